What follows belongs to an exercise in optimizing a design on an open flow for small area, a short achievable clock period and few clock cycles per item; a production flow would make more cautious choices.
At most, simulation tests tie the RTL to the original design; equivalence was not proved.
Runs are listed by start time; runs that overlapped did not see each other's results, and the first one shown may already differ from the original design.
Not every run is shown, and edits may drop behaviour that the tests do not exercise.
For runs 3, 4, 14, 16, 17 and 23, only the layout was checked, not whether the RTL still works.
Power and IR drop assume default switching activity.

<file path="run.sh">
#!/bin/bash
# synth_recipe.tcl (not shown) runs the flow's synth.tcl, then flattens the netlist and writes it again
# the make line also repeats each setting of config.mk as NAME=value (left out here)
make -C /OpenROAD-flow-scripts/flow DESIGN_CONFIG=/design/flow/config.mk WORK_HOME=/design/flow/orfs CLKGATE_MAP_FILE= SYNTH_SCRIPT=/design/flow/synth_recipe.tcl finish
</file>
<file path="config.mk">
export PLATFORM = sky130hd
export DESIGN_NAME = matrix_mul
export DESIGN_NICKNAME = matrix_mul
export VERILOG_FILES = /design/flow/design.v
export SDC_FILE = /design/flow/constraint.sdc
export NUM_CORES = 4
export LEC_CHECK = 0
export CAP_MARGIN = 20
export CORE_MARGIN = 2
export CORE_UTILIZATION = 40
export SLEW_MARGIN = 20
</file>
<file path="constraint.sdc">
create_clock -name core_clock -period 8.0 [get_ports {clk}]
set_input_delay 1.6000 -clock core_clock [delete_from_list [all_inputs] [get_ports {clk}]]
set_output_delay 1.6000 -clock core_clock [all_outputs]
set_load 0.01 [all_outputs]
</file>
<file path="design.v">
`timescale 1ns / 1ps
module matrix_mul (
    input wire clk,
    input wire rst_n,
    input wire [127:0] matrix_a,
    input wire [127:0] matrix_b,
    input wire start,
    output reg done,
    output reg [255:0] result
);
    localparam IDLE = 2'b00;
    localparam COMPUTE = 2'b01;
    localparam DONE = 2'b10;
    reg [1:0] state;
    reg [3:0] i, j, k;
    reg [15:0] temp_result;
    always @(posedge clk or negedge rst_n) begin
        if (!rst_n) begin
            state <= IDLE;
            done <= 1'b0;
            i <= 4'b0;
            j <= 4'b0;
            k <= 4'b0;
            temp_result <= 16'b0;
        end else begin
            case (state)
                IDLE: begin
                    if (start) begin
                        state <= COMPUTE;
                        i <= 4'b0;
                        j <= 4'b0;
                        k <= 4'b0;
                        temp_result <= 16'b0;
                    end
                end
                COMPUTE: begin
                    if (i < 4) begin
                        if (j < 4) begin
                            if (k < 4) begin
                                temp_result <= temp_result +
                                    matrix_a[(i*4 + k)*8 +: 8] * matrix_b[(k*4 + j)*8 +: 8];
                                k <= k + 1;
                            end else begin
                                result[(i*4 + j)*16 +: 16] <= temp_result;
                                temp_result <= 16'b0;
                                k <= 4'b0;
                                j <= j + 1;
                            end
                        end else begin
                            j <= 4'b0;
                            i <= i + 1;
                        end
                    end else begin
                        state <= DONE;
                        done <= 1'b1;
                    end
                end
                DONE: begin
                    if (!start) begin
                        state <= IDLE;
                        done <= 1'b0;
                    end
                end
            endcase
        end
    end
endmodule
</file>
==> results of run 1 <==
logic make-up after synthesis:
family,Yosys count
buffers and inverters,163
and+or+nand+nor,186
AOI/OAI and AO/OA,115
DFF,287
adders and majority gates,103
muxes,328
xor gates and xnor gates,15
metal layers:
metal / wire length, um / part of all wire, % / up-vias
li1: - / - / 5506
met2: 27140 / 49 / 389
met1: 23850 / 43 / 6208
met3: 3023 / 5.5 / 60
met5: 38 / 0.069 / -
met4: 1036 / 1.9 / 6
state kept, by name, indices dropped and copies added, names as in the netlist:
name / cells
temp_result: 16
j: 4
state: 2
k: 4
i: 4
result: 256
done: 1
synth_stat cells, types with 23 or more instances:
cell,count,area share [%]
ha_1,50,3.5
dfrtp_1,31,4.4
clkbuf_1,29,0.62
inv_1,94,2.0
and2_1,31,1.1
mux2_2,195,12
o21ai_0,23,0.65
edfxtp_1,256,44
nand2_1,71,1.5
mux2_1,23,1.5
mux4_2,64,8.2
mux2_4,30,2.6
a211oi_1,30,1.3
fa_1,53,6.0
stage by stage:
step,hold WS (ns),instances,area [um^2],setup slack [ns]
after floorplan,0.5013,1197,17630,1.681
after global placement,0.5047,2250,23220,0.6190
after detailed placement,0.5148,2250,23220,0.5420
after CTS,0.5512,2311,24320,1.104
after global routing,0.5849,2312,24330,0.7016
final,0.5460,2312,24330,1.050
layout make-up:
| cell class | instances | area share [%] |
|---|---|---|
| inverters | 95 | 1.486 |
| clock buffers | 47 | 3.950 |
| multi-input cells | 747 | 34.28 |
| well taps | 585 | 3.008 |
| flip-flops and latches | 287 | 34.80 |
| clock inverters | 14 | 0.5708 |
| repair buffers | 537 | 21.91 |
critical path, cell delays in order:
cell,delay [ns]
clkdlybuf4s50_1,0.59
mux4_2,0.28
nor2b_1,0.13
a211oi_1,0.07
a211oi_1,0.84
nand2_1,0.17
fa_1,0.47
fa_1,0.52
fa_1,0.50
fa_1,0.49
inv_1,0.04
ha_1,0.33
a21o_1,0.18
a31oi_1,0.20
a22oi_1,0.15
a311oi_1,0.48
xnor2_1,0.12
a22o_1,0.21
how the worst max path moves through the flow:
stage	slack [ns]	cells past startpoint	to	from
floorplan	1.68	18	temp_result[12]	matrix_b[42]
global placement	0.62	18	temp_result[12]	matrix_b[0]
detailed placement	0.54	18	temp_result[12]	matrix_b[0]
CTS	1.10	18	temp_result[12]	matrix_b[0]
global route	0.70	18	temp_result[15]	matrix_a[13]
finish	1.05	18	temp_result[12]	matrix_a[13]
layout by cell type, fill, tap and decap left out, types with 18 or more instances in the layout:
| cell type | synthesis | layout |
|---|---|---|
| mux4_2 | 64 | 64 |
| edfxtp_1 | 256 | 256 |
| mux2_2 | 195 | 195 |
| inv_1 | 94 | 94 |
| ha_1 | 50 | 50 |
| clkbuf_16 | 0 | 35 |
| clkdlybuf4s50_1 | 0 | 515 |
| nor2_1 | 18 | 18 |
| o21ai_0 | 23 | 23 |
| a211oi_1 | 30 | 29 |
| nor2b_1 | 18 | 18 |
| mux2_4 | 30 | 30 |
| dfrtp_1 | 31 | 29 |
| fa_1 | 53 | 53 |
| nand2_1 | 71 | 71 |
| and2_1 | 31 | 31 |
| buf_4 | 5 | 20 |
| mux2_1 | 23 | 23 |
==> run_results.csv, run 1 <==
group,metric,value,unit
setup_path,worst_ep_required_time,8.42,ns
timing,worstMarginPinSlew,1.090,ns
clocking,numCtsBuffers,34,
synth,synth_edf_count,256,
timing,finalMaxSlewViolations,0,
outcome,outcome,"timing/DRC/antenna clean",
global_route,met3_usage,5.155,%
synth,synth_area_per_cell,14.73,um^2
clocking,cts_tree,"yes",
floorplan,core_area,43270,um^2
synth,yosys.area_share.xor_xnor,1.001,%
clocking,post_cts_buffers,0,
global_route,overflow,0,
final_layout,area_growth_syn_to_layout,37.99,%
synth,synth_mux_area_share,25.56,%
routing,wl,55090,um
timing,skew,0.01547,ns
synth,synth_ff_type,"edfxtp_1",
clocking,cts_sinks,287,
final_layout,fillers,3608,
synth,synth_fa_ha_area_share,9.566,%
setup_path,cp_max_fo,8,
final_layout,nNetsFinal,2064,
routing,drcViolationCount,0,
synth,synth_top_family_by_area,"multiplexers",
timing,fin_crit_sh,86.87,%
timing,grt_setup_unrepaired,"no",
clocking,cts.path.max_buffers,3,
final_layout,layout-drive-gt1-share,23.05,%
synth,syn-num-nets,1559,
clocking,clk_pin_slew,0.06,ns
setup_path,r2r_slack,1.42,ns
worst_hold_path,worstHoldEndpoint,"done",
worst_hold_path,holdCritStartpoint,"done",
timing,hold_viol,0,
clocking,ctsResizeCount,0,
synth,ys_ff_latch,287,
timing,setup_viol,0,
setup_path,rr_worst_depth,19,
routing,drt_iter0_drc,851,
placed_design,io_buffers,515,
routing,first_pass_iters,4,
setup_path,critPathKind,"input port to flip-flop",
synth,synth_compound_area_share,4.854,%
worst_hold_path,hold_class,"flip-flop to flip-flop",
floorplan,dieArea,45770,um^2
floorplan,start_util,40.75,%
timing,slew_headroom,27.32,%
routing,wl_per_cell,23.83,um
synth,yosysSeqAreaShare,48.00,%
global_route,grt_util_met1,30.84,%
job,cap_violations,0,
synth,async_flop_share,10.80,%
synth,synth_cell_types,73,
timing,finalSetupTns,0,ns
final_layout,multiInputGateArea,8341,um^2
synth,synth-simple-area-share,6.266,%
timing,timing.final.crit_period,6.950,ns
clocking,root_buffer,"clkbuf_16",
global_route,grt_pass1_wl,82150,um
floorplan,die_width,214.0,um
setup_path,endpoint_kind,"flip-flop",
setup_path,worst_setup_path_start_kind,"input port",
global_route,grt_pass1_vias,12610,
clocking,h-tree-depth,2,
final_layout,regArea,8466,um^2
final_layout,fin_util,56.23,%
final_layout,insertedDiodeCount,0,
placed_design,gp_congestion,0.8785,
global_route,grt_max_degree,170,
timing,fmax,0.1439,GHz
floorplan,rows,76,
clocking,ctsHoldBuffers,0,
setup_path,cp.arrival,7.37,ns
global_route,antenna_found_initial,3,
global_route,grt_usage,23.67,%
setup_path,reg2reg_to,"temp_result[14]",
routing,detail-route-antenna-nets,0,
global_route,grtUsageMet2,40.37,%
synth,yosys_warnings,1,
routing,num_vias,12170,
global_route,grt-busiest-layer,"met2",
synth,synthCells,1197,
setup_path,reg2reg_from,"j[2]",
floorplan,io-pin-count,516,
clocking,clkLatencyLatePin,0.53,ns
routing,avgViaCountPerCell,5.263,
floorplan,fp.dieH,214.0,um
worst_hold_path,hold_depth,2,
placed_design,hpwl,41950,um
synth,syn_area,17630,um^2
Testbench counts, summed over its fixed seeds: cycles 22,520, items 256.
Power of run 1 is not shown: the default activity estimate is doubtful for this run.
==> run 2, diff against run 1 <==
==> design.v (replaced) <==
`timescale 1ns / 1ps
module matrix_mul (
    input wire clk,
    input wire rst_n,
    input wire [127:0] matrix_a,
    input wire [127:0] matrix_b,
    input wire start,
    output reg done,
    output reg [255:0] result
);
    reg       busy;    
    reg [1:0] k;       
    reg [31:0] a_col;
    reg [31:0] b_row;
    integer r, c;
    always @(*) begin
        for (r = 0; r < 4; r = r + 1)
            a_col[r*8 +: 8] = done ? 8'd0 : matrix_a[(r*4 + k)*8 +: 8];
        for (c = 0; c < 4; c = c + 1)
            b_row[c*8 +: 8] = matrix_b[(k*4 + c)*8 +: 8];
    end
    genvar gr, gc;
    generate
        for (gr = 0; gr < 4; gr = gr + 1) begin : row
            for (gc = 0; gc < 4; gc = gc + 1) begin : col
                wire [15:0] acc = result[(gr*4 + gc)*16 +: 16] & {16{busy | done}};
                always @(posedge clk)
                    result[(gr*4 + gc)*16 +: 16] <=
                        acc + a_col[gr*8 +: 8] * b_row[gc*8 +: 8];
            end
        end
    endgenerate
    always @(posedge clk or negedge rst_n) begin
        if (!rst_n) begin
            busy <= 1'b0;
            k <= 2'd0;
            done <= 1'b0;
        end else if (done) begin
            if (!start)
                done <= 1'b0;
        end else if (busy) begin
            k <= k + 2'd1;
            if (k == 2'd3) begin
                busy <= 1'b0;
                done <= 1'b1;
            end
        end else if (start) begin
            busy <= 1'b1;
            k <= 2'd1;
        end
    end
endmodule
==> run 2 against run 1 <==
Via count rose to 3.3 times the previous value. Clock skew grew 0.0035 ns. Flip-flop and latch count fell by 27. First-iteration DRC count rose to 3.2 times the previous value. Critical path depth increased by 1. Synthesized cell count rose to 4.8 times the previous value. Still clean on timing, DRC and antenna. Maximum frequency is 0.22% higher. Register-to-register slack worse by 0.08 ns. Final area up 130%.
==> run_results.csv, run 2 <==
group,metric,value,unit
routing,drcViolationCount,0,
setup_path,worst_setup_path_start_kind,"input port",
final_layout,mostFrequentLayoutCell,"inv_1",
clocking,cts.path.max_buffers,3,
routing,drt_iter0_drc,2742,
timing,worstMarginPinSlew,1.052,ns
global_route,grt_pass1_wl,247700,um
synth,synthTopCellsByArea,"fa_1, ha_1, inv_1",
final_layout,largest_reg_flops,256,
routing,first_pass_iters,5,
global_route,antenna_found_initial,2,
setup_path,worst_ep_required_time,8.49,ns
setup_path,endpoint_kind,"flip-flop",
routing,avgViaCountPerCell,5.063,
final_layout,fin_util,47.65,%
synth,synth_cell_types,67,
setup_path,critPathTopFamily,"adder cells",
placed_design,hpwl,131500,um
clocking,numCtsBuffers,39,
timing,finalSetupTns,0,ns
final_layout,area_growth_syn_to_layout,18.73,%
placed_design,gp_congestion,0.9153,
global_route,grt_pass1_vias,41070,
final_layout,largestRegisters,"result: 256 flops, k: 2 flops",
timing,skew,0.01898,ns
setup_path,crit_top_cell,"fa_1",
synth,ys_ff_latch,260,
clocking,ctsResizeCount,0,
clocking,ctsHoldBuffers,0,
floorplan,die_width,350.2,um
floorplan,dieArea,122700,um^2
synth,synth_most_common_cell,"inv_1",
timing,setup_viol,0,
floorplan,core_area,119500,um^2
synth,synth_area_leader_cell,"fa_1",
setup_path,slowest_stage,"a211oi_1",
synth,syn-num-nets,7325,
routing,num_vias,39720,
timing,fin_crit_sh,86.68,%
timing,timing.final.ws_setup,1.065,ns
clocking,cts_sinks,260,
timing,hold_viol,0,
synth,yosys_warnings,1,
timing,grt_setup_unrepaired,"no",
synth,async_flop_share,1.538,%
routing,detail-route-antenna-nets,0,
final_layout,multiInputGateArea,36640,um^2
setup_path,cp.arrival,7.43,ns
floorplan,fp.dieH,350.2,um
routing,wl_per_cell,20.83,um
setup_path,cp_max_fo,9,
clocking,root_buffer,"clkbuf_16",
outcome,outcome,"timing/DRC/antenna clean",
setup_path,max_stage_delay,0.81,ns
synth,syn_area,47950,um^2
routing,wl,163400,um
synth,synth_area_per_cell,8.405,um^2
global_route,grt_usage,27.00,%
timing,fmax,0.1442,GHz
global_route,overflow,0,
clocking,cts_tree,"yes",
placed_design,io_buffers,515,
synth,synthCells,5705,
floorplan,rows,127,
floorplan,io-pin-count,516,
synth,synth_ff_type,"dfxtp_1",
clocking,clkLatencyLatePin,0.62,ns
setup_path,crit_chain,"clkdlybuf4s50_1 > nor2b_1 > a211oi_1 > a21oi_1 > nand2_1 > nor2_1 > fa_1 > fa_1 > fa_1 > inv_1 > fa_1 > inv_1 > ha_1 > a21o_1 > a21oi_1 > o21ai_1 > or4_1 > a31o_2 > xnor2_1",
clocking,post_cts_buffers,0,
synth,synth_commonest_cells,"inv_1, fa_1, nand2_1, nor2_1, ha_1",
placed_design,dp.cells,7775,
setup_path,critPathKind,"input port to flip-flop",
final_layout,finalNonFillerCells,7846,
placed_design,dpl_worst_slack,0.4398,ns
synth,synth_edf_count,0,
synth,yosys.area.top_type_share,33.40,%
floorplan,start_util,40.13,%
final_layout,fillers,11720,
job,cap_violations,0,
synth,yosysSeqAreaShare,10.90,%
timing,timing.final.crit_period,6.935,ns
clocking,h-tree-depth,2,
setup_path,path_buf_inv,3,
worst_hold_path,hold_class,"flip-flop to flip-flop",
final_layout,final_cell_mix,"inv_1, fa_1, nand2_1, nor2_1, ha_1",
final_layout,regArea,5236,um^2
final_layout,nNetsFinal,7824,
final_layout,layout-drive-gt1-share,5.647,%
clocking,clk_pin_slew,0.06,ns
timing,slew_headroom,27.84,%
final_layout,regMostFlops,"result",
timing,finalMaxSlewViolations,0,
global_route,grt_max_degree,55,
run 2: changes by cell type after synthesis, moves of 56 or more:
cell and delta:
xnor2_1 +136, dfxtp_1 +256, and2_1 +101, mux4_2 -56
a21oi_1 +144, buf_2 +122, o21ai_0 +73, mux2_2 -171
nand2_1 +629, fa_1 +747, nor2_1 +595, edfxtp_1 -256
inv_1 +1288, ha_1 +511
run 2: path summary, 6_finish.rpt:
kind                               from          end  slack (ns)  cells after the start
max                        matrix_a[36]  result[111]        1.07                     19
min                          result[80]   result[80]        0.57                      2
max reg2reg                        k[0]  result[126]        1.34                     19
min reg2reg                  result[80]   result[80]        0.57                      2
max in group asynchronous         rst_n         done        6.63                      1
min in group asynchronous         rst_n         k[0]        1.19                      1
run 2: cells by family (layout without fill, tap and decap cells):
logic type | Yosys count | count (layout) | synth area share (%)
other | 0 | 1 | 0
adders and majority gates | 1361 | 1361 | 48.04
DFF | 260 | 260 | 10.90
AOI/OAI and AO/OA | 573 | 573 | 7.963
and+or+nand+nor | 1610 | 1610 | 14.11
buffers and inverters | 1620 | 2148 | 13.34
muxes | 93 | 93 | 2.213
xor gates and xnor gates | 188 | 188 | 3.434
run 2: cell type report:
cell class / count / area share, %
multi-input combinational: 3825 / 64.35
timing repair buffer: 695 / 11.54
sequential: 260 / 9.197
inverter: 1383 / 9.118
tap: 1612 / 3.543
clock buffer: 54 / 1.901
clock inverter: 16 / 0.3516
antenna: 1 / 0.004395
run 2: worst register-to-register path: cells and delay by family (launching register included):
kind	cells	cell delay, ns
adders and majority gates	5	2.38
xor gates and xnor gates	1	0.14
buffers and inverters	6	1.19
AOI/OAI and AO/OA	5	1.82
DFF	1	0.84
and+or+nand+nor	2	0.19
run 2: routing by layer:
layer,wire length [um],share of wire (%),global-route usage (%),vias up
met5,0,0,0,-
met4,7176,4.4,10.08,0
met3,14580,8.9,5.816,290
met2,74220,45,43.93,1535
met1,67440,41,35.22,19740
li1,-,-,-,18160
run 2: through the flow:
stage / area (um^2) / hold slack [ns]
2_1_floorplan: 47950 / 0.5130
3_3_place_gp: 55650 / 0.5571
3_5_place_dp: 55650 / 0.5667
4_1_cts: 56930 / 0.5793
5_1_grt: 56930 / 0.5886
6_report: 56930 / 0.5748
Testbench counts for the RTL of run 2, summed over its fixed seeds: cycles 1,528, items 256.
Power of run 2 is not shown: default switching activity piles up to over one toggle a cycle in this logic, so the estimate is an artifact.
==> run 3: too many edits to list; what changed since run 2 <==
design.v: 52 -> 1915 lines; modules unchanged: 0
  matrix_mul: edited, 51 -> 1914 lines, shown in part
==> module matrix_mul, changes in run 3, first 59 of 1952 lines <==
@@ -4,48 +4,1911 @@
     input wire [127:0] matrix_a,
     input wire [127:0] matrix_b,
     input wire start,
-    output reg done,
+    output wire done,
     output reg [255:0] result
 );
-    reg       busy;    
-    reg [1:0] k;       
-    reg [31:0] a_col;
-    reg [31:0] b_row;
-    integer r, c;
-    always @(*) begin
-        for (r = 0; r < 4; r = r + 1)
-            a_col[r*8 +: 8] = done ? 8'd0 : matrix_a[(r*4 + k)*8 +: 8];
-        for (c = 0; c < 4; c = c + 1)
-            b_row[c*8 +: 8] = matrix_b[(k*4 + c)*8 +: 8];
-    end
-    genvar gr, gc;
-    generate
-        for (gr = 0; gr < 4; gr = gr + 1) begin : row
-            for (gc = 0; gc < 4; gc = gc + 1) begin : col
-                wire [15:0] acc = result[(gr*4 + gc)*16 +: 16] & {16{busy | done}};
-                always @(posedge clk)
-                    result[(gr*4 + gc)*16 +: 16] <=
-                        acc + a_col[gr*8 +: 8] * b_row[gc*8 +: 8];
-            end
-        end
-    endgenerate
+    reg [3:0] st;
+    assign done = ~|st;
     always @(posedge clk or negedge rst_n) begin
-        if (!rst_n) begin
-            busy <= 1'b0;
-            k <= 2'd0;
-            done <= 1'b0;
-        end else if (done) begin
-            if (!start)
-                done <= 1'b0;
-        end else if (busy) begin
-            k <= k + 2'd1;
-            if (k == 2'd3) begin
-                busy <= 1'b0;
-                done <= 1'b1;
-            end
-        end else if (start) begin
-            busy <= 1'b1;
-            k <= 2'd1;
-        end
+        if (!rst_n)
+            st <= 4'b0001;
+        else
+            st <= {st[2], st[1], st[0] & start, (st[0] | done) & ~start};
+    end
+    reg [31:0] ar;
+    integer k;
+    always @(*) begin
+        ar = 32'd0;
==> run 3 against run 2 <==
Final area decreased by 11%. Flip-flop and latch count unchanged. Maximum frequency decreased by 12%. Highest routed layer is now met5. Critical path depth increased by 7. Routed wire length decreased by 24%. Critical endpoint is now result[174]. Die area decreased by 21%. Utilization increased by 6.6 points. First-iteration DRC count decreased by 32%. Clock skew increased by 0.024 ns.
==> run_results.csv, run 3 <==
group,metric,value,unit
outcome,outcome,"timing/DRC/antenna clean",
setup_path,endpoint_kind,"flip-flop",
global_route,grt_pass1_wl,186400,um
synth,syn_area,37770,um^2
placed_design,gp_congestion,0.9089,
worst_hold_path,holdCritStartpoint,"st[0]",
setup_path,max_stage_delay,0.57,ns
timing,skew,0.04263,ns
routing,wl,123600,um
synth,synthTopCellsByArea,"fa_1, edfxtp_1, and2_1",
setup_path,cp_max_fo,5,
final_layout,fin_util,54.24,%
synth,synth_cell_types,41,
final_layout,fillers,8208,
job,cap_violations,0,
synth,synth_ff_type,"edfxtp_1",
clocking,cts_sinks,260,
timing,finalSetupTns,0,ns
final_layout,layout-drive-gt1-share,19.43,%
final_layout,mostFrequentLayoutCell,"inv_1",
placed_design,hpwl,105000,um
setup_path,crit_start,"matrix_a[32]",
routing,num_vias,27460,
placed_design,io_buffers,515,
global_route,grt_pass1_vias,30320,
timing,timing.final.crit_period,7.920,ns
timing,finalMaxSlewViolations,0,
global_route,overflow,0,
timing,hold_viol,0,
clocking,numCtsBuffers,27,
synth,yosys.area.top_type_share,48.56,%
timing,grt_setup_unrepaired,"yes",
global_route,grt_usage,26.02,%
timing,setup_viol,0,
final_layout,largest_reg_flops,256,
final_layout,largestRegisters,"result: 256 flops, st: 4 flops",
setup_path,worst_setup_path_start_kind,"input port",
synth,async_flop_share,1.538,%
routing,drcViolationCount,0,
synth,yosysSeqAreaShare,20.62,%
floorplan,dieArea,96890,um^2
synth,synth_most_common_cell,"fa_1",
synth,ys_ff_latch,260,
synth,syn-num-nets,4703,
clocking,clk_pin_slew,0.06,ns
setup_path,crit_top_cell,"fa_2",
clocking,cts.path.max_buffers,3,
routing,first_pass_iters,5,
timing,worstMarginPinSlew,0.6299,ns
floorplan,fp.dieH,311.3,um
timing,fin_crit_sh,99.00,%
routing,wl_per_cell,21.59,um
floorplan,die_width,311.3,um
setup_path,slowest_stage,"fa_2",
setup_path,cp.depth,26,
floorplan,rows,112,
setup_path,critPathKind,"input port to flip-flop",
synth,synth_edf_count,256,
clocking,cts_tree,"yes",
final_layout,area_growth_syn_to_layout,34.24,%
setup_path,critPathTopFamily,"adder cells",
floorplan,core_area,93470,um^2
final_layout,regMostFlops,"result",
routing,avgViaCountPerCell,4.795,
synth,synth_area_leader_cell,"fa_1",
routing,drt_iter0_drc,1867,
global_route,antenna_found_initial,17,
timing,slew_headroom,58.01,%
routing,detail-route-antenna-nets,0,
floorplan,start_util,40.40,%
synth,synthCells,3500,
clocking,root_buffer,"clkbuf_16",
synth,synth_area_per_cell,10.79,um^2
global_route,grt_max_degree,38,
synth,synth_commonest_cells,"fa_1, inv_1, and2_1, nand2_1, edfxtp_1",
setup_path,worst_ep_required_time,8.31,ns
worst_hold_path,hold_class,"flip-flop to flip-flop",
setup_path,cp.arrival,8.23,ns
clocking,h-tree-depth,1,
setup_path,path_buf_inv,7,
setup_path,reg2reg_from,"st[1]",
final_layout,final_cell_mix,"inv_1, fa_1, and2_1, clkdlybuf4s50_1, buf_4",
clocking,clkLatencyLatePin,0.60,ns
timing,fmax,0.1263,GHz
final_layout,nNetsFinal,5645,
setup_path,rr_worst_depth,27,
worst_hold_path,hold_depth,0,
synth,yosys_warnings,1,
floorplan,io-pin-count,516,
[run 3: cell count changes after synthesis, moves of 84 or more]
cell      change
a211oi_1     -84
ha_1        -533
dfxtp_1     -256
buf_2       -131
o21ai_0      -94
edfxtp_1    +256
a21oi_1     -149
nor2_1      -599
xnor2_1      -90
inv_1       -500
and2_1      +594
nand2_1     -348
fa_1        +116
[run 3: worst paths after layout]
kind,end,slack [ns]
hold reg to reg,result[15],0.81
min in group asynchronous,st[2],1.23
hold / removal,result[15],0.81
setup / recovery,result[174],0.08
setup reg to reg,result[127],0.38
max in group asynchronous,st[0],6.54
[run 3: kinds of logic (layout without fill, tap and decap cells)]
family          after synthesis  in the layout  share of synthesized area [%]
compound gates              102            102                          2.028
other cells                   0             10                              0
xor+xnor                     76             76                          1.763
simple gates               1124           1124                          16.22
fa+ha+maj                   944            944                          49.48
buf+inv                     994           1956                          9.879
flops                       260            260                          20.62
[run 3: routing by layer]
| layer | track usage, % | routed length, um | up-vias |
|---|---|---|---|
| li1 | - | - | 12000 |
| met1 | 36.30 | 51420 | 14150 |
| met2 | 40.82 | 56750 | 1105 |
| met3 | 5.045 | 10850 | 188 |
| met4 | 8.970 | 4498 | 14 |
| met5 | 0 | 84 | - |
[run 3: timing repair]
action,4_1_cts,5_1_grt
pin swaps,102,166
cloned,3,5
resized for setup,188,275
setup endpoints to repair,96,80
setup buffers,47,31
hold buffers,0,0
[run 3: area by class of cell]
cell class	instances	area (um^2)	area share, %
multi-input cells	2246	27130	53.51
repair buffers	1025	9967	19.66
flip-flops and latches	260	7804	15.39
inverters	882	3311	6.530
well taps	1254	1569	3.095
clock buffers	28	679.4	1.340
clock inverters	21	211.5	0.4171
diodes	10	25.02	0.04936
[run 3: per-stage QoR]
step           area (um^2)  std cells  setup slack (ns)  hold slack, ns
3_5_place_dp         47820       5588            -1.422          0.7937
3_3_place_gp         47820       5588            -1.270          0.7996
4_1_cts              49650       5685          0.003104          0.7835
5_1_grt              50690       5724          -0.01820          0.8075
2_1_floorplan        37850       3500           0.01786          0.8750
6_report             50700       5726           0.08026          0.8073
Power of run 3 is left out for the same reason.
## Run 4: large edit since run 3, in outline
design.v: 1915 -> 1938 lines; modules unchanged: 0
  matrix_mul: edited, 1914 -> 1937 lines, shown in part
==> module matrix_mul, changes in run 4, first 39 of 3814 lines <==
@@ -15,1900 +15,1923 @@
         else
             st <= {st[2], st[1], st[0] & start, (st[0] | done) & ~start};
     end
-    reg [31:0] ar;
-    integer k;
+    reg [7:0] av [0:3];
+    reg [7:0] bv [0:3];
+    integer r, k;
     always @(*) begin
-        ar = 32'd0;
-        for (k = 0; k < 4; k = k + 1)
-            ar = ar | (matrix_a[k*32 +: 32] & {32{st[k]}});
+        for (r = 0; r < 4; r = r + 1) begin
+            av[r] = 8'd0;
+            bv[r] = 8'd0;
+            for (k = 0; k < 4; k = k + 1) begin
+                av[r] = av[r] | (matrix_a[(r*4 + k)*8 +: 8] & {8{st[k]}});
+                bv[r] = bv[r] | (matrix_b[(k*4 + r)*8 +: 8] & {8{st[k]}});
+            end
+        end
     end
-    wire [7:0] a0_0 = ar[7:0];
-    wire [7:0] b0_0 = matrix_b[7:0];
-    wire [7:0] a0_1 = ar[15:8];
-    wire [7:0] b0_1 = matrix_b[39:32];
-    wire [7:0] a0_2 = ar[23:16];
-    wire [7:0] b0_2 = matrix_b[71:64];
-    wire [7:0] a0_3 = ar[31:24];
-    wire [7:0] b0_3 = matrix_b[103:96];
+    wire [7:0] a0 = av[0];
+    wire [7:0] b0 = bv[0];
+    wire [15:0] q0 = result[15:0] & {16{~st[0]}};
     wire [15:0] n0;
-    wire u0_s1 = (a0_0[0] & b0_0[0]) ^ (a0_1[0] & b0_1[0]) ^ (a0_2[0] & b0_2[0]);
-    wire u0_c1 = ((a0_0[0] & b0_0[0]) & (a0_1[0] & b0_1[0])) | ((a0_0[0] & b0_0[0]) & (a0_2[0] & b0_2[0])) | ((a0_1[0] & b0_1[0]) & (a0_2[0] & b0_2[0]));
-    wire u0_s2 = (a0_0[0] & b0_0[1]) ^ (a0_0[1] & b0_0[0]) ^ (a0_1[0] & b0_1[1]);
-    wire u0_c2 = ((a0_0[0] & b0_0[1]) & (a0_0[1] & b0_0[0])) | ((a0_0[0] & b0_0[1]) & (a0_1[0] & b0_1[1])) | ((a0_0[1] & b0_0[0]) & (a0_1[0] & b0_1[1]));
-    wire u0_s3 = (a0_1[1] & b0_1[0]) ^ (a0_2[0] & b0_2[1]) ^ (a0_2[1] & b0_2[0]);
==> run 4 against run 3 <==
Via count increased by 19%. Routed wire length grew 12%. Largest cell class unchanged. Maximum frequency up 10%. Hold slack got worse by 0.21 ns. Cell count grew 14%. Sequential share of layout area down 5.0 points. First-iteration DRC count rose by 6.5%. Synthesized area increased by 9.7%. Critical endpoint is now result[159].
==> run_results.csv, run 4 <==
group,metric,value,unit
synth,synth_commonest_cells,"fa_1, inv_1, nor2_1, nand2_1, dfxtp_1",
final_layout,layout-drive-gt1-share,7.037,%
clocking,clk_pin_slew,0.06,ns
final_layout,insertedDiodeCount,0,
timing,setup_viol,0,
global_route,grt_max_degree,64,
floorplan,start_util,40.20,%
synth,synth_cell_types,66,
routing,num_vias,32760,
routing,detail-route-antenna-nets,0,
timing,grt_setup_unrepaired,"no",
clocking,cts.path.max_buffers,3,
final_layout,finalNonFillerCells,6524,
global_route,grt_pass1_wl,211800,um
routing,dr_wl_met3,11850,um
synth,synthTopCellsByArea,"fa_1, dfxtp_1, inv_1",
synth,synth_ff_type,"dfxtp_1",
floorplan,rows,118,
synth,ys_ff_latch,260,
setup_path,cp.arrival,7.66,ns
final_layout,nNetsFinal,6400,
worst_hold_path,hold_class,"flip-flop to flip-flop",
clocking,h-tree-depth,2,
clocking,clkLatencyLatePin,0.59,ns
synth,synthCells,4617,
routing,wl_met1,55510,um
floorplan,dieArea,106200,um^2
synth,syn-num-nets,5900,
floorplan,core_area,103100,um^2
setup_path,cp_max_fo,18,
final_layout,area_growth_syn_to_layout,21.76,%
synth,yosys.area.top_type_share,43.30,%
timing,slew_headroom,41.28,%
pwr,power.static_leakage,23.00,nW
routing,wl_per_cell,21.22,um
pwr,peakVddDrop,210.3,uV
synth,synth_area_per_cell,8.973,um^2
floorplan,fp.dieH,325.8,um
synth,synth_edf_count,0,
final_layout,largestRegisters,"result: 256 flops, st: 4 flops",
placed_design,io_buffers,515,
setup_path,reg2reg_from,"st[2]",
timing,skew,0.01260,ns
global_route,grt_pass1_vias,35300,
setup_path,rr_worst_depth,21,
final_layout,multiInputGateArea,31990,um^2
routing,wl,138400,um
pwr,power_density,443.6,nW/um^2
synth,async_flop_share,1.538,%
final_layout,fillers,10010,
placed_design,dp.cells,6456,
global_route,grt_usage,26.49,%
final_layout,regArea,5241,um^2
synth,yosysSeqAreaShare,12.61,%
setup_path,worst_ep_required_time,8.45,ns
routing,first_pass_iters,5,
floorplan,io-pin-count,516,
outcome,outcome,"timing/DRC/antenna clean",
routing,drt_iter0_drc,1988,
timing,timing.final.crit_period,7.203,ns
synth,synth_most_common_cell,"fa_1",
clocking,ctsHoldBuffers,0,
setup_path,reg2reg_to,"result[124]",
job,cap_violations,0,
setup_path,crit_start,"matrix_b[40]",
setup_path,critPathKind,"input port to flip-flop",
clocking,cts_tree,"yes",
setup_path,endpoint_kind,"flip-flop",
clocking,root_buffer,"clkbuf_16",
final_layout,regMostFlops,"result",
routing,met2RoutedLength,66880,um
global_route,antenna_found_initial,4,
final_layout,largest_reg_flops,256,
clocking,post_cts_buffers,0,
synth,synth_area_leader_cell,"fa_1",
timing,fin_crit_sh,90.04,%
timing,finalMaxSlewViolations,0,
timing,hold_viol,0,
final_layout,final_cell_mix,"fa_1, inv_1, nor2_1, clkdlybuf4s50_1, nand2_1",
floorplan,die_width,325.8,um
setup_path,worst_setup_path_start_kind,"input port",
timing,fmax,0.1388,GHz
routing,drcViolationCount,0,
setup_path,crit_end,"result[159]",
placed_design,hpwl,114200,um
clocking,cts_sinks,260,
synth,syn_area,41430,um^2
routing,top_layer,"met4",
placed_design,gp_congestion,0.8940,
routing,avgViaCountPerCell,5.021,
timing,worstMarginPinSlew,0.8809,ns
global_route,overflow,0,
timing,finalSetupTns,0,ns
clocking,numCtsBuffers,39,
clocking,ctsResizeCount,0,
synth,yosys_warnings,3,
final_layout,mostFrequentLayoutCell,"fa_1",
setup_path,r2r_slack,1.12,ns
-- run 4: changes by cell type after synthesis, sizes merged, moves of 100 or more --
cell,previous run,this run
nor2,14,794
and2,726,52
dfxtp,0,256
edfxtp,256,0
buf,0,176
nor2b,1,158
nand2b,1,139
xnor2,53,158
ha,28,128
-- run 4: layout make-up --
type / count / share of cell area, %
timing repair buffer: 704 / 13.80
inverter: 866 / 6.444
clock inverter: 8 / 0.1463
tap: 1380 / 3.423
sequential: 260 / 10.39
clock buffer: 60 / 2.374
multi-input combinational: 3246 / 63.42
-- run 4: cell families after synthesis --
group                    Yosys count  share of synthesized area, %
buffers and inverters           1111                         10.81
adder cells (fa/ha/maj)         1024                         47.16
multiplexers                       1                       0.02416
AO/OA/AOI/OAI                    321                         5.823
AND/OR/NAND/NOR                 1670                         18.66
flip-flops                       260                         12.61
XOR/XNOR                         230                         4.899
-- run 4: metrics by stage --
stage               utilization, %  hold slack (ns)  total power [mW]  area [um^2]  setup slack (ns)
floorplan                        -           0.3753             15.24        41430             1.014
global placement             47.72           0.5816             20.36        49170            0.2410
detailed placement           47.72           0.5830             20.60        49170            0.1402
CTS                          48.95           0.6014             22.59        50440            0.7757
global route                 48.95           0.6344             24.85        50440            0.4218
finish                       48.95           0.5968             22.38        50440            0.7972
-- run 4: worst min-delay path by stage --
| stage | from | to | slack, ns | cells after the start |
|---|---|---|---|---|
| after CTS | result[80] | result[80] | 0.60 | 2 |
| after floorplan | st[2] | st[3] | 0.38 | 0 |
| final | result[192] | result[192] | 0.60 | 2 |
| after detailed placement | result[80] | result[80] | 0.58 | 2 |
| after global routing | result[128] | result[128] | 0.63 | 2 |
| after global placement | result[64] | result[64] | 0.58 | 2 |
-- run 4: report_power, final --
group | leakage, nW | internal (mW) | switching [mW] | total [mW]
clock | 0.631 | 1.06 | 0.709 | 1.77
combinational | 20.2 | 8.01 | 9.78 | 17.8
sequential | 2.20 | 2.22 | 0.602 | 2.83
total | 23.0 | 11.3 | 11.1 | 22.4
-- run 4: worst max-delay path, cell delays in order --
cell and delay (ns):
clkdlybuf4s50_1 0.40, a22oi_1 0.34, and2_1 0.42, buf_4 0.34, nor2_1 0.11, fa_1 0.54, fa_1 0.46, fa_1 0.44
fa_1 0.42, inv_1 0.09, fa_1 0.17, inv_1 0.05, fa_1 0.45, fa_1 0.42, inv_1 0.09, fa_1 0.42
nor2b_1 0.26, and3_1 0.23, a41oi_1 0.19, nor2_1 0.15, a211oi_1 0.05
-- run 4: metal layers --
| layer | up-vias | GRT usage [%] |
|---|---|---|
| li1 | 14730 | - |
| met5 | - | 0 |
| met1 | 16630 | 33.35 |
| met4 | 0 | 7.233 |
| met2 | 1208 | 45.33 |
| met3 | 184 | 6.479 |
==> run 5: too many edits to list; what changed since run 4 <==
design.v: 1938 -> 1938 lines; modules unchanged: 0
  matrix_mul: edited, 1937 -> 1937 lines, shown in part
==> module matrix_mul as of run 5, first 44 of 1937 lines <==
module matrix_mul (
    input wire clk,
    input wire rst_n,
    input wire [127:0] matrix_a,
    input wire [127:0] matrix_b,
    input wire start,
    output wire done,
    output reg [255:0] result
);
    reg [3:0] st;
    assign done = ~|st;
    always @(posedge clk or negedge rst_n) begin
        if (!rst_n)
            st <= 4'b0001;
        else
            st <= {st[2], st[1], st[0] & start, (st[0] | done) & ~start};
    end
    reg [7:0] av [0:3];
    reg [7:0] bv [0:3];
    integer r, k;
    always @(*) begin
        for (r = 0; r < 4; r = r + 1) begin
            av[r] = 8'd0;
            bv[r] = 8'd0;
            for (k = 0; k < 4; k = k + 1) begin
                av[r] = av[r] | (matrix_a[(r*4 + k)*8 +: 8] & {8{st[k]}});
                bv[r] = bv[r] | (matrix_b[(k*4 + r)*8 +: 8] & {8{st[k]}});
            end
        end
    end
    wire [7:0] a0 = av[0];
    wire [7:0] b0 = bv[0];
    wire [15:0] q0 = result[15:0] & {16{~st[0]}};
    wire [15:0] n0;
    wire e0_s1 = (a0[0] & b0[5]) ^ (a0[1] & b0[4]);
    wire e0_c1 = (a0[0] & b0[5]) & (a0[1] & b0[4]);
    wire e0_s2 = (a0[0] & b0[6]) ^ (a0[1] & b0[5]) ^ (a0[2] & b0[4]);
    wire e0_c2 = ((a0[0] & b0[6]) & (a0[1] & b0[5])) | ((a0[0] & b0[6]) & (a0[2] & b0[4])) | ((a0[1] & b0[5]) & (a0[2] & b0[4]));
    wire e0_s3 = (a0[3] & b0[3]) ^ (a0[4] & b0[2]);
    wire e0_c3 = (a0[3] & b0[3]) & (a0[4] & b0[2]);
    wire e0_s4 = (a0[0] & b0[7]) ^ (a0[1] & b0[6]) ^ (a0[2] & b0[5]);
    wire e0_c4 = ((a0[0] & b0[7]) & (a0[1] & b0[6])) | ((a0[0] & b0[7]) & (a0[2] & b0[5])) | ((a0[1] & b0[6]) & (a0[2] & b0[5]));
    wire e0_s5 = (a0[3] & b0[4]) ^ (a0[4] & b0[3]) ^ (a0[5] & b0[2]);
    wire e0_c5 = ((a0[3] & b0[4]) & (a0[4] & b0[3])) | ((a0[3] & b0[4]) & (a0[5] & b0[2])) | ((a0[4] & b0[3]) & (a0[5] & b0[2]));
==> run 5 against run 4 <==
Routed wire length rose by 4.4%. Maximum frequency grew 6.6%. Synthesized area increased by 7.1%. Utilization grew 0.32 points. Via count increased by 12%. Critical path depth is 2 lower. Critical endpoint is now result[191]. Still clean on timing, DRC and antenna. Global-route usage fell by 0.49 points. Die area increased by 7.0%.
==> run_results.csv, run 5 <==
group,metric,value,unit
global_route,overflow,0,
synth,synth_mux_area_share,0.04511,%
floorplan,fp.dieH,337.1,um
floorplan,rows,122,
outcome,outcome,"timing/DRC/antenna clean",
final_layout,nNetsFinal,7109,
setup_path,reg2reg_to,"result[191]",
clocking,cts.path.max_buffers,3,
final_layout,layout-drive-gt1-share,7.089,%
worst_hold_path,hold_class,"flip-flop to flip-flop",
timing,timing.final.crit_period,6.755,ns
global_route,grt_max_degree,97,
timing,whs,0.5963,ns
routing,wl_met1,62530,um
routing,drt_iter0_drc,2140,
setup_path,slowest_stage,"a221oi_4",
routing,detail-route-antenna-nets,0,
final_layout,final_cell_mix,"inv_1, nor2_1, fa_1, clkdlybuf4s50_1, ha_1",
synth,synth_area_leader_cell,"fa_1",
final_layout,area_growth_syn_to_layout,22.51,%
synth,synth_compound_area_share,9.881,%
final_layout,largest_reg_flops,256,
clocking,cts_sinks,260,
synth,synth_area_per_cell,8.460,um^2
clocking,ctsHoldBuffers,0,
setup_path,cp_max_fo,8,
synth,yosys.area.top_type_share,35.36,%
synth,synth_commonest_cells,"inv_1, nor2_1, fa_1, ha_1, dfxtp_1",
setup_path,r2r_slack,1.47,ns
timing,finalSetupTns,0,ns
global_route,grt_pass1_vias,38420,
synth,synth_edf_count,0,
synth,synth_cell_types,75,
clocking,h-tree-depth,2,
timing,finalMaxSlewViolations,0,
timing,fmax,0.1480,GHz
timing,skew,0.02340,ns
synth,synth_most_common_cell,"inv_1",
job,cap_violations,0,
routing,wl_per_cell,20.01,um
routing,wl,144400,um
setup_path,critPathKind,"input port to flip-flop",
timing,worstMarginPinSlew,1.192,ns
synth,yosysSeqAreaShare,11.78,%
synth,async_flop_share,1.538,%
clocking,clk_pin_slew,0.06,ns
worst_hold_path,hold_depth,2,
placed_design,gp_congestion,0.9137,
synth,synthTopCellsByArea,"fa_1, dfxtp_1, ha_1",
timing,fin_crit_sh,84.43,%
setup_path,cp.arrival,7.24,ns
floorplan,die_width,337.1,um
setup_path,max_stage_delay,0.89,ns
clocking,root_buffer,"clkbuf_16",
synth,synth_top_family_by_area,"adder cells",
global_route,grt_usage,26.00,%
setup_path,endpoint_kind,"flip-flop",
synth,synth_fa_ha_area_share,45.74,%
synth,yosys_warnings,3,
synth,yosys.area_share.xor_xnor,4.223,%
timing,grt_setup_unrepaired,"no",
clocking,clkLatencyLatePin,0.62,ns
setup_path,rr_worst_depth,19,
placed_design,io_buffers,515,
routing,first_pass_iters,6,
final_layout,mostFrequentLayoutCell,"inv_1",
worst_hold_path,holdCritStartpoint,"result[48]",
setup_path,crit_top_cell,"fa_1",
synth,ys_ff_latch,260,
routing,met2RoutedLength,68660,um
timing,setup_viol,0,
synth,syn-num-nets,6657,
final_layout,largestRegisters,"result: 256 flops, st: 4 flops",
setup_path,worst_setup_path_start_kind,"input port",
clocking,ctsResizeCount,0,
clocking,numCtsBuffers,41,
setup_path,reg2reg_from,"st[0]",
timing,hold_viol,0,
synth,synth-simple-area-share,16.81,%
global_route,antenna_found_initial,9,
routing,avgViaCountPerCell,5.079,
routing,dr_wl_met3,9406,um
worst_hold_path,worstHoldEndpoint,"result[48]",
synth,synth_ff_type,"dfxtp_1",
floorplan,start_util,40.21,%
final_layout,regMostFlops,"result",
floorplan,core_area,110400,um^2
floorplan,io-pin-count,516,
global_route,grt_pass1_wl,225600,um
routing,num_vias,36660,
synth,synthCells,5246,
setup_path,worst_ep_required_time,8.49,ns
floorplan,dieArea,113600,um^2
routing,drcViolationCount,0,
setup_path,crit_chain,"clkdlybuf4s50_1 > a22o_1 > a221oi_4 > buf_4 > nor2_1 > fa_1 > inv_1 > fa_1 > fa_1 > fa_1 > inv_1 > ha_1 > a21o_1 > a21oi_1 > o21bai_1 > a31oi_1 > a21oi_1 > nor4_1 > a311oi_1",
timing,slew_headroom,20.52,%
clocking,cts_tree,"yes",
synth,syn_area,44380,um^2
placed_design,hpwl,115300,um
routing,top_layer,"met5",
clocking,post_cts_buffers,0,
-- run 5: cell count changes after synthesis, sizes merged, moves of 112 or more --
| cell | change |
|---|---|
| buf | -120 |
| ha | +240 |
| clkbuf | +135 |
| nand2 | -220 |
| nor2 | +238 |
| fa | -112 |
| inv | +221 |
-- run 5: layer usage --
metal | up-vias | track usage (%)
met5 | - | 0
met4 | 2 | 6.782
met3 | 162 | 4.015
met2 | 1068 | 43.80
met1 | 18470 | 34.79
li1 | 16960 | -
-- run 5: logic make-up after synthesis --
logic type / Yosys count
buf+inv: 1347
compound gates: 627
mux: 2
fa+ha+maj: 1152
flops: 260
xor+xnor: 214
simple gates: 1644
-- run 5: worst max-delay path: cells and delay by family --
family,cells,cell delay [ns]
adders and majority gates,5,2.27
AOI/OAI and AO/OA,8,2.21
buffers and inverters,4,0.83
and+or+nand+nor,2,0.33
-- run 5: area by class of cell --
type                    count  area (um^2)
diodes                      3        7.507
clock buffers              58         1211
clock inverters            14        212.7
fillers                 10510        55990
inverters                1087         4080
multi-input cells        3639        35160
flip-flops and latches    260         5239
well taps                1488         1862
repair buffers            669         6599
-- run 5: per-stage QoR --
step           setup WS (ns)  area [um^2]  cells  utilization, %
5_1_grt                1.017        54370   7216           49.26
2_1_floorplan          1.602        44380   5246               -
6_report               1.245        54370   7218           49.27
4_1_cts                1.322        54370   7215           49.26
3_5_place_dp          0.6745        52940   7143           47.97
3_3_place_gp          0.7134        52940   7143           47.97
-- run 5: worst max path at each step --
stage	startpoint	endpoint	slack, ns	cells after the start
finish	matrix_b[63]	result[191]	1.25	19
global route	matrix_b[63]	result[127]	1.02	18
CTS	matrix_a[69]	result[143]	1.32	17
detailed placement	matrix_b[63]	result[127]	0.67	18
global placement	matrix_a[69]	result[141]	0.71	17
floorplan	matrix_b[58]	result[127]	1.60	18
Testbench counts for the RTL of run 5, summed over its fixed seeds: cycles 1,528, items 256.
Power of run 5 is not shown: the default activity estimate is doubtful for this run.
==> run 6, diff against run 5 <==
--- a/config.mk
+++ b/config.mk
@@ -8,4 +8,5 @@
 export CAP_MARGIN = 20
 export CORE_MARGIN = 2
 export CORE_UTILIZATION = 40
+export SETUP_SLACK_MARGIN = 1.5
 export SLEW_MARGIN = 20
==> run 6 against run 5 <==
Routed wire length rose by 2.7%. Via count rose by 1.3%. Critical endpoint is now result[46]. First-iteration DRC count up 8.3%. Maximum frequency up 5.4%. Global-route usage rose by 0.10 points. Synthesized cell count stayed put. Highest routed layer unchanged. Setup slack improved by 0.35 ns.
==> run_results.csv, run 6 <==
group,metric,value,unit
setup_path,crit_chain,"clkdlybuf4s50_1 > a22o_1 > a221oi_4 > buf_8 > nor2_1 > fa_1 > inv_1 > fa_1 > fa_1 > fa_1 > inv_1 > ha_1 > a2111oi_1 > o211ai_1 > nand3_1 > a31oi_1 > o21a_1 > nor2_1 > xnor2_1",
final_layout,multiInputGateArea,35210,um^2
timing,finalMaxSlewViolations,0,
global_route,grt_pass1_vias,38580,
synth,yosys.area.top_type_share,35.36,%
clocking,h-tree-depth,2,
routing,num_vias,37130,
floorplan,fp.dieH,337.1,um
timing,fin_crit_sh,80.10,%
timing,grt_setup_unrepaired,"yes",
final_layout,regArea,5239,um^2
global_route,overflow,0,
timing,hold_viol,0,
timing,fmax,0.1560,GHz
job,cap_violations,0,
routing,wl,148300,um
clocking,root_buffer,"clkbuf_16",
synth,syn_area,44380,um^2
final_layout,area_growth_syn_to_layout,25.60,%
global_route,grt_max_degree,97,
routing,wl_per_cell,20.29,um
floorplan,dieArea,113600,um^2
routing,drcViolationCount,0,
timing,slew_headroom,36.64,%
synth,synth_area_per_cell,8.460,um^2
routing,avgViaCountPerCell,5.078,
synth,synth_most_common_cell,"inv_1",
clocking,cts.path.max_buffers,3,
floorplan,rows,122,
routing,first_pass_iters,5,
final_layout,regMostFlops,"result",
global_route,antenna_found_initial,8,
synth,async_flop_share,1.538,%
synth,synthCells,5246,
setup_path,worst_setup_path_start_kind,"input port",
worst_hold_path,hold_class,"flip-flop to flip-flop",
synth,synthTopCellsByArea,"fa_1, dfxtp_1, ha_1",
final_layout,layout-drive-gt1-share,8.710,%
setup_path,crit_top_cell,"fa_1",
setup_path,critPathTopFamily,"adder cells",
final_layout,mostFrequentLayoutCell,"inv_1",
final_layout,final_cell_mix,"inv_1, nor2_1, fa_1, clkdlybuf4s50_1, ha_1",
placed_design,io_buffers,515,
timing,skew,0.02664,ns
routing,detail-route-antenna-nets,0,
setup_path,worst_ep_required_time,8.54,ns
timing,setup_viol,0,
synth,yosysSeqAreaShare,11.78,%
global_route,grt_pass1_wl,226400,um
placed_design,dpl_worst_slack,0.6745,ns
setup_path,cp.arrival,6.95,ns
synth,synth_area_leader_cell,"fa_1",
global_route,grt_usage,26.10,%
timing,timing.final.ws_setup,1.592,ns
timing,timing.final.crit_period,6.408,ns
floorplan,start_util,40.21,%
setup_path,cp_max_fo,32,
clocking,clkLatencyLatePin,0.62,ns
synth,synth_commonest_cells,"inv_1, nor2_1, fa_1, ha_1, dfxtp_1",
synth,synth_cell_types,75,
setup_path,max_stage_delay,0.55,ns
setup_path,critPathKind,"input port to flip-flop",
outcome,outcome,"timing/DRC/antenna clean",
setup_path,endpoint_kind,"flip-flop",
synth,ys_ff_latch,260,
floorplan,io-pin-count,516,
clocking,numCtsBuffers,41,
synth,yosys_warnings,3,
final_layout,nNetsFinal,7203,
placed_design,gp_congestion,0.9137,
final_layout,largest_reg_flops,256,
synth,synth_edf_count,0,
clocking,clk_pin_slew,0.05,ns
synth,syn-num-nets,6657,
timing,finalSetupTns,0,ns
final_layout,largestRegisters,"result: 256 flops, st: 4 flops",
timing,worstMarginPinSlew,0.9504,ns
floorplan,core_area,110400,um^2
clocking,ctsHoldBuffers,0,
setup_path,r2r_slack,1.80,ns
synth,synth_ff_type,"dfxtp_1",
setup_path,slowest_stage,"fa_1",
clocking,cts_sinks,260,
placed_design,hpwl,115300,um
floorplan,die_width,337.1,um
final_layout,fillers,10390,
clocking,cts_tree,"yes",
setup_path,path_buf_inv,4,
routing,drt_iter0_drc,2317,
[run 6: cell counts after synthesis]
Identical to the previous run, type by type.
[run 6: layout make-up]
class                           count  share of cell area [%]
Tap cell                         1488                   3.340
Inverter                         1087                   7.319
Timing Repair Buffer              762                   14.22
Clock buffer                       58                   2.173
Multi-Input combinational cell   3640                   63.15
Antenna cell                        3                 0.01347
Clock inverter                     14                  0.3816
Sequential cell                   260                   9.398
[run 6: repair_timing]
item                                    4_1_cts  5_1_grt
endpoints found under the setup margin       11       41
gates resized for setup                       2       39
buffers inserted                             20       70
pin swaps                                     0        1
gates cloned                                  0        4
[run 6: final timing paths]
check | start | endpoint | cells past startpoint
hold / removal | result[48] | result[48] | 2
max in group asynchronous | rst_n | st[0] | 1
min in group asynchronous | rst_n | st[3] | 1
setup reg to reg | st[2] | result[239] | 20
setup / recovery | matrix_b[22] | result[46] | 19
hold reg to reg | result[48] | result[48] | 2
[run 6: kinds of logic (layout without fill, tap and decap cells)]
kind of cell | count (synthesis) | after routing | share of synthesized area, %
buffers and inverters | 1347 | 1921 | 11.52
AO/OA/AOI/OAI | 627 | 628 | 9.881
XOR/XNOR | 214 | 214 | 4.223
other | 0 | 3 | 0
AND/OR/NAND/NOR | 1644 | 1644 | 16.81
adder cells (fa/ha/maj) | 1152 | 1152 | 45.74
flip-flops | 260 | 260 | 11.78
multiplexers | 2 | 2 | 0.04511
[run 6: metrics by stage]
step	std cells	hold slack (ns)	utilization (%)	area, um^2
3_3_place_gp	7143	0.5816	47.97	52940
5_1_grt	7309	0.6291	50.50	55740
6_report	7312	0.5945	50.51	55740
4_1_cts	7235	0.5975	49.52	54650
2_1_floorplan	5246	0.3704	-	44380
3_5_place_dp	7143	0.5795	47.97	52940
[run 6: worst register-to-register path: stages (launching register included)]
cell and delay [ns]:
dfrtp_4 0.97, buf_4 0.75, a22o_1 0.32, a221oi_4 0.05, buf_12 0.20, buf_12 0.16, nor2_1 0.13, ha_1 0.25
inv_1 0.08, fa_1 0.44, fa_1 0.52, fa_1 0.54, inv_1 0.04, ha_1 0.33, a21o_1 0.20, a21oi_1 0.22
nand2_1 0.08, a21oi_1 0.17, o211ai_1 0.13, a2111o_1 0.37, o211a_1 0.12
[run 6: routing by layer]
metal / routed length, um / global-route usage (%) / vias up
met4: 4193 / 6.905 / 2
li1: - / - / 17170
met2: 70190 / 43.93 / 1110
met1: 63440 / 34.93 / 18670
met3: 10510 / 4.032 / 180
met5: 13 / 0 / -
Power of run 6 is not shown: the default activity estimate is doubtful for this run.
==> run 7, diff against run 6 <==
==> flow/run.sh (new file) <==
#!/bin/bash
# The standard layout, with a 1x buffer (sky130_fd_sc_hd__buf_1) on every
# input and output port instead of the default delay buffer. make's output
# goes to standard.log; each ORFS step logs under orfs/logs/.
set -euo pipefail
export BUFFER_PORTS_ARGS="-buffer_cell sky130_fd_sc_hd__buf_1"
bash standard.sh finish > standard.log 2>&1
==> standard.sh (new file) <==
#!/bin/bash
# synth_recipe.tcl (not shown) runs the flow's synth.tcl, then flattens the netlist and writes it again
# the make line also repeats each setting of config.mk as NAME=value (left out here)
make -C /OpenROAD-flow-scripts/flow DESIGN_CONFIG=/design/flow/config.mk WORK_HOME=/design/flow/orfs CLKGATE_MAP_FILE= SYNTH_SCRIPT=/design/flow/synth_recipe.tcl "${@:-finish}"
--- a/config.mk
+++ b/config.mk
@@ -8,5 +8,4 @@
 export CAP_MARGIN = 20
 export CORE_MARGIN = 2
 export CORE_UTILIZATION = 40
-export SETUP_SLACK_MARGIN = 1.5
 export SLEW_MARGIN = 20
removed: run.sh
==> run 7 against run 6 <==
Maximum frequency rose by 0.22%. Highest routed layer is now met4. Cell count fell by 1.6%. Critical endpoint is now result[207]. First-iteration DRC count did not move. Critical path type unchanged.
==> run_results.csv, run 7 <==
group,metric,value,unit
synth,syn-num-nets,6657,
synth,async_flop_share,1.538,%
floorplan,rows,122,
synth,synth_area_per_cell,8.460,um^2
clocking,root_buffer,"clkbuf_16",
timing,fmax,0.1564,GHz
clocking,clkLatencyLatePin,0.62,ns
global_route,grtUsageMet2,41.90,%
placed_design,dp.cells,7123,
synth,yosys.area.top_type_share,35.36,%
routing,detail-route-antenna-nets,0,
clocking,post_cts_buffers,0,
final_layout,mostFrequentLayoutCell,"inv_1",
setup_path,worst_ep_required_time,8.54,ns
setup_path,rr_worst_depth,19,
setup_path,r2r_slack,1.63,ns
outcome,outcome,"timing/DRC/antenna clean",
routing,drcViolationCount,0,
final_layout,fillers,10830,
setup_path,max_stage_delay,0.73,ns
timing,skew,0.02913,ns
timing,finalMaxSlewViolations,0,
setup_path,reg2reg_from,"st[2]",
synth,synth_most_common_cell,"inv_1",
synth,ys_ff_latch,260,
setup_path,crit_end,"result[207]",
setup_path,reg2reg_to,"result[46]",
setup_path,endpoint_kind,"flip-flop",
placed_design,io_buffers,515,
job,cap_violations,0,
placed_design,dpl_worst_slack,1.059,ns
final_layout,finalNonFillerCells,7197,
placed_design,gp_congestion,0.8970,
timing,worstMarginPinSlew,0.9991,ns
clocking,clk_pin_slew,0.05,ns
setup_path,slowest_stage,"a221oi_4",
routing,wl_per_cell,19.78,um
global_route,antenna_found_initial,3,
global_route,grt-busiest-layer,"met2",
clocking,cts_tree,"yes",
floorplan,dieArea,113600,um^2
global_route,grt_pass1_wl,222000,um
global_route,overflow,0,
routing,avgViaCountPerCell,5.095,
timing,timing.final.crit_period,6.394,ns
floorplan,io-pin-count,516,
final_layout,nNetsFinal,7088,
routing,drt_iter0_drc,2317,
setup_path,worst_setup_path_start_kind,"input port",
clocking,h-tree-depth,2,
final_layout,final_cell_mix,"inv_1, nor2_1, fa_1, buf_1, ha_1",
final_layout,regMostFlops,"result",
setup_path,critPathKind,"input port to flip-flop",
clocking,cts_sinks,260,
clocking,cts.path.max_buffers,3,
setup_path,critPathTopFamily,"adder cells",
synth,yosys_warnings,3,
setup_path,crit_start,"matrix_a[106]",
synth,synthTopCellsByArea,"fa_1, dfxtp_1, ha_1",
floorplan,core_area,110400,um^2
final_layout,layout-drive-gt1-share,6.797,%
worst_hold_path,hold_class,"flip-flop to flip-flop",
synth,synth_area_leader_cell,"fa_1",
timing,finalSetupTns,0,ns
synth,synthCells,5246,
routing,first_pass_iters,7,
synth,yosysSeqAreaShare,11.78,%
setup_path,crit_chain,"buf_1 > a22o_1 > a221oi_4 > nor2_1 > fa_1 > inv_1 > fa_1 > fa_1 > fa_1 > inv_1 > ha_1 > and3_1 > and3_1 > a211o_1 > a21oi_1 > o21ai_0 > a21oi_1 > xnor2_1",
synth,syn_area,44380,um^2
final_layout,fin_util,46.24,%
final_layout,area_growth_syn_to_layout,14.97,%
clocking,ctsHoldBuffers,0,
synth,synth_ff_type,"dfxtp_1",
setup_path,cp.depth,18,
placed_design,hpwl,113800,um
global_route,grt_max_degree,78,
timing,grt_setup_unrepaired,"no",
timing,setup_viol,0,
synth,synth_commonest_cells,"inv_1, nor2_1, fa_1, ha_1, dfxtp_1",
routing,wl,142300,um
setup_path,path_buf_inv,3,
floorplan,die_width,337.1,um
global_route,grt_pass1_vias,37990,
global_route,met3_usage,4.290,%
clocking,numCtsBuffers,40,
global_route,grt_usage,25.53,%
final_layout,largest_reg_flops,256,
timing,timing.final.ws_setup,1.606,ns
final_layout,largestRegisters,"result: 256 flops, st: 4 flops",
setup_path,cp_max_fo,11,
synth,synth_cell_types,75,
global_route,grt_util_met1,34.54,%
setup_path,cp.arrival,6.94,ns
timing,slew_headroom,33.39,%
routing,num_vias,36670,
clocking,ctsResizeCount,0,
floorplan,fp.dieH,337.1,um
setup_path,crit_top_cell,"fa_1",
timing,fin_crit_sh,79.93,%
timing,hold_viol,0,
floorplan,start_util,40.21,%
synth,synth_edf_count,0,
worst_hold_path,holdCritStartpoint,"result[224]",
## run 7: cell counts after synthesis
Identical to the previous run, type by type.
## run 7: tightest hold or removal path, cell delays in order, from the launching register on
cell	delay (ns)
dfxtp_1	0.32
nor2b_1	0.13
ha_1	0.12
## run 7: layout make-up
cell class,instances,area [um^2],area share (%)
Antenna cell,1,2.502,0.004904
Clock buffer,56,1182,2.317
Clock inverter,17,271.5,0.5321
Inverter,1087,4080,7.996
Multi-Input combinational cell,3639,35160,68.91
Sequential cell,260,5239,10.27
Tap cell,1488,1862,3.649
Timing Repair Buffer,649,3227,6.324
## run 7: worst min path at each step
stage | to | cells past startpoint
2_1_floorplan | st[2] | 0
3_3_place_gp | result[224] | 2
3_5_place_dp | result[176] | 2
4_1_cts | result[224] | 2
5_1_grt | result[224] | 2
6_report | result[224] | 2
## run 7: logic make-up (layout without fill, tap and decap cells)
logic type	after synthesis	in the layout	share of synthesized area [%]
AND/OR/NAND/NOR	1644	1644	16.81
multiplexers	2	2	0.04511
adder cells (fa/ha/maj)	1152	1152	45.74
AO/OA/AOI/OAI	627	627	9.881
flip-flops	260	260	11.78
XOR/XNOR	214	214	4.223
other	0	1	0
buffers and inverters	1347	1809	11.52
## run 7: metrics by stage
step           hold WS [ns]  cell area (um^2)
2_1_floorplan        0.3704             44380
6_report             0.5957             51030
5_1_grt              0.6467             51020
3_3_place_gp         0.5720             49570
4_1_cts              0.6048             51020
3_5_place_dp         0.5913             49570
## run 7: per-layer routing
layer  part of all wire, %  wire length, um
met5                     0                0
met4                   3.1             4390
met3                   6.9             9758
met2                    46            65710
met1                    44            62480
Power of run 7 is not shown: the default activity estimate is doubtful for this run.
==> run 8, diff against run 7 <==
==> flow/run.sh (replaced) <==
#!/bin/bash
# The standard layout with two changes:
#  - every input and output port gets a 1x buffer (sky130_fd_sc_hd__buf_1)
#    instead of the default delay buffer;
#  - after synthesis, flow/fa_polarity.tcl picks the polarity of each full
#    adder so that fewer inverters sit between adders (no register changes).
# make's output goes to standard.log; each ORFS step logs under orfs/logs/.
set -euo pipefail
export BUFFER_PORTS_ARGS="-buffer_cell sky130_fd_sc_hd__buf_1"
export POST_SYNTH_TCL="$PWD/flow/fa_polarity.tcl"
bash standard.sh finish > standard.log 2>&1
==> flow/fa_polarity.tcl (new file) <==
# Remove inverters around full-adder cells.
#
# A full adder is self-dual: FA(~a, ~b, ~c) = (~sum, ~cout). Yosys's adder
# extraction picks each adder's polarity on its own, which leaves inverters
# between adders. This chooses, for every sky130_fd_sc_hd__fa_* cell, whether
# to implement it as is or with all its inputs and outputs complemented, so
# that as few inverters as possible are needed, then rebuilds the inverters.
# Only combinational cells change; registers, ports and port nets do not.

proc fp_log {msg} { puts "fa_polarity: $msg" }

set fp_block [ord::get_db_block]
set fp_inv_master [[ord::get_db] findMaster sky130_fd_sc_hd__inv_1]

proc fp_is_inv {inst} {
  return [string match "sky130_fd_sc_hd__inv_*" [[$inst getMaster] getName]]
}
proc fp_is_fa {inst} {
  return [string match "sky130_fd_sc_hd__fa_*" [[$inst getMaster] getName]]
}
proc fp_pin {inst name} {
  foreach it [$inst getITerms] {
    if {[[$it getMTerm] getName] eq $name} { return $it }
  }
  return ""
}
proc fp_driver {net} {
  foreach it [$net getITerms] {
    if {[$it isOutputSignal]} { return $it }
  }
  return ""
}

# Inverters that are free to go: input and output nets are not port nets.
set fp_invs {}
foreach inst [$fp_block getInsts] {
  if {![fp_is_inv $inst]} { continue }
  set a [[fp_pin $inst A] getNet]
  set y [[fp_pin $inst Y] getNet]
  if {$a eq "" || $y eq ""} { continue }
  if {[llength [$a getBTerms]] || [llength [$y getBTerms]]} { continue }
  set ::fp_free([$inst getId]) 1
  lappend fp_invs $inst
}

# root and polarity of each net: follow free inverters back to their source.
proc fp_root {net} {
  set pol 0
  set n $net
  for {set i 0} {$i < 64} {incr i} {
    set d [fp_driver $n]
    if {$d eq ""} { break }
    set inst [$d getInst]
    if {![info exists ::fp_free([$inst getId])]} { break }
    set n [[fp_pin $inst A] getNet]
    set pol [expr {!$pol}]
  }
  return [list $n $pol]
}

# Loads: every input pin of a cell that is not a free inverter, and every
# output port, with the root net and polarity it needs.
# roots(net) -> list of {iterm pol fa_id}; fa_id is "" for a non-adder load.
array set fp_loads {}
array set fp_rootnet {}
set fp_nloads 0
foreach inst [$fp_block getInsts] {
  if {[info exists ::fp_free([$inst getId])]} { continue }
  set fa [expr {[fp_is_fa $inst] ? [$inst getId] : ""}]
  foreach it [$inst getITerms] {
    if {![$it isInputSignal]} { continue }
    set net [$it getNet]
    if {$net eq ""} { continue }
    lassign [fp_root $net] r pol
    set rid [$r getId]
    set fp_rootnet($rid) $r
    lappend fp_loads($rid) [list $it $pol $fa]
    incr fp_nloads
  }
}

# Adders: which roots they drive and which roots they read.
array set fp_flip {}
array set fp_drives {}
array set fp_reads {}
array set fp_drvfa {}
foreach inst [$fp_block getInsts] {
  if {![fp_is_fa $inst]} { continue }
  set id [$inst getId]
  set fp_flip($id) 0
  set fp_drives($id) {}
  set fp_reads($id) {}
  foreach p {SUM COUT} {
    set it [fp_pin $inst $p]
    set net [$it getNet]
    if {$net eq ""} { continue }
    set fp_drvfa([$net getId]) $id
    set fp_rootnet([$net getId]) $net
    lappend fp_drives($id) [$net getId]
  }
  foreach p {A B CIN} {
    set net [[fp_pin $inst $p] getNet]
    if {$net eq ""} { continue }
    lappend fp_reads($id) [[lindex [fp_root $net] 0] getId]
  }
}

proc fp_cost {rid} {
  if {![info exists ::fp_loads($rid)]} { return 0 }
  set phys 0
  if {[info exists ::fp_drvfa($rid)]} { set phys $::fp_flip($::fp_drvfa($rid)) }
  foreach l $::fp_loads($rid) {
    lassign $l it pol fa
    if {$fa ne ""} { set pol [expr {$pol ^ $::fp_flip($fa)}] }
    if {$pol != $phys} { return 1 }
  }
  return 0
}
proc fp_touch {id} {
  return [lsort -unique [concat $::fp_drives($id) $::fp_reads($id)]]
}

set fp_total 0
foreach rid [array names fp_loads] { incr fp_total [fp_cost $rid] }
fp_log "free inverters [llength $fp_invs], adders [array size fp_flip], inverted roots before $fp_total"

# Local search: flip an adder while that lowers the count.
for {set pass 0} {$pass < 20} {incr pass} {
  set gain 0
  foreach id [array names fp_flip] {
    set t [fp_touch $id]
    set before 0
    foreach r $t { incr before [fp_cost $r] }
    set fp_flip($id) [expr {!$fp_flip($id)}]
    set after 0
    foreach r $t { incr after [fp_cost $r] }
    if {$after < $before} {
      incr gain [expr {$before - $after}]
    } else {
      set fp_flip($id) [expr {!$fp_flip($id)}]
    }
  }
  fp_log "pass $pass: saved $gain"
  if {$gain == 0} { break }
}
set fp_total 0
foreach rid [array names fp_loads] { incr fp_total [fp_cost $rid] }
fp_log "inverted roots after $fp_total"

# Rebuild: drop the free inverters, connect each load to its root or to one
# new inverter of that root.
foreach inst $fp_invs {
  foreach it [$inst getITerms] { $it disconnect }
  odb::dbInst_destroy $inst
}
set fp_new 0
foreach rid [array names fp_loads] {
  set r $fp_rootnet($rid)
  set phys 0
  if {[info exists fp_drvfa($rid)]} { set phys $fp_flip($fp_drvfa($rid)) }
  set inv ""
  foreach l $fp_loads($rid) {
    lassign $l it pol fa
    if {$fa ne ""} { set pol [expr {$pol ^ $fp_flip($fa)}] }
    set old [$it getNet]
    if {$pol == $phys} {
      set want $r
    } else {
      if {$inv eq ""} {
        incr fp_new
        set inv [odb::dbNet_create $fp_block "fa_pol_n$fp_new"]
        set ii [odb::dbInst_create $fp_block $fp_inv_master "fa_pol_inv$fp_new"]
        [fp_pin $ii A] connect $r
        [fp_pin $ii Y] connect $inv
      }
      set want $inv
    }
    if {$old ne $want} {
      $it disconnect
      $it connect $want
    }
  }
}
# Nets left without pins: the inverters' old outputs.
set fp_gone 0
foreach net [$fp_block getNets] {
  if {[llength [$net getITerms]] == 0 && [llength [$net getBTerms]] == 0} {
    odb::dbNet_destroy $net
    incr fp_gone
  }
}
fp_log "removed $fp_gone empty nets"
fp_log "inverters now $fp_new"
==> run 8 against run 7 <==
The run now fails in netlist read-in after synthesis (1_synth).
==> run_results.csv, run 8 <==
group,metric,value,unit
synth,yosys_warnings,3,
outcome,error_line,"Error: synth_odb.tcl, 7 can't read \"::fp_drives(3835)\": no such variable",
outcome,outcome,"did not finish",
outcome,haltStage,"netlist read-in after synthesis (1_synth)",
==> run 9, diff against run 8 <==
--- a/config.mk
+++ b/config.mk
@@ -7,5 +7,5 @@
 export LEC_CHECK = 0
 export CAP_MARGIN = 20
 export CORE_MARGIN = 2
-export CORE_UTILIZATION = 40
+export CORE_UTILIZATION = 60
 export SLEW_MARGIN = 20
==> run 9 against run 8 <==
The flow again stops in netlist read-in after synthesis (1_synth).
==> run_results.csv, run 9 <==
group,metric,value,unit
outcome,error_line,"Error: synth_odb.tcl, 7 can't read \"::fp_drives(3835)\": no such variable",
synth,yosys_warnings,3,
outcome,haltStage,"netlist read-in after synthesis (1_synth)",
outcome,outcome,"did not finish",
==> run 10, diff against run 9 <==
--- a/flow/fa_polarity.tcl
+++ b/flow/fa_polarity.tcl
@@ -6,6 +6,12 @@
 # to implement it as is or with all its inputs and outputs complemented, so
 # that as few inverters as possible are needed, then rebuilds the inverters.
 # Only combinational cells change; registers, ports and port nets do not.
+
+# ORFS sources this from inside a proc; run it at global level instead.
+if {[info level] > 0} {
+  uplevel #0 [list source [info script]]
+  return
+}
 
 proc fp_log {msg} { puts "fa_polarity: $msg" }
 
==> run 10 against run 9 <==
The run now finishes clean.
==> run_results.csv, run 10 <==
group,metric,value,unit
clocking,h-tree-depth,2,
clocking,clk_pin_slew,0.06,ns
timing,hold_viol,0,
placed_design,dpl_worst_slack,1.136,ns
setup_path,rr_worst_depth,15,
global_route,grt_max_degree,61,
final_layout,largest_reg_flops,256,
timing,timing.final.ws_setup,1.550,ns
routing,drcViolationCount,0,
setup_path,reg2reg_to,"result[127]",
timing,slew_headroom,20.82,%
setup_path,critPathTopFamily,"adder cells",
clocking,ctsResizeCount,0,
outcome,outcome,"timing/DRC/antenna clean",
floorplan,core_area,67400,um^2
final_layout,final_cell_mix,"nor2_1, fa_1, buf_1, ha_1, dfxtp_1",
clocking,root_buffer,"clkbuf_16",
clocking,post_cts_buffers,0,
global_route,grt_pass1_vias,35200,
synth,syn_area,41010,um^2
worst_hold_path,worstHoldEndpoint,"result[0]",
setup_path,endpoint_kind,"flip-flop",
placed_design,hpwl,99530,um
clocking,cts_sinks,260,
routing,num_vias,33610,
global_route,grt_pass1_wl,199300,um
clocking,ctsHoldBuffers,0,
timing,skew,0.02220,ns
setup_path,cp_max_fo,38,
final_layout,insertedDiodeCount,0,
synth,yosys_warnings,3,
synth,synth_area_per_cell,9.433,um^2
setup_path,crit_chain,"buf_4 > a221oi_4 > buf_4 > nor2_1 > fa_1 > fa_1 > fa_1 > fa_1 > ha_1 > nor2b_1 > or2_1 > a21o_1 > a2111oi_0 > o221ai_1 > xnor2_1",
routing,first_pass_iters,5,
routing,avgViaCountPerCell,5.908,
routing,wl_per_cell,21.98,um
final_layout,regMostFlops,"result",
timing,whs,0.5906,ns
timing,worstMarginPinSlew,1.188,ns
final_layout,nNetsFinal,6200,
floorplan,die_width,265.4,um
placed_design,io_buffers,515,
floorplan,io-pin-count,516,
final_layout,fillers,5526,
routing,drt_iter0_drc,2324,
final_layout,area_growth_syn_to_layout,13.63,%
setup_path,reg2reg_from,"st[3]",
global_route,antenna_found_initial,2,
clocking,clkLatencyLatePin,0.59,ns
setup_path,crit_top_cell,"fa_1",
worst_hold_path,hold_depth,2,
timing,fin_crit_sh,80.63,%
timing,finalSetupTns,0,ns
worst_hold_path,holdCritStartpoint,"result[0]",
setup_path,worst_ep_required_time,8.47,ns
timing,finalMaxSlewViolations,0,
worst_hold_path,hold_class,"flip-flop to flip-flop",
placed_design,gp_congestion,0.9080,
setup_path,worst_setup_path_start_kind,"flip-flop",
synth,synthCells,4347,
clocking,cts.path.max_buffers,3,
setup_path,slowest_stage,"dfrtp_4",
global_route,grt_usage,36.67,%
job,cap_violations,0,
final_layout,mostFrequentLayoutCell,"nor2_1",
setup_path,cp.arrival,6.92,ns
global_route,overflow,0,
clocking,numCtsBuffers,37,
setup_path,r2r_slack,1.55,ns
final_layout,largestRegisters,"result: 256 flops, st: 4 flops",
routing,detail-route-antenna-nets,0,
setup_path,critPathKind,"flip-flop to flip-flop",
routing,wl,125100,um
floorplan,start_util,60.84,%
floorplan,dieArea,70450,um^2
timing,timing.final.crit_period,6.450,ns
floorplan,rows,95,
final_layout,layout-drive-gt1-share,8.119,%
setup_path,max_stage_delay,0.81,ns
timing,grt_setup_unrepaired,"no",
timing,fmax,0.1550,GHz
floorplan,fp.dieH,265.4,um
clocking,cts_tree,"yes",
synth,syn-num-nets,5758,
setup_path,path_buf_inv,2,
timing,setup_viol,0,
run 10: metal layers:
| metal | part of all wire [%] | GRT usage (%) | up-vias |
|---|---|---|---|
| met5 | 0.010 | 0 | - |
| met1 | 42 | 50.37 | 16920 |
| met2 | 46 | 58.96 | 1317 |
| met3 | 8.1 | 6.841 | 219 |
| met4 | 3.5 | 12.12 | 2 |
| li1 | - | - | 15150 |
run 10: worst reg2reg max path: stages, from the launching register on:
cell       delay, ns
dfrtp_4         0.81
buf_4           0.54
a221oi_4        0.78
buf_4           0.32
nor2_1          0.07
fa_1            0.53
fa_1            0.47
fa_1            0.50
fa_1            0.49
ha_1            0.35
nor2b_1         0.16
or2_1           0.22
a21o_1          0.19
a2111oi_0       0.53
o221ai_1        0.23
xnor2_1         0.16
run 10: per-stage QoR:
stage	utilization, %	cells	cell area, um^2
floorplan	-	4347	41010
global placement	67.18	5621	45280
detailed placement	67.22	5623	45300
CTS	69.14	5689	46600
global route	69.14	5689	46600
finish	69.14	5689	46600
run 10: worst max path at each step:
stage                  from          end  slack (ns)  cells past startpoint
2_1_floorplan  matrix_a[33]  result[127]        1.72                     16
3_3_place_gp   matrix_b[38]  result[141]        1.14                     15
3_5_place_dp   matrix_a[35]  result[127]        1.14                     15
4_1_cts               st[3]  result[159]        1.62                     16
5_1_grt               st[3]  result[127]        1.35                     15
6_report              st[3]  result[127]        1.55                     15
run 10: layout make-up:
type / count / area, um^2 / share of cell area (%)
Clock buffer: 53 / 1067 / 2.290
Clock inverter: 13 / 227.7 / 0.4887
Inverter: 188 / 705.7 / 1.514
Multi-Input combinational cell: 3639 / 35160 / 75.46
Sequential cell: 260 / 5239 / 11.24
Tap cell: 873 / 1092 / 2.344
Timing Repair Buffer: 663 / 3102 / 6.657
Power of run 10 is not shown: the default activity estimate is doubtful for this run.
==> run 11, diff against run 10 <==
--- a/config.mk
+++ b/config.mk
@@ -7,5 +7,5 @@
 export LEC_CHECK = 0
 export CAP_MARGIN = 20
 export CORE_MARGIN = 2
-export CORE_UTILIZATION = 60
+export CORE_UTILIZATION = 40
 export SLEW_MARGIN = 20
==> run 11 against run 10 <==
Hold slack gained 0.0050 ns. Count of clock-buffer cells in the layout decreased by 4. Flip-flop and latch count did not move. Critical path depth is the same. Maximum frequency increased by 2.4%. Utilization shrank 23 points. Still clean on timing, DRC and antenna. Clock skew increased by 0.00056 ns. Via count fell by 0.83%. Final area increased by 1.8%. Synthesized area unchanged. Non-clock buffer count fell by 1.
==> run_results.csv, run 11 <==
group,metric,value,unit
placed_design,dp.cells,6116,
clocking,root_buffer,"clkbuf_16",
timing,setup_viol,0,
synth,yosys_warnings,3,
final_layout,area_growth_syn_to_layout,15.68,%
final_layout,regMostFlops,"result",
synth,synthCells,4347,
timing,finalMaxSlewViolations,0,
setup_path,worst_setup_path_start_kind,"flip-flop",
setup_path,critPathKind,"flip-flop to flip-flop",
clocking,numCtsBuffers,39,
final_layout,finalNonFillerCells,6187,
global_route,antenna_found_initial,4,
clocking,cts.path.max_buffers,3,
floorplan,die_width,324.2,um
routing,wl,134000,um
routing,drcViolationCount,0,
timing,timing.final.crit_period,6.300,ns
routing,num_vias,33330,
placed_design,dpl_cell_area,46040,um^2
final_layout,largestRegisters,"result: 256 flops, st: 4 flops",
timing,slew_headroom,26.44,%
floorplan,start_util,40.30,%
worst_hold_path,hold_class,"flip-flop to flip-flop",
floorplan,dieArea,105100,um^2
placed_design,gp_congestion,0.8943,
clocking,ctsHoldBuffers,0,
timing,skew,0.02276,ns
placed_design,hpwl,108100,um
final_layout,final_cell_mix,"nor2_1, fa_1, buf_1, ha_1, dfxtp_1",
setup_path,worst_ep_required_time,8.53,ns
job,cap_violations,0,
routing,drt_iter0_drc,2203,
routing,avgViaCountPerCell,5.387,
timing,fmax,0.1587,GHz
routing,detail-route-antenna-nets,0,
placed_design,io_buffers,515,
setup_path,r2r_slack,1.70,ns
clocking,clk_pin_slew,0.06,ns
final_layout,mostFrequentLayoutCell,"nor2_1",
final_layout,nNetsFinal,6201,
floorplan,fp.dieH,324.2,um
clocking,clkLatencyLatePin,0.60,ns
timing,grt_setup_unrepaired,"no",
global_route,grt_pass1_vias,35090,
setup_path,cp_max_fo,29,
final_layout,largest_reg_flops,256,
clocking,h-tree-depth,2,
global_route,grt_pass1_wl,208100,um
global_route,overflow,0,
final_layout,layout-drive-gt1-share,8.240,%
routing,first_pass_iters,5,
final_layout,postLayoutCellArea,47440,um^2
timing,worstMarginPinSlew,1.103,ns
clocking,cts_tree,"yes",
synth,syn_area,41010,um^2
outcome,outcome,"timing/DRC/antenna clean",
floorplan,io-pin-count,516,
timing,hold_viol,0,
setup_path,cp.arrival,6.83,ns
setup_path,endpoint_kind,"flip-flop",
global_route,grt_usage,26.07,%
clocking,post_cts_buffers,0,
floorplan,core_area,101700,um^2
timing,finalSetupTns,0,ns
timing,fin_crit_sh,78.75,%
global_route,grt_max_degree,119,
routing,wl_per_cell,21.66,um
clocking,cts_sinks,260,
clocking,ctsResizeCount,0,
synth,synth_area_per_cell,9.433,um^2
synth,syn-num-nets,5758,
floorplan,rows,117,
## run 11: cell count changes in the layout (fill, tap and decap cells not counted), moves of 3 or more
cell / change
inv_6: +3
buf_12: +11
clkinv_2: +5
bufinv_16: +3
buf_4: -12
clkbuf_1: -4
## run 11: path summary, 6_finish.rpt
path                             from           to  cells after the start
max in group asynchronous       rst_n        st[0]                      1
max reg2reg                     st[2]  result[207]                     15
min in group asynchronous       rst_n        st[2]                      1
max                             st[2]  result[207]                     15
min reg2reg                result[80]   result[80]                      2
min                        result[80]   result[80]                      2
## run 11: per-stage QoR
| step | setup WS (ns) | utilization, % | hold WS [ns] |
|---|---|---|---|
| finish | 1.700 | 46.62 | 0.5956 |
| floorplan | 1.722 | - | 0.3704 |
| global placement | 1.059 | 45.24 | 0.5731 |
| CTS | 1.625 | 46.61 | 0.6088 |
| detailed placement | 0.9984 | 45.25 | 0.5876 |
| global route | 1.311 | 46.62 | 0.6324 |
## run 11: final cells by class
| cell class | instances | area [um^2] |
|---|---|---|
| fillers | 9809 | 54300 |
| flip-flops and latches | 260 | 5239 |
| clock buffers | 49 | 1064 |
| well taps | 1368 | 1712 |
| diodes | 1 | 2.502 |
| inverters | 188 | 705.7 |
| multi-input cells | 3639 | 35160 |
| repair buffers | 662 | 3236 |
| clock inverters | 20 | 316.6 |
## run 11: worst max-delay path, stage by stage, from the launching register on
cell	delay, ns
dfrtp_4	0.73
buf_4	0.44
a221oi_4	0.96
buf_4	0.34
nor2_1	0.09
fa_1	0.52
fa_1	0.47
fa_1	0.51
fa_1	0.49
ha_1	0.37
and3_1	0.18
a211o_1	0.26
a21oi_1	0.31
o21ai_0	0.17
a21oi_1	0.19
xnor2_1	0.13
## run 11: layer usage
| metal | share of wire, % | global-route usage [%] |
|---|---|---|
| met1 | 43 | 35.14 |
| met4 | 3.4 | 8.230 |
| met5 | 0 | 0 |
| met3 | 7.8 | 5.597 |
| met2 | 46 | 41.88 |
Power of run 11 is not shown: the default activity estimate is doubtful for this run.
==> run 12, diff against run 11 <==
--- a/config.mk
+++ b/config.mk
@@ -8,4 +8,5 @@
 export CAP_MARGIN = 20
 export CORE_MARGIN = 2
 export CORE_UTILIZATION = 40
+export SETUP_SLACK_MARGIN = 1.0
 export SLEW_MARGIN = 20
==> run 12 against run 11 <==
Synthesized area is the same. Sequential share of layout area is the same. Still clean on timing, DRC and antenna. Register-to-register slack is essentially flat. Hold slack is the same. Synthesized cell count is the same. Final area is the same. Die area is the same. Maximum frequency is the same. Global-route usage is the same. Via count is the same. Clock skew is the same. Setup slack is the same.
==> run_results.csv, run 12 <==
group,metric,value,unit
synth,synth_area_per_cell,9.433,um^2
synth,syn_area,41010,um^2
setup_path,worst_ep_required_time,8.53,ns
timing,fin_crit_sh,78.75,%
global_route,grt_max_degree,119,
floorplan,fp.dieH,324.2,um
setup_path,max_stage_delay,0.96,ns
timing,grt_setup_unrepaired,"no",
clocking,post_cts_buffers,0,
timing,hold_viol,0,
timing,timing.final.crit_period,6.300,ns
outcome,outcome,"timing/DRC/antenna clean",
worst_hold_path,holdCritStartpoint,"result[80]",
routing,detail-route-antenna-nets,0,
final_layout,area_growth_syn_to_layout,15.68,%
placed_design,io_buffers,515,
synth,syn-num-nets,5758,
routing,wl,134000,um
synth,yosys_warnings,3,
setup_path,crit_start,"st[2]",
floorplan,io-pin-count,516,
clocking,ctsResizeCount,0,
floorplan,start_util,40.30,%
floorplan,core_area,101700,um^2
setup_path,cp_max_fo,29,
setup_path,cp.arrival,6.83,ns
job,cap_violations,0,
synth,synthCells,4347,
final_layout,regMostFlops,"result",
setup_path,reg2reg_from,"st[2]",
final_layout,fillers,9809,
timing,fmax,0.1587,GHz
global_route,antenna_found_initial,4,
clocking,h-tree-depth,2,
timing,skew,0.02276,ns
timing,finalSetupTns,0,ns
placed_design,hpwl,108100,um
clocking,root_buffer,"clkbuf_16",
routing,drt_iter0_drc,2203,
routing,num_vias,33330,
timing,slew_headroom,26.44,%
setup_path,critPathKind,"flip-flop to flip-flop",
clocking,cts_sinks,260,
clocking,cts_tree,"yes",
setup_path,crit_top_cell,"fa_1",
routing,avgViaCountPerCell,5.387,
worst_hold_path,hold_class,"flip-flop to flip-flop",
final_layout,mostFrequentLayoutCell,"nor2_1",
clocking,ctsHoldBuffers,0,
floorplan,dieArea,105100,um^2
timing,worstMarginPinSlew,1.103,ns
setup_path,crit_chain,"buf_4 > a221oi_4 > buf_4 > nor2_1 > fa_1 > fa_1 > fa_1 > fa_1 > ha_1 > and3_1 > a211o_1 > a21oi_1 > o21ai_0 > a21oi_1 > xnor2_1",
final_layout,largest_reg_flops,256,
global_route,grt_usage,26.07,%
global_route,grt_pass1_wl,208100,um
routing,first_pass_iters,5,
setup_path,slowest_stage,"a221oi_4",
floorplan,die_width,324.2,um
clocking,cts.path.max_buffers,3,
final_layout,layout-drive-gt1-share,8.240,%
setup_path,worst_setup_path_start_kind,"flip-flop",
global_route,grt_pass1_vias,35090,
clocking,numCtsBuffers,39,
routing,drcViolationCount,0,
final_layout,largestRegisters,"result: 256 flops, st: 4 flops",
final_layout,nNetsFinal,6201,
routing,wl_per_cell,21.66,um
floorplan,rows,117,
setup_path,endpoint_kind,"flip-flop",
clocking,clkLatencyLatePin,0.60,ns
final_layout,final_cell_mix,"nor2_1, fa_1, buf_1, ha_1, dfxtp_1",
timing,setup_viol,0,
clocking,clk_pin_slew,0.06,ns
placed_design,gp_congestion,0.8943,
global_route,overflow,0,
timing,finalMaxSlewViolations,0,
[run 12: per-layer routing]
metal  part of all wire (%)  GRT usage [%]  up-vias
met5                      0              0        -
met4                    3.4          8.230        0
met3                    7.8          5.597      171
met2                     46          41.88     1141
met1                     43          35.14    16870
li1                       -              -    15150
[run 12: area by class of cell]
| cell class | count | area (um^2) | share of cell area [%] |
|---|---|---|---|
| Multi-Input combinational cell | 3639 | 35160 | 74.13 |
| Sequential cell | 260 | 5239 | 11.04 |
| Timing Repair Buffer | 662 | 3236 | 6.821 |
| Tap cell | 1368 | 1712 | 3.608 |
| Clock buffer | 49 | 1064 | 2.242 |
| Inverter | 188 | 705.7 | 1.488 |
| Clock inverter | 20 | 316.6 | 0.6673 |
| Antenna cell | 1 | 2.502 | 0.005275 |
[run 12: worst max-delay path: cells and delay by family (launching register included)]
kind / cells / cell delay (ns)
adders and majority gates: 5 / 2.36
DFF: 1 / 0.73
buffers and inverters: 2 / 0.78
and+or+nand+nor: 2 / 0.27
xor gates and xnor gates: 1 / 0.13
AOI/OAI and AO/OA: 5 / 1.89
[run 12: per-stage QoR]
step	cell area (um^2)	utilization [%]	setup slack [ns]	cells	hold WS, ns
after floorplan	41010	-	1.722	4347	0.3704
after global placement	46030	45.24	1.059	6115	0.5731
after detailed placement	46040	45.25	0.9984	6116	0.5876
after CTS	47420	46.61	1.625	6185	0.6088
after global routing	47440	46.62	1.311	6187	0.6324
final	47440	46.62	1.700	6187	0.5956
[run 12: final timing paths]
kind                            depth (start not counted)          end  slack (ns)
worst min-delay path                                    2   result[80]        0.60
worst min register to register                          2   result[80]        0.60
min in group asynchronous                               1        st[2]        0.82
worst max register to register                         15  result[207]        1.70
max in group asynchronous                               1        st[0]        6.93
worst max-delay path                                   15  result[207]        1.70
Power of run 12 is not shown: the default activity estimate is doubtful for this run.
==> run 13, diff against run 12 <==
--- a/config.mk
+++ b/config.mk
@@ -5,8 +5,8 @@
 export SDC_FILE = /design/flow/constraint.sdc
 export NUM_CORES = 4
 export LEC_CHECK = 0
+export ABC_AREA = 1
 export CAP_MARGIN = 20
 export CORE_MARGIN = 2
 export CORE_UTILIZATION = 40
-export SETUP_SLACK_MARGIN = 1.0
 export SLEW_MARGIN = 20
==> run 13 against run 12 <==
Still clean. Global-route usage up 0.62 points. Critical path depth rose by 2. Non-clock buffer count decreased by 56. Register-to-register slack improved by 0.50 ns. Largest cell class unchanged. Highest routed layer unchanged.
==> run_results.csv, run 13 <==
group,metric,value,unit
outcome,outcome,"timing/DRC/antenna clean",
floorplan,start_util,40.20,%
synth,syn_area,45780,um^2
placed_design,dpl_worst_slack,1.645,ns
final_layout,fin_util,44.48,%
setup_path,r2r_slack,2.20,ns
worst_hold_path,hold_class,"flip-flop to flip-flop",
clocking,post_cts_buffers,0,
clocking,numCtsBuffers,41,
routing,wl_per_cell,19.31,um
final_layout,regMostFlops,"result",
global_route,grt_usage,26.69,%
timing,fin_crit_sh,72.44,%
timing,skew,0.03601,ns
floorplan,die_width,342.3,um
timing,grt_setup_unrepaired,"no",
clocking,cts_tree,"yes",
final_layout,fillers,11660,
global_route,antenna_found_initial,6,
timing,finalSetupTns,0,ns
global_route,grt_max_degree,48,
global_route,grt_pass1_vias,40690,
placed_design,dp.cells,7952,
final_layout,multiInputGateArea,35800,um^2
placed_design,gp_congestion,0.9315,
final_layout,largestRegisters,"result: 256 flops, st: 4 flops",
routing,drcViolationCount,0,
routing,wl,155100,um
final_layout,regArea,5241,um^2
timing,slew_headroom,20.16,%
routing,avgViaCountPerCell,4.998,
timing,fmax,0.1726,GHz
setup_path,endpoint_kind,"flip-flop",
setup_path,reg2reg_from,"st[2]",
clocking,h-tree-depth,2,
setup_path,cp.arrival,6.29,ns
floorplan,core_area,113900,um^2
setup_path,cp_max_fo,43,
timing,hold_viol,0,
setup_path,worst_ep_required_time,8.50,ns
final_layout,layout-drive-gt1-share,3.927,%
synth,synthCells,6083,
floorplan,io-pin-count,516,
clocking,ctsHoldBuffers,0,
clocking,root_buffer,"clkbuf_16",
timing,timing.final.crit_period,5.795,ns
routing,first_pass_iters,5,
routing,drt_iter0_drc,2794,
worst_hold_path,hold_depth,3,
synth,synth_area_per_cell,7.527,um^2
worst_hold_path,holdCritStartpoint,"result[64]",
timing,setup_viol,0,
floorplan,dieArea,117200,um^2
synth,syn-num-nets,7494,
routing,detail-route-antenna-nets,0,
final_layout,largest_reg_flops,256,
synth,yosys_warnings,3,
final_layout,final_cell_mix,"nand2_1, nor2_1, inv_1, fa_1, buf_1",
final_layout,finalNonFillerCells,8032,
global_route,grt_pass1_wl,239600,um
clocking,cts.path.max_buffers,3,
worst_hold_path,worstHoldEndpoint,"result[64]",
floorplan,fp.dieH,342.3,um
setup_path,reg2reg_to,"result[191]",
global_route,overflow,0,
setup_path,worst_setup_path_start_kind,"flip-flop",
placed_design,hpwl,122800,um
timing,finalMaxSlewViolations,0,
floorplan,rows,124,
clocking,cts_sinks,260,
timing,worstMarginPinSlew,1.198,ns
routing,num_vias,40140,
job,cap_violations,0,
setup_path,rr_worst_depth,17,
final_layout,area_growth_syn_to_layout,10.64,%
final_layout,nNetsFinal,7899,
timing,timing.final.ws_setup,2.205,ns
placed_design,io_buffers,515,
clocking,clk_pin_slew,0.05,ns
clocking,clkLatencyLatePin,0.64,ns
final_layout,mostFrequentLayoutCell,"nand2_1",
setup_path,critPathKind,"flip-flop to flip-flop",
clocking,ctsResizeCount,0,
==> run 13: area by class of cell <==
type	instances	share of cell area, %
Antenna cell	1	0.004940
Clock buffer	57	2.386
Clock inverter	17	0.4322
Inverter	947	7.022
Multi-Input combinational cell	4632	70.68
Sequential cell	260	10.35
Tap cell	1512	3.735
Timing Repair Buffer	606	5.397
==> run 13: layer usage <==
| metal | up-vias | wire length, um | part of all wire [%] | global-route usage [%] |
|---|---|---|---|---|
| met5 | - | 0 | 0 | 0 |
| met4 | 0 | 4128 | 2.7 | 6.771 |
| met3 | 177 | 12150 | 7.8 | 5.104 |
| met2 | 1384 | 70210 | 45 | 42.90 |
| met1 | 19570 | 68580 | 44 | 36.88 |
| li1 | 19010 | - | - | - |
==> run 13: critical path, stage by stage, from the launching register on <==
cell	delay, ns
dfrtp_4	0.68
buf_4	0.36
a22o_1	0.26
nor2_4	0.85
nor2_1	0.31
fa_1	0.58
fa_1	0.47
fa_1	0.52
fa_1	0.49
ha_1	0.37
nand2_1	0.13
inv_1	0.06
nand2_1	0.06
nand2_1	0.08
a21oi_1	0.19
nand2_1	0.08
nand2_1	0.06
nand2_1	0.04
==> run 13: worst max path at each step <==
stage / slack [ns] / cells after the start / startpoint / end
after floorplan: 2.73 / 17 / matrix_a[31] / result[47]
after CTS: 2.19 / 17 / st[2] / result[191]
after detailed placement: 1.64 / 17 / matrix_a[32] / result[95]
final: 2.20 / 17 / st[2] / result[191]
after global placement: 1.61 / 16 / matrix_a[32] / result[94]
after global routing: 1.93 / 17 / st[2] / result[191]
==> run 13: metrics by stage <==
stage | area [um^2] | hold slack, ns
3_5_place_dp | 49090 | 0.5773
6_report | 50660 | 0.5852
3_3_place_gp | 49090 | 0.5682
2_1_floorplan | 45780 | 0.3700
5_1_grt | 50650 | 0.6308
4_1_cts | 50510 | 0.5917
Power of run 13 is not shown: the default activity estimate is doubtful for this run.
==> run 14, diff against run 13 <==
--- a/design.v
+++ b/design.v
@@ -145,8 +145,25 @@
     wire e0_c55 = (e0_c30 & e0_s42) | (e0_c30 & e0_c41) | (e0_s42 & e0_c41);
     wire e0_s56 = (a0[7] & b0[7]) ^ q0[14] ^ e0_c42;
     wire e0_c56 = ((a0[7] & b0[7]) & q0[14]) | ((a0[7] & b0[7]) & e0_c42) | (q0[14] & e0_c42);
-    assign n0 = {e0_c56, e0_c55, e0_c54, e0_c53, e0_c52, e0_c51, e0_c50, e0_c49, e0_c48, e0_c47, e0_c46, e0_c45, e0_c44, e0_c43, e0_s43, (a0[0] & b0[0])}
-                 + {q0[15], e0_s56, e0_s55, e0_s54, e0_s53, e0_s52, e0_s51, e0_s50, e0_s49, e0_s48, e0_s47, e0_s46, e0_s45, e0_s44, q0[1], q0[0]};
+    wire e0_s57 = (a0[0] & b0[0]) ^ q0[0];
+    wire e0_c57 = (a0[0] & b0[0]) & q0[0];
+    wire e0_s58 = e0_s43 ^ q0[1] ^ e0_c57;
+    wire e0_c58 = (e0_s43 & q0[1]) | (e0_s43 & e0_c57) | (q0[1] & e0_c57);
+    wire e0_s59 = e0_c43 ^ e0_s44 ^ e0_c58;
+    wire e0_c59 = (e0_c43 & e0_s44) | (e0_c43 & e0_c58) | (e0_s44 & e0_c58);
+    wire e0_s60 = e0_c44 ^ e0_s45 ^ e0_c59;
+    wire e0_c60 = (e0_c44 & e0_s45) | (e0_c44 & e0_c59) | (e0_s45 & e0_c59);
+    wire e0_s61 = e0_c45 ^ e0_s46 ^ e0_c60;
+    wire e0_c61 = (e0_c45 & e0_s46) | (e0_c45 & e0_c60) | (e0_s46 & e0_c60);
+    wire e0_s62 = e0_c46 ^ e0_s47 ^ e0_c61;
+    wire e0_c62 = (e0_c46 & e0_s47) | (e0_c46 & e0_c61) | (e0_s47 & e0_c61);
+    wire e0_s63 = e0_c47 ^ e0_s48 ^ e0_c62;
+    wire e0_c63 = (e0_c47 & e0_s48) | (e0_c47 & e0_c62) | (e0_s48 & e0_c62);
+    wire e0_s64 = e0_c48 ^ e0_s49 ^ e0_c63;
+    wire e0_c64 = (e0_c48 & e0_s49) | (e0_c48 & e0_c63) | (e0_s49 & e0_c63);
+    assign n0[7:0] = {e0_s64, e0_s63, e0_s62, e0_s61, e0_s60, e0_s59, e0_s58, e0_s57};
+    assign n0[15:8] = {e0_c56, e0_c55, e0_c54, e0_c53, e0_c52, e0_c51, e0_c50, e0_c49}
+                 + {q0[15], e0_s56, e0_s55, e0_s54, e0_s53, e0_s52, e0_s51, e0_s50} + e0_c64;
     wire [7:0] a1 = av[0];
     wire [7:0] b1 = bv[1];
     wire [15:0] q1 = result[31:16] & {16{~st[0]}};
@@ -263,8 +280,25 @@
     wire e1_c55 = (e1_c30 & e1_s42) | (e1_c30 & e1_c41) | (e1_s42 & e1_c41);
     wire e1_s56 = (a1[7] & b1[7]) ^ q1[14] ^ e1_c42;
     wire e1_c56 = ((a1[7] & b1[7]) & q1[14]) | ((a1[7] & b1[7]) & e1_c42) | (q1[14] & e1_c42);
-    assign n1 = {e1_c56, e1_c55, e1_c54, e1_c53, e1_c52, e1_c51, e1_c50, e1_c49, e1_c48, e1_c47, e1_c46, e1_c45, e1_c44, e1_c43, e1_s43, (a1[0] & b1[0])}
-                 + {q1[15], e1_s56, e1_s55, e1_s54, e1_s53, e1_s52, e1_s51, e1_s50, e1_s49, e1_s48, e1_s47, e1_s46, e1_s45, e1_s44, q1[1], q1[0]};
+    wire e1_s57 = (a1[0] & b1[0]) ^ q1[0];
+    wire e1_c57 = (a1[0] & b1[0]) & q1[0];
+    wire e1_s58 = e1_s43 ^ q1[1] ^ e1_c57;
+    wire e1_c58 = (e1_s43 & q1[1]) | (e1_s43 & e1_c57) | (q1[1] & e1_c57);
+    wire e1_s59 = e1_c43 ^ e1_s44 ^ e1_c58;
+    wire e1_c59 = (e1_c43 & e1_s44) | (e1_c43 & e1_c58) | (e1_s44 & e1_c58);
+    wire e1_s60 = e1_c44 ^ e1_s45 ^ e1_c59;
+    wire e1_c60 = (e1_c44 & e1_s45) | (e1_c44 & e1_c59) | (e1_s45 & e1_c59);
+    wire e1_s61 = e1_c45 ^ e1_s46 ^ e1_c60;
+    wire e1_c61 = (e1_c45 & e1_s46) | (e1_c45 & e1_c60) | (e1_s46 & e1_c60);
+    wire e1_s62 = e1_c46 ^ e1_s47 ^ e1_c61;
+    wire e1_c62 = (e1_c46 & e1_s47) | (e1_c46 & e1_c61) | (e1_s47 & e1_c61);
+    wire e1_s63 = e1_c47 ^ e1_s48 ^ e1_c62;
+    wire e1_c63 = (e1_c47 & e1_s48) | (e1_c47 & e1_c62) | (e1_s48 & e1_c62);
+    wire e1_s64 = e1_c48 ^ e1_s49 ^ e1_c63;
+    wire e1_c64 = (e1_c48 & e1_s49) | (e1_c48 & e1_c63) | (e1_s49 & e1_c63);
+    assign n1[7:0] = {e1_s64, e1_s63, e1_s62, e1_s61, e1_s60, e1_s59, e1_s58, e1_s57};
+    assign n1[15:8] = {e1_c56, e1_c55, e1_c54, e1_c53, e1_c52, e1_c51, e1_c50, e1_c49}
+                 + {q1[15], e1_s56, e1_s55, e1_s54, e1_s53, e1_s52, e1_s51, e1_s50} + e1_c64;
     wire [7:0] a2 = av[0];
     wire [7:0] b2 = bv[2];
     wire [15:0] q2 = result[47:32] & {16{~st[0]}};
@@ -381,8 +415,25 @@
     wire e2_c55 = (e2_c30 & e2_s42) | (e2_c30 & e2_c41) | (e2_s42 & e2_c41);
     wire e2_s56 = (a2[7] & b2[7]) ^ q2[14] ^ e2_c42;
     wire e2_c56 = ((a2[7] & b2[7]) & q2[14]) | ((a2[7] & b2[7]) & e2_c42) | (q2[14] & e2_c42);
-    assign n2 = {e2_c56, e2_c55, e2_c54, e2_c53, e2_c52, e2_c51, e2_c50, e2_c49, e2_c48, e2_c47, e2_c46, e2_c45, e2_c44, e2_c43, e2_s43, (a2[0] & b2[0])}
-                 + {q2[15], e2_s56, e2_s55, e2_s54, e2_s53, e2_s52, e2_s51, e2_s50, e2_s49, e2_s48, e2_s47, e2_s46, e2_s45, e2_s44, q2[1], q2[0]};
+    wire e2_s57 = (a2[0] & b2[0]) ^ q2[0];
+    wire e2_c57 = (a2[0] & b2[0]) & q2[0];
+    wire e2_s58 = e2_s43 ^ q2[1] ^ e2_c57;
+    wire e2_c58 = (e2_s43 & q2[1]) | (e2_s43 & e2_c57) | (q2[1] & e2_c57);
+    wire e2_s59 = e2_c43 ^ e2_s44 ^ e2_c58;
+    wire e2_c59 = (e2_c43 & e2_s44) | (e2_c43 & e2_c58) | (e2_s44 & e2_c58);
+    wire e2_s60 = e2_c44 ^ e2_s45 ^ e2_c59;
+    wire e2_c60 = (e2_c44 & e2_s45) | (e2_c44 & e2_c59) | (e2_s45 & e2_c59);
+    wire e2_s61 = e2_c45 ^ e2_s46 ^ e2_c60;
+    wire e2_c61 = (e2_c45 & e2_s46) | (e2_c45 & e2_c60) | (e2_s46 & e2_c60);
+    wire e2_s62 = e2_c46 ^ e2_s47 ^ e2_c61;
+    wire e2_c62 = (e2_c46 & e2_s47) | (e2_c46 & e2_c61) | (e2_s47 & e2_c61);
+    wire e2_s63 = e2_c47 ^ e2_s48 ^ e2_c62;
+    wire e2_c63 = (e2_c47 & e2_s48) | (e2_c47 & e2_c62) | (e2_s48 & e2_c62);
+    wire e2_s64 = e2_c48 ^ e2_s49 ^ e2_c63;
+    wire e2_c64 = (e2_c48 & e2_s49) | (e2_c48 & e2_c63) | (e2_s49 & e2_c63);
+    assign n2[7:0] = {e2_s64, e2_s63, e2_s62, e2_s61, e2_s60, e2_s59, e2_s58, e2_s57};
+    assign n2[15:8] = {e2_c56, e2_c55, e2_c54, e2_c53, e2_c52, e2_c51, e2_c50, e2_c49}
+                 + {q2[15], e2_s56, e2_s55, e2_s54, e2_s53, e2_s52, e2_s51, e2_s50} + e2_c64;
     wire [7:0] a3 = av[0];
     wire [7:0] b3 = bv[3];
     wire [15:0] q3 = result[63:48] & {16{~st[0]}};
@@ -499,8 +550,25 @@
     wire e3_c55 = (e3_c30 & e3_s42) | (e3_c30 & e3_c41) | (e3_s42 & e3_c41);
     wire e3_s56 = (a3[7] & b3[7]) ^ q3[14] ^ e3_c42;
     wire e3_c56 = ((a3[7] & b3[7]) & q3[14]) | ((a3[7] & b3[7]) & e3_c42) | (q3[14] & e3_c42);
-    assign n3 = {e3_c56, e3_c55, e3_c54, e3_c53, e3_c52, e3_c51, e3_c50, e3_c49, e3_c48, e3_c47, e3_c46, e3_c45, e3_c44, e3_c43, e3_s43, (a3[0] & b3[0])}
-                 + {q3[15], e3_s56, e3_s55, e3_s54, e3_s53, e3_s52, e3_s51, e3_s50, e3_s49, e3_s48, e3_s47, e3_s46, e3_s45, e3_s44, q3[1], q3[0]};
+    wire e3_s57 = (a3[0] & b3[0]) ^ q3[0];
+    wire e3_c57 = (a3[0] & b3[0]) & q3[0];
+    wire e3_s58 = e3_s43 ^ q3[1] ^ e3_c57;
+    wire e3_c58 = (e3_s43 & q3[1]) | (e3_s43 & e3_c57) | (q3[1] & e3_c57);
+    wire e3_s59 = e3_c43 ^ e3_s44 ^ e3_c58;
+    wire e3_c59 = (e3_c43 & e3_s44) | (e3_c43 & e3_c58) | (e3_s44 & e3_c58);
+    wire e3_s60 = e3_c44 ^ e3_s45 ^ e3_c59;
+    wire e3_c60 = (e3_c44 & e3_s45) | (e3_c44 & e3_c59) | (e3_s45 & e3_c59);
+    wire e3_s61 = e3_c45 ^ e3_s46 ^ e3_c60;
+    wire e3_c61 = (e3_c45 & e3_s46) | (e3_c45 & e3_c60) | (e3_s46 & e3_c60);
+    wire e3_s62 = e3_c46 ^ e3_s47 ^ e3_c61;
+    wire e3_c62 = (e3_c46 & e3_s47) | (e3_c46 & e3_c61) | (e3_s47 & e3_c61);
+    wire e3_s63 = e3_c47 ^ e3_s48 ^ e3_c62;
+    wire e3_c63 = (e3_c47 & e3_s48) | (e3_c47 & e3_c62) | (e3_s48 & e3_c62);
+    wire e3_s64 = e3_c48 ^ e3_s49 ^ e3_c63;
+    wire e3_c64 = (e3_c48 & e3_s49) | (e3_c48 & e3_c63) | (e3_s49 & e3_c63);
+    assign n3[7:0] = {e3_s64, e3_s63, e3_s62, e3_s61, e3_s60, e3_s59, e3_s58, e3_s57};
+    assign n3[15:8] = {e3_c56, e3_c55, e3_c54, e3_c53, e3_c52, e3_c51, e3_c50, e3_c49}
+                 + {q3[15], e3_s56, e3_s55, e3_s54, e3_s53, e3_s52, e3_s51, e3_s50} + e3_c64;
     wire [7:0] a4 = av[1];
     wire [7:0] b4 = bv[0];
     wire [15:0] q4 = result[79:64] & {16{~st[0]}};
@@ -617,8 +685,25 @@
     wire e4_c55 = (e4_c30 & e4_s42) | (e4_c30 & e4_c41) | (e4_s42 & e4_c41);
     wire e4_s56 = (a4[7] & b4[7]) ^ q4[14] ^ e4_c42;
     wire e4_c56 = ((a4[7] & b4[7]) & q4[14]) | ((a4[7] & b4[7]) & e4_c42) | (q4[14] & e4_c42);
-    assign n4 = {e4_c56, e4_c55, e4_c54, e4_c53, e4_c52, e4_c51, e4_c50, e4_c49, e4_c48, e4_c47, e4_c46, e4_c45, e4_c44, e4_c43, e4_s43, (a4[0] & b4[0])}
-                 + {q4[15], e4_s56, e4_s55, e4_s54, e4_s53, e4_s52, e4_s51, e4_s50, e4_s49, e4_s48, e4_s47, e4_s46, e4_s45, e4_s44, q4[1], q4[0]};
+    wire e4_s57 = (a4[0] & b4[0]) ^ q4[0];
+    wire e4_c57 = (a4[0] & b4[0]) & q4[0];
+    wire e4_s58 = e4_s43 ^ q4[1] ^ e4_c57;
+    wire e4_c58 = (e4_s43 & q4[1]) | (e4_s43 & e4_c57) | (q4[1] & e4_c57);
+    wire e4_s59 = e4_c43 ^ e4_s44 ^ e4_c58;
+    wire e4_c59 = (e4_c43 & e4_s44) | (e4_c43 & e4_c58) | (e4_s44 & e4_c58);
+    wire e4_s60 = e4_c44 ^ e4_s45 ^ e4_c59;
+    wire e4_c60 = (e4_c44 & e4_s45) | (e4_c44 & e4_c59) | (e4_s45 & e4_c59);
+    wire e4_s61 = e4_c45 ^ e4_s46 ^ e4_c60;
+    wire e4_c61 = (e4_c45 & e4_s46) | (e4_c45 & e4_c60) | (e4_s46 & e4_c60);
+    wire e4_s62 = e4_c46 ^ e4_s47 ^ e4_c61;
+    wire e4_c62 = (e4_c46 & e4_s47) | (e4_c46 & e4_c61) | (e4_s47 & e4_c61);
+    wire e4_s63 = e4_c47 ^ e4_s48 ^ e4_c62;
+    wire e4_c63 = (e4_c47 & e4_s48) | (e4_c47 & e4_c62) | (e4_s48 & e4_c62);
+    wire e4_s64 = e4_c48 ^ e4_s49 ^ e4_c63;
+    wire e4_c64 = (e4_c48 & e4_s49) | (e4_c48 & e4_c63) | (e4_s49 & e4_c63);
+    assign n4[7:0] = {e4_s64, e4_s63, e4_s62, e4_s61, e4_s60, e4_s59, e4_s58, e4_s57};
+    assign n4[15:8] = {e4_c56, e4_c55, e4_c54, e4_c53, e4_c52, e4_c51, e4_c50, e4_c49}
+                 + {q4[15], e4_s56, e4_s55, e4_s54, e4_s53, e4_s52, e4_s51, e4_s50} + e4_c64;
     wire [7:0] a5 = av[1];
     wire [7:0] b5 = bv[1];
     wire [15:0] q5 = result[95:80] & {16{~st[0]}};
@@ -735,8 +820,25 @@
     wire e5_c55 = (e5_c30 & e5_s42) | (e5_c30 & e5_c41) | (e5_s42 & e5_c41);
     wire e5_s56 = (a5[7] & b5[7]) ^ q5[14] ^ e5_c42;
     wire e5_c56 = ((a5[7] & b5[7]) & q5[14]) | ((a5[7] & b5[7]) & e5_c42) | (q5[14] & e5_c42);
-    assign n5 = {e5_c56, e5_c55, e5_c54, e5_c53, e5_c52, e5_c51, e5_c50, e5_c49, e5_c48, e5_c47, e5_c46, e5_c45, e5_c44, e5_c43, e5_s43, (a5[0] & b5[0])}
-                 + {q5[15], e5_s56, e5_s55, e5_s54, e5_s53, e5_s52, e5_s51, e5_s50, e5_s49, e5_s48, e5_s47, e5_s46, e5_s45, e5_s44, q5[1], q5[0]};
+    wire e5_s57 = (a5[0] & b5[0]) ^ q5[0];
+    wire e5_c57 = (a5[0] & b5[0]) & q5[0];
+    wire e5_s58 = e5_s43 ^ q5[1] ^ e5_c57;
+    wire e5_c58 = (e5_s43 & q5[1]) | (e5_s43 & e5_c57) | (q5[1] & e5_c57);
+    wire e5_s59 = e5_c43 ^ e5_s44 ^ e5_c58;
+    wire e5_c59 = (e5_c43 & e5_s44) | (e5_c43 & e5_c58) | (e5_s44 & e5_c58);
+    wire e5_s60 = e5_c44 ^ e5_s45 ^ e5_c59;
+    wire e5_c60 = (e5_c44 & e5_s45) | (e5_c44 & e5_c59) | (e5_s45 & e5_c59);
+    wire e5_s61 = e5_c45 ^ e5_s46 ^ e5_c60;
+    wire e5_c61 = (e5_c45 & e5_s46) | (e5_c45 & e5_c60) | (e5_s46 & e5_c60);
+    wire e5_s62 = e5_c46 ^ e5_s47 ^ e5_c61;
+    wire e5_c62 = (e5_c46 & e5_s47) | (e5_c46 & e5_c61) | (e5_s47 & e5_c61);
+    wire e5_s63 = e5_c47 ^ e5_s48 ^ e5_c62;
+    wire e5_c63 = (e5_c47 & e5_s48) | (e5_c47 & e5_c62) | (e5_s48 & e5_c62);
+    wire e5_s64 = e5_c48 ^ e5_s49 ^ e5_c63;
+    wire e5_c64 = (e5_c48 & e5_s49) | (e5_c48 & e5_c63) | (e5_s49 & e5_c63);
+    assign n5[7:0] = {e5_s64, e5_s63, e5_s62, e5_s61, e5_s60, e5_s59, e5_s58, e5_s57};
+    assign n5[15:8] = {e5_c56, e5_c55, e5_c54, e5_c53, e5_c52, e5_c51, e5_c50, e5_c49}
+                 + {q5[15], e5_s56, e5_s55, e5_s54, e5_s53, e5_s52, e5_s51, e5_s50} + e5_c64;
     wire [7:0] a6 = av[1];
     wire [7:0] b6 = bv[2];
     wire [15:0] q6 = result[111:96] & {16{~st[0]}};
@@ -853,8 +955,25 @@
     wire e6_c55 = (e6_c30 & e6_s42) | (e6_c30 & e6_c41) | (e6_s42 & e6_c41);
     wire e6_s56 = (a6[7] & b6[7]) ^ q6[14] ^ e6_c42;
     wire e6_c56 = ((a6[7] & b6[7]) & q6[14]) | ((a6[7] & b6[7]) & e6_c42) | (q6[14] & e6_c42);
-    assign n6 = {e6_c56, e6_c55, e6_c54, e6_c53, e6_c52, e6_c51, e6_c50, e6_c49, e6_c48, e6_c47, e6_c46, e6_c45, e6_c44, e6_c43, e6_s43, (a6[0] & b6[0])}
-                 + {q6[15], e6_s56, e6_s55, e6_s54, e6_s53, e6_s52, e6_s51, e6_s50, e6_s49, e6_s48, e6_s47, e6_s46, e6_s45, e6_s44, q6[1], q6[0]};
+    wire e6_s57 = (a6[0] & b6[0]) ^ q6[0];
+    wire e6_c57 = (a6[0] & b6[0]) & q6[0];
+    wire e6_s58 = e6_s43 ^ q6[1] ^ e6_c57;
+    wire e6_c58 = (e6_s43 & q6[1]) | (e6_s43 & e6_c57) | (q6[1] & e6_c57);
+    wire e6_s59 = e6_c43 ^ e6_s44 ^ e6_c58;
+    wire e6_c59 = (e6_c43 & e6_s44) | (e6_c43 & e6_c58) | (e6_s44 & e6_c58);
+    wire e6_s60 = e6_c44 ^ e6_s45 ^ e6_c59;
+    wire e6_c60 = (e6_c44 & e6_s45) | (e6_c44 & e6_c59) | (e6_s45 & e6_c59);
+    wire e6_s61 = e6_c45 ^ e6_s46 ^ e6_c60;
+    wire e6_c61 = (e6_c45 & e6_s46) | (e6_c45 & e6_c60) | (e6_s46 & e6_c60);
+    wire e6_s62 = e6_c46 ^ e6_s47 ^ e6_c61;
+    wire e6_c62 = (e6_c46 & e6_s47) | (e6_c46 & e6_c61) | (e6_s47 & e6_c61);
+    wire e6_s63 = e6_c47 ^ e6_s48 ^ e6_c62;
+    wire e6_c63 = (e6_c47 & e6_s48) | (e6_c47 & e6_c62) | (e6_s48 & e6_c62);
+    wire e6_s64 = e6_c48 ^ e6_s49 ^ e6_c63;
+    wire e6_c64 = (e6_c48 & e6_s49) | (e6_c48 & e6_c63) | (e6_s49 & e6_c63);
+    assign n6[7:0] = {e6_s64, e6_s63, e6_s62, e6_s61, e6_s60, e6_s59, e6_s58, e6_s57};
+    assign n6[15:8] = {e6_c56, e6_c55, e6_c54, e6_c53, e6_c52, e6_c51, e6_c50, e6_c49}
+                 + {q6[15], e6_s56, e6_s55, e6_s54, e6_s53, e6_s52, e6_s51, e6_s50} + e6_c64;
     wire [7:0] a7 = av[1];
     wire [7:0] b7 = bv[3];
     wire [15:0] q7 = result[127:112] & {16{~st[0]}};
@@ -971,8 +1090,25 @@
     wire e7_c55 = (e7_c30 & e7_s42) | (e7_c30 & e7_c41) | (e7_s42 & e7_c41);
     wire e7_s56 = (a7[7] & b7[7]) ^ q7[14] ^ e7_c42;
     wire e7_c56 = ((a7[7] & b7[7]) & q7[14]) | ((a7[7] & b7[7]) & e7_c42) | (q7[14] & e7_c42);
-    assign n7 = {e7_c56, e7_c55, e7_c54, e7_c53, e7_c52, e7_c51, e7_c50, e7_c49, e7_c48, e7_c47, e7_c46, e7_c45, e7_c44, e7_c43, e7_s43, (a7[0] & b7[0])}
-                 + {q7[15], e7_s56, e7_s55, e7_s54, e7_s53, e7_s52, e7_s51, e7_s50, e7_s49, e7_s48, e7_s47, e7_s46, e7_s45, e7_s44, q7[1], q7[0]};
+    wire e7_s57 = (a7[0] & b7[0]) ^ q7[0];
+    wire e7_c57 = (a7[0] & b7[0]) & q7[0];
+    wire e7_s58 = e7_s43 ^ q7[1] ^ e7_c57;
+    wire e7_c58 = (e7_s43 & q7[1]) | (e7_s43 & e7_c57) | (q7[1] & e7_c57);
+    wire e7_s59 = e7_c43 ^ e7_s44 ^ e7_c58;
+    wire e7_c59 = (e7_c43 & e7_s44) | (e7_c43 & e7_c58) | (e7_s44 & e7_c58);
+    wire e7_s60 = e7_c44 ^ e7_s45 ^ e7_c59;
+    wire e7_c60 = (e7_c44 & e7_s45) | (e7_c44 & e7_c59) | (e7_s45 & e7_c59);
+    wire e7_s61 = e7_c45 ^ e7_s46 ^ e7_c60;
+    wire e7_c61 = (e7_c45 & e7_s46) | (e7_c45 & e7_c60) | (e7_s46 & e7_c60);
+    wire e7_s62 = e7_c46 ^ e7_s47 ^ e7_c61;
+    wire e7_c62 = (e7_c46 & e7_s47) | (e7_c46 & e7_c61) | (e7_s47 & e7_c61);
+    wire e7_s63 = e7_c47 ^ e7_s48 ^ e7_c62;
+    wire e7_c63 = (e7_c47 & e7_s48) | (e7_c47 & e7_c62) | (e7_s48 & e7_c62);
+    wire e7_s64 = e7_c48 ^ e7_s49 ^ e7_c63;
+    wire e7_c64 = (e7_c48 & e7_s49) | (e7_c48 & e7_c63) | (e7_s49 & e7_c63);
+    assign n7[7:0] = {e7_s64, e7_s63, e7_s62, e7_s61, e7_s60, e7_s59, e7_s58, e7_s57};
+    assign n7[15:8] = {e7_c56, e7_c55, e7_c54, e7_c53, e7_c52, e7_c51, e7_c50, e7_c49}
+                 + {q7[15], e7_s56, e7_s55, e7_s54, e7_s53, e7_s52, e7_s51, e7_s50} + e7_c64;
     wire [7:0] a8 = av[2];
     wire [7:0] b8 = bv[0];
     wire [15:0] q8 = result[143:128] & {16{~st[0]}};
@@ -1089,8 +1225,25 @@
     wire e8_c55 = (e8_c30 & e8_s42) | (e8_c30 & e8_c41) | (e8_s42 & e8_c41);
     wire e8_s56 = (a8[7] & b8[7]) ^ q8[14] ^ e8_c42;
     wire e8_c56 = ((a8[7] & b8[7]) & q8[14]) | ((a8[7] & b8[7]) & e8_c42) | (q8[14] & e8_c42);
-    assign n8 = {e8_c56, e8_c55, e8_c54, e8_c53, e8_c52, e8_c51, e8_c50, e8_c49, e8_c48, e8_c47, e8_c46, e8_c45, e8_c44, e8_c43, e8_s43, (a8[0] & b8[0])}
-                 + {q8[15], e8_s56, e8_s55, e8_s54, e8_s53, e8_s52, e8_s51, e8_s50, e8_s49, e8_s48, e8_s47, e8_s46, e8_s45, e8_s44, q8[1], q8[0]};
+    wire e8_s57 = (a8[0] & b8[0]) ^ q8[0];
+    wire e8_c57 = (a8[0] & b8[0]) & q8[0];
+    wire e8_s58 = e8_s43 ^ q8[1] ^ e8_c57;
+    wire e8_c58 = (e8_s43 & q8[1]) | (e8_s43 & e8_c57) | (q8[1] & e8_c57);
+    wire e8_s59 = e8_c43 ^ e8_s44 ^ e8_c58;
+    wire e8_c59 = (e8_c43 & e8_s44) | (e8_c43 & e8_c58) | (e8_s44 & e8_c58);
+    wire e8_s60 = e8_c44 ^ e8_s45 ^ e8_c59;
+    wire e8_c60 = (e8_c44 & e8_s45) | (e8_c44 & e8_c59) | (e8_s45 & e8_c59);
+    wire e8_s61 = e8_c45 ^ e8_s46 ^ e8_c60;
+    wire e8_c61 = (e8_c45 & e8_s46) | (e8_c45 & e8_c60) | (e8_s46 & e8_c60);
+    wire e8_s62 = e8_c46 ^ e8_s47 ^ e8_c61;
+    wire e8_c62 = (e8_c46 & e8_s47) | (e8_c46 & e8_c61) | (e8_s47 & e8_c61);
+    wire e8_s63 = e8_c47 ^ e8_s48 ^ e8_c62;
+    wire e8_c63 = (e8_c47 & e8_s48) | (e8_c47 & e8_c62) | (e8_s48 & e8_c62);
+    wire e8_s64 = e8_c48 ^ e8_s49 ^ e8_c63;
+    wire e8_c64 = (e8_c48 & e8_s49) | (e8_c48 & e8_c63) | (e8_s49 & e8_c63);
+    assign n8[7:0] = {e8_s64, e8_s63, e8_s62, e8_s61, e8_s60, e8_s59, e8_s58, e8_s57};
+    assign n8[15:8] = {e8_c56, e8_c55, e8_c54, e8_c53, e8_c52, e8_c51, e8_c50, e8_c49}
+                 + {q8[15], e8_s56, e8_s55, e8_s54, e8_s53, e8_s52, e8_s51, e8_s50} + e8_c64;
     wire [7:0] a9 = av[2];
     wire [7:0] b9 = bv[1];
     wire [15:0] q9 = result[159:144] & {16{~st[0]}};
@@ -1207,8 +1360,25 @@
     wire e9_c55 = (e9_c30 & e9_s42) | (e9_c30 & e9_c41) | (e9_s42 & e9_c41);
     wire e9_s56 = (a9[7] & b9[7]) ^ q9[14] ^ e9_c42;
     wire e9_c56 = ((a9[7] & b9[7]) & q9[14]) | ((a9[7] & b9[7]) & e9_c42) | (q9[14] & e9_c42);
-    assign n9 = {e9_c56, e9_c55, e9_c54, e9_c53, e9_c52, e9_c51, e9_c50, e9_c49, e9_c48, e9_c47, e9_c46, e9_c45, e9_c44, e9_c43, e9_s43, (a9[0] & b9[0])}
-                 + {q9[15], e9_s56, e9_s55, e9_s54, e9_s53, e9_s52, e9_s51, e9_s50, e9_s49, e9_s48, e9_s47, e9_s46, e9_s45, e9_s44, q9[1], q9[0]};
+    wire e9_s57 = (a9[0] & b9[0]) ^ q9[0];
+    wire e9_c57 = (a9[0] & b9[0]) & q9[0];
+    wire e9_s58 = e9_s43 ^ q9[1] ^ e9_c57;
+    wire e9_c58 = (e9_s43 & q9[1]) | (e9_s43 & e9_c57) | (q9[1] & e9_c57);
+    wire e9_s59 = e9_c43 ^ e9_s44 ^ e9_c58;
+    wire e9_c59 = (e9_c43 & e9_s44) | (e9_c43 & e9_c58) | (e9_s44 & e9_c58);
+    wire e9_s60 = e9_c44 ^ e9_s45 ^ e9_c59;
+    wire e9_c60 = (e9_c44 & e9_s45) | (e9_c44 & e9_c59) | (e9_s45 & e9_c59);
+    wire e9_s61 = e9_c45 ^ e9_s46 ^ e9_c60;
+    wire e9_c61 = (e9_c45 & e9_s46) | (e9_c45 & e9_c60) | (e9_s46 & e9_c60);
+    wire e9_s62 = e9_c46 ^ e9_s47 ^ e9_c61;
+    wire e9_c62 = (e9_c46 & e9_s47) | (e9_c46 & e9_c61) | (e9_s47 & e9_c61);
+    wire e9_s63 = e9_c47 ^ e9_s48 ^ e9_c62;
+    wire e9_c63 = (e9_c47 & e9_s48) | (e9_c47 & e9_c62) | (e9_s48 & e9_c62);
+    wire e9_s64 = e9_c48 ^ e9_s49 ^ e9_c63;
+    wire e9_c64 = (e9_c48 & e9_s49) | (e9_c48 & e9_c63) | (e9_s49 & e9_c63);
+    assign n9[7:0] = {e9_s64, e9_s63, e9_s62, e9_s61, e9_s60, e9_s59, e9_s58, e9_s57};
+    assign n9[15:8] = {e9_c56, e9_c55, e9_c54, e9_c53, e9_c52, e9_c51, e9_c50, e9_c49}
+                 + {q9[15], e9_s56, e9_s55, e9_s54, e9_s53, e9_s52, e9_s51, e9_s50} + e9_c64;
     wire [7:0] a10 = av[2];
     wire [7:0] b10 = bv[2];
     wire [15:0] q10 = result[175:160] & {16{~st[0]}};
@@ -1325,8 +1495,25 @@
     wire e10_c55 = (e10_c30 & e10_s42) | (e10_c30 & e10_c41) | (e10_s42 & e10_c41);
     wire e10_s56 = (a10[7] & b10[7]) ^ q10[14] ^ e10_c42;
     wire e10_c56 = ((a10[7] & b10[7]) & q10[14]) | ((a10[7] & b10[7]) & e10_c42) | (q10[14] & e10_c42);
-    assign n10 = {e10_c56, e10_c55, e10_c54, e10_c53, e10_c52, e10_c51, e10_c50, e10_c49, e10_c48, e10_c47, e10_c46, e10_c45, e10_c44, e10_c43, e10_s43, (a10[0] & b10[0])}
-                 + {q10[15], e10_s56, e10_s55, e10_s54, e10_s53, e10_s52, e10_s51, e10_s50, e10_s49, e10_s48, e10_s47, e10_s46, e10_s45, e10_s44, q10[1], q10[0]};
+    wire e10_s57 = (a10[0] & b10[0]) ^ q10[0];
+    wire e10_c57 = (a10[0] & b10[0]) & q10[0];
+    wire e10_s58 = e10_s43 ^ q10[1] ^ e10_c57;
+    wire e10_c58 = (e10_s43 & q10[1]) | (e10_s43 & e10_c57) | (q10[1] & e10_c57);
+    wire e10_s59 = e10_c43 ^ e10_s44 ^ e10_c58;
+    wire e10_c59 = (e10_c43 & e10_s44) | (e10_c43 & e10_c58) | (e10_s44 & e10_c58);
+    wire e10_s60 = e10_c44 ^ e10_s45 ^ e10_c59;
+    wire e10_c60 = (e10_c44 & e10_s45) | (e10_c44 & e10_c59) | (e10_s45 & e10_c59);
+    wire e10_s61 = e10_c45 ^ e10_s46 ^ e10_c60;
+    wire e10_c61 = (e10_c45 & e10_s46) | (e10_c45 & e10_c60) | (e10_s46 & e10_c60);
+    wire e10_s62 = e10_c46 ^ e10_s47 ^ e10_c61;
+    wire e10_c62 = (e10_c46 & e10_s47) | (e10_c46 & e10_c61) | (e10_s47 & e10_c61);
+    wire e10_s63 = e10_c47 ^ e10_s48 ^ e10_c62;
+    wire e10_c63 = (e10_c47 & e10_s48) | (e10_c47 & e10_c62) | (e10_s48 & e10_c62);
+    wire e10_s64 = e10_c48 ^ e10_s49 ^ e10_c63;
+    wire e10_c64 = (e10_c48 & e10_s49) | (e10_c48 & e10_c63) | (e10_s49 & e10_c63);
+    assign n10[7:0] = {e10_s64, e10_s63, e10_s62, e10_s61, e10_s60, e10_s59, e10_s58, e10_s57};
+    assign n10[15:8] = {e10_c56, e10_c55, e10_c54, e10_c53, e10_c52, e10_c51, e10_c50, e10_c49}
+                 + {q10[15], e10_s56, e10_s55, e10_s54, e10_s53, e10_s52, e10_s51, e10_s50} + e10_c64;
     wire [7:0] a11 = av[2];
     wire [7:0] b11 = bv[3];
     wire [15:0] q11 = result[191:176] & {16{~st[0]}};
@@ -1443,8 +1630,25 @@
     wire e11_c55 = (e11_c30 & e11_s42) | (e11_c30 & e11_c41) | (e11_s42 & e11_c41);
     wire e11_s56 = (a11[7] & b11[7]) ^ q11[14] ^ e11_c42;
     wire e11_c56 = ((a11[7] & b11[7]) & q11[14]) | ((a11[7] & b11[7]) & e11_c42) | (q11[14] & e11_c42);
-    assign n11 = {e11_c56, e11_c55, e11_c54, e11_c53, e11_c52, e11_c51, e11_c50, e11_c49, e11_c48, e11_c47, e11_c46, e11_c45, e11_c44, e11_c43, e11_s43, (a11[0] & b11[0])}
-                 + {q11[15], e11_s56, e11_s55, e11_s54, e11_s53, e11_s52, e11_s51, e11_s50, e11_s49, e11_s48, e11_s47, e11_s46, e11_s45, e11_s44, q11[1], q11[0]};
+    wire e11_s57 = (a11[0] & b11[0]) ^ q11[0];
+    wire e11_c57 = (a11[0] & b11[0]) & q11[0];
+    wire e11_s58 = e11_s43 ^ q11[1] ^ e11_c57;
+    wire e11_c58 = (e11_s43 & q11[1]) | (e11_s43 & e11_c57) | (q11[1] & e11_c57);
+    wire e11_s59 = e11_c43 ^ e11_s44 ^ e11_c58;
+    wire e11_c59 = (e11_c43 & e11_s44) | (e11_c43 & e11_c58) | (e11_s44 & e11_c58);
+    wire e11_s60 = e11_c44 ^ e11_s45 ^ e11_c59;
+    wire e11_c60 = (e11_c44 & e11_s45) | (e11_c44 & e11_c59) | (e11_s45 & e11_c59);
+    wire e11_s61 = e11_c45 ^ e11_s46 ^ e11_c60;
+    wire e11_c61 = (e11_c45 & e11_s46) | (e11_c45 & e11_c60) | (e11_s46 & e11_c60);
+    wire e11_s62 = e11_c46 ^ e11_s47 ^ e11_c61;
+    wire e11_c62 = (e11_c46 & e11_s47) | (e11_c46 & e11_c61) | (e11_s47 & e11_c61);
+    wire e11_s63 = e11_c47 ^ e11_s48 ^ e11_c62;
+    wire e11_c63 = (e11_c47 & e11_s48) | (e11_c47 & e11_c62) | (e11_s48 & e11_c62);
+    wire e11_s64 = e11_c48 ^ e11_s49 ^ e11_c63;
+    wire e11_c64 = (e11_c48 & e11_s49) | (e11_c48 & e11_c63) | (e11_s49 & e11_c63);
+    assign n11[7:0] = {e11_s64, e11_s63, e11_s62, e11_s61, e11_s60, e11_s59, e11_s58, e11_s57};
+    assign n11[15:8] = {e11_c56, e11_c55, e11_c54, e11_c53, e11_c52, e11_c51, e11_c50, e11_c49}
+                 + {q11[15], e11_s56, e11_s55, e11_s54, e11_s53, e11_s52, e11_s51, e11_s50} + e11_c64;
     wire [7:0] a12 = av[3];
     wire [7:0] b12 = bv[0];
     wire [15:0] q12 = result[207:192] & {16{~st[0]}};
@@ -1561,8 +1765,25 @@
     wire e12_c55 = (e12_c30 & e12_s42) | (e12_c30 & e12_c41) | (e12_s42 & e12_c41);
     wire e12_s56 = (a12[7] & b12[7]) ^ q12[14] ^ e12_c42;
     wire e12_c56 = ((a12[7] & b12[7]) & q12[14]) | ((a12[7] & b12[7]) & e12_c42) | (q12[14] & e12_c42);
-    assign n12 = {e12_c56, e12_c55, e12_c54, e12_c53, e12_c52, e12_c51, e12_c50, e12_c49, e12_c48, e12_c47, e12_c46, e12_c45, e12_c44, e12_c43, e12_s43, (a12[0] & b12[0])}
-                 + {q12[15], e12_s56, e12_s55, e12_s54, e12_s53, e12_s52, e12_s51, e12_s50, e12_s49, e12_s48, e12_s47, e12_s46, e12_s45, e12_s44, q12[1], q12[0]};
+    wire e12_s57 = (a12[0] & b12[0]) ^ q12[0];
+    wire e12_c57 = (a12[0] & b12[0]) & q12[0];
+    wire e12_s58 = e12_s43 ^ q12[1] ^ e12_c57;
+    wire e12_c58 = (e12_s43 & q12[1]) | (e12_s43 & e12_c57) | (q12[1] & e12_c57);
+    wire e12_s59 = e12_c43 ^ e12_s44 ^ e12_c58;
+    wire e12_c59 = (e12_c43 & e12_s44) | (e12_c43 & e12_c58) | (e12_s44 & e12_c58);
+    wire e12_s60 = e12_c44 ^ e12_s45 ^ e12_c59;
+    wire e12_c60 = (e12_c44 & e12_s45) | (e12_c44 & e12_c59) | (e12_s45 & e12_c59);
+    wire e12_s61 = e12_c45 ^ e12_s46 ^ e12_c60;
+    wire e12_c61 = (e12_c45 & e12_s46) | (e12_c45 & e12_c60) | (e12_s46 & e12_c60);
+    wire e12_s62 = e12_c46 ^ e12_s47 ^ e12_c61;
+    wire e12_c62 = (e12_c46 & e12_s47) | (e12_c46 & e12_c61) | (e12_s47 & e12_c61);
+    wire e12_s63 = e12_c47 ^ e12_s48 ^ e12_c62;
+    wire e12_c63 = (e12_c47 & e12_s48) | (e12_c47 & e12_c62) | (e12_s48 & e12_c62);
+    wire e12_s64 = e12_c48 ^ e12_s49 ^ e12_c63;
+    wire e12_c64 = (e12_c48 & e12_s49) | (e12_c48 & e12_c63) | (e12_s49 & e12_c63);
+    assign n12[7:0] = {e12_s64, e12_s63, e12_s62, e12_s61, e12_s60, e12_s59, e12_s58, e12_s57};
+    assign n12[15:8] = {e12_c56, e12_c55, e12_c54, e12_c53, e12_c52, e12_c51, e12_c50, e12_c49}
+                 + {q12[15], e12_s56, e12_s55, e12_s54, e12_s53, e12_s52, e12_s51, e12_s50} + e12_c64;
     wire [7:0] a13 = av[3];
     wire [7:0] b13 = bv[1];
     wire [15:0] q13 = result[223:208] & {16{~st[0]}};
@@ -1679,8 +1900,25 @@
     wire e13_c55 = (e13_c30 & e13_s42) | (e13_c30 & e13_c41) | (e13_s42 & e13_c41);
     wire e13_s56 = (a13[7] & b13[7]) ^ q13[14] ^ e13_c42;
     wire e13_c56 = ((a13[7] & b13[7]) & q13[14]) | ((a13[7] & b13[7]) & e13_c42) | (q13[14] & e13_c42);
-    assign n13 = {e13_c56, e13_c55, e13_c54, e13_c53, e13_c52, e13_c51, e13_c50, e13_c49, e13_c48, e13_c47, e13_c46, e13_c45, e13_c44, e13_c43, e13_s43, (a13[0] & b13[0])}
-                 + {q13[15], e13_s56, e13_s55, e13_s54, e13_s53, e13_s52, e13_s51, e13_s50, e13_s49, e13_s48, e13_s47, e13_s46, e13_s45, e13_s44, q13[1], q13[0]};
+    wire e13_s57 = (a13[0] & b13[0]) ^ q13[0];
+    wire e13_c57 = (a13[0] & b13[0]) & q13[0];
+    wire e13_s58 = e13_s43 ^ q13[1] ^ e13_c57;
+    wire e13_c58 = (e13_s43 & q13[1]) | (e13_s43 & e13_c57) | (q13[1] & e13_c57);
+    wire e13_s59 = e13_c43 ^ e13_s44 ^ e13_c58;
+    wire e13_c59 = (e13_c43 & e13_s44) | (e13_c43 & e13_c58) | (e13_s44 & e13_c58);
+    wire e13_s60 = e13_c44 ^ e13_s45 ^ e13_c59;
+    wire e13_c60 = (e13_c44 & e13_s45) | (e13_c44 & e13_c59) | (e13_s45 & e13_c59);
+    wire e13_s61 = e13_c45 ^ e13_s46 ^ e13_c60;
+    wire e13_c61 = (e13_c45 & e13_s46) | (e13_c45 & e13_c60) | (e13_s46 & e13_c60);
+    wire e13_s62 = e13_c46 ^ e13_s47 ^ e13_c61;
+    wire e13_c62 = (e13_c46 & e13_s47) | (e13_c46 & e13_c61) | (e13_s47 & e13_c61);
+    wire e13_s63 = e13_c47 ^ e13_s48 ^ e13_c62;
+    wire e13_c63 = (e13_c47 & e13_s48) | (e13_c47 & e13_c62) | (e13_s48 & e13_c62);
+    wire e13_s64 = e13_c48 ^ e13_s49 ^ e13_c63;
+    wire e13_c64 = (e13_c48 & e13_s49) | (e13_c48 & e13_c63) | (e13_s49 & e13_c63);
+    assign n13[7:0] = {e13_s64, e13_s63, e13_s62, e13_s61, e13_s60, e13_s59, e13_s58, e13_s57};
+    assign n13[15:8] = {e13_c56, e13_c55, e13_c54, e13_c53, e13_c52, e13_c51, e13_c50, e13_c49}
+                 + {q13[15], e13_s56, e13_s55, e13_s54, e13_s53, e13_s52, e13_s51, e13_s50} + e13_c64;
     wire [7:0] a14 = av[3];
     wire [7:0] b14 = bv[2];
     wire [15:0] q14 = result[239:224] & {16{~st[0]}};
@@ -1797,8 +2035,25 @@
     wire e14_c55 = (e14_c30 & e14_s42) | (e14_c30 & e14_c41) | (e14_s42 & e14_c41);
     wire e14_s56 = (a14[7] & b14[7]) ^ q14[14] ^ e14_c42;
     wire e14_c56 = ((a14[7] & b14[7]) & q14[14]) | ((a14[7] & b14[7]) & e14_c42) | (q14[14] & e14_c42);
-    assign n14 = {e14_c56, e14_c55, e14_c54, e14_c53, e14_c52, e14_c51, e14_c50, e14_c49, e14_c48, e14_c47, e14_c46, e14_c45, e14_c44, e14_c43, e14_s43, (a14[0] & b14[0])}
-                 + {q14[15], e14_s56, e14_s55, e14_s54, e14_s53, e14_s52, e14_s51, e14_s50, e14_s49, e14_s48, e14_s47, e14_s46, e14_s45, e14_s44, q14[1], q14[0]};
+    wire e14_s57 = (a14[0] & b14[0]) ^ q14[0];
+    wire e14_c57 = (a14[0] & b14[0]) & q14[0];
+    wire e14_s58 = e14_s43 ^ q14[1] ^ e14_c57;
+    wire e14_c58 = (e14_s43 & q14[1]) | (e14_s43 & e14_c57) | (q14[1] & e14_c57);
+    wire e14_s59 = e14_c43 ^ e14_s44 ^ e14_c58;
+    wire e14_c59 = (e14_c43 & e14_s44) | (e14_c43 & e14_c58) | (e14_s44 & e14_c58);
+    wire e14_s60 = e14_c44 ^ e14_s45 ^ e14_c59;
+    wire e14_c60 = (e14_c44 & e14_s45) | (e14_c44 & e14_c59) | (e14_s45 & e14_c59);
+    wire e14_s61 = e14_c45 ^ e14_s46 ^ e14_c60;
+    wire e14_c61 = (e14_c45 & e14_s46) | (e14_c45 & e14_c60) | (e14_s46 & e14_c60);
+    wire e14_s62 = e14_c46 ^ e14_s47 ^ e14_c61;
+    wire e14_c62 = (e14_c46 & e14_s47) | (e14_c46 & e14_c61) | (e14_s47 & e14_c61);
+    wire e14_s63 = e14_c47 ^ e14_s48 ^ e14_c62;
+    wire e14_c63 = (e14_c47 & e14_s48) | (e14_c47 & e14_c62) | (e14_s48 & e14_c62);
+    wire e14_s64 = e14_c48 ^ e14_s49 ^ e14_c63;
+    wire e14_c64 = (e14_c48 & e14_s49) | (e14_c48 & e14_c63) | (e14_s49 & e14_c63);
+    assign n14[7:0] = {e14_s64, e14_s63, e14_s62, e14_s61, e14_s60, e14_s59, e14_s58, e14_s57};
+    assign n14[15:8] = {e14_c56, e14_c55, e14_c54, e14_c53, e14_c52, e14_c51, e14_c50, e14_c49}
+                 + {q14[15], e14_s56, e14_s55, e14_s54, e14_s53, e14_s52, e14_s51, e14_s50} + e14_c64;
     wire [7:0] a15 = av[3];
     wire [7:0] b15 = bv[3];
     wire [15:0] q15 = result[255:240] & {16{~st[0]}};
@@ -1915,8 +2170,25 @@
     wire e15_c55 = (e15_c30 & e15_s42) | (e15_c30 & e15_c41) | (e15_s42 & e15_c41);
     wire e15_s56 = (a15[7] & b15[7]) ^ q15[14] ^ e15_c42;
     wire e15_c56 = ((a15[7] & b15[7]) & q15[14]) | ((a15[7] & b15[7]) & e15_c42) | (q15[14] & e15_c42);
-    assign n15 = {e15_c56, e15_c55, e15_c54, e15_c53, e15_c52, e15_c51, e15_c50, e15_c49, e15_c48, e15_c47, e15_c46, e15_c45, e15_c44, e15_c43, e15_s43, (a15[0] & b15[0])}
-                 + {q15[15], e15_s56, e15_s55, e15_s54, e15_s53, e15_s52, e15_s51, e15_s50, e15_s49, e15_s48, e15_s47, e15_s46, e15_s45, e15_s44, q15[1], q15[0]};
+    wire e15_s57 = (a15[0] & b15[0]) ^ q15[0];
+    wire e15_c57 = (a15[0] & b15[0]) & q15[0];
+    wire e15_s58 = e15_s43 ^ q15[1] ^ e15_c57;
+    wire e15_c58 = (e15_s43 & q15[1]) | (e15_s43 & e15_c57) | (q15[1] & e15_c57);
+    wire e15_s59 = e15_c43 ^ e15_s44 ^ e15_c58;
+    wire e15_c59 = (e15_c43 & e15_s44) | (e15_c43 & e15_c58) | (e15_s44 & e15_c58);
+    wire e15_s60 = e15_c44 ^ e15_s45 ^ e15_c59;
+    wire e15_c60 = (e15_c44 & e15_s45) | (e15_c44 & e15_c59) | (e15_s45 & e15_c59);
+    wire e15_s61 = e15_c45 ^ e15_s46 ^ e15_c60;
+    wire e15_c61 = (e15_c45 & e15_s46) | (e15_c45 & e15_c60) | (e15_s46 & e15_c60);
+    wire e15_s62 = e15_c46 ^ e15_s47 ^ e15_c61;
+    wire e15_c62 = (e15_c46 & e15_s47) | (e15_c46 & e15_c61) | (e15_s47 & e15_c61);
+    wire e15_s63 = e15_c47 ^ e15_s48 ^ e15_c62;
+    wire e15_c63 = (e15_c47 & e15_s48) | (e15_c47 & e15_c62) | (e15_s48 & e15_c62);
+    wire e15_s64 = e15_c48 ^ e15_s49 ^ e15_c63;
+    wire e15_c64 = (e15_c48 & e15_s49) | (e15_c48 & e15_c63) | (e15_s49 & e15_c63);
+    assign n15[7:0] = {e15_s64, e15_s63, e15_s62, e15_s61, e15_s60, e15_s59, e15_s58, e15_s57};
+    assign n15[15:8] = {e15_c56, e15_c55, e15_c54, e15_c53, e15_c52, e15_c51, e15_c50, e15_c49}
+                 + {q15[15], e15_s56, e15_s55, e15_s54, e15_s53, e15_s52, e15_s51, e15_s50} + e15_c64;
     always @(posedge clk) begin
         result[15:0] <= n0;
         result[31:16] <= n1;
--- a/config.mk
+++ b/config.mk
@@ -5,7 +5,6 @@
 export SDC_FILE = /design/flow/constraint.sdc
 export NUM_CORES = 4
 export LEC_CHECK = 0
-export ABC_AREA = 1
 export CAP_MARGIN = 20
 export CORE_MARGIN = 2
 export CORE_UTILIZATION = 40
==> run 14 against run 13 <==
Still clean on timing, DRC and antenna. Non-clock buffer count increased by 145. Count of clock-buffer cells in the layout increased by 4. Die area decreased by 15%. Highest routed layer unchanged.
==> run_results.csv, run 14 <==
group,metric,value,unit
timing,fmax,0.1339,GHz
floorplan,start_util,40.37,%
timing,whs,0.6060,ns
routing,avgViaCountPerCell,5.119,
setup_path,worst_setup_path_start_kind,"input port",
setup_path,crit_chain,"buf_1 > a22o_1 > a221oi_4 > buf_4 > nor2_1 > ha_1 > fa_1 > fa_1 > fa_1 > fa_1 > fa_1 > fa_1 > fa_1 > fa_1 > fa_1 > a21o_1 > a21oi_1 > o21bai_1 > a21oi_1 > xnor2_1",
setup_path,cp.arrival,7.98,ns
clocking,cts_sinks,260,
placed_design,dpl_worst_slack,-0.06058,ns
clocking,root_buffer,"clkbuf_16",
final_layout,largestRegisters,"result: 256 flops, st: 4 flops",
floorplan,io-pin-count,516,
final_layout,fin_util,46.50,%
placed_design,dp.cells,5761,
outcome,outcome,"timing/DRC/antenna clean",
final_layout,regMostFlops,"result",
pwr,power_density,408.8,nW/um^2
floorplan,core_area,96570,um^2
synth,synthCells,3977,
final_layout,mostFrequentLayoutCell,"fa_1",
setup_path,cp.depth,20,
final_layout,postLayoutCellArea,44910,um^2
timing,fin_crit_sh,93.35,%
global_route,grt_pass1_wl,204500,um
timing,hold_viol,0,
clocking,ctsResizeCount,0,
floorplan,fp.dieH,316.2,um
setup_path,critPathTopFamily,"adder cells",
routing,wl,136300,um
final_layout,multiInputGateArea,30880,um^2
routing,num_vias,29880,
synth,syn-num-nets,5388,
final_layout,nNetsFinal,5938,
final_layout,finalNonFillerCells,5837,
timing,finalMaxSlewViolations,0,
timing,setup_viol,0,
synth,synth_area_per_cell,9.801,um^2
final_layout,largest_reg_flops,256,
timing,timing.final.crit_period,7.468,ns
setup_path,crit_top_cell,"fa_1",
routing,wl_per_cell,23.35,um
setup_path,endpoint_kind,"flip-flop",
setup_path,r2r_slack,0.65,ns
final_layout,fillers,9254,
setup_path,path_buf_inv,2,
setup_path,critPathKind,"input port to flip-flop",
final_layout,area_growth_syn_to_layout,15.21,%
final_layout,layout-drive-gt1-share,7.414,%
synth,syn_area,38980,um^2
global_route,grt_pass1_vias,32630,
routing,met2RoutedLength,63560,um
setup_path,rr_worst_depth,18,
timing,skew,0.02029,ns
final_layout,final_cell_mix,"fa_1, nor2_1, buf_1, inv_1, nand2_1",
clocking,clk_pin_slew,0.06,ns
floorplan,dieArea,99960,um^2
final_layout,regArea,5241,um^2
global_route,overflow,0,
routing,dr_wl_met3,13680,um
worst_hold_path,hold_depth,2,
setup_path,worst_ep_required_time,8.51,ns
setup_path,max_stage_delay,0.48,ns
floorplan,rows,114,
pwr,peakVddDrop,190.9,uV
clocking,cts_tree,"yes",
clocking,cts.path.max_buffers,3,
global_route,antenna_found_initial,2,
clocking,h-tree-depth,2,
placed_design,hpwl,111700,um
routing,detail-route-antenna-nets,0,
placed_design,gp_congestion,0.9258,
pwr,finalPower,18.36,mW
clocking,numCtsBuffers,40,
timing,worstMarginPinSlew,1.045,ns
placed_design,io_buffers,515,
routing,drt_iter0_drc,2177,
clocking,ctsHoldBuffers,0,
timing,slew_headroom,30.36,%
routing,wl_met1,54040,um
setup_path,cp_max_fo,8,
clocking,post_cts_buffers,0,
timing,grt_setup_unrepaired,"no",
timing,timing.final.ws_setup,0.5318,ns
global_route,grt_max_degree,48,
floorplan,die_width,316.2,um
routing,drcViolationCount,0,
global_route,grt_usage,27.93,%
worst_hold_path,hold_class,"flip-flop to flip-flop",
routing,top_layer,"met4",
job,cap_violations,0,
clocking,clkLatencyLatePin,0.59,ns
pwr,power.static_leakage,22.08,nW
timing,finalSetupTns,0,ns
setup_path,slowest_stage,"fa_1",
placed_design,dpl_cell_area,43410,um^2
synth,yosys_warnings,3,
routing,first_pass_iters,6,
## run 14: cell types whose count changed in the layout (fill, tap and decap cells not counted), moves of 40 or more
cell / delta
a22o_1: -76
a22oi_1: +108
and2_1: +40
buf_4: +131
fa_1: +128
ha_1: -128
inv_1: -488
nand2_1: -1092
nand2b_1: +181
nand3_1: -149
nor2_1: -640
nor2b_1: +125
xnor2_1: +84
xor2_1: -100
## run 14: cell type report
cell class,instances,area share [%]
diodes,2,0.01114
clock buffers,61,2.744
clock inverters,13,0.5823
inverters,458,3.828
multi-input cells,3016,68.77
flip-flops and latches,260,11.67
well taps,1276,3.555
repair buffers,751,8.835
## run 14: routing by layer
metal	vias up	GRT usage [%]
met5	-	0
met4	0	9.005
met3	216	6.730
met2	1320	45.61
met1	15220	36.65
li1	13130	-
## run 14: where the power goes
group          leakage (nW)  internal (mW)  switching (mW)
logic                  19.2           5.82            7.67
clock network         0.728           1.29           0.762
registers              2.20           2.23           0.584
## run 14: final timing paths
path / end / startpoint
max in group asynchronous: st[0] / rst_n
min: result[160] / result[160]
min in group asynchronous: st[2] / rst_n
max: result[142] / matrix_a[65]
max reg2reg: result[46] / st[3]
min reg2reg: result[160] / result[160]
## run 14: worst register-to-register path, stage by stage (launching register included)
cell and delay, ns:
dfrtp_4 1.00, a22oi_1 0.29, nand2_1 0.64, nand2_1 0.19
fa_1 0.54, inv_1 0.06, fa_1 0.50, fa_1 0.43
fa_1 0.46, fa_1 0.46, fa_1 0.46, fa_1 0.47
fa_1 0.51, fa_1 0.49, a21o_1 0.18, a21oi_1 0.21
o21bai_1 0.09, a21oi_1 0.18, xnor2_1 0.15
==> run 15, diff against run 14 <==
==> design.v: back to that of run 5 <==
--- a/config.mk
+++ b/config.mk
@@ -5,6 +5,7 @@
 export SDC_FILE = /design/flow/constraint.sdc
 export NUM_CORES = 4
 export LEC_CHECK = 0
+export ABC_CLOCK_PERIOD_IN_PS = 4000
 export CAP_MARGIN = 20
 export CORE_MARGIN = 2
 export CORE_UTILIZATION = 40
==> run 15 against run 14 <==
Cell count grew 6.0%. Maximum frequency rose by 19%. Synthesized cell count grew 9.3%. Via count rose by 12%. Count of clock-buffer cells in the layout decreased by 12. Final area increased by 5.6%. Flip-flop and latch count stayed put. Global-route usage fell by 1.9 points. Critical endpoint is now result[207]. Highest routed layer unchanged.
==> run_results.csv, run 15 <==
group,metric,value,unit
worst_hold_path,holdCritStartpoint,"result[80]",
setup_path,worst_ep_required_time,8.53,ns
floorplan,die_width,324.2,um
worst_hold_path,worstHoldEndpoint,"result[80]",
final_layout,largestRegisters,"result: 256 flops, st: 4 flops",
timing,hold_viol,0,
setup_path,r2r_slack,1.70,ns
floorplan,fp.dieH,324.2,um
clocking,clkLatencyLatePin,0.60,ns
clocking,h-tree-depth,2,
floorplan,rows,117,
routing,detail-route-antenna-nets,0,
timing,finalSetupTns,0,ns
routing,first_pass_iters,5,
routing,wl,134000,um
clocking,post_cts_buffers,0,
routing,num_vias,33330,
placed_design,io_buffers,515,
clocking,cts_sinks,260,
synth,syn-num-nets,5758,
timing,worstMarginPinSlew,1.103,ns
clocking,clk_pin_slew,0.06,ns
synth,synth_area_per_cell,9.433,um^2
timing,finalMaxSlewViolations,0,
floorplan,core_area,101700,um^2
clocking,ctsHoldBuffers,0,
global_route,antenna_found_initial,4,
global_route,overflow,0,
setup_path,reg2reg_from,"st[2]",
timing,fmax,0.1587,GHz
timing,setup_viol,0,
final_layout,area_growth_syn_to_layout,15.68,%
clocking,root_buffer,"clkbuf_16",
synth,synthCells,4347,
worst_hold_path,hold_class,"flip-flop to flip-flop",
placed_design,gp_congestion,0.8943,
global_route,grt_usage,26.07,%
timing,slew_headroom,26.44,%
setup_path,rr_worst_depth,15,
floorplan,dieArea,105100,um^2
timing,fin_crit_sh,78.75,%
final_layout,layout-drive-gt1-share,8.240,%
clocking,ctsResizeCount,0,
global_route,grt_pass1_vias,35090,
final_layout,mostFrequentLayoutCell,"nor2_1",
synth,syn_area,41010,um^2
timing,skew,0.02276,ns
global_route,grt_pass1_wl,208100,um
clocking,cts.path.max_buffers,3,
floorplan,io-pin-count,516,
job,cap_violations,0,
routing,wl_per_cell,21.66,um
final_layout,regMostFlops,"result",
setup_path,reg2reg_to,"result[207]",
clocking,cts_tree,"yes",
outcome,outcome,"timing/DRC/antenna clean",
floorplan,start_util,40.30,%
routing,avgViaCountPerCell,5.387,
final_layout,largest_reg_flops,256,
setup_path,cp.arrival,6.83,ns
worst_hold_path,hold_depth,2,
placed_design,hpwl,108100,um
timing,timing.final.crit_period,6.300,ns
routing,drt_iter0_drc,2203,
global_route,grt_max_degree,119,
clocking,numCtsBuffers,39,
setup_path,cp_max_fo,29,
final_layout,nNetsFinal,6201,
routing,drcViolationCount,0,
setup_path,worst_setup_path_start_kind,"flip-flop",
timing,grt_setup_unrepaired,"no",
setup_path,endpoint_kind,"flip-flop",
synth,yosys_warnings,3,
setup_path,critPathKind,"flip-flop to flip-flop",
final_layout,final_cell_mix,"nor2_1, fa_1, buf_1, ha_1, dfxtp_1",
-- run 15: per-stage QoR --
stage	hold slack (ns)	setup slack, ns	std cells	utilization [%]	area (um^2)
6_report	0.5956	1.700	6187	46.62	47440
3_5_place_dp	0.5876	0.9984	6116	45.25	46040
2_1_floorplan	0.3704	1.722	4347	-	41010
4_1_cts	0.6088	1.625	6185	46.61	47420
3_3_place_gp	0.5731	1.059	6115	45.24	46030
5_1_grt	0.6324	1.311	6187	46.62	47440
-- run 15: layout make-up --
cell class	count	area, um^2
clock buffer	49	1064
timing repair buffer	662	3236
multi-input combinational	3639	35160
antenna	1	2.502
fill	9809	54300
inverter	188	705.7
tap	1368	1712
sequential	260	5239
clock inverter	20	316.6
-- run 15: how the worst max path moves through the flow --
stage / start / end / slack [ns] / cells past startpoint
floorplan: matrix_a[33] / result[127] / 1.72 / 16
global placement: matrix_b[6] / result[78] / 1.06 / 16
detailed placement: matrix_b[6] / result[78] / 1.0 / 16
CTS: matrix_b[6] / result[78] / 1.63 / 16
global route: matrix_b[61] / result[255] / 1.31 / 17
finish: st[2] / result[207] / 1.70 / 15
-- run 15: worst max-delay path, stage by stage (launching register included) --
cell and delay [ns]:
dfrtp_4 0.73, buf_4 0.44, a221oi_4 0.96, buf_4 0.34, nor2_1 0.09, fa_1 0.52
fa_1 0.47, fa_1 0.51, fa_1 0.49, ha_1 0.37, and3_1 0.18, a211o_1 0.26
a21oi_1 0.31, o21ai_0 0.17, a21oi_1 0.19, xnor2_1 0.13
-- run 15: per-layer routing --
metal | up-vias | global-route usage [%] | wire length, um
li1 | 15150 | - | -
met1 | 16870 | 35.14 | 57590
met2 | 1141 | 41.88 | 61430
met3 | 171 | 5.597 | 10450
met4 | 0 | 8.230 | 4531
met5 | - | 0 | 0
Testbench counts for the RTL of run 15, summed over its fixed seeds: cycles 1,528, items 256.
Power of run 15 is not shown: the default activity estimate is doubtful for this run.
--- run 16: outline of the changes from run 15 ---
design.v: 1938 -> 3458 lines; modules unchanged: 0
  matrix_mul: edited, 1937 -> 3457 lines, shown in part
==> module matrix_mul, changes in run 16, first 40 of 1696 lines <==
@@ -144,8 +144,103 @@
     wire e0_c55 = (e0_c30 & e0_s42) | (e0_c30 & e0_c41) | (e0_s42 & e0_c41);
     wire e0_s56 = (a0[7] & b0[7]) ^ q0[14] ^ e0_c42;
     wire e0_c56 = ((a0[7] & b0[7]) & q0[14]) | ((a0[7] & b0[7]) & e0_c42) | (q0[14] & e0_c42);
-    assign n0 = {e0_c56, e0_c55, e0_c54, e0_c53, e0_c52, e0_c51, e0_c50, e0_c49, e0_c48, e0_c47, e0_c46, e0_c45, e0_c44, e0_c43, e0_s43, (a0[0] & b0[0])}
-                 + {q0[15], e0_s56, e0_s55, e0_s54, e0_s53, e0_s52, e0_s51, e0_s50, e0_s49, e0_s48, e0_s47, e0_s46, e0_s45, e0_s44, q0[1], q0[0]};
+    wire e0_p0 = (a0[0] & b0[0]) ^ q0[0];
+    wire e0_g0 = (a0[0] & b0[0]) & q0[0];
+    wire e0_p1 = e0_s43 ^ q0[1];
+    wire e0_g1 = e0_s43 & q0[1];
+    wire e0_p2 = e0_c43 ^ e0_s44;
+    wire e0_g2 = e0_c43 & e0_s44;
+    wire e0_p3 = e0_c44 ^ e0_s45;
+    wire e0_g3 = e0_c44 & e0_s45;
+    wire e0_p4 = e0_c45 ^ e0_s46;
+    wire e0_g4 = e0_c45 & e0_s46;
+    wire e0_p5 = e0_c46 ^ e0_s47;
+    wire e0_g5 = e0_c46 & e0_s47;
+    wire e0_p6 = e0_c47 ^ e0_s48;
+    wire e0_g6 = e0_c47 & e0_s48;
+    wire e0_p7 = e0_c48 ^ e0_s49;
+    wire e0_g7 = e0_c48 & e0_s49;
+    wire e0_p8 = e0_c49 ^ e0_s50;
+    wire e0_g8 = e0_c49 & e0_s50;
+    wire e0_p9 = e0_c50 ^ e0_s51;
+    wire e0_g9 = e0_c50 & e0_s51;
+    wire e0_p10 = e0_c51 ^ e0_s52;
+    wire e0_g10 = e0_c51 & e0_s52;
+    wire e0_p11 = e0_c52 ^ e0_s53;
+    wire e0_g11 = e0_c52 & e0_s53;
+    wire e0_p12 = e0_c53 ^ e0_s54;
+    wire e0_g12 = e0_c53 & e0_s54;
+    wire e0_p13 = e0_c54 ^ e0_s55;
+    wire e0_g13 = e0_c54 & e0_s55;
+    wire e0_p14 = e0_c55 ^ e0_s56;
+    wire e0_g14 = e0_c55 & e0_s56;
+    wire e0_p15 = e0_c56 ^ q0[15];
+    wire e0_g15 = e0_c56 & q0[15];
+    wire e0_G0_1 = e0_g1 | (e0_p1 & e0_g0);
+    wire e0_P0_1 = e0_p1 & e0_p0;
--- a/config.mk
+++ b/config.mk
@@ -5,7 +5,6 @@
 export SDC_FILE = /design/flow/constraint.sdc
 export NUM_CORES = 4
 export LEC_CHECK = 0
-export ABC_CLOCK_PERIOD_IN_PS = 4000
 export CAP_MARGIN = 20
 export CORE_MARGIN = 2
 export CORE_UTILIZATION = 40
==> run 16 against run 15 <==
Critical endpoint unchanged. Largest cell class unchanged. Utilization is 1.4 points lower. Register-to-register slack improved by 0.08 ns. Count of clock-buffer cells in the layout up 11. Synthesized area fell by 0.42%.
==> run_results.csv, run 16 <==
group,metric,value,unit
global_route,grt-busiest-layer,"met2",
clocking,clkLatencyLatePin,0.61,ns
final_layout,area_growth_syn_to_layout,12.42,%
setup_path,r2r_slack,1.78,ns
final_layout,final_cell_mix,"nor2_1, fa_1, buf_1, ha_1, inv_1",
setup_path,crit_start,"st[2]",
floorplan,rows,117,
routing,drcViolationCount,0,
final_layout,regMostFlops,"result",
timing,skew,0.01935,ns
clocking,post_cts_buffers,0,
timing,hold_viol,0,
clocking,numCtsBuffers,39,
synth,synth_area_per_cell,9.730,um^2
outcome,outcome,"timing/DRC/antenna clean",
final_layout,largest_reg_flops,256,
setup_path,cp.arrival,6.70,ns
clocking,h-tree-depth,2,
clocking,cts.path.max_buffers,3,
global_route,grt_pass1_wl,213800,um
floorplan,fp.dieH,323.5,um
timing,finalSetupTns,0,ns
routing,avgViaCountPerCell,5.337,
routing,num_vias,32160,
routing,detail-route-antenna-nets,0,
timing,fin_crit_sh,77.70,%
global_route,antenna_found_initial,9,
floorplan,die_width,323.5,um
setup_path,worst_setup_path_start_kind,"flip-flop",
global_route,grt_pass1_vias,34560,
floorplan,io-pin-count,516,
placed_design,io_buffers,515,
routing,wl,141600,um
setup_path,endpoint_kind,"flip-flop",
timing,whs,0.5934,ns
synth,yosys_warnings,3,
global_route,met3_usage,7.049,%
floorplan,dieArea,104700,um^2
routing,wl_per_cell,23.51,um
setup_path,critPathKind,"flip-flop to flip-flop",
timing,finalMaxSlewViolations,0,
setup_path,rr_worst_depth,16,
routing,first_pass_iters,5,
floorplan,start_util,40.25,%
final_layout,regArea,5241,um^2
synth,syn_area,40840,um^2
global_route,overflow,0,
timing,grt_setup_unrepaired,"no",
pwr,power.static_leakage,22.38,nW
job,cap_violations,0,
final_layout,nNetsFinal,6067,
timing,worstMarginPinSlew,1.179,ns
final_layout,layout-drive-gt1-share,6.447,%
pwr,finalPower,20.56,mW
synth,syn-num-nets,5640,
timing,fmax,0.1609,GHz
placed_design,hpwl,110800,um
final_layout,multiInputGateArea,33660,um^2
setup_path,worst_ep_required_time,8.49,ns
pwr,power_density,447.8,nW/um^2
final_layout,fillers,9953,
global_route,grt_util_met1,35.04,%
clocking,cts_sinks,260,
routing,drt_iter0_drc,2210,
timing,slew_headroom,21.39,%
clocking,ctsHoldBuffers,0,
final_layout,mostFrequentLayoutCell,"nor2_1",
placed_design,gp_congestion,0.8813,
setup_path,crit_end,"result[207]",
setup_path,cp_max_fo,38,
floorplan,core_area,101400,um^2
clocking,root_buffer,"clkbuf_16",
pwr,peakVddDrop,201.8,uV
final_layout,largestRegisters,"result: 256 flops, st: 4 flops",
timing,timing.final.crit_period,6.216,ns
synth,synthCells,4197,
global_route,grt_max_degree,87,
clocking,ctsResizeCount,0,
global_route,grtUsageMet2,45.44,%
timing,setup_viol,0,
clocking,cts_tree,"yes",
setup_path,reg2reg_from,"st[2]",
setup_path,reg2reg_to,"result[207]",
global_route,grt_usage,27.68,%
worst_hold_path,hold_class,"flip-flop to flip-flop",
clocking,clk_pin_slew,0.05,ns
-- run 16: layout make-up --
type                            count  share of cell area [%]
Clock inverter                     10                  0.2507
Antenna cell                        4                 0.02180
Tap cell                         1368                   3.728
Multi-Input combinational cell   3382                   73.33
Clock buffer                       60                   2.516
Timing Repair Buffer              628                   6.176
Sequential cell                   260                   11.42
Inverter                          313                   2.559
-- run 16: worst max-delay path, cell delays in order, from the launching register on --
cell and delay (ns):
dfrtp_4 0.96, buf_4 0.39, a22oi_1 0.11, and2_1 0.54, buf_4 0.36, or2_2 0.32
fa_1 0.53, inv_1 0.05, fa_1 0.39, fa_1 0.53, fa_1 0.42, ha_1 0.35
a21o_1 0.20, a21o_1 0.20, a221oi_2 0.38, o21ai_0 0.18, xnor2_1 0.15
-- run 16: worst min-delay path by stage --
stage                   to  cells past startpoint        start
2_1_floorplan        st[2]                      0        st[1]
3_3_place_gp   result[224]                      2  result[224]
3_5_place_dp   result[208]                      2  result[208]
4_1_cts        result[208]                      2  result[208]
5_1_grt        result[128]                      2  result[128]
6_report       result[208]                      2  result[208]
-- run 16: per-stage QoR --
stage	cells	cell area (um^2)	util [%]	setup WS, ns
floorplan	4197	40840	-	1.938
global route	6021	45900	45.24	1.495
finish	6025	45910	45.25	1.784
detailed placement	5951	44630	43.99	1.299
global placement	5950	44620	43.98	1.245
CTS	6021	45900	45.24	1.737
-- run 16: power by group --
| group | leakage (nW) | switching (mW) | internal (mW) | total, mW |
|---|---|---|---|---|
| logic | 19.6 | 9.33 | 6.67 | 16.0 |
| clock network | 0.615 | 0.731 | 1.06 | 1.79 |
| registers | 2.20 | 0.531 | 2.24 | 2.77 |
| total | 22.4 | 10.6 | 9.96 | 20.6 |
-- run 16: layer usage --
metal	vias to the layer above	wire, um
li1	14270	-
met1	16420	56450
met2	1240	65680
met3	221	13420
met4	2	6065
met5	-	13
--- run 17: outline of the changes from run 16 ---
design.v: 3458 -> 1943 lines; modules unchanged: 0
  matrix_mul: edited, 3457 -> 1942 lines, shown in part
==> module matrix_mul, changes in run 17, first 52 of 1836 lines <==
@@ -7,30 +7,35 @@
     output wire done,
     output reg [255:0] result
 );
-    reg [3:0] st;
+    reg [4:0] st;
     assign done = ~|st;
     always @(posedge clk or negedge rst_n) begin
         if (!rst_n)
-            st <= 4'b0001;
+            st <= 5'b00001;
         else
-            st <= {st[2], st[1], st[0] & start, (st[0] | done) & ~start};
+            st <= {st[3], st[2], st[1], st[0] & start, (st[0] | done) & ~start};
     end
-    reg [7:0] av [0:3];
-    reg [7:0] bv [0:3];
+    reg [31:0] opa;    
+    reg [31:0] opb;    
+    reg [31:0] na, nb;
     integer r, k;
     always @(*) begin
-        for (r = 0; r < 4; r = r + 1) begin
-            av[r] = 8'd0;
-            bv[r] = 8'd0;
+        na = 32'd0;
+        nb = 32'd0;
+        for (r = 0; r < 4; r = r + 1)
             for (k = 0; k < 4; k = k + 1) begin
-                av[r] = av[r] | (matrix_a[(r*4 + k)*8 +: 8] & {8{st[k]}});
-                bv[r] = bv[r] | (matrix_b[(k*4 + r)*8 +: 8] & {8{st[k]}});
+                na[r*8 +: 8] = na[r*8 +: 8] | (matrix_a[(r*4 + k)*8 +: 8] & {8{st[k]}});
+                nb[r*8 +: 8] = nb[r*8 +: 8] | (matrix_b[(k*4 + r)*8 +: 8] & {8{st[k]}});
             end
-        end
     end
-    wire [7:0] a0 = av[0];
-    wire [7:0] b0 = bv[0];
-    wire [15:0] q0 = result[15:0] & {16{~st[0]}};
+    always @(posedge clk) begin
+        opa <= na;
+        opb <= nb;
+    end
+    wire first = st[0] | st[1];
+    wire [7:0] a0 = opa[7:0];
+    wire [7:0] b0 = opb[7:0];
+    wire [15:0] q0 = result[15:0] & {16{~first}};
     wire [15:0] n0;
     wire e0_s1 = (a0[0] & b0[5]) ^ (a0[1] & b0[4]);
     wire e0_c1 = (a0[0] & b0[5]) & (a0[1] & b0[4]);
@@ -144,106 +149,11 @@
     wire e0_c55 = (e0_c30 & e0_s42) | (e0_c30 & e0_c41) | (e0_s42 & e0_c41);
==> run 17 against run 16 <==
Still clean. Die area grew 7.8%. Setup slack improved by 0.59 ns. Register-to-register slack better by 0.59 ns. Flip-flop and latch count up 65. Maximum frequency increased by 10%. Sequential share of layout area rose by 2.0 points. Critical path type unchanged. Highest routed layer unchanged.
==> run_results.csv, run 17 <==
group,metric,value,unit
global_route,grt_usage,22.95,%
routing,detail-route-antenna-nets,0,
final_layout,nNetsFinal,6181,
job,cap_violations,0,
setup_path,crit_chain,"nor2_4 > buf_12 > and2_1 > ha_1 > fa_1 > inv_1 > fa_1 > fa_1 > inv_1 > ha_1 > and2_1 > and3_1 > nand3_1 > nor3_1 > or3_1 > a21oi_1 > xnor2_1",
timing,setup_viol,0,
final_layout,area_growth_syn_to_layout,11.15,%
timing,finalMaxSlewViolations,0,
timing,finalSetupTns,0,ns
final_layout,regMostFlops,"result",
global_route,grt_pass1_vias,34570,
routing,wl,127400,um
placed_design,dp.cells,6133,
placed_design,hpwl,94850,um
global_route,overflow,0,
floorplan,core_area,109000,um^2
floorplan,dieArea,112800,um^2
final_layout,postLayoutCellArea,48960,um^2
setup_path,slowest_stage,"dfstp_4",
placed_design,gp_congestion,0.8265,
clocking,clk_pin_slew,0.06,ns
clocking,root_buffer,"clkbuf_16",
clocking,ctsHoldBuffers,0,
routing,first_pass_iters,6,
global_route,grt_pass1_wl,200900,um
setup_path,worst_setup_path_start_kind,"flip-flop",
floorplan,start_util,40.41,%
timing,timing.final.crit_period,5.626,ns
worst_hold_path,worstHoldEndpoint,"st[0]",
outcome,outcome,"timing/DRC/antenna clean",
placed_design,dpl_cell_area,47280,um^2
floorplan,io-pin-count,516,
final_layout,finalNonFillerCells,6221,
floorplan,die_width,335.8,um
setup_path,critPathKind,"flip-flop to flip-flop",
floorplan,fp.dieH,335.8,um
setup_path,reg2reg_to,"result[254]",
routing,avgViaCountPerCell,5.233,
clocking,h-tree-depth,2,
final_layout,largestRegisters,"result: 256 flops, opa: 32 flops, opb: 32 flops",
worst_hold_path,holdCritStartpoint,"st[4]",
setup_path,cp.arrival,6.17,ns
final_layout,layout-drive-gt1-share,3.872,%
routing,drt_iter0_drc,1430,
final_layout,final_cell_mix,"and2_1, fa_1, buf_1, ha_1, dfxtp_1",
worst_hold_path,hold_class,"flip-flop to flip-flop",
floorplan,rows,121,
final_layout,mostFrequentLayoutCell,"and2_1",
worst_hold_path,hold_depth,3,
global_route,antenna_found_initial,5,
synth,syn-num-nets,5811,
routing,num_vias,32560,
timing,hold_viol,0,
clocking,post_cts_buffers,0,
setup_path,r2r_slack,2.37,ns
setup_path,cp_max_fo,115,
synth,yosys_warnings,1,
setup_path,path_buf_inv,3,
clocking,cts.path.max_buffers,3,
timing,whs,0.5139,ns
setup_path,critPathTopFamily,"adder cells",
timing,fin_crit_sh,70.32,%
placed_design,io_buffers,515,
final_layout,largest_reg_flops,256,
synth,synth_area_per_cell,10.01,um^2
clocking,numCtsBuffers,49,
routing,drcViolationCount,0,
setup_path,worst_ep_required_time,8.54,ns
setup_path,crit_top_cell,"fa_1",
timing,worstMarginPinSlew,1.118,ns
synth,syn_area,44050,um^2
timing,grt_setup_unrepaired,"no",
setup_path,endpoint_kind,"flip-flop",
global_route,grt_max_degree,116,
setup_path,rr_worst_depth,17,
synth,synthCells,4400,
clocking,clkLatencyLatePin,0.64,ns
setup_path,max_stage_delay,1.19,ns
setup_path,reg2reg_from,"st[0]",
routing,wl_per_cell,20.48,um
timing,fmax,0.1778,GHz
clocking,cts_tree,"yes",
timing,slew_headroom,25.37,%
clocking,cts_sinks,325,
timing,skew,0.03025,ns
clocking,ctsResizeCount,0,
## run 17: how the worst max path moves through the flow
stage / cells past startpoint / slack (ns) / start / end
2_1_floorplan: 16 / 3.50 / st[0] / result[95]
5_1_grt: 17 / 2.15 / st[0] / result[254]
3_5_place_dp: 15 / 2.45 / st[0] / result[95]
3_3_place_gp: 17 / 2.52 / st[0] / result[254]
4_1_cts: 15 / 2.39 / st[0] / result[95]
6_report: 17 / 2.37 / st[0] / result[254]
## run 17: cell type report
cell class | count | area (um^2)
fill | 10420 | 60050
multi-input combinational | 3655 | 35950
sequential | 325 | 6565
timing repair buffer | 568 | 2356
tap | 1414 | 1769
clock buffer | 70 | 1438
inverter | 171 | 641.9
clock inverter | 15 | 235.2
antenna | 3 | 7.507
## run 17: through the flow
| stage | utilization (%) | setup WS (ns) |
|---|---|---|
| floorplan | - | 3.500 |
| global placement | 43.37 | 2.524 |
| detailed placement | 43.37 | 2.446 |
| CTS | 44.91 | 2.388 |
| global route | 44.91 | 2.146 |
| finish | 44.92 | 2.374 |
## run 17: worst reg2reg max path, delay by kind of cell (launching register included)
family	cells	cell delay [ns]
adder cells (fa/ha/maj)	5	2.11
buffers and inverters	3	0.36
AND/OR/NAND/NOR	7	1.58
flip-flops	1	1.19
AO/OA/AOI/OAI	1	0.18
XOR/XNOR	1	0.13
## run 17: per-layer routing
layer,GRT usage (%),vias up,wire length [um]
li1,-,15060,-
met1,31.02,16680,57400
met2,38.76,695,61450
met3,3.293,120,5818
met4,5.562,2,2692
met5,0,-,20
Power of run 17 is not shown: the default activity estimate is doubtful for this run.
## Run 18: large edit since run 17, in outline
design.v: 1943 -> 3250 lines; modules unchanged: 0
  matrix_mul: edited, 1942 -> 3249 lines, shown in part
==> module matrix_mul, changes in run 18, first 52 of 1628 lines <==
@@ -7,35 +7,30 @@
     output wire done,
     output reg [255:0] result
 );
-    reg [4:0] st;
+    reg [3:0] st;
     assign done = ~|st;
     always @(posedge clk or negedge rst_n) begin
         if (!rst_n)
-            st <= 5'b00001;
+            st <= 4'b0001;
         else
-            st <= {st[3], st[2], st[1], st[0] & start, (st[0] | done) & ~start};
+            st <= {st[2], st[1], st[0] & start, (st[0] | done) & ~start};
     end
-    reg [31:0] opa;    
-    reg [31:0] opb;    
-    reg [31:0] na, nb;
+    reg [7:0] av [0:3];
+    reg [7:0] bv [0:3];
     integer r, k;
     always @(*) begin
-        na = 32'd0;
-        nb = 32'd0;
-        for (r = 0; r < 4; r = r + 1)
+        for (r = 0; r < 4; r = r + 1) begin
+            av[r] = 8'd0;
+            bv[r] = 8'd0;
             for (k = 0; k < 4; k = k + 1) begin
-                na[r*8 +: 8] = na[r*8 +: 8] | (matrix_a[(r*4 + k)*8 +: 8] & {8{st[k]}});
-                nb[r*8 +: 8] = nb[r*8 +: 8] | (matrix_b[(k*4 + r)*8 +: 8] & {8{st[k]}});
+                av[r] = av[r] | (matrix_a[(r*4 + k)*8 +: 8] & {8{st[k]}});
+                bv[r] = bv[r] | (matrix_b[(k*4 + r)*8 +: 8] & {8{st[k]}});
             end
+        end
     end
-    always @(posedge clk) begin
-        opa <= na;
-        opb <= nb;
-    end
-    wire first = st[0] | st[1];
-    wire [7:0] a0 = opa[7:0];
-    wire [7:0] b0 = opb[7:0];
-    wire [15:0] q0 = result[15:0] & {16{~first}};
+    wire [7:0] a0 = av[0];
+    wire [7:0] b0 = bv[0];
+    wire [15:0] q0 = result[15:0] & {16{~st[0]}};
     wire [15:0] n0;
     wire e0_s1 = (a0[0] & b0[5]) ^ (a0[1] & b0[4]);
     wire e0_c1 = (a0[0] & b0[5]) & (a0[1] & b0[4]);
@@ -149,11 +144,93 @@
     wire e0_c55 = (e0_c30 & e0_s42) | (e0_c30 & e0_c41) | (e0_s42 & e0_c41);
==> run 18 against run 17 <==
Still clean. Critical path depth decreased by 2. Routed wire length increased by 9.4%. Synthesized area decreased by 11%. Maximum frequency decreased by 11%. Clock skew increased by 0.0014 ns. First-iteration DRC count increased by 57%. Critical path type unchanged. Critical endpoint is now result[14].
==> run_results.csv, run 18 <==
group,metric,value,unit
clocking,clk_pin_slew,0.06,ns
synth,syn-num-nets,5358,
clocking,ctsHoldBuffers,0,
global_route,grt_pass1_wl,208600,um
pwr,power_density,435.9,nW/um^2
routing,wl_per_cell,24.46,um
pwr,peakVddDrop,232.2,uV
final_layout,area_growth_syn_to_layout,11.41,%
timing,slew_headroom,21.11,%
placed_design,io_buffers,515,
routing,drt_iter0_drc,2243,
floorplan,die_width,317.6,um
global_route,grt_usage,28.13,%
setup_path,endpoint_kind,"flip-flop",
synth,synth_area_per_cell,9.966,um^2
routing,drcViolationCount,0,
timing,worstMarginPinSlew,1.183,ns
synth,yosys_warnings,3,
routing,num_vias,29970,
timing,timing.final.ws_setup,1.664,ns
floorplan,rows,115,
clocking,h-tree-depth,2,
clocking,numCtsBuffers,38,
pwr,switching_share,50.54,%
timing,finalMaxSlewViolations,0,
pwr,comb_power_share,75.2,%
routing,detail-route-antenna-nets,0,
setup_path,critPathKind,"flip-flop to flip-flop",
pwr,seq_power_share,14.8,%
pwr,finalPower,19.10,mW
placed_design,dpl_worst_slack,1.155,ns
placed_design,gp_congestion,0.8828,
worst_hold_path,hold_class,"flip-flop to flip-flop",
final_layout,layout-drive-gt1-share,5.970,%
floorplan,core_area,97990,um^2
timing,fmax,0.1578,GHz
timing,timing.final.crit_period,6.336,ns
floorplan,start_util,40.14,%
global_route,overflow,0,
global_route,met3_usage,8.286,%
setup_path,cp.arrival,6.80,ns
routing,wl,139300,um
clocking,cts_tree,"yes",
routing,avgViaCountPerCell,5.260,
timing,skew,0.03165,ns
setup_path,cp_max_fo,41,
clocking,post_cts_buffers,0,
clocking,cts.path.max_buffers,3,
setup_path,worst_setup_path_start_kind,"flip-flop",
global_route,grtUsageMet2,45.66,%
synth,syn_area,39330,um^2
clocking,clkLatencyLatePin,0.60,ns
final_layout,largestRegisters,"result: 256 flops, st: 4 flops",
placed_design,dpl_cell_area,42450,um^2
final_layout,final_cell_mix,"fa_1, nor2_1, buf_1, inv_1, ha_1",
final_layout,mostFrequentLayoutCell,"fa_1",
pwr,internal-power,9.447,mW
clocking,ctsResizeCount,0,
floorplan,io-pin-count,516,
final_layout,regMostFlops,"result",
global_route,antenna_found_initial,7,
floorplan,dieArea,100900,um^2
final_layout,nNetsFinal,5786,
routing,first_pass_iters,5,
timing,hold_viol,0,
timing,fin_crit_sh,79.21,%
pwr,p_switching,9.655,mW
setup_path,worst_ep_required_time,8.46,ns
global_route,grt_util_met1,35.68,%
placed_design,hpwl,109700,um
global_route,grt-busiest-layer,"met2",
outcome,outcome,"timing/DRC/antenna clean",
clocking,root_buffer,"clkbuf_16",
clocking,cts_sinks,260,
global_route,grt_max_degree,49,
synth,synthCells,3947,
timing,finalSetupTns,0,ns
timing,grt_setup_unrepaired,"no",
job,cap_violations,0,
final_layout,postLayoutCellArea,43820,um^2
pwr,clkPwrFrac,10.0,%
global_route,grt_pass1_vias,32390,
pwr,power.static_leakage,21.03,nW
floorplan,fp.dieH,317.6,um
final_layout,largest_reg_flops,256,
timing,setup_viol,0,
## run 18: per-layer routing
layer | vias to the layer above | wire [um]
li1 | 13110 | -
met1 | 15330 | 55140
met2 | 1310 | 64540
met3 | 213 | 13990
met4 | 2 | 5626
met5 | - | 23
## run 18: worst max-delay path: stages (launching register included)
cell	delay [ns]
dfrtp_4	0.76
buf_4	0.39
a22oi_1	0.25
and2_1	0.86
nor2_1	0.13
ha_1	0.35
fa_1	0.51
fa_1	0.44
fa_1	0.46
fa_1	0.46
fa_1	0.47
a21oi_1	0.20
o22ai_1	0.18
a41oi_1	0.39
a21boi_0	0.17
xor2_1	0.17
## run 18: final cells by class
class	instances	area, um^2
Antenna cell	5	12.51
Multi-Input combinational cell	3132	31560
Clock inverter	21	262.8
Fill cell	9564	54170
Timing Repair Buffer	637	2890
Clock buffer	49	1096
Tap cell	1287	1610
Inverter	306	1149
Sequential cell	260	5241
## run 18: power groups by stage
stage                     sequential [mW]  clock, mW  combinational, mW
after floorplan                      2.86          0               10.4
after global placement               2.83          0               14.1
after detailed placement             2.83          0               14.3
after CTS                            2.82       1.94               14.5
after global routing                 2.88       1.99               16.3
final                                2.82       1.91               14.4
## run 18: final timing paths
kind | start | endpoint | slack (ns) | cells past startpoint
worst min register to register | result[48] | result[48] | 0.60 | 2
worst min-delay path | result[48] | result[48] | 0.60 | 2
worst max-delay path | st[2] | result[14] | 1.66 | 15
max in group asynchronous | rst_n | st[0] | 6.88 | 1
worst max register to register | st[2] | result[14] | 1.66 | 15
min in group asynchronous | rst_n | st[3] | 0.86 | 1
## run 18: stage by stage
stage | std cells | hold slack (ns) | util, %
after floorplan | 3947 | 0.3753 | -
after global placement | 5621 | 0.5860 | 43.31
after detailed placement | 5622 | 0.5918 | 43.32
after CTS | 5692 | 0.6131 | 44.71
after global routing | 5692 | 0.6491 | 44.71
final | 5697 | 0.6034 | 44.72
Testbench counts for the RTL of run 18, summed over its fixed seeds: cycles 1,528, items 256.
--- run 19: outline of the changes from run 18 ---
design.v: 3250 -> 3511 lines; modules unchanged: 0
  matrix_mul: edited, 3249 -> 3510 lines, shown in part
==> module matrix_mul, changes in run 19, first 53 of 1772 lines <==
@@ -7,30 +7,35 @@
     output wire done,
     output reg [255:0] result
 );
-    reg [3:0] st;
+    reg [4:0] st;
     assign done = ~|st;
     always @(posedge clk or negedge rst_n) begin
         if (!rst_n)
-            st <= 4'b0001;
+            st <= 5'b00001;
         else
-            st <= {st[2], st[1], st[0] & start, (st[0] | done) & ~start};
+            st <= {st[3], st[2], st[1], st[0] & start, (st[0] | done) & ~start};
     end
-    reg [7:0] av [0:3];
-    reg [7:0] bv [0:3];
+    reg [31:0] opa;    
+    reg [31:0] opb;    
+    reg [31:0] na, nb;
     integer r, k;
     always @(*) begin
-        for (r = 0; r < 4; r = r + 1) begin
-            av[r] = 8'd0;
-            bv[r] = 8'd0;
+        na = 32'd0;
+        nb = 32'd0;
+        for (r = 0; r < 4; r = r + 1)
             for (k = 0; k < 4; k = k + 1) begin
-                av[r] = av[r] | (matrix_a[(r*4 + k)*8 +: 8] & {8{st[k]}});
-                bv[r] = bv[r] | (matrix_b[(k*4 + r)*8 +: 8] & {8{st[k]}});
+                na[r*8 +: 8] = na[r*8 +: 8] | (matrix_a[(r*4 + k)*8 +: 8] & {8{st[k]}});
+                nb[r*8 +: 8] = nb[r*8 +: 8] | (matrix_b[(k*4 + r)*8 +: 8] & {8{st[k]}});
             end
-        end
     end
-    wire [7:0] a0 = av[0];
-    wire [7:0] b0 = bv[0];
-    wire [15:0] q0 = result[15:0] & {16{~st[0]}};
+    always @(posedge clk) begin
+        opa <= na;
+        opb <= nb;
+    end
+    wire clear = st[0];
+    wire [7:0] a0 = opa[7:0];
+    wire [7:0] b0 = opb[7:0];
+    wire [15:0] q0 = result[15:0];
     wire [15:0] n0;
     wire e0_s1 = (a0[0] & b0[5]) ^ (a0[1] & b0[4]);
     wire e0_c1 = (a0[0] & b0[5]) & (a0[1] & b0[4]);
@@ -152,30 +157,30 @@
     wire e0_c59 = (e0_c43 & e0_s44) | (e0_c43 & e0_c58) | (e0_s44 & e0_c58);
     wire e0_s60 = e0_c44 ^ e0_s45 ^ e0_c59;
==> run 19 against run 18 <==
Non-clock buffer count is 56 lower. Setup slack gained 1.3 ns. First-iteration DRC count fell by 34%. Cell count rose by 6.6%. Critical path type unchanged.
==> run_results.csv, run 19 <==
group,metric,value,unit
clocking,root_buffer,"clkbuf_16",
final_layout,area_growth_syn_to_layout,11.68,%
timing,slew_headroom,30.39,%
worst_hold_path,holdCritStartpoint,"st[4]",
clocking,ctsHoldBuffers,0,
clocking,ctsResizeCount,0,
routing,num_vias,30670,
timing,fin_crit_sh,63.28,%
floorplan,io-pin-count,516,
setup_path,r2r_slack,2.94,ns
setup_path,max_stage_delay,0.86,ns
setup_path,reg2reg_from,"opa[20]",
timing,finalMaxSlewViolations,0,
setup_path,cp.arrival,5.58,ns
worst_hold_path,worstHoldEndpoint,"st[0]",
floorplan,dieArea,108500,um^2
global_route,grt_pass1_vias,32580,
final_layout,layout-drive-gt1-share,3.975,%
routing,wl,119200,um
setup_path,crit_chain,"buf_4 > and2_1 > fa_1 > fa_1 > fa_1 > fa_1 > ha_1 > nor3_1 > o21ai_1 > a31o_1 > o41a_1 > a31oi_1 > mux2_1",
clocking,clkLatencyLatePin,0.63,ns
clocking,post_cts_buffers,0,
floorplan,rows,119,
global_route,grt_max_degree,162,
synth,synth_area_per_cell,9.935,um^2
final_layout,largest_reg_flops,256,
timing,finalSetupTns,0,ns
routing,drt_iter0_drc,1480,
routing,detail-route-antenna-nets,0,
clocking,cts.path.max_buffers,3,
global_route,grt_usage,22.56,%
clocking,clk_pin_slew,0.07,ns
timing,skew,0.02747,ns
routing,first_pass_iters,7,
clocking,cts_tree,"yes",
final_layout,regArea,6555,um^2
final_layout,fillers,10260,
routing,avgViaCountPerCell,5.049,
placed_design,hpwl,89750,um
worst_hold_path,hold_class,"flip-flop to flip-flop",
final_layout,final_cell_mix,"and2_1, fa_1, buf_1, inv_1, ha_1",
setup_path,endpoint_kind,"flip-flop",
timing,setup_viol,0,
global_route,antenna_found_initial,12,
floorplan,core_area,105100,um^2
worst_hold_path,hold_depth,2,
floorplan,start_util,40.29,%
timing,worstMarginPinSlew,1.044,ns
clocking,cts_sinks,325,
timing,timing.final.crit_period,5.062,ns
final_layout,nNetsFinal,6054,
setup_path,critPathKind,"flip-flop to flip-flop",
global_route,overflow,0,
timing,grt_setup_unrepaired,"no",
routing,wl_per_cell,19.63,um
floorplan,fp.dieH,329.4,um
synth,syn-num-nets,5674,
synth,syn_area,42350,um^2
final_layout,regMostFlops,"result",
global_route,grt_pass1_wl,188100,um
setup_path,reg2reg_to,"result[159]",
outcome,outcome,"timing/DRC/antenna clean",
placed_design,gp_congestion,0.8306,
clocking,h-tree-depth,2,
setup_path,worst_setup_path_start_kind,"flip-flop",
routing,drcViolationCount,0,
setup_path,slowest_stage,"dfxtp_1",
job,cap_violations,0,
clocking,numCtsBuffers,47,
placed_design,io_buffers,515,
floorplan,die_width,329.4,um
synth,synthCells,4263,
synth,yosys_warnings,1,
setup_path,worst_ep_required_time,8.52,ns
timing,hold_viol,0,
setup_path,crit_top_cell,"fa_1",
timing,fmax,0.1975,GHz
final_layout,largestRegisters,"result: 256 flops, opa: 32 flops, opb: 32 flops",
setup_path,cp_max_fo,19,
final_layout,multiInputGateArea,33240,um^2
setup_path,rr_worst_depth,13,
final_layout,mostFrequentLayoutCell,"and2_1",
[run 19: changes by cell type in the layout (fill, tap and decap cells not counted), moves of 53 or more]
| cell | previous run | this run |
|---|---|---|
| and2_1 | 42 | 839 |
| buf_4 | 118 | 65 |
| nand2b_1 | 136 | 11 |
| dfxtp_1 | 256 | 314 |
| nor2b_1 | 144 | 56 |
| nor2_1 | 813 | 215 |
| inv_1 | 306 | 437 |
[run 19: cell type report]
class                   instances  area share, %
multi-input cells            3251          70.28
repair buffers                581          5.161
inverters                     437          3.468
diodes                          4        0.02116
well taps                    1391          3.680
clock inverters                27         0.7433
flip-flops and latches        325          13.86
clock buffers                  58          2.791
[run 19: layer usage]
layer	GRT usage [%]	wire length, um	vias up
li1	-	-	14140
met4	4.664	2438	2
met1	30.40	52160	15710
met3	4.878	7905	120
met5	1.000	154	-
met2	37.29	56580	691
[run 19: worst max path at each step]
stage	start	endpoint	slack (ns)	depth (start not counted)
4_1_cts	opa[20]	result[159]	2.92	13
5_1_grt	opa[20]	result[158]	2.72	13
2_1_floorplan	opb[13]	result[159]	3.73	13
3_3_place_gp	opa[20]	result[159]	3.00	13
6_report	opa[20]	result[159]	2.94	13
3_5_place_dp	opa[20]	result[159]	2.95	13
[run 19: stage by stage]
stage | std cells | hold slack (ns) | util, % | setup slack, ns | area [um^2]
5_1_grt | 6070 | 0.5442 | 44.99 | 2.721 | 47290
4_1_cts | 6070 | 0.4959 | 44.99 | 2.918 | 47290
2_1_floorplan | 4263 | 0.3648 | - | 3.731 | 42350
3_5_place_dp | 5985 | 0.4838 | 43.40 | 2.947 | 45620
3_3_place_gp | 5985 | 0.4858 | 43.40 | 3.000 | 45620
6_report | 6074 | 0.4967 | 45.00 | 2.938 | 47300
[run 19: worst max-delay path: cells and delay by family, from the launching register on]
family	cells	cell delay, ns
adders and majority gates	5	2.07
buffers and inverters	1	0.33
DFF	1	0.86
AOI/OAI and AO/OA	4	0.99
and+or+nand+nor	2	0.36
muxes	1	0.33
Testbench counts for the RTL of run 19, summed over its fixed seeds: cycles 1,784, items 256.
Power of run 19 is not shown: the default activity estimate is doubtful for this run.
==> run 20, diff against run 19 <==
--- a/config.mk
+++ b/config.mk
@@ -5,6 +5,7 @@
 export SDC_FILE = /design/flow/constraint.sdc
 export NUM_CORES = 4
 export LEC_CHECK = 0
+export ABC_AREA = 1
 export CAP_MARGIN = 20
 export CORE_MARGIN = 2
 export CORE_UTILIZATION = 40
==> run 20 against run 19 <==
Routed wire length grew 17%. Sequential share of layout area is 1.1 points lower. Critical endpoint is now result[173]. Final area grew 8.8%. Hold slack better by 0.087 ns. Non-clock buffer count down 13. Highest routed layer is now met4. Still clean on timing, DRC and antenna. Setup slack improved by 0.61 ns.
==> run_results.csv, run 20 <==
group,metric,value,unit
routing,num_vias,39520,
clocking,root_buffer,"clkbuf_16",
final_layout,largest_reg_flops,256,
outcome,outcome,"timing/DRC/antenna clean",
timing,setup_viol,0,
final_layout,area_growth_syn_to_layout,10.69,%
clocking,cts.path.max_buffers,3,
routing,first_pass_iters,5,
final_layout,finalNonFillerCells,8190,
setup_path,r2r_slack,3.54,ns
clocking,clkLatencyLatePin,0.64,ns
routing,avgViaCountPerCell,4.825,
clocking,ctsHoldBuffers,0,
global_route,overflow,0,
worst_hold_path,holdCritStartpoint,"result[160]",
clocking,cts_sinks,325,
setup_path,crit_chain,"nand2_1 > fa_1 > inv_1 > fa_1 > fa_1 > fa_1 > ha_1 > nand2_1 > inv_1 > a21oi_1 > nand2_1 > nand2_1 > nand3_1 > nand2_1 > nor2_1",
final_layout,layout-drive-gt1-share,3.617,%
final_layout,regMostFlops,"result",
floorplan,start_util,40.19,%
synth,synth_area_per_cell,7.436,um^2
final_layout,multiInputGateArea,33410,um^2
job,cap_violations,0,
timing,fin_crit_sh,55.70,%
routing,wl,139800,um
synth,syn-num-nets,7666,
setup_path,endpoint_kind,"flip-flop",
placed_design,dp.cells,8098,
clocking,post_cts_buffers,0,
final_layout,regArea,6591,um^2
setup_path,critPathTopFamily,"adder cells",
floorplan,die_width,345.0,um
clocking,numCtsBuffers,48,
setup_path,rr_worst_depth,15,
synth,yosys_warnings,1,
final_layout,largestRegisters,"result: 256 flops, opa: 32 flops, opb: 32 flops",
global_route,grt_usage,23.97,%
setup_path,slowest_stage,"dfxtp_2",
clocking,cts_tree,"yes",
timing,hold_viol,0,
setup_path,critPathKind,"flip-flop to flip-flop",
final_layout,fin_util,44.48,%
floorplan,fp.dieH,345.0,um
timing,grt_setup_unrepaired,"no",
setup_path,reg2reg_to,"result[173]",
clocking,clk_pin_slew,0.06,ns
final_layout,mostFrequentLayoutCell,"nand2_1",
final_layout,fillers,11830,
timing,fmax,0.2244,GHz
worst_hold_path,hold_depth,3,
final_layout,nNetsFinal,8035,
floorplan,dieArea,119000,um^2
timing,timing.final.crit_period,4.456,ns
setup_path,cp.arrival,4.98,ns
clocking,h-tree-depth,2,
timing,finalSetupTns,0,ns
global_route,grt_pass1_wl,220900,um
setup_path,crit_top_cell,"nand2_1",
worst_hold_path,worstHoldEndpoint,"result[160]",
setup_path,path_buf_inv,2,
worst_hold_path,hold_class,"flip-flop to flip-flop",
synth,syn_area,46510,um^2
timing,slew_headroom,24.43,%
floorplan,io-pin-count,516,
timing,worstMarginPinSlew,1.134,ns
global_route,antenna_found_initial,5,
routing,drcViolationCount,0,
routing,drt_iter0_drc,2017,
setup_path,reg2reg_from,"opb[22]",
synth,synthCells,6255,
clocking,ctsResizeCount,0,
routing,wl_per_cell,17.07,um
setup_path,cp_max_fo,32,
setup_path,max_stage_delay,1.08,ns
global_route,grt_max_degree,74,
floorplan,rows,125,
global_route,grt_pass1_vias,40260,
placed_design,hpwl,103000,um
setup_path,worst_setup_path_start_kind,"flip-flop",
final_layout,final_cell_mix,"nand2_1, inv_1, fa_1, buf_1, nor2_1",
routing,detail-route-antenna-nets,0,
setup_path,worst_ep_required_time,8.53,ns
timing,skew,0.02793,ns
timing,finalMaxSlewViolations,0,
floorplan,core_area,115700,um^2
placed_design,io_buffers,515,
placed_design,gp_congestion,0.8736,
run 20: how the worst max path moves through the flow:
stage	from	end	slack [ns]	cells past startpoint
final	opb[22]	result[173]	3.54	15
after global routing	opb[22]	result[238]	3.27	15
after CTS	opb[22]	result[173]	3.55	15
after detailed placement	opb[12]	result[222]	3.57	15
after global placement	opb[12]	result[218]	3.64	15
after floorplan	opb[20]	result[173]	4.23	16
run 20: worst register-to-register path, stage by stage (launching register included):
cell     delay [ns]
dfxtp_2        1.08
nand2_1        0.17
fa_1           0.52
inv_1          0.05
fa_1           0.45
fa_1           0.52
fa_1           0.49
ha_1           0.36
nand2_1        0.12
inv_1          0.06
a21oi_1        0.14
nand2_1        0.10
nand2_1        0.11
nand3_1        0.07
nand2_1        0.06
nor2_1         0.05
run 20: final cells by class:
| class | instances | share of cell area [%] |
|---|---|---|
| Antenna cell | 3 | 0.01458 |
| Clock buffer | 70 | 2.790 |
| Clock inverter | 19 | 0.5298 |
| Inverter | 1470 | 10.72 |
| Multi-Input combinational cell | 4211 | 64.91 |
| Sequential cell | 325 | 12.80 |
| Tap cell | 1524 | 3.704 |
| Timing Repair Buffer | 568 | 4.528 |
run 20: layer usage:
layer  vias to the layer above  global-route usage [%]  part of all wire, %  wire length, um
li1                      18840                       -                    -                -
met1                     19350                   31.21                   43            60510
met2                      1143                   40.88                   47            65890
met3                       186                   3.925                  6.5             9055
met4                         0                   7.170                  3.1             4328
met5                         -                       0                    0                0
run 20: metrics by stage:
| stage | setup WS, ns | area [um^2] | hold WS, ns |
|---|---|---|---|
| 3_3_place_gp | 3.643 | 49760 | 0.5663 |
| 2_1_floorplan | 4.228 | 46510 | 0.3689 |
| 3_5_place_dp | 3.570 | 49760 | 0.5718 |
| 6_report | 3.544 | 51480 | 0.5834 |
| 4_1_cts | 3.551 | 51470 | 0.5887 |
| 5_1_grt | 3.269 | 51470 | 0.6394 |
Power of run 20 is not shown: the default activity estimate is doubtful for this run.
==> run 21, diff against run 20 <==
--- a/config.mk
+++ b/config.mk
@@ -5,8 +5,8 @@
 export SDC_FILE = /design/flow/constraint.sdc
 export NUM_CORES = 4
 export LEC_CHECK = 0
-export ABC_AREA = 1
 export CAP_MARGIN = 20
 export CORE_MARGIN = 2
 export CORE_UTILIZATION = 40
+export SETUP_SLACK_MARGIN = 5.0
 export SLEW_MARGIN = 20
==> run 21 against run 20 <==
Still clean. Routed wire length grew 22%. Sequential share of layout area is 1.5 points lower. Via count decreased by 10%. Die area fell by 8.8%. Register-to-register slack better by 0.17 ns. Critical endpoint is now result[222].
==> run_results.csv, run 21 <==
group,metric,value,unit
outcome,outcome,"timing/DRC/antenna clean",
worst_hold_path,hold_depth,2,
routing,num_vias,35400,
timing,finalSetupTns,0,ns
worst_hold_path,worstHoldEndpoint,"st[0]",
setup_path,crit_chain,"buf_12 > and2_4 > fa_2 > fa_2 > fa_1 > fa_1 > ha_4 > and2_4 > a221oi_4 > nand4_1 > a311oi_2 > or3_1 > a21oi_2",
setup_path,worst_ep_required_time,8.47,ns
synth,syn_area,42350,um^2
timing,worstMarginPinSlew,0.9352,ns
timing,grt_setup_unrepaired,"yes",
clocking,numCtsBuffers,47,
synth,syn-num-nets,5674,
timing,timing.final.crit_period,4.290,ns
routing,first_pass_iters,7,
clocking,cts_sinks,325,
clocking,clkLatencyLatePin,0.65,ns
clocking,cts_tree,"yes",
global_route,grt_usage,30.94,%
placed_design,hpwl,89190,um
job,cap_violations,0,
final_layout,mostFrequentLayoutCell,"and2_1",
global_route,grt_pass1_vias,36800,
placed_design,gp_congestion,0.8247,
final_layout,layout-drive-gt1-share,32.36,%
global_route,antenna_found_initial,22,
placed_design,io_buffers,515,
setup_path,endpoint_kind,"flip-flop",
timing,hold_viol,0,
final_layout,nNetsFinal,6625,
setup_path,path_buf_inv,1,
setup_path,max_stage_delay,0.57,ns
setup_path,rr_worst_depth,13,
global_route,grt_max_degree,129,
setup_path,slowest_stage,"fa_1",
global_route,grt_pass1_wl,243300,um
timing,fin_crit_sh,53.62,%
timing,finalMaxSlewViolations,0,
floorplan,rows,119,
global_route,overflow,0,
clocking,clk_pin_slew,0.06,ns
timing,fmax,0.2331,GHz
routing,drt_iter0_drc,2221,
final_layout,regMostFlops,"result",
routing,avgViaCountPerCell,5.326,
timing,setup_viol,0,
setup_path,reg2reg_from,"opa[24]",
floorplan,fp.dieH,329.4,um
setup_path,critPathKind,"flip-flop to flip-flop",
floorplan,start_util,40.29,%
final_layout,final_cell_mix,"and2_1, fa_1, buf_1, inv_1, buf_4",
floorplan,dieArea,108500,um^2
setup_path,reg2reg_to,"result[222]",
clocking,h-tree-depth,2,
routing,drcViolationCount,0,
final_layout,area_growth_syn_to_layout,42.01,%
routing,wl,170700,um
floorplan,core_area,105100,um^2
floorplan,io-pin-count,516,
clocking,ctsHoldBuffers,0,
timing,slew_headroom,37.65,%
clocking,root_buffer,"clkbuf_16",
floorplan,die_width,329.4,um
final_layout,largest_reg_flops,256,
setup_path,r2r_slack,3.71,ns
setup_path,critPathTopFamily,"adder cells",
setup_path,worst_setup_path_start_kind,"flip-flop",
synth,yosys_warnings,1,
worst_hold_path,hold_class,"flip-flop to flip-flop",
synth,synth_area_per_cell,9.935,um^2
routing,wl_per_cell,25.69,um
synth,synthCells,4263,
worst_hold_path,holdCritStartpoint,"st[4]",
timing,skew,0.03773,ns
routing,detail-route-antenna-nets,0,
setup_path,cp.arrival,4.76,ns
final_layout,largestRegisters,"result: 256 flops, opa: 32 flops, opb: 32 flops",
setup_path,cp_max_fo,6,
clocking,cts.path.max_buffers,3,
## run 21: repair_timing
action | in CTS | in global routing
setup buffers | 425 | 124
resized for setup | 788 | 285
gates cloned | 42 | 7
endpoints found under the hold margin | 0 | 0
pin swaps | 518 | 337
endpoints found under the setup margin | 206 | 201
## run 21: how the worst max path moves through the flow
| stage | startpoint | endpoint | slack [ns] | cells after the start |
|---|---|---|---|---|
| 4_1_cts | opb[14] | result[159] | 3.83 | 13 |
| 2_1_floorplan | opb[15] | result[159] | 3.90 | 13 |
| 6_report | opa[24] | result[222] | 3.71 | 13 |
| 3_3_place_gp | opa[19] | result[159] | 3.09 | 12 |
| 3_5_place_dp | opa[19] | result[159] | 3.07 | 12 |
| 5_1_grt | opa[21] | result[159] | 3.62 | 13 |
## run 21: metal layers
| layer | share of wire (%) | global-route usage, % | up-vias |
|---|---|---|---|
| met5 | 0.040 | 0 | - |
| met4 | 5.4 | 13.15 | 10 |
| met3 | 8.1 | 6.805 | 352 |
| met2 | 47 | 49.84 | 1338 |
| met1 | 40 | 40.21 | 18360 |
| li1 | - | - | 15330 |
## run 21: final cells by class
cell class / count / area [um^2]
Inverter: 437 / 1643
Clock inverter: 25 / 280.3
Clock buffer: 60 / 1285
Timing Repair Buffer: 1152 / 10250
Fill cell: 8980 / 44970
Sequential cell: 325 / 6773
Multi-Input combinational cell: 3251 / 38160
Tap cell: 1391 / 1740
Antenna cell: 5 / 12.51
## run 21: metrics by stage
step           cell area, um^2  hold WS [ns]  setup slack [ns]  util, %  std cells
2_1_floorplan            44870        0.3648             3.897        -       4263
3_3_place_gp             47180        0.4768             3.095    44.88       5958
3_5_place_dp             47180        0.4949             3.066    44.88       5958
4_1_cts                  57640        0.5167             3.830    54.83       6510
5_1_grt                  60130        0.5487             3.616    57.20       6641
6_report                 60150        0.5252             3.710    57.22       6646
## run 21: worst register-to-register path: stages, from the launching register on
cell and delay [ns]:
dfxtp_4 0.35, buf_12 0.14, and2_4 0.16, fa_2 0.43, fa_2 0.37, fa_1 0.49
fa_1 0.57, ha_4 0.23, and2_4 0.16, a221oi_4 0.29, nand4_1 0.29, a311oi_2 0.40
or3_1 0.19, a21oi_2 0.05
Power of run 21 is not shown: the default activity estimate is doubtful for this run.
==> run 22, diff against run 21 <==
--- a/config.mk
+++ b/config.mk
@@ -8,5 +8,5 @@
 export CAP_MARGIN = 20
 export CORE_MARGIN = 2
 export CORE_UTILIZATION = 40
-export SETUP_SLACK_MARGIN = 5.0
+export SETUP_SLACK_MARGIN = 4.0
 export SLEW_MARGIN = 20
==> run 22 against run 21 <==
Still clean on timing, DRC and antenna. Setup slack lost 0.062 ns. Final area fell by 9.8%. Flip-flop and latch count unchanged. First-iteration DRC count is 2.0% lower. Clock skew is 0.010 ns lower. Critical path depth grew 1. Via count shrank 6.3%. Utilization shrank 5.6 points. Critical path type unchanged. Highest routed layer unchanged.
==> run_results.csv, run 22 <==
group,metric,value,unit
timing,skew,0.02744,ns
setup_path,reg2reg_to,"result[222]",
routing,drt_iter0_drc,2176,
clocking,clk_pin_slew,0.05,ns
synth,yosys_warnings,1,
floorplan,core_area,105100,um^2
setup_path,slowest_stage,"fa_1",
setup_path,path_buf_inv,2,
job,cap_violations,0,
final_layout,area_growth_syn_to_layout,28.08,%
global_route,grt_max_degree,142,
setup_path,max_stage_delay,0.54,ns
floorplan,dieArea,108500,um^2
clocking,cts_tree,"yes",
final_layout,final_cell_mix,"and2_1, fa_1, buf_1, inv_1, nand2_1",
routing,num_vias,33170,
worst_hold_path,hold_depth,2,
global_route,overflow,0,
placed_design,io_buffers,515,
clocking,cts_sinks,325,
routing,detail-route-antenna-nets,0,
final_layout,finalNonFillerCells,6333,
global_route,grt_pass1_wl,216800,um
synth,synthCells,4263,
final_layout,nNetsFinal,6307,
timing,setup_viol,0,
worst_hold_path,worstHoldEndpoint,"st[0]",
clocking,h-tree-depth,2,
timing,timing.final.crit_period,4.352,ns
floorplan,io-pin-count,516,
floorplan,start_util,40.29,%
global_route,grt_pass1_vias,34590,
final_layout,regMostFlops,"result",
final_layout,regArea,6748,um^2
timing,fmax,0.2298,GHz
setup_path,critPathTopFamily,"adder cells",
setup_path,crit_start,"opb[13]",
routing,drcViolationCount,0,
timing,slew_headroom,32.20,%
synth,synth_area_per_cell,9.935,um^2
timing,worstMarginPinSlew,1.017,ns
clocking,clkLatencyLatePin,0.65,ns
setup_path,worst_setup_path_start_kind,"flip-flop",
final_layout,largestRegisters,"result: 256 flops, opa: 32 flops, opb: 32 flops",
outcome,outcome,"timing/DRC/antenna clean",
worst_hold_path,hold_class,"flip-flop to flip-flop",
setup_path,r2r_slack,3.65,ns
floorplan,fp.dieH,329.4,um
setup_path,crit_chain,"buf_12 > buf_6 > and2_1 > fa_2 > fa_1 > fa_1 > fa_1 > ha_4 > o21ai_1 > a21bo_2 > a21oi_4 > a311oi_2 > or3_1 > a21oi_2",
timing,grt_setup_unrepaired,"yes",
final_layout,largest_reg_flops,256,
routing,wl_per_cell,23.74,um
setup_path,rr_worst_depth,14,
setup_path,endpoint_kind,"flip-flop",
global_route,antenna_found_initial,21,
clocking,cts.path.max_buffers,3,
clocking,numCtsBuffers,48,
timing,hold_viol,0,
setup_path,critPathKind,"flip-flop to flip-flop",
timing,fin_crit_sh,54.40,%
setup_path,reg2reg_from,"opb[13]",
final_layout,multiInputGateArea,35780,um^2
placed_design,dp.cells,5987,
placed_design,gp_congestion,0.8426,
routing,first_pass_iters,5,
setup_path,cp.arrival,4.91,ns
placed_design,hpwl,89210,um
timing,finalSetupTns,0,ns
floorplan,die_width,329.4,um
setup_path,crit_top_cell,"fa_1",
final_layout,fillers,9568,
timing,finalMaxSlewViolations,0,
floorplan,rows,119,
global_route,grt_usage,26.98,%
routing,avgViaCountPerCell,5.237,
setup_path,worst_ep_required_time,8.56,ns
clocking,ctsHoldBuffers,0,
synth,syn_area,42350,um^2
worst_hold_path,holdCritStartpoint,"st[4]",
final_layout,layout-drive-gt1-share,18.58,%
setup_path,cp_max_fo,9,
routing,wl,150300,um
clocking,root_buffer,"clkbuf_16",
synth,syn-num-nets,5674,
final_layout,mostFrequentLayoutCell,"and2_1",
==> run 22: what timing repair did <==
item | in CTS | in global routing
cloned | 42 | 12
pin swaps | 231 | 304
setup endpoints to repair | 124 | 100
buffers inserted | 122 | 74
resized for setup | 540 | 296
==> run 22: how the worst max path moves through the flow <==
stage                     slack, ns  cells past startpoint          end
after global placement         2.98                     13  result[159]
after detailed placement       2.83                     13  result[158]
after floorplan                3.89                     13  result[159]
after CTS                      3.70                     13  result[159]
after global routing           3.53                     14  result[222]
final                          3.65                     14  result[222]
==> run 22: per-stage QoR <==
stage / setup slack, ns / area, um^2 / util, % / hold WS (ns)
4_1_cts: 3.701 / 52010 / 49.48 / 0.5932
5_1_grt: 3.530 / 54220 / 51.58 / 0.6156
2_1_floorplan: 3.891 / 42600 / - / 0.3648
3_5_place_dp: 2.828 / 45800 / 43.57 / 0.5800
6_report: 3.648 / 54250 / 51.60 / 0.5836
3_3_place_gp: 2.982 / 45800 / 43.57 / 0.5748
==> run 22: layout make-up <==
cell class / instances / share of cell area, %
Antenna cell: 12 / 0.05536
Clock buffer: 70 / 2.627
Clock inverter: 14 / 0.3229
Inverter: 437 / 3.024
Multi-Input combinational cell: 3251 / 65.96
Sequential cell: 325 / 12.44
Tap cell: 1391 / 3.208
Timing Repair Buffer: 833 / 12.37
==> run 22: tightest hold or removal path, cell delays in order, from the launching register on <==
cell and delay, ns:
dfrtp_1 0.31, or4_1 0.18, a21oi_1 0.09
==> run 22: layer usage <==
layer,track usage [%],share of wire (%),vias to the layer above
met4,7.105,3.4,4
met3,5.793,8.4,223
met2,44.67,47,1101
met1,35.83,41,17140
li1,-,-,14710
met5,0,0.018,-
Power of run 22 is not shown: the default activity estimate is doubtful for this run.
==> run 23, diff against run 22 <==
--- a/design.v
+++ b/design.v
@@ -33,10 +33,11 @@
         opa <= na;
         opb <= nb;
     end
-    wire clear = st[0];
+    wire clear = 1'b0;
+    wire first = st[1];
     wire [7:0] a0 = opa[7:0];
     wire [7:0] b0 = opb[7:0];
-    wire [15:0] q0 = result[15:0];
+    wire [15:0] q0 = result[15:0] & {16{~first}};
     wire [15:0] n0;
     wire e0_s1 = (a0[0] & b0[5]) ^ (a0[1] & b0[4]);
     wire e0_c1 = (a0[0] & b0[5]) & (a0[1] & b0[4]);
@@ -252,7 +253,7 @@
     assign n0[15:4] = {(e0_p11 ^ (e0_G3_10 | (e0_P3_10 & e0_c60))), (e0_p10 ^ (e0_G3_9 | (e0_P3_9 & e0_c60))), (e0_p9 ^ (e0_G3_8 | (e0_P3_8 & e0_c60))), (e0_p8 ^ (e0_G2_7 | (e0_P2_7 & e0_c60))), (e0_p7 ^ (e0_G2_6 | (e0_P2_6 & e0_c60))), (e0_p6 ^ (e0_G2_5 | (e0_P2_5 & e0_c60))), (e0_p5 ^ (e0_G2_4 | (e0_P2_4 & e0_c60))), (e0_p4 ^ (e0_G1_3 | (e0_P1_3 & e0_c60))), (e0_p3 ^ (e0_G1_2 | (e0_P1_2 & e0_c60))), (e0_p2 ^ (e0_G0_1 | (e0_P0_1 & e0_c60))), (e0_p1 ^ (e0_g0 | (e0_p0 & e0_c60))), (e0_p0 ^ e0_c60)};
     wire [7:0] a1 = opa[7:0];
     wire [7:0] b1 = opb[15:8];
-    wire [15:0] q1 = result[31:16];
+    wire [15:0] q1 = result[31:16] & {16{~first}};
     wire [15:0] n1;
     wire e1_s1 = (a1[0] & b1[5]) ^ (a1[1] & b1[4]);
     wire e1_c1 = (a1[0] & b1[5]) & (a1[1] & b1[4]);
@@ -468,7 +469,7 @@
     assign n1[15:4] = {(e1_p11 ^ (e1_G3_10 | (e1_P3_10 & e1_c60))), (e1_p10 ^ (e1_G3_9 | (e1_P3_9 & e1_c60))), (e1_p9 ^ (e1_G3_8 | (e1_P3_8 & e1_c60))), (e1_p8 ^ (e1_G2_7 | (e1_P2_7 & e1_c60))), (e1_p7 ^ (e1_G2_6 | (e1_P2_6 & e1_c60))), (e1_p6 ^ (e1_G2_5 | (e1_P2_5 & e1_c60))), (e1_p5 ^ (e1_G2_4 | (e1_P2_4 & e1_c60))), (e1_p4 ^ (e1_G1_3 | (e1_P1_3 & e1_c60))), (e1_p3 ^ (e1_G1_2 | (e1_P1_2 & e1_c60))), (e1_p2 ^ (e1_G0_1 | (e1_P0_1 & e1_c60))), (e1_p1 ^ (e1_g0 | (e1_p0 & e1_c60))), (e1_p0 ^ e1_c60)};
     wire [7:0] a2 = opa[7:0];
     wire [7:0] b2 = opb[23:16];
-    wire [15:0] q2 = result[47:32];
+    wire [15:0] q2 = result[47:32] & {16{~first}};
     wire [15:0] n2;
     wire e2_s1 = (a2[0] & b2[5]) ^ (a2[1] & b2[4]);
     wire e2_c1 = (a2[0] & b2[5]) & (a2[1] & b2[4]);
@@ -684,7 +685,7 @@
     assign n2[15:4] = {(e2_p11 ^ (e2_G3_10 | (e2_P3_10 & e2_c60))), (e2_p10 ^ (e2_G3_9 | (e2_P3_9 & e2_c60))), (e2_p9 ^ (e2_G3_8 | (e2_P3_8 & e2_c60))), (e2_p8 ^ (e2_G2_7 | (e2_P2_7 & e2_c60))), (e2_p7 ^ (e2_G2_6 | (e2_P2_6 & e2_c60))), (e2_p6 ^ (e2_G2_5 | (e2_P2_5 & e2_c60))), (e2_p5 ^ (e2_G2_4 | (e2_P2_4 & e2_c60))), (e2_p4 ^ (e2_G1_3 | (e2_P1_3 & e2_c60))), (e2_p3 ^ (e2_G1_2 | (e2_P1_2 & e2_c60))), (e2_p2 ^ (e2_G0_1 | (e2_P0_1 & e2_c60))), (e2_p1 ^ (e2_g0 | (e2_p0 & e2_c60))), (e2_p0 ^ e2_c60)};
     wire [7:0] a3 = opa[7:0];
     wire [7:0] b3 = opb[31:24];
-    wire [15:0] q3 = result[63:48];
+    wire [15:0] q3 = result[63:48] & {16{~first}};
     wire [15:0] n3;
     wire e3_s1 = (a3[0] & b3[5]) ^ (a3[1] & b3[4]);
     wire e3_c1 = (a3[0] & b3[5]) & (a3[1] & b3[4]);
@@ -900,7 +901,7 @@
     assign n3[15:4] = {(e3_p11 ^ (e3_G3_10 | (e3_P3_10 & e3_c60))), (e3_p10 ^ (e3_G3_9 | (e3_P3_9 & e3_c60))), (e3_p9 ^ (e3_G3_8 | (e3_P3_8 & e3_c60))), (e3_p8 ^ (e3_G2_7 | (e3_P2_7 & e3_c60))), (e3_p7 ^ (e3_G2_6 | (e3_P2_6 & e3_c60))), (e3_p6 ^ (e3_G2_5 | (e3_P2_5 & e3_c60))), (e3_p5 ^ (e3_G2_4 | (e3_P2_4 & e3_c60))), (e3_p4 ^ (e3_G1_3 | (e3_P1_3 & e3_c60))), (e3_p3 ^ (e3_G1_2 | (e3_P1_2 & e3_c60))), (e3_p2 ^ (e3_G0_1 | (e3_P0_1 & e3_c60))), (e3_p1 ^ (e3_g0 | (e3_p0 & e3_c60))), (e3_p0 ^ e3_c60)};
     wire [7:0] a4 = opa[15:8];
     wire [7:0] b4 = opb[7:0];
-    wire [15:0] q4 = result[79:64];
+    wire [15:0] q4 = result[79:64] & {16{~first}};
     wire [15:0] n4;
     wire e4_s1 = (a4[0] & b4[5]) ^ (a4[1] & b4[4]);
     wire e4_c1 = (a4[0] & b4[5]) & (a4[1] & b4[4]);
@@ -1116,7 +1117,7 @@
     assign n4[15:4] = {(e4_p11 ^ (e4_G3_10 | (e4_P3_10 & e4_c60))), (e4_p10 ^ (e4_G3_9 | (e4_P3_9 & e4_c60))), (e4_p9 ^ (e4_G3_8 | (e4_P3_8 & e4_c60))), (e4_p8 ^ (e4_G2_7 | (e4_P2_7 & e4_c60))), (e4_p7 ^ (e4_G2_6 | (e4_P2_6 & e4_c60))), (e4_p6 ^ (e4_G2_5 | (e4_P2_5 & e4_c60))), (e4_p5 ^ (e4_G2_4 | (e4_P2_4 & e4_c60))), (e4_p4 ^ (e4_G1_3 | (e4_P1_3 & e4_c60))), (e4_p3 ^ (e4_G1_2 | (e4_P1_2 & e4_c60))), (e4_p2 ^ (e4_G0_1 | (e4_P0_1 & e4_c60))), (e4_p1 ^ (e4_g0 | (e4_p0 & e4_c60))), (e4_p0 ^ e4_c60)};
     wire [7:0] a5 = opa[15:8];
     wire [7:0] b5 = opb[15:8];
-    wire [15:0] q5 = result[95:80];
+    wire [15:0] q5 = result[95:80] & {16{~first}};
     wire [15:0] n5;
     wire e5_s1 = (a5[0] & b5[5]) ^ (a5[1] & b5[4]);
     wire e5_c1 = (a5[0] & b5[5]) & (a5[1] & b5[4]);
@@ -1332,7 +1333,7 @@
     assign n5[15:4] = {(e5_p11 ^ (e5_G3_10 | (e5_P3_10 & e5_c60))), (e5_p10 ^ (e5_G3_9 | (e5_P3_9 & e5_c60))), (e5_p9 ^ (e5_G3_8 | (e5_P3_8 & e5_c60))), (e5_p8 ^ (e5_G2_7 | (e5_P2_7 & e5_c60))), (e5_p7 ^ (e5_G2_6 | (e5_P2_6 & e5_c60))), (e5_p6 ^ (e5_G2_5 | (e5_P2_5 & e5_c60))), (e5_p5 ^ (e5_G2_4 | (e5_P2_4 & e5_c60))), (e5_p4 ^ (e5_G1_3 | (e5_P1_3 & e5_c60))), (e5_p3 ^ (e5_G1_2 | (e5_P1_2 & e5_c60))), (e5_p2 ^ (e5_G0_1 | (e5_P0_1 & e5_c60))), (e5_p1 ^ (e5_g0 | (e5_p0 & e5_c60))), (e5_p0 ^ e5_c60)};
     wire [7:0] a6 = opa[15:8];
     wire [7:0] b6 = opb[23:16];
-    wire [15:0] q6 = result[111:96];
+    wire [15:0] q6 = result[111:96] & {16{~first}};
     wire [15:0] n6;
     wire e6_s1 = (a6[0] & b6[5]) ^ (a6[1] & b6[4]);
     wire e6_c1 = (a6[0] & b6[5]) & (a6[1] & b6[4]);
@@ -1548,7 +1549,7 @@
     assign n6[15:4] = {(e6_p11 ^ (e6_G3_10 | (e6_P3_10 & e6_c60))), (e6_p10 ^ (e6_G3_9 | (e6_P3_9 & e6_c60))), (e6_p9 ^ (e6_G3_8 | (e6_P3_8 & e6_c60))), (e6_p8 ^ (e6_G2_7 | (e6_P2_7 & e6_c60))), (e6_p7 ^ (e6_G2_6 | (e6_P2_6 & e6_c60))), (e6_p6 ^ (e6_G2_5 | (e6_P2_5 & e6_c60))), (e6_p5 ^ (e6_G2_4 | (e6_P2_4 & e6_c60))), (e6_p4 ^ (e6_G1_3 | (e6_P1_3 & e6_c60))), (e6_p3 ^ (e6_G1_2 | (e6_P1_2 & e6_c60))), (e6_p2 ^ (e6_G0_1 | (e6_P0_1 & e6_c60))), (e6_p1 ^ (e6_g0 | (e6_p0 & e6_c60))), (e6_p0 ^ e6_c60)};
     wire [7:0] a7 = opa[15:8];
     wire [7:0] b7 = opb[31:24];
-    wire [15:0] q7 = result[127:112];
+    wire [15:0] q7 = result[127:112] & {16{~first}};
     wire [15:0] n7;
     wire e7_s1 = (a7[0] & b7[5]) ^ (a7[1] & b7[4]);
     wire e7_c1 = (a7[0] & b7[5]) & (a7[1] & b7[4]);
@@ -1764,7 +1765,7 @@
     assign n7[15:4] = {(e7_p11 ^ (e7_G3_10 | (e7_P3_10 & e7_c60))), (e7_p10 ^ (e7_G3_9 | (e7_P3_9 & e7_c60))), (e7_p9 ^ (e7_G3_8 | (e7_P3_8 & e7_c60))), (e7_p8 ^ (e7_G2_7 | (e7_P2_7 & e7_c60))), (e7_p7 ^ (e7_G2_6 | (e7_P2_6 & e7_c60))), (e7_p6 ^ (e7_G2_5 | (e7_P2_5 & e7_c60))), (e7_p5 ^ (e7_G2_4 | (e7_P2_4 & e7_c60))), (e7_p4 ^ (e7_G1_3 | (e7_P1_3 & e7_c60))), (e7_p3 ^ (e7_G1_2 | (e7_P1_2 & e7_c60))), (e7_p2 ^ (e7_G0_1 | (e7_P0_1 & e7_c60))), (e7_p1 ^ (e7_g0 | (e7_p0 & e7_c60))), (e7_p0 ^ e7_c60)};
     wire [7:0] a8 = opa[23:16];
     wire [7:0] b8 = opb[7:0];
-    wire [15:0] q8 = result[143:128];
+    wire [15:0] q8 = result[143:128] & {16{~first}};
     wire [15:0] n8;
     wire e8_s1 = (a8[0] & b8[5]) ^ (a8[1] & b8[4]);
     wire e8_c1 = (a8[0] & b8[5]) & (a8[1] & b8[4]);
@@ -1980,7 +1981,7 @@
     assign n8[15:4] = {(e8_p11 ^ (e8_G3_10 | (e8_P3_10 & e8_c60))), (e8_p10 ^ (e8_G3_9 | (e8_P3_9 & e8_c60))), (e8_p9 ^ (e8_G3_8 | (e8_P3_8 & e8_c60))), (e8_p8 ^ (e8_G2_7 | (e8_P2_7 & e8_c60))), (e8_p7 ^ (e8_G2_6 | (e8_P2_6 & e8_c60))), (e8_p6 ^ (e8_G2_5 | (e8_P2_5 & e8_c60))), (e8_p5 ^ (e8_G2_4 | (e8_P2_4 & e8_c60))), (e8_p4 ^ (e8_G1_3 | (e8_P1_3 & e8_c60))), (e8_p3 ^ (e8_G1_2 | (e8_P1_2 & e8_c60))), (e8_p2 ^ (e8_G0_1 | (e8_P0_1 & e8_c60))), (e8_p1 ^ (e8_g0 | (e8_p0 & e8_c60))), (e8_p0 ^ e8_c60)};
     wire [7:0] a9 = opa[23:16];
     wire [7:0] b9 = opb[15:8];
-    wire [15:0] q9 = result[159:144];
+    wire [15:0] q9 = result[159:144] & {16{~first}};
     wire [15:0] n9;
     wire e9_s1 = (a9[0] & b9[5]) ^ (a9[1] & b9[4]);
     wire e9_c1 = (a9[0] & b9[5]) & (a9[1] & b9[4]);
@@ -2196,7 +2197,7 @@
     assign n9[15:4] = {(e9_p11 ^ (e9_G3_10 | (e9_P3_10 & e9_c60))), (e9_p10 ^ (e9_G3_9 | (e9_P3_9 & e9_c60))), (e9_p9 ^ (e9_G3_8 | (e9_P3_8 & e9_c60))), (e9_p8 ^ (e9_G2_7 | (e9_P2_7 & e9_c60))), (e9_p7 ^ (e9_G2_6 | (e9_P2_6 & e9_c60))), (e9_p6 ^ (e9_G2_5 | (e9_P2_5 & e9_c60))), (e9_p5 ^ (e9_G2_4 | (e9_P2_4 & e9_c60))), (e9_p4 ^ (e9_G1_3 | (e9_P1_3 & e9_c60))), (e9_p3 ^ (e9_G1_2 | (e9_P1_2 & e9_c60))), (e9_p2 ^ (e9_G0_1 | (e9_P0_1 & e9_c60))), (e9_p1 ^ (e9_g0 | (e9_p0 & e9_c60))), (e9_p0 ^ e9_c60)};
     wire [7:0] a10 = opa[23:16];
     wire [7:0] b10 = opb[23:16];
-    wire [15:0] q10 = result[175:160];
+    wire [15:0] q10 = result[175:160] & {16{~first}};
     wire [15:0] n10;
     wire e10_s1 = (a10[0] & b10[5]) ^ (a10[1] & b10[4]);
     wire e10_c1 = (a10[0] & b10[5]) & (a10[1] & b10[4]);
@@ -2412,7 +2413,7 @@
     assign n10[15:4] = {(e10_p11 ^ (e10_G3_10 | (e10_P3_10 & e10_c60))), (e10_p10 ^ (e10_G3_9 | (e10_P3_9 & e10_c60))), (e10_p9 ^ (e10_G3_8 | (e10_P3_8 & e10_c60))), (e10_p8 ^ (e10_G2_7 | (e10_P2_7 & e10_c60))), (e10_p7 ^ (e10_G2_6 | (e10_P2_6 & e10_c60))), (e10_p6 ^ (e10_G2_5 | (e10_P2_5 & e10_c60))), (e10_p5 ^ (e10_G2_4 | (e10_P2_4 & e10_c60))), (e10_p4 ^ (e10_G1_3 | (e10_P1_3 & e10_c60))), (e10_p3 ^ (e10_G1_2 | (e10_P1_2 & e10_c60))), (e10_p2 ^ (e10_G0_1 | (e10_P0_1 & e10_c60))), (e10_p1 ^ (e10_g0 | (e10_p0 & e10_c60))), (e10_p0 ^ e10_c60)};
     wire [7:0] a11 = opa[23:16];
     wire [7:0] b11 = opb[31:24];
-    wire [15:0] q11 = result[191:176];
+    wire [15:0] q11 = result[191:176] & {16{~first}};
     wire [15:0] n11;
     wire e11_s1 = (a11[0] & b11[5]) ^ (a11[1] & b11[4]);
     wire e11_c1 = (a11[0] & b11[5]) & (a11[1] & b11[4]);
@@ -2628,7 +2629,7 @@
     assign n11[15:4] = {(e11_p11 ^ (e11_G3_10 | (e11_P3_10 & e11_c60))), (e11_p10 ^ (e11_G3_9 | (e11_P3_9 & e11_c60))), (e11_p9 ^ (e11_G3_8 | (e11_P3_8 & e11_c60))), (e11_p8 ^ (e11_G2_7 | (e11_P2_7 & e11_c60))), (e11_p7 ^ (e11_G2_6 | (e11_P2_6 & e11_c60))), (e11_p6 ^ (e11_G2_5 | (e11_P2_5 & e11_c60))), (e11_p5 ^ (e11_G2_4 | (e11_P2_4 & e11_c60))), (e11_p4 ^ (e11_G1_3 | (e11_P1_3 & e11_c60))), (e11_p3 ^ (e11_G1_2 | (e11_P1_2 & e11_c60))), (e11_p2 ^ (e11_G0_1 | (e11_P0_1 & e11_c60))), (e11_p1 ^ (e11_g0 | (e11_p0 & e11_c60))), (e11_p0 ^ e11_c60)};
     wire [7:0] a12 = opa[31:24];
     wire [7:0] b12 = opb[7:0];
-    wire [15:0] q12 = result[207:192];
+    wire [15:0] q12 = result[207:192] & {16{~first}};
     wire [15:0] n12;
     wire e12_s1 = (a12[0] & b12[5]) ^ (a12[1] & b12[4]);
     wire e12_c1 = (a12[0] & b12[5]) & (a12[1] & b12[4]);
@@ -2844,7 +2845,7 @@
     assign n12[15:4] = {(e12_p11 ^ (e12_G3_10 | (e12_P3_10 & e12_c60))), (e12_p10 ^ (e12_G3_9 | (e12_P3_9 & e12_c60))), (e12_p9 ^ (e12_G3_8 | (e12_P3_8 & e12_c60))), (e12_p8 ^ (e12_G2_7 | (e12_P2_7 & e12_c60))), (e12_p7 ^ (e12_G2_6 | (e12_P2_6 & e12_c60))), (e12_p6 ^ (e12_G2_5 | (e12_P2_5 & e12_c60))), (e12_p5 ^ (e12_G2_4 | (e12_P2_4 & e12_c60))), (e12_p4 ^ (e12_G1_3 | (e12_P1_3 & e12_c60))), (e12_p3 ^ (e12_G1_2 | (e12_P1_2 & e12_c60))), (e12_p2 ^ (e12_G0_1 | (e12_P0_1 & e12_c60))), (e12_p1 ^ (e12_g0 | (e12_p0 & e12_c60))), (e12_p0 ^ e12_c60)};
     wire [7:0] a13 = opa[31:24];
     wire [7:0] b13 = opb[15:8];
-    wire [15:0] q13 = result[223:208];
+    wire [15:0] q13 = result[223:208] & {16{~first}};
     wire [15:0] n13;
     wire e13_s1 = (a13[0] & b13[5]) ^ (a13[1] & b13[4]);
     wire e13_c1 = (a13[0] & b13[5]) & (a13[1] & b13[4]);
@@ -3060,7 +3061,7 @@
     assign n13[15:4] = {(e13_p11 ^ (e13_G3_10 | (e13_P3_10 & e13_c60))), (e13_p10 ^ (e13_G3_9 | (e13_P3_9 & e13_c60))), (e13_p9 ^ (e13_G3_8 | (e13_P3_8 & e13_c60))), (e13_p8 ^ (e13_G2_7 | (e13_P2_7 & e13_c60))), (e13_p7 ^ (e13_G2_6 | (e13_P2_6 & e13_c60))), (e13_p6 ^ (e13_G2_5 | (e13_P2_5 & e13_c60))), (e13_p5 ^ (e13_G2_4 | (e13_P2_4 & e13_c60))), (e13_p4 ^ (e13_G1_3 | (e13_P1_3 & e13_c60))), (e13_p3 ^ (e13_G1_2 | (e13_P1_2 & e13_c60))), (e13_p2 ^ (e13_G0_1 | (e13_P0_1 & e13_c60))), (e13_p1 ^ (e13_g0 | (e13_p0 & e13_c60))), (e13_p0 ^ e13_c60)};
     wire [7:0] a14 = opa[31:24];
     wire [7:0] b14 = opb[23:16];
-    wire [15:0] q14 = result[239:224];
+    wire [15:0] q14 = result[239:224] & {16{~first}};
     wire [15:0] n14;
     wire e14_s1 = (a14[0] & b14[5]) ^ (a14[1] & b14[4]);
     wire e14_c1 = (a14[0] & b14[5]) & (a14[1] & b14[4]);
@@ -3276,7 +3277,7 @@
     assign n14[15:4] = {(e14_p11 ^ (e14_G3_10 | (e14_P3_10 & e14_c60))), (e14_p10 ^ (e14_G3_9 | (e14_P3_9 & e14_c60))), (e14_p9 ^ (e14_G3_8 | (e14_P3_8 & e14_c60))), (e14_p8 ^ (e14_G2_7 | (e14_P2_7 & e14_c60))), (e14_p7 ^ (e14_G2_6 | (e14_P2_6 & e14_c60))), (e14_p6 ^ (e14_G2_5 | (e14_P2_5 & e14_c60))), (e14_p5 ^ (e14_G2_4 | (e14_P2_4 & e14_c60))), (e14_p4 ^ (e14_G1_3 | (e14_P1_3 & e14_c60))), (e14_p3 ^ (e14_G1_2 | (e14_P1_2 & e14_c60))), (e14_p2 ^ (e14_G0_1 | (e14_P0_1 & e14_c60))), (e14_p1 ^ (e14_g0 | (e14_p0 & e14_c60))), (e14_p0 ^ e14_c60)};
     wire [7:0] a15 = opa[31:24];
     wire [7:0] b15 = opb[31:24];
-    wire [15:0] q15 = result[255:240];
+    wire [15:0] q15 = result[255:240] & {16{~first}};
     wire [15:0] n15;
     wire e15_s1 = (a15[0] & b15[5]) ^ (a15[1] & b15[4]);
     wire e15_c1 = (a15[0] & b15[5]) & (a15[1] & b15[4]);
--- a/config.mk
+++ b/config.mk
@@ -8,5 +8,5 @@
 export CAP_MARGIN = 20
 export CORE_MARGIN = 2
 export CORE_UTILIZATION = 40
-export SETUP_SLACK_MARGIN = 4.0
+export SETUP_SLACK_MARGIN = 3.0
 export SLEW_MARGIN = 20
==> run 23 against run 22 <==
Setup slack worse by 0.42 ns. Clock skew is 0.0071 ns higher. Hold slack better by 0.0029 ns. Synthesized area hardly changed. Count of clock-buffer cells in the layout is 11 lower. Synthesized cell count is 0.54% higher. Register-to-register slack worse by 0.42 ns. First-iteration DRC count is 37% lower. Via count is 8.5% lower. Routed wire length is 21% lower. Flip-flop and latch count stayed put.
==> run_results.csv, run 23 <==
group,metric,value,unit
outcome,outcome,"timing/DRC/antenna clean",
timing,timing.final.crit_period,4.775,ns
floorplan,fp.dieH,329.5,um
synth,synthCells,4286,
timing,finalSetupTns,0,ns
timing,slew_headroom,39.73,%
routing,avgViaCountPerCell,4.969,
worst_hold_path,worstHoldEndpoint,"st[0]",
clocking,cts_tree,"yes",
setup_path,worst_setup_path_start_kind,"flip-flop",
placed_design,io_buffers,515,
timing,fin_crit_sh,59.69,%
clocking,cts.path.max_buffers,3,
setup_path,rr_worst_depth,16,
clocking,cts_sinks,325,
floorplan,start_util,40.31,%
setup_path,reg2reg_to,"result[31]",
worst_hold_path,holdCritStartpoint,"st[4]",
clocking,root_buffer,"clkbuf_16",
timing,fmax,0.2094,GHz
routing,detail-route-antenna-nets,0,
setup_path,critPathKind,"flip-flop to flip-flop",
worst_hold_path,hold_class,"flip-flop to flip-flop",
timing,worstMarginPinSlew,0.9040,ns
clocking,numCtsBuffers,48,
timing,finalMaxSlewViolations,0,
worst_hold_path,hold_depth,4,
placed_design,hpwl,88440,um
clocking,clk_pin_slew,0.06,ns
job,cap_violations,0,
routing,wl_per_cell,19.51,um
timing,setup_viol,0,
synth,syn_area,42380,um^2
routing,drcViolationCount,0,
setup_path,cp_max_fo,24,
final_layout,nNetsFinal,6087,
global_route,grt_pass1_vias,33150,
final_layout,mostFrequentLayoutCell,"fa_1",
routing,wl,119200,um
final_layout,fillers,10140,
final_layout,final_cell_mix,"fa_1, and2_1, buf_1, inv_1, nand2_1",
setup_path,cp.arrival,5.33,ns
setup_path,reg2reg_from,"opa[1]",
routing,first_pass_iters,5,
global_route,grt_usage,22.75,%
synth,syn-num-nets,5697,
routing,num_vias,30360,
setup_path,r2r_slack,3.22,ns
global_route,grt_pass1_wl,189600,um
final_layout,area_growth_syn_to_layout,12.02,%
final_layout,largestRegisters,"result: 256 flops, opa: 32 flops, opb: 32 flops",
synth,synth_area_per_cell,9.887,um^2
global_route,antenna_found_initial,11,
routing,drt_iter0_drc,1375,
final_layout,largest_reg_flops,256,
floorplan,die_width,329.5,um
clocking,h-tree-depth,2,
timing,grt_setup_unrepaired,"no",
global_route,overflow,0,
final_layout,layout-drive-gt1-share,4.179,%
global_route,grt_max_degree,80,
floorplan,dieArea,108600,um^2
final_layout,regMostFlops,"result",
timing,skew,0.03454,ns
synth,yosys_warnings,1,
clocking,clkLatencyLatePin,0.64,ns
floorplan,core_area,105100,um^2
setup_path,worst_ep_required_time,8.56,ns
floorplan,rows,119,
floorplan,io-pin-count,516,
setup_path,endpoint_kind,"flip-flop",
timing,hold_viol,0,
placed_design,gp_congestion,0.8112,
## run 23: cell types whose count changed in the layout (fill, tap and decap cells not counted), moves of 70 or more
cell	delta
buf_12	-80
fa_2	-140
ha_4	-70
buf_4	-72
ha_1	+80
nor2b_1	+117
fa_1	+140
nor2_1	-115
nand2_1	+96
nand2b_1	+101
## run 23: metal layers
layer	up-vias	share of wire, %	global-route usage [%]
met1	15470	43	29.63
met2	768	48	38.37
li1	13970	-	-
met3	146	6.6	4.842
met4	4	2.7	6.038
met5	-	0.028	0
## run 23: metrics by stage
stage          util, %  cells  worst slack [ns]  instance area (um^2)  hold slack, ns
6_report         45.16   6110             3.225                 47470          0.5865
5_1_grt          45.15   6105             3.004                 47460          0.6268
4_1_cts          45.11   6103             3.011                 47420          0.5918
3_5_place_dp     43.44   6013             2.760                 45660          0.5792
3_3_place_gp     43.44   6013             2.890                 45660          0.5704
2_1_floorplan        -   4286             3.528                 42380          0.3648
## run 23: what timing repair did
item | 4_1_cts | 5_1_grt
gates resized for setup | 2 | 12
hold buffers | 0 | 0
setup endpoints to repair | 15 | 20
buffers inserted | 2 | 2
## run 23: how the worst max path moves through the flow
| stage | slack, ns | cells after the start | to | startpoint |
|---|---|---|---|---|
| final | 3.22 | 16 | result[31] | opa[1] |
| after global routing | 3.00 | 16 | result[31] | opa[1] |
| after floorplan | 3.53 | 17 | result[95] | st[1] |
| after CTS | 3.01 | 15 | result[111] | opa[15] |
| after detailed placement | 2.76 | 16 | result[79] | st[1] |
| after global placement | 2.89 | 16 | result[126] | st[1] |
## run 23: final cells by class
type | instances | area [um^2] | area share, %
Multi-Input combinational cell | 3228 | 33100 | 69.73
Sequential cell | 325 | 6560 | 13.82
Timing Repair Buffer | 588 | 2530 | 5.330
Inverter | 485 | 1821 | 3.835
Tap cell | 1391 | 1740 | 3.666
Clock buffer | 59 | 1313 | 2.765
Clock inverter | 29 | 395.4 | 0.8329
Antenna cell | 5 | 12.51 | 0.02636
## run 23: critical path, cell delays in order, from the launching register on
cell       delay [ns]
dfxtp_1          0.48
buf_4            0.38
and2_1           0.21
fa_1             0.46
fa_1             0.40
inv_1            0.08
fa_1             0.44
fa_1             0.49
inv_1            0.04
ha_1             0.32
a21o_1           0.21
a21o_1           0.17
a21oi_1          0.16
o21ai_2          0.12
a2111oi_2        0.41
o41a_1           0.19
xnor2_1          0.11
Power of run 23 is not shown: the default activity estimate is doubtful for this run.
==> run 24, diff against run 23 <==
==> design.v: back to that of run 19 <==
==> run 24 against run 23 <==
Still clean. Synthesized cell count decreased by 0.54%. Setup slack got worse by 0.0050 ns. Maximum frequency decreased by 0.10%. Final area decreased by 0.26%. Hold slack got worse by 0.090 ns. Sequential share of layout area increased by 0.089 points. Count of clock-buffer cells in the layout decreased by 1. First-iteration DRC count increased by 8.8%. Non-clock buffer count decreased by 7. Critical path depth decreased by 3. Clock skew decreased by 0.0077 ns. Flip-flop and latch count unchanged. Critical endpoint is now result[159]. Highest routed layer unchanged.
==> run_results.csv, run 24 <==
group,metric,value,unit
outcome,outcome,"timing/DRC/antenna clean",
routing,drt_iter0_drc,1496,
global_route,antenna_found_initial,12,
timing,timing.final.crit_period,4.780,ns
timing,fmax,0.2092,GHz
timing,finalSetupTns,0,ns
global_route,grt_pass1_vias,32580,
routing,drcViolationCount,0,
timing,finalMaxSlewViolations,0,
final_layout,largestRegisters,"result: 256 flops, opa: 32 flops, opb: 32 flops",
final_layout,area_growth_syn_to_layout,11.78,%
setup_path,worst_setup_path_start_kind,"flip-flop",
final_layout,final_cell_mix,"and2_1, fa_1, buf_1, inv_1, ha_1",
final_layout,regArea,6585,um^2
final_layout,layout-drive-gt1-share,4.232,%
synth,synthCells,4263,
placed_design,io_buffers,515,
final_layout,multiInputGateArea,33240,um^2
job,cap_violations,0,
timing,worstMarginPinSlew,1.034,ns
routing,num_vias,30680,
placed_design,gp_congestion,0.8306,
final_layout,mostFrequentLayoutCell,"and2_1",
synth,syn_area,42350,um^2
setup_path,worst_ep_required_time,8.52,ns
clocking,post_cts_buffers,0,
floorplan,io-pin-count,516,
routing,wl_per_cell,19.63,um
final_layout,largest_reg_flops,256,
synth,yosys_warnings,1,
timing,fin_crit_sh,59.75,%
global_route,grt_pass1_wl,188100,um
clocking,cts.path.max_buffers,3,
clocking,ctsHoldBuffers,0,
clocking,root_buffer,"clkbuf_16",
timing,grt_setup_unrepaired,"yes",
floorplan,fp.dieH,329.4,um
setup_path,critPathKind,"flip-flop to flip-flop",
floorplan,dieArea,108500,um^2
worst_hold_path,hold_class,"flip-flop to flip-flop",
timing,timing.final.ws_setup,3.220,ns
timing,setup_viol,0,
routing,detail-route-antenna-nets,0,
final_layout,nNetsFinal,6054,
routing,avgViaCountPerCell,5.050,
floorplan,die_width,329.4,um
timing,hold_viol,0,
clocking,cts_sinks,325,
floorplan,core_area,105100,um^2
placed_design,dpl_worst_slack,2.947,ns
synth,synth_area_per_cell,9.935,um^2
clocking,h-tree-depth,2,
placed_design,dpl_cell_area,45620,um^2
global_route,grt_max_degree,162,
placed_design,hpwl,89750,um
clocking,clkLatencyLatePin,0.63,ns
clocking,numCtsBuffers,47,
floorplan,start_util,40.29,%
clocking,clk_pin_slew,0.07,ns
routing,wl,119300,um
final_layout,fillers,10250,
final_layout,postLayoutCellArea,47340,um^2
setup_path,cp_max_fo,19,
global_route,grt_usage,22.56,%
setup_path,endpoint_kind,"flip-flop",
timing,skew,0.02681,ns
floorplan,rows,119,
clocking,cts_tree,"yes",
setup_path,cp.arrival,5.30,ns
global_route,overflow,0,
routing,first_pass_iters,7,
final_layout,regMostFlops,"result",
timing,slew_headroom,31.07,%
synth,syn-num-nets,5674,
==> run 24: cell count changes in the layout (fill, tap and decap cells not counted), sizes merged, moves of 52 or more <==
cell,delta
and2,+96
nand2,-94
nand2b,-101
nor2,+127
nor2b,-117
xnor2,-52
==> run 24: metrics by stage <==
stage          util (%)  instances  hold WS [ns]
3_5_place_dp      43.40       5985        0.4838
2_1_floorplan         -       4263        0.3648
6_report          45.04       6075        0.4966
4_1_cts           44.99       6070        0.4959
5_1_grt           45.03       6070        0.5442
3_3_place_gp      43.40       5985        0.4858
==> run 24: layout make-up <==
type | instances | share of cell area, %
antenna | 5 | 0.02643
timing repair buffer | 581 | 5.180
clock inverter | 27 | 0.7426
multi-input combinational | 3251 | 70.21
clock buffer | 58 | 2.788
inverter | 437 | 3.465
tap | 1391 | 3.676
sequential | 325 | 13.91
==> run 24: final timing paths <==
kind | slack (ns) | startpoint | endpoint | cells after the start
worst max-delay path | 3.22 | opa[20] | result[159] | 13
worst min-delay path | 0.50 | st[4] | st[0] | 2
worst max register to register | 3.22 | opa[20] | result[159] | 13
worst min register to register | 0.50 | st[4] | st[0] | 2
max in group asynchronous | 6.91 | rst_n | st[0] | 1
min in group asynchronous | 0.81 | rst_n | st[4] | 1
==> run 24: repair_timing <==
item	CTS	global route
hold endpoints to repair	0	0
pin swaps	0	1
resized for setup	1	20
setup endpoints to repair	2	26
==> run 24: critical path, stage by stage (launching register included) <==
cell	delay (ns)
dfxtp_2	0.61
buf_4	0.29
and2_1	0.17
fa_1	0.44
fa_1	0.46
fa_1	0.53
fa_1	0.41
ha_1	0.23
nor3_1	0.19
o21ai_1	0.13
a31o_1	0.27
o41a_1	0.38
a31oi_1	0.21
mux2_1	0.33
==> run 24: metal layers <==
metal	up-vias	global-route usage, %	part of all wire [%]
met5	-	1.000	0.13
met4	2	4.664	2.0
met3	119	4.878	6.7
met2	713	37.29	47
met1	15710	30.40	44
li1	14140	-	-
Testbench counts for the RTL of run 24, summed over its fixed seeds: cycles 1,784, items 256.
Power of run 24 is not shown: the default activity estimate is doubtful for this run.
==> run 25, diff against run 24 <==
--- a/design.v
+++ b/design.v
@@ -34,9 +34,10 @@
         opb <= nb;
     end
     wire clear = st[0];
+    wire first = 1'b0;
     wire [7:0] a0 = opa[7:0];
     wire [7:0] b0 = opb[7:0];
-    wire [15:0] q0 = result[15:0];
+    wire [15:0] q0 = result[15:0] & {16{~first}};
     wire [15:0] n0;
     wire e0_s1 = (a0[0] & b0[5]) ^ (a0[1] & b0[4]);
     wire e0_c1 = (a0[0] & b0[5]) & (a0[1] & b0[4]);
@@ -252,7 +253,7 @@
     assign n0[15:4] = {(e0_p11 ^ (e0_G3_10 | (e0_P3_10 & e0_c60))), (e0_p10 ^ (e0_G3_9 | (e0_P3_9 & e0_c60))), (e0_p9 ^ (e0_G3_8 | (e0_P3_8 & e0_c60))), (e0_p8 ^ (e0_G2_7 | (e0_P2_7 & e0_c60))), (e0_p7 ^ (e0_G2_6 | (e0_P2_6 & e0_c60))), (e0_p6 ^ (e0_G2_5 | (e0_P2_5 & e0_c60))), (e0_p5 ^ (e0_G2_4 | (e0_P2_4 & e0_c60))), (e0_p4 ^ (e0_G1_3 | (e0_P1_3 & e0_c60))), (e0_p3 ^ (e0_G1_2 | (e0_P1_2 & e0_c60))), (e0_p2 ^ (e0_G0_1 | (e0_P0_1 & e0_c60))), (e0_p1 ^ (e0_g0 | (e0_p0 & e0_c60))), (e0_p0 ^ e0_c60)};
     wire [7:0] a1 = opa[7:0];
     wire [7:0] b1 = opb[15:8];
-    wire [15:0] q1 = result[31:16];
+    wire [15:0] q1 = result[31:16] & {16{~first}};
     wire [15:0] n1;
     wire e1_s1 = (a1[0] & b1[5]) ^ (a1[1] & b1[4]);
     wire e1_c1 = (a1[0] & b1[5]) & (a1[1] & b1[4]);
@@ -468,7 +469,7 @@
     assign n1[15:4] = {(e1_p11 ^ (e1_G3_10 | (e1_P3_10 & e1_c60))), (e1_p10 ^ (e1_G3_9 | (e1_P3_9 & e1_c60))), (e1_p9 ^ (e1_G3_8 | (e1_P3_8 & e1_c60))), (e1_p8 ^ (e1_G2_7 | (e1_P2_7 & e1_c60))), (e1_p7 ^ (e1_G2_6 | (e1_P2_6 & e1_c60))), (e1_p6 ^ (e1_G2_5 | (e1_P2_5 & e1_c60))), (e1_p5 ^ (e1_G2_4 | (e1_P2_4 & e1_c60))), (e1_p4 ^ (e1_G1_3 | (e1_P1_3 & e1_c60))), (e1_p3 ^ (e1_G1_2 | (e1_P1_2 & e1_c60))), (e1_p2 ^ (e1_G0_1 | (e1_P0_1 & e1_c60))), (e1_p1 ^ (e1_g0 | (e1_p0 & e1_c60))), (e1_p0 ^ e1_c60)};
     wire [7:0] a2 = opa[7:0];
     wire [7:0] b2 = opb[23:16];
-    wire [15:0] q2 = result[47:32];
+    wire [15:0] q2 = result[47:32] & {16{~first}};
     wire [15:0] n2;
     wire e2_s1 = (a2[0] & b2[5]) ^ (a2[1] & b2[4]);
     wire e2_c1 = (a2[0] & b2[5]) & (a2[1] & b2[4]);
@@ -684,7 +685,7 @@
     assign n2[15:4] = {(e2_p11 ^ (e2_G3_10 | (e2_P3_10 & e2_c60))), (e2_p10 ^ (e2_G3_9 | (e2_P3_9 & e2_c60))), (e2_p9 ^ (e2_G3_8 | (e2_P3_8 & e2_c60))), (e2_p8 ^ (e2_G2_7 | (e2_P2_7 & e2_c60))), (e2_p7 ^ (e2_G2_6 | (e2_P2_6 & e2_c60))), (e2_p6 ^ (e2_G2_5 | (e2_P2_5 & e2_c60))), (e2_p5 ^ (e2_G2_4 | (e2_P2_4 & e2_c60))), (e2_p4 ^ (e2_G1_3 | (e2_P1_3 & e2_c60))), (e2_p3 ^ (e2_G1_2 | (e2_P1_2 & e2_c60))), (e2_p2 ^ (e2_G0_1 | (e2_P0_1 & e2_c60))), (e2_p1 ^ (e2_g0 | (e2_p0 & e2_c60))), (e2_p0 ^ e2_c60)};
     wire [7:0] a3 = opa[7:0];
     wire [7:0] b3 = opb[31:24];
-    wire [15:0] q3 = result[63:48];
+    wire [15:0] q3 = result[63:48] & {16{~first}};
     wire [15:0] n3;
     wire e3_s1 = (a3[0] & b3[5]) ^ (a3[1] & b3[4]);
     wire e3_c1 = (a3[0] & b3[5]) & (a3[1] & b3[4]);
@@ -900,7 +901,7 @@
     assign n3[15:4] = {(e3_p11 ^ (e3_G3_10 | (e3_P3_10 & e3_c60))), (e3_p10 ^ (e3_G3_9 | (e3_P3_9 & e3_c60))), (e3_p9 ^ (e3_G3_8 | (e3_P3_8 & e3_c60))), (e3_p8 ^ (e3_G2_7 | (e3_P2_7 & e3_c60))), (e3_p7 ^ (e3_G2_6 | (e3_P2_6 & e3_c60))), (e3_p6 ^ (e3_G2_5 | (e3_P2_5 & e3_c60))), (e3_p5 ^ (e3_G2_4 | (e3_P2_4 & e3_c60))), (e3_p4 ^ (e3_G1_3 | (e3_P1_3 & e3_c60))), (e3_p3 ^ (e3_G1_2 | (e3_P1_2 & e3_c60))), (e3_p2 ^ (e3_G0_1 | (e3_P0_1 & e3_c60))), (e3_p1 ^ (e3_g0 | (e3_p0 & e3_c60))), (e3_p0 ^ e3_c60)};
     wire [7:0] a4 = opa[15:8];
     wire [7:0] b4 = opb[7:0];
-    wire [15:0] q4 = result[79:64];
+    wire [15:0] q4 = result[79:64] & {16{~first}};
     wire [15:0] n4;
     wire e4_s1 = (a4[0] & b4[5]) ^ (a4[1] & b4[4]);
     wire e4_c1 = (a4[0] & b4[5]) & (a4[1] & b4[4]);
@@ -1116,7 +1117,7 @@
     assign n4[15:4] = {(e4_p11 ^ (e4_G3_10 | (e4_P3_10 & e4_c60))), (e4_p10 ^ (e4_G3_9 | (e4_P3_9 & e4_c60))), (e4_p9 ^ (e4_G3_8 | (e4_P3_8 & e4_c60))), (e4_p8 ^ (e4_G2_7 | (e4_P2_7 & e4_c60))), (e4_p7 ^ (e4_G2_6 | (e4_P2_6 & e4_c60))), (e4_p6 ^ (e4_G2_5 | (e4_P2_5 & e4_c60))), (e4_p5 ^ (e4_G2_4 | (e4_P2_4 & e4_c60))), (e4_p4 ^ (e4_G1_3 | (e4_P1_3 & e4_c60))), (e4_p3 ^ (e4_G1_2 | (e4_P1_2 & e4_c60))), (e4_p2 ^ (e4_G0_1 | (e4_P0_1 & e4_c60))), (e4_p1 ^ (e4_g0 | (e4_p0 & e4_c60))), (e4_p0 ^ e4_c60)};
     wire [7:0] a5 = opa[15:8];
     wire [7:0] b5 = opb[15:8];
-    wire [15:0] q5 = result[95:80];
+    wire [15:0] q5 = result[95:80] & {16{~first}};
     wire [15:0] n5;
     wire e5_s1 = (a5[0] & b5[5]) ^ (a5[1] & b5[4]);
     wire e5_c1 = (a5[0] & b5[5]) & (a5[1] & b5[4]);
@@ -1332,7 +1333,7 @@
     assign n5[15:4] = {(e5_p11 ^ (e5_G3_10 | (e5_P3_10 & e5_c60))), (e5_p10 ^ (e5_G3_9 | (e5_P3_9 & e5_c60))), (e5_p9 ^ (e5_G3_8 | (e5_P3_8 & e5_c60))), (e5_p8 ^ (e5_G2_7 | (e5_P2_7 & e5_c60))), (e5_p7 ^ (e5_G2_6 | (e5_P2_6 & e5_c60))), (e5_p6 ^ (e5_G2_5 | (e5_P2_5 & e5_c60))), (e5_p5 ^ (e5_G2_4 | (e5_P2_4 & e5_c60))), (e5_p4 ^ (e5_G1_3 | (e5_P1_3 & e5_c60))), (e5_p3 ^ (e5_G1_2 | (e5_P1_2 & e5_c60))), (e5_p2 ^ (e5_G0_1 | (e5_P0_1 & e5_c60))), (e5_p1 ^ (e5_g0 | (e5_p0 & e5_c60))), (e5_p0 ^ e5_c60)};
     wire [7:0] a6 = opa[15:8];
     wire [7:0] b6 = opb[23:16];
-    wire [15:0] q6 = result[111:96];
+    wire [15:0] q6 = result[111:96] & {16{~first}};
     wire [15:0] n6;
     wire e6_s1 = (a6[0] & b6[5]) ^ (a6[1] & b6[4]);
     wire e6_c1 = (a6[0] & b6[5]) & (a6[1] & b6[4]);
@@ -1548,7 +1549,7 @@
     assign n6[15:4] = {(e6_p11 ^ (e6_G3_10 | (e6_P3_10 & e6_c60))), (e6_p10 ^ (e6_G3_9 | (e6_P3_9 & e6_c60))), (e6_p9 ^ (e6_G3_8 | (e6_P3_8 & e6_c60))), (e6_p8 ^ (e6_G2_7 | (e6_P2_7 & e6_c60))), (e6_p7 ^ (e6_G2_6 | (e6_P2_6 & e6_c60))), (e6_p6 ^ (e6_G2_5 | (e6_P2_5 & e6_c60))), (e6_p5 ^ (e6_G2_4 | (e6_P2_4 & e6_c60))), (e6_p4 ^ (e6_G1_3 | (e6_P1_3 & e6_c60))), (e6_p3 ^ (e6_G1_2 | (e6_P1_2 & e6_c60))), (e6_p2 ^ (e6_G0_1 | (e6_P0_1 & e6_c60))), (e6_p1 ^ (e6_g0 | (e6_p0 & e6_c60))), (e6_p0 ^ e6_c60)};
     wire [7:0] a7 = opa[15:8];
     wire [7:0] b7 = opb[31:24];
-    wire [15:0] q7 = result[127:112];
+    wire [15:0] q7 = result[127:112] & {16{~first}};
     wire [15:0] n7;
     wire e7_s1 = (a7[0] & b7[5]) ^ (a7[1] & b7[4]);
     wire e7_c1 = (a7[0] & b7[5]) & (a7[1] & b7[4]);
@@ -1764,7 +1765,7 @@
     assign n7[15:4] = {(e7_p11 ^ (e7_G3_10 | (e7_P3_10 & e7_c60))), (e7_p10 ^ (e7_G3_9 | (e7_P3_9 & e7_c60))), (e7_p9 ^ (e7_G3_8 | (e7_P3_8 & e7_c60))), (e7_p8 ^ (e7_G2_7 | (e7_P2_7 & e7_c60))), (e7_p7 ^ (e7_G2_6 | (e7_P2_6 & e7_c60))), (e7_p6 ^ (e7_G2_5 | (e7_P2_5 & e7_c60))), (e7_p5 ^ (e7_G2_4 | (e7_P2_4 & e7_c60))), (e7_p4 ^ (e7_G1_3 | (e7_P1_3 & e7_c60))), (e7_p3 ^ (e7_G1_2 | (e7_P1_2 & e7_c60))), (e7_p2 ^ (e7_G0_1 | (e7_P0_1 & e7_c60))), (e7_p1 ^ (e7_g0 | (e7_p0 & e7_c60))), (e7_p0 ^ e7_c60)};
     wire [7:0] a8 = opa[23:16];
     wire [7:0] b8 = opb[7:0];
-    wire [15:0] q8 = result[143:128];
+    wire [15:0] q8 = result[143:128] & {16{~first}};
     wire [15:0] n8;
     wire e8_s1 = (a8[0] & b8[5]) ^ (a8[1] & b8[4]);
     wire e8_c1 = (a8[0] & b8[5]) & (a8[1] & b8[4]);
@@ -1980,7 +1981,7 @@
     assign n8[15:4] = {(e8_p11 ^ (e8_G3_10 | (e8_P3_10 & e8_c60))), (e8_p10 ^ (e8_G3_9 | (e8_P3_9 & e8_c60))), (e8_p9 ^ (e8_G3_8 | (e8_P3_8 & e8_c60))), (e8_p8 ^ (e8_G2_7 | (e8_P2_7 & e8_c60))), (e8_p7 ^ (e8_G2_6 | (e8_P2_6 & e8_c60))), (e8_p6 ^ (e8_G2_5 | (e8_P2_5 & e8_c60))), (e8_p5 ^ (e8_G2_4 | (e8_P2_4 & e8_c60))), (e8_p4 ^ (e8_G1_3 | (e8_P1_3 & e8_c60))), (e8_p3 ^ (e8_G1_2 | (e8_P1_2 & e8_c60))), (e8_p2 ^ (e8_G0_1 | (e8_P0_1 & e8_c60))), (e8_p1 ^ (e8_g0 | (e8_p0 & e8_c60))), (e8_p0 ^ e8_c60)};
     wire [7:0] a9 = opa[23:16];
     wire [7:0] b9 = opb[15:8];
-    wire [15:0] q9 = result[159:144];
+    wire [15:0] q9 = result[159:144] & {16{~first}};
     wire [15:0] n9;
     wire e9_s1 = (a9[0] & b9[5]) ^ (a9[1] & b9[4]);
     wire e9_c1 = (a9[0] & b9[5]) & (a9[1] & b9[4]);
@@ -2196,7 +2197,7 @@
     assign n9[15:4] = {(e9_p11 ^ (e9_G3_10 | (e9_P3_10 & e9_c60))), (e9_p10 ^ (e9_G3_9 | (e9_P3_9 & e9_c60))), (e9_p9 ^ (e9_G3_8 | (e9_P3_8 & e9_c60))), (e9_p8 ^ (e9_G2_7 | (e9_P2_7 & e9_c60))), (e9_p7 ^ (e9_G2_6 | (e9_P2_6 & e9_c60))), (e9_p6 ^ (e9_G2_5 | (e9_P2_5 & e9_c60))), (e9_p5 ^ (e9_G2_4 | (e9_P2_4 & e9_c60))), (e9_p4 ^ (e9_G1_3 | (e9_P1_3 & e9_c60))), (e9_p3 ^ (e9_G1_2 | (e9_P1_2 & e9_c60))), (e9_p2 ^ (e9_G0_1 | (e9_P0_1 & e9_c60))), (e9_p1 ^ (e9_g0 | (e9_p0 & e9_c60))), (e9_p0 ^ e9_c60)};
     wire [7:0] a10 = opa[23:16];
     wire [7:0] b10 = opb[23:16];
-    wire [15:0] q10 = result[175:160];
+    wire [15:0] q10 = result[175:160] & {16{~first}};
     wire [15:0] n10;
     wire e10_s1 = (a10[0] & b10[5]) ^ (a10[1] & b10[4]);
     wire e10_c1 = (a10[0] & b10[5]) & (a10[1] & b10[4]);
@@ -2412,7 +2413,7 @@
     assign n10[15:4] = {(e10_p11 ^ (e10_G3_10 | (e10_P3_10 & e10_c60))), (e10_p10 ^ (e10_G3_9 | (e10_P3_9 & e10_c60))), (e10_p9 ^ (e10_G3_8 | (e10_P3_8 & e10_c60))), (e10_p8 ^ (e10_G2_7 | (e10_P2_7 & e10_c60))), (e10_p7 ^ (e10_G2_6 | (e10_P2_6 & e10_c60))), (e10_p6 ^ (e10_G2_5 | (e10_P2_5 & e10_c60))), (e10_p5 ^ (e10_G2_4 | (e10_P2_4 & e10_c60))), (e10_p4 ^ (e10_G1_3 | (e10_P1_3 & e10_c60))), (e10_p3 ^ (e10_G1_2 | (e10_P1_2 & e10_c60))), (e10_p2 ^ (e10_G0_1 | (e10_P0_1 & e10_c60))), (e10_p1 ^ (e10_g0 | (e10_p0 & e10_c60))), (e10_p0 ^ e10_c60)};
     wire [7:0] a11 = opa[23:16];
     wire [7:0] b11 = opb[31:24];
-    wire [15:0] q11 = result[191:176];
+    wire [15:0] q11 = result[191:176] & {16{~first}};
     wire [15:0] n11;
     wire e11_s1 = (a11[0] & b11[5]) ^ (a11[1] & b11[4]);
     wire e11_c1 = (a11[0] & b11[5]) & (a11[1] & b11[4]);
@@ -2628,7 +2629,7 @@
     assign n11[15:4] = {(e11_p11 ^ (e11_G3_10 | (e11_P3_10 & e11_c60))), (e11_p10 ^ (e11_G3_9 | (e11_P3_9 & e11_c60))), (e11_p9 ^ (e11_G3_8 | (e11_P3_8 & e11_c60))), (e11_p8 ^ (e11_G2_7 | (e11_P2_7 & e11_c60))), (e11_p7 ^ (e11_G2_6 | (e11_P2_6 & e11_c60))), (e11_p6 ^ (e11_G2_5 | (e11_P2_5 & e11_c60))), (e11_p5 ^ (e11_G2_4 | (e11_P2_4 & e11_c60))), (e11_p4 ^ (e11_G1_3 | (e11_P1_3 & e11_c60))), (e11_p3 ^ (e11_G1_2 | (e11_P1_2 & e11_c60))), (e11_p2 ^ (e11_G0_1 | (e11_P0_1 & e11_c60))), (e11_p1 ^ (e11_g0 | (e11_p0 & e11_c60))), (e11_p0 ^ e11_c60)};
     wire [7:0] a12 = opa[31:24];
     wire [7:0] b12 = opb[7:0];
-    wire [15:0] q12 = result[207:192];
+    wire [15:0] q12 = result[207:192] & {16{~first}};
     wire [15:0] n12;
     wire e12_s1 = (a12[0] & b12[5]) ^ (a12[1] & b12[4]);
     wire e12_c1 = (a12[0] & b12[5]) & (a12[1] & b12[4]);
@@ -2844,7 +2845,7 @@
     assign n12[15:4] = {(e12_p11 ^ (e12_G3_10 | (e12_P3_10 & e12_c60))), (e12_p10 ^ (e12_G3_9 | (e12_P3_9 & e12_c60))), (e12_p9 ^ (e12_G3_8 | (e12_P3_8 & e12_c60))), (e12_p8 ^ (e12_G2_7 | (e12_P2_7 & e12_c60))), (e12_p7 ^ (e12_G2_6 | (e12_P2_6 & e12_c60))), (e12_p6 ^ (e12_G2_5 | (e12_P2_5 & e12_c60))), (e12_p5 ^ (e12_G2_4 | (e12_P2_4 & e12_c60))), (e12_p4 ^ (e12_G1_3 | (e12_P1_3 & e12_c60))), (e12_p3 ^ (e12_G1_2 | (e12_P1_2 & e12_c60))), (e12_p2 ^ (e12_G0_1 | (e12_P0_1 & e12_c60))), (e12_p1 ^ (e12_g0 | (e12_p0 & e12_c60))), (e12_p0 ^ e12_c60)};
     wire [7:0] a13 = opa[31:24];
     wire [7:0] b13 = opb[15:8];
-    wire [15:0] q13 = result[223:208];
+    wire [15:0] q13 = result[223:208] & {16{~first}};
     wire [15:0] n13;
     wire e13_s1 = (a13[0] & b13[5]) ^ (a13[1] & b13[4]);
     wire e13_c1 = (a13[0] & b13[5]) & (a13[1] & b13[4]);
@@ -3060,7 +3061,7 @@
     assign n13[15:4] = {(e13_p11 ^ (e13_G3_10 | (e13_P3_10 & e13_c60))), (e13_p10 ^ (e13_G3_9 | (e13_P3_9 & e13_c60))), (e13_p9 ^ (e13_G3_8 | (e13_P3_8 & e13_c60))), (e13_p8 ^ (e13_G2_7 | (e13_P2_7 & e13_c60))), (e13_p7 ^ (e13_G2_6 | (e13_P2_6 & e13_c60))), (e13_p6 ^ (e13_G2_5 | (e13_P2_5 & e13_c60))), (e13_p5 ^ (e13_G2_4 | (e13_P2_4 & e13_c60))), (e13_p4 ^ (e13_G1_3 | (e13_P1_3 & e13_c60))), (e13_p3 ^ (e13_G1_2 | (e13_P1_2 & e13_c60))), (e13_p2 ^ (e13_G0_1 | (e13_P0_1 & e13_c60))), (e13_p1 ^ (e13_g0 | (e13_p0 & e13_c60))), (e13_p0 ^ e13_c60)};
     wire [7:0] a14 = opa[31:24];
     wire [7:0] b14 = opb[23:16];
-    wire [15:0] q14 = result[239:224];
+    wire [15:0] q14 = result[239:224] & {16{~first}};
     wire [15:0] n14;
     wire e14_s1 = (a14[0] & b14[5]) ^ (a14[1] & b14[4]);
     wire e14_c1 = (a14[0] & b14[5]) & (a14[1] & b14[4]);
@@ -3276,7 +3277,7 @@
     assign n14[15:4] = {(e14_p11 ^ (e14_G3_10 | (e14_P3_10 & e14_c60))), (e14_p10 ^ (e14_G3_9 | (e14_P3_9 & e14_c60))), (e14_p9 ^ (e14_G3_8 | (e14_P3_8 & e14_c60))), (e14_p8 ^ (e14_G2_7 | (e14_P2_7 & e14_c60))), (e14_p7 ^ (e14_G2_6 | (e14_P2_6 & e14_c60))), (e14_p6 ^ (e14_G2_5 | (e14_P2_5 & e14_c60))), (e14_p5 ^ (e14_G2_4 | (e14_P2_4 & e14_c60))), (e14_p4 ^ (e14_G1_3 | (e14_P1_3 & e14_c60))), (e14_p3 ^ (e14_G1_2 | (e14_P1_2 & e14_c60))), (e14_p2 ^ (e14_G0_1 | (e14_P0_1 & e14_c60))), (e14_p1 ^ (e14_g0 | (e14_p0 & e14_c60))), (e14_p0 ^ e14_c60)};
     wire [7:0] a15 = opa[31:24];
     wire [7:0] b15 = opb[31:24];
-    wire [15:0] q15 = result[255:240];
+    wire [15:0] q15 = result[255:240] & {16{~first}};
     wire [15:0] n15;
     wire e15_s1 = (a15[0] & b15[5]) ^ (a15[1] & b15[4]);
     wire e15_c1 = (a15[0] & b15[5]) & (a15[1] & b15[4]);
--- a/flow/fa_polarity.tcl
+++ b/flow/fa_polarity.tcl
@@ -3,8 +3,10 @@
 # A full adder is self-dual: FA(~a, ~b, ~c) = (~sum, ~cout). Yosys's adder
 # extraction picks each adder's polarity on its own, which leaves inverters
 # between adders. This chooses, for every sky130_fd_sc_hd__fa_* cell, whether
-# to implement it as is or with all its inputs and outputs complemented, so
-# that as few inverters as possible are needed, then rebuilds the inverters.
+# to implement it as is or with all its inputs and outputs complemented, and
+# for every simple gate that drives such a net whether to use its complement
+# cell (AND2 <-> NAND2 and the like), so that the inverters and gates needed
+# take as little area as possible, then rebuilds the inverters.
 # Only combinational cells change; registers, ports and port nets do not.
 
 # ORFS sources this from inside a proc; run it at global level instead.
@@ -111,24 +113,59 @@
   }
 }
 
-proc fp_cost {rid} {
-  if {![info exists ::fp_loads($rid)]} { return 0 }
-  set phys 0
-  if {[info exists ::fp_drvfa($rid)]} { set phys $::fp_flip($::fp_drvfa($rid)) }
+# Simple gates whose complement cell has the same inputs: the net they drive
+# may carry either polarity, at the difference in area.
+array set fp_comp {
+  and2_1 {nand2_1 X Y} nand2_1 {and2_1 Y X} or2_1 {nor2_1 X Y} nor2_1 {or2_1 Y X}
+  and2_0 {nand2_1 X Y} or2_0 {nor2_1 X Y}
+  xor2_1 {xnor2_1 X Y} xnor2_1 {xor2_1 Y X} and3_1 {nand3_1 X Y} nand3_1 {and3_1 Y X}
+  or3_1 {nor3_1 X Y} nor3_1 {or3_1 Y X}
+}
+proc fp_area {name} {
+  return [expr {[[[ord::get_db] findMaster sky130_fd_sc_hd__$name] getWidth] / 1000.0 * 2.72}]
+}
+set fp_inv_area [fp_area inv_1]
+array set fp_gate {}
+foreach inst [$fp_block getInsts] {
+  set m [string map {sky130_fd_sc_hd__ {}} [[$inst getMaster] getName]]
+  if {![info exists fp_comp($m)]} { continue }
+  lassign $fp_comp($m) cm op cp
+  set net [[fp_pin $inst $op] getNet]
+  if {$net eq "" || [llength [$net getBTerms]]} { continue }
+  set rid [$net getId]
+  if {![info exists fp_loads($rid)]} { continue }
+  set fp_gate($rid) [list $inst $cm $op $cp [expr {[fp_area $cm] - [fp_area $m]}]]
+  set fp_rootnet($rid) $net
+}
+array set fp_gflip {}
+
+proc fp_cost_phys {rid phys} {
   foreach l $::fp_loads($rid) {
     lassign $l it pol fa
     if {$fa ne ""} { set pol [expr {$pol ^ $::fp_flip($fa)}] }
-    if {$pol != $phys} { return 1 }
+    if {$pol != $phys} { return $::fp_inv_area }
   }
   return 0
+}
+proc fp_cost {rid} {
+  if {![info exists ::fp_loads($rid)]} { return 0 }
+  if {[info exists ::fp_gate($rid)]} {
+    set c0 [fp_cost_phys $rid 0]
+    set c1 [expr {[fp_cost_phys $rid 1] + [lindex $::fp_gate($rid) 4]}]
+    set ::fp_gflip($rid) [expr {$c1 < $c0}]
+    return [expr {min($c0, $c1)}]
+  }
+  set phys 0
+  if {[info exists ::fp_drvfa($rid)]} { set phys $::fp_flip($::fp_drvfa($rid)) }
+  return [fp_cost_phys $rid $phys]
 }
 proc fp_touch {id} {
   return [lsort -unique [concat $::fp_drives($id) $::fp_reads($id)]]
 }
 
 set fp_total 0
-foreach rid [array names fp_loads] { incr fp_total [fp_cost $rid] }
-fp_log "free inverters [llength $fp_invs], adders [array size fp_flip], inverted roots before $fp_total"
+foreach rid [array names fp_loads] { set fp_total [expr {$fp_total + [fp_cost $rid]}] }
+fp_log "free inverters [llength $fp_invs], adders [array size fp_flip], flippable gates [array size fp_gate], area before [format %.1f $fp_total]"
 
 # Local search: flip an adder while that lowers the count.
 for {set pass 0} {$pass < 20} {incr pass} {
@@ -136,22 +173,23 @@
   foreach id [array names fp_flip] {
     set t [fp_touch $id]
     set before 0
-    foreach r $t { incr before [fp_cost $r] }
+    foreach r $t { set before [expr {$before + [fp_cost $r]}] }
     set fp_flip($id) [expr {!$fp_flip($id)}]
     set after 0
-    foreach r $t { incr after [fp_cost $r] }
-    if {$after < $before} {
-      incr gain [expr {$before - $after}]
+    foreach r $t { set after [expr {$after + [fp_cost $r]}] }
+    if {$after < $before - 1e-6} {
+      set gain [expr {$gain + $before - $after}]
     } else {
       set fp_flip($id) [expr {!$fp_flip($id)}]
+      foreach r $t { fp_cost $r }
     }
   }
-  fp_log "pass $pass: saved $gain"
-  if {$gain == 0} { break }
+  fp_log "pass $pass: saved [format %.1f $gain]"
+  if {$gain < 1e-6} { break }
 }
 set fp_total 0
-foreach rid [array names fp_loads] { incr fp_total [fp_cost $rid] }
-fp_log "inverted roots after $fp_total"
+foreach rid [array names fp_loads] { set fp_total [expr {$fp_total + [fp_cost $rid]}] }
+fp_log "area after [format %.1f $fp_total]"
 
 # Rebuild: drop the free inverters, connect each load to its root or to one
 # new inverter of that root.
@@ -164,6 +202,10 @@
   set r $fp_rootnet($rid)
   set phys 0
   if {[info exists fp_drvfa($rid)]} { set phys $fp_flip($fp_drvfa($rid)) }
+  if {[info exists fp_gate($rid)]} {
+    fp_cost $rid
+    set phys $fp_gflip($rid)
+  }
   set inv ""
   foreach l $fp_loads($rid) {
     lassign $l it pol fa
@@ -187,6 +229,28 @@
     }
   }
 }
+# Gates that now drive the complement: swap in the complement cell.
+set fp_swapped 0
+foreach rid [array names fp_gate] {
+  if {!$fp_gflip($rid)} { continue }
+  lassign $fp_gate($rid) inst cm op cp
+  set conns {}
+  foreach it [$inst getITerms] {
+    if {![$it isInputSignal] && ![$it isOutputSignal]} { continue }
+    set n [$it getNet]
+    if {$n ne "" && $n ne "NULL"} { lappend conns [[$it getMTerm] getName] $n }
+  }
+  set name [$inst getName]
+  foreach it [$inst getITerms] { $it disconnect }
+  odb::dbInst_destroy $inst
+  set ni [odb::dbInst_create $fp_block [[ord::get_db] findMaster sky130_fd_sc_hd__$cm] $name]
+  foreach {p n} $conns {
+    if {$p eq $op} { set p $cp }
+    [fp_pin $ni $p] connect $n
+  }
+  incr fp_swapped
+}
+fp_log "gates swapped to their complement $fp_swapped"
 # Nets left without pins: the inverters' old outputs.
 set fp_gone 0
 foreach net [$fp_block getNets] {
==> run 25 against run 24 <==
Still clean. Routed wire length increased by 3.1%. Global-route usage increased by 0.76 points. First-iteration DRC count increased by 14%. Critical endpoint is now result[79]. Highest routed layer unchanged.
==> run_results.csv, run 25 <==
group,metric,value,unit
global_route,overflow,0,
clocking,h-tree-depth,2,
global_route,antenna_found_initial,9,
synth,syn_area,42200,um^2
final_layout,multiInputGateArea,31990,um^2
final_layout,regMostFlops,"result",
global_route,grt_usage,23.32,%
setup_path,worst_ep_required_time,8.53,ns
final_layout,postLayoutCellArea,47080,um^2
clocking,ctsHoldBuffers,0,
routing,detail-route-antenna-nets,0,
final_layout,area_growth_syn_to_layout,11.55,%
timing,grt_setup_unrepaired,"yes",
setup_path,critPathKind,"flip-flop to flip-flop",
worst_hold_path,hold_class,"flip-flop to flip-flop",
routing,wl_per_cell,19.35,um
final_layout,mostFrequentLayoutCell,"fa_1",
placed_design,hpwl,91570,um
routing,wl,122900,um
timing,finalSetupTns,0,ns
final_layout,largest_reg_flops,256,
final_layout,nNetsFinal,6336,
clocking,clkLatencyLatePin,0.63,ns
clocking,root_buffer,"clkbuf_16",
floorplan,rows,119,
final_layout,regArea,6639,um^2
global_route,grt_pass1_wl,193300,um
floorplan,io-pin-count,516,
synth,synth_area_per_cell,9.259,um^2
worst_hold_path,hold_depth,2,
setup_path,cp_max_fo,32,
clocking,cts_sinks,325,
setup_path,worst_setup_path_start_kind,"flip-flop",
routing,avgViaCountPerCell,5.066,
setup_path,r2r_slack,3.26,ns
setup_path,rr_worst_depth,13,
setup_path,cp.arrival,5.27,ns
routing,drt_iter0_drc,1709,
synth,yosys_warnings,1,
outcome,outcome,"timing/DRC/antenna clean",
timing,fin_crit_sh,59.20,%
timing,fmax,0.2111,GHz
placed_design,dpl_worst_slack,2.922,ns
final_layout,fillers,10330,
worst_hold_path,worstHoldEndpoint,"st[0]",
final_layout,largestRegisters,"result: 256 flops, opa: 32 flops, opb: 32 flops",
global_route,grt_pass1_vias,33960,
synth,syn-num-nets,5969,
timing,timing.final.ws_setup,3.264,ns
routing,drcViolationCount,0,
timing,finalMaxSlewViolations,0,
floorplan,core_area,105000,um^2
timing,timing.final.crit_period,4.736,ns
synth,synthCells,4558,
job,cap_violations,0,
clocking,numCtsBuffers,46,
final_layout,layout-drive-gt1-share,4.013,%
setup_path,reg2reg_to,"result[79]",
placed_design,io_buffers,515,
floorplan,die_width,328.8,um
floorplan,fp.dieH,328.8,um
clocking,clk_pin_slew,0.06,ns
global_route,grt_max_degree,76,
timing,worstMarginPinSlew,1.094,ns
timing,slew_headroom,27.02,%
floorplan,start_util,40.20,%
routing,num_vias,32180,
worst_hold_path,holdCritStartpoint,"st[4]",
clocking,cts_tree,"yes",
clocking,cts.path.max_buffers,3,
routing,first_pass_iters,5,
timing,skew,0.04597,ns
placed_design,dpl_cell_area,45380,um^2
final_layout,final_cell_mix,"fa_1, nand2_1, inv_1, buf_1, and2_1",
setup_path,endpoint_kind,"flip-flop",
floorplan,dieArea,108100,um^2
timing,setup_viol,0,
timing,hold_viol,0,
setup_path,reg2reg_from,"opb[6]",
placed_design,gp_congestion,0.8277,
run 25: changes by cell type in the layout (fill, tap and decap cells not counted), sizes merged, moves of 4 or more:
cell / change
and2: -503
nand2: +503
inv: +296
buf: -12
clkbuf: +6
clkinv: -4
run 25: routing by layer:
metal	global-route usage, %	part of all wire, %	wire length [um]
met1	30.38	43	52350
met2	38.24	47	57260
met3	5.403	7.1	8732
met4	7.634	3.7	4566
met5	0	0.011	13
run 25: area by class of cell:
| type | count | share of cell area (%) |
|---|---|---|
| Clock inverter | 18 | 0.5156 |
| Multi-Input combinational cell | 3251 | 67.96 |
| Timing Repair Buffer | 569 | 5.058 |
| Sequential cell | 325 | 14.10 |
| Tap cell | 1391 | 3.697 |
| Clock buffer | 64 | 2.823 |
| Inverter | 732 | 5.837 |
| Antenna cell | 2 | 0.01063 |
run 25: worst max path at each step:
stage                  from          end  cells past startpoint
floorplan           opa[26]  result[223]                     14
global placement    opb[13]  result[223]                     13
detailed placement  opb[13]  result[223]                     13
CTS                 opb[27]  result[255]                     14
global route         opb[6]   result[79]                     13
finish               opb[6]   result[79]                     13
run 25: worst max-delay path: stages, from the launching register on:
cell      delay (ns)
dfxtp_4         0.70
nand2_1         0.16
fa_1            0.56
inv_1           0.05
fa_1            0.38
fa_1            0.51
fa_1            0.43
ha_1            0.33
o21ai_0         0.32
a211oi_1        0.15
a221oi_1        0.47
o21bai_1        0.17
a21oi_1         0.21
mux2i_1         0.19
run 25: per-stage QoR:
stage	instances	hold WS, ns	utilization (%)
6_report	6352	0.5254	44.85
5_1_grt	6350	0.5592	44.84
4_1_cts	6349	0.5173	44.74
3_5_place_dp	6267	0.4989	43.23
3_3_place_gp	6267	0.4968	43.23
2_1_floorplan	4558	0.3648	-
run 25: what timing repair did:
item                       in CTS  in global routing
pin swaps                       0                  1
resized for setup               4                 34
setup endpoints to repair       4                 40
setup buffers                   0                  1
Testbench counts for the RTL of run 25, summed over its fixed seeds: cycles 1,784, items 256.
Power of run 25 is not shown: the default activity estimate is doubtful for this run.
==> run 26, diff against run 25 <==
--- a/config.mk
+++ b/config.mk
@@ -8,5 +8,6 @@
 export CAP_MARGIN = 20
 export CORE_MARGIN = 2
 export CORE_UTILIZATION = 40
+export CTS_BUF_LIST = sky130_fd_sc_hd__clkbuf_4 sky130_fd_sc_hd__clkbuf_8
 export SETUP_SLACK_MARGIN = 3.0
 export SLEW_MARGIN = 20
==> run 26 against run 25 <==
Maximum frequency barely moved. Flip-flop and latch count did not move. Critical path depth rose by 1. Setup slack improved by 0.00067 ns. Count of clock-buffer cells in the layout rose by 47. Critical endpoint is now result[222].
==> run_results.csv, run 26 <==
group,metric,value,unit
clocking,root_buffer,"clkbuf_8",
global_route,overflow,0,
floorplan,core_area,105000,um^2
setup_path,max_stage_delay,0.53,ns
setup_path,slowest_stage,"fa_1",
setup_path,cp_max_fo,32,
final_layout,layout-drive-gt1-share,5.016,%
routing,wl_per_cell,19.26,um
timing,finalMaxSlewViolations,0,
clocking,clkLatencyLatePin,0.73,ns
final_layout,regMostFlops,"result",
routing,avgViaCountPerCell,5.021,
routing,drt_iter0_drc,1790,
global_route,grt_max_degree,76,
final_layout,area_growth_syn_to_layout,11.47,%
clocking,cts.path.max_buffers,3,
placed_design,io_buffers,515,
setup_path,worst_ep_required_time,8.65,ns
timing,setup_viol,0,
timing,grt_setup_unrepaired,"yes",
clocking,cts_sinks,325,
setup_path,cp.arrival,5.39,ns
placed_design,gp_congestion,0.8277,
timing,skew,0.03852,ns
worst_hold_path,hold_class,"flip-flop to flip-flop",
final_layout,largest_reg_flops,256,
synth,synthCells,4558,
clocking,numCtsBuffers,71,
routing,num_vias,32150,
timing,slew_headroom,25.33,%
setup_path,reg2reg_from,"opa[24]",
routing,detail-route-antenna-nets,0,
worst_hold_path,holdCritStartpoint,"st[4]",
final_layout,postLayoutCellArea,47040,um^2
global_route,antenna_found_initial,11,
clocking,h-tree-depth,3,
final_layout,final_cell_mix,"fa_1, nand2_1, inv_1, buf_1, and2_1",
clocking,ctsHoldBuffers,0,
floorplan,rows,119,
timing,fmax,0.2112,GHz
final_layout,nNetsFinal,6361,
synth,syn_area,42200,um^2
setup_path,crit_start,"opa[24]",
clocking,clk_pin_slew,0.06,ns
setup_path,path_buf_inv,2,
timing,finalSetupTns,0,ns
setup_path,critPathTopFamily,"adder cells",
floorplan,dieArea,108100,um^2
job,cap_violations,0,
outcome,outcome,"timing/DRC/antenna clean",
setup_path,critPathKind,"flip-flop to flip-flop",
timing,fin_crit_sh,59.19,%
global_route,grt_pass1_wl,193600,um
placed_design,hpwl,91570,um
setup_path,crit_chain,"buf_4 > nand2_1 > fa_1 > inv_1 > fa_1 > fa_1 > fa_1 > ha_1 > and2_1 > a221oi_2 > nand4_1 > a311oi_2 > o21ai_0 > a21oi_1",
placed_design,dpl_cell_area,45380,um^2
timing,hold_viol,0,
floorplan,start_util,40.20,%
setup_path,worst_setup_path_start_kind,"flip-flop",
final_layout,largestRegisters,"result: 256 flops, opa: 32 flops, opb: 32 flops",
synth,yosys_warnings,1,
routing,drcViolationCount,0,
floorplan,die_width,328.8,um
setup_path,endpoint_kind,"flip-flop",
timing,timing.final.crit_period,4.736,ns
synth,syn-num-nets,5969,
final_layout,mostFrequentLayoutCell,"fa_1",
final_layout,fin_util,44.82,%
global_route,grt_usage,23.42,%
clocking,cts_tree,"yes",
final_layout,fillers,10350,
synth,synth_area_per_cell,9.259,um^2
timing,whs,0.5125,ns
routing,wl,123300,um
floorplan,io-pin-count,516,
floorplan,fp.dieH,328.8,um
global_route,grt_pass1_vias,34130,
timing,worstMarginPinSlew,1.119,ns
routing,first_pass_iters,5,
setup_path,crit_top_cell,"fa_1",
run 26: path summary, 6_finish.rpt:
path	slack [ns]	endpoint	cells after the start
max	3.26	result[222]	14
min	0.51	st[0]	2
min reg2reg	0.51	st[0]	2
max reg2reg	3.26	result[222]	14
max in group asynchronous	6.96	st[0]	1
min in group asynchronous	0.76	st[4]	1
run 26: cell type report:
type                       count  area [um^2]  area share [%]
multi-input combinational   3251        31990           68.00
inverter                     732         2748           5.841
timing repair buffer         569         2374           5.045
sequential                   325         6634           14.10
clock inverter                16        141.4          0.3005
tap                         1391         1740           3.700
clock buffer                 111         1396           2.968
antenna                        8        20.02         0.04255
run 26: what timing repair did:
item | CTS | global route
endpoints found under the hold margin | 0 | 0
setup endpoints to repair | 4 | 39
buffers inserted | 0 | 1
gates resized for setup | 4 | 32
pin swaps | 0 | 1
run 26: metrics by stage:
stage / std cells / setup slack (ns)
detailed placement: 6267 / 2.922
floorplan: 4558 / 3.621
CTS: 6394 / 3.030
global route: 6398 / 2.912
finish: 6403 / 3.264
global placement: 6267 / 3.009
run 26: metal layers:
layer	share of wire [%]	wire (um)	up-vias	global-route usage, %
li1	-	-	14750	-
met4	4.0	4971	0	8.279
met5	0	0	-	0
met2	46	57160	915	38.25
met1	42	51850	16300	30.38
met3	7.6	9365	180	5.451
run 26: worst reg2reg max path: cells and delay by family (launching register included):
kind	cells	cell delay, ns
AO/OA/AOI/OAI	4	1.06
adder cells (fa/ha/maj)	5	2.30
buffers and inverters	2	0.38
flip-flops	1	0.31
AND/OR/NAND/NOR	3	0.63
Power of run 26 is not shown: the default activity estimate is doubtful for this run.
==> run 27: too many edits to list; what changed since run 26 <==
design.v: 3512 -> 3256 lines; modules unchanged: 0
  matrix_mul: edited, 3511 -> 3255 lines, shown in part
==> module matrix_mul, changes in run 27, first 45 of 1600 lines <==
@@ -158,30 +158,30 @@
     wire e0_c59 = (e0_c43 & e0_s44) | (e0_c43 & e0_c58) | (e0_s44 & e0_c58);
     wire e0_s60 = e0_c44 ^ e0_s45 ^ e0_c59;
     wire e0_c60 = (e0_c44 & e0_s45) | (e0_c44 & e0_c59) | (e0_s45 & e0_c59);
-    wire e0_p0 = e0_c45 ^ e0_s46;
-    wire e0_g0 = e0_c45 & e0_s46;
-    wire e0_p1 = e0_c46 ^ e0_s47;
-    wire e0_g1 = e0_c46 & e0_s47;
-    wire e0_p2 = e0_c47 ^ e0_s48;
-    wire e0_g2 = e0_c47 & e0_s48;
-    wire e0_p3 = e0_c48 ^ e0_s49;
-    wire e0_g3 = e0_c48 & e0_s49;
-    wire e0_p4 = e0_c49 ^ e0_s50;
-    wire e0_g4 = e0_c49 & e0_s50;
-    wire e0_p5 = e0_c50 ^ e0_s51;
-    wire e0_g5 = e0_c50 & e0_s51;
-    wire e0_p6 = e0_c51 ^ e0_s52;
-    wire e0_g6 = e0_c51 & e0_s52;
-    wire e0_p7 = e0_c52 ^ e0_s53;
-    wire e0_g7 = e0_c52 & e0_s53;
-    wire e0_p8 = e0_c53 ^ e0_s54;
-    wire e0_g8 = e0_c53 & e0_s54;
-    wire e0_p9 = e0_c54 ^ e0_s55;
-    wire e0_g9 = e0_c54 & e0_s55;
-    wire e0_p10 = e0_c55 ^ e0_s56;
-    wire e0_g10 = e0_c55 & e0_s56;
-    wire e0_p11 = e0_c56 ^ q0[15];
-    wire e0_g11 = e0_c56 & q0[15];
+    wire e0_s61 = e0_c45 ^ e0_s46 ^ e0_c60;
+    wire e0_c61 = (e0_c45 & e0_s46) | (e0_c45 & e0_c60) | (e0_s46 & e0_c60);
+    wire e0_s62 = e0_c46 ^ e0_s47 ^ e0_c61;
+    wire e0_c62 = (e0_c46 & e0_s47) | (e0_c46 & e0_c61) | (e0_s47 & e0_c61);
+    wire e0_p0 = e0_c47 ^ e0_s48;
+    wire e0_g0 = e0_c47 & e0_s48;
+    wire e0_p1 = e0_c48 ^ e0_s49;
+    wire e0_g1 = e0_c48 & e0_s49;
+    wire e0_p2 = e0_c49 ^ e0_s50;
+    wire e0_g2 = e0_c49 & e0_s50;
+    wire e0_p3 = e0_c50 ^ e0_s51;
+    wire e0_g3 = e0_c50 & e0_s51;
+    wire e0_p4 = e0_c51 ^ e0_s52;
+    wire e0_g4 = e0_c51 & e0_s52;
+    wire e0_p5 = e0_c52 ^ e0_s53;
+    wire e0_g5 = e0_c52 & e0_s53;
+    wire e0_p6 = e0_c53 ^ e0_s54;
--- a/config.mk
+++ b/config.mk
@@ -8,6 +8,5 @@
 export CAP_MARGIN = 20
 export CORE_MARGIN = 2
 export CORE_UTILIZATION = 40
-export CTS_BUF_LIST = sky130_fd_sc_hd__clkbuf_4 sky130_fd_sc_hd__clkbuf_8
 export SETUP_SLACK_MARGIN = 3.0
 export SLEW_MARGIN = 20
==> run 27 against run 26 <==
Still clean on timing, DRC and antenna. Die area is 1.6% lower. Synthesized area shrank 1.6%. Via count decreased by 4.9%. Critical path type unchanged.
==> run_results.csv, run 27 <==
group,metric,value,unit
setup_path,reg2reg_from,"opb[2]",
timing,timing.final.ws_setup,3.184,ns
setup_path,crit_top_cell,"fa_1",
timing,hold_viol,0,
clocking,cts_sinks,325,
synth,syn-num-nets,5772,
timing,finalSetupTns,0,ns
routing,wl_per_cell,19.04,um
timing,worstMarginPinSlew,0.9357,ns
clocking,clk_pin_slew,0.06,ns
worst_hold_path,hold_class,"flip-flop to flip-flop",
routing,avgViaCountPerCell,4.957,
setup_path,slowest_stage,"fa_1",
floorplan,io-pin-count,516,
clocking,numCtsBuffers,47,
global_route,grt_usage,22.50,%
setup_path,endpoint_kind,"flip-flop",
timing,skew,0.02097,ns
timing,finalMaxSlewViolations,0,
timing,fmax,0.2076,GHz
timing,timing.final.crit_period,4.816,ns
routing,detail-route-antenna-nets,0,
setup_path,crit_end,"result[207]",
routing,drt_iter0_drc,1518,
routing,drcViolationCount,0,
placed_design,dp.cells,6070,
setup_path,reg2reg_to,"result[207]",
placed_design,hpwl,87900,um
final_layout,layout-drive-gt1-share,4.473,%
routing,num_vias,30570,
final_layout,regMostFlops,"result",
setup_path,worst_setup_path_start_kind,"flip-flop",
floorplan,start_util,40.23,%
routing,first_pass_iters,5,
clocking,h-tree-depth,2,
setup_path,worst_ep_required_time,8.51,ns
setup_path,crit_chain,"buf_12 > and2_1 > ha_1 > fa_1 > fa_1 > fa_1 > fa_1 > fa_1 > a21oi_2 > nor2b_1 > a311o_1 > a211o_1 > a21oi_1 > mux2_1",
routing,wl,117500,um
setup_path,max_stage_delay,0.50,ns
placed_design,dpl_cell_area,44750,um^2
floorplan,dieArea,106400,um^2
final_layout,mostFrequentLayoutCell,"fa_1",
setup_path,rr_worst_depth,14,
final_layout,largestRegisters,"result: 256 flops, opa: 32 flops, opb: 32 flops",
placed_design,gp_congestion,0.8240,
placed_design,io_buffers,515,
floorplan,rows,118,
job,cap_violations,0,
floorplan,core_area,103200,um^2
setup_path,cp_max_fo,32,
global_route,grt_pass1_vias,32560,
clocking,cts_tree,"yes",
synth,synth_area_per_cell,9.521,um^2
final_layout,area_growth_syn_to_layout,12.65,%
setup_path,cp.arrival,5.33,ns
clocking,cts.path.max_buffers,3,
clocking,root_buffer,"clkbuf_16",
global_route,grt_max_degree,123,
global_route,grt_pass1_wl,186200,um
synth,syn_area,41520,um^2
timing,grt_setup_unrepaired,"yes",
global_route,overflow,0,
final_layout,largest_reg_flops,256,
final_layout,nNetsFinal,6160,
floorplan,die_width,326.2,um
floorplan,fp.dieH,326.2,um
placed_design,dpl_worst_slack,2.668,ns
timing,fin_crit_sh,60.20,%
timing,slew_headroom,37.62,%
synth,yosys_warnings,1,
timing,setup_viol,0,
setup_path,crit_start,"opb[2]",
final_layout,final_cell_mix,"fa_1, nand2_1, inv_1, buf_1, and2_1",
clocking,clkLatencyLatePin,0.64,ns
setup_path,critPathKind,"flip-flop to flip-flop",
setup_path,r2r_slack,3.18,ns
final_layout,postLayoutCellArea,46770,um^2
outcome,outcome,"timing/DRC/antenna clean",
synth,synthCells,4361,
final_layout,finalNonFillerCells,6168,
global_route,antenna_found_initial,9,
[run 27: final cells by class]
class                           instances  area (um^2)
Fill cell                           10120        56430
Multi-Input combinational cell       3120        31570
Sequential cell                       325         6606
Timing Repair Buffer                  588         2628
Inverter                              667         2504
Tap cell                             1380         1727
Clock buffer                           67         1384
Clock inverter                         17        344.1
Antenna cell                            4        10.01
[run 27: metrics by stage]
| step | hold slack, ns | util (%) |
|---|---|---|
| 6_report | 0.5211 | 45.32 |
| 5_1_grt | 0.5583 | 45.32 |
| 4_1_cts | 0.5367 | 45.09 |
| 3_5_place_dp | 0.5301 | 43.36 |
| 3_3_place_gp | 0.5325 | 43.36 |
| 2_1_floorplan | 0.3648 | - |
[run 27: worst min path at each step]
stage,start,endpoint,slack [ns],cells after the start
floorplan,st[1],st[2],0.36,0
global placement,st[4],st[0],0.53,2
detailed placement,st[4],st[0],0.53,2
CTS,st[4],st[0],0.54,2
global route,st[4],st[0],0.56,2
finish,st[4],st[0],0.52,2
[run 27: per-layer routing]
metal,vias to the layer above,wire length [um],GRT usage (%)
met5,-,0,0
met4,0,3496,6.071
met3,144,7623,4.403
met2,811,55240,36.96
met1,15580,51100,30.35
li1,14040,-,-
[run 27: critical path: cells and delay by family (launching register included)]
kind                     cells  cell delay (ns)
multiplexers                 1             0.33
adder cells (fa/ha/maj)      6             2.58
buffers and inverters        1             0.23
AND/OR/NAND/NOR              2             0.23
AO/OA/AOI/OAI                4             0.94
flip-flops                   1             0.37
[run 27: what timing repair did]
item,4_1_cts,5_1_grt
buffers inserted,0,9
endpoints found under the setup margin,34,41
cloned,0,1
pin swaps,0,5
resized for setup,22,45
hold buffers,0,0
Testbench counts for the RTL of run 27, summed over its fixed seeds: cycles 1,784, items 256.
Power of run 27 is not shown: the default activity estimate is doubtful for this run.
==> run 28, diff against run 27 <==
==> design.v: back to that of run 25 <==
--- a/flow/fa_polarity.tcl
+++ b/flow/fa_polarity.tcl
@@ -167,28 +167,55 @@
 foreach rid [array names fp_loads] { set fp_total [expr {$fp_total + [fp_cost $rid]}] }
 fp_log "free inverters [llength $fp_invs], adders [array size fp_flip], flippable gates [array size fp_gate], area before [format %.1f $fp_total]"
 
-# Local search: flip an adder while that lowers the count.
-for {set pass 0} {$pass < 20} {incr pass} {
-  set gain 0
-  foreach id [array names fp_flip] {
-    set t [fp_touch $id]
-    set before 0
-    foreach r $t { set before [expr {$before + [fp_cost $r]}] }
+# Local search: flip an adder while that lowers the area.
+proc fp_descend {} {
+  for {set pass 0} {$pass < 20} {incr pass} {
+    set gain 0
+    foreach id [array names ::fp_flip] {
+      set t [fp_touch $id]
+      set before 0
+      foreach r $t { set before [expr {$before + [fp_cost $r]}] }
+      set ::fp_flip($id) [expr {!$::fp_flip($id)}]
+      set after 0
+      foreach r $t { set after [expr {$after + [fp_cost $r]}] }
+      if {$after < $before - 1e-6} {
+        set gain [expr {$gain + $before - $after}]
+      } else {
+        set ::fp_flip($id) [expr {!$::fp_flip($id)}]
+        foreach r $t { fp_cost $r }
+      }
+    }
+    if {$gain < 1e-6} { break }
+  }
+}
+proc fp_total {} {
+  set total 0
+  foreach rid [array names ::fp_loads] { set total [expr {$total + [fp_cost $rid]}] }
+  return $total
+}
+fp_descend
+set fp_best [fp_total]
+fp_log "area after descent [format %.1f $fp_best]"
+# Iterated local search: flip a few random adders, descend again, keep the
+# result if it is better (fixed seed, so the result is reproducible).
+expr {srand(12345)}
+set fp_ids [lsort -integer [array names fp_flip]]
+set fp_n [llength $fp_ids]
+for {set iter 0} {$iter < 300} {incr iter} {
+  set saved [array get fp_flip]
+  for {set i 0} {$i < 20} {incr i} {
+    set id [lindex $fp_ids [expr {int(rand() * $fp_n)}]]
     set fp_flip($id) [expr {!$fp_flip($id)}]
-    set after 0
-    foreach r $t { set after [expr {$after + [fp_cost $r]}] }
-    if {$after < $before - 1e-6} {
-      set gain [expr {$gain + $before - $after}]
-    } else {
-      set fp_flip($id) [expr {!$fp_flip($id)}]
-      foreach r $t { fp_cost $r }
-    }
-  }
-  fp_log "pass $pass: saved [format %.1f $gain]"
-  if {$gain < 1e-6} { break }
-}
-set fp_total 0
-foreach rid [array names fp_loads] { set fp_total [expr {$fp_total + [fp_cost $rid]}] }
+  }
+  fp_descend
+  set t [fp_total]
+  if {$t < $fp_best - 1e-6} {
+    set fp_best $t
+  } else {
+    array set fp_flip $saved
+  }
+}
+set fp_total [fp_total]
 fp_log "area after [format %.1f $fp_total]"
 
 # Rebuild: drop the free inverters, connect each load to its root or to one
--- a/config.mk
+++ b/config.mk
@@ -8,5 +8,6 @@
 export CAP_MARGIN = 20
 export CORE_MARGIN = 2
 export CORE_UTILIZATION = 40
+export CTS_BUF_LIST = sky130_fd_sc_hd__clkbuf_4 sky130_fd_sc_hd__clkbuf_8
 export SETUP_SLACK_MARGIN = 3.0
 export SLEW_MARGIN = 20
==> run 28 against run 27 <==
Die area is 1.0% higher. Register-to-register slack better by 0.05 ns. Via count is 3.8% higher. Routed wire length is 2.9% higher. Utilization is 0.12 points lower. Global-route usage is 0.61 points higher. Maximum frequency is 0.95% higher. First-iteration DRC count is 11% higher. Count of clock-buffer cells in the layout is 51 higher. Critical path type unchanged. Critical endpoint unchanged. Highest routed layer unchanged.
==> run_results.csv, run 28 <==
group,metric,value,unit
final_layout,nNetsFinal,6279,
job,cap_violations,0,
routing,wl,120900,um
setup_path,slowest_stage,"dfxtp_2",
setup_path,max_stage_delay,0.91,ns
synth,synth_area_per_cell,9.386,um^2
timing,fin_crit_sh,59.63,%
placed_design,gp_congestion,0.8387,
routing,detail-route-antenna-nets,0,
timing,slew_headroom,32.67,%
routing,num_vias,31730,
timing,hold_viol,0,
routing,drcViolationCount,0,
floorplan,rows,118,
routing,avgViaCountPerCell,5.029,
final_layout,largest_reg_flops,256,
synth,synthCells,4470,
synth,syn_area,41960,um^2
floorplan,io-pin-count,516,
global_route,grt_usage,23.10,%
placed_design,hpwl,88600,um
final_layout,largestRegisters,"result: 256 flops, opa: 32 flops, opb: 32 flops",
setup_path,cp.arrival,5.35,ns
clocking,numCtsBuffers,74,
setup_path,worst_ep_required_time,8.58,ns
global_route,grt_pass1_wl,190600,um
final_layout,postLayoutCellArea,46920,um^2
timing,worstMarginPinSlew,1.010,ns
timing,finalMaxSlewViolations,0,
placed_design,dpl_worst_slack,2.842,ns
clocking,root_buffer,"clkbuf_8",
clocking,clk_pin_slew,0.06,ns
timing,timing.final.ws_setup,3.229,ns
setup_path,crit_top_cell,"fa_1",
final_layout,final_cell_mix,"fa_1, nand2_1, inv_1, buf_1, and2_1",
routing,first_pass_iters,7,
timing,skew,0.04800,ns
final_layout,mostFrequentLayoutCell,"fa_1",
timing,setup_viol,0,
final_layout,fin_util,45.20,%
floorplan,die_width,327.9,um
clocking,h-tree-depth,3,
final_layout,regMostFlops,"result",
clocking,cts_tree,"yes",
global_route,antenna_found_initial,11,
floorplan,start_util,40.42,%
floorplan,fp.dieH,327.9,um
clocking,clkLatencyLatePin,0.74,ns
timing,grt_setup_unrepaired,"no",
global_route,grt_max_degree,160,
clocking,cts.path.max_buffers,3,
timing,finalSetupTns,0,ns
floorplan,core_area,103800,um^2
setup_path,critPathKind,"flip-flop to flip-flop",
worst_hold_path,hold_class,"flip-flop to flip-flop",
global_route,grt_pass1_vias,33560,
setup_path,cp_max_fo,32,
routing,wl_per_cell,19.16,um
placed_design,dpl_cell_area,45140,um^2
final_layout,fillers,10140,
setup_path,endpoint_kind,"flip-flop",
global_route,overflow,0,
setup_path,crit_chain,"nand2_1 > fa_1 > fa_1 > inv_1 > fa_1 > fa_1 > ha_1 > nor3_1 > o21a_1 > o21bai_1 > a221oi_1 > xnor2_1 > nor2_1",
setup_path,worst_setup_path_start_kind,"flip-flop",
timing,timing.final.crit_period,4.771,ns
synth,yosys_warnings,1,
clocking,cts_sinks,325,
synth,syn-num-nets,5881,
routing,drt_iter0_drc,1682,
clocking,ctsHoldBuffers,0,
floorplan,dieArea,107500,um^2
final_layout,layout-drive-gt1-share,5.120,%
placed_design,io_buffers,515,
final_layout,area_growth_syn_to_layout,11.82,%
outcome,outcome,"timing/DRC/antenna clean",
timing,fmax,0.2096,GHz
==> run 28: cell count changes in the layout (fill, tap and decap cells not counted), sizes merged, moves of 12 or more <==
| cell | delta |
|---|---|
| nor3 | +21 |
| fa | -32 |
| buf | -15 |
| xor2 | +31 |
| nor2b | -48 |
| ha | +32 |
| clkbuf | +50 |
| nor2 | +17 |
| a21oi | +13 |
| a31oi | +12 |
| and2 | +27 |
| inv | -22 |
| nand3 | +16 |
| nand2 | -15 |
==> run 28: layout make-up <==
cell class	instances	area, um^2	area share (%)
repair buffers	572	2415	5.147
multi-input cells	3251	32070	68.35
clock buffers	118	1505	3.208
diodes	7	17.52	0.03734
well taps	1380	1727	3.680
clock inverters	12	138.9	0.2960
flip-flops and latches	325	6626	14.12
inverters	644	2417	5.153
==> run 28: through the flow <==
step	instances	hold slack, ns
6_report	6309	0.5151
5_1_grt	6303	0.5549
4_1_cts	6299	0.5184
3_5_place_dp	6169	0.5097
3_3_place_gp	6169	0.5250
2_1_floorplan	4470	0.3648
==> run 28: path summary, 6_finish.rpt <==
kind                          endpoint  slack (ns)  depth (start not counted)    from
hold / removal                   st[0]        0.52                          2   st[4]
setup reg to reg           result[207]        3.23                         13  opb[2]
hold reg to reg                  st[0]        0.52                          2   st[4]
min in group asynchronous        st[2]        0.71                          1   rst_n
max in group asynchronous        st[0]        7.00                          1   rst_n
setup / recovery           result[207]        3.23                         13  opb[2]
==> run 28: worst max-delay path: cells and delay by family, from the launching register on <==
family | cells | cell delay [ns]
DFF | 1 | 0.91
buffers and inverters | 1 | 0.09
and+or+nand+nor | 3 | 0.43
AOI/OAI and AO/OA | 3 | 0.83
xor gates and xnor gates | 1 | 0.16
adders and majority gates | 5 | 2.17
==> run 28: routing by layer <==
layer / vias up / global-route usage, % / wire length, um
met5: - / 0 / 0
met4: 0 / 8.586 / 4157
met1: 16030 / 30.58 / 52530
met3: 169 / 5.386 / 9227
li1: 14590 / - / -
met2: 943 / 36.88 / 54980
==> run 28: timing repair <==
action,in CTS,in global routing
hold endpoints to repair,0,0
setup buffers,0,3
resized for setup,3,31
pin swaps,0,2
setup endpoints to repair,5,31
Testbench counts for the RTL of run 28, summed over its fixed seeds: cycles 1,784, items 256.
Power of run 28 is not shown: the default activity estimate is doubtful for this run.
==> run 29, diff against run 28 <==
--- a/config.mk
+++ b/config.mk
@@ -9,5 +9,5 @@
 export CORE_MARGIN = 2
 export CORE_UTILIZATION = 40
 export CTS_BUF_LIST = sky130_fd_sc_hd__clkbuf_4 sky130_fd_sc_hd__clkbuf_8
-export SETUP_SLACK_MARGIN = 3.0
+export SETUP_SLACK_MARGIN = 3.5
 export SLEW_MARGIN = 20
==> run 29 against run 28 <==
Largest cell class unchanged. Final area rose by 5.1%. Count of clock-buffer cells in the layout did not move. Setup slack improved by 0.35 ns. Critical endpoint is now result[159]. Register-to-register slack improved by 0.35 ns. Hold slack improved by 0.011 ns. Die area did not move. Critical path depth rose by 1. Global-route usage rose by 1.3 points. Flip-flop and latch count did not move. Non-clock buffer count rose by 126. Critical path type unchanged.
==> run_results.csv, run 29 <==
group,metric,value,unit
floorplan,core_area,103800,um^2
floorplan,start_util,40.42,%
final_layout,layout-drive-gt1-share,8.578,%
floorplan,rows,118,
routing,wl,136200,um
floorplan,io-pin-count,516,
global_route,grt_max_degree,160,
floorplan,die_width,327.9,um
synth,syn_area,41960,um^2
synth,synth_area_per_cell,9.386,um^2
job,cap_violations,0,
timing,setup_viol,0,
timing,fin_crit_sh,55.20,%
routing,drt_iter0_drc,2192,
setup_path,reg2reg_to,"result[159]",
setup_path,crit_top_cell,"fa_1",
setup_path,reg2reg_from,"opa[17]",
routing,num_vias,32830,
timing,timing.final.ws_setup,3.584,ns
final_layout,fillers,9951,
clocking,root_buffer,"clkbuf_8",
synth,yosys_warnings,1,
final_layout,largestRegisters,"result: 256 flops, opa: 32 flops, opb: 32 flops",
timing,skew,0.04322,ns
setup_path,critPathKind,"flip-flop to flip-flop",
timing,worstMarginPinSlew,1.052,ns
global_route,grt_pass1_wl,198000,um
setup_path,cp_max_fo,16,
setup_path,slowest_stage,"fa_1",
routing,wl_per_cell,21.17,um
setup_path,cp.arrival,5.02,ns
routing,detail-route-antenna-nets,0,
setup_path,worst_ep_required_time,8.61,ns
synth,syn-num-nets,5881,
timing,finalMaxSlewViolations,0,
clocking,cts_tree,"yes",
final_layout,mostFrequentLayoutCell,"fa_1",
setup_path,max_stage_delay,0.55,ns
floorplan,dieArea,107500,um^2
clocking,clkLatencyLatePin,0.74,ns
clocking,ctsHoldBuffers,0,
clocking,cts.path.max_buffers,3,
setup_path,r2r_slack,3.58,ns
floorplan,fp.dieH,327.9,um
timing,fmax,0.2265,GHz
clocking,cts_sinks,325,
final_layout,multiInputGateArea,32340,um^2
placed_design,dpl_worst_slack,2.842,ns
setup_path,crit_end,"result[159]",
global_route,overflow,0,
final_layout,regMostFlops,"result",
timing,whs,0.5260,ns
final_layout,final_cell_mix,"fa_1, nand2_1, inv_1, buf_1, and2_1",
routing,first_pass_iters,6,
timing,slew_headroom,29.84,%
timing,grt_setup_unrepaired,"yes",
placed_design,hpwl,88600,um
timing,finalSetupTns,0,ns
placed_design,gp_congestion,0.8387,
clocking,clk_pin_slew,0.06,ns
setup_path,worst_setup_path_start_kind,"flip-flop",
synth,synthCells,4470,
placed_design,io_buffers,515,
worst_hold_path,hold_class,"flip-flop to flip-flop",
global_route,grt_usage,24.35,%
outcome,outcome,"timing/DRC/antenna clean",
setup_path,rr_worst_depth,14,
routing,avgViaCountPerCell,5.103,
clocking,numCtsBuffers,74,
routing,drcViolationCount,0,
timing,timing.final.crit_period,4.416,ns
global_route,antenna_found_initial,17,
global_route,grt_pass1_vias,33880,
timing,hold_viol,0,
setup_path,crit_start,"opa[17]",
final_layout,regArea,6696,um^2
clocking,h-tree-depth,3,
final_layout,largest_reg_flops,256,
final_layout,area_growth_syn_to_layout,17.53,%
final_layout,nNetsFinal,6405,
setup_path,endpoint_kind,"flip-flop",
setup_path,crit_chain,"buf_12 > nand2_1 > fa_1 > inv_1 > fa_1 > fa_1 > fa_1 > ha_4 > nor3_2 > nor2_1 > a31o_1 > o41a_1 > a31oi_2 > mux2_1",
-- run 29: worst min path at each step --
| stage | start | end | cells past startpoint |
|---|---|---|---|
| floorplan | st[1] | st[2] | 0 |
| global placement | st[4] | st[0] | 2 |
| detailed placement | st[4] | st[0] | 2 |
| CTS | st[4] | st[0] | 2 |
| global route | st[4] | st[0] | 2 |
| finish | st[4] | st[0] | 2 |
-- run 29: per-stage QoR --
stage / cells / utilization [%] / instance area [um^2]
after global placement: 6169 / 43.49 / 45140
after floorplan: 4470 / - / 41960
after global routing: 6429 / 47.50 / 49300
final: 6434 / 47.51 / 49310
after CTS: 6346 / 45.94 / 47680
after detailed placement: 6169 / 43.49 / 45140
-- run 29: what timing repair did --
| item | 4_1_cts | 5_1_grt |
|---|---|---|
| resized for setup | 97 | 146 |
| pin swaps | 6 | 24 |
| endpoints found under the hold margin | 0 | 0 |
| cloned | 3 | 12 |
| endpoints found under the setup margin | 74 | 58 |
| buffers inserted | 44 | 70 |
-- run 29: cell type report --
cell class | count | area share [%]
inverters | 644 | 4.902
diodes | 6 | 0.03045
well taps | 1380 | 3.502
repair buffers | 698 | 9.059
clock buffers | 118 | 3.053
clock inverters | 12 | 0.2817
flip-flops and latches | 325 | 13.58
multi-input cells | 3251 | 65.59
-- run 29: critical path: cells and delay by family (launching register included) --
family          cells  cell delay [ns]
compound gates      3             0.87
fa+ha+maj           5             2.14
buf+inv             2             0.22
flops               1             0.39
mux                 1             0.33
simple gates        3             0.34
-- run 29: layer usage --
metal  global-route usage (%)  wire length [um]
met5                        0                15
met4                    9.454              4928
met3                    6.673             13650
met2                    37.96             60880
met1                    32.22             56740
Power of run 29 is not shown: the default activity estimate is doubtful for this run.
==> run 30, diff against run 29 <==
--- a/config.mk
+++ b/config.mk
@@ -9,5 +9,5 @@
 export CORE_MARGIN = 2
 export CORE_UTILIZATION = 40
 export CTS_BUF_LIST = sky130_fd_sc_hd__clkbuf_4 sky130_fd_sc_hd__clkbuf_8
-export SETUP_SLACK_MARGIN = 3.5
+export SETUP_SLACK_MARGIN = 3.7
 export SLEW_MARGIN = 20
==> run 30 against run 29 <==
Still clean on timing, DRC and antenna. Routed wire length increased by 6.4%. Sequential share of layout area fell by 0.52 points. Flip-flop and latch count unchanged.
==> run_results.csv, run 30 <==
group,metric,value,unit
outcome,outcome,"timing/DRC/antenna clean",
timing,grt_setup_unrepaired,"yes",
setup_path,r2r_slack,3.68,ns
timing,skew,0.03216,ns
routing,wl_per_cell,22.18,um
synth,synth_area_per_cell,9.386,um^2
worst_hold_path,hold_depth,2,
routing,drcViolationCount,0,
setup_path,reg2reg_to,"result[159]",
clocking,h-tree-depth,3,
synth,synthCells,4470,
synth,syn-num-nets,5881,
worst_hold_path,worstHoldEndpoint,"st[0]",
placed_design,dpl_worst_slack,2.882,ns
global_route,overflow,0,
synth,yosys_warnings,1,
clocking,ctsHoldBuffers,0,
timing,finalMaxSlewViolations,0,
routing,drt_iter0_drc,2153,
timing,worstMarginPinSlew,1.026,ns
final_layout,fin_util,49.70,%
timing,timing.final.ws_setup,3.678,ns
setup_path,reg2reg_from,"opb[12]",
clocking,clkLatencyLatePin,0.74,ns
routing,detail-route-antenna-nets,0,
setup_path,worst_setup_path_start_kind,"flip-flop",
final_layout,fillers,9714,
worst_hold_path,holdCritStartpoint,"st[4]",
floorplan,die_width,327.9,um
synth,syn_area,41960,um^2
timing,timing.final.crit_period,4.322,ns
timing,setup_viol,0,
final_layout,mostFrequentLayoutCell,"fa_1",
final_layout,area_growth_syn_to_layout,22.96,%
timing,slew_headroom,31.59,%
final_layout,regMostFlops,"result",
global_route,grt_pass1_wl,208100,um
setup_path,cp.arrival,4.92,ns
global_route,grt_pass1_vias,34790,
final_layout,largest_reg_flops,256,
timing,fmax,0.2314,GHz
floorplan,rows,118,
worst_hold_path,hold_class,"flip-flop to flip-flop",
clocking,cts_tree,"yes",
clocking,cts_sinks,325,
floorplan,start_util,40.42,%
placed_design,hpwl,88250,um
routing,avgViaCountPerCell,5.146,
clocking,clk_pin_slew,0.05,ns
floorplan,fp.dieH,327.9,um
floorplan,dieArea,107500,um^2
placed_design,gp_congestion,0.8374,
placed_design,io_buffers,515,
timing,finalSetupTns,0,ns
global_route,antenna_found_initial,11,
setup_path,critPathKind,"flip-flop to flip-flop",
clocking,root_buffer,"clkbuf_8",
clocking,cts.path.max_buffers,3,
final_layout,nNetsFinal,6501,
setup_path,cp_max_fo,4,
setup_path,rr_worst_depth,15,
setup_path,endpoint_kind,"flip-flop",
floorplan,core_area,103800,um^2
clocking,numCtsBuffers,73,
job,cap_violations,0,
setup_path,worst_ep_required_time,8.60,ns
timing,fin_crit_sh,54.02,%
routing,num_vias,33630,
final_layout,final_cell_mix,"fa_1, nand2_1, inv_1, buf_1, and2_1",
global_route,grt_max_degree,180,
routing,wl,144900,um
routing,first_pass_iters,5,
floorplan,io-pin-count,516,
timing,hold_viol,0,
global_route,grt_usage,25.79,%
final_layout,layout-drive-gt1-share,12.58,%
final_layout,largestRegisters,"result: 256 flops, opa: 32 flops, opb: 32 flops",
[run 30: worst max-delay path by stage]
stage / start / endpoint / cells past startpoint
finish: opb[12] / result[159] / 15
global route: opb[12] / result[159] / 15
CTS: opb[28] / result[189] / 13
detailed placement: opb[12] / result[223] / 13
global placement: opb[12] / result[223] / 13
floorplan: opb[31] / result[191] / 14
[run 30: metal layers]
layer / vias up / wire length, um / global-route usage (%)
li1: 15080 / - / -
met1: 17170 / 61270 / 34.74
met2: 1194 / 67050 / 41.52
met3: 177 / 12240 / 6.008
met4: 4 / 4357 / 7.300
met5: - / 26 / 0
[run 30: what timing repair did]
action | CTS | global route
gates resized for setup | 208 | 244
setup buffers | 114 | 68
setup endpoints to repair | 105 | 70
pin swaps | 27 | 112
cloned | 19 | 20
[run 30: layout make-up]
cell class	instances	area, um^2	area share (%)
Timing Repair Buffer	795	6035	11.70
Multi-Input combinational cell	3251	33070	64.11
Inverter	644	2417	4.686
Sequential cell	325	6735	13.06
Antenna cell	11	27.53	0.05336
Clock buffer	113	1430	2.772
Tap cell	1380	1727	3.347
Clock inverter	16	142.6	0.2765
[run 30: worst max-delay path: stages, from the launching register on]
cell     delay [ns]
dfxtp_4        0.41
buf_12         0.14
buf_8          0.10
nand2_4        0.04
fa_1           0.49
fa_2           0.37
inv_2          0.08
fa_1           0.45
fa_1           0.54
ha_4           0.20
nor3_4         0.17
o21ai_2        0.10
a31o_1         0.20
o41a_1         0.36
a31oi_1        0.20
mux2_1         0.33
[run 30: metrics by stage]
stage	std cells	area, um^2	hold slack, ns
2_1_floorplan	4470	41970	0.3648
3_3_place_gp	6174	45170	0.4928
3_5_place_dp	6174	45170	0.5011
4_1_cts	6436	49420	0.5088
5_1_grt	6525	51560	0.5399
6_report	6535	51590	0.5176
Power of run 30 is not shown: the default activity estimate is doubtful for this run.
==> run 31, diff against run 30 <==
--- a/config.mk
+++ b/config.mk
@@ -9,5 +9,6 @@
 export CORE_MARGIN = 2
 export CORE_UTILIZATION = 40
 export CTS_BUF_LIST = sky130_fd_sc_hd__clkbuf_4 sky130_fd_sc_hd__clkbuf_8
-export SETUP_SLACK_MARGIN = 3.7
+export SETUP_SLACK_MARGIN = 3.5
 export SLEW_MARGIN = 20
+export TNS_END_PERCENT = 10
==> run 31 against run 30 <==
Still clean. Cell count decreased by 2.0%. Maximum frequency decreased by 3.1%. Non-clock buffer count decreased by 124. Largest cell class unchanged.
==> run_results.csv, run 31 <==
group,metric,value,unit
outcome,outcome,"timing/DRC/antenna clean",
placed_design,dpl_cell_area,45140,um^2
global_route,grt_max_degree,160,
final_layout,final_cell_mix,"fa_1, nand2_1, inv_1, buf_1, and2_1",
routing,detail-route-antenna-nets,0,
synth,yosys_warnings,1,
timing,skew,0.04624,ns
floorplan,fp.dieH,327.9,um
floorplan,io-pin-count,516,
worst_hold_path,hold_class,"flip-flop to flip-flop",
synth,synth_area_per_cell,9.386,um^2
global_route,grt_pass1_vias,33850,
timing,fin_crit_sh,55.75,%
timing,grt_setup_unrepaired,"yes",
clocking,numCtsBuffers,74,
floorplan,die_width,327.9,um
synth,syn_area,41960,um^2
setup_path,crit_end,"result[159]",
setup_path,crit_chain,"buf_12 > nand2_1 > fa_1 > inv_1 > fa_1 > fa_1 > fa_1 > ha_1 > nor3_2 > nor2_1 > a31o_1 > o41a_1 > a31oi_2 > mux2_1",
clocking,cts_tree,"yes",
placed_design,io_buffers,515,
clocking,clkLatencyLatePin,0.73,ns
setup_path,max_stage_delay,0.52,ns
timing,finalMaxSlewViolations,0,
clocking,root_buffer,"clkbuf_8",
routing,first_pass_iters,5,
clocking,clk_pin_slew,0.06,ns
routing,drt_iter0_drc,2082,
global_route,grt-busiest-layer,"met2",
synth,syn-num-nets,5881,
timing,slew_headroom,27.06,%
routing,wl_per_cell,20.94,um
global_route,met3_usage,6.781,%
timing,hold_viol,0,
final_layout,area_growth_syn_to_layout,16.35,%
setup_path,cp.arrival,5.06,ns
final_layout,postLayoutCellArea,48810,um^2
routing,wl,134100,um
placed_design,hpwl,88600,um
routing,avgViaCountPerCell,5.095,
setup_path,r2r_slack,3.54,ns
setup_path,cp_max_fo,16,
synth,synthCells,4470,
final_layout,mostFrequentLayoutCell,"fa_1",
global_route,antenna_found_initial,14,
setup_path,worst_setup_path_start_kind,"flip-flop",
routing,drcViolationCount,0,
clocking,h-tree-depth,3,
floorplan,start_util,40.42,%
final_layout,regMostFlops,"result",
timing,setup_viol,0,
clocking,cts_sinks,325,
global_route,grt_pass1_wl,197500,um
final_layout,layout-drive-gt1-share,7.608,%
timing,fmax,0.2242,GHz
clocking,cts.path.max_buffers,3,
worst_hold_path,hold_depth,2,
floorplan,rows,118,
global_route,grt_util_met1,32.02,%
final_layout,nNetsFinal,6378,
timing,finalSetupTns,0,ns
final_layout,largest_reg_flops,256,
timing,worstMarginPinSlew,1.094,ns
setup_path,reg2reg_from,"opa[17]",
setup_path,rr_worst_depth,14,
global_route,overflow,0,
floorplan,core_area,103800,um^2
global_route,grt_usage,24.28,%
timing,timing.final.crit_period,4.460,ns
placed_design,gp_congestion,0.8387,
setup_path,endpoint_kind,"flip-flop",
floorplan,dieArea,107500,um^2
setup_path,crit_start,"opa[17]",
timing,whs,0.5273,ns
setup_path,slowest_stage,"fa_1",
job,cap_violations,0,
setup_path,crit_top_cell,"fa_1",
setup_path,reg2reg_to,"result[159]",
routing,num_vias,32640,
global_route,grtUsageMet2,37.86,%
clocking,ctsHoldBuffers,0,
setup_path,critPathKind,"flip-flop to flip-flop",
final_layout,largestRegisters,"result: 256 flops, opa: 32 flops, opb: 32 flops",
setup_path,worst_ep_required_time,8.60,ns
run 31: critical path, delay by kind of cell, from the launching register on:
kind / cells / cell delay [ns]
adders and majority gates: 5 / 2.18
AOI/OAI and AO/OA: 3 / 0.84
DFF: 1 / 0.39
and+or+nand+nor: 3 / 0.37
muxes: 1 / 0.33
buffers and inverters: 2 / 0.23
run 31: final cells by class:
cell class,count,area (um^2)
tap,1380,1727
fill,9969,54980
timing repair buffer,671,4123
multi-input combinational,3251,32200
inverter,644,2417
antenna,5,12.51
clock inverter,12,138.9
clock buffer,118,1505
sequential,325,6686
run 31: metrics by stage:
| step | setup WS, ns | cells | util (%) |
|---|---|---|---|
| final | 3.540 | 6406 | 47.03 |
| after global routing | 3.394 | 6402 | 47.02 |
| after CTS | 3.464 | 6337 | 45.86 |
| after detailed placement | 2.842 | 6169 | 43.49 |
| after global placement | 2.964 | 6169 | 43.49 |
| after floorplan | 3.613 | 4470 | - |
run 31: layer usage:
metal  part of all wire, %  vias to the layer above
li1                      -                    14800
met1                    42                    16470
met2                    45                     1170
met3                   9.4                      194
met4                   3.7                        0
met5                     0                        -
run 31: worst min path at each step:
stage | endpoint | slack, ns | start
floorplan | st[2] | 0.36 | st[1]
global placement | st[0] | 0.52 | st[4]
detailed placement | st[0] | 0.51 | st[4]
CTS | st[0] | 0.52 | st[4]
global route | st[0] | 0.55 | st[4]
finish | st[0] | 0.53 | st[4]
run 31: what timing repair did:
item                       CTS  global route
buffers inserted            35            54
gates resized for setup     96            99
pin swaps                    6            14
setup endpoints to repair   74            59
cloned                       3            10
Power of run 31 is not shown: the default activity estimate is doubtful for this run.
==> run 32, diff against run 31 <==
--- a/config.mk
+++ b/config.mk
@@ -5,10 +5,10 @@
 export SDC_FILE = /design/flow/constraint.sdc
 export NUM_CORES = 4
 export LEC_CHECK = 0
+export ABC_AREA = 1
 export CAP_MARGIN = 20
 export CORE_MARGIN = 2
 export CORE_UTILIZATION = 40
 export CTS_BUF_LIST = sky130_fd_sc_hd__clkbuf_4 sky130_fd_sc_hd__clkbuf_8
 export SETUP_SLACK_MARGIN = 3.5
 export SLEW_MARGIN = 20
-export TNS_END_PERCENT = 10
==> run 32 against run 31 <==
First-iteration DRC count is 14% lower. Non-clock buffer count fell by 104. Synthesized area grew 9.2%. Still clean on timing, DRC and antenna. Synthesized cell count up 30%.
==> run_results.csv, run 32 <==
group,metric,value,unit
outcome,outcome,"timing/DRC/antenna clean",
timing,finalSetupTns,0,ns
final_layout,final_cell_mix,"nand2_1, inv_1, fa_1, buf_1, and2_1",
setup_path,rr_worst_depth,14,
synth,syn_area,45820,um^2
global_route,grt_pass1_vias,39290,
timing,slew_headroom,37.00,%
routing,first_pass_iters,6,
floorplan,die_width,342.4,um
synth,synthCells,5798,
placed_design,dpl_cell_area,49040,um^2
placed_design,dp.cells,7628,
setup_path,cp.arrival,4.82,ns
setup_path,worst_ep_required_time,8.61,ns
timing,setup_viol,0,
clocking,post_cts_buffers,0,
global_route,grt_usage,23.76,%
floorplan,start_util,40.18,%
timing,grt_setup_unrepaired,"no",
routing,detail-route-antenna-nets,0,
routing,num_vias,37690,
clocking,ctsResizeCount,0,
routing,avgViaCountPerCell,4.855,
setup_path,worst_setup_path_start_kind,"flip-flop",
final_layout,regMostFlops,"result",
clocking,cts_sinks,325,
routing,wl,135300,um
worst_hold_path,hold_class,"flip-flop to flip-flop",
timing,hold_viol,0,
placed_design,hpwl,100900,um
routing,drcViolationCount,0,
setup_path,critPathKind,"flip-flop to flip-flop",
timing,fmax,0.2371,GHz
final_layout,finalNonFillerCells,7763,
global_route,grt_pass1_wl,215900,um
routing,wl_per_cell,17.43,um
floorplan,rows,124,
setup_path,reg2reg_to,"result[175]",
setup_path,endpoint_kind,"flip-flop",
clocking,ctsHoldBuffers,0,
final_layout,nNetsFinal,7604,
final_layout,area_growth_syn_to_layout,10.69,%
job,cap_violations,0,
clocking,numCtsBuffers,75,
clocking,clkLatencyLatePin,0.75,ns
floorplan,core_area,114000,um^2
setup_path,crit_end,"result[175]",
timing,timing.final.crit_period,4.218,ns
final_layout,multiInputGateArea,34440,um^2
synth,syn-num-nets,7209,
final_layout,largestRegisters,"result: 256 flops, opa: 32 flops, opb: 32 flops",
placed_design,gp_congestion,0.8835,
final_layout,fillers,11590,
global_route,grt_util_met1,29.44,%
setup_path,cp_max_fo,32,
placed_design,dpl_worst_slack,3.588,ns
final_layout,postLayoutCellArea,50710,um^2
final_layout,largest_reg_flops,256,
global_route,grtUsageMet2,40.04,%
global_route,antenna_found_initial,8,
setup_path,r2r_slack,3.78,ns
placed_design,io_buffers,515,
global_route,grt_max_degree,75,
floorplan,dieArea,117300,um^2
final_layout,mostFrequentLayoutCell,"nand2_1",
setup_path,crit_start,"opa[22]",
clocking,root_buffer,"clkbuf_8",
global_route,grt-busiest-layer,"met2",
setup_path,reg2reg_from,"opa[22]",
floorplan,io-pin-count,516,
synth,yosys_warnings,1,
clocking,clk_pin_slew,0.05,ns
routing,drt_iter0_drc,1789,
worst_hold_path,holdCritStartpoint,"result[48]",
final_layout,layout-drive-gt1-share,4.577,%
global_route,overflow,0,
clocking,h-tree-depth,3,
timing,fin_crit_sh,52.73,%
clocking,cts_tree,"yes",
clocking,cts.path.max_buffers,3,
global_route,met3_usage,5.415,%
timing,skew,0.04871,ns
timing,worstMarginPinSlew,0.9451,ns
synth,synth_area_per_cell,7.902,um^2
floorplan,fp.dieH,342.4,um
timing,finalMaxSlewViolations,0,
final_layout,regArea,6616,um^2
timing,timing.final.ws_setup,3.782,ns
[run 32: layer usage]
| metal | routed length, um | share of wire (%) | vias to the layer above |
|---|---|---|---|
| met4 | 5790 | 4.3 | 0 |
| met2 | 63680 | 47 | 1010 |
| met3 | 9673 | 7.1 | 225 |
| li1 | - | - | 17970 |
| met5 | 0 | 0 | - |
| met1 | 56160 | 42 | 18480 |
[run 32: worst min-delay path by stage]
stage | end | slack [ns] | cells past startpoint
global route | result[128] | 0.64 | 3
floorplan | st[4] | 0.37 | 0
finish | result[48] | 0.59 | 3
global placement | result[160] | 0.56 | 3
detailed placement | result[128] | 0.57 | 3
CTS | st[1] | 0.59 | 1
[run 32: critical path, stage by stage (launching register included)]
cell and delay, ns:
dfxtp_1 0.32, buf_4 0.45, nand2_1 0.16, fa_1 0.51, fa_1 0.47, fa_1 0.52, fa_1 0.55, inv_1 0.04
ha_1 0.34, a21oi_1 0.23, nand2_1 0.09, a21oi_1 0.19, nand3_1 0.09, nand2_1 0.07, nor2_1 0.05
[run 32: cell type report]
cell class / count / area share [%]
multi-input cells: 4211 / 67.90
flip-flops and latches: 325 / 13.05
inverters: 1013 / 7.503
repair buffers: 567 / 4.582
well taps: 1512 / 3.730
clock buffers: 111 / 2.778
clock inverters: 21 / 0.4416
diodes: 3 / 0.01480
[run 32: per-stage QoR]
stage	hold WS (ns)	utilization, %
global route	0.6406	44.47
global placement	0.5635	43.00
CTS	0.5877	44.43
finish	0.5856	44.47
detailed placement	0.5712	43.00
floorplan	0.3689	-
Power of run 32 is not shown: the default activity estimate is doubtful for this run.
==> run 33, diff against run 32 <==
--- a/config.mk
+++ b/config.mk
@@ -5,10 +5,9 @@
 export SDC_FILE = /design/flow/constraint.sdc
 export NUM_CORES = 4
 export LEC_CHECK = 0
-export ABC_AREA = 1
 export CAP_MARGIN = 20
 export CORE_MARGIN = 2
-export CORE_UTILIZATION = 40
+export CORE_UTILIZATION = 55
 export CTS_BUF_LIST = sky130_fd_sc_hd__clkbuf_4 sky130_fd_sc_hd__clkbuf_8
 export SETUP_SLACK_MARGIN = 3.5
 export SLEW_MARGIN = 20
==> run 33 against run 32 <==
Synthesized area is 8.4% lower. First-iteration DRC count is 14% higher. Final area is 4.9% lower. Clock skew is 0.020 ns lower. Non-clock buffer count is 103 higher. Cell count is 23% lower. Setup slack worse by 0.15 ns. Flip-flop and latch count stayed put. Routed wire length is 10% lower. Critical path type unchanged.
==> run_results.csv, run 33 <==
group,metric,value,unit
outcome,outcome,"timing/DRC/antenna clean",
worst_hold_path,hold_class,"flip-flop to flip-flop",
placed_design,hpwl,82740,um
routing,num_vias,32480,
setup_path,r2r_slack,3.64,ns
timing,fmax,0.2292,GHz
clocking,cts_tree,"yes",
final_layout,layout-drive-gt1-share,7.602,%
final_layout,final_cell_mix,"fa_1, nand2_1, inv_1, buf_1, and2_1",
timing,finalMaxSlewViolations,0,
floorplan,io-pin-count,516,
synth,synthCells,4470,
routing,wl_per_cell,20.23,um
clocking,numCtsBuffers,69,
floorplan,core_area,75700,um^2
global_route,grt_usage,31.15,%
synth,yosys_warnings,1,
final_layout,largest_reg_flops,256,
floorplan,rows,101,
clocking,cts_sinks,325,
final_layout,largestRegisters,"result: 256 flops, opa: 32 flops, opb: 32 flops",
clocking,clkLatencyLatePin,0.68,ns
setup_path,critPathKind,"flip-flop to flip-flop",
timing,slew_headroom,35.08,%
timing,finalSetupTns,0,ns
floorplan,start_util,55.43,%
floorplan,die_width,280.2,um
routing,drcViolationCount,0,
timing,hold_viol,0,
placed_design,io_buffers,515,
final_layout,area_growth_syn_to_layout,14.99,%
global_route,grt_pass1_wl,188500,um
timing,skew,0.02877,ns
clocking,h-tree-depth,3,
global_route,grt_max_degree,167,
placed_design,gp_congestion,0.8483,
final_layout,fillers,6638,
timing,worstMarginPinSlew,0.9738,ns
setup_path,cp.arrival,4.92,ns
timing,setup_viol,0,
timing,fin_crit_sh,54.55,%
setup_path,endpoint_kind,"flip-flop",
synth,syn_area,41960,um^2
clocking,cts.path.max_buffers,3,
floorplan,dieArea,78510,um^2
setup_path,worst_setup_path_start_kind,"flip-flop",
setup_path,cp_max_fo,7,
timing,timing.final.crit_period,4.364,ns
setup_path,worst_ep_required_time,8.56,ns
global_route,overflow,0,
synth,syn-num-nets,5881,
routing,detail-route-antenna-nets,0,
global_route,antenna_found_initial,3,
global_route,grt_pass1_vias,33760,
routing,avgViaCountPerCell,5.419,
clocking,clk_pin_slew,0.06,ns
job,cap_violations,0,
routing,wl,121200,um
final_layout,mostFrequentLayoutCell,"fa_1",
routing,first_pass_iters,5,
timing,grt_setup_unrepaired,"yes",
clocking,root_buffer,"clkbuf_8",
synth,synth_area_per_cell,9.386,um^2
routing,drt_iter0_drc,2042,
floorplan,fp.dieH,280.2,um
final_layout,regMostFlops,"result",
final_layout,nNetsFinal,6372,
[run 33: timing repair]
action | in CTS | in global routing
hold endpoints to repair | 0 | 0
setup endpoints to repair | 93 | 46
hold buffers | 0 | 0
setup buffers | 27 | 42
pin swaps | 4 | 25
gates cloned | 4 | 11
gates resized for setup | 118 | 139
[run 33: path summary, 6_finish.rpt]
| check | from | to | depth (start not counted) |
|---|---|---|---|
| min reg2reg | st[4] | st[0] | 2 |
| min | st[4] | st[0] | 2 |
| max in group asynchronous | rst_n | st[0] | 1 |
| max | opb[13] | result[159] | 15 |
| min in group asynchronous | rst_n | st[4] | 1 |
| max reg2reg | opb[13] | result[159] | 15 |
[run 33: per-layer routing]
| layer | track usage, % | vias up | share of wire, % |
|---|---|---|---|
| met4 | 9.159 | 0 | 3.9 |
| met3 | 3.914 | 184 | 6.0 |
| met1 | 43.14 | 16530 | 43 |
| met5 | 0 | - | 0 |
| li1 | - | 14800 | - |
| met2 | 51.54 | 974 | 47 |
[run 33: final cells by class]
type                       instances  area [um^2]  share of cell area, %
multi-input combinational       3251        32330                  67.00
sequential                       325         6665                  13.81
timing repair buffer             670         4056                  8.408
inverter                         644         2417                  5.010
clock buffer                     102         1316                  2.728
tap                              978         1224                  2.536
clock inverter                    20        230.2                 0.4772
antenna                            4        10.01                0.02075
[run 33: critical path, cell delays in order (launching register included)]
cell and delay [ns]:
dfxtp_4 0.36, buf_12 0.12, buf_12 0.13, nand2_1 0.07
fa_1 0.51, inv_1 0.05, fa_1 0.37, fa_1 0.45
fa_1 0.53, ha_4 0.22, nor3_2 0.17, nor2_1 0.08
a31o_1 0.26, o41a_1 0.42, a31oi_1 0.18, mux2_1 0.34
[run 33: stage by stage]
| stage | utilization (%) | instances | instance area [um^2] | setup slack, ns | hold WS, ns |
|---|---|---|---|---|---|
| 3_5_place_dp | 59.09 | 5784 | 44730 | 2.735 | 0.5099 |
| 3_3_place_gp | 59.09 | 5784 | 44730 | 2.849 | 0.5049 |
| 2_1_floorplan | - | 4470 | 41960 | 3.613 | 0.3648 |
| 5_1_grt | 63.74 | 5994 | 48250 | 3.457 | 0.5480 |
| 6_report | 63.74 | 5994 | 48250 | 3.636 | 0.5092 |
| 4_1_cts | 62.22 | 5937 | 47100 | 3.505 | 0.5195 |
Power of run 33 is not shown: the default activity estimate is doubtful for this run.
==> run 34, diff against run 33 <==
--- a/config.mk
+++ b/config.mk
@@ -5,6 +5,7 @@
 export SDC_FILE = /design/flow/constraint.sdc
 export NUM_CORES = 4
 export LEC_CHECK = 0
+export ABC_AREA = 1
 export CAP_MARGIN = 20
 export CORE_MARGIN = 2
 export CORE_UTILIZATION = 55
==> run 34 against run 33 <==
Still clean on timing, DRC and antenna. Clock skew up 0.0061 ns. Count of clock-buffer cells in the layout increased by 7. Synthesized cell count up 30%. Flip-flop and latch count is the same. Critical endpoint is now result[111].
==> run_results.csv, run 34 <==
group,metric,value,unit
outcome,outcome,"timing/DRC/antenna clean",
routing,drt_iter0_drc,1998,
timing,timing.final.crit_period,4.246,ns
floorplan,dieArea,85630,um^2
routing,wl,134200,um
clocking,cts.path.max_buffers,3,
floorplan,start_util,55.71,%
setup_path,critPathKind,"flip-flop to flip-flop",
timing,setup_viol,0,
global_route,grt_max_degree,75,
synth,yosys_warnings,1,
routing,detail-route-antenna-nets,0,
timing,fin_crit_sh,53.07,%
global_route,overflow,0,
worst_hold_path,holdCritStartpoint,"result[64]",
floorplan,die_width,292.6,um
timing,finalMaxSlewViolations,0,
final_layout,fillers,7719,
placed_design,io_buffers,515,
routing,avgViaCountPerCell,5.196,
setup_path,rr_worst_depth,16,
clocking,h-tree-depth,3,
global_route,grt_pass1_vias,39530,
setup_path,reg2reg_to,"result[111]",
floorplan,rows,105,
synth,synth_area_per_cell,7.902,um^2
clocking,clk_pin_slew,0.05,ns
setup_path,slowest_stage,"dfxtp_2",
timing,whs,0.5792,ns
final_layout,largestRegisters,"result: 256 flops, opa: 32 flops, opb: 32 flops",
setup_path,critPathTopFamily,"adder cells",
clocking,root_buffer,"clkbuf_8",
placed_design,hpwl,98660,um
final_layout,largest_reg_flops,256,
clocking,cts_sinks,325,
setup_path,path_buf_inv,2,
timing,fmax,0.2355,GHz
final_layout,area_growth_syn_to_layout,9.490,%
setup_path,cp.arrival,4.88,ns
setup_path,endpoint_kind,"flip-flop",
clocking,post_cts_buffers,0,
placed_design,gp_congestion,0.9047,
timing,skew,0.03487,ns
setup_path,r2r_slack,3.75,ns
final_layout,mostFrequentLayoutCell,"nand2_1",
synth,syn-num-nets,7209,
final_layout,regMostFlops,"result",
timing,hold_viol,0,
setup_path,worst_setup_path_start_kind,"flip-flop",
final_layout,fin_util,61.00,%
routing,wl_per_cell,18.31,um
routing,drcViolationCount,0,
routing,first_pass_iters,6,
final_layout,layout-drive-gt1-share,4.415,%
timing,worstMarginPinSlew,1.093,ns
global_route,antenna_found_initial,6,
setup_path,max_stage_delay,0.90,ns
timing,slew_headroom,27.15,%
timing,grt_setup_unrepaired,"no",
final_layout,nNetsFinal,7609,
final_layout,postLayoutCellArea,50170,um^2
final_layout,final_cell_mix,"nand2_1, inv_1, fa_1, buf_1, and2_1",
clocking,numCtsBuffers,73,
global_route,grt_pass1_wl,216200,um
job,cap_violations,0,
setup_path,crit_chain,"nand2_1 > fa_1 > fa_1 > fa_1 > inv_1 > fa_1 > ha_1 > nand2_1 > inv_1 > nand2_1 > nand2_1 > nor2_1 > nand2_1 > nand3_1 > nand2_1 > nor2_1",
global_route,grt_usage,32.46,%
placed_design,dpl_cell_area,48520,um^2
synth,syn_area,45820,um^2
floorplan,fp.dieH,292.6,um
floorplan,core_area,82240,um^2
setup_path,crit_top_cell,"nand2_1",
timing,finalSetupTns,0,ns
worst_hold_path,worstHoldEndpoint,"result[64]",
setup_path,worst_ep_required_time,8.63,ns
setup_path,cp_max_fo,32,
routing,num_vias,38080,
synth,synthCells,5798,
clocking,cts_tree,"yes",
floorplan,io-pin-count,516,
clocking,clkLatencyLatePin,0.71,ns
setup_path,reg2reg_from,"opa[13]",
worst_hold_path,hold_class,"flip-flop to flip-flop",
worst_hold_path,hold_depth,3,
-- run 34: area by class of cell --
type                            instances  area, um^2  share of cell area (%)
Antenna cell                            6       15.01                 0.02993
Timing Repair Buffer                  574        2380                   4.744
Inverter                             1013        3805                   7.585
Clock inverter                         20       207.7                  0.4140
Multi-Input combinational cell       4211       34440                   68.65
Clock buffer                          109        1394                   2.778
Tap cell                             1070        1339                   2.669
Sequential cell                       325        6589                   13.13
-- run 34: stage by stage --
step	std cells	setup WS, ns
global route	7326	3.519
detailed placement	7193	3.539
CTS	7322	3.546
finish	7328	3.754
floorplan	5798	4.216
global placement	7193	3.601
-- run 34: worst max path at each step --
stage                 start     endpoint  slack, ns  depth (start not counted)
floorplan           opa[29]  result[206]       4.22                         16
global placement    opa[28]  result[255]       3.60                         16
detailed placement  opa[28]  result[255]       3.54                         16
CTS                 opa[28]  result[255]       3.55                         16
global route         opb[2]  result[207]       3.52                         14
finish              opa[13]  result[111]       3.75                         16
-- run 34: what timing repair did --
item | 4_1_cts | 5_1_grt
gates resized for setup | 0 | 13
setup endpoints to repair | 0 | 71
hold buffers | 0 | 0
-- run 34: layer usage --
layer	track usage [%]	wire length, um	vias to the layer above
met4	11.49	4858	0
li1	-	-	18000
met2	55.35	64200	1130
met1	41.58	56270	18740
met5	0	0	-
met3	5.774	8842	211
-- run 34: worst reg2reg max path: cells and delay by family (launching register included) --
kind                       cells  cell delay, ns
adders and majority gates      5            2.24
DFF                            1            0.90
and+or+nand+nor                9            0.94
buffers and inverters          2            0.10
Power of run 34 is not shown: the default activity estimate is doubtful for this run.
==> run 35, diff against run 34 <==
--- a/config.mk
+++ b/config.mk
@@ -10,5 +10,5 @@
 export CORE_MARGIN = 2
 export CORE_UTILIZATION = 55
 export CTS_BUF_LIST = sky130_fd_sc_hd__clkbuf_4 sky130_fd_sc_hd__clkbuf_8
-export SETUP_SLACK_MARGIN = 3.5
+export SETUP_SLACK_MARGIN = 3.8
 export SLEW_MARGIN = 20
==> run 35 against run 34 <==
Critical endpoint is now result[175]. Critical path depth did not move. Global-route usage is essentially flat. Synthesized area unchanged. Die area is the same. Synthesized cell count is the same. Routed wire length is 5.7% higher. Setup slack better by 0.21 ns. Flip-flop and latch count is the same. Largest cell class unchanged. Cell count rose by 0.40%. Final area up 1.8%.
==> run_results.csv, run 35 <==
group,metric,value,unit
outcome,outcome,"timing/DRC/antenna clean",
routing,wl,141800,um
timing,finalMaxSlewViolations,0,
timing,timing.final.ws_setup,3.963,ns
routing,avgViaCountPerCell,5.247,
global_route,grtUsageMet2,55.43,%
setup_path,r2r_slack,3.96,ns
setup_path,rr_worst_depth,16,
synth,synthCells,5798,
clocking,clk_pin_slew,0.06,ns
final_layout,largest_reg_flops,256,
global_route,grt_pass1_wl,216200,um
final_layout,layout-drive-gt1-share,4.939,%
timing,fmax,0.2477,GHz
timing,grt_setup_unrepaired,"no",
floorplan,core_area,82240,um^2
synth,yosys_warnings,1,
synth,syn-num-nets,7209,
floorplan,fp.dieH,292.6,um
clocking,clkLatencyLatePin,0.72,ns
routing,first_pass_iters,6,
final_layout,nNetsFinal,7633,
timing,hold_viol,0,
global_route,grt_max_degree,75,
setup_path,cp.arrival,4.62,ns
setup_path,path_buf_inv,3,
floorplan,rows,105,
routing,drt_iter0_drc,2357,
timing,fin_crit_sh,50.47,%
global_route,grt-busiest-layer,"met2",
final_layout,area_growth_syn_to_layout,11.43,%
setup_path,slowest_stage,"fa_1",
floorplan,die_width,292.6,um
placed_design,io_buffers,515,
timing,worstMarginPinSlew,1.090,ns
floorplan,start_util,55.71,%
global_route,grt_pass1_vias,39530,
job,cap_violations,0,
clocking,cts_sinks,325,
final_layout,multiInputGateArea,34450,um^2
routing,detail-route-antenna-nets,0,
clocking,root_buffer,"clkbuf_8",
setup_path,worst_ep_required_time,8.58,ns
clocking,ctsHoldBuffers,0,
setup_path,crit_start,"opa[23]",
final_layout,regMostFlops,"result",
global_route,met3_usage,5.729,%
setup_path,critPathKind,"flip-flop to flip-flop",
worst_hold_path,holdCritStartpoint,"result[160]",
worst_hold_path,hold_depth,3,
timing,slew_headroom,27.31,%
global_route,grt_usage,32.45,%
setup_path,worst_setup_path_start_kind,"flip-flop",
final_layout,final_cell_mix,"nand2_1, inv_1, fa_1, buf_1, and2_1",
placed_design,gp_congestion,0.9047,
global_route,grt_util_met1,41.60,%
final_layout,regArea,6625,um^2
global_route,overflow,0,
synth,synth_area_per_cell,7.902,um^2
global_route,antenna_found_initial,7,
timing,timing.final.crit_period,4.037,ns
synth,syn_area,45820,um^2
setup_path,crit_top_cell,"nand2_1",
setup_path,reg2reg_to,"result[175]",
setup_path,crit_chain,"buf_8 > nand2_1 > fa_1 > fa_1 > fa_1 > fa_1 > inv_1 > ha_1 > nand2_1 > inv_1 > nand2_1 > nand2_1 > a21oi_1 > nand3_1 > nand2_1 > nor2_1",
worst_hold_path,worstHoldEndpoint,"result[160]",
setup_path,reg2reg_from,"opa[23]",
final_layout,largestRegisters,"result: 256 flops, opa: 32 flops, opb: 32 flops",
final_layout,fillers,7626,
clocking,h-tree-depth,3,
floorplan,dieArea,85630,um^2
setup_path,max_stage_delay,0.54,ns
timing,skew,0.03872,ns
final_layout,mostFrequentLayoutCell,"nand2_1",
timing,finalSetupTns,0,ns
placed_design,dpl_worst_slack,3.539,ns
clocking,numCtsBuffers,73,
clocking,cts_tree,"yes",
worst_hold_path,hold_class,"flip-flop to flip-flop",
clocking,cts.path.max_buffers,3,
floorplan,io-pin-count,516,
routing,num_vias,38600,
placed_design,hpwl,98660,um
setup_path,endpoint_kind,"flip-flop",
routing,drcViolationCount,0,
timing,setup_viol,0,
setup_path,critPathTopFamily,"adder cells",
routing,wl_per_cell,19.27,um
setup_path,cp_max_fo,32,
[run 35: changes by cell type in the layout (fill, tap and decap cells not counted), sizes merged]
cell | previous run | this run
buf | 574 | 591
clkbuf | 109 | 116
diode | 6 | 11
[run 35: tightest hold or removal path, cell delays in order, from the launching register on]
cell	delay, ns
dfxtp_1	0.33
ha_1	0.13
inv_1	0.03
nor2_1	0.06
[run 35: routing by layer]
layer / share of wire, % / routed length [um]
met4: 3.7 / 5274
met2: 47 / 66700
met1: 41 / 58440
met3: 8.0 / 11360
met5: 0 / 0
[run 35: through the flow]
| stage | utilization [%] | area, um^2 | hold slack (ns) | std cells |
|---|---|---|---|---|
| global route | 62.07 | 51050 | 0.6160 | 7353 |
| CTS | 60.99 | 50160 | 0.5876 | 7322 |
| detailed placement | 59.00 | 48520 | 0.5746 | 7193 |
| finish | 62.08 | 51060 | 0.5793 | 7357 |
| floorplan | - | 45820 | 0.3689 | 5798 |
| global placement | 59.00 | 48520 | 0.5650 | 7193 |
[run 35: layout make-up]
type | count | share of cell area, %
antenna | 11 | 0.05391
clock buffer | 109 | 2.730
clock inverter | 20 | 0.4068
inverter | 1013 | 7.452
multi-input combinational | 4211 | 67.47
sequential | 325 | 12.98
tap | 1070 | 2.622
timing repair buffer | 598 | 6.288
[run 35: what timing repair did]
action	in CTS	in global routing
buffers inserted	0	17
setup endpoints to repair	86	93
gates cloned	0	7
resized for setup	16	136
[run 35: worst max path at each step]
stage | to | depth (start not counted)
final | result[175] | 16
after global placement | result[255] | 16
after global routing | result[255] | 15
after detailed placement | result[255] | 16
after floorplan | result[206] | 16
after CTS | result[255] | 16
Power of run 35 is not shown: the default activity estimate is doubtful for this run.
==> run 36, diff against run 35 <==
--- a/config.mk
+++ b/config.mk
@@ -8,7 +8,7 @@
 export ABC_AREA = 1
 export CAP_MARGIN = 20
 export CORE_MARGIN = 2
-export CORE_UTILIZATION = 55
+export CORE_UTILIZATION = 40
 export CTS_BUF_LIST = sky130_fd_sc_hd__clkbuf_4 sky130_fd_sc_hd__clkbuf_8
 export SETUP_SLACK_MARGIN = 3.8
 export SLEW_MARGIN = 20
==> run 36 against run 35 <==
Sequential share of layout area is 0.17 points lower. Setup slack better by 0.050 ns. Register-to-register slack better by 0.05 ns. Count of clock-buffer cells in the layout is 2 higher. Critical path depth is 1 lower. Highest routed layer unchanged.
==> run_results.csv, run 36 <==
group,metric,value,unit
final_layout,largestRegisters,"result: 256 flops, opa: 32 flops, opb: 32 flops",
timing,hold_viol,0,
timing,finalSetupTns,0,ns
clocking,ctsHoldBuffers,0,
setup_path,reg2reg_to,"result[159]",
placed_design,dpl_worst_slack,3.588,ns
routing,wl_met1,58870,um
outcome,outcome,"timing/DRC/antenna clean",
setup_path,r2r_slack,4.01,ns
timing,fmax,0.2508,GHz
synth,synthCells,5798,
routing,met2RoutedLength,67620,um
worst_hold_path,holdCritStartpoint,"result[48]",
final_layout,final_cell_mix,"nand2_1, inv_1, fa_1, buf_1, and2_1",
floorplan,start_util,40.18,%
synth,synth_area_per_cell,7.902,um^2
routing,wl,143600,um
worst_hold_path,hold_depth,3,
final_layout,nNetsFinal,7653,
global_route,antenna_found_initial,10,
synth,syn_area,45820,um^2
global_route,grt_pass1_vias,39310,
timing,finalMaxSlewViolations,0,
final_layout,multiInputGateArea,34450,um^2
timing,skew,0.05425,ns
clocking,numCtsBuffers,75,
routing,first_pass_iters,5,
floorplan,core_area,114000,um^2
clocking,clkLatencyLatePin,0.75,ns
floorplan,io-pin-count,516,
timing,timing.final.crit_period,3.988,ns
clocking,h-tree-depth,3,
setup_path,crit_end,"result[159]",
setup_path,critPathKind,"flip-flop to flip-flop",
floorplan,die_width,342.4,um
setup_path,crit_start,"opa[22]",
setup_path,endpoint_kind,"flip-flop",
placed_design,hpwl,100900,um
setup_path,cp_max_fo,33,
final_layout,regArea,6640,um^2
routing,num_vias,38130,
floorplan,rows,124,
clocking,cts_sinks,325,
clocking,root_buffer,"clkbuf_8",
global_route,grt_usage,23.79,%
timing,slew_headroom,36.95,%
floorplan,dieArea,117300,um^2
routing,wl_per_cell,18.38,um
clocking,cts.path.max_buffers,3,
floorplan,fp.dieH,342.4,um
routing,dr_wl_met3,11220,um
final_layout,mostFrequentLayoutCell,"nand2_1",
clocking,clk_pin_slew,0.06,ns
setup_path,worst_ep_required_time,8.68,ns
final_layout,largest_reg_flops,256,
job,cap_violations,0,
clocking,cts_tree,"yes",
global_route,grt_max_degree,75,
setup_path,worst_setup_path_start_kind,"flip-flop",
routing,top_layer,"met4",
placed_design,io_buffers,515,
setup_path,cp.arrival,4.67,ns
timing,grt_setup_unrepaired,"no",
final_layout,fillers,11490,
routing,drt_iter0_drc,2087,
final_layout,area_growth_syn_to_layout,13.17,%
routing,avgViaCountPerCell,4.880,
global_route,grt_pass1_wl,216100,um
setup_path,rr_worst_depth,15,
setup_path,reg2reg_from,"opa[22]",
timing,setup_viol,0,
worst_hold_path,hold_class,"flip-flop to flip-flop",
final_layout,regMostFlops,"result",
placed_design,gp_congestion,0.8835,
routing,drcViolationCount,0,
timing,timing.final.ws_setup,4.012,ns
timing,worstMarginPinSlew,0.9458,ns
timing,fin_crit_sh,49.85,%
synth,syn-num-nets,7209,
synth,yosys_warnings,1,
final_layout,layout-drive-gt1-share,5.431,%
routing,detail-route-antenna-nets,0,
global_route,overflow,0,
run 36: worst max-delay path, cell delays in order, from the launching register on:
cell and delay (ns):
dfxtp_1 0.37, buf_12 0.23, nand2_1 0.12, fa_1 0.52, fa_1 0.48, fa_1 0.48, fa_1 0.56, inv_1 0.05
ha_1 0.32, a21oi_1 0.23, nand2_1 0.12, nor2_1 0.12, nand2_1 0.08, nand3_1 0.07, nand2_1 0.05, nor2_1 0.12
run 36: routing by layer:
layer / vias up / GRT usage [%]
met5: - / 0
met4: 0 / 9.631
met3: 221 / 5.454
met2: 1062 / 40.05
met1: 18770 / 29.42
li1: 18080 / -
run 36: worst min path at each step:
stage | to | slack, ns
6_report | result[48] | 0.59
3_3_place_gp | result[160] | 0.56
5_1_grt | result[128] | 0.64
2_1_floorplan | st[4] | 0.37
3_5_place_dp | result[128] | 0.57
4_1_cts | st[1] | 0.59
run 36: metrics by stage:
stage	cells	utilization (%)	hold slack [ns]	instance area (um^2)
after floorplan	5798	-	0.3689	45820
after global placement	7628	43.00	0.5635	49040
after detailed placement	7628	43.00	0.5712	49040
after CTS	7762	44.49	0.5877	50730
after global routing	7810	45.46	0.6406	51840
final	7813	45.47	0.5856	51850
run 36: final cells by class:
class	instances	share of cell area (%)
well taps	1512	3.648
clock buffers	111	2.717
clock inverters	21	0.4319
flip-flops and latches	325	12.81
diodes	4	0.01930
inverters	1013	7.338
multi-input cells	4211	66.44
repair buffers	616	6.597
run 36: repair_timing:
| item | 4_1_cts | 5_1_grt |
|---|---|---|
| setup buffers | 2 | 44 |
| gates resized for setup | 18 | 117 |
| endpoints found under the setup margin | 109 | 92 |
| gates cloned | 0 | 3 |
Power of run 36 is not shown: the default activity estimate is doubtful for this run.
==> run 37, diff against run 36 <==
--- a/config.mk
+++ b/config.mk
@@ -10,5 +10,5 @@
 export CORE_MARGIN = 2
 export CORE_UTILIZATION = 40
 export CTS_BUF_LIST = sky130_fd_sc_hd__clkbuf_4 sky130_fd_sc_hd__clkbuf_8
-export SETUP_SLACK_MARGIN = 3.8
+export SETUP_SLACK_MARGIN = 4.1
 export SLEW_MARGIN = 20
==> run 37 against run 36 <==
Routed wire length increased by 18%. Clock skew rose by 0.011 ns. Still clean on timing, DRC and antenna. Hold slack gained 0.0018 ns. Via count is 5.3% higher. Synthesized cell count unchanged. Critical endpoint is now result[142].
==> run_results.csv, run 37 <==
group,metric,value,unit
outcome,outcome,"timing/DRC/antenna clean",
timing,fin_crit_sh,48.18,%
timing,finalMaxSlewViolations,0,
placed_design,gp_congestion,0.8835,
timing,finalSetupTns,0,ns
global_route,grt_pass1_wl,235200,um
timing,setup_viol,0,
timing,fmax,0.2594,GHz
final_layout,largestRegisters,"result: 256 flops, opa: 32 flops, opb: 32 flops",
setup_path,reg2reg_from,"opb[7]",
final_layout,finalNonFillerCells,8014,
routing,wl,169700,um
timing,worstMarginPinSlew,0.9488,ns
final_layout,regMostFlops,"result",
timing,grt_setup_unrepaired,"yes",
floorplan,dieArea,117300,um^2
setup_path,max_stage_delay,0.53,ns
synth,syn_area,45820,um^2
clocking,h-tree-depth,3,
placed_design,dp.cells,7628,
global_route,antenna_found_initial,15,
routing,drt_iter0_drc,2470,
clocking,cts_sinks,325,
clocking,clkLatencyLatePin,0.77,ns
job,cap_violations,0,
routing,drcViolationCount,0,
final_layout,nNetsFinal,7854,
setup_path,rr_worst_depth,17,
setup_path,crit_start,"opb[7]",
setup_path,crit_top_cell,"nand2_1",
setup_path,worst_ep_required_time,8.63,ns
placed_design,hpwl,100900,um
floorplan,io-pin-count,516,
synth,synthCells,5798,
placed_design,io_buffers,515,
routing,wl_met1,66270,um
clocking,numCtsBuffers,75,
routing,wl_per_cell,21.18,um
floorplan,start_util,40.18,%
worst_hold_path,hold_class,"flip-flop to flip-flop",
routing,avgViaCountPerCell,5.008,
worst_hold_path,hold_depth,3,
setup_path,critPathKind,"flip-flop to flip-flop",
worst_hold_path,worstHoldEndpoint,"result[80]",
setup_path,cp.arrival,4.48,ns
final_layout,mostFrequentLayoutCell,"nand2_1",
global_route,grt_max_degree,75,
floorplan,fp.dieH,342.4,um
global_route,overflow,0,
timing,slew_headroom,36.75,%
routing,dr_wl_met3,15610,um
timing,timing.final.crit_period,3.855,ns
setup_path,endpoint_kind,"flip-flop",
clocking,clk_pin_slew,0.05,ns
floorplan,core_area,114000,um^2
synth,syn-num-nets,7209,
setup_path,reg2reg_to,"result[142]",
global_route,grt_usage,26.58,%
setup_path,cp_max_fo,6,
floorplan,die_width,342.4,um
floorplan,rows,124,
worst_hold_path,holdCritStartpoint,"result[80]",
clocking,cts.path.max_buffers,3,
final_layout,largest_reg_flops,256,
routing,first_pass_iters,6,
clocking,root_buffer,"clkbuf_8",
final_layout,fin_util,50.29,%
synth,synth_area_per_cell,7.902,um^2
routing,detail-route-antenna-nets,0,
routing,met2RoutedLength,78580,um
routing,top_layer,"met5",
timing,hold_viol,0,
setup_path,crit_chain,"buf_12 > buf_6 > nand2_1 > fa_2 > fa_2 > inv_1 > fa_2 > fa_1 > ha_4 > nand2_1 > inv_1 > nand2_1 > nand2_1 > a21oi_2 > nand3_1 > nand2_1 > nor2_1",
final_layout,final_cell_mix,"nand2_1, inv_1, fa_1, buf_1, and2_1",
timing,whs,0.5873,ns
final_layout,area_growth_syn_to_layout,25.16,%
setup_path,worst_setup_path_start_kind,"flip-flop",
global_route,grt_pass1_vias,40000,
synth,yosys_warnings,1,
timing,skew,0.06539,ns
routing,num_vias,40140,
setup_path,slowest_stage,"fa_2",
clocking,ctsHoldBuffers,0,
setup_path,r2r_slack,4.15,ns
final_layout,layout-drive-gt1-share,14.87,%
clocking,cts_tree,"yes",
## run 37: metrics by stage
| step | instance area (um^2) | setup WS [ns] |
|---|---|---|
| finish | 57350 | 4.145 |
| CTS | 52900 | 4.044 |
| floorplan | 45820 | 4.216 |
| detailed placement | 49040 | 3.588 |
| global placement | 49040 | 3.641 |
| global route | 57340 | 3.998 |
## run 37: final cells by class
type | count | area (um^2)
antenna | 4 | 10.01
clock buffer | 111 | 1409
clock inverter | 21 | 224.0
fill | 10800 | 56690
inverter | 1013 | 3807
multi-input combinational | 4211 | 36650
sequential | 325 | 6730
tap | 1512 | 1892
timing repair buffer | 817 | 6625
## run 37: routing by layer
layer,vias to the layer above,track usage (%)
met1,19750,33.05
met4,8,9.603
li1,18510,-
met3,370,6.181
met2,1494,44.97
met5,-,0
## run 37: repair_timing
action | in CTS | in global routing
pin swaps | 1 | 226
resized for setup | 157 | 505
buffers inserted | 74 | 128
setup endpoints to repair | 136 | 118
cloned | 16 | 32
## run 37: worst max-delay path by stage
stage	slack, ns	end
global route	4.00	result[218]
global placement	3.64	result[207]
detailed placement	3.59	result[255]
floorplan	4.22	result[206]
finish	4.15	result[142]
CTS	4.04	result[175]
## run 37: worst max-delay path, delay by kind of cell (launching register included)
| kind | cells | cell delay [ns] |
|---|---|---|
| adders and majority gates | 5 | 2.17 |
| and+or+nand+nor | 7 | 0.54 |
| DFF | 1 | 0.43 |
| buffers and inverters | 4 | 0.42 |
| AOI/OAI and AO/OA | 1 | 0.17 |
Power of run 37 is not shown: the default activity estimate is doubtful for this run.
==> run 38, diff against run 37 <==
--- a/config.mk
+++ b/config.mk
@@ -10,5 +10,6 @@
 export CORE_MARGIN = 2
 export CORE_UTILIZATION = 40
 export CTS_BUF_LIST = sky130_fd_sc_hd__clkbuf_4 sky130_fd_sc_hd__clkbuf_8
-export SETUP_SLACK_MARGIN = 4.1
+export SETUP_SLACK_MARGIN = 3.8
 export SLEW_MARGIN = 20
+export TNS_END_PERCENT = 5
==> run 38 against run 37 <==
Routed wire length decreased by 16%. Non-clock buffer count decreased by 203. Utilization decreased by 4.9 points. Setup slack got worse by 0.15 ns. Register-to-register slack got worse by 0.15 ns. Flip-flop and latch count unchanged. Maximum frequency decreased by 3.7%. Hold slack got worse by 0.0018 ns. Clock skew decreased by 0.014 ns.
==> run_results.csv, run 38 <==
group,metric,value,unit
outcome,outcome,"timing/DRC/antenna clean",
setup_path,crit_chain,"buf_6 > nand2_1 > fa_1 > inv_1 > fa_1 > fa_1 > fa_1 > ha_1 > and2_1 > nand2_1 > nand2_1 > nand2_1 > nand2_1 > and2_1 > nor2_1",
floorplan,rows,124,
setup_path,path_buf_inv,2,
floorplan,fp.dieH,342.4,um
worst_hold_path,holdCritStartpoint,"result[48]",
routing,wl,143200,um
timing,finalMaxSlewViolations,0,
floorplan,start_util,40.18,%
timing,hold_viol,0,
global_route,grt_pass1_wl,215900,um
job,cap_violations,0,
setup_path,r2r_slack,4.00,ns
final_layout,largest_reg_flops,256,
floorplan,io-pin-count,516,
worst_hold_path,worstHoldEndpoint,"result[48]",
clocking,numCtsBuffers,75,
routing,num_vias,38110,
global_route,grt_pass1_vias,39290,
synth,syn_area,45820,um^2
setup_path,rr_worst_depth,15,
floorplan,core_area,114000,um^2
global_route,grt_usage,23.76,%
timing,timing.final.crit_period,4.003,ns
clocking,cts.path.max_buffers,3,
final_layout,regMostFlops,"result",
worst_hold_path,hold_depth,3,
clocking,clk_pin_slew,0.05,ns
final_layout,final_cell_mix,"nand2_1, inv_1, fa_1, buf_1, and2_1",
timing,fin_crit_sh,50.04,%
timing,fmax,0.2498,GHz
global_route,grt_max_degree,75,
setup_path,worst_ep_required_time,8.67,ns
synth,yosys_warnings,1,
timing,setup_viol,0,
clocking,cts_tree,"yes",
floorplan,dieArea,117300,um^2
final_layout,nNetsFinal,7651,
synth,synthCells,5798,
placed_design,io_buffers,515,
synth,synth_area_per_cell,7.902,um^2
worst_hold_path,hold_class,"flip-flop to flip-flop",
synth,syn-num-nets,7209,
clocking,root_buffer,"clkbuf_8",
final_layout,layout-drive-gt1-share,5.385,%
routing,met2RoutedLength,67330,um
placed_design,hpwl,100900,um
routing,dr_wl_met3,11580,um
global_route,overflow,0,
timing,worstMarginPinSlew,0.9418,ns
routing,first_pass_iters,5,
clocking,ctsHoldBuffers,0,
setup_path,worst_setup_path_start_kind,"flip-flop",
clocking,cts_sinks,325,
timing,finalSetupTns,0,ns
placed_design,gp_congestion,0.8835,
routing,drt_iter0_drc,1975,
final_layout,area_growth_syn_to_layout,12.94,%
routing,avgViaCountPerCell,4.878,
setup_path,max_stage_delay,0.52,ns
clocking,h-tree-depth,3,
routing,wl_per_cell,18.33,um
setup_path,cp.arrival,4.68,ns
final_layout,mostFrequentLayoutCell,"nand2_1",
setup_path,critPathKind,"flip-flop to flip-flop",
final_layout,largestRegisters,"result: 256 flops, opa: 32 flops, opb: 32 flops",
routing,drcViolationCount,0,
routing,wl_met1,58550,um
routing,top_layer,"met4",
timing,skew,0.05182,ns
global_route,antenna_found_initial,9,
clocking,clkLatencyLatePin,0.75,ns
setup_path,slowest_stage,"fa_1",
setup_path,reg2reg_from,"opa[25]",
routing,detail-route-antenna-nets,0,
setup_path,crit_top_cell,"nand2_1",
timing,slew_headroom,37.21,%
setup_path,endpoint_kind,"flip-flop",
floorplan,die_width,342.4,um
setup_path,reg2reg_to,"result[220]",
setup_path,critPathTopFamily,"adder cells",
timing,grt_setup_unrepaired,"yes",
setup_path,cp_max_fo,32,
setup_path,cp.depth,15,
run 38: tightest hold or removal path, stage by stage (launching register included):
cell     delay, ns
dfxtp_1       0.33
ha_1          0.13
inv_1         0.03
nor2_1        0.06
run 38: layer usage:
layer  track usage [%]  vias up
li1                  -    18070
met1             29.44    18690
met2             40.04     1113
met3             5.415      225
met4             9.375        0
met5                 0        -
run 38: final cells by class:
| type | count | area (um^2) |
|---|---|---|
| Multi-Input combinational cell | 4211 | 34450 |
| Clock buffer | 111 | 1409 |
| Clock inverter | 21 | 224.0 |
| Tap cell | 1512 | 1892 |
| Fill cell | 11510 | 62290 |
| Timing Repair Buffer | 614 | 3314 |
| Sequential cell | 325 | 6636 |
| Inverter | 1013 | 3805 |
| Antenna cell | 4 | 10.01 |
run 38: worst max-delay path by stage:
stage	from	slack [ns]	end
5_1_grt	opb[10]	3.77	result[159]
3_5_place_dp	opb[27]	3.59	result[255]
4_1_cts	opb[4]	3.61	result[204]
2_1_floorplan	opa[29]	4.22	result[206]
6_report	opa[25]	4.00	result[220]
3_3_place_gp	opb[6]	3.64	result[207]
run 38: timing repair:
action / CTS / global route
cloned: 0 / 2
setup endpoints to repair: 109 / 109
setup buffers: 0 / 45
pin swaps: 0 / 0
gates resized for setup: 12 / 108
run 38: metrics by stage:
stage | hold WS (ns) | setup WS (ns) | instances | util [%] | instance area [um^2]
2_1_floorplan | 0.3689 | 4.216 | 5798 | - | 45820
3_5_place_dp | 0.5712 | 3.588 | 7628 | 43.00 | 49040
3_3_place_gp | 0.5635 | 3.641 | 7628 | 43.00 | 49040
5_1_grt | 0.6406 | 3.768 | 7808 | 45.37 | 51740
6_report | 0.5856 | 3.997 | 7811 | 45.38 | 51740
4_1_cts | 0.5877 | 3.612 | 7760 | 44.46 | 50700
Power of run 38 is not shown: the default activity estimate is doubtful for this run.
==> run 39, diff against run 38 <==
==> design.v: back to that of run 27 <==
--- a/config.mk
+++ b/config.mk
@@ -12,4 +12,3 @@
 export CTS_BUF_LIST = sky130_fd_sc_hd__clkbuf_4 sky130_fd_sc_hd__clkbuf_8
 export SETUP_SLACK_MARGIN = 3.8
 export SLEW_MARGIN = 20
-export TNS_END_PERCENT = 5
==> run 39 against run 38 <==
Synthesized cell count is 7.4% lower. Non-clock buffer count fell by 4. Utilization grew 0.43 points. Final area shrank 2.4%. Hold slack got worse by 0.0049 ns. Flip-flop and latch count stayed put. Synthesized area shrank 3.4%. Clock skew rose by 0.00061 ns. Register-to-register slack lost 0.03 ns. Count of clock-buffer cells in the layout increased by 1. Routed wire length is 3.2% lower. Setup slack worse by 0.031 ns. Critical path type unchanged. Highest routed layer is now met5.
==> run_results.csv, run 39 <==
group,metric,value,unit
routing,wl_per_cell,18.87,um
routing,drt_iter0_drc,1883,
final_layout,largest_reg_flops,256,
setup_path,worst_ep_required_time,8.64,ns
floorplan,start_util,40.14,%
setup_path,cp_max_fo,16,
clocking,root_buffer,"clkbuf_8",
setup_path,cp.arrival,4.68,ns
clocking,cts_sinks,325,
setup_path,path_buf_inv,1,
final_layout,fillers,11090,
timing,fin_crit_sh,50.42,%
setup_path,slowest_stage,"fa_1",
job,cap_violations,0,
placed_design,dp.cells,7193,
routing,detail-route-antenna-nets,0,
final_layout,layout-drive-gt1-share,5.495,%
synth,syn-num-nets,6782,
global_route,antenna_found_initial,7,
placed_design,gp_congestion,0.8780,
synth,synthCells,5371,
timing,worstMarginPinSlew,1.011,ns
final_layout,multiInputGateArea,33620,um^2
global_route,overflow,0,
setup_path,critPathTopFamily,"adder cells",
clocking,h-tree-depth,3,
timing,grt_setup_unrepaired,"yes",
routing,num_vias,36650,
routing,avgViaCountPerCell,4.986,
clocking,cts_tree,"yes",
clocking,clkLatencyLatePin,0.75,ns
timing,finalMaxSlewViolations,0,
floorplan,die_width,336.6,um
timing,slew_headroom,32.62,%
setup_path,max_stage_delay,0.50,ns
global_route,grt_usage,23.93,%
synth,synth_area_per_cell,8.237,um^2
final_layout,area_growth_syn_to_layout,14.11,%
global_route,grt_pass1_vias,37690,
timing,fmax,0.2479,GHz
routing,drcViolationCount,0,
clocking,numCtsBuffers,74,
floorplan,core_area,110200,um^2
floorplan,io-pin-count,516,
final_layout,regArea,6606,um^2
timing,skew,0.05243,ns
outcome,outcome,"timing/DRC/antenna clean",
worst_hold_path,hold_class,"flip-flop to flip-flop",
setup_path,crit_chain,"buf_4 > and2_1 > ha_1 > fa_1 > fa_1 > fa_1 > fa_1 > fa_1 > a21o_1 > nand2_1 > nand2_2 > nand2_1 > nand2_1 > nand2_1 > nand2_1 > nor2_1",
setup_path,worst_setup_path_start_kind,"flip-flop",
timing,timing.final.crit_period,4.034,ns
global_route,grt_max_degree,104,
synth,syn_area,44240,um^2
clocking,clk_pin_slew,0.07,ns
placed_design,hpwl,100200,um
final_layout,nNetsFinal,7219,
timing,hold_viol,0,
global_route,grt_pass1_wl,208700,um
timing,setup_viol,0,
routing,wl,138700,um
floorplan,dieArea,113300,um^2
final_layout,finalNonFillerCells,7352,
final_layout,mostFrequentLayoutCell,"nand2_1",
clocking,cts.path.max_buffers,3,
clocking,ctsHoldBuffers,0,
final_layout,regMostFlops,"result",
floorplan,fp.dieH,336.6,um
synth,yosys_warnings,1,
setup_path,endpoint_kind,"flip-flop",
setup_path,critPathKind,"flip-flop to flip-flop",
routing,first_pass_iters,7,
timing,finalSetupTns,0,ns
final_layout,final_cell_mix,"nand2_1, inv_1, fa_1, buf_1, nor2_1",
final_layout,largestRegisters,"result: 256 flops, opa: 32 flops, opb: 32 flops",
placed_design,io_buffers,515,
floorplan,rows,122,
timing,whs,0.5807,ns
run 39: path summary, 6_finish.rpt:
| path | from | to | slack (ns) | depth (start not counted) |
|---|---|---|---|---|
| max in group asynchronous | rst_n | st[0] | 7.02 | 1 |
| min reg2reg | result[80] | result[80] | 0.58 | 3 |
| min in group asynchronous | rst_n | st[4] | 0.72 | 1 |
| max reg2reg | opa[17] | result[141] | 3.97 | 16 |
| max | opa[17] | result[141] | 3.97 | 16 |
| min | result[80] | result[80] | 0.58 | 3 |
run 39: worst register-to-register path, delay by kind of cell (launching register included):
family / cells / cell delay, ns
AO/OA/AOI/OAI: 1 / 0.24
buffers and inverters: 1 / 0.21
adder cells (fa/ha/maj): 6 / 2.46
flip-flops: 1 / 0.36
AND/OR/NAND/NOR: 8 / 0.67
run 39: what timing repair did:
item | 4_1_cts | 5_1_grt
setup buffers | 1 | 16
pin swaps | 0 | 8
gates cloned | 1 | 9
setup endpoints to repair | 91 | 120
resized for setup | 66 | 175
run 39: area by class of cell:
cell class / instances / share of cell area, %
Inverter: 875 / 6.521
Tap cell: 1488 / 3.688
Clock buffer: 112 / 2.843
Timing Repair Buffer: 610 / 6.855
Sequential cell: 325 / 13.09
Multi-Input combinational cell: 3922 / 66.60
Antenna cell: 4 / 0.01983
Clock inverter: 16 / 0.3842
run 39: stage by stage:
step                setup WS [ns]  area [um^2]  utilization (%)
finish                      3.966        50480            45.81
global placement            3.212        47600            43.19
CTS                         3.737        49490            44.90
global route                3.737        50480            45.80
detailed placement          3.145        47600            43.19
floorplan                   3.900        44240                -
run 39: layer usage:
metal  GRT usage [%]  share of wire (%)
met1           29.19                 41
met2           40.25                 47
met3           6.223                8.3
met4           9.641                3.8
met5               0             0.0079
Testbench counts for the RTL of run 39, summed over its fixed seeds: cycles 1,784, items 256.
Power of run 39 is not shown: the default activity estimate is doubtful for this run.
==> run 40, diff against run 39 <==
--- a/config.mk
+++ b/config.mk
@@ -10,5 +10,5 @@
 export CORE_MARGIN = 2
 export CORE_UTILIZATION = 40
 export CTS_BUF_LIST = sky130_fd_sc_hd__clkbuf_4 sky130_fd_sc_hd__clkbuf_8
-export SETUP_SLACK_MARGIN = 3.8
+export SETUP_SLACK_MARGIN = 3.9
 export SLEW_MARGIN = 20
==> run 40 against run 39 <==
Non-clock buffer count grew 59. Critical endpoint is now result[154]. Clock skew shrank 0.0097 ns. Cell count grew 0.79%. Flip-flop and latch count is the same. Synthesized cell count is the same.
==> run_results.csv, run 40 <==
group,metric,value,unit
clocking,h-tree-depth,3,
setup_path,slowest_stage,"fa_1",
routing,drcViolationCount,0,
clocking,cts.path.max_buffers,3,
setup_path,endpoint_kind,"flip-flop",
timing,fmax,0.2529,GHz
routing,first_pass_iters,6,
synth,yosys_warnings,1,
placed_design,dpl_cell_area,47600,um^2
setup_path,cp.arrival,4.57,ns
setup_path,crit_chain,"buf_16 > nand2_1 > fa_1 > fa_1 > fa_1 > inv_1 > fa_1 > ha_1 > a21oi_1 > o21ai_1 > a21oi_1 > nand2_1 > nand2_1 > nor2_1",
worst_hold_path,hold_class,"flip-flop to flip-flop",
floorplan,core_area,110200,um^2
final_layout,postLayoutCellArea,51750,um^2
floorplan,io-pin-count,516,
synth,syn-num-nets,6782,
final_layout,layout-drive-gt1-share,7.552,%
timing,skew,0.04270,ns
synth,synth_area_per_cell,8.237,um^2
floorplan,die_width,336.6,um
final_layout,largestRegisters,"result: 256 flops, opa: 32 flops, opb: 32 flops",
placed_design,io_buffers,515,
setup_path,path_buf_inv,2,
clocking,numCtsBuffers,74,
clocking,cts_sinks,325,
global_route,overflow,0,
global_route,antenna_found_initial,7,
routing,avgViaCountPerCell,5.052,
timing,timing.final.crit_period,3.954,ns
global_route,grt_usage,24.24,%
routing,detail-route-antenna-nets,0,
placed_design,hpwl,100200,um
timing,finalSetupTns,0,ns
setup_path,max_stage_delay,0.52,ns
setup_path,worst_setup_path_start_kind,"flip-flop",
timing,setup_viol,0,
setup_path,worst_ep_required_time,8.62,ns
timing,fin_crit_sh,49.42,%
routing,wl,148600,um
final_layout,regMostFlops,"result",
final_layout,final_cell_mix,"nand2_1, inv_1, fa_1, buf_1, nor2_1",
floorplan,fp.dieH,336.6,um
timing,slew_headroom,32.57,%
synth,syn_area,44240,um^2
timing,grt_setup_unrepaired,"yes",
clocking,clkLatencyLatePin,0.73,ns
final_layout,finalNonFillerCells,7410,
routing,wl_per_cell,20.05,um
global_route,grt_pass1_wl,211400,um
global_route,grt_max_degree,104,
final_layout,nNetsFinal,7278,
setup_path,critPathKind,"flip-flop to flip-flop",
setup_path,cp_max_fo,16,
clocking,root_buffer,"clkbuf_8",
floorplan,rows,122,
job,cap_violations,0,
clocking,cts_tree,"yes",
timing,finalMaxSlewViolations,0,
placed_design,gp_congestion,0.8780,
outcome,outcome,"timing/DRC/antenna clean",
floorplan,dieArea,113300,um^2
routing,drt_iter0_drc,2134,
final_layout,area_growth_syn_to_layout,16.97,%
global_route,grt_pass1_vias,37640,
final_layout,fin_util,46.96,%
placed_design,dp.cells,7193,
timing,hold_viol,0,
setup_path,crit_top_cell,"fa_1",
routing,num_vias,37440,
timing,worstMarginPinSlew,1.011,ns
clocking,clk_pin_slew,0.07,ns
synth,synthCells,5371,
final_layout,largest_reg_flops,256,
setup_path,critPathTopFamily,"adder cells",
clocking,ctsHoldBuffers,0,
final_layout,mostFrequentLayoutCell,"nand2_1",
floorplan,start_util,40.14,%
## run 40: what timing repair did
action / CTS / global route
buffers inserted: 13 / 45
gates cloned: 2 / 26
gates resized for setup: 98 / 258
pin swaps: 5 / 22
endpoints found under the setup margin: 111 / 138
## run 40: layout make-up
cell class,count,area [um^2]
Clock buffer,112,1435
Clock inverter,16,193.9
Fill cell,10950,58460
Inverter,875,3292
Timing Repair Buffer,669,4441
Tap cell,1488,1862
Multi-Input combinational cell,3922,33850
Antenna cell,3,7.507
Sequential cell,325,6671
## run 40: per-layer routing
layer / global-route usage, % / wire [um] / vias to the layer above
met5: 0 / 0 / -
met4: 6.430 / 3657 / 0
met2: 42.13 / 70960 / 1321
met3: 5.176 / 12720 / 173
li1: - / - / 17130
met1: 30.44 / 61250 / 18810
## run 40: final timing paths
kind	depth (start not counted)	slack, ns	endpoint	startpoint
worst max-delay path	14	4.05	result[154]	opa[18]
worst max register to register	14	4.05	result[154]	opa[18]
min in group asynchronous	1	0.72	st[4]	rst_n
worst min-delay path	3	0.58	result[80]	result[80]
max in group asynchronous	1	7.01	st[0]	rst_n
worst min register to register	3	0.58	result[80]	result[80]
## run 40: worst register-to-register path: cells and delay by family, from the launching register on
| family | cells | cell delay, ns |
|---|---|---|
| buffers and inverters | 2 | 0.26 |
| adders and majority gates | 5 | 2.22 |
| and+or+nand+nor | 4 | 0.28 |
| DFF | 1 | 0.47 |
| AOI/OAI and AO/OA | 3 | 0.63 |
## run 40: stage by stage
step | hold WS (ns) | worst slack (ns)
floorplan | 0.3689 | 3.900
global placement | 0.5662 | 3.212
detailed placement | 0.5757 | 3.145
CTS | 0.5912 | 3.828
global route | 0.6180 | 3.852
finish | 0.5818 | 4.046
Power of run 40 is not shown: the default activity estimate is doubtful for this run.
==> run 41, diff against run 40 <==
--- a/config.mk
+++ b/config.mk
@@ -8,7 +8,7 @@
 export ABC_AREA = 1
 export CAP_MARGIN = 20
 export CORE_MARGIN = 2
-export CORE_UTILIZATION = 40
+export CORE_UTILIZATION = 50
 export CTS_BUF_LIST = sky130_fd_sc_hd__clkbuf_4 sky130_fd_sc_hd__clkbuf_8
-export SETUP_SLACK_MARGIN = 3.9
+export SETUP_SLACK_MARGIN = 3.8
 export SLEW_MARGIN = 20
==> run 41 against run 40 <==
Maximum frequency fell by 2.0%. Global-route usage rose by 4.9 points. Final area fell by 3.2%. Register-to-register slack got worse by 0.08 ns. Clock skew rose by 0.0070 ns. Critical path type unchanged. Largest cell class unchanged. Highest routed layer unchanged.
==> run_results.csv, run 41 <==
group,metric,value,unit
outcome,outcome,"timing/DRC/antenna clean",
final_layout,largestRegisters,"result: 256 flops, opa: 32 flops, opb: 32 flops",
global_route,grt_max_degree,77,
final_layout,fillers,8300,
global_route,grt_pass1_vias,37390,
global_route,antenna_found_initial,11,
clocking,cts_tree,"yes",
synth,yosys_warnings,1,
floorplan,fp.dieH,301.5,um
final_layout,fin_util,56.85,%
setup_path,critPathTopFamily,"adder cells",
timing,timing.final.crit_period,4.036,ns
timing,slew_headroom,29.09,%
job,cap_violations,0,
clocking,cts_sinks,325,
setup_path,worst_setup_path_start_kind,"flip-flop",
routing,first_pass_iters,5,
placed_design,hpwl,95150,um
setup_path,cp.depth,11,
setup_path,reg2reg_to,"result[199]",
final_layout,layout-drive-gt1-share,5.773,%
final_layout,area_growth_syn_to_layout,13.21,%
worst_hold_path,hold_class,"flip-flop to flip-flop",
setup_path,crit_top_cell,"fa_1",
clocking,ctsHoldBuffers,0,
floorplan,core_area,88100,um^2
synth,synth_area_per_cell,8.237,um^2
final_layout,largest_reg_flops,256,
floorplan,dieArea,90880,um^2
clocking,clk_pin_slew,0.07,ns
clocking,root_buffer,"clkbuf_8",
placed_design,gp_congestion,0.8985,
timing,finalMaxSlewViolations,0,
routing,drcViolationCount,0,
timing,setup_viol,0,
placed_design,dp.cells,6868,
clocking,cts.path.max_buffers,3,
setup_path,path_buf_inv,1,
timing,fmax,0.2477,GHz
final_layout,nNetsFinal,7226,
global_route,grt_pass1_wl,204900,um
global_route,overflow,0,
final_layout,regMostFlops,"result",
synth,syn_area,44240,um^2
placed_design,io_buffers,515,
setup_path,cp.arrival,4.64,ns
routing,wl_per_cell,19.35,um
floorplan,die_width,301.5,um
worst_hold_path,hold_depth,3,
timing,skew,0.04972,ns
floorplan,rows,109,
routing,avgViaCountPerCell,5.240,
timing,finalSetupTns,0,ns
setup_path,worst_ep_required_time,8.60,ns
setup_path,cp_max_fo,16,
setup_path,slowest_stage,"fa_1",
final_layout,final_cell_mix,"nand2_1, inv_1, fa_1, buf_1, nor2_1",
setup_path,reg2reg_from,"opa[25]",
floorplan,start_util,50.22,%
routing,num_vias,36890,
routing,drt_iter0_drc,2338,
timing,fin_crit_sh,50.45,%
final_layout,postLayoutCellArea,50090,um^2
timing,hold_viol,0,
placed_design,dpl_cell_area,47160,um^2
final_layout,mostFrequentLayoutCell,"nand2_1",
global_route,grt_usage,29.14,%
floorplan,io-pin-count,516,
routing,wl,136200,um
setup_path,max_stage_delay,0.49,ns
routing,detail-route-antenna-nets,0,
setup_path,rr_worst_depth,11,
clocking,clkLatencyLatePin,0.73,ns
synth,syn-num-nets,6782,
setup_path,crit_chain,"buf_12 > and2_1 > ha_1 > fa_1 > fa_1 > fa_1 > fa_1 > fa_2 > fa_1 > o21ai_0 > a21oi_1",
worst_hold_path,holdCritStartpoint,"result[96]",
setup_path,critPathKind,"flip-flop to flip-flop",
clocking,numCtsBuffers,71,
final_layout,finalNonFillerCells,7039,
timing,worstMarginPinSlew,1.064,ns
setup_path,endpoint_kind,"flip-flop",
setup_path,r2r_slack,3.96,ns
timing,grt_setup_unrepaired,"yes",
worst_hold_path,worstHoldEndpoint,"result[96]",
synth,synthCells,5371,
clocking,h-tree-depth,3,
## run 41: cell types whose count changed in the layout (fill, tap and decap cells not counted), moves of 10 or more
| cell | before | now |
|---|---|---|
| a21oi_1 | 134 | 144 |
| buf_12 | 60 | 30 |
| buf_4 | 51 | 30 |
| buf_6 | 8 | 22 |
| clkbuf_16 | 26 | 13 |
| dfxtp_4 | 33 | 22 |
| fa_1 | 831 | 850 |
| fa_2 | 33 | 14 |
| ha_1 | 263 | 280 |
| ha_4 | 13 | 0 |
## run 41: final cells by class
type	instances	area [um^2]	share of cell area, %
multi-input cells	3922	33560	66.99
flip-flops and latches	325	6630	13.24
repair buffers	620	3532	7.052
inverters	875	3289	6.567
well taps	1165	1458	2.910
clock buffers	111	1440	2.875
clock inverters	19	177.7	0.3547
diodes	2	5.005	0.009992
## run 41: worst max-delay path by stage
stage                     startpoint     endpoint  slack [ns]
after floorplan              opa[25]  result[199]        3.90
after global placement        opb[2]  result[199]        3.30
after detailed placement      opb[2]  result[199]        3.20
after CTS                     opb[2]  result[199]        3.75
after global routing         opa[30]  result[202]        3.78
final                        opa[25]  result[199]        3.96
## run 41: worst min-delay path, stage by stage, from the launching register on
cell and delay (ns):
dfxtp_1 0.32, ha_1 0.13, inv_1 0.03, nor2_1 0.06
## run 41: timing repair
item / CTS / global route
gates resized for setup: 62 / 165
pin swaps: 0 / 7
endpoints found under the setup margin: 122 / 126
buffers inserted: 1 / 25
gates cloned: 0 / 13
## run 41: layer usage
metal  routed length [um]  share of wire [%]  global-route usage [%]
met1                57100                 42                   38.46
met2                64960                 48                   48.88
met3                10580                7.8                   5.497
met4                 3583                2.6                   8.569
met5                    0                  0                       0
## run 41: through the flow
step           setup WS [ns]  hold slack [ns]
4_1_cts                3.753           0.5863
3_3_place_gp           3.303           0.5626
5_1_grt                3.781           0.6206
2_1_floorplan          3.900           0.3689
6_report               3.964           0.5842
3_5_place_dp           3.204           0.5731
Power of run 41 is not shown: the default activity estimate is doubtful for this run.

[static timing again, ports no longer ideal]
How much do the figures lean on ideal ports? The routed layouts below were timed once more, with nothing changed but the port constraints. Step 1 assumes that a clkbuf_16 drives the clock port and a buf_2 every other input. Step 2 also shifts input and output timing later by t, the mid clock arrival at the registers, as if the neighbouring blocks saw the same clock. a / b / c = ideal ports / drivers / drivers and shift; a / b = the first two.
run	shift t [ns]	setup WS [ns]	worst setup path after step 2	latest minus earliest clock arrival (ns)	slew at the worst register clock pin (ns)
run 1	0.583	1.050 / 1.070 / 0.487	input to register	0.018 / 0.019	0.06 / 0.06
run 2	0.684	1.065 / 1.115 / 0.431	input to register	0.021 / 0.022	0.07 / 0.07
run 3	0.647	0.080 / 0.117 / -0.529	input to register	0.043 / 0.043	0.06 / 0.06
run 4	0.650	0.797 / 0.844 / 0.194	input to register	0.014 / 0.014	0.06 / 0.06
run 5	0.677	1.245 / 1.287 / 0.610	input to register	0.029 / 0.028	0.06 / 0.06
run 6	0.676	1.592 / 1.631 / 0.955	input to register	0.032 / 0.032	0.06 / 0.06
run 7	0.679	1.606 / 1.629 / 0.977	input to register	0.036 / 0.036	0.07 / 0.07
run 10	0.645	1.550 / 1.550 / 1.054	input to register	0.030 / 0.030	0.06 / 0.06
run 11	0.662	1.700 / 1.700 / 1.093	input to register	0.028 / 0.028	0.07 / 0.07
run 12	0.662	1.700 / 1.700 / 1.093	input to register	0.028 / 0.028	0.07 / 0.07
run 13	0.694	2.205 / 2.205 / 1.599	input to register	0.042 / 0.042	0.06 / 0.06
run 14	0.643	0.532 / 0.579 / -0.065	input to register	0.023 / 0.023	0.06 / 0.06
run 15	0.662	1.700 / 1.700 / 1.093	input to register	0.028 / 0.028	0.07 / 0.07
run 16	0.670	1.784 / 1.784 / 1.256	input to register	0.020 / 0.020	0.06 / 0.06
run 17	0.696	2.374 / 2.374 / 2.374	register to register	0.031 / 0.030	0.06 / 0.06
run 18	0.646	1.664 / 1.664 / 1.147	input to register	0.032 / 0.032	0.07 / 0.07
run 19	0.689	2.938 / 2.938 / 2.938	register to register	0.028 / 0.027	0.07 / 0.07
run 20	0.702	3.544 / 3.544 / 3.544	register to register	0.029 / 0.028	0.06 / 0.06
run 21	0.709	3.710 / 3.710 / 3.710	register to register	0.038 / 0.038	0.06 / 0.06
run 22	0.705	3.648 / 3.648 / 3.648	register to register	0.033 / 0.032	0.06 / 0.06
run 23	0.697	3.225 / 3.225 / 3.225	register to register	0.034 / 0.035	0.07 / 0.07
run 24	0.690	3.220 / 3.220 / 3.220	register to register	0.027 / 0.027	0.07 / 0.07
run 25	0.680	3.264 / 3.264 / 3.264	register to register	0.046 / 0.046	0.07 / 0.07
run 26	0.776	3.264 / 3.264 / 3.264	register to register	0.047 / 0.048	0.07 / 0.07
run 27	0.698	3.184 / 3.184 / 3.184	register to register	0.022 / 0.022	0.06 / 0.06
run 28	0.783	3.229 / 3.229 / 3.229	register to register	0.048 / 0.048	0.07 / 0.07
run 29	0.784	3.584 / 3.584 / 3.584	register to register	0.043 / 0.043	0.07 / 0.07
run 30	0.795	3.678 / 3.678 / 3.678	register to register	0.037 / 0.037	0.07 / 0.07
run 31	0.780	3.540 / 3.540 / 3.540	register to register	0.046 / 0.046	0.07 / 0.07
run 32	0.788	3.782 / 3.782 / 3.782	register to register	0.050 / 0.049	0.07 / 0.07
run 33	0.726	3.636 / 3.636 / 3.636	register to register	0.032 / 0.033	0.07 / 0.07
run 34	0.754	3.754 / 3.754 / 3.754	register to register	0.037 / 0.037	0.07 / 0.07
run 35	0.770	3.963 / 3.963 / 3.963	register to register	0.041 / 0.041	0.07 / 0.07
run 36	0.792	4.012 / 4.012 / 4.012	register to register	0.055 / 0.055	0.07 / 0.07
run 37	0.808	4.145 / 4.145 / 4.145	register to register	0.066 / 0.066	0.07 / 0.07
run 38	0.794	3.997 / 3.997 / 3.997	register to register	0.052 / 0.052	0.07 / 0.07
run 39	0.791	3.966 / 3.966 / 3.966	register to register	0.055 / 0.056	0.07 / 0.07
run 40	0.786	4.046 / 4.022 / 4.046	register to register	0.043 / 0.043	0.07 / 0.07
run 41	0.771	3.964 / 3.964 / 3.964	register to register	0.050 / 0.050	0.07 / 0.07
Met with ideal ports but missed after step 2: setup timing in run 3 and run 14. The setup slack of run 6, which loses most, moves by +0.039 ns with the drivers and by -0.637 ns with both steps.
